From an optimization exercise on the open Yosys and OpenROAD flow, aimed at small area and a short achievable clock period; shortcuts taken in it are not production practice.
At most, simulation tests tie the RTL to the original design; equivalence was not proved.
Runs are listed by start time; runs that overlapped did not see each other's results, and the first one shown may already differ from the original design.
Not every run is shown, and edits may drop behaviour that the tests do not exercise.
No functional check of the RTL was part of runs 2, 3, 7, 10, 18, 20, 21, 23 to 25, 28 and 29.
Power figures rest on the tool's default switching activity, not on a simulated workload.

<file path="design/flow/config.mk">
export PLATFORM = sky130hd
export DESIGN_NAME = wallace_tree_multiplier
export DESIGN_NICKNAME = wallace_tree_multiplier
export VERILOG_FILES = /design/flow/design.v
export SDC_FILE = /design/flow/constraint.sdc
export NUM_CORES = 4
export LEC_CHECK = 0
export CAP_MARGIN = 20
export CORE_MARGIN = 2
export CORE_UTILIZATION = 40
export SLEW_MARGIN = 20
</file>
<file path="design/flow/constraint.sdc">
create_clock -name core_clock -period 13.5 [get_ports {clk}]
set_input_delay 2.7000 -clock core_clock [delete_from_list [all_inputs] [get_ports {clk}]]
set_output_delay 2.7000 -clock core_clock [all_outputs]
set_load 0.01 [all_outputs]
</file>
<file path="design/flow/design.v">
module wallace_tree_multiplier (
    input  logic        clk,
    input  logic        reset,
    input  logic [31:0] multiplicand,
    input  logic [31:0] multiplier,
    output logic [63:0] product,
    output logic        overflow
);
    logic [63:0] partial_products [32];
    logic sign_a, sign_b;
    logic [31:0] abs_multiplicand, abs_multiplier;
    logic [63:0] temp_product;
    assign sign_a = multiplicand[31];
    assign sign_b = multiplier[31];
    function automatic [31:0] get_absolute(input [31:0] value);
        get_absolute = value[31] ? (~value + 1'b1) : value;
    endfunction
    always_comb begin
        abs_multiplicand = get_absolute(multiplicand);
        abs_multiplier = get_absolute(multiplier);
        for (int i = 0; i < 32; i++) begin
            partial_products[i] = abs_multiplier[i] ? (64'(abs_multiplicand) << i) : '0;
        end
    end
    always_ff @(posedge clk or posedge reset) begin
        if (reset) begin
            product <= '0;
            overflow <= 1'b0;
            temp_product <= '0;
        end else begin
            temp_product = '0;
            for (int i = 0; i < 32; i++) begin
                temp_product = temp_product + partial_products[i];
            end
            if (sign_a ^ sign_b) begin
                product <= ~temp_product + 1'b1;
            end else begin
                product <= temp_product;
            end
            overflow <= (product[63] != product[62]) && (|product[61:0]);
        end
    end
endmodule
</file>
<file path="design/flow/run.sh">
#!/bin/bash
# synth_recipe.tcl (not shown) runs the flow's synth.tcl, then flattens the netlist and writes it again
# the make line also repeats each setting of config.mk as NAME=value (left out here)
make -C /OpenROAD-flow-scripts/flow DESIGN_CONFIG=/design/flow/config.mk WORK_HOME=/design/flow/orfs CLKGATE_MAP_FILE= SYNTH_SCRIPT=/design/flow/synth_recipe.tcl finish
</file>
==> run summary, run 1 <==
Final hold violation count: 0
P&R area growth vs syn: 19.8%
Largest net degree at the start of global routing: 66
Clock root buffer: clkbuf_16
Hold Path Class: flop to flop
CTS Buffer Depth: 2
Cts hold-fix bufs: 0
DRC errors left: 0
Post-DP HPWL: 104000 um
CP Class: input port to flop
CP bufs+invs: 6
First-pass GRT wire length: 187000 um
Worst Skew: 0.00729 ns
Synthesis-stage register bit count: 65
Grt ovf: 0
Post-synth EDFFs: 0
N_diodes: 0
Post-synthesis cell area: 0.0375 mm^2
Final instance count without filler cells: 6029
Placed cells: 6005
Startpoint types: input port
# rows: 112
Chip width: 310 um
Fmax: 75.5 MHz
CTS tree: done
Routed Antenna Nets: 0
IO Port Bufs: 130
Share of post-route cells with drive strength above 1: 14.8%
1st-pass router iterations: 5
Status: no timing/DRC/antenna violations
TritonCTS Buffers: 9
Most frequent cells in the layout: fa_1 (896), inv_1 (845), nand2_1 (816), buf_4 (504), nor2_1 (328)
Setup violations, final: 0
Slew @ Worst Pin: 1.10 ns
Slowest cell on the critical path: fa_1
Netlist cell types: 84
Register area share after synthesis: 4.34%
Vias in the first global route: 33100
Number of vias after detailed routing: 31500
Starting Density: 40.3%
Crit path max-delay family: simple AND/OR/NAND/NOR gates
Die H: 310 um
Gate count of the mapped netlist: 4316
Top cell by count, worst path: fa_1
Max Fanout on Critical Path: 8
Max Slew Vio Count: 0
Die area: 0.0961 mm^2
CP Capture Type: flop
Nets: 5998
WP data arrival: 13.45 ns
GPL Wtd Cong: 0.934
Starting DRT DRC Count: 2028
Async S/R FF share, synth: 100%
I/O pins: 131
Syn_area_per_cell: 8.68 um^2
Worst-Skew Late Latency: 0.33 ns
Clk sinks: 65
Drt wl/cell: 19.7 um
Period utilisation layout: 98.1%
H-tree Lvls: 3
Initial antenna violation count: 3
Clock transition at path regs: 0.06 ns
Unrepaired setup endpoints after global routing: true
Final min period: 13.24 ns
Core Box Area: 0.0930 mm^2
Commonest register cell after synthesis: dfrtp_1
Slew headroom: 26.4%
Most common cell after layout, fill and taps aside: fa_1
CP max stage delay: 0.61 ns
Via density: 5.23
Syn. warnings: 2
Routed WL: 119000 um
Worst EP required: 13.71 ns
Max Cap Viol: 0
Syn Nets: 5544
GRT Util Overall: 25.4%
[area by class of cell]
type | count | area, um^2
flip-flops and latches | 65 | 1630
well taps | 1254 | 1570
fillers | 8974 | 48200
clock buffers | 11 | 253
inverters | 847 | 3180
repair buffers | 651 | 5360
multi-input cells | 3196 | 32800
clock inverters | 5 | 77.6
[kinds of logic after synthesis]
logic type / Yosys count / synth area share [%]
muxes: 5 / 0.134
DFF: 65 / 4.34
adders and majority gates: 1162 / 56.9
AOI/OAI and AO/OA: 398 / 7.08
xor gates and xnor gates: 188 / 4.42
and+or+nand+nor: 1443 / 16.5
buffers and inverters: 1055 / 10.6
[state kept, by name, indices dropped and copies added (netlist names)]
name and cells:
overflow 1, product 64
[cell usage after synthesis (6+ instances only)]
library cell / count / area, um^2
o31ai_1: 21 / 158
nor2_1: 334 / 1250
and2_1: 70 / 438
a31oi_1: 15 / 93.8
o211ai_1: 18 / 135
a41oi_1: 8 / 70.1
xnor2_1: 117 / 1020
o21a_1: 18 / 135
xor2_1: 70 / 613
inv_1: 846 / 3180
or4_1: 14 / 105
o2111ai_1: 6 / 52.6
a21oi_1: 99 / 495
dfrtp_1: 65 / 1630
o21ai_0: 76 / 380
nand2b_1: 7 / 43.8
or3_1: 22 / 138
fa_1: 902 / 18100
nand2_1: 831 / 3120
nor3_1: 33 / 165
and4_1: 7 / 61.3
o22ai_1: 8 / 50.1
clkbuf_1: 199 / 747
o31a_1: 7 / 61.3
o41ai_1: 8 / 70.1
nand3_1: 12 / 60.1
or2_2: 10 / 62.6
nor4_1: 26 / 163
ha_1: 260 / 3250
a21o_1: 21 / 158
nand4_1: 40 / 250
a211oi_1: 22 / 165
and3_1: 11 / 68.8
[worst min-delay path: stages, from the launching register on]
cell     delay, ns
dfrtp_1       0.37
xnor2_1       0.08
nor2_1        0.07
[final timing paths]
check | from | end | slack [ns] | cells past startpoint
max in group asynchronous | reset | product[6]$_DFF_PP0_ | 10.04 | 3
worst max register to register | product[9]$_DFF_PP0_ | overflow$_DFF_PP0_ | 11.34 | 4
worst min-delay path | product[62]$_DFF_PP0_ | overflow$_DFF_PP0_ | 0.57 | 2
worst min register to register | product[62]$_DFF_PP0_ | overflow$_DFF_PP0_ | 0.57 | 2
min in group asynchronous | reset | product[62]$_DFF_PP0_ | 2.92 | 3
worst max-delay path | multiplier[6] | product[54]$_DFF_PP0_ | 0.26 | 32
[routing by layer]
metal / share of wire, % / vias up / track usage, %
met4: 4.0 / 6 / 8.26
met3: 5.2 / 212 / 2.36
met1: 41 / 16300 / 33.9
met2: 49 / 960 / 43.7
met5: 0.029 / - / 0
li1: - / 14000 / -
[metrics by stage]
stage	util [%]	setup TNS, ns	worst slack (ns)	area (um^2)	hold slack [ns]
final	48.2	0	0.257	44900	0.573
after CTS	47.5	0	0.000283	44200	0.572
after global placement	47.1	-7.28	-0.381	43800	0.554
after floorplan	-	0	0.0385	37500	0.562
after global routing	48.2	-0.283	-0.0542	44900	0.613
after detailed placement	47.1	-9.13	-0.431	43900	0.555
[repair_timing]
item,4_1_cts,5_1_grt
pin swaps,0,42
buffers inserted,0,8
setup endpoints to repair,21,29
cloned,0,0
gates resized for setup,10,125
Power of run 1 is left out: the tool's default activity adds up to more than one toggle a clock period on the data nets, which glitch-free logic cannot reach.
--- run 2: outline of the changes from run 1 ---
design/flow/design.v: 43 -> 1635 lines; modules unchanged: 0
  wallace_tree_multiplier: edited, 43 -> 1635 lines, shown in part
==> module wallace_tree_multiplier, changes in run 2, first 38 of 1654 lines <==
@@ -7,35 +7,1627 @@
     output logic        overflow
 );
-    logic [63:0] partial_products [32];
-    logic sign_a, sign_b;
-    logic [31:0] abs_multiplicand, abs_multiplier;
-    logic [63:0] temp_product;
-    assign sign_a = multiplicand[31];
-    assign sign_b = multiplier[31];
-    function automatic [31:0] get_absolute(input [31:0] value);
-        get_absolute = value[31] ? (~value + 1'b1) : value;
-    endfunction
-    always_comb begin
-        abs_multiplicand = get_absolute(multiplicand);
-        abs_multiplier = get_absolute(multiplier);
-        for (int i = 0; i < 32; i++) begin
-            partial_products[i] = abs_multiplier[i] ? (64'(abs_multiplicand) << i) : '0;
-        end
-    end
+    logic [15:0] one, two, neg;
+    logic [33:0] ae;
+    assign ae = {multiplicand[31], multiplicand, 1'b0};
+    logic [32:0] pp0;
+    logic [32:0] pp1;
+    logic [32:0] pp2;
+    logic [32:0] pp3;
+    logic [32:0] pp4;
+    logic [32:0] pp5;
+    logic [32:0] pp6;
+    logic [32:0] pp7;
+    logic [32:0] pp8;
+    logic [32:0] pp9;
+    logic [32:0] pp10;
+    logic [32:0] pp11;
+    logic [32:0] pp12;
+    logic [32:0] pp13;
+    logic [32:0] pp14;
+    logic [32:0] pp15;
--- a/design/flow/config.mk
+++ b/design/flow/config.mk
@@ -6,4 +6,5 @@
 export NUM_CORES = 4
 export LEC_CHECK = 0
+export ABC_AREA = 1
 export CAP_MARGIN = 20
 export CORE_MARGIN = 2
==> run 2 against run 1 <==
  * Still clean
  * Setup slack better by 2.7 ns
  * Register-to-register slack worse by 0.04 ns
  * Synthesized area down 31%
  * Sequential share of layout area increased by 2.2 points
  * Wire length fell by 21%
  * Clock skew rose by 0.0020 ns
  * Flip-flop and latch count stayed put
  * Highest routed layer unchanged
==> run summary, run 2 <==
CP max stage delay: 1.05 ns (+0.44 ns)
Core Box Area: 0.0641 mm^2 (-31%)
First-pass GRT wire length: 143000 um (-24%)
Synth area leader: fa_1
Final hold violation count: 0 (unchanged)
Starting Density: 40.2% (about the same)
Syn Nets: 3780 (-32%)
Post-synthesis cell area: 0.0258 mm^2 (-31%)
Post-synth EDFFs: 0 (unchanged)
Placed cells: 3981 (-34%)
Slowest cell on the critical path: clkdlybuf4s50_1
TritonCTS Buffers: 9 (unchanged)
DRC errors left: 0 (unchanged)
Status: no timing/DRC/antenna violations
IO Port Bufs: 130 (unchanged)
Max Slew Vio Count: 0 (unchanged)
Number of setup buffers added after CTS: 0 (unchanged)
Syn. warnings: 1 (-1)
Post-cts resize count: 0 (-10)
Most frequent cells in the layout: inv_1 (616), xor2_1 (524), o22ai_1 (495), fa_1 (427), nand2_1 (307)
Via density: 5.73 (+9.5%)
P&R area growth vs syn: 9.09%
CP Launch Point: multiplier[17]
Startpoint types: input port
Routed wl met2: 41500 um (-29%)
Die H: 258 um (-17%)
Most frequent cell after synthesis: inv_1
Clock transition at path regs: 0.07 ns (about the same)
Setup TNS: 0 ns (unchanged)
Starting DRT DRC Count: 2573 (+27%)
Cts hold-fix bufs: 0 (unchanged)
Synth area leaders: fa_1 (33%), xor2_1 (18%), o22ai_1 (12%)
Grt ovf: 0 (unchanged)
Synth top area share: 33.1% (-15 points)
I/O pins: 131 (unchanged)
Clk sinks: 65 (unchanged)
Netlist cell types: 39 (-54%)
Vias in the first global route: 23200 (-30%)
Top Registers: product (64), overflow (1)
Fin Hold WS: 0.546 ns (-0.0272 ns)
Worst EP required: 13.76 ns (+0.05 ns)
Commonest register cell after synthesis: dfrtp_1
Worst-Skew Late Latency: 0.37 ns (+0.04 ns)
Max Cap Viol: 0 (unchanged)
Largest Register: product
Chip width: 258 um (-17%)
Syn_area_per_cell: 8.15 um^2 (-6.1%)
Die area: 0.0665 mm^2 (-31%)
Fill cells: 6328 (-29%)
End of the worst register-to-register path: overflow$_DFF_PP0_
Async S/R FF share, synth: 100% (unchanged)
Unrepaired setup endpoints after global routing: false
Fmax: 94.9 MHz (+26%)
Final min period: 10.54 ns (-2.70 ns)
Slew headroom: 31.5% (+5.1 points)
Slew @ Worst Pin: 1.03 ns (-0.0727 ns)
Drt wl/cell: 23.4 um (+19%)
CP Capture Type: flop
Number of vias after detailed routing: 22900 (-27%)
Max reg flops: 64 (unchanged)
Worst reg2reg path depth: 4 (unchanged)
Final instance count without filler cells: 4000 (-34%)
GPL Wtd Cong: 0.907 (-2.9%)
CTS Buffer Depth: 2 (unchanged)
WL met1: 37400 um (-24%)
Setup violations, final: 0 (unchanged)
Register-to-register setup slack: 11.30 ns (-0.04 ns)
Initial antenna violation count: 5 (+2)
Gate count of the mapped netlist: 3166 (-27%)
Register area share after synthesis: 6.30% (+2.0 points)
H-tree Lvls: 3 (unchanged)
Hold Path Class: flop to flop
Largest net degree at the start of global routing: 66 (unchanged)
Routed Antenna Nets: 0 (unchanged)
Period utilisation layout: 78.1% (-20 points)
CP Class: input port to flop
Clock root buffer: clkbuf_16
Synthesis-stage register bit count: 65 (unchanged)
Synth top cells by count: inv_1 (631), xor2_1 (524), o22ai_1 (495), fa_1 (427), nand2_1 (313)
# rows: 93 (-17%)
Worst Skew: 0.00928 ns (+0.00199 ns)
Share of post-route cells with drive strength above 1: 5.57% (-9.3 points)
Max Fanout on Critical Path: 18 (+10)
Routed WL: 93600 um (-21%)
CTS tree: done
Worst setup path end: product[57]$_DFF_PP0_
1st-pass router iterations: 6 (+1)
Met3 WL: 10400 um (+68%)
Most common cell after layout, fill and taps aside: inv_1
Top layer in use: met5
GRT Util Overall: 28.1% (+2.7 points)
WP data arrival: 10.81 ns (-2.64 ns)
Post-DP HPWL: 62400 um (-40%)
Top cell by count, worst path: fa_1
Worst r2r src: product[17]$_DFF_PP0_
Hold-critical path depth: 2 (unchanged)
Nets: 3751 (-37%)
## run 2: through the flow
| stage | cell area, um^2 | utilization, % | setup WS, ns |
|---|---|---|---|
| 2_1_floorplan | 25800 | - | 4.80 |
| 3_3_place_gp | 27800 | 43.3 | 2.79 |
| 3_5_place_dp | 27800 | 43.3 | 2.72 |
| 4_1_cts | 28100 | 43.9 | 3.12 |
| 5_1_grt | 28100 | 43.9 | 2.56 |
| 6_report | 28100 | 43.9 | 2.96 |
## run 2: worst max-delay path, delay by kind of cell
| family | cells | cell delay (ns) |
|---|---|---|
| adder cells (fa/ha/maj) | 8 | 3.73 |
| buffers and inverters | 8 | 2.36 |
| AND/OR/NAND/NOR | 9 | 1.10 |
| AO/OA/AOI/OAI | 2 | 0.67 |
| XOR/XNOR | 1 | 0.20 |
## run 2: area by class of cell
cell class	count	area, um^2	area share [%]
Antenna cell	3	7.51	0.0267
Clock buffer	11	243	0.862
Clock inverter	5	103	0.365
Inverter	647	2430	8.63
Multi-Input combinational cell	2198	20700	73.6
Sequential cell	65	1630	5.78
Tap cell	855	1070	3.80
Timing Repair Buffer	216	1950	6.92
## run 2: worst min-delay path by stage
stage	from	end	slack (ns)
CTS	product[62]$_DFF_PP0_	overflow$_DFF_PP0_	0.55
finish	product[62]$_DFF_PP0_	overflow$_DFF_PP0_	0.55
detailed placement	product[62]$_DFF_PP0_	overflow$_DFF_PP0_	0.54
global placement	product[62]$_DFF_PP0_	overflow$_DFF_PP0_	0.55
floorplan	product[62]$_DFF_PP0_	overflow$_DFF_PP0_	0.58
global route	product[62]$_DFF_PP0_	overflow$_DFF_PP0_	0.58
## run 2: cells by family (layout without fill, tap and decap cells)
| family | after synthesis | count (layout) | share of synthesized area, % |
|---|---|---|---|
| DFF | 65 | 65 | 6.30 |
| adders and majority gates | 548 | 548 | 39.0 |
| other | 0 | 3 | 0 |
| and+or+nand+nor | 507 | 507 | 8.32 |
| AOI/OAI and AO/OA | 613 | 613 | 14.7 |
| xor gates and xnor gates | 530 | 530 | 18.0 |
| buffers and inverters | 903 | 879 | 13.7 |
## run 2: routing by layer
layer	GRT usage, %	vias to the layer above
met1	37.0	11100
met2	43.8	1450
met5	0	-
li1	-	9975
met3	6.96	329
met4	12.2	2
Power of run 2 is left out for the same reason.
==> run 3: changes to the inputs <==
--- a/design/flow/config.mk
+++ b/design/flow/config.mk
@@ -6,5 +6,4 @@
 export NUM_CORES = 4
 export LEC_CHECK = 0
-export ABC_AREA = 1
 export CAP_MARGIN = 20
 export CORE_MARGIN = 2
==> run 3 against run 2 <==
  * Still clean on timing, DRC and antenna
  * Wire length rose by 52%
  * Setup slack got worse by 0.42 ns
  * Synthesized cell count up 52%
  * Critical path depth unchanged
  * Utilization is 1.8 points lower
  * Non-clock buffer count grew 32
  * Critical path type unchanged
  * Critical endpoint is now product[60]$_DFF_PP0_
==> run summary, run 3 <==
Routed Antenna Nets: 0 (unchanged)
Met3 WL: 12800 um (+23%)
Commonest register cell after synthesis: dfrtp_1
Register area share after synthesis: 4.88% (-1.4 points)
Max Slew Vio Count: 0 (unchanged)
Routed wl met2: 65100 um (+57%)
Post-DP HPWL: 103000 um (+64%)
Nets: 5070 (+35%)
Synth top area share: 25.6% (-7.5 points)
IO Port Bufs: 130 (unchanged)
Top Registers: product (64), overflow (1)
# rows: 105 (+13%)
Gate count of the mapped netlist: 4820 (+52%)
Setup violations, final: 0 (unchanged)
Clk sinks: 65 (unchanged)
CP Capture Type: flop
Unrepaired setup endpoints after global routing: false
Die H: 293 um (+13%)
Post-cts resize count: 0 (unchanged)
WL met1: 53800 um (+44%)
Syn. warnings: 1 (unchanged)
Share of post-route cells with drive strength above 1: 4.95% (-0.62 points)
Setup TNS: 0 ns (unchanged)
Slew headroom: 28.6% (-3.0 points)
Die area: 0.0857 mm^2 (+29%)
WP data arrival: 11.29 ns (+0.48 ns)
Synth top cells by count: nand2_1 (654), clkbuf_1 (517), a21oi_1 (502), inv_1 (500), fa_1 (427)
TritonCTS Buffers: 9 (unchanged)
Top cell by count, worst path: fa_1
Period utilisation layout: 81.2% (+3.1 points)
Worst EP required: 13.83 ns (+0.07 ns)
CP max stage delay: 0.79 ns (-0.26 ns)
Largest Register: product
Max Fanout on Critical Path: 31 (+13)
Reg area: 0.00163 mm^2 (unchanged)
CP Class: input port to flop
CTS tree: done
Clock root buffer: clkbuf_16
Worst-Skew Late Latency: 0.40 ns (+0.03 ns)
Via density: 6.40 (+12%)
First-pass GRT wire length: 214000 um (+50%)
1st-pass router iterations: 7 (+1)
Multi-input gate area: 0.0276 mm^2 (+33%)
Routed WL: 142000 um (+52%)
Vias in the first global route: 32600 (+41%)
P&R area growth vs syn: 3.96%
Hold Path Class: flop to flop
Fill cells: 8624 (+36%)
Top layer in use: met5
Netlist cell types: 64 (+64%)
Max Cap Viol: 0 (unchanged)
I/O pins: 131 (unchanged)
CTS Buffer Depth: 2 (unchanged)
Drt wl/cell: 25.6 um (+9.6%)
Most frequent cells in the layout: nand2_1 (653), a21oi_1 (502), inv_1 (499), fa_1 (427), o21ai_0 (379)
Slew @ Worst Pin: 1.07 ns (+0.0425 ns)
Starting DRT DRC Count: 4866 (+89%)
GRT Util Overall: 32.8% (+4.7 points)
Most frequent cell after synthesis: nand2_1
DRC errors left: 0 (unchanged)
Synth area leader: fa_1
Post-synth EDFFs: 0 (unchanged)
Fmax: 91.2 MHz (-3.8%)
Number of vias after detailed routing: 35400 (+55%)
Starting Density: 40.5% (+0.25 points)
Max reg flops: 64 (unchanged)
Worst Skew: 0.0119 ns (+0.00261 ns)
Core Box Area: 0.0824 mm^2 (+28%)
Cts hold-fix bufs: 0 (unchanged)
CP bufs+invs: 7 (-1)
Startpoint types: input port
Final min period: 10.96 ns (+0.418 ns)
Syn_area_per_cell: 6.92 um^2 (-15%)
Chip width: 293 um (+13%)
Synth area leaders: fa_1 (26%), a21oi_1 (7.5%), nand2_1 (7.4%)
Async S/R FF share, synth: 100% (unchanged)
Clock transition at path regs: 0.07 ns (about the same)
Number of setup buffers added after CTS: 0 (unchanged)
Final hold violation count: 0 (unchanged)
GPL Wtd Cong: 0.992 (+9.4%)
Status: no timing/DRC/antenna violations
Most common cell after layout, fill and taps aside: nand2_1
Crit path max-delay family: adder cells
Synthesis-stage register bit count: 65 (unchanged)
Initial antenna violation count: 2 (-3)
Syn Nets: 5434 (+44%)
Post-synthesis cell area: 0.0333 mm^2 (+29%)
Slowest cell on the critical path: nor2_1
H-tree Lvls: 3 (unchanged)
Grt ovf: 0 (unchanged)
Largest net degree at the start of global routing: 109 (+65%)
[run 3: through the flow]
stage	util, %	std cells	setup slack, ns	hold slack (ns)	cell area [um^2]
2_1_floorplan	-	4820	4.15	0.562	33300
3_3_place_gp	41.7	5514	2.26	0.683	34300
3_5_place_dp	41.7	5514	2.23	0.674	34300
4_1_cts	42.0	5530	2.61	0.692	34600
5_1_grt	42.1	5531	2.17	0.774	34700
6_report	42.1	5533	2.54	0.684	34700
[run 3: cells by family after synthesis]
logic type               count (synthesis)  share of synthesized area (%)
adder cells (fa/ha/maj)                670                           33.8
flip-flops                              65                           4.88
AND/OR/NAND/NOR                       1182                           14.7
XOR/XNOR                               104                           2.73
multiplexers                             5                          0.150
buffers and inverters                 1126                           12.7
AO/OA/AOI/OAI                         1668                           31.0
[run 3: path summary, 6_finish.rpt]
path	start	endpoint	cells past startpoint	slack (ns)
min in group asynchronous	reset	product[21]$_DFF_PP0_	3	2.94
setup reg to reg	product[35]$_DFF_PP0_	overflow$_DFF_PP0_	4	10.44
setup / recovery	multiplier[6]	product[60]$_DFF_PP0_	28	2.54
max in group asynchronous	reset	product[54]$_DFF_PP0_	3	9.86
hold / removal	product[3]$_DFF_PP0_	overflow$_DFF_PP0_	4	0.68
hold reg to reg	product[3]$_DFF_PP0_	overflow$_DFF_PP0_	4	0.68
[run 3: cell type report]
type / instances / area share (%)
inverter: 503 / 5.45
multi-input combinational: 3629 / 79.6
tap: 1070 / 3.86
clock inverter: 3 / 0.0433
timing repair buffer: 248 / 5.62
sequential: 65 / 4.69
clock buffer: 13 / 0.751
antenna: 2 / 0.0144
[run 3: per-layer routing]
| layer | global-route usage (%) | up-vias |
|---|---|---|
| met4 | 19.7 | 2 |
| li1 | - | 15700 |
| met5 | 0 | - |
| met3 | 5.05 | 412 |
| met1 | 41.6 | 17200 |
| met2 | 52.7 | 2029 |
[run 3: tightest hold or removal path: cells and delay by family (launching register included)]
family           cells  cell delay, ns
DFF                  1            0.34
and+or+nand+nor      4            0.29
Power of run 3 is left out for the same reason.
--- run 4: outline of the changes from run 3 ---
design/flow/design.v: 1635 -> 1176 lines; modules unchanged: 0
  wallace_tree_multiplier: edited, 1635 -> 1168 lines, shown in part
  mul_fa: new, 4 lines
  mul_ha: new, 4 lines
==> module wallace_tree_multiplier as of run 4, first 27 of 1168 lines <==
module wallace_tree_multiplier (
    input  logic        clk,
    input  logic        reset,
    input  logic [31:0] multiplicand,
    input  logic [31:0] multiplier,
    output logic [63:0] product,
    output logic        overflow
);
    logic [15:0] one, two, neg;
    logic [33:0] ae;
    assign ae = {multiplicand[31], multiplicand, 1'b0};
    logic [32:0] pp0;
    logic [32:0] pp1;
    logic [32:0] pp2;
    logic [32:0] pp3;
    logic [32:0] pp4;
    logic [32:0] pp5;
    logic [32:0] pp6;
    logic [32:0] pp7;
    logic [32:0] pp8;
    logic [32:0] pp9;
    logic [32:0] pp10;
    logic [32:0] pp11;
    logic [32:0] pp12;
    logic [32:0] pp13;
    logic [32:0] pp14;
    logic [32:0] pp15;
==> module mul_fa as of run 4 <==
module mul_fa (input logic a, b, c, output logic s, co);
    assign s = ~(~a ^ b ^ c);
    assign co = ~((~a & ~b) | (~a & ~c) | (~b & ~c));
endmodule
==> module mul_ha as of run 4 <==
module mul_ha (input logic a, b, output logic s, co);
    assign s = a ^ b;
    assign co = a & b;
endmodule
--- a/design/flow/config.mk
+++ b/design/flow/config.mk
@@ -6,6 +6,8 @@
 export NUM_CORES = 4
 export LEC_CHECK = 0
+export ABC_AREA = 1
 export CAP_MARGIN = 20
 export CORE_MARGIN = 2
 export CORE_UTILIZATION = 40
 export SLEW_MARGIN = 20
+export SYNTH_HIERARCHICAL = 1
==> run 4 against run 3 <==
  * Still clean on timing, DRC and antenna
  * Utilization rose by 1.6 points
  * Wire length fell by 37%
  * Largest cell class unchanged
  * Register-to-register slack improved by 0.68 ns
==> run summary, run 4 <==
Synth area leader: fa_1
Critical Path Stages: 25 (-11%)
Slowest cell on the critical path: o21ai_2
Worst Skew: 0.00970 ns (-0.00220 ns)
Fill cells: 5744 (-33%)
Starting Density: 40.4% (-0.042 points)
Syn Nets: 3356 (-38%)
Worst-Skew Late Latency: 0.38 ns (-0.02 ns)
Met3 WL: 9680 um (-24%)
Register area share after synthesis: 6.68% (+1.8 points)
Number of vias after detailed routing: 21700 (-39%)
Synthesis-stage register bit count: 65 (unchanged)
Top cell by count, worst path: fa_1
P&R area growth vs syn: 8.12%
Crit path max-delay family: adder cells
Commonest register cell after synthesis: dfrtp_1
Synth top area share: 35.1% (+9.5 points)
Largest net degree at the start of global routing: 66 (-39%)
Gate count of the mapped netlist: 2742 (-43%)
Most frequent cell after synthesis: xor2_1
Drt wl/cell: 25.5 um (-0.38%)
Initial antenna violation count: 0 (-2)
Unrepaired setup endpoints after global routing: false
Post-synthesis cell area: 0.0244 mm^2 (-27%)
WL met1: 34900 um (-35%)
Routed WL: 89100 um (-37%)
Netlist cell types: 43 (-33%)
GRT Util Overall: 28.5% (-4.3 points)
CTS Buffer Depth: 2 (unchanged)
First-pass GRT wire length: 137000 um (-36%)
Max Cap Viol: 0 (unchanged)
Core Box Area: 0.0602 mm^2 (-27%)
Largest Register: product
Async S/R FF share, synth: 100% (unchanged)
Final min period: 9.63 ns (-1.33 ns)
Synth top cells by count: xor2_1 (527), o22ai_1 (495), fa_1 (427), nand2_1 (289), inv_1 (212)
Startpoint types: input port
Hold Path Class: flop to flop
Max reg flops: 64 (unchanged)
CP Class: input port to flop
Routed Antenna Nets: 0 (unchanged)
CTS tree: done
Syn. warnings: 7 (+6)
DRC errors left: 0 (unchanged)
N_diodes: 0 (-2)
Worst reg2reg path depth: 4 (unchanged)
1st-pass router iterations: 6 (-1)
GPL Wtd Cong: 0.899 (-9.4%)
Status: no timing/DRC/antenna violations
Syn_area_per_cell: 8.89 um^2 (+28%)
Fmax: 104 MHz (+14%)
Die area: 0.0629 mm^2 (-27%)
Setup TNS: 0 ns (unchanged)
Reg area: 0.00163 mm^2 (unchanged)
H-tree Lvls: 3 (unchanged)
CP bufs+invs: 5 (-2)
Most frequent cells in the layout: xor2_1 (527), o22ai_1 (495), fa_1 (427), nand2_1 (287), inv_1 (210)
IO Port Bufs: 130 (unchanged)
Max Slew Vio Count: 0 (unchanged)
Max Fanout on Critical Path: 36 (+16%)
Worst EP required: 13.76 ns (-0.07 ns)
Vias in the first global route: 23100 (-29%)
Setup violations, final: 0 (unchanged)
TritonCTS Buffers: 9 (unchanged)
Post-synth EDFFs: 0 (unchanged)
Clk sinks: 65 (unchanged)
WP data arrival: 9.90 ns (-1.39 ns)
Chip width: 251 um (-14%)
I/O pins: 131 (unchanged)
Multi-input gate area: 0.0208 mm^2 (-25%)
Period utilisation layout: 71.4% (-9.8 points)
Clock transition at path regs: 0.06 ns (about the same)
Final hold violation count: 0 (unchanged)
Post-cts resize count: 0 (unchanged)
Hold-critical path depth: 2 (-2)
Top layer in use: met4
Starting DRT DRC Count: 2503 (-49%)
CP max stage delay: 0.61 ns (-0.18 ns)
Top Registers: product (64), overflow (1)
Slew @ Worst Pin: 1.08 ns (+0.0143 ns)
Via density: 6.22 (-2.8%)
Post-DP HPWL: 59200 um (-42%)
Number of setup buffers added after CTS: 0 (unchanged)
Routed wl met2: 40400 um (-38%)
Synth area leaders: fa_1 (35%), xor2_1 (19%), o22ai_1 (13%)
CP Capture Type: flop
# rows: 90 (-14%)
Die H: 251 um (-14%)
Cts hold-fix bufs: 0 (unchanged)
Nets: 3314 (-35%)
Clock root buffer: clkbuf_16
Most common cell after layout, fill and taps aside: xor2_1
Share of post-route cells with drive strength above 1: 6.88% (+1.9 points)
Grt ovf: 0 (unchanged)
Slew headroom: 27.2% (-1.4 points)
run 4: Yosys stat by module, one instance, submodules excluded:
module | flip-flops and latches | cells inside | area, um^2
mul_ha | 0 | 1 | 12.5
mul_fa | 0 | 1 | 20.0
wallace_tree_multiplier | 65 | 2275 | 15400
run 4: through the flow:
| stage | hold WS (ns) | setup slack [ns] | util, % | instances | area (um^2) |
|---|---|---|---|---|---|
| after global placement | 0.671 | 3.51 | 43.3 | 3471 | 26100 |
| after global routing | 0.738 | 3.59 | 43.7 | 3487 | 26300 |
| after floorplan | 0.584 | 5.23 | - | 2742 | 24400 |
| after detailed placement | 0.673 | 3.48 | 43.3 | 3471 | 26100 |
| after CTS | 0.689 | 3.88 | 43.7 | 3487 | 26300 |
| final | 0.671 | 3.87 | 43.7 | 3487 | 26300 |
run 4: area by class of cell:
cell class	instances	area share (%)
inverter	218	3.11
timing repair buffer	210	6.92
clock inverter	5	0.119
tap	782	3.71
multi-input combinational	2196	79.0
clock buffer	11	0.921
sequential	65	6.17
run 4: path summary, 6_finish.rpt:
| path | startpoint | endpoint | slack (ns) |
|---|---|---|---|
| min in group asynchronous | reset | product[34]$_DFF_PP0_ | 2.94 |
| max reg2reg | product[21]$_DFF_PP0_ | overflow$_DFF_PP0_ | 11.12 |
| max | multiplier[5] | product[33]$_DFF_PP0_ | 3.87 |
| min | product[62]$_DFF_PP0_ | overflow$_DFF_PP0_ | 0.67 |
| min reg2reg | product[62]$_DFF_PP0_ | overflow$_DFF_PP0_ | 0.67 |
| max in group asynchronous | reset | product[13]$_DFF_PP0_ | 9.93 |
run 4: metal layers:
metal  track usage [%]  up-vias
met3              7.20      278
li1                  -     9087
met1              36.9    10900
met4              13.9        0
met2              44.5     1419
met5                 0        -
run 4: kinds of logic (layout without fill, tap and decap cells):
| kind of cell | count (synthesis) | after routing | synth area share [%] |
|---|---|---|---|
| AOI/OAI and AO/OA | 615 | 615 | 15.8 |
| adders and majority gates | 548 | 548 | 41.3 |
| xor gates and xnor gates | 533 | 533 | 19.2 |
| and+or+nand+nor | 500 | 500 | 8.90 |
| buffers and inverters | 481 | 444 | 8.17 |
| DFF | 65 | 65 | 6.68 |
run 4: worst min-delay path: stages, from the launching register on:
cell and delay, ns:
dfrtp_1 0.36, xnor2_1 0.21, a21oi_1 0.06
Power of run 4 is left out for the same reason.
==> run 5: changes to the inputs <==
--- a/design/flow/config.mk
+++ b/design/flow/config.mk
@@ -10,4 +10,5 @@
 export CORE_MARGIN = 2
 export CORE_UTILIZATION = 40
+export SETUP_SLACK_MARGIN = 3
 export SLEW_MARGIN = 20
 export SYNTH_HIERARCHICAL = 1
==> run 5 against run 4 <==
  * Clock skew stayed put
  * Maximum frequency stayed put
  * Still clean on timing, DRC and antenna
  * Critical path depth stayed put
==> run summary, run 5 <==
Syn_area_per_cell: 8.89 um^2 (unchanged)
Final min period: 9.63 ns (unchanged)
Fmax: 104 MHz (unchanged)
Largest Register: product
Period utilisation layout: 71.4% (unchanged)
Largest net degree at the start of global routing: 66 (unchanged)
Max Slew Vio Count: 0 (unchanged)
N_diodes: 0 (unchanged)
Synth top area share: 35.1% (unchanged)
Worst Skew: 0.00970 ns (unchanged)
Worst EP required: 13.76 ns (about the same)
Top cell by count, worst path: fa_1
Most frequent cells in the layout: xor2_1 (527), o22ai_1 (495), fa_1 (427), nand2_1 (287), inv_1 (210)
Max Fanout on Critical Path: 36 (unchanged)
Via density: 6.22 (unchanged)
Status: no timing/DRC/antenna violations
CP max stage delay: 0.61 ns (about the same)
Slew headroom: 27.2% (unchanged)
Number of vias after detailed routing: 21700 (unchanged)
Register area share after synthesis: 6.68% (unchanged)
Post-synthesis cell area: 0.0244 mm^2 (unchanged)
Most frequent cell after synthesis: xor2_1
Slowest cell on the critical path: o21ai_2
Clock root buffer: clkbuf_16
TritonCTS Buffers: 9 (unchanged)
CP Capture Type: flop
Syn. warnings: 7 (unchanged)
GPL Wtd Cong: 0.899 (unchanged)
First-pass GRT wire length: 137000 um (unchanged)
Synth top cells by count: xor2_1 (527), o22ai_1 (495), fa_1 (427), nand2_1 (289), inv_1 (212)
DRC errors left: 0 (unchanged)
Final hold violation count: 0 (unchanged)
Die H: 251 um (unchanged)
Netlist cell types: 43 (unchanged)
IO Port Bufs: 130 (unchanged)
Final instance count without filler cells: 3487 (unchanged)
Synth area leader: fa_1
Die area: 0.0629 mm^2 (unchanged)
Vias in the first global route: 23100 (unchanged)
Worst setup path end: product[33]$_DFF_PP0_
Critical Path Stages: 25 (unchanged)
Worst-Skew Late Latency: 0.38 ns (about the same)
Fin Hold WS: 0.671 ns (unchanged)
Starting DRT DRC Count: 2503 (unchanged)
End of the worst register-to-register path: overflow$_DFF_PP0_
CP Class: input port to flop
GRT Util Overall: 28.5% (unchanged)
Placed cells: 3471 (unchanged)
CTS tree: done
I/O pins: 131 (unchanged)
Cts hold-fix bufs: 0 (unchanged)
CP bufs+invs: 5 (unchanged)
Max reg flops: 64 (unchanged)
Routed WL: 89100 um (unchanged)
Commonest register cell after synthesis: dfrtp_1
Worst reg2reg path depth: 4 (unchanged)
CP Launch Point: multiplier[5]
WP data arrival: 9.90 ns (about the same)
Gate count of the mapped netlist: 2742 (unchanged)
Setup TNS: 0 ns (unchanged)
Syn Nets: 3356 (unchanged)
Async S/R FF share, synth: 100% (unchanged)
Synth area leaders: fa_1 (35%), xor2_1 (19%), o22ai_1 (13%)
Synthesis-stage register bit count: 65 (unchanged)
CTS Buffer Depth: 2 (unchanged)
Hold-critical path depth: 2 (unchanged)
Drt wl/cell: 25.5 um (unchanged)
Register-to-register setup slack: 11.12 ns (about the same)
1st-pass router iterations: 6 (unchanged)
Clock transition at path regs: 0.06 ns (about the same)
Routed Antenna Nets: 0 (unchanged)
P&R area growth vs syn: 8.12% (unchanged)
Post-synth EDFFs: 0 (unchanged)
Post-DP HPWL: 59200 um (unchanged)
Top Registers: product (64), overflow (1)
Slew @ Worst Pin: 1.08 ns (unchanged)
Chip width: 251 um (unchanged)
Clk sinks: 65 (unchanged)
Max Cap Viol: 0 (unchanged)
Nets: 3314 (unchanged)
Share of post-route cells with drive strength above 1: 6.88% (unchanged)
Hold Path Class: flop to flop
Unrepaired setup endpoints after global routing: false
Worst r2r src: product[21]$_DFF_PP0_
Number of setup buffers added after CTS: 0 (unchanged)
Startpoint types: input port
Initial antenna violation count: 0 (unchanged)
Setup violations, final: 0 (unchanged)
Grt ovf: 0 (unchanged)
Crit path max-delay family: adder cells
# rows: 90 (unchanged)
Starting Density: 40.4% (unchanged)
Most common cell after layout, fill and taps aside: xor2_1
Post-cts resize count: 0 (unchanged)
Core Box Area: 0.0602 mm^2 (unchanged)
H-tree Lvls: 3 (unchanged)
## run 5: worst min-delay path by stage
stage                         endpoint                   from
finish              overflow$_DFF_PP0_  product[62]$_DFF_PP0_
global route        overflow$_DFF_PP0_  product[62]$_DFF_PP0_
global placement    overflow$_DFF_PP0_  product[56]$_DFF_PP0_
detailed placement  overflow$_DFF_PP0_  product[36]$_DFF_PP0_
floorplan           overflow$_DFF_PP0_  product[62]$_DFF_PP0_
CTS                 overflow$_DFF_PP0_  product[62]$_DFF_PP0_
## run 5: through the flow
step	utilization, %	setup slack, ns	area (um^2)
final	43.7	3.87	26300
after global routing	43.7	3.59	26300
after CTS	43.7	3.88	26300
after detailed placement	43.3	3.48	26100
after global placement	43.3	3.51	26100
after floorplan	-	5.23	24400
## run 5: per-layer routing
metal  GRT usage (%)  wire length [um]
met5               0                 0
met1            36.9             34900
met2            44.5             40400
met4            13.9              4060
met3            7.20              9680
## run 5: kinds of logic (layout without fill, tap and decap cells)
| kind of cell | Yosys count | count (layout) | share of synthesized area (%) |
|---|---|---|---|
| AO/OA/AOI/OAI | 615 | 615 | 15.8 |
| adder cells (fa/ha/maj) | 548 | 548 | 41.3 |
| XOR/XNOR | 533 | 533 | 19.2 |
| AND/OR/NAND/NOR | 500 | 500 | 8.90 |
| buffers and inverters | 481 | 444 | 8.17 |
| flip-flops | 65 | 65 | 6.68 |
## run 5: final cells by class
type | instances | area [um^2]
fillers | 5744 | 33900
multi-input cells | 2196 | 20800
repair buffers | 210 | 1820
flip-flops and latches | 65 | 1630
well taps | 782 | 978
inverters | 218 | 818
clock buffers | 11 | 243
clock inverters | 5 | 31.3
## run 5: worst reg2reg max path: stages (launching register included)
cell,delay (ns)
dfrtp_1,0.38
nor4_1,0.92
nand4_1,0.16
nor2_1,0.63
a21oi_1,0.14
## run 5: Yosys stat by module (local to each module, per instance)
module                   flip-flops and latches  copies in the design  cell area [um^2]  cells
wallace_tree_multiplier                      65                     1             15400   2275
mul_fa                                        0                   422              20.0      1
mul_ha                                        0                    45              12.5      1
Power of run 5 is left out for the same reason.
==> run 6: changes to the inputs <==
--- a/design/flow/config.mk
+++ b/design/flow/config.mk
@@ -10,5 +10,5 @@
 export CORE_MARGIN = 2
 export CORE_UTILIZATION = 40
-export SETUP_SLACK_MARGIN = 3
+export SETUP_SLACK_MARGIN = 5
 export SLEW_MARGIN = 20
 export SYNTH_HIERARCHICAL = 1
==> run 6 against run 5 <==
  * Synthesized area unchanged
  * Highest routed layer is now met5
  * Non-clock buffer count increased by 120
  * Cell count increased by 3.7%
  * Utilization grew 4.9 points
  * Design area increased by 11%
  * Critical path type unchanged
  * Register-to-register slack barely moved
  * Via count increased by 6.5%
  * Maximum frequency increased by 15%
  * Global-route usage up 0.65 points
==> run summary, run 6 <==
Status: no timing/DRC/antenna violations
Final min period: 8.38 ns (-1.25 ns)
Number of vias after detailed routing: 23100 (+6.5%)
GPL Wtd Cong: 0.899 (unchanged)
Hold Path Class: flop to flop
Setup TNS: 0 ns (unchanged)
CP Capture Type: flop
WP data arrival: 8.65 ns (-1.25 ns)
Max Fanout on Critical Path: 18 (-50%)
H-tree Lvls: 3 (unchanged)
Initial antenna violation count: 4 (+4)
Drt wl/cell: 27.3 um (+6.9%)
Startpoint types: input port
Clock root buffer: clkbuf_16
Routed Antenna Nets: 0 (unchanged)
Post-Synth XOR/XNOR Area: 19.2% (unchanged)
Worst-Skew Late Latency: 0.38 ns (about the same)
1st-pass router iterations: 6 (unchanged)
IO Port Bufs: 130 (unchanged)
Syn_area_per_cell: 8.89 um^2 (unchanged)
Starting DRT DRC Count: 3039 (+21%)
Final hold violation count: 0 (unchanged)
Core Box Area: 0.0602 mm^2 (unchanged)
Fill cells: 5463 (-4.9%)
Synth top area share: 35.1% (unchanged)
Worst Skew: 0.0102 ns (+0.000510 ns)
Reg area: 0.00163 mm^2 (unchanged)
Register-to-register setup slack: 11.11 ns (about the same)
Post-synthesis mux area share: 0% (unchanged)
CTS Buffer Depth: 2 (unchanged)
Starting Density: 40.4% (unchanged)
Most frequent cell after synthesis: xor2_1
Unrepaired setup endpoints after global routing: false
Chip width: 251 um (unchanged)
Slew headroom: 29.8% (+2.6 points)
CTS tree: done
Vias in the first global route: 23400 (+1.4%)
Die H: 251 um (unchanged)
Most frequent cells in the layout: xor2_1 (519), o22ai_1 (478), fa_1 (397), nand2_1 (260), inv_1 (192)
Synth top cells by count: xor2_1 (527), o22ai_1 (495), fa_1 (427), nand2_1 (289), inv_1 (212)
Post-synthesis cell area: 0.0244 mm^2 (unchanged)
Worst EP required: 13.77 ns (about the same)
Post-Synth Adder-Cell Area: 41.3% (unchanged)
Worst slack at placement: 3.48 ns (unchanged)
Via density: 6.39 (+2.7%)
Most common cell after layout, fill and taps aside: xor2_1
Async S/R FF share, synth: 100% (unchanged)
Period utilisation layout: 62.1% (-9.3 points)
Fin Hold WS: 0.663 ns (-0.00728 ns)
Syn. warnings: 7 (unchanged)
Placed inst area: 0.0261 mm^2 (unchanged)
Largest family of logic cells by synthesized area: adder cells
Post-route cell area: 0.0293 mm^2 (+11%)
I/O pins: 131 (unchanged)
P&R area growth vs syn: 20.4%
Fmax: 119 MHz (+15%)
Clk sinks: 65 (unchanged)
Die area: 0.0629 mm^2 (unchanged)
CP Class: input port to flop
Largest net degree at the start of global routing: 66 (unchanged)
Grt ovf: 0 (unchanged)
Max reg flops: 64 (unchanged)
Synthesis-stage register bit count: 65 (unchanged)
DRC errors left: 0 (unchanged)
TritonCTS Buffers: 9 (unchanged)
Setup violations, final: 0 (unchanged)
Post-DP HPWL: 59200 um (unchanged)
Register area share after synthesis: 6.68% (unchanged)
Routed WL: 98700 um (+11%)
Syn Nets: 3356 (unchanged)
Netlist cell types: 43 (unchanged)
Nets: 3441 (+3.8%)
Gate count of the mapped netlist: 2742 (unchanged)
Max Slew Vio Count: 0 (unchanged)
# rows: 90 (unchanged)
Final Worst Setup Slack: 5.12 ns (+1.25 ns)
Share of post-route cells with drive strength above 1: 16.1% (+9.2 points)
Max Cap Viol: 0 (unchanged)
Slew @ Worst Pin: 1.04 ns (-0.0389 ns)
Largest Register: product
Simple-Gate Fraction of Synth Area: 8.90% (unchanged)
First-pass GRT wire length: 140000 um (+2.0%)
Post-synthesis compound-gate area fraction: 15.8% (unchanged)
Commonest register cell after synthesis: dfrtp_1
GRT Util Overall: 29.2% (+0.65 points)
Top Registers: product (64), overflow (1)
Synth area leader: fa_1
Synth area leaders: fa_1 (35%), xor2_1 (19%), o22ai_1 (13%)
Clock transition at path regs: 0.06 ns (about the same)
Multi-input gate area: 0.0217 mm^2 (+4.1%)
Post-synth EDFFs: 0 (unchanged)
## run 6: cell counts after synthesis
No cell type changed its count.
## run 6: critical path: stages
cell and delay (ns):
buf_2 0.15, buf_12 0.24, inv_1 0.16, o21ai_4 0.31
buf_12 0.20, o22ai_1 0.09, xor2_1 0.21, fa_1 0.49
fa_1 0.52, fa_1 0.42, fa_2 0.35, fa_1 0.50
fa_1 0.44, ha_1 0.30, ha_1 0.33, inv_1 0.12
o21bai_1 0.08, nor2_1 0.10, nand2_1 0.09, a21oi_4 0.21
nand2_8 0.11, fa_1 0.39, xor2_1 0.15
## run 6: per-stage QoR
| stage | utilization, % | cells |
|---|---|---|
| finish | 48.7 | 3615 |
| detailed placement | 43.3 | 3471 |
| floorplan | - | 2742 |
| global route | 48.7 | 3615 |
| CTS | 45.2 | 3519 |
| global placement | 43.3 | 3471 |
## run 6: modules after synthesis (local to each module, per instance)
module | cell area (um^2) | times used | cells
mul_fa | 20.0 | 422 | 1
mul_ha | 12.5 | 45 | 1
wallace_tree_multiplier | 15400 | 1 | 2275
## run 6: metal layers
layer  wire [um]  vias to the layer above  global-route usage (%)
met1       36700                    11400                    37.9
met2       43100                     1872                    45.0
met5          28                        -                       0
met3       12800                      435                    7.33
li1            -                     9379                       -
met4        6020                        6                    15.0
## run 6: layout make-up
type	count	share of cell area, %
clock inverters	5	0.107
multi-input cells	2202	73.9
repair buffers	330	13.3
clock buffers	11	0.828
well taps	782	3.34
repair inverters	1	0.0256
flip-flops and latches	65	5.55
inverters	218	2.96
diodes	1	0.00853
## run 6: worst paths after layout
| path | startpoint | endpoint | cells after the start |
|---|---|---|---|
| worst max-delay path | multiplier[17] | product[33]$_DFF_PP0_ | 23 |
| worst min-delay path | product[62]$_DFF_PP0_ | overflow$_DFF_PP0_ | 2 |
| worst min register to register | product[62]$_DFF_PP0_ | overflow$_DFF_PP0_ | 2 |
| worst max register to register | product[21]$_DFF_PP0_ | overflow$_DFF_PP0_ | 4 |
| min in group asynchronous | reset | product[34]$_DFF_PP0_ | 3 |
| max in group asynchronous | reset | product[13]$_DFF_PP0_ | 3 |
## run 6: kinds of logic after synthesis
| group | Yosys count |
|---|---|
| flops | 65 |
| xor+xnor | 533 |
| fa+ha+maj | 548 |
| compound gates | 615 |
| buf+inv | 481 |
| simple gates | 500 |
## run 6: what timing repair did
item | CTS | global route
endpoints found under the setup margin | 40 | 32
gates cloned | 5 | 31
setup buffers | 27 | 64
resized for setup | 142 | 218
hold buffers | 0 | 0
pin swaps | 14 | 51
Power of run 6 is left out for the same reason.
==> run 7: changes to the inputs <==
--- a/design/flow/design.v
+++ b/design/flow/design.v
@@ -26,5 +26,5 @@
     logic [32:0] pp14;
     logic [32:0] pp15;
-    logic s1, c2, s3, c4, s5, c6, s7, c8, s9, c10, s11, c12, s13, c14, s15, c16, s17, c18, s19, c20, s21, c22, s23, c24, s25, c26, s27, c28, s29, c30, s31, c32, s33, c34, s35, c36, s37, c38, s39, c40, s41, c42, s43, c44, s45, c46, s47, c48, s49, c50, s51, c52, s53, c54, s55, c56, s57, c58, s59, c60, s61, c62, s63, c64, s65, c66, s67, c68, s69, c70, s71, c72, s73, c74, s75, c76, s77, c78, s79, c80, s81, c82, s83, c84, s85, c86, s87, c88, s89, c90, s91, c92, s93, c94, s95, c96, s97, c98, s99, c100, s101, c102, s103, c104, s105, c106, s107, c108, s109, c110, s111, c112, s113, c114, s115, c116, s117, c118, s119, c120, s121, c122, s123, c124, s125, c126, s127, c128, s129, c130, s131, c132, s133, c134, s135, c136, s137, c138, s139, c140, s141, c142, s143, c144, s145, c146, s147, c148, s149, c150, s151, c152, s153, c154, s155, c156, s157, c158, s159, c160, s161, c162, s163, c164, s165, c166, s167, c168, s169, c170, s171, c172, s173, c174, s175, c176, s177, c178, s179, c180, s181, c182, s183, c184, s185, c186, s187, c188, s189, c190, s191, c192, s193, c194, s195, c196, s197, c198, s199, c200, s201, c202, s203, c204, s205, c206, s207, c208, s209, c210, s211, c212, s213, c214, s215, c216, s217, c218, s219, c220, s221, c222, s223, c224, s225, c226, s227, c228, s229, c230, s231, c232, s233, c234, s235, c236, s237, c238, s239, c240, s241, c242, s243, c244, s245, c246, s247, c248, s249, c250, s251, c252, s253, c254, s255, c256, s257, c258, s259, c260, s261, c262, s263, c264, s265, c266, s267, c268, s269, c270, s271, c272, s273, c274, s275, c276, s277, c278, s279, c280, s281, c282, s283, c284, s285, c286, s287, c288, s289, c290, s291, c292, s293, c294, s295, c296, s297, c298, s299, c300, s301, c302, s303, c304, s305, c306, s307, c308, s309, c310, s311, c312, s313, c314, s315, c316, s317, c318, s319, c320, s321, c322, s323, c324, s325, c326, s327, c328, s329, c330, s331, c332, s333, c334, s335, c336, s337, c338, s339, c340, s341, c342, s343, c344, s345, c346, s347, c348, s349, c350, s351, c352, s353, c354, s355, c356, s357, c358, s359, c360, s361, c362, s363, c364, s365, c366, s367, c368, s369, c370, s371, c372, s373, c374, s375, c376, s377, c378, s379, c380, s381, c382, s383, c384, s385, c386, s387, c388, s389, c390, s391, c392, s393, c394, s395, c396, s397, c398, s399, c400, s401, c402, s403, c404, s405, c406, s407, c408, s409, c410, s411, c412, s413, c414, s415, c416, s417, c418, s419, c420, s421, c422, s423, c424, s425, c426, s427, c428, s429, c430, s431, c432, s433, c434, s435, c436, s437, c438, s439, c440, s441, c442, s443, c444, s445, c446, s447, c448, s449, c450, s451, c452, s453, c454, s455, c456, s457, c458, s459, c460, s461, c462, s463, c464, s465, c466, s467, c468, s469, c470, s471, c472, s473, c474, s475, c476, s477, c478, s479, c480, s481, c482, s483, c484, s485, c486, s487, c488, s489, c490, s491, c492, s493, c494, s495, c496, s497, c498, s499, c500, s501, c502, s503, c504, s505, c506, s507, c508, s509, c510, s511, c512, s513, c514, s515, c516, s517, c518, s519, c520, s521, c522, s523, c524, s525, c526, s527, c528, s529, c530, s531, c532, s533, c534, s535, c536, s537, c538, s539, c540, s541, c542, s543, c544, s545, c546, s547, c548, s549, c550, s551, c552, s553, c554, s555, c556, s557, c558, s559, c560, s561, c562, s563, c564, s565, c566, s567, c568, s569, c570, s571, c572, s573, c574, s575, c576, s577, c578, s579, c580, s581, c582, s583, c584, s585, c586, s587, c588, s589, c590, s591, c592, s593, c594, s595, c596, s597, c598, s599, c600, s601, c602, s603, c604, s605, c606, s607, c608, s609, c610, s611, c612, s613, c614, s615, c616, s617, c618, s619, c620, s621, c622, s623, c624, s625, c626, s627, c628, s629, c630, s631, c632, s633, c634, s635, c636, s637, c638, s639, c640, s641, c642, s643, c644, s645, c646, s647, c648, s649, c650, s651, c652, s653, c654, s655, c656, s657, c658, s659, c660, s661, c662, s663, c664, s665, c666, s667, c668, s669, c670, s671, c672, s673, c674, s675, c676, s677, c678, s679, c680, s681, c682, s683, c684, s685, c686, s687, c688, s689, c690, s691, c692, s693, c694, s695, c696, s697, c698, s699, c700, s701, c702, s703, c704, s705, c706, s707, c708, s709, c710, s711, c712, s713, c714, s715, c716, s717, c718, s719, c720, s721, c722, s723, c724, s725, c726, s727, c728, s729, c730, s731, c732, s733, c734, s735, c736, s737, c738, s739, c740, s741, c742, s743, c744, s745, c746, s747, c748, s749, c750, s751, c752, s753, c754, s755, c756, s757, c758, s759, c760, s761, c762, s763, c764, s765, c766, s767, c768, s769, c770, s771, c772, s773, c774, s775, c776, s777, c778, s779, c780, s781, c782, s783, c784, s785, c786, s787, c788, s789, c790, s791, c792, s793, c794, s795, c796, s797, c798, s799, c800, s801, c802, s803, c804, s805, c806, s807, c808, s809, c810, s811, c812, s813, c814, s815, c816, s817, c818, s819, c820, s821, c822, s823, c824, s825, c826, s827, c828, s829, c830, s831, c832, s833, c834, s835, c836, s837, c838, s839, c840, s841, c842, s843, c844, s845, c846, s847, c848, s849, c850, s851, c852, s853, c854, s855, c856, s857, c858, s859, c860, s861, c862, s863, c864, s865, c866, s867, c868, s869, c870, s871, c872, s873, c874, s875, c876, s877, c878, s879, c880, s881, c882, s883, c884, s885, c886, s887, c888, s889, c890, s891, c892, s893, c894, s895, c896, s897, c898, s899, c900, s901, c902, s903, c904, s905, c906, s907, c908, s909, c910, s911, c912, s913, c914, s915, c916, s917, c918, s919, c920, s921, c922, s923, c924, s925, c926, s927, c928, s929, c930, s931, c932, s933, c934, s935, c936, s937, c938, s939, c940, s941, c942, s943, c944, s945, c946, s947, c948, s949, c950, s951, c952, s953, c954, s955, c956, s957, c958, s959, c960, s961, c962, g963, p964, g965, p966, g967, p968, g969, p970, g971, p972, g973, p974, g975, p976, g977, p978, g979, p980, g981, p982, g983, p984, g985, p986, g987, p988, g989, p990, g991, p992, g993, p994, g995, p996, g997, p998, g999, p1000, g1001, p1002, g1003, p1004, g1005, p1006, g1007, p1008, g1009, p1010, g1011, p1012, g1013, p1014, g1015, p1016, g1017, p1018, g1019, p1020, g1021, p1022, g1023, p1024, g1025, p1026, g1027, p1028, g1029, p1030, g1031, p1032, g1033, p1034, g1035, p1036, g1037, p1038, g1039, p1040, g1041, p1042, g1043, p1044, g1045, p1046, g1047, p1048, g1049, p1050, g1051, p1052, g1053, p1054, g1055, p1056, g1057, p1058, g1059, p1060, g1061, p1062, g1063, p1064, g1065, p1066, g1067, p1068, g1069, p1070, g1071, p1072, g1073, p1074, g1075, p1076, g1077, p1078, g1079, p1080, g1081, p1082, g1083, p1084, G1085, P1086, G1087, P1088, G1089, P1090, G1091, P1092, G1093, P1094, G1095, P1096, G1097, P1098, G1099, P1100, G1101, P1102, G1103, P1104, G1105, P1106, G1107, P1108, G1109, P1110, G1111, P1112, G1113, P1114, G1115, P1116, G1117, P1118, G1119, P1120, G1121, P1122, G1123, P1124, G1125, P1126, G1127, P1128, G1129, P1130, G1131, P1132, G1133, P1134, G1135, P1136, G1137, P1138, G1139, P1140, G1141, P1142, G1143, P1144, G1145, P1146, G1147, P1148, G1149, P1150, G1151, P1152, G1153, P1154, G1155, P1156, G1157, P1158, G1159, P1160, G1161, P1162, G1163, P1164, G1165, P1166, G1167, P1168, G1169, P1170, G1171, P1172, G1173, P1174, G1175, P1176, G1177, P1178, G1179, P1180, G1181, P1182, G1183, P1184, G1185, P1186, G1187, P1188, G1189, P1190, G1191, P1192, G1193, P1194, G1195, P1196, G1197, P1198, G1199, P1200, G1201, P1202, G1203, P1204, G1205, P1206, G1207, P1208, G1209, P1210, G1211, P1212, G1213, P1214, G1215, P1216, G1217, P1218, G1219, P1220, G1221, P1222, G1223, P1224, G1225, P1226, G1227, P1228, G1229, P1230, G1231, P1232, G1233, P1234, G1235, P1236, G1237, P1238, G1239, P1240, G1241, P1242, G1243, P1244, G1245, P1246, G1247, P1248, G1249, P1250, G1251, P1252, G1253, P1254, G1255, P1256, G1257, P1258, G1259, P1260, G1261, P1262, G1263, P1264, G1265, P1266, G1267, P1268, G1269, P1270, G1271, P1272, G1273, P1274, G1275, P1276, G1277, P1278, G1279, P1280, G1281, P1282, G1283, P1284, G1285, P1286, G1287, P1288, G1289, P1290, G1291, P1292, G1293, P1294, G1295, P1296, G1297, P1298, G1299, P1300, G1301, P1302, G1303, P1304, G1305, P1306, G1307, P1308, G1309, P1310, G1311, P1312, G1313, P1314, G1315, P1316, G1317, P1318, G1319, P1320, G1321, P1322, G1323, P1324, G1325, P1326, G1327, P1328, G1329, P1330, G1331, P1332, G1333, P1334, G1335, P1336, G1337, P1338, G1339, P1340, G1341, P1342, G1343, P1344, G1345, P1346, G1347, P1348, G1349, P1350, G1351, P1352, G1353, P1354, G1355, P1356, G1357, P1358, G1359, P1360, G1361, P1362, G1363, P1364, G1365, P1366, G1367, P1368, G1369, P1370, G1371, P1372, G1373, P1374, G1375, P1376, G1377, P1378, G1379, P1380, G1381, P1382, G1383, P1384, G1385, P1386, G1387, P1388, G1389, P1390, G1391, P1392, G1393, P1394, G1395, P1396, G1397, P1398, G1399, P1400, G1401, P1402, G1403, P1404, G1405, P1406, G1407, P1408, G1409, P1410, G1411, P1412, G1413, P1414, G1415, P1416, G1417, P1418, G1419, P1420, G1421, P1422, G1423, P1424, G1425, P1426, G1427, P1428, G1429, P1430, G1431, P1432, G1433, P1434, G1435, P1436, G1437, P1438, G1439, P1440, G1441, P1442, G1443, P1444, G1445, P1446, G1447, P1448, G1449, P1450, G1451, P1452, G1453, P1454, G1455, P1456, G1457, P1458, G1459, P1460, G1461, P1462, G1463, P1464, G1465, P1466, G1467, P1468;
+    logic s1, c2, s3, c4, s5, c6, s7, c8, s9, c10, s11, c12, s13, c14, s15, c16, s17, c18, s19, c20, s21, c22, s23, c24, s25, c26, s27, c28, s29, c30, s31, c32, s33, c34, s35, c36, s37, c38, s39, c40, s41, c42, s43, c44, s45, c46, s47, c48, s49, c50, s51, c52, s53, c54, s55, c56, s57, c58, s59, c60, s61, c62, s63, c64, s65, c66, s67, c68, s69, c70, s71, c72, s73, c74, s75, c76, s77, c78, s79, c80, s81, c82, s83, c84, s85, c86, s87, c88, s89, c90, s91, c92, s93, c94, s95, c96, s97, c98, s99, c100, s101, c102, s103, c104, s105, c106, s107, c108, s109, c110, s111, c112, s113, c114, s115, c116, s117, c118, s119, c120, s121, c122, s123, c124, s125, c126, s127, c128, s129, c130, s131, c132, s133, c134, s135, c136, s137, c138, s139, c140, s141, c142, s143, c144, s145, c146, s147, c148, s149, c150, s151, c152, s153, c154, s155, c156, s157, c158, s159, c160, s161, c162, s163, c164, s165, c166, s167, c168, s169, c170, s171, c172, s173, c174, s175, c176, s177, c178, s179, c180, s181, c182, s183, c184, s185, c186, s187, c188, s189, c190, s191, c192, s193, c194, s195, c196, s197, c198, s199, c200, s201, c202, s203, c204, s205, c206, s207, c208, s209, c210, s211, c212, s213, c214, s215, c216, s217, c218, s219, c220, s221, c222, s223, c224, s225, c226, s227, c228, s229, c230, s231, c232, s233, c234, s235, c236, s237, c238, s239, c240, s241, c242, s243, c244, s245, c246, s247, c248, s249, c250, s251, c252, s253, c254, s255, c256, s257, c258, s259, c260, s261, c262, s263, c264, s265, c266, s267, c268, s269, c270, s271, c272, s273, c274, s275, c276, s277, c278, s279, c280, s281, c282, s283, c284, s285, c286, s287, c288, s289, c290, s291, c292, s293, c294, s295, c296, s297, c298, s299, c300, s301, c302, s303, c304, s305, c306, s307, c308, s309, c310, s311, c312, s313, c314, s315, c316, s317, c318, s319, c320, s321, c322, s323, c324, s325, c326, s327, c328, s329, c330, s331, c332, s333, c334, s335, c336, s337, c338, s339, c340, s341, c342, s343, c344, s345, c346, s347, c348, s349, c350, s351, c352, s353, c354, s355, c356, s357, c358, s359, c360, s361, c362, s363, c364, s365, c366, s367, c368, s369, c370, s371, c372, s373, c374, s375, c376, s377, c378, s379, c380, s381, c382, s383, c384, s385, c386, s387, c388, s389, c390, s391, c392, s393, c394, s395, c396, s397, c398, s399, c400, s401, c402, s403, c404, s405, c406, s407, c408, s409, c410, s411, c412, s413, c414, s415, c416, s417, c418, s419, c420, s421, c422, s423, c424, s425, c426, s427, c428, s429, c430, s431, c432, s433, c434, s435, c436, s437, c438, s439, c440, s441, c442, s443, c444, s445, c446, s447, c448, s449, c450, s451, c452, s453, c454, s455, c456, s457, c458, s459, c460, s461, c462, s463, c464, s465, c466, s467, c468, s469, c470, s471, c472, s473, c474, s475, c476, s477, c478, s479, c480, s481, c482, s483, c484, s485, c486, s487, c488, s489, c490, s491, c492, s493, c494, s495, c496, s497, c498, s499, c500, s501, c502, s503, c504, s505, c506, s507, c508, s509, c510, s511, c512, s513, c514, s515, c516, s517, c518, s519, c520, s521, c522, s523, c524, s525, c526, s527, c528, s529, c530, s531, c532, s533, c534, s535, c536, s537, c538, s539, c540, s541, c542, s543, c544, s545, c546, s547, c548, s549, c550, s551, c552, s553, c554, s555, c556, s557, c558, s559, c560, s561, c562, s563, c564, s565, c566, s567, c568, s569, c570, s571, c572, s573, c574, s575, c576, s577, c578, s579, c580, s581, c582, s583, c584, s585, c586, s587, c588, s589, c590, s591, c592, s593, c594, s595, c596, s597, c598, s599, c600, s601, c602, s603, c604, s605, c606, s607, c608, s609, c610, s611, c612, s613, c614, s615, c616, s617, c618, s619, c620, s621, c622, s623, c624, s625, c626, s627, c628, s629, c630, s631, c632, s633, c634, s635, c636, s637, c638, s639, c640, s641, c642, s643, c644, s645, c646, s647, c648, s649, c650, s651, c652, s653, c654, s655, c656, s657, c658, s659, c660, s661, c662, s663, c664, s665, c666, s667, c668, s669, c670, s671, c672, s673, c674, s675, c676, s677, c678, s679, c680, s681, c682, s683, c684, s685, c686, s687, c688, s689, c690, s691, c692, s693, c694, s695, c696, s697, c698, s699, c700, s701, c702, s703, c704, s705, c706, s707, c708, s709, c710, s711, c712, s713, c714, s715, c716, s717, c718, s719, c720, s721, c722, s723, c724, s725, c726, s727, c728, s729, c730, s731, c732, s733, c734, s735, c736, s737, c738, s739, c740, s741, c742, s743, c744, s745, c746, s747, c748, s749, c750, s751, c752, s753, c754, s755, c756, s757, c758, s759, c760, s761, c762, s763, c764, s765, c766, s767, c768, s769, c770, s771, c772, s773, c774, s775, c776, s777, c778, s779, c780, s781, c782, s783, c784, s785, c786, s787, c788, s789, c790, s791, c792, s793, c794, s795, c796, s797, c798, s799, c800, s801, c802, s803, c804, s805, c806, s807, c808, s809, c810, s811, c812, s813, c814, s815, c816, s817, c818, s819, c820, s821, c822, s823, c824, s825, c826, s827, c828, s829, c830, s831, c832, s833, c834, s835, c836, s837, c838, s839, c840, s841, c842, s843, c844, s845, c846, s847, c848, s849, c850, s851, c852, s853, c854, s855, c856, s857, c858, s859, c860, s861, c862, s863, c864, s865, c866, s867, c868, s869, c870, s871, c872, s873, c874, s875, c876, s877, c878, s879, c880, s881, c882, s883, c884, s885, c886, s887, c888, s889, c890, s891, c892, s893, c894, s895, c896, s897, c898, s899, c900, s901, c902, s903, c904, s905, c906, s907, c908, s909, c910, s911, c912, s913, c914, s915, c916, s917, c918, s919, c920, s921, c922, s923, c924, s925, c926, s927, c928, s929, c930, s931, c932, s933, c934, s935, c936, s937, c938, s939, c940, s941, c942, s943, c944, s945, c946, s947, c948, s949, c950, s951, c952, s953, c954, s955, c956, s957, c958, s959, c960, s961, c962, g963, p964, g965, p966, g967, p968, g969, p970, g971, p972, g973, p974, g975, p976, g977, p978, g979, p980, g981, p982, g983, p984, g985, p986, g987, p988, g989, p990, g991, p992, g993, p994, g995, p996, g997, p998, g999, p1000, g1001, p1002, g1003, p1004, g1005, p1006, g1007, p1008, g1009, p1010, g1011, p1012, g1013, p1014, g1015, p1016, g1017, p1018, g1019, p1020, g1021, p1022, g1023, p1024, g1025, p1026, g1027, p1028, g1029, p1030, g1031, p1032, g1033, p1034, g1035, p1036, g1037, p1038, g1039, p1040, g1041, p1042, g1043, p1044, g1045, p1046, g1047, p1048, g1049, p1050, g1051, p1052, g1053, p1054, g1055, p1056, g1057, p1058, g1059, p1060, g1061, p1062, g1063, p1064, g1065, p1066, g1067, p1068, g1069, p1070, g1071, p1072, g1073, p1074, g1075, p1076, g1077, p1078, g1079, p1080, g1081, p1082, g1083, p1084, rc1085, rc1086, rc1087, rc1088, rc1089, rc1090, rc1091, g1092, G1093, P1094, G1095, P1096, G1097, P1098, G1099, P1100, G1101, P1102, G1103, P1104, G1105, P1106, G1107, P1108, G1109, P1110, G1111, P1112, G1113, P1114, G1115, P1116, G1117, P1118, G1119, P1120, G1121, P1122, G1123, P1124, G1125, P1126, G1127, P1128, G1129, P1130, G1131, P1132, G1133, P1134, G1135, P1136, G1137, P1138, G1139, P1140, G1141, P1142, G1143, P1144, G1145, P1146, G1147, P1148, G1149, P1150, G1151, P1152, G1153, P1154, G1155, P1156, G1157, P1158, G1159, P1160, G1161, P1162, G1163, P1164, G1165, P1166, G1167, P1168, G1169, P1170, G1171, P1172, G1173, P1174, G1175, P1176, G1177, P1178, G1179, P1180, G1181, P1182, G1183, P1184, G1185, P1186, G1187, P1188, G1189, P1190, G1191, P1192, G1193, P1194, G1195, P1196, G1197, P1198, G1199, P1200, G1201, P1202, G1203, P1204, G1205, P1206, G1207, P1208, G1209, P1210, G1211, P1212, G1213, P1214, G1215, P1216, G1217, P1218, G1219, P1220, G1221, P1222, G1223, P1224, G1225, P1226, G1227, P1228, G1229, P1230, G1231, P1232, G1233, P1234, G1235, P1236, G1237, P1238, G1239, P1240, G1241, P1242, G1243, P1244, G1245, P1246, G1247, P1248, G1249, P1250, G1251, P1252, G1253, P1254, G1255, P1256, G1257, P1258, G1259, P1260, G1261, P1262, G1263, P1264, G1265, P1266, G1267, P1268, G1269, P1270, G1271, P1272, G1273, P1274, G1275, P1276, G1277, P1278, G1279, P1280, G1281, P1282, G1283, P1284, G1285, P1286, G1287, P1288, G1289, P1290, G1291, P1292, G1293, P1294, G1295, P1296, G1297, P1298, G1299, P1300, G1301, P1302, G1303, P1304, G1305, P1306, G1307, P1308, G1309, P1310, G1311, P1312, G1313, P1314, G1315, P1316, G1317, P1318, G1319, P1320, G1321, P1322, G1323, P1324, G1325, P1326, G1327, P1328, G1329, P1330, G1331, P1332, G1333, P1334, G1335, P1336, G1337, P1338, G1339, P1340, G1341, P1342, G1343, P1344, G1345, P1346, G1347, P1348, G1349, P1350, G1351, P1352, G1353, P1354, G1355, P1356, G1357, P1358, G1359, P1360, G1361, P1362, G1363, P1364, G1365, P1366, G1367, P1368, G1369, P1370, G1371, P1372, G1373, P1374, G1375, P1376, G1377, P1378, G1379, P1380, G1381, P1382, G1383, P1384, G1385, P1386, G1387, P1388, G1389, P1390, G1391, P1392, G1393, P1394, G1395, P1396, G1397, P1398, G1399, P1400, G1401, P1402, G1403, P1404;
     logic [63:0] sum;
     assign one[0] = multiplier[0] ^ 1'b0;
@@ -709,13 +709,13 @@
     assign g1083 = ~pp15[32] & c962;
     assign p1084 = ~pp15[32] ^ c962;
-    assign G1085 = 1'b0 | (pp0[1] & g963);
-    assign P1086 = pp0[1] & p964;
-    assign G1087 = g967 | (p968 & g965);
-    assign P1088 = p968 & p966;
-    assign G1089 = g971 | (p972 & g969);
-    assign P1090 = p972 & p970;
-    assign G1091 = g975 | (p976 & g973);
-    assign P1092 = p976 & p974;
-    assign G1093 = g979 | (p980 & g977);
+    assign rc1085 = 1'b0 | (pp0[1] & g963);
+    assign rc1086 = g965 | (p966 & rc1085);
+    assign rc1087 = g967 | (p968 & rc1086);
+    assign rc1088 = g969 | (p970 & rc1087);
+    assign rc1089 = g971 | (p972 & rc1088);
+    assign rc1090 = g973 | (p974 & rc1089);
+    assign rc1091 = g975 | (p976 & rc1090);
+    assign g1092 = g977 | (p978 & rc1091);
+    assign G1093 = g979 | (p980 & g1092);
     assign P1094 = p980 & p978;
     assign G1095 = g983 | (p984 & g981);
@@ -773,388 +773,324 @@
     assign G1147 = 1'b0 | (1'b1 & g1083);
     assign P1148 = 1'b1 & p1084;
-    assign G1149 = g965 | (p966 & G1085);
-    assign P1150 = p966 & P1086;
-    assign G1151 = G1087 | (P1088 & G1085);
-    assign P1152 = P1088 & P1086;
-    assign G1153 = g973 | (p974 & G1089);
-    assign P1154 = p974 & P1090;
-    assign G1155 = G1091 | (P1092 & G1089);
-    assign P1156 = P1092 & P1090;
-    assign G1157 = g981 | (p982 & G1093);
-    assign P1158 = p982 & P1094;
-    assign G1159 = G1095 | (P1096 & G1093);
-    assign P1160 = P1096 & P1094;
-    assign G1161 = g989 | (p990 & G1097);
-    assign P1162 = p990 & P1098;
-    assign G1163 = G1099 | (P1100 & G1097);
-    assign P1164 = P1100 & P1098;
-    assign G1165 = g997 | (p998 & G1101);
-    assign P1166 = p998 & P1102;
-    assign G1167 = G1103 | (P1104 & G1101);
-    assign P1168 = P1104 & P1102;
-    assign G1169 = g1005 | (p1006 & G1105);
-    assign P1170 = p1006 & P1106;
-    assign G1171 = G1107 | (P1108 & G1105);
-    assign P1172 = P1108 & P1106;
-    assign G1173 = g1013 | (p1014 & G1109);
-    assign P1174 = p1014 & P1110;
-    assign G1175 = G1111 | (P1112 & G1109);
-    assign P1176 = P1112 & P1110;
-    assign G1177 = g1021 | (p1022 & G1113);
-    assign P1178 = p1022 & P1114;
-    assign G1179 = G1115 | (P1116 & G1113);
-    assign P1180 = P1116 & P1114;
-    assign G1181 = g1029 | (p1030 & G1117);
-    assign P1182 = p1030 & P1118;
-    assign G1183 = G1119 | (P1120 & G1117);
-    assign P1184 = P1120 & P1118;
-    assign G1185 = g1037 | (p1038 & G1121);
-    assign P1186 = p1038 & P1122;
-    assign G1187 = G1123 | (P1124 & G1121);
-    assign P1188 = P1124 & P1122;
-    assign G1189 = g1045 | (p1046 & G1125);
-    assign P1190 = p1046 & P1126;
-    assign G1191 = G1127 | (P1128 & G1125);
-    assign P1192 = P1128 & P1126;
-    assign G1193 = g1053 | (p1054 & G1129);
-    assign P1194 = p1054 & P1130;
-    assign G1195 = G1131 | (P1132 & G1129);
-    assign P1196 = P1132 & P1130;
-    assign G1197 = g1061 | (p1062 & G1133);
-    assign P1198 = p1062 & P1134;
-    assign G1199 = G1135 | (P1136 & G1133);
-    assign P1200 = P1136 & P1134;
-    assign G1201 = g1069 | (p1070 & G1137);
-    assign P1202 = p1070 & P1138;
-    assign G1203 = G1139 | (P1140 & G1137);
-    assign P1204 = P1140 & P1138;
-    assign G1205 = g1077 | (p1078 & G1141);
-    assign P1206 = p1078 & P1142;
-    assign G1207 = G1143 | (P1144 & G1141);
-    assign P1208 = P1144 & P1142;
-    assign G1209 = g1083 | (p1084 & G1145);
-    assign P1210 = p1084 & P1146;
-    assign G1211 = G1147 | (P1148 & G1145);
-    assign P1212 = P1148 & P1146;
-    assign G1213 = g969 | (p970 & G1151);
-    assign P1214 = p970 & P1152;
-    assign G1215 = G1089 | (P1090 & G1151);
-    assign P1216 = P1090 & P1152;
-    assign G1217 = G1153 | (P1154 & G1151);
-    assign P1218 = P1154 & P1152;
-    assign G1219 = G1155 | (P1156 & G1151);
-    assign P1220 = P1156 & P1152;
-    assign G1221 = g985 | (p986 & G1159);
-    assign P1222 = p986 & P1160;
-    assign G1223 = G1097 | (P1098 & G1159);
-    assign P1224 = P1098 & P1160;
-    assign G1225 = G1161 | (P1162 & G1159);
-    assign P1226 = P1162 & P1160;
-    assign G1227 = G1163 | (P1164 & G1159);
-    assign P1228 = P1164 & P1160;
-    assign G1229 = g1001 | (p1002 & G1167);
-    assign P1230 = p1002 & P1168;
-    assign G1231 = G1105 | (P1106 & G1167);
-    assign P1232 = P1106 & P1168;
-    assign G1233 = G1169 | (P1170 & G1167);
-    assign P1234 = P1170 & P1168;
-    assign G1235 = G1171 | (P1172 & G1167);
-    assign P1236 = P1172 & P1168;
-    assign G1237 = g1017 | (p1018 & G1175);
-    assign P1238 = p1018 & P1176;
-    assign G1239 = G1113 | (P1114 & G1175);
-    assign P1240 = P1114 & P1176;
-    assign G1241 = G1177 | (P1178 & G1175);
-    assign P1242 = P1178 & P1176;
-    assign G1243 = G1179 | (P1180 & G1175);
-    assign P1244 = P1180 & P1176;
-    assign G1245 = g1033 | (p1034 & G1183);
-    assign P1246 = p1034 & P1184;
-    assign G1247 = G1121 | (P1122 & G1183);
-    assign P1248 = P1122 & P1184;
-    assign G1249 = G1185 | (P1186 & G1183);
-    assign P1250 = P1186 & P1184;
-    assign G1251 = G1187 | (P1188 & G1183);
-    assign P1252 = P1188 & P1184;
-    assign G1253 = g1049 | (p1050 & G1191);
-    assign P1254 = p1050 & P1192;
-    assign G1255 = G1129 | (P1130 & G1191);
-    assign P1256 = P1130 & P1192;
-    assign G1257 = G1193 | (P1194 & G1191);
-    assign P1258 = P1194 & P1192;
-    assign G1259 = G1195 | (P1196 & G1191);
-    assign P1260 = P1196 & P1192;
-    assign G1261 = g1065 | (p1066 & G1199);
-    assign P1262 = p1066 & P1200;
-    assign G1263 = G1137 | (P1138 & G1199);
-    assign P1264 = P1138 & P1200;
-    assign G1265 = G1201 | (P1202 & G1199);
-    assign P1266 = P1202 & P1200;
-    assign G1267 = G1203 | (P1204 & G1199);
-    assign P1268 = P1204 & P1200;
-    assign G1269 = g1081 | (p1082 & G1207);
-    assign P1270 = p1082 & P1208;
-    assign G1271 = G1145 | (P1146 & G1207);
-    assign P1272 = P1146 & P1208;
-    assign G1273 = G1209 | (P1210 & G1207);
-    assign P1274 = P1210 & P1208;
-    assign G1275 = G1211 | (P1212 & G1207);
-    assign P1276 = P1212 & P1208;
-    assign G1277 = g977 | (p978 & G1219);
-    assign P1278 = p978 & P1220;
-    assign G1279 = G1093 | (P1094 & G1219);
-    assign P1280 = P1094 & P1220;
-    assign G1281 = G1157 | (P1158 & G1219);
-    assign P1282 = P1158 & P1220;
-    assign G1283 = G1159 | (P1160 & G1219);
-    assign P1284 = P1160 & P1220;
-    assign G1285 = G1221 | (P1222 & G1219);
-    assign P1286 = P1222 & P1220;
-    assign G1287 = G1223 | (P1224 & G1219);
-    assign P1288 = P1224 & P1220;
-    assign G1289 = G1225 | (P1226 & G1219);
-    assign P1290 = P1226 & P1220;
-    assign G1291 = G1227 | (P1228 & G1219);
-    assign P1292 = P1228 & P1220;
-    assign G1293 = g1009 | (p1010 & G1235);
-    assign P1294 = p1010 & P1236;
-    assign G1295 = G1109 | (P1110 & G1235);
-    assign P1296 = P1110 & P1236;
-    assign G1297 = G1173 | (P1174 & G1235);
-    assign P1298 = P1174 & P1236;
-    assign G1299 = G1175 | (P1176 & G1235);
-    assign P1300 = P1176 & P1236;
-    assign G1301 = G1237 | (P1238 & G1235);
-    assign P1302 = P1238 & P1236;
-    assign G1303 = G1239 | (P1240 & G1235);
-    assign P1304 = P1240 & P1236;
-    assign G1305 = G1241 | (P1242 & G1235);
-    assign P1306 = P1242 & P1236;
-    assign G1307 = G1243 | (P1244 & G1235);
-    assign P1308 = P1244 & P1236;
-    assign G1309 = g1041 | (p1042 & G1251);
-    assign P1310 = p1042 & P1252;
-    assign G1311 = G1125 | (P1126 & G1251);
-    assign P1312 = P1126 & P1252;
-    assign G1313 = G1189 | (P1190 & G1251);
-    assign P1314 = P1190 & P1252;
-    assign G1315 = G1191 | (P1192 & G1251);
-    assign P1316 = P1192 & P1252;
-    assign G1317 = G1253 | (P1254 & G1251);
-    assign P1318 = P1254 & P1252;
-    assign G1319 = G1255 | (P1256 & G1251);
-    assign P1320 = P1256 & P1252;
-    assign G1321 = G1257 | (P1258 & G1251);
-    assign P1322 = P1258 & P1252;
-    assign G1323 = G1259 | (P1260 & G1251);
-    assign P1324 = P1260 & P1252;
-    assign G1325 = g1073 | (p1074 & G1267);
-    assign P1326 = p1074 & P1268;
-    assign G1327 = G1141 | (P1142 & G1267);
-    assign P1328 = P1142 & P1268;
-    assign G1329 = G1205 | (P1206 & G1267);
-    assign P1330 = P1206 & P1268;
-    assign G1331 = G1207 | (P1208 & G1267);
-    assign P1332 = P1208 & P1268;
-    assign G1333 = G1269 | (P1270 & G1267);
-    assign P1334 = P1270 & P1268;
-    assign G1335 = G1271 | (P1272 & G1267);
-    assign P1336 = P1272 & P1268;
-    assign G1337 = G1273 | (P1274 & G1267);
-    assign P1338 = P1274 & P1268;
-    assign G1339 = G1275 | (P1276 & G1267);
-    assign P1340 = P1276 & P1268;
-    assign G1341 = g993 | (p994 & G1291);
-    assign P1342 = p994 & P1292;
-    assign G1343 = G1101 | (P1102 & G1291);
-    assign P1344 = P1102 & P1292;
-    assign G1345 = G1165 | (P1166 & G1291);
-    assign P1346 = P1166 & P1292;
-    assign G1347 = G1167 | (P1168 & G1291);
-    assign P1348 = P1168 & P1292;
-    assign G1349 = G1229 | (P1230 & G1291);
-    assign P1350 = P1230 & P1292;
-    assign G1351 = G1231 | (P1232 & G1291);
-    assign P1352 = P1232 & P1292;
-    assign G1353 = G1233 | (P1234 & G1291);
-    assign P1354 = P1234 & P1292;
-    assign G1355 = G1235 | (P1236 & G1291);
-    assign P1356 = P1236 & P1292;
-    assign G1357 = G1293 | (P1294 & G1291);
-    assign P1358 = P1294 & P1292;
-    assign G1359 = G1295 | (P1296 & G1291);
-    assign P1360 = P1296 & P1292;
-    assign G1361 = G1297 | (P1298 & G1291);
-    assign P1362 = P1298 & P1292;
-    assign G1363 = G1299 | (P1300 & G1291);
-    assign P1364 = P1300 & P1292;
-    assign G1365 = G1301 | (P1302 & G1291);
-    assign P1366 = P1302 & P1292;
-    assign G1367 = G1303 | (P1304 & G1291);
-    assign P1368 = P1304 & P1292;
-    assign G1369 = G1305 | (P1306 & G1291);
-    assign P1370 = P1306 & P1292;
-    assign G1371 = G1307 | (P1308 & G1291);
-    assign P1372 = P1308 & P1292;
-    assign G1373 = g1057 | (p1058 & G1323);
-    assign P1374 = p1058 & P1324;
-    assign G1375 = G1133 | (P1134 & G1323);
-    assign P1376 = P1134 & P1324;
-    assign G1377 = G1197 | (P1198 & G1323);
-    assign P1378 = P1198 & P1324;
-    assign G1379 = G1199 | (P1200 & G1323);
-    assign P1380 = P1200 & P1324;
-    assign G1381 = G1261 | (P1262 & G1323);
-    assign P1382 = P1262 & P1324;
-    assign G1383 = G1263 | (P1264 & G1323);
-    assign P1384 = P1264 & P1324;
-    assign G1385 = G1265 | (P1266 & G1323);
-    assign P1386 = P1266 & P1324;
-    assign G1387 = G1267 | (P1268 & G1323);
-    assign P1388 = P1268 & P1324;
-    assign G1389 = G1325 | (P1326 & G1323);
-    assign P1390 = P1326 & P1324;
-    assign G1391 = G1327 | (P1328 & G1323);
-    assign P1392 = P1328 & P1324;
-    assign G1393 = G1329 | (P1330 & G1323);
-    assign P1394 = P1330 & P1324;
-    assign G1395 = G1331 | (P1332 & G1323);
-    assign P1396 = P1332 & P1324;
-    assign G1397 = G1333 | (P1334 & G1323);
-    assign P1398 = P1334 & P1324;
-    assign G1399 = G1335 | (P1336 & G1323);
-    assign P1400 = P1336 & P1324;
-    assign G1401 = G1337 | (P1338 & G1323);
-    assign P1402 = P1338 & P1324;
-    assign G1403 = G1339 | (P1340 & G1323);
-    assign P1404 = P1340 & P1324;
-    assign G1405 = g1025 | (p1026 & G1371);
-    assign P1406 = p1026 & P1372;
-    assign G1407 = G1117 | (P1118 & G1371);
-    assign P1408 = P1118 & P1372;
-    assign G1409 = G1181 | (P1182 & G1371);
-    assign P1410 = P1182 & P1372;
-    assign G1411 = G1183 | (P1184 & G1371);
-    assign P1412 = P1184 & P1372;
-    assign G1413 = G1245 | (P1246 & G1371);
-    assign P1414 = P1246 & P1372;
-    assign G1415 = G1247 | (P1248 & G1371);
-    assign P1416 = P1248 & P1372;
-    assign G1417 = G1249 | (P1250 & G1371);
-    assign P1418 = P1250 & P1372;
-    assign G1419 = G1251 | (P1252 & G1371);
-    assign P1420 = P1252 & P1372;
-    assign G1421 = G1309 | (P1310 & G1371);
-    assign P1422 = P1310 & P1372;
-    assign G1423 = G1311 | (P1312 & G1371);
-    assign P1424 = P1312 & P1372;
-    assign G1425 = G1313 | (P1314 & G1371);
-    assign P1426 = P1314 & P1372;
-    assign G1427 = G1315 | (P1316 & G1371);
-    assign P1428 = P1316 & P1372;
-    assign G1429 = G1317 | (P1318 & G1371);
-    assign P1430 = P1318 & P1372;
-    assign G1431 = G1319 | (P1320 & G1371);
-    assign P1432 = P1320 & P1372;
-    assign G1433 = G1321 | (P1322 & G1371);
-    assign P1434 = P1322 & P1372;
-    assign G1435 = G1323 | (P1324 & G1371);
-    assign P1436 = P1324 & P1372;
-    assign G1437 = G1373 | (P1374 & G1371);
-    assign P1438 = P1374 & P1372;
-    assign G1439 = G1375 | (P1376 & G1371);
-    assign P1440 = P1376 & P1372;
-    assign G1441 = G1377 | (P1378 & G1371);
-    assign P1442 = P1378 & P1372;
-    assign G1443 = G1379 | (P1380 & G1371);
-    assign P1444 = P1380 & P1372;
-    assign G1445 = G1381 | (P1382 & G1371);
-    assign P1446 = P1382 & P1372;
-    assign G1447 = G1383 | (P1384 & G1371);
-    assign P1448 = P1384 & P1372;
-    assign G1449 = G1385 | (P1386 & G1371);
-    assign P1450 = P1386 & P1372;
-    assign G1451 = G1387 | (P1388 & G1371);
-    assign P1452 = P1388 & P1372;
-    assign G1453 = G1389 | (P1390 & G1371);
-    assign P1454 = P1390 & P1372;
-    assign G1455 = G1391 | (P1392 & G1371);
-    assign P1456 = P1392 & P1372;
-    assign G1457 = G1393 | (P1394 & G1371);
-    assign P1458 = P1394 & P1372;
-    assign G1459 = G1395 | (P1396 & G1371);
-    assign P1460 = P1396 & P1372;
-    assign G1461 = G1397 | (P1398 & G1371);
-    assign P1462 = P1398 & P1372;
-    assign G1463 = G1399 | (P1400 & G1371);
-    assign P1464 = P1400 & P1372;
-    assign G1465 = G1401 | (P1402 & G1371);
-    assign P1466 = P1402 & P1372;
-    assign G1467 = G1403 | (P1404 & G1371);
-    assign P1468 = P1404 & P1372;
+    assign G1149 = g981 | (p982 & G1093);
+    assign P1150 = p982 & P1094;
+    assign G1151 = G1095 | (P1096 & G1093);
+    assign P1152 = P1096 & P1094;
+    assign G1153 = g989 | (p990 & G1097);
+    assign P1154 = p990 & P1098;
+    assign G1155 = G1099 | (P1100 & G1097);
+    assign P1156 = P1100 & P1098;
+    assign G1157 = g997 | (p998 & G1101);
+    assign P1158 = p998 & P1102;
+    assign G1159 = G1103 | (P1104 & G1101);
+    assign P1160 = P1104 & P1102;
+    assign G1161 = g1005 | (p1006 & G1105);
+    assign P1162 = p1006 & P1106;
+    assign G1163 = G1107 | (P1108 & G1105);
+    assign P1164 = P1108 & P1106;
+    assign G1165 = g1013 | (p1014 & G1109);
+    assign P1166 = p1014 & P1110;
+    assign G1167 = G1111 | (P1112 & G1109);
+    assign P1168 = P1112 & P1110;
+    assign G1169 = g1021 | (p1022 & G1113);
+    assign P1170 = p1022 & P1114;
+    assign G1171 = G1115 | (P1116 & G1113);
+    assign P1172 = P1116 & P1114;
+    assign G1173 = g1029 | (p1030 & G1117);
+    assign P1174 = p1030 & P1118;
+    assign G1175 = G1119 | (P1120 & G1117);
+    assign P1176 = P1120 & P1118;
+    assign G1177 = g1037 | (p1038 & G1121);
+    assign P1178 = p1038 & P1122;
+    assign G1179 = G1123 | (P1124 & G1121);
+    assign P1180 = P1124 & P1122;
+    assign G1181 = g1045 | (p1046 & G1125);
+    assign P1182 = p1046 & P1126;
+    assign G1183 = G1127 | (P1128 & G1125);
+    assign P1184 = P1128 & P1126;
+    assign G1185 = g1053 | (p1054 & G1129);
+    assign P1186 = p1054 & P1130;
+    assign G1187 = G1131 | (P1132 & G1129);
+    assign P1188 = P1132 & P1130;
+    assign G1189 = g1061 | (p1062 & G1133);
+    assign P1190 = p1062 & P1134;
+    assign G1191 = G1135 | (P1136 & G1133);
+    assign P1192 = P1136 & P1134;
+    assign G1193 = g1069 | (p1070 & G1137);
+    assign P1194 = p1070 & P1138;
+    assign G1195 = G1139 | (P1140 & G1137);
+    assign P1196 = P1140 & P1138;
+    assign G1197 = g1077 | (p1078 & G1141);
+    assign P1198 = p1078 & P1142;
+    assign G1199 = G1143 | (P1144 & G1141);
+    assign P1200 = P1144 & P1142;
+    assign G1201 = g1083 | (p1084 & G1145);
+    assign P1202 = p1084 & P1146;
+    assign G1203 = G1147 | (P1148 & G1145);
+    assign P1204 = P1148 & P1146;
+    assign G1205 = g985 | (p986 & G1151);
+    assign P1206 = p986 & P1152;
+    assign G1207 = G1097 | (P1098 & G1151);
+    assign P1208 = P1098 & P1152;
+    assign G1209 = G1153 | (P1154 & G1151);
+    assign P1210 = P1154 & P1152;
+    assign G1211 = G1155 | (P1156 & G1151);
+    assign P1212 = P1156 & P1152;
+    assign G1213 = g1001 | (p1002 & G1159);
+    assign P1214 = p1002 & P1160;
+    assign G1215 = G1105 | (P1106 & G1159);
+    assign P1216 = P1106 & P1160;
+    assign G1217 = G1161 | (P1162 & G1159);
+    assign P1218 = P1162 & P1160;
+    assign G1219 = G1163 | (P1164 & G1159);
+    assign P1220 = P1164 & P1160;
+    assign G1221 = g1017 | (p1018 & G1167);
+    assign P1222 = p1018 & P1168;
+    assign G1223 = G1113 | (P1114 & G1167);
+    assign P1224 = P1114 & P1168;
+    assign G1225 = G1169 | (P1170 & G1167);
+    assign P1226 = P1170 & P1168;
+    assign G1227 = G1171 | (P1172 & G1167);
+    assign P1228 = P1172 & P1168;
+    assign G1229 = g1033 | (p1034 & G1175);
+    assign P1230 = p1034 & P1176;
+    assign G1231 = G1121 | (P1122 & G1175);
+    assign P1232 = P1122 & P1176;
+    assign G1233 = G1177 | (P1178 & G1175);
+    assign P1234 = P1178 & P1176;
+    assign G1235 = G1179 | (P1180 & G1175);
+    assign P1236 = P1180 & P1176;
+    assign G1237 = g1049 | (p1050 & G1183);
+    assign P1238 = p1050 & P1184;
+    assign G1239 = G1129 | (P1130 & G1183);
+    assign P1240 = P1130 & P1184;
+    assign G1241 = G1185 | (P1186 & G1183);
+    assign P1242 = P1186 & P1184;
+    assign G1243 = G1187 | (P1188 & G1183);
+    assign P1244 = P1188 & P1184;
+    assign G1245 = g1065 | (p1066 & G1191);
+    assign P1246 = p1066 & P1192;
+    assign G1247 = G1137 | (P1138 & G1191);
+    assign P1248 = P1138 & P1192;
+    assign G1249 = G1193 | (P1194 & G1191);
+    assign P1250 = P1194 & P1192;
+    assign G1251 = G1195 | (P1196 & G1191);
+    assign P1252 = P1196 & P1192;
+    assign G1253 = g1081 | (p1082 & G1199);
+    assign P1254 = p1082 & P1200;
+    assign G1255 = G1145 | (P1146 & G1199);
+    assign P1256 = P1146 & P1200;
+    assign G1257 = G1201 | (P1202 & G1199);
+    assign P1258 = P1202 & P1200;
+    assign G1259 = G1203 | (P1204 & G1199);
+    assign P1260 = P1204 & P1200;
+    assign G1261 = g993 | (p994 & G1211);
+    assign P1262 = p994 & P1212;
+    assign G1263 = G1101 | (P1102 & G1211);
+    assign P1264 = P1102 & P1212;
+    assign G1265 = G1157 | (P1158 & G1211);
+    assign P1266 = P1158 & P1212;
+    assign G1267 = G1159 | (P1160 & G1211);
+    assign P1268 = P1160 & P1212;
+    assign G1269 = G1213 | (P1214 & G1211);
+    assign P1270 = P1214 & P1212;
+    assign G1271 = G1215 | (P1216 & G1211);
+    assign P1272 = P1216 & P1212;
+    assign G1273 = G1217 | (P1218 & G1211);
+    assign P1274 = P1218 & P1212;
+    assign G1275 = G1219 | (P1220 & G1211);
+    assign P1276 = P1220 & P1212;
+    assign G1277 = g1025 | (p1026 & G1227);
+    assign P1278 = p1026 & P1228;
+    assign G1279 = G1117 | (P1118 & G1227);
+    assign P1280 = P1118 & P1228;
+    assign G1281 = G1173 | (P1174 & G1227);
+    assign P1282 = P1174 & P1228;
+    assign G1283 = G1175 | (P1176 & G1227);
+    assign P1284 = P1176 & P1228;
+    assign G1285 = G1229 | (P1230 & G1227);
+    assign P1286 = P1230 & P1228;
+    assign G1287 = G1231 | (P1232 & G1227);
+    assign P1288 = P1232 & P1228;
+    assign G1289 = G1233 | (P1234 & G1227);
+    assign P1290 = P1234 & P1228;
+    assign G1291 = G1235 | (P1236 & G1227);
+    assign P1292 = P1236 & P1228;
+    assign G1293 = g1057 | (p1058 & G1243);
+    assign P1294 = p1058 & P1244;
+    assign G1295 = G1133 | (P1134 & G1243);
+    assign P1296 = P1134 & P1244;
+    assign G1297 = G1189 | (P1190 & G1243);
+    assign P1298 = P1190 & P1244;
+    assign G1299 = G1191 | (P1192 & G1243);
+    assign P1300 = P1192 & P1244;
+    assign G1301 = G1245 | (P1246 & G1243);
+    assign P1302 = P1246 & P1244;
+    assign G1303 = G1247 | (P1248 & G1243);
+    assign P1304 = P1248 & P1244;
+    assign G1305 = G1249 | (P1250 & G1243);
+    assign P1306 = P1250 & P1244;
+    assign G1307 = G1251 | (P1252 & G1243);
+    assign P1308 = P1252 & P1244;
+    assign G1309 = g1009 | (p1010 & G1275);
+    assign P1310 = p1010 & P1276;
+    assign G1311 = G1109 | (P1110 & G1275);
+    assign P1312 = P1110 & P1276;
+    assign G1313 = G1165 | (P1166 & G1275);
+    assign P1314 = P1166 & P1276;
+    assign G1315 = G1167 | (P1168 & G1275);
+    assign P1316 = P1168 & P1276;
+    assign G1317 = G1221 | (P1222 & G1275);
+    assign P1318 = P1222 & P1276;
+    assign G1319 = G1223 | (P1224 & G1275);
+    assign P1320 = P1224 & P1276;
+    assign G1321 = G1225 | (P1226 & G1275);
+    assign P1322 = P1226 & P1276;
+    assign G1323 = G1227 | (P1228 & G1275);
+    assign P1324 = P1228 & P1276;
+    assign G1325 = G1277 | (P1278 & G1275);
+    assign P1326 = P1278 & P1276;
+    assign G1327 = G1279 | (P1280 & G1275);
+    assign P1328 = P1280 & P1276;
+    assign G1329 = G1281 | (P1282 & G1275);
+    assign P1330 = P1282 & P1276;
+    assign G1331 = G1283 | (P1284 & G1275);
+    assign P1332 = P1284 & P1276;
+    assign G1333 = G1285 | (P1286 & G1275);
+    assign P1334 = P1286 & P1276;
+    assign G1335 = G1287 | (P1288 & G1275);
+    assign P1336 = P1288 & P1276;
+    assign G1337 = G1289 | (P1290 & G1275);
+    assign P1338 = P1290 & P1276;
+    assign G1339 = G1291 | (P1292 & G1275);
+    assign P1340 = P1292 & P1276;
+    assign G1341 = g1073 | (p1074 & G1307);
+    assign P1342 = p1074 & P1308;
+    assign G1343 = G1141 | (P1142 & G1307);
+    assign P1344 = P1142 & P1308;
+    assign G1345 = G1197 | (P1198 & G1307);
+    assign P1346 = P1198 & P1308;
+    assign G1347 = G1199 | (P1200 & G1307);
+    assign P1348 = P1200 & P1308;
+    assign G1349 = G1253 | (P1254 & G1307);
+    assign P1350 = P1254 & P1308;
+    assign G1351 = G1255 | (P1256 & G1307);
+    assign P1352 = P1256 & P1308;
+    assign G1353 = G1257 | (P1258 & G1307);
+    assign P1354 = P1258 & P1308;
+    assign G1355 = G1259 | (P1260 & G1307);
+    assign P1356 = P1260 & P1308;
+    assign G1357 = g1041 | (p1042 & G1339);
+    assign P1358 = p1042 & P1340;
+    assign G1359 = G1125 | (P1126 & G1339);
+    assign P1360 = P1126 & P1340;
+    assign G1361 = G1181 | (P1182 & G1339);
+    assign P1362 = P1182 & P1340;
+    assign G1363 = G1183 | (P1184 & G1339);
+    assign P1364 = P1184 & P1340;
+    assign G1365 = G1237 | (P1238 & G1339);
+    assign P1366 = P1238 & P1340;
+    assign G1367 = G1239 | (P1240 & G1339);
+    assign P1368 = P1240 & P1340;
+    assign G1369 = G1241 | (P1242 & G1339);
+    assign P1370 = P1242 & P1340;
+    assign G1371 = G1243 | (P1244 & G1339);
+    assign P1372 = P1244 & P1340;
+    assign G1373 = G1293 | (P1294 & G1339);
+    assign P1374 = P1294 & P1340;
+    assign G1375 = G1295 | (P1296 & G1339);
+    assign P1376 = P1296 & P1340;
+    assign G1377 = G1297 | (P1298 & G1339);
+    assign P1378 = P1298 & P1340;
+    assign G1379 = G1299 | (P1300 & G1339);
+    assign P1380 = P1300 & P1340;
+    assign G1381 = G1301 | (P1302 & G1339);
+    assign P1382 = P1302 & P1340;
+    assign G1383 = G1303 | (P1304 & G1339);
+    assign P1384 = P1304 & P1340;
+    assign G1385 = G1305 | (P1306 & G1339);
+    assign P1386 = P1306 & P1340;
+    assign G1387 = G1307 | (P1308 & G1339);
+    assign P1388 = P1308 & P1340;
+    assign G1389 = G1341 | (P1342 & G1339);
+    assign P1390 = P1342 & P1340;
+    assign G1391 = G1343 | (P1344 & G1339);
+    assign P1392 = P1344 & P1340;
+    assign G1393 = G1345 | (P1346 & G1339);
+    assign P1394 = P1346 & P1340;
+    assign G1395 = G1347 | (P1348 & G1339);
+    assign P1396 = P1348 & P1340;
+    assign G1397 = G1349 | (P1350 & G1339);
+    assign P1398 = P1350 & P1340;
+    assign G1399 = G1351 | (P1352 & G1339);
+    assign P1400 = P1352 & P1340;
+    assign G1401 = G1353 | (P1354 & G1339);
+    assign P1402 = P1354 & P1340;
+    assign G1403 = G1355 | (P1356 & G1339);
+    assign P1404 = P1356 & P1340;
     assign sum[0] = p964;
     assign sum[1] = pp0[1] ^ g963;
-    assign sum[2] = p966 ^ G1085;
-    assign sum[3] = p968 ^ G1149;
-    assign sum[4] = p970 ^ G1151;
-    assign sum[5] = p972 ^ G1213;
-    assign sum[6] = p974 ^ G1215;
-    assign sum[7] = p976 ^ G1217;
-    assign sum[8] = p978 ^ G1219;
-    assign sum[9] = p980 ^ G1277;
-    assign sum[10] = p982 ^ G1279;
-    assign sum[11] = p984 ^ G1281;
-    assign sum[12] = p986 ^ G1283;
-    assign sum[13] = p988 ^ G1285;
-    assign sum[14] = p990 ^ G1287;
-    assign sum[15] = p992 ^ G1289;
-    assign sum[16] = p994 ^ G1291;
-    assign sum[17] = p996 ^ G1341;
-    assign sum[18] = p998 ^ G1343;
-    assign sum[19] = p1000 ^ G1345;
-    assign sum[20] = p1002 ^ G1347;
-    assign sum[21] = p1004 ^ G1349;
-    assign sum[22] = p1006 ^ G1351;
-    assign sum[23] = p1008 ^ G1353;
-    assign sum[24] = p1010 ^ G1355;
-    assign sum[25] = p1012 ^ G1357;
-    assign sum[26] = p1014 ^ G1359;
-    assign sum[27] = p1016 ^ G1361;
-    assign sum[28] = p1018 ^ G1363;
-    assign sum[29] = p1020 ^ G1365;
-    assign sum[30] = p1022 ^ G1367;
-    assign sum[31] = p1024 ^ G1369;
-    assign sum[32] = p1026 ^ G1371;
-    assign sum[33] = p1028 ^ G1405;
-    assign sum[34] = p1030 ^ G1407;
-    assign sum[35] = p1032 ^ G1409;
-    assign sum[36] = p1034 ^ G1411;
-    assign sum[37] = p1036 ^ G1413;
-    assign sum[38] = p1038 ^ G1415;
-    assign sum[39] = p1040 ^ G1417;
-    assign sum[40] = p1042 ^ G1419;
-    assign sum[41] = p1044 ^ G1421;
-    assign sum[42] = p1046 ^ G1423;
-    assign sum[43] = p1048 ^ G1425;
-    assign sum[44] = p1050 ^ G1427;
-    assign sum[45] = p1052 ^ G1429;
-    assign sum[46] = p1054 ^ G1431;
-    assign sum[47] = p1056 ^ G1433;
-    assign sum[48] = p1058 ^ G1435;
-    assign sum[49] = p1060 ^ G1437;
-    assign sum[50] = p1062 ^ G1439;
-    assign sum[51] = p1064 ^ G1441;
-    assign sum[52] = p1066 ^ G1443;
-    assign sum[53] = p1068 ^ G1445;
-    assign sum[54] = p1070 ^ G1447;
-    assign sum[55] = p1072 ^ G1449;
-    assign sum[56] = p1074 ^ G1451;
-    assign sum[57] = p1076 ^ G1453;
-    assign sum[58] = p1078 ^ G1455;
-    assign sum[59] = p1080 ^ G1457;
-    assign sum[60] = p1082 ^ G1459;
-    assign sum[61] = s961 ^ G1461;
-    assign sum[62] = p1084 ^ G1463;
-    assign sum[63] = 1'b1 ^ G1465;
+    assign sum[2] = p966 ^ rc1085;
+    assign sum[3] = p968 ^ rc1086;
+    assign sum[4] = p970 ^ rc1087;
+    assign sum[5] = p972 ^ rc1088;
+    assign sum[6] = p974 ^ rc1089;
+    assign sum[7] = p976 ^ rc1090;
+    assign sum[8] = p978 ^ rc1091;
+    assign sum[9] = p980 ^ g1092;
+    assign sum[10] = p982 ^ G1093;
+    assign sum[11] = p984 ^ G1149;
+    assign sum[12] = p986 ^ G1151;
+    assign sum[13] = p988 ^ G1205;
+    assign sum[14] = p990 ^ G1207;
+    assign sum[15] = p992 ^ G1209;
+    assign sum[16] = p994 ^ G1211;
+    assign sum[17] = p996 ^ G1261;
+    assign sum[18] = p998 ^ G1263;
+    assign sum[19] = p1000 ^ G1265;
+    assign sum[20] = p1002 ^ G1267;
+    assign sum[21] = p1004 ^ G1269;
+    assign sum[22] = p1006 ^ G1271;
+    assign sum[23] = p1008 ^ G1273;
+    assign sum[24] = p1010 ^ G1275;
+    assign sum[25] = p1012 ^ G1309;
+    assign sum[26] = p1014 ^ G1311;
+    assign sum[27] = p1016 ^ G1313;
+    assign sum[28] = p1018 ^ G1315;
+    assign sum[29] = p1020 ^ G1317;
+    assign sum[30] = p1022 ^ G1319;
+    assign sum[31] = p1024 ^ G1321;
+    assign sum[32] = p1026 ^ G1323;
+    assign sum[33] = p1028 ^ G1325;
+    assign sum[34] = p1030 ^ G1327;
+    assign sum[35] = p1032 ^ G1329;
+    assign sum[36] = p1034 ^ G1331;
+    assign sum[37] = p1036 ^ G1333;
+    assign sum[38] = p1038 ^ G1335;
+    assign sum[39] = p1040 ^ G1337;
+    assign sum[40] = p1042 ^ G1339;
+    assign sum[41] = p1044 ^ G1357;
+    assign sum[42] = p1046 ^ G1359;
+    assign sum[43] = p1048 ^ G1361;
+    assign sum[44] = p1050 ^ G1363;
+    assign sum[45] = p1052 ^ G1365;
+    assign sum[46] = p1054 ^ G1367;
+    assign sum[47] = p1056 ^ G1369;
+    assign sum[48] = p1058 ^ G1371;
+    assign sum[49] = p1060 ^ G1373;
+    assign sum[50] = p1062 ^ G1375;
+    assign sum[51] = p1064 ^ G1377;
+    assign sum[52] = p1066 ^ G1379;
+    assign sum[53] = p1068 ^ G1381;
+    assign sum[54] = p1070 ^ G1383;
+    assign sum[55] = p1072 ^ G1385;
+    assign sum[56] = p1074 ^ G1387;
+    assign sum[57] = p1076 ^ G1389;
+    assign sum[58] = p1078 ^ G1391;
+    assign sum[59] = p1080 ^ G1393;
+    assign sum[60] = p1082 ^ G1395;
+    assign sum[61] = s961 ^ G1397;
+    assign sum[62] = p1084 ^ G1399;
+    assign sum[63] = 1'b1 ^ G1401;
     always_ff @(posedge clk or posedge reset) begin
         if (reset) begin
==> run 7 against run 6 <==
  * Critical path depth grew 3
  * Flip-flop and latch count is the same
  * Cell count shrank 3.4%
  * Critical path type unchanged
  * Critical endpoint is now product[40]$_DFF_PP0_
  * Largest cell class unchanged
==> run summary, run 7 <==
Status: no timing/DRC/antenna violations
Commonest register cell after synthesis: dfrtp_1
Number of vias after detailed routing: 22500 (-2.7%)
CP Class: input port to flop
Fin Hold WS: 0.577 ns (-0.0868 ns)
Post-route cell area: 0.0296 mm^2 (+1.1%)
Worst r2r src: product[17]$_DFF_PP0_
CP Capture Type: flop
Synth area leader: fa_1
Clk sinks: 65 (unchanged)
Hold path endpoint: overflow$_DFF_PP0_
Syn_area_per_cell: 9.07 um^2 (+2.1%)
Placed inst area: 0.0255 mm^2 (-2.2%)
Grt ovf: 0 (unchanged)
Post-synthesis cell area: 0.0237 mm^2 (-2.7%)
Vias in the first global route: 23200 (-0.77%)
Period utilisation layout: 62.4% (+0.29 points)
Gate count of the mapped netlist: 2613 (-4.7%)
Initial antenna violation count: 4 (unchanged)
IO Port Bufs: 130 (unchanged)
Worst Skew: 0.0124 ns (+0.00218 ns)
# rows: 89 (-1.1%)
Register-to-register setup slack: 11.26 ns (+0.15 ns)
I/O pins: 131 (unchanged)
Unrepaired setup endpoints after global routing: true
Routed Antenna Nets: 0 (unchanged)
Synth top cells by count: xor2_1 (527), o22ai_1 (495), fa_1 (435), nand2_1 (244), inv_1 (194)
Synthesis-stage register bit count: 65 (unchanged)
P&R area growth vs syn: 25.1%
First-pass GRT wire length: 145000 um (+3.8%)
End of the worst register-to-register path: overflow$_DFF_PP0_
GPL Wtd Cong: 0.927 (+3.2%)
Clock transition at path regs: 0.06 ns (about the same)
Largest Register: product
Final hold violation count: 0 (unchanged)
Async S/R FF share, synth: 100% (unchanged)
Post-DP HPWL: 59500 um (+0.50%)
Largest net degree at the start of global routing: 66 (unchanged)
Die H: 247 um (-1.3%)
Syn. warnings: 7 (unchanged)
1st-pass router iterations: 8 (+2)
WP data arrival: 8.70 ns (+0.05 ns)
Starting DRT DRC Count: 2908 (-4.3%)
DRC errors left: 0 (unchanged)
Drt wl/cell: 28.6 um (+4.9%)
Register area share after synthesis: 6.86% (+0.18 points)
Netlist cell types: 37 (-14%)
Most frequent cells in the layout: xor2_1 (515), o22ai_1 (464), fa_1 (351), nand2_1 (206), inv_1 (170)
CTS tree: done
Fill cells: 5354 (-2.0%)
Synth area leaders: fa_1 (37%), xor2_1 (19%), o22ai_1 (13%)
Most common cell after layout, fill and taps aside: xor2_1
Max Slew Vio Count: 0 (unchanged)
Setup TNS: 0 ns (unchanged)
Clock root buffer: clkbuf_16
Worst EP required: 13.79 ns (+0.02 ns)
Top Registers: product (64), overflow (1)
CTS Buffer Depth: 2 (unchanged)
Max Cap Viol: 0 (unchanged)
Synth top area share: 36.7% (+1.6 points)
Die area: 0.0612 mm^2 (-2.6%)
Final instance count without filler cells: 3491 (-3.4%)
Core Box Area: 0.0588 mm^2 (-2.4%)
Cts hold-fix bufs: 0 (unchanged)
Via density: 6.44 (+0.77%)
TritonCTS Buffers: 9 (unchanged)
Worst-Skew Late Latency: 0.39 ns (about the same)
Hold_sp: product[63]$_DFF_PP0_
GRT Util Overall: 32.0% (+2.9 points)
Nets: 3328 (-3.3%)
Max Fanout on Critical Path: 7 (-11)
Fmax: 119 MHz (-0.46%)
H-tree Lvls: 3 (unchanged)
Slew @ Worst Pin: 1.17 ns (+0.131 ns)
Placed cells: 3341 (-3.7%)
Most frequent cell after synthesis: xor2_1
Chip width: 247 um (-1.3%)
Setup violations, final: 0 (unchanged)
Slew headroom: 21.0% (-8.8 points)
Post-synth EDFFs: 0 (unchanged)
Starting Density: 40.3% (-0.12 points)
Share of post-route cells with drive strength above 1: 20.0% (+3.9 points)
Hold-critical path depth: 2 (unchanged)
Syn Nets: 3227 (-3.8%)
Final min period: 8.42 ns (+0.0389 ns)
Worst reg2reg path depth: 4 (unchanged)
Hold Path Class: flop to flop
Routed WL: 100000 um (+1.3%)
Startpoint types: input port
Max reg flops: 64 (unchanged)
N_diodes: 0 (-1)
run 7: what timing repair did:
action	CTS	global route
cloned	24	9
buffers inserted	72	30
pin swaps	38	79
resized for setup	281	261
endpoints found under the setup margin	45	28
run 7: layout make-up:
class	instances	area (um^2)	area share [%]
Clock buffer	12	246	0.831
Clock inverter	3	65.1	0.219
Inverter	196	782	2.64
Multi-Input combinational cell	2096	21600	72.9
Sequential cell	65	1630	5.49
Tap cell	773	967	3.26
Timing Repair Buffer	344	4320	14.6
Timing Repair inverter	2	15.0	0.0506
run 7: worst max path at each step:
stage / from / end / slack [ns]
after detailed placement: multiplier[17] / product[41]$_DFF_PP0_ / 3.24
after global routing: multiplicand[26] / product[40]$_DFF_PP0_ / 4.96
final: multiplier[17] / product[40]$_DFF_PP0_ / 5.08
after floorplan: multiplier[3] / product[41]$_DFF_PP0_ / 5.09
after global placement: multiplier[17] / product[40]$_DFF_PP0_ / 3.29
after CTS: multiplicand[21] / product[41]$_DFF_PP0_ / 5.01
run 7: stage by stage:
step	util [%]	setup slack [ns]
global route	50.4	4.96
global placement	43.4	3.29
floorplan	-	5.09
finish	50.4	5.08
CTS	47.9	5.01
detailed placement	43.4	3.24
run 7: cells by family (layout without fill, tap and decap cells):
| kind of cell | after synthesis | in the layout | share of synthesized area (%) |
|---|---|---|---|
| AOI/OAI and AO/OA | 603 | 603 | 15.6 |
| adders and majority gates | 548 | 548 | 42.7 |
| xor gates and xnor gates | 533 | 533 | 19.7 |
| buffers and inverters | 455 | 557 | 7.85 |
| and+or+nand+nor | 409 | 412 | 7.27 |
| DFF | 65 | 65 | 6.86 |
run 7: per-layer routing:
metal  vias up  part of all wire [%]  track usage, %
li1       8991                     -               -
met1     11100                    36            39.5
met2      1870                    44            48.4
met3       511                    13            10.2
met4         8                   7.0            20.4
met5         -                 0.056               0
run 7: worst max-delay path, stage by stage:
cell        delay (ns)
buf_2             0.14
buf_12            0.15
clkinvlp_4        0.14
o21ai_4           0.20
buf_12            0.16
buf_12            0.15
buf_4             0.18
o22ai_1           0.09
xor2_1            0.19
fa_1              0.43
fa_1              0.52
fa_1              0.48
fa_1              0.50
fa_2              0.61
fa_2              0.50
ha_4              0.32
nand2_2           0.10
nor2_1            0.12
nand2_1           0.06
nand2_1           0.11
a21oi_4           0.05
nand2_4           0.07
buf_12            0.14
inv_1             0.06
fa_1              0.47
inv_1             0.04
run 7: Yosys stat by module, one instance, submodules excluded:
module | cells | copies in the design | cell area, um^2 | flops+latches
mul_ha | 1 | 45 | 12.5 | 0
wallace_tree_multiplier | 2146 | 1 | 14700 | 65
mul_fa | 1 | 422 | 20.0 | 0
Power of run 7 is left out for the same reason.
==> run 8: changes to the inputs <==
==> design/flow/design.v: back to that of run 4 <==
==> design/flow/flow/run.sh (new file) <==
#!/bin/bash
# Standard ORFS layout, with plain buf_1 cells as the port buffers (buffer_ports
# otherwise picks a delay-cell buffer for every port).
set -euo pipefail
export BUFFER_PORTS_ARGS="-buffer_cell sky130_fd_sc_hd__buf_1"
bash standard.sh > standard_flow.log 2>&1
==> design/flow/standard.sh (new file) <==
#!/bin/bash
# synth_recipe.tcl (not shown) runs the flow's synth.tcl, then flattens the netlist and writes it again
# the make line also repeats each setting of config.mk as NAME=value (left out here)
make -C /OpenROAD-flow-scripts/flow DESIGN_CONFIG=/design/flow/config.mk WORK_HOME=/design/flow/orfs CLKGATE_MAP_FILE= SYNTH_SCRIPT=/design/flow/synth_recipe.tcl "${@:-finish}"
removed: design/flow/run.sh
==> run 8 against run 7 <==
  * Design area fell by 5.7%
  * Global-route usage fell by 2.4 points
  * Utilization fell by 4.0 points
  * Worst hold slack improved by 0.098 ns
  * First-iteration DRC count rose by 8.5%
  * Non-clock buffer count fell by 58
  * Still clean
  * Synthesized cell count rose by 4.9%
  * Die area rose by 2.7%
  * Clock-buffer cell count fell by 1
  * Critical path type unchanged
  * Synthesized area rose by 2.8%
  * Setup slack improved by 0.020 ns
  * Critical path depth fell by 1
==> run summary, run 8 <==
Worst Skew: 0.0116 ns (-0.000815 ns)
Die area: 0.0629 mm^2 (+2.7%)
Gate count of the mapped netlist: 2742 (+4.9%)
P&R area growth vs syn: 14.7%
GPL Wtd Cong: 0.933 (+0.65%)
Syn Nets: 3356 (+4.0%)
Max Slew Vio Count: 0 (unchanged)
Worst-Skew Late Latency: 0.39 ns (about the same)
Via density: 6.38 (-0.88%)
Grt ovf: 0 (unchanged)
Worst r2r src: product[21]$_DFF_PP0_
Worst EP required: 13.78 ns (about the same)
Cts hold-fix bufs: 0 (unchanged)
H-tree Lvls: 3 (unchanged)
Unrepaired setup endpoints after global routing: true
Initial antenna violation count: 2 (-2)
Routed Antenna Nets: 0 (unchanged)
Die H: 251 um (+1.3%)
CP max stage delay: 0.59 ns (-0.02 ns)
Netlist cell types: 43 (+16%)
Synth top area share: 35.1% (-1.6 points)
Syn. warnings: 7 (unchanged)
Top cell by count, worst path: fa_1
Max reg flops: 64 (unchanged)
Clock transition at path regs: 0.06 ns (about the same)
Startpoint types: input port
Starting DRT DRC Count: 3155 (+8.5%)
Most frequent cell after synthesis: xor2_1
Slowest cell on the critical path: fa_2
Max Fanout on Critical Path: 23 (+16)
Async S/R FF share, synth: 100% (unchanged)
Register-to-register setup slack: 11.01 ns (-0.25 ns)
Core Box Area: 0.0602 mm^2 (+2.5%)
Routed WL: 96600 um (-3.4%)
# rows: 90 (+1.1%)
Hold_sp: product[62]$_DFF_PP0_
Chip width: 251 um (+1.3%)
Hold path endpoint: overflow$_DFF_PP0_
Commonest register cell after synthesis: dfrtp_1
End of the worst register-to-register path: overflow$_DFF_PP0_
Top Registers: product (64), overflow (1)
Largest Register: product
Post-synthesis cell area: 0.0244 mm^2 (+2.8%)
Max Cap Viol: 0 (unchanged)
Synth top cells by count: xor2_1 (527), o22ai_1 (495), fa_1 (427), nand2_1 (289), inv_1 (212)
Crit path max-delay family: adder cells
WP data arrival: 8.68 ns (-0.02 ns)
Synth area leaders: fa_1 (35%), xor2_1 (19%), o22ai_1 (13%)
Slew headroom: 20.9% (-0.12 points)
Nets: 3395 (+2.0%)
GRT Util Overall: 29.6% (-2.4 points)
Starting Density: 40.4% (+0.12 points)
Number of vias after detailed routing: 22800 (+1.3%)
Post-DP HPWL: 59500 um (about the same)
Worst reg2reg path depth: 4 (unchanged)
Most frequent cells in the layout: xor2_1 (523), o22ai_1 (485), fa_1 (406), nand2_1 (275), inv_1 (197)
Slew @ Worst Pin: 1.18 ns (+0.00184 ns)
CP bufs+invs: 6 (-3)
1st-pass router iterations: 8 (unchanged)
Synthesis-stage register bit count: 65 (unchanged)
Post-synth EDFFs: 0 (unchanged)
Status: no timing/DRC/antenna violations
Vias in the first global route: 23300 (+0.30%)
Hold Path Class: flop to flop
N_diodes: 0 (unchanged)
CTS Buffer Depth: 2 (unchanged)
Drt wl/cell: 27.1 um (-5.4%)
IO Port Bufs: 130 (unchanged)
First-pass GRT wire length: 141000 um (-2.9%)
CP Capture Type: flop
Clock root buffer: clkbuf_16
CTS tree: done
Syn_area_per_cell: 8.89 um^2 (-2.1%)
Hold-critical path depth: 2 (unchanged)
Fmax: 119 MHz (+0.23%)
Largest net degree at the start of global routing: 66 (unchanged)
Setup violations, final: 0 (unchanged)
TritonCTS Buffers: 9 (unchanged)
Register area share after synthesis: 6.68% (-0.18 points)
Synth area leader: fa_1
Period utilisation layout: 62.2% (-0.14 points)
Critical Path Stages: 25 (-3.8%)
Final min period: 8.40 ns (-0.0195 ns)
Share of post-route cells with drive strength above 1: 13.3% (-6.7 points)
CP Class: input port to flop
Most common cell after layout, fill and taps aside: xor2_1
I/O pins: 131 (unchanged)
Final hold violation count: 0 (unchanged)
DRC errors left: 0 (unchanged)
Setup TNS: 0 ns (unchanged)
CP Launch Point: multiplier[3]
Clk sinks: 65 (unchanged)
run 8: cell types whose count changed in the layout (fill, tap and decap cells not counted), moves of 27 or more:
cell / previous run / this run
inv_1: 170 / 197
nand2_1: 206 / 275
buf_1: 0 / 112
fa_2: 84 / 21
fa_1: 351 / 406
clkdlybuf4s50_1: 97 / 0
run 8: cell type report:
type,count,area [um^2]
clock buffer,11,243
clock inverter,5,31.3
fill,5550,32300
inverter,218,851
multi-input combinational,2200,21500
sequential,65,1630
tap,782,978
timing repair buffer,286,2720
timing repair inverter,1,7.51
run 8: timing repair:
| action | 4_1_cts | 5_1_grt |
|---|---|---|
| pin swaps | 11 | 55 |
| resized for setup | 152 | 130 |
| buffers inserted | 16 | 37 |
| setup endpoints to repair | 41 | 34 |
| cloned | 15 | 12 |
run 8: through the flow:
stage / hold WS (ns) / area [um^2] / utilization (%) / cells / worst slack [ns]
2_1_floorplan: 0.584 / 24400 / - / 2742 / 5.23
3_3_place_gp: 0.665 / 25300 / 42.1 / 3472 / 3.78
3_5_place_dp: 0.668 / 25300 / 42.1 / 3472 / 3.71
4_1_cts: 0.681 / 26800 / 44.5 / 3519 / 5.00
5_1_grt: 0.720 / 27900 / 46.4 / 3568 / 4.95
6_report: 0.675 / 27900 / 46.4 / 3568 / 5.10
run 8: tightest hold or removal path: stages (launching register included):
cell     delay [ns]
dfrtp_1        0.37
xnor2_1        0.20
a21oi_1        0.06
run 8: cell families (layout without fill, tap and decap cells):
logic type | Yosys count | in the layout | synth area share, %
buf+inv | 481 | 521 | 8.17
flops | 65 | 65 | 6.68
compound gates | 615 | 615 | 15.8
simple gates | 500 | 504 | 8.90
xor+xnor | 533 | 533 | 19.2
fa+ha+maj | 548 | 548 | 41.3
run 8: worst max path at each step:
stage / end / slack (ns)
3_3_place_gp: product[33]$_DFF_PP0_ / 3.78
4_1_cts: product[46]$_DFF_PP0_ / 5.00
3_5_place_dp: product[33]$_DFF_PP0_ / 3.71
5_1_grt: product[45]$_DFF_PP0_ / 4.95
2_1_floorplan: product[33]$_DFF_PP0_ / 5.23
6_report: product[49]$_DFF_PP0_ / 5.10
run 8: Yosys stat by module, one instance, submodules excluded:
module / times used / flops+latches
wallace_tree_multiplier: 1 / 65
mul_ha: 45 / 0
mul_fa: 422 / 0
run 8: routing by layer:
layer	track usage (%)	part of all wire, %	vias up
met5	0	0.12	-
met4	17.0	6.5	6
met3	8.90	13	453
met2	45.3	44	1820
met1	37.2	37	11200
li1	-	-	9272
Power of run 8 is left out for the same reason.
==> run 9: changes to the inputs <==
==> design/flow/run.sh (new file) <==
#!/bin/bash
# synth_recipe.tcl (not shown) runs the flow's synth.tcl, then flattens the netlist and writes it again
# the make line also repeats each setting of config.mk as NAME=value (left out here)
make -C /OpenROAD-flow-scripts/flow DESIGN_CONFIG=/design/flow/config.mk WORK_HOME=/design/flow/orfs CLKGATE_MAP_FILE= SYNTH_SCRIPT=/design/flow/synth_recipe.tcl finish
--- a/design/flow/config.mk
+++ b/design/flow/config.mk
@@ -9,5 +9,5 @@
 export CAP_MARGIN = 20
 export CORE_MARGIN = 2
-export CORE_UTILIZATION = 40
+export CORE_UTILIZATION = 60
 export SETUP_SLACK_MARGIN = 5
 export SLEW_MARGIN = 20
removed: design/flow/flow/run.sh
removed: design/flow/standard.sh
==> run 9 against run 8 <==
  * Utilization rose by 25 points
  * Die area is 33% lower
  * Synthesized area unchanged
  * Critical path depth unchanged
  * Design area is 2.6% higher
  * Register-to-register slack better by 0.53 ns
  * First-iteration DRC count up 19%
  * Flip-flop and latch count is the same
  * Wire length barely moved
  * Synthesized cell count is the same
  * Maximum frequency is 0.35% lower
  * Critical endpoint is now product[53]$_DFF_PP0_
==> run summary, run 9 <==
Slew headroom: 33.8% (+13 points)
Post-synth EDFFs: 0 (unchanged)
Syn_area_per_cell: 8.89 um^2 (unchanged)
TritonCTS Buffers: 9 (unchanged)
Unrepaired setup endpoints after global routing: false
Max Slew Vio Count: 0 (unchanged)
Vias in the first global route: 23300 (-0.069%)
Routed Antenna Nets: 0 (unchanged)
H-tree Lvls: 3 (unchanged)
# rows: 73 (-19%)
CP max stage delay: 0.70 ns (+0.11 ns)
Gate count of the mapped netlist: 2742 (unchanged)
Worst Skew: 0.00801 ns (-0.00356 ns)
CP bufs+invs: 4 (-2)
Clk sinks: 65 (unchanged)
Syn Nets: 3356 (unchanged)
Clock transition at path regs: 0.06 ns (about the same)
Async S/R FF share, synth: 100% (unchanged)
Most frequent cells in the layout: xor2_1 (524), o22ai_1 (485), fa_1 (393), nand2_1 (262), inv_1 (200)
Slew @ Worst Pin: 0.983 ns (-0.193 ns)
Synth area leader: fa_1
Routed WL: 96600 um (about the same)
CTS Buffer Depth: 2 (unchanged)
Most common cell after layout, fill and taps aside: xor2_1
Chip width: 206 um (-18%)
GPL Wtd Cong: 0.993 (+6.4%)
Setup TNS: 0 ns (unchanged)
Largest net degree at the start of global routing: 66 (unchanged)
Max Cap Viol: 0 (unchanged)
Via density: 6.98 (+9.5%)
Most frequent cell after synthesis: xor2_1
Synth top area share: 35.1% (unchanged)
Top cell by count, worst path: fa_1
Status: no timing/DRC/antenna violations
Initial antenna violation count: 2 (unchanged)
Final min period: 8.43 ns (+0.0298 ns)
Register area share after synthesis: 6.68% (unchanged)
First-pass GRT wire length: 137000 um (-2.6%)
Fmax: 119 MHz (-0.35%)
Max Fanout on Critical Path: 32 (+39%)
GRT Util Overall: 43.6% (+14 points)
Nets: 3433 (+1.1%)
Share of post-route cells with drive strength above 1: 15.3% (+2.1 points)
I/O pins: 131 (unchanged)
Synth top cells by count: xor2_1 (527), o22ai_1 (495), fa_1 (427), nand2_1 (289), inv_1 (212)
Clock root buffer: clkbuf_16
Syn. warnings: 7 (unchanged)
Reg area: 0.00163 mm^2 (unchanged)
Period utilisation layout: 62.4% (+0.22 points)
Top Registers: product (64), overflow (1)
CP Capture Type: flop
Hold Path Class: flop to flop
Synthesis-stage register bit count: 65 (unchanged)
Worst-Skew Late Latency: 0.38 ns (about the same)
Drt wl/cell: 28.8 um (+6.5%)
Crit path max-delay family: adder cells
Multi-input gate area: 0.0216 mm^2 (+0.75%)
Starting DRT DRC Count: 3742 (+19%)
Starting Density: 61.0% (+21 points)
Final hold violation count: 0 (unchanged)
1st-pass router iterations: 13 (+5)
Fill cells: 3037 (-45%)
Post-DP HPWL: 58700 um (-1.4%)
IO Port Bufs: 130 (unchanged)
CTS tree: done
Die H: 206 um (-18%)
WP data arrival: 8.69 ns (about the same)
Worst EP required: 13.76 ns (-0.02 ns)
CP Class: input port to flop
Largest Register: product
Startpoint types: input port
P&R area growth vs syn: 17.7%
Core Box Area: 0.0399 mm^2 (-34%)
Slowest cell on the critical path: fa_2
Max reg flops: 64 (unchanged)
Register-to-register setup slack: 11.54 ns (+0.53 ns)
Number of vias after detailed routing: 23400 (+2.8%)
Synth area leaders: fa_1 (35%), xor2_1 (19%), o22ai_1 (13%)
Commonest register cell after synthesis: dfrtp_1
Die area: 0.0422 mm^2 (-33%)
DRC errors left: 0 (unchanged)
Grt ovf: 0 (unchanged)
Setup violations, final: 0 (unchanged)
Post-synthesis cell area: 0.0244 mm^2 (unchanged)
Netlist cell types: 43 (unchanged)
Cts hold-fix bufs: 0 (unchanged)
run 9: worst paths after layout:
path | cells after the start | startpoint | end
setup reg to reg | 4 | product[17]$_DFF_PP0_ | overflow$_DFF_PP0_
setup / recovery | 25 | multiplicand[14] | product[53]$_DFF_PP0_
min in group asynchronous | 3 | reset | product[58]$_DFF_PP0_
max in group asynchronous | 3 | reset | product[15]$_DFF_PP0_
hold reg to reg | 2 | product[63]$_DFF_PP0_ | overflow$_DFF_PP0_
hold / removal | 2 | product[63]$_DFF_PP0_ | overflow$_DFF_PP0_
run 9: repair_timing:
action / in CTS / in global routing
pin swaps: 19 / 44
resized for setup: 131 / 185
setup endpoints to repair: 43 / 32
buffers inserted: 38 / 56
gates cloned: 6 / 19
run 9: modules after synthesis (local to each module, per instance):
module	area (um^2)	copies in the design	flops+latches	cells
wallace_tree_multiplier	15400	1	65	2275
mul_ha	12.5	45	0	1
mul_fa	20.0	422	0	1
run 9: metrics by stage:
step	hold slack (ns)	setup slack [ns]	area, um^2	cells	utilization, %
after floorplan	0.584	5.23	24400	2742	-
after global placement	0.583	3.58	25700	3214	64.5
after detailed placement	0.580	3.51	25700	3214	64.5
after CTS	0.593	4.97	27000	3274	67.7
after global routing	0.600	4.91	28700	3350	71.8
final	0.586	5.07	28700	3350	71.8
run 9: cell type report:
cell class | count | area share (%)
flip-flops and latches | 65 | 5.67
clock buffers | 11 | 0.847
multi-input cells | 2201 | 75.5
well taps | 525 | 2.29
repair buffers | 324 | 12.6
clock inverters | 5 | 0.109
diodes | 1 | 0.00873
inverters | 218 | 2.94
run 9: worst min-delay path, cell delays in order, from the launching register on:
cell and delay [ns]:
dfrtp_1 0.35, xnor2_1 0.15, a21oi_1 0.04
run 9: per-layer routing:
layer / vias to the layer above / share of wire, % / global-route usage (%)
li1: 9347 / - / -
met1: 11200 / 37 / 58.7
met2: 2268 / 41 / 62.4
met3: 542 / 16 / 16.1
met4: 2 / 6.0 / 20.1
met5: - / 0.019 / 0.357
run 9: cells by family after synthesis:
logic type | synth area share [%]
compound gates | 15.8
flops | 6.68
buf+inv | 8.17
fa+ha+maj | 41.3
simple gates | 8.90
xor+xnor | 19.2
Power of run 9 is left out for the same reason.
==> run 10: changes to the inputs <==
--- a/design/flow/design.v
+++ b/design/flow/design.v
@@ -26,5 +26,5 @@
     logic [32:0] pp14;
     logic [32:0] pp15;
-    logic s1, c2, s3, c4, s5, c6, s7, c8, s9, c10, s11, c12, s13, c14, s15, c16, s17, c18, s19, c20, s21, c22, s23, c24, s25, c26, s27, c28, s29, c30, s31, c32, s33, c34, s35, c36, s37, c38, s39, c40, s41, c42, s43, c44, s45, c46, s47, c48, s49, c50, s51, c52, s53, c54, s55, c56, s57, c58, s59, c60, s61, c62, s63, c64, s65, c66, s67, c68, s69, c70, s71, c72, s73, c74, s75, c76, s77, c78, s79, c80, s81, c82, s83, c84, s85, c86, s87, c88, s89, c90, s91, c92, s93, c94, s95, c96, s97, c98, s99, c100, s101, c102, s103, c104, s105, c106, s107, c108, s109, c110, s111, c112, s113, c114, s115, c116, s117, c118, s119, c120, s121, c122, s123, c124, s125, c126, s127, c128, s129, c130, s131, c132, s133, c134, s135, c136, s137, c138, s139, c140, s141, c142, s143, c144, s145, c146, s147, c148, s149, c150, s151, c152, s153, c154, s155, c156, s157, c158, s159, c160, s161, c162, s163, c164, s165, c166, s167, c168, s169, c170, s171, c172, s173, c174, s175, c176, s177, c178, s179, c180, s181, c182, s183, c184, s185, c186, s187, c188, s189, c190, s191, c192, s193, c194, s195, c196, s197, c198, s199, c200, s201, c202, s203, c204, s205, c206, s207, c208, s209, c210, s211, c212, s213, c214, s215, c216, s217, c218, s219, c220, s221, c222, s223, c224, s225, c226, s227, c228, s229, c230, s231, c232, s233, c234, s235, c236, s237, c238, s239, c240, s241, c242, s243, c244, s245, c246, s247, c248, s249, c250, s251, c252, s253, c254, s255, c256, s257, c258, s259, c260, s261, c262, s263, c264, s265, c266, s267, c268, s269, c270, s271, c272, s273, c274, s275, c276, s277, c278, s279, c280, s281, c282, s283, c284, s285, c286, s287, c288, s289, c290, s291, c292, s293, c294, s295, c296, s297, c298, s299, c300, s301, c302, s303, c304, s305, c306, s307, c308, s309, c310, s311, c312, s313, c314, s315, c316, s317, c318, s319, c320, s321, c322, s323, c324, s325, c326, s327, c328, s329, c330, s331, c332, s333, c334, s335, c336, s337, c338, s339, c340, s341, c342, s343, c344, s345, c346, s347, c348, s349, c350, s351, c352, s353, c354, s355, c356, s357, c358, s359, c360, s361, c362, s363, c364, s365, c366, s367, c368, s369, c370, s371, c372, s373, c374, s375, c376, s377, c378, s379, c380, s381, c382, s383, c384, s385, c386, s387, c388, s389, c390, s391, c392, s393, c394, s395, c396, s397, c398, s399, c400, s401, c402, s403, c404, s405, c406, s407, c408, s409, c410, s411, c412, s413, c414, s415, c416, s417, c418, s419, c420, s421, c422, s423, c424, s425, c426, s427, c428, s429, c430, s431, c432, s433, c434, s435, c436, s437, c438, s439, c440, s441, c442, s443, c444, s445, c446, s447, c448, s449, c450, s451, c452, s453, c454, s455, c456, s457, c458, s459, c460, s461, c462, s463, c464, s465, c466, s467, c468, s469, c470, s471, c472, s473, c474, s475, c476, s477, c478, s479, c480, s481, c482, s483, c484, s485, c486, s487, c488, s489, c490, s491, c492, s493, c494, s495, c496, s497, c498, s499, c500, s501, c502, s503, c504, s505, c506, s507, c508, s509, c510, s511, c512, s513, c514, s515, c516, s517, c518, s519, c520, s521, c522, s523, c524, s525, c526, s527, c528, s529, c530, s531, c532, s533, c534, s535, c536, s537, c538, s539, c540, s541, c542, s543, c544, s545, c546, s547, c548, s549, c550, s551, c552, s553, c554, s555, c556, s557, c558, s559, c560, s561, c562, s563, c564, s565, c566, s567, c568, s569, c570, s571, c572, s573, c574, s575, c576, s577, c578, s579, c580, s581, c582, s583, c584, s585, c586, s587, c588, s589, c590, s591, c592, s593, c594, s595, c596, s597, c598, s599, c600, s601, c602, s603, c604, s605, c606, s607, c608, s609, c610, s611, c612, s613, c614, s615, c616, s617, c618, s619, c620, s621, c622, s623, c624, s625, c626, s627, c628, s629, c630, s631, c632, s633, c634, s635, c636, s637, c638, s639, c640, s641, c642, s643, c644, s645, c646, s647, c648, s649, c650, s651, c652, s653, c654, s655, c656, s657, c658, s659, c660, s661, c662, s663, c664, s665, c666, s667, c668, s669, c670, s671, c672, s673, c674, s675, c676, s677, c678, s679, c680, s681, c682, s683, c684, s685, c686, s687, c688, s689, c690, s691, c692, s693, c694, s695, c696, s697, c698, s699, c700, s701, c702, s703, c704, s705, c706, s707, c708, s709, c710, s711, c712, s713, c714, s715, c716, s717, c718, s719, c720, s721, c722, s723, c724, s725, c726, s727, c728, s729, c730, s731, c732, s733, c734, s735, c736, s737, c738, s739, c740, s741, c742, s743, c744, s745, c746, s747, c748, s749, c750, s751, c752, s753, c754, s755, c756, s757, c758, s759, c760, s761, c762, s763, c764, s765, c766, s767, c768, s769, c770, s771, c772, s773, c774, s775, c776, s777, c778, s779, c780, s781, c782, s783, c784, s785, c786, s787, c788, s789, c790, s791, c792, s793, c794, s795, c796, s797, c798, s799, c800, s801, c802, s803, c804, s805, c806, s807, c808, s809, c810, s811, c812, s813, c814, s815, c816, s817, c818, s819, c820, s821, c822, s823, c824, s825, c826, s827, c828, s829, c830, s831, c832, s833, c834, s835, c836, s837, c838, s839, c840, s841, c842, s843, c844, s845, c846, s847, c848, s849, c850, s851, c852, s853, c854, s855, c856, s857, c858, s859, c860, s861, c862, s863, c864, s865, c866, s867, c868, s869, c870, s871, c872, s873, c874, s875, c876, s877, c878, s879, c880, s881, c882, s883, c884, s885, c886, s887, c888, s889, c890, s891, c892, s893, c894, s895, c896, s897, c898, s899, c900, s901, c902, s903, c904, s905, c906, s907, c908, s909, c910, s911, c912, s913, c914, s915, c916, s917, c918, s919, c920, s921, c922, s923, c924, s925, c926, s927, c928, s929, c930, s931, c932, s933, c934, s935, c936, s937, c938, s939, c940, s941, c942, s943, c944, s945, c946, s947, c948, s949, c950, s951, c952, s953, c954, s955, c956, s957, c958, s959, c960, s961, c962, g963, p964, g965, p966, g967, p968, g969, p970, g971, p972, g973, p974, g975, p976, g977, p978, g979, p980, g981, p982, g983, p984, g985, p986, g987, p988, g989, p990, g991, p992, g993, p994, g995, p996, g997, p998, g999, p1000, g1001, p1002, g1003, p1004, g1005, p1006, g1007, p1008, g1009, p1010, g1011, p1012, g1013, p1014, g1015, p1016, g1017, p1018, g1019, p1020, g1021, p1022, g1023, p1024, g1025, p1026, g1027, p1028, g1029, p1030, g1031, p1032, g1033, p1034, g1035, p1036, g1037, p1038, g1039, p1040, g1041, p1042, g1043, p1044, g1045, p1046, g1047, p1048, g1049, p1050, g1051, p1052, g1053, p1054, g1055, p1056, g1057, p1058, g1059, p1060, g1061, p1062, g1063, p1064, g1065, p1066, g1067, p1068, g1069, p1070, g1071, p1072, g1073, p1074, g1075, p1076, g1077, p1078, g1079, p1080, g1081, p1082, g1083, p1084, G1085, P1086, G1087, P1088, G1089, P1090, G1091, P1092, G1093, P1094, G1095, P1096, G1097, P1098, G1099, P1100, G1101, P1102, G1103, P1104, G1105, P1106, G1107, P1108, G1109, P1110, G1111, P1112, G1113, P1114, G1115, P1116, G1117, P1118, G1119, P1120, G1121, P1122, G1123, P1124, G1125, P1126, G1127, P1128, G1129, P1130, G1131, P1132, G1133, P1134, G1135, P1136, G1137, P1138, G1139, P1140, G1141, P1142, G1143, P1144, G1145, P1146, G1147, P1148, G1149, P1150, G1151, P1152, G1153, P1154, G1155, P1156, G1157, P1158, G1159, P1160, G1161, P1162, G1163, P1164, G1165, P1166, G1167, P1168, G1169, P1170, G1171, P1172, G1173, P1174, G1175, P1176, G1177, P1178, G1179, P1180, G1181, P1182, G1183, P1184, G1185, P1186, G1187, P1188, G1189, P1190, G1191, P1192, G1193, P1194, G1195, P1196, G1197, P1198, G1199, P1200, G1201, P1202, G1203, P1204, G1205, P1206, G1207, P1208, G1209, P1210, G1211, P1212, G1213, P1214, G1215, P1216, G1217, P1218, G1219, P1220, G1221, P1222, G1223, P1224, G1225, P1226, G1227, P1228, G1229, P1230, G1231, P1232, G1233, P1234, G1235, P1236, G1237, P1238, G1239, P1240, G1241, P1242, G1243, P1244, G1245, P1246, G1247, P1248, G1249, P1250, G1251, P1252, G1253, P1254, G1255, P1256, G1257, P1258, G1259, P1260, G1261, P1262, G1263, P1264, G1265, P1266, G1267, P1268, G1269, P1270, G1271, P1272, G1273, P1274, G1275, P1276, G1277, P1278, G1279, P1280, G1281, P1282, G1283, P1284, G1285, P1286, G1287, P1288, G1289, P1290, G1291, P1292, G1293, P1294, G1295, P1296, G1297, P1298, G1299, P1300, G1301, P1302, G1303, P1304, G1305, P1306, G1307, P1308, G1309, P1310, G1311, P1312, G1313, P1314, G1315, P1316, G1317, P1318, G1319, P1320, G1321, P1322, G1323, P1324, G1325, P1326, G1327, P1328, G1329, P1330, G1331, P1332, G1333, P1334, G1335, P1336, G1337, P1338, G1339, P1340, G1341, P1342, G1343, P1344, G1345, P1346, G1347, P1348, G1349, P1350, G1351, P1352, G1353, P1354, G1355, P1356, G1357, P1358, G1359, P1360, G1361, P1362, G1363, P1364, G1365, P1366, G1367, P1368, G1369, P1370, G1371, P1372, G1373, P1374, G1375, P1376, G1377, P1378, G1379, P1380, G1381, P1382, G1383, P1384, G1385, P1386, G1387, P1388, G1389, P1390, G1391, P1392, G1393, P1394, G1395, P1396, G1397, P1398, G1399, P1400, G1401, P1402, G1403, P1404, G1405, P1406, G1407, P1408, G1409, P1410, G1411, P1412, G1413, P1414, G1415, P1416, G1417, P1418, G1419, P1420, G1421, P1422, G1423, P1424, G1425, P1426, G1427, P1428, G1429, P1430, G1431, P1432, G1433, P1434, G1435, P1436, G1437, P1438, G1439, P1440, G1441, P1442, G1443, P1444, G1445, P1446, G1447, P1448, G1449, P1450, G1451, P1452, G1453, P1454, G1455, P1456, G1457, P1458, G1459, P1460, G1461, P1462, G1463, P1464, G1465, P1466, G1467, P1468;
+    logic s1, c2, s3, c4, s5, c6, s7, c8, s9, c10, s11, c12, s13, c14, s15, c16, s17, c18, s19, c20, s21, c22, s23, c24, s25, c26, s27, c28, s29, c30, s31, c32, s33, c34, s35, c36, s37, c38, s39, c40, s41, c42, s43, c44, s45, c46, s47, c48, s49, c50, s51, c52, s53, c54, s55, c56, s57, c58, s59, c60, s61, c62, s63, c64, s65, c66, s67, c68, s69, c70, s71, c72, s73, c74, s75, c76, s77, c78, s79, c80, s81, c82, s83, c84, s85, c86, s87, c88, s89, c90, s91, c92, s93, c94, s95, c96, s97, c98, s99, c100, s101, c102, s103, c104, s105, c106, s107, c108, s109, c110, s111, c112, s113, c114, s115, c116, s117, c118, s119, c120, s121, c122, s123, c124, s125, c126, s127, c128, s129, c130, s131, c132, s133, c134, s135, c136, s137, c138, s139, c140, s141, c142, s143, c144, s145, c146, s147, c148, s149, c150, s151, c152, s153, c154, s155, c156, s157, c158, s159, c160, s161, c162, s163, c164, s165, c166, s167, c168, s169, c170, s171, c172, s173, c174, s175, c176, s177, c178, s179, c180, s181, c182, s183, c184, s185, c186, s187, c188, s189, c190, s191, c192, s193, c194, s195, c196, s197, c198, s199, c200, s201, c202, s203, c204, s205, c206, s207, c208, s209, c210, s211, c212, s213, c214, s215, c216, s217, c218, s219, c220, s221, c222, s223, c224, s225, c226, s227, c228, s229, c230, s231, c232, s233, c234, s235, c236, s237, c238, s239, c240, s241, c242, s243, c244, s245, c246, s247, c248, s249, c250, s251, c252, s253, c254, s255, c256, s257, c258, s259, c260, s261, c262, s263, c264, s265, c266, s267, c268, s269, c270, s271, c272, s273, c274, s275, c276, s277, c278, s279, c280, s281, c282, s283, c284, s285, c286, s287, c288, s289, c290, s291, c292, s293, c294, s295, c296, s297, c298, s299, c300, s301, c302, s303, c304, s305, c306, s307, c308, s309, c310, s311, c312, s313, c314, s315, c316, s317, c318, s319, c320, s321, c322, s323, c324, s325, c326, s327, c328, s329, c330, s331, c332, s333, c334, s335, c336, s337, c338, s339, c340, s341, c342, s343, c344, s345, c346, s347, c348, s349, c350, s351, c352, s353, c354, s355, c356, s357, c358, s359, c360, s361, c362, s363, c364, s365, c366, s367, c368, s369, c370, s371, c372, s373, c374, s375, c376, s377, c378, s379, c380, s381, c382, s383, c384, s385, c386, s387, c388, s389, c390, s391, c392, s393, c394, s395, c396, s397, c398, s399, c400, s401, c402, s403, c404, s405, c406, s407, c408, s409, c410, s411, c412, s413, c414, s415, c416, s417, c418, s419, c420, s421, c422, s423, c424, s425, c426, s427, c428, s429, c430, s431, c432, s433, c434, s435, c436, s437, c438, s439, c440, s441, c442, s443, c444, s445, c446, s447, c448, s449, c450, s451, c452, s453, c454, s455, c456, s457, c458, s459, c460, s461, c462, s463, c464, s465, c466, s467, c468, s469, c470, s471, c472, s473, c474, s475, c476, s477, c478, s479, c480, s481, c482, s483, c484, s485, c486, s487, c488, s489, c490, s491, c492, s493, c494, s495, c496, s497, c498, s499, c500, s501, c502, s503, c504, s505, c506, s507, c508, s509, c510, s511, c512, s513, c514, s515, c516, s517, c518, s519, c520, s521, c522, s523, c524, s525, c526, s527, c528, s529, c530, s531, c532, s533, c534, s535, c536, s537, c538, s539, c540, s541, c542, s543, c544, s545, c546, s547, c548, s549, c550, s551, c552, s553, c554, s555, c556, s557, c558, s559, c560, s561, c562, s563, c564, s565, c566, s567, c568, s569, c570, s571, c572, s573, c574, s575, c576, s577, c578, s579, c580, s581, c582, s583, c584, s585, c586, s587, c588, s589, c590, s591, c592, s593, c594, s595, c596, s597, c598, s599, c600, s601, c602, s603, c604, s605, c606, s607, c608, s609, c610, s611, c612, s613, c614, s615, c616, s617, c618, s619, c620, s621, c622, s623, c624, s625, c626, s627, c628, s629, c630, s631, c632, s633, c634, s635, c636, s637, c638, s639, c640, s641, c642, s643, c644, s645, c646, s647, c648, s649, c650, s651, c652, s653, c654, s655, c656, s657, c658, s659, c660, s661, c662, s663, c664, s665, c666, s667, c668, s669, c670, s671, c672, s673, c674, s675, c676, s677, c678, s679, c680, s681, c682, s683, c684, s685, c686, s687, c688, s689, c690, s691, c692, s693, c694, s695, c696, s697, c698, s699, c700, s701, c702, s703, c704, s705, c706, s707, c708, s709, c710, s711, c712, s713, c714, s715, c716, s717, c718, s719, c720, s721, c722, s723, c724, s725, c726, s727, c728, s729, c730, s731, c732, s733, c734, s735, c736, s737, c738, s739, c740, s741, c742, s743, c744, s745, c746, s747, c748, s749, c750, s751, c752, s753, c754, s755, c756, s757, c758, s759, c760, s761, c762, s763, c764, s765, c766, s767, c768, s769, c770, s771, c772, s773, c774, s775, c776, s777, c778, s779, c780, s781, c782, s783, c784, s785, c786, s787, c788, s789, c790, s791, c792, s793, c794, s795, c796, s797, c798, s799, c800, s801, c802, s803, c804, s805, c806, s807, c808, s809, c810, s811, c812, s813, c814, s815, c816, s817, c818, s819, c820, s821, c822, s823, c824, s825, c826, s827, c828, s829, c830, s831, c832, s833, c834, s835, c836, s837, c838, s839, c840, s841, c842, s843, c844, s845, c846, s847, c848, s849, c850, s851, c852, s853, c854, s855, c856, s857, c858, s859, c860, s861, c862, s863, c864, s865, c866, s867, c868, s869, c870, s871, c872, s873, c874, s875, c876, s877, c878, s879, c880, s881, c882, s883, c884, s885, c886, s887, c888, s889, c890, s891, c892, s893, c894, s895, c896, s897, c898, s899, c900, s901, c902, s903, c904, s905, c906, s907, c908, s909, c910, s911, c912, s913, c914, s915, c916, s917, c918, s919, c920, s921, c922, s923, c924, s925, c926, s927, c928, s929, c930, s931, c932, s933, c934, s935, c936, s937, c938, s939, c940, s941, c942, s943, c944, s945, c946, s947, c948, s949, c950, s951, c952, s953, c954, s955, c956, s957, c958, s959, c960, s961, c962, g963, p964, g965, p966, g967, p968, g969, p970, g971, p972, g973, p974, g975, p976, g977, p978, g979, p980, g981, p982, g983, p984, g985, p986, g987, p988, g989, p990, g991, p992, g993, p994, g995, p996, g997, p998, g999, p1000, g1001, p1002, g1003, p1004, g1005, p1006, g1007, p1008, g1009, p1010, g1011, p1012, g1013, p1014, g1015, p1016, g1017, p1018, g1019, p1020, g1021, p1022, g1023, p1024, g1025, p1026, g1027, p1028, g1029, p1030, g1031, p1032, g1033, p1034, g1035, p1036, g1037, p1038, g1039, p1040, g1041, p1042, g1043, p1044, g1045, p1046, g1047, p1048, g1049, p1050, g1051, p1052, g1053, p1054, g1055, p1056, g1057, p1058, g1059, p1060, g1061, p1062, g1063, p1064, g1065, p1066, g1067, p1068, g1069, p1070, g1071, p1072, g1073, p1074, g1075, p1076, g1077, p1078, g1079, p1080, g1081, p1082, g1083, p1084, G1085, P1086, G1087, P1088, G1089, P1090, G1091, P1092, G1093, P1094, G1095, P1096, G1097, P1098, G1099, P1100, G1101, P1102, G1103, P1104, G1105, P1106, G1107, P1108, G1109, P1110, G1111, P1112, G1113, P1114, G1115, P1116, G1117, P1118, G1119, P1120, G1121, P1122, G1123, P1124, G1125, P1126, G1127, P1128, G1129, P1130, G1131, P1132, G1133, P1134, G1135, P1136, G1137, P1138, G1139, P1140, G1141, P1142, G1143, P1144, G1145, P1146, G1147, P1148, G1149, P1150, G1151, P1152, G1153, P1154, G1155, P1156, G1157, P1158, G1159, P1160, G1161, P1162, G1163, P1164, G1165, P1166, G1167, P1168, G1169, P1170, G1171, P1172, G1173, P1174, G1175, P1176, G1177, P1178, G1179, P1180, G1181, P1182, G1183, P1184, G1185, P1186, G1187, P1188, G1189, P1190, G1191, P1192, G1193, P1194, G1195, P1196, G1197, P1198, G1199, P1200, G1201, P1202, G1203, P1204, G1205, P1206, G1207, P1208, G1209, P1210, G1211, P1212, G1213, P1214, G1215, P1216, G1217, P1218, G1219, P1220, G1221, P1222, G1223, P1224, G1225, P1226, G1227, P1228, G1229, P1230, G1231, P1232, G1233, P1234, G1235, P1236, G1237, P1238, G1239, P1240, G1241, P1242, G1243, P1244, G1245, P1246, G1247, P1248, G1249, P1250, G1251, P1252, G1253, P1254, G1255, P1256, G1257, P1258, G1259, P1260, G1261, P1262, G1263, P1264, G1265, P1266, G1267, P1268, G1269, P1270, G1271, P1272, G1273, P1274, G1275, P1276, G1277, P1278, G1279, P1280, G1281, P1282, G1283, P1284, G1285, P1286, G1287, P1288, G1289, P1290, G1291, P1292, G1293, P1294, G1295, P1296, G1297, P1298, G1299, P1300, G1301, P1302, G1303, P1304, G1305, P1306, G1307, P1308, G1309, P1310, G1311, P1312, G1313, P1314, G1315, P1316, G1317, P1318, G1319, P1320, G1321, P1322, G1323, P1324;
     logic [63:0] sum;
     assign one[0] = multiplier[0] ^ 1'b0;
@@ -773,388 +773,244 @@
     assign G1147 = 1'b0 | (1'b1 & g1083);
     assign P1148 = 1'b1 & p1084;
-    assign G1149 = g965 | (p966 & G1085);
-    assign P1150 = p966 & P1086;
-    assign G1151 = G1087 | (P1088 & G1085);
-    assign P1152 = P1088 & P1086;
-    assign G1153 = g973 | (p974 & G1089);
-    assign P1154 = p974 & P1090;
-    assign G1155 = G1091 | (P1092 & G1089);
-    assign P1156 = P1092 & P1090;
-    assign G1157 = g981 | (p982 & G1093);
-    assign P1158 = p982 & P1094;
-    assign G1159 = G1095 | (P1096 & G1093);
-    assign P1160 = P1096 & P1094;
-    assign G1161 = g989 | (p990 & G1097);
-    assign P1162 = p990 & P1098;
-    assign G1163 = G1099 | (P1100 & G1097);
-    assign P1164 = P1100 & P1098;
-    assign G1165 = g997 | (p998 & G1101);
-    assign P1166 = p998 & P1102;
-    assign G1167 = G1103 | (P1104 & G1101);
-    assign P1168 = P1104 & P1102;
-    assign G1169 = g1005 | (p1006 & G1105);
-    assign P1170 = p1006 & P1106;
-    assign G1171 = G1107 | (P1108 & G1105);
-    assign P1172 = P1108 & P1106;
-    assign G1173 = g1013 | (p1014 & G1109);
-    assign P1174 = p1014 & P1110;
-    assign G1175 = G1111 | (P1112 & G1109);
-    assign P1176 = P1112 & P1110;
-    assign G1177 = g1021 | (p1022 & G1113);
-    assign P1178 = p1022 & P1114;
-    assign G1179 = G1115 | (P1116 & G1113);
-    assign P1180 = P1116 & P1114;
-    assign G1181 = g1029 | (p1030 & G1117);
-    assign P1182 = p1030 & P1118;
-    assign G1183 = G1119 | (P1120 & G1117);
-    assign P1184 = P1120 & P1118;
-    assign G1185 = g1037 | (p1038 & G1121);
-    assign P1186 = p1038 & P1122;
-    assign G1187 = G1123 | (P1124 & G1121);
-    assign P1188 = P1124 & P1122;
-    assign G1189 = g1045 | (p1046 & G1125);
-    assign P1190 = p1046 & P1126;
-    assign G1191 = G1127 | (P1128 & G1125);
-    assign P1192 = P1128 & P1126;
-    assign G1193 = g1053 | (p1054 & G1129);
-    assign P1194 = p1054 & P1130;
-    assign G1195 = G1131 | (P1132 & G1129);
-    assign P1196 = P1132 & P1130;
-    assign G1197 = g1061 | (p1062 & G1133);
-    assign P1198 = p1062 & P1134;
-    assign G1199 = G1135 | (P1136 & G1133);
-    assign P1200 = P1136 & P1134;
-    assign G1201 = g1069 | (p1070 & G1137);
-    assign P1202 = p1070 & P1138;
-    assign G1203 = G1139 | (P1140 & G1137);
-    assign P1204 = P1140 & P1138;
-    assign G1205 = g1077 | (p1078 & G1141);
-    assign P1206 = p1078 & P1142;
-    assign G1207 = G1143 | (P1144 & G1141);
-    assign P1208 = P1144 & P1142;
-    assign G1209 = g1083 | (p1084 & G1145);
-    assign P1210 = p1084 & P1146;
-    assign G1211 = G1147 | (P1148 & G1145);
-    assign P1212 = P1148 & P1146;
-    assign G1213 = g969 | (p970 & G1151);
-    assign P1214 = p970 & P1152;
-    assign G1215 = G1089 | (P1090 & G1151);
-    assign P1216 = P1090 & P1152;
-    assign G1217 = G1153 | (P1154 & G1151);
-    assign P1218 = P1154 & P1152;
-    assign G1219 = G1155 | (P1156 & G1151);
-    assign P1220 = P1156 & P1152;
-    assign G1221 = g985 | (p986 & G1159);
-    assign P1222 = p986 & P1160;
-    assign G1223 = G1097 | (P1098 & G1159);
-    assign P1224 = P1098 & P1160;
-    assign G1225 = G1161 | (P1162 & G1159);
-    assign P1226 = P1162 & P1160;
-    assign G1227 = G1163 | (P1164 & G1159);
-    assign P1228 = P1164 & P1160;
-    assign G1229 = g1001 | (p1002 & G1167);
-    assign P1230 = p1002 & P1168;
-    assign G1231 = G1105 | (P1106 & G1167);
-    assign P1232 = P1106 & P1168;
-    assign G1233 = G1169 | (P1170 & G1167);
-    assign P1234 = P1170 & P1168;
-    assign G1235 = G1171 | (P1172 & G1167);
-    assign P1236 = P1172 & P1168;
-    assign G1237 = g1017 | (p1018 & G1175);
-    assign P1238 = p1018 & P1176;
-    assign G1239 = G1113 | (P1114 & G1175);
-    assign P1240 = P1114 & P1176;
-    assign G1241 = G1177 | (P1178 & G1175);
-    assign P1242 = P1178 & P1176;
-    assign G1243 = G1179 | (P1180 & G1175);
-    assign P1244 = P1180 & P1176;
-    assign G1245 = g1033 | (p1034 & G1183);
-    assign P1246 = p1034 & P1184;
-    assign G1247 = G1121 | (P1122 & G1183);
-    assign P1248 = P1122 & P1184;
-    assign G1249 = G1185 | (P1186 & G1183);
-    assign P1250 = P1186 & P1184;
-    assign G1251 = G1187 | (P1188 & G1183);
-    assign P1252 = P1188 & P1184;
-    assign G1253 = g1049 | (p1050 & G1191);
-    assign P1254 = p1050 & P1192;
-    assign G1255 = G1129 | (P1130 & G1191);
-    assign P1256 = P1130 & P1192;
-    assign G1257 = G1193 | (P1194 & G1191);
-    assign P1258 = P1194 & P1192;
-    assign G1259 = G1195 | (P1196 & G1191);
-    assign P1260 = P1196 & P1192;
-    assign G1261 = g1065 | (p1066 & G1199);
-    assign P1262 = p1066 & P1200;
-    assign G1263 = G1137 | (P1138 & G1199);
-    assign P1264 = P1138 & P1200;
-    assign G1265 = G1201 | (P1202 & G1199);
-    assign P1266 = P1202 & P1200;
-    assign G1267 = G1203 | (P1204 & G1199);
-    assign P1268 = P1204 & P1200;
-    assign G1269 = g1081 | (p1082 & G1207);
-    assign P1270 = p1082 & P1208;
-    assign G1271 = G1145 | (P1146 & G1207);
-    assign P1272 = P1146 & P1208;
-    assign G1273 = G1209 | (P1210 & G1207);
-    assign P1274 = P1210 & P1208;
-    assign G1275 = G1211 | (P1212 & G1207);
-    assign P1276 = P1212 & P1208;
-    assign G1277 = g977 | (p978 & G1219);
-    assign P1278 = p978 & P1220;
-    assign G1279 = G1093 | (P1094 & G1219);
-    assign P1280 = P1094 & P1220;
-    assign G1281 = G1157 | (P1158 & G1219);
-    assign P1282 = P1158 & P1220;
-    assign G1283 = G1159 | (P1160 & G1219);
-    assign P1284 = P1160 & P1220;
-    assign G1285 = G1221 | (P1222 & G1219);
-    assign P1286 = P1222 & P1220;
-    assign G1287 = G1223 | (P1224 & G1219);
-    assign P1288 = P1224 & P1220;
-    assign G1289 = G1225 | (P1226 & G1219);
-    assign P1290 = P1226 & P1220;
-    assign G1291 = G1227 | (P1228 & G1219);
-    assign P1292 = P1228 & P1220;
-    assign G1293 = g1009 | (p1010 & G1235);
-    assign P1294 = p1010 & P1236;
-    assign G1295 = G1109 | (P1110 & G1235);
-    assign P1296 = P1110 & P1236;
-    assign G1297 = G1173 | (P1174 & G1235);
-    assign P1298 = P1174 & P1236;
-    assign G1299 = G1175 | (P1176 & G1235);
-    assign P1300 = P1176 & P1236;
-    assign G1301 = G1237 | (P1238 & G1235);
-    assign P1302 = P1238 & P1236;
-    assign G1303 = G1239 | (P1240 & G1235);
-    assign P1304 = P1240 & P1236;
-    assign G1305 = G1241 | (P1242 & G1235);
-    assign P1306 = P1242 & P1236;
-    assign G1307 = G1243 | (P1244 & G1235);
-    assign P1308 = P1244 & P1236;
-    assign G1309 = g1041 | (p1042 & G1251);
-    assign P1310 = p1042 & P1252;
-    assign G1311 = G1125 | (P1126 & G1251);
-    assign P1312 = P1126 & P1252;
-    assign G1313 = G1189 | (P1190 & G1251);
-    assign P1314 = P1190 & P1252;
-    assign G1315 = G1191 | (P1192 & G1251);
-    assign P1316 = P1192 & P1252;
-    assign G1317 = G1253 | (P1254 & G1251);
-    assign P1318 = P1254 & P1252;
-    assign G1319 = G1255 | (P1256 & G1251);
-    assign P1320 = P1256 & P1252;
-    assign G1321 = G1257 | (P1258 & G1251);
-    assign P1322 = P1258 & P1252;
-    assign G1323 = G1259 | (P1260 & G1251);
-    assign P1324 = P1260 & P1252;
-    assign G1325 = g1073 | (p1074 & G1267);
-    assign P1326 = p1074 & P1268;
-    assign G1327 = G1141 | (P1142 & G1267);
-    assign P1328 = P1142 & P1268;
-    assign G1329 = G1205 | (P1206 & G1267);
-    assign P1330 = P1206 & P1268;
-    assign G1331 = G1207 | (P1208 & G1267);
-    assign P1332 = P1208 & P1268;
-    assign G1333 = G1269 | (P1270 & G1267);
-    assign P1334 = P1270 & P1268;
-    assign G1335 = G1271 | (P1272 & G1267);
-    assign P1336 = P1272 & P1268;
-    assign G1337 = G1273 | (P1274 & G1267);
-    assign P1338 = P1274 & P1268;
-    assign G1339 = G1275 | (P1276 & G1267);
-    assign P1340 = P1276 & P1268;
-    assign G1341 = g993 | (p994 & G1291);
-    assign P1342 = p994 & P1292;
-    assign G1343 = G1101 | (P1102 & G1291);
-    assign P1344 = P1102 & P1292;
-    assign G1345 = G1165 | (P1166 & G1291);
-    assign P1346 = P1166 & P1292;
-    assign G1347 = G1167 | (P1168 & G1291);
-    assign P1348 = P1168 & P1292;
-    assign G1349 = G1229 | (P1230 & G1291);
-    assign P1350 = P1230 & P1292;
-    assign G1351 = G1231 | (P1232 & G1291);
-    assign P1352 = P1232 & P1292;
-    assign G1353 = G1233 | (P1234 & G1291);
-    assign P1354 = P1234 & P1292;
-    assign G1355 = G1235 | (P1236 & G1291);
-    assign P1356 = P1236 & P1292;
-    assign G1357 = G1293 | (P1294 & G1291);
-    assign P1358 = P1294 & P1292;
-    assign G1359 = G1295 | (P1296 & G1291);
-    assign P1360 = P1296 & P1292;
-    assign G1361 = G1297 | (P1298 & G1291);
-    assign P1362 = P1298 & P1292;
-    assign G1363 = G1299 | (P1300 & G1291);
-    assign P1364 = P1300 & P1292;
-    assign G1365 = G1301 | (P1302 & G1291);
-    assign P1366 = P1302 & P1292;
-    assign G1367 = G1303 | (P1304 & G1291);
-    assign P1368 = P1304 & P1292;
-    assign G1369 = G1305 | (P1306 & G1291);
-    assign P1370 = P1306 & P1292;
-    assign G1371 = G1307 | (P1308 & G1291);
-    assign P1372 = P1308 & P1292;
-    assign G1373 = g1057 | (p1058 & G1323);
-    assign P1374 = p1058 & P1324;
-    assign G1375 = G1133 | (P1134 & G1323);
-    assign P1376 = P1134 & P1324;
-    assign G1377 = G1197 | (P1198 & G1323);
-    assign P1378 = P1198 & P1324;
-    assign G1379 = G1199 | (P1200 & G1323);
-    assign P1380 = P1200 & P1324;
-    assign G1381 = G1261 | (P1262 & G1323);
-    assign P1382 = P1262 & P1324;
-    assign G1383 = G1263 | (P1264 & G1323);
-    assign P1384 = P1264 & P1324;
-    assign G1385 = G1265 | (P1266 & G1323);
-    assign P1386 = P1266 & P1324;
-    assign G1387 = G1267 | (P1268 & G1323);
-    assign P1388 = P1268 & P1324;
-    assign G1389 = G1325 | (P1326 & G1323);
-    assign P1390 = P1326 & P1324;
-    assign G1391 = G1327 | (P1328 & G1323);
-    assign P1392 = P1328 & P1324;
-    assign G1393 = G1329 | (P1330 & G1323);
-    assign P1394 = P1330 & P1324;
-    assign G1395 = G1331 | (P1332 & G1323);
-    assign P1396 = P1332 & P1324;
-    assign G1397 = G1333 | (P1334 & G1323);
-    assign P1398 = P1334 & P1324;
-    assign G1399 = G1335 | (P1336 & G1323);
-    assign P1400 = P1336 & P1324;
-    assign G1401 = G1337 | (P1338 & G1323);
-    assign P1402 = P1338 & P1324;
-    assign G1403 = G1339 | (P1340 & G1323);
-    assign P1404 = P1340 & P1324;
-    assign G1405 = g1025 | (p1026 & G1371);
-    assign P1406 = p1026 & P1372;
-    assign G1407 = G1117 | (P1118 & G1371);
-    assign P1408 = P1118 & P1372;
-    assign G1409 = G1181 | (P1182 & G1371);
-    assign P1410 = P1182 & P1372;
-    assign G1411 = G1183 | (P1184 & G1371);
-    assign P1412 = P1184 & P1372;
-    assign G1413 = G1245 | (P1246 & G1371);
-    assign P1414 = P1246 & P1372;
-    assign G1415 = G1247 | (P1248 & G1371);
-    assign P1416 = P1248 & P1372;
-    assign G1417 = G1249 | (P1250 & G1371);
-    assign P1418 = P1250 & P1372;
-    assign G1419 = G1251 | (P1252 & G1371);
-    assign P1420 = P1252 & P1372;
-    assign G1421 = G1309 | (P1310 & G1371);
-    assign P1422 = P1310 & P1372;
-    assign G1423 = G1311 | (P1312 & G1371);
-    assign P1424 = P1312 & P1372;
-    assign G1425 = G1313 | (P1314 & G1371);
-    assign P1426 = P1314 & P1372;
-    assign G1427 = G1315 | (P1316 & G1371);
-    assign P1428 = P1316 & P1372;
-    assign G1429 = G1317 | (P1318 & G1371);
-    assign P1430 = P1318 & P1372;
-    assign G1431 = G1319 | (P1320 & G1371);
-    assign P1432 = P1320 & P1372;
-    assign G1433 = G1321 | (P1322 & G1371);
-    assign P1434 = P1322 & P1372;
-    assign G1435 = G1323 | (P1324 & G1371);
-    assign P1436 = P1324 & P1372;
-    assign G1437 = G1373 | (P1374 & G1371);
-    assign P1438 = P1374 & P1372;
-    assign G1439 = G1375 | (P1376 & G1371);
-    assign P1440 = P1376 & P1372;
-    assign G1441 = G1377 | (P1378 & G1371);
-    assign P1442 = P1378 & P1372;
-    assign G1443 = G1379 | (P1380 & G1371);
-    assign P1444 = P1380 & P1372;
-    assign G1445 = G1381 | (P1382 & G1371);
-    assign P1446 = P1382 & P1372;
-    assign G1447 = G1383 | (P1384 & G1371);
-    assign P1448 = P1384 & P1372;
-    assign G1449 = G1385 | (P1386 & G1371);
-    assign P1450 = P1386 & P1372;
-    assign G1451 = G1387 | (P1388 & G1371);
-    assign P1452 = P1388 & P1372;
-    assign G1453 = G1389 | (P1390 & G1371);
-    assign P1454 = P1390 & P1372;
-    assign G1455 = G1391 | (P1392 & G1371);
-    assign P1456 = P1392 & P1372;
-    assign G1457 = G1393 | (P1394 & G1371);
-    assign P1458 = P1394 & P1372;
-    assign G1459 = G1395 | (P1396 & G1371);
-    assign P1460 = P1396 & P1372;
-    assign G1461 = G1397 | (P1398 & G1371);
-    assign P1462 = P1398 & P1372;
-    assign G1463 = G1399 | (P1400 & G1371);
-    assign P1464 = P1400 & P1372;
-    assign G1465 = G1401 | (P1402 & G1371);
-    assign P1466 = P1402 & P1372;
-    assign G1467 = G1403 | (P1404 & G1371);
-    assign P1468 = P1404 & P1372;
+    assign G1149 = G1087 | (P1088 & G1085);
+    assign P1150 = P1088 & P1086;
+    assign G1151 = G1091 | (P1092 & G1089);
+    assign P1152 = P1092 & P1090;
+    assign G1153 = G1095 | (P1096 & G1093);
+    assign P1154 = P1096 & P1094;
+    assign G1155 = G1099 | (P1100 & G1097);
+    assign P1156 = P1100 & P1098;
+    assign G1157 = G1103 | (P1104 & G1101);
+    assign P1158 = P1104 & P1102;
+    assign G1159 = G1107 | (P1108 & G1105);
+    assign P1160 = P1108 & P1106;
+    assign G1161 = G1111 | (P1112 & G1109);
+    assign P1162 = P1112 & P1110;
+    assign G1163 = G1115 | (P1116 & G1113);
+    assign P1164 = P1116 & P1114;
+    assign G1165 = G1119 | (P1120 & G1117);
+    assign P1166 = P1120 & P1118;
+    assign G1167 = G1123 | (P1124 & G1121);
+    assign P1168 = P1124 & P1122;
+    assign G1169 = G1127 | (P1128 & G1125);
+    assign P1170 = P1128 & P1126;
+    assign G1171 = G1131 | (P1132 & G1129);
+    assign P1172 = P1132 & P1130;
+    assign G1173 = G1135 | (P1136 & G1133);
+    assign P1174 = P1136 & P1134;
+    assign G1175 = G1139 | (P1140 & G1137);
+    assign P1176 = P1140 & P1138;
+    assign G1177 = G1143 | (P1144 & G1141);
+    assign P1178 = P1144 & P1142;
+    assign G1179 = G1147 | (P1148 & G1145);
+    assign P1180 = P1148 & P1146;
+    assign G1181 = G1151 | (P1152 & G1149);
+    assign P1182 = P1152 & P1150;
+    assign G1183 = G1155 | (P1156 & G1153);
+    assign P1184 = P1156 & P1154;
+    assign G1185 = G1159 | (P1160 & G1157);
+    assign P1186 = P1160 & P1158;
+    assign G1187 = G1163 | (P1164 & G1161);
+    assign P1188 = P1164 & P1162;
+    assign G1189 = G1167 | (P1168 & G1165);
+    assign P1190 = P1168 & P1166;
+    assign G1191 = G1171 | (P1172 & G1169);
+    assign P1192 = P1172 & P1170;
+    assign G1193 = G1175 | (P1176 & G1173);
+    assign P1194 = P1176 & P1174;
+    assign G1195 = G1179 | (P1180 & G1177);
+    assign P1196 = P1180 & P1178;
+    assign G1197 = G1183 | (P1184 & G1181);
+    assign P1198 = P1184 & P1182;
+    assign G1199 = G1187 | (P1188 & G1185);
+    assign P1200 = P1188 & P1186;
+    assign G1201 = G1191 | (P1192 & G1189);
+    assign P1202 = P1192 & P1190;
+    assign G1203 = G1195 | (P1196 & G1193);
+    assign P1204 = P1196 & P1194;
+    assign G1205 = G1199 | (P1200 & G1197);
+    assign P1206 = P1200 & P1198;
+    assign G1207 = G1203 | (P1204 & G1201);
+    assign P1208 = P1204 & P1202;
+    assign G1209 = G1207 | (P1208 & G1205);
+    assign P1210 = P1208 & P1206;
+    assign G1211 = G1201 | (P1202 & G1205);
+    assign P1212 = P1202 & P1206;
+    assign G1213 = G1185 | (P1186 & G1197);
+    assign P1214 = P1186 & P1198;
+    assign G1215 = G1189 | (P1190 & G1205);
+    assign P1216 = P1190 & P1206;
+    assign G1217 = G1193 | (P1194 & G1211);
+    assign P1218 = P1194 & P1212;
+    assign G1219 = G1153 | (P1154 & G1181);
+    assign P1220 = P1154 & P1182;
+    assign G1221 = G1157 | (P1158 & G1197);
+    assign P1222 = P1158 & P1198;
+    assign G1223 = G1161 | (P1162 & G1213);
+    assign P1224 = P1162 & P1214;
+    assign G1225 = G1165 | (P1166 & G1205);
+    assign P1226 = P1166 & P1206;
+    assign G1227 = G1169 | (P1170 & G1215);
+    assign P1228 = P1170 & P1216;
+    assign G1229 = G1173 | (P1174 & G1211);
+    assign P1230 = P1174 & P1212;
+    assign G1231 = G1177 | (P1178 & G1217);
+    assign P1232 = P1178 & P1218;
+    assign G1233 = G1089 | (P1090 & G1149);
+    assign P1234 = P1090 & P1150;
+    assign G1235 = G1093 | (P1094 & G1181);
+    assign P1236 = P1094 & P1182;
+    assign G1237 = G1097 | (P1098 & G1219);
+    assign P1238 = P1098 & P1220;
+    assign G1239 = G1101 | (P1102 & G1197);
+    assign P1240 = P1102 & P1198;
+    assign G1241 = G1105 | (P1106 & G1221);
+    assign P1242 = P1106 & P1222;
+    assign G1243 = G1109 | (P1110 & G1213);
+    assign P1244 = P1110 & P1214;
+    assign G1245 = G1113 | (P1114 & G1223);
+    assign P1246 = P1114 & P1224;
+    assign G1247 = G1117 | (P1118 & G1205);
+    assign P1248 = P1118 & P1206;
+    assign G1249 = G1121 | (P1122 & G1225);
+    assign P1250 = P1122 & P1226;
+    assign G1251 = G1125 | (P1126 & G1215);
+    assign P1252 = P1126 & P1216;
+    assign G1253 = G1129 | (P1130 & G1227);
+    assign P1254 = P1130 & P1228;
+    assign G1255 = G1133 | (P1134 & G1211);
+    assign P1256 = P1134 & P1212;
+    assign G1257 = G1137 | (P1138 & G1229);
+    assign P1258 = P1138 & P1230;
+    assign G1259 = G1141 | (P1142 & G1217);
+    assign P1260 = P1142 & P1218;
+    assign G1261 = G1145 | (P1146 & G1231);
+    assign P1262 = P1146 & P1232;
+    assign G1263 = g965 | (p966 & G1085);
+    assign P1264 = p966 & P1086;
+    assign G1265 = g969 | (p970 & G1149);
+    assign P1266 = p970 & P1150;
+    assign G1267 = g973 | (p974 & G1233);
+    assign P1268 = p974 & P1234;
+    assign G1269 = g977 | (p978 & G1181);
+    assign P1270 = p978 & P1182;
+    assign G1271 = g981 | (p982 & G1235);
+    assign P1272 = p982 & P1236;
+    assign G1273 = g985 | (p986 & G1219);
+    assign P1274 = p986 & P1220;
+    assign G1275 = g989 | (p990 & G1237);
+    assign P1276 = p990 & P1238;
+    assign G1277 = g993 | (p994 & G1197);
+    assign P1278 = p994 & P1198;
+    assign G1279 = g997 | (p998 & G1239);
+    assign P1280 = p998 & P1240;
+    assign G1281 = g1001 | (p1002 & G1221);
+    assign P1282 = p1002 & P1222;
+    assign G1283 = g1005 | (p1006 & G1241);
+    assign P1284 = p1006 & P1242;
+    assign G1285 = g1009 | (p1010 & G1213);
+    assign P1286 = p1010 & P1214;
+    assign G1287 = g1013 | (p1014 & G1243);
+    assign P1288 = p1014 & P1244;
+    assign G1289 = g1017 | (p1018 & G1223);
+    assign P1290 = p1018 & P1224;
+    assign G1291 = g1021 | (p1022 & G1245);
+    assign P1292 = p1022 & P1246;
+    assign G1293 = g1025 | (p1026 & G1205);
+    assign P1294 = p1026 & P1206;
+    assign G1295 = g1029 | (p1030 & G1247);
+    assign P1296 = p1030 & P1248;
+    assign G1297 = g1033 | (p1034 & G1225);
+    assign P1298 = p1034 & P1226;
+    assign G1299 = g1037 | (p1038 & G1249);
+    assign P1300 = p1038 & P1250;
+    assign G1301 = g1041 | (p1042 & G1215);
+    assign P1302 = p1042 & P1216;
+    assign G1303 = g1045 | (p1046 & G1251);
+    assign P1304 = p1046 & P1252;
+    assign G1305 = g1049 | (p1050 & G1227);
+    assign P1306 = p1050 & P1228;
+    assign G1307 = g1053 | (p1054 & G1253);
+    assign P1308 = p1054 & P1254;
+    assign G1309 = g1057 | (p1058 & G1211);
+    assign P1310 = p1058 & P1212;
+    assign G1311 = g1061 | (p1062 & G1255);
+    assign P1312 = p1062 & P1256;
+    assign G1313 = g1065 | (p1066 & G1229);
+    assign P1314 = p1066 & P1230;
+    assign G1315 = g1069 | (p1070 & G1257);
+    assign P1316 = p1070 & P1258;
+    assign G1317 = g1073 | (p1074 & G1217);
+    assign P1318 = p1074 & P1218;
+    assign G1319 = g1077 | (p1078 & G1259);
+    assign P1320 = p1078 & P1260;
+    assign G1321 = g1081 | (p1082 & G1231);
+    assign P1322 = p1082 & P1232;
+    assign G1323 = g1083 | (p1084 & G1261);
+    assign P1324 = p1084 & P1262;
     assign sum[0] = p964;
     assign sum[1] = pp0[1] ^ g963;
     assign sum[2] = p966 ^ G1085;
-    assign sum[3] = p968 ^ G1149;
-    assign sum[4] = p970 ^ G1151;
-    assign sum[5] = p972 ^ G1213;
-    assign sum[6] = p974 ^ G1215;
-    assign sum[7] = p976 ^ G1217;
-    assign sum[8] = p978 ^ G1219;
-    assign sum[9] = p980 ^ G1277;
-    assign sum[10] = p982 ^ G1279;
-    assign sum[11] = p984 ^ G1281;
-    assign sum[12] = p986 ^ G1283;
-    assign sum[13] = p988 ^ G1285;
-    assign sum[14] = p990 ^ G1287;
-    assign sum[15] = p992 ^ G1289;
-    assign sum[16] = p994 ^ G1291;
-    assign sum[17] = p996 ^ G1341;
-    assign sum[18] = p998 ^ G1343;
-    assign sum[19] = p1000 ^ G1345;
-    assign sum[20] = p1002 ^ G1347;
-    assign sum[21] = p1004 ^ G1349;
-    assign sum[22] = p1006 ^ G1351;
-    assign sum[23] = p1008 ^ G1353;
-    assign sum[24] = p1010 ^ G1355;
-    assign sum[25] = p1012 ^ G1357;
-    assign sum[26] = p1014 ^ G1359;
-    assign sum[27] = p1016 ^ G1361;
-    assign sum[28] = p1018 ^ G1363;
-    assign sum[29] = p1020 ^ G1365;
-    assign sum[30] = p1022 ^ G1367;
-    assign sum[31] = p1024 ^ G1369;
-    assign sum[32] = p1026 ^ G1371;
-    assign sum[33] = p1028 ^ G1405;
-    assign sum[34] = p1030 ^ G1407;
-    assign sum[35] = p1032 ^ G1409;
-    assign sum[36] = p1034 ^ G1411;
-    assign sum[37] = p1036 ^ G1413;
-    assign sum[38] = p1038 ^ G1415;
-    assign sum[39] = p1040 ^ G1417;
-    assign sum[40] = p1042 ^ G1419;
-    assign sum[41] = p1044 ^ G1421;
-    assign sum[42] = p1046 ^ G1423;
-    assign sum[43] = p1048 ^ G1425;
-    assign sum[44] = p1050 ^ G1427;
-    assign sum[45] = p1052 ^ G1429;
-    assign sum[46] = p1054 ^ G1431;
-    assign sum[47] = p1056 ^ G1433;
-    assign sum[48] = p1058 ^ G1435;
-    assign sum[49] = p1060 ^ G1437;
-    assign sum[50] = p1062 ^ G1439;
-    assign sum[51] = p1064 ^ G1441;
-    assign sum[52] = p1066 ^ G1443;
-    assign sum[53] = p1068 ^ G1445;
-    assign sum[54] = p1070 ^ G1447;
-    assign sum[55] = p1072 ^ G1449;
-    assign sum[56] = p1074 ^ G1451;
-    assign sum[57] = p1076 ^ G1453;
-    assign sum[58] = p1078 ^ G1455;
-    assign sum[59] = p1080 ^ G1457;
-    assign sum[60] = p1082 ^ G1459;
-    assign sum[61] = s961 ^ G1461;
-    assign sum[62] = p1084 ^ G1463;
-    assign sum[63] = 1'b1 ^ G1465;
+    assign sum[3] = p968 ^ G1263;
+    assign sum[4] = p970 ^ G1149;
+    assign sum[5] = p972 ^ G1265;
+    assign sum[6] = p974 ^ G1233;
+    assign sum[7] = p976 ^ G1267;
+    assign sum[8] = p978 ^ G1181;
+    assign sum[9] = p980 ^ G1269;
+    assign sum[10] = p982 ^ G1235;
+    assign sum[11] = p984 ^ G1271;
+    assign sum[12] = p986 ^ G1219;
+    assign sum[13] = p988 ^ G1273;
+    assign sum[14] = p990 ^ G1237;
+    assign sum[15] = p992 ^ G1275;
+    assign sum[16] = p994 ^ G1197;
+    assign sum[17] = p996 ^ G1277;
+    assign sum[18] = p998 ^ G1239;
+    assign sum[19] = p1000 ^ G1279;
+    assign sum[20] = p1002 ^ G1221;
+    assign sum[21] = p1004 ^ G1281;
+    assign sum[22] = p1006 ^ G1241;
+    assign sum[23] = p1008 ^ G1283;
+    assign sum[24] = p1010 ^ G1213;
+    assign sum[25] = p1012 ^ G1285;
+    assign sum[26] = p1014 ^ G1243;
+    assign sum[27] = p1016 ^ G1287;
+    assign sum[28] = p1018 ^ G1223;
+    assign sum[29] = p1020 ^ G1289;
+    assign sum[30] = p1022 ^ G1245;
+    assign sum[31] = p1024 ^ G1291;
+    assign sum[32] = p1026 ^ G1205;
+    assign sum[33] = p1028 ^ G1293;
+    assign sum[34] = p1030 ^ G1247;
+    assign sum[35] = p1032 ^ G1295;
+    assign sum[36] = p1034 ^ G1225;
+    assign sum[37] = p1036 ^ G1297;
+    assign sum[38] = p1038 ^ G1249;
+    assign sum[39] = p1040 ^ G1299;
+    assign sum[40] = p1042 ^ G1215;
+    assign sum[41] = p1044 ^ G1301;
+    assign sum[42] = p1046 ^ G1251;
+    assign sum[43] = p1048 ^ G1303;
+    assign sum[44] = p1050 ^ G1227;
+    assign sum[45] = p1052 ^ G1305;
+    assign sum[46] = p1054 ^ G1253;
+    assign sum[47] = p1056 ^ G1307;
+    assign sum[48] = p1058 ^ G1211;
+    assign sum[49] = p1060 ^ G1309;
+    assign sum[50] = p1062 ^ G1255;
+    assign sum[51] = p1064 ^ G1311;
+    assign sum[52] = p1066 ^ G1229;
+    assign sum[53] = p1068 ^ G1313;
+    assign sum[54] = p1070 ^ G1257;
+    assign sum[55] = p1072 ^ G1315;
+    assign sum[56] = p1074 ^ G1217;
+    assign sum[57] = p1076 ^ G1317;
+    assign sum[58] = p1078 ^ G1259;
+    assign sum[59] = p1080 ^ G1319;
+    assign sum[60] = p1082 ^ G1231;
+    assign sum[61] = s961 ^ G1321;
+    assign sum[62] = p1084 ^ G1261;
+    assign sum[63] = 1'b1 ^ G1323;
     always_ff @(posedge clk or posedge reset) begin
         if (reset) begin
==> design/flow/flow/run.sh (new file) <==
#!/bin/bash
# Standard ORFS layout, with plain buf_1 cells as the port buffers (buffer_ports
# otherwise picks a delay-cell buffer for every port).
set -euo pipefail
export BUFFER_PORTS_ARGS="-buffer_cell sky130_fd_sc_hd__buf_1"
bash standard.sh > standard_flow.log 2>&1
==> design/flow/standard.sh (new file) <==
#!/bin/bash
# synth_recipe.tcl (not shown) runs the flow's synth.tcl, then flattens the netlist and writes it again
# the make line also repeats each setting of config.mk as NAME=value (left out here)
make -C /OpenROAD-flow-scripts/flow DESIGN_CONFIG=/design/flow/config.mk WORK_HOME=/design/flow/orfs CLKGATE_MAP_FILE= SYNTH_SCRIPT=/design/flow/synth_recipe.tcl "${@:-finish}"
--- a/design/flow/config.mk
+++ b/design/flow/config.mk
@@ -9,5 +9,5 @@
 export CAP_MARGIN = 20
 export CORE_MARGIN = 2
-export CORE_UTILIZATION = 60
+export CORE_UTILIZATION = 40
 export SETUP_SLACK_MARGIN = 5
 export SLEW_MARGIN = 20
removed: design/flow/run.sh
==> run 10 against run 9 <==
  * Setup slack got worse by 0.24 ns
  * Via count is 6.1% lower
  * Critical path depth decreased by 1
  * First-iteration DRC count fell by 15%
  * Non-clock buffer count increased by 38
  * Design area up 1.2%
  * Utilization down 21 points
  * Cell count down 1.8%
  * Maximum frequency fell by 2.8%
  * Worst hold slack worse by 0.025 ns
  * Synthesized cell count fell by 12%
  * Register-to-register slack lost 0.81 ns
==> run summary, run 10 <==
Status: no timing/DRC/antenna violations
Met1 usage: 38.5% (-20 points)
Commonest register cell after synthesis: dfrtp_1
1st-pass router iterations: 6 (-7)
Final min period: 8.67 ns (+0.240 ns)
End of the worst register-to-register path: overflow$_DFF_PP0_
Gate count of the mapped netlist: 2401 (-12%)
CP Launch Point: multiplier[13]
Starting DRT DRC Count: 3166 (-15%)
Slew @ Worst Pin: 1.04 ns (+0.0533 ns)
Largest Register: product
Top Registers: product (64), overflow (1)
Post-synth EDFFs: 0 (unchanged)
Most common cell after layout, fill and taps aside: xor2_1
Core Box Area: 0.0576 mm^2 (+44%)
Grt ovf: 0 (unchanged)
Worst r2r src: product[14]$_DFF_PP0_
GRT Util Overall: 33.3% (-10 points)
Max reg flops: 64 (unchanged)
Chip width: 245 um (+19%)
Final hold violation count: 0 (unchanged)
Die area: 0.0601 mm^2 (+42%)
TritonCTS Buffers: 9 (unchanged)
Routed Antenna Nets: 0 (unchanged)
Syn. warnings: 7 (unchanged)
Worst Skew: 0.0130 ns (+0.00503 ns)
Startpoint types: input port
DRC errors left: 0 (unchanged)
Worst EP required: 13.80 ns (+0.04 ns)
I/O pins: 131 (unchanged)
Hold path endpoint: overflow$_DFF_PP0_
Most frequent cells in the layout: xor2_1 (517), o22ai_1 (464), fa_1 (356), inv_1 (132), buf_4 (129)
Register-to-register setup slack: 10.73 ns (-0.81 ns)
Met2 GRT Util: 50.1% (-12 points)
Via density: 6.68 (-4.4%)
Synth top cells by count: xor2_1 (532), o22ai_1 (495), fa_1 (453), inv_1 (151), clkbuf_1 (126)
Netlist cell types: 38 (-12%)
Reg area: 0.00163 mm^2 (unchanged)
First-pass GRT wire length: 148000 um (+7.9%)
CP Capture Type: flop
Largest net degree at the start of global routing: 38 (-42%)
Fmax: 115 MHz (-2.8%)
Final instance count without filler cells: 3290 (-1.8%)
GPL Wtd Cong: 0.927 (-6.7%)
Synth area leader: fa_1
Worst-Skew Late Latency: 0.40 ns (+0.02 ns)
IO Port Bufs: 130 (unchanged)
P&R area growth vs syn: 24.6%
Drt wl/cell: 30.7 um (+6.3%)
# rows: 88 (+21%)
CTS tree: done
Routed WL: 101000 um (+4.4%)
Synth area leaders: fa_1 (39%), xor2_1 (20%), o22ai_1 (13%)
Most frequent cell after synthesis: xor2_1
Multi-input gate area: 0.0214 mm^2 (-1.1%)
Register area share after synthesis: 6.99% (+0.31 points)
Max Slew Vio Count: 0 (unchanged)
Async S/R FF share, synth: 100% (unchanged)
Period utilisation layout: 64.2% (+1.8 points)
Hold Path Class: flop to flop
WP data arrival: 8.97 ns (+0.28 ns)
GR Util met3: 13.0% (-3.1 points)
Syn_area_per_cell: 9.69 um^2 (+9.1%)
CP Class: input port to flop
CTS Buffer Depth: 2 (unchanged)
Number of vias after detailed routing: 22000 (-6.1%)
Unrepaired setup endpoints after global routing: true
Most Crowded Layer GR: met2
Placed cells: 3115 (-3.1%)
Max Fanout on Critical Path: 16 (-50%)
Hold_sp: product[62]$_DFF_PP0_
Clk sinks: 65 (unchanged)
Worst reg2reg path depth: 4 (unchanged)
Post-synthesis cell area: 0.0233 mm^2 (-4.5%)
Die H: 245 um (+19%)
Clock root buffer: clkbuf_16
Syn Nets: 3040 (-9.4%)
Starting Density: 40.4% (-21 points)
N_diodes: 0 (-1)
Setup TNS: 0 ns (unchanged)
Vias in the first global route: 23400 (+0.67%)
Nets: 3159 (-8.0%)
Synth top area share: 39.0% (+3.9 points)
Clock transition at path regs: 0.07 ns (about the same)
Max Cap Viol: 0 (unchanged)
Share of post-route cells with drive strength above 1: 22.9% (+7.6 points)
Fill cells: 5057 (+67%)
Setup violations, final: 0 (unchanged)
H-tree Lvls: 3 (unchanged)
Hold-critical path depth: 2 (unchanged)
Synthesis-stage register bit count: 65 (unchanged)
Post-DP HPWL: 57800 um (-1.4%)
Initial antenna violation count: 0 (-2)
Slew headroom: 30.3% (-3.6 points)
run 10: routing by layer:
metal | vias to the layer above | wire length, um
met5 | - | 147
met2 | 2028 | 44400
li1 | 8412 | -
met4 | 2 | 8760
met3 | 663 | 13600
met1 | 10900 | 34000
run 10: cell type report:
| class | instances | share of cell area, % |
|---|---|---|
| inverters | 155 | 2.19 |
| well taps | 765 | 3.30 |
| repair buffers | 362 | 13.8 |
| flip-flops and latches | 65 | 5.61 |
| clock buffers | 10 | 0.790 |
| repair inverters | 1 | 0.0173 |
| clock inverters | 6 | 0.397 |
| multi-input cells | 1926 | 73.9 |
run 10: worst max-delay path by stage:
stage / end / slack, ns / cells past startpoint
floorplan: product[55]$_DFF_PP0_ / 5.00 / 27
global placement: product[62]$_DFF_PP0_ / 2.96 / 28
detailed placement: product[47]$_DFF_PP0_ / 2.83 / 25
CTS: product[47]$_DFF_PP0_ / 4.89 / 32
global route: product[62]$_DFF_PP0_ / 4.67 / 25
finish: product[60]$_DFF_PP0_ / 4.83 / 24
run 10: timing repair:
item / 4_1_cts / 5_1_grt
pin swaps: 61 / 91
endpoints found under the setup margin: 48 / 38
hold buffers: 0 / 0
resized for setup: 300 / 164
setup buffers: 86 / 33
cloned: 38 / 2
run 10: through the flow:
stage | hold WS [ns] | utilization [%] | worst slack, ns | area (um^2)
finish | 0.560 | 50.4 | 4.83 | 29000
global route | 0.581 | 50.4 | 4.67 | 29000
CTS | 0.563 | 48.5 | 4.89 | 27900
detailed placement | 0.553 | 42.3 | 2.83 | 24400
global placement | 0.560 | 42.3 | 2.96 | 24400
floorplan | 0.578 | - | 5.00 | 23400
run 10: critical path, cell delays in order:
cell and delay [ns]:
buf_8 0.19, clkinvlp_4 0.19, o21ai_4 0.24, bufbuf_16 0.36, o22ai_2 0.12, xor2_2 0.21, fa_1 0.54, fa_2 0.37
fa_1 0.57, fa_1 0.48, fa_1 0.59, fa_2 0.52, ha_4 0.29, nand4_1 0.19, nor4_4 0.35, nand2_4 0.07
nand2_4 0.10, nand2_4 0.05, nand2_4 0.07, nand2_2 0.05, nand2_2 0.07, inv_1 0.06, fa_2 0.52, inv_1 0.04
run 10: cells by family after synthesis:
kind of cell	after synthesis	synth area share (%)
AOI/OAI and AO/OA	580	15.6
adders and majority gates	573	45.4
buffers and inverters	412	7.10
and+or+nand+nor	229	4.52
DFF	65	6.99
xor gates and xnor gates	542	20.4
run 10: per-module statistics from Yosys (local to each module, per instance):
| module | flops+latches | area, um^2 | times used | cells |
|---|---|---|---|---|
| mul_fa | 0 | 20.0 | 422 | 1 |
| mul_ha | 0 | 12.5 | 45 | 1 |
| wallace_tree_multiplier | 65 | 14300 | 1 | 1934 |
Power of run 10 is left out for the same reason.
## Run 11: large edit since run 10, in outline
design/flow/design.v: 1032 -> 1136 lines; modules unchanged: 2
  wallace_tree_multiplier: edited, 1024 -> 1128 lines, shown in part
==> module wallace_tree_multiplier, changes in run 11, first 3 of 1090 lines <==
@@ -26,5 +26,5 @@
     logic [32:0] pp14;
     logic [32:0] pp15;
==> run 11 against run 10 <==
  * Still clean on timing, DRC and antenna
  * Worst hold slack worse by 0.0037 ns
  * Setup slack gained 0.25 ns
  * Clock skew down 0.0050 ns
  * Critical path type unchanged
  * Critical endpoint is now product[33]$_DFF_PP0_
==> run summary, run 11 <==
Status: no timing/DRC/antenna violations
Largest net degree at the start of global routing: 66 (+74%)
Post-synthesis cell area: 0.0239 mm^2 (+2.8%)
Worst Skew: 0.00803 ns (-0.00501 ns)
Grt ovf: 0 (unchanged)
CP Class: input port to flop
CP Capture Type: flop
Clk sinks: 65 (unchanged)
Initial antenna violation count: 2 (+2)
Fmax: 119 MHz (+3.0%)
Met2 GRT Util: 45.4% (-4.7 points)
Synthesis-stage register bit count: 65 (unchanged)
Worst-Skew Late Latency: 0.38 ns (-0.02 ns)
WP data arrival: 8.68 ns (-0.29 ns)
Starting DRT DRC Count: 3032 (-4.2%)
Worst reg2reg path depth: 4 (unchanged)
CTS Buffer Depth: 2 (unchanged)
Die H: 249 um (+1.3%)
TritonCTS Buffers: 9 (unchanged)
First-pass GRT wire length: 142000 um (-4.2%)
# rows: 89 (+1.1%)
Final min period: 8.42 ns (-0.251 ns)
CP Launch Point: multiplicand[9]
P&R area growth vs syn: 15.6%
Syn Nets: 3246 (+6.8%)
Routed Antenna Nets: 0 (unchanged)
Max reg flops: 64 (unchanged)
Max Cap Viol: 0 (unchanged)
Slew headroom: 24.5% (-5.8 points)
N_diodes: 0 (unchanged)
Commonest register cell after synthesis: dfrtp_1
Setup violations, final: 0 (unchanged)
Worst EP required: 13.76 ns (-0.04 ns)
Fill cells: 5518 (+9.1%)
Core Box Area: 0.0590 mm^2 (+2.5%)
Most Crowded Layer GR: met2
Vias in the first global route: 22700 (-3.2%)
Hold Path Class: flop to flop
Syn. warnings: 7 (unchanged)
Post-synth EDFFs: 0 (unchanged)
Most common cell after layout, fill and taps aside: xor2_1
Netlist cell types: 43 (+13%)
Async S/R FF share, synth: 100% (unchanged)
Synth area leaders: fa_1 (37%), xor2_1 (19%), o22ai_1 (13%)
GRT Util Overall: 30.3% (-3.0 points)
Top Registers: product (64), overflow (1)
Final hold violation count: 0 (unchanged)
1st-pass router iterations: 9 (+3)
Clock transition at path regs: 0.06 ns (about the same)
Startpoint types: input port
GPL Wtd Cong: 0.958 (+3.3%)
CTS tree: done
End of the worst register-to-register path: overflow$_DFF_PP0_
Share of post-route cells with drive strength above 1: 14.9% (-8.1 points)
Post-DP HPWL: 60700 um (+4.9%)
Unrepaired setup endpoints after global routing: false
Starting Density: 40.5% (+0.11 points)
Final Worst Setup Slack: 5.08 ns (+0.251 ns)
GR Util met3: 8.72% (-4.2 points)
DRC errors left: 0 (unchanged)
Chip width: 249 um (+1.3%)
I/O pins: 131 (unchanged)
Max Slew Vio Count: 0 (unchanged)
Setup TNS: 0 ns (unchanged)
Worst r2r src: product[21]$_DFF_PP0_
Max Fanout on Critical Path: 32 (+16)
Routed WL: 97900 um (-2.9%)
Syn_area_per_cell: 9.02 um^2 (-7.0%)
Register area share after synthesis: 6.80% (-0.19 points)
Period utilisation layout: 62.4% (-1.9 points)
H-tree Lvls: 3 (unchanged)
Largest Register: product
Via density: 6.48 (-3.0%)
IO Port Bufs: 130 (unchanged)
Most frequent cells in the layout: xor2_1 (523), o22ai_1 (478), fa_1 (417), nand2_1 (233), inv_1 (154)
Synth top cells by count: xor2_1 (527), o22ai_1 (495), fa_1 (444), nand2_1 (248), inv_1 (186)
Register-to-register setup slack: 11.41 ns (+0.68 ns)
Slew @ Worst Pin: 1.12 ns (+0.0862 ns)
Synth area leader: fa_1
Die area: 0.0618 mm^2 (+2.7%)
Nets: 3286 (+4.0%)
Most frequent cell after synthesis: xor2_1
Worst setup path end: product[33]$_DFF_PP0_
Synth top area share: 37.2% (-1.8 points)
Gate count of the mapped netlist: 2652 (+10%)
Clock root buffer: clkbuf_16
Number of vias after detailed routing: 22500 (+2.3%)
Worst slack at placement: 3.32 ns (+0.495 ns)
Drt wl/cell: 28.2 um (-7.9%)
Met1 usage: 38.9% (+0.41 points)
-- run 11: worst min-delay path by stage --
stage | endpoint | slack (ns) | from | cells past startpoint
4_1_cts | overflow$_DFF_PP0_ | 0.57 | product[63]$_DFF_PP0_ | 2
5_1_grt | overflow$_DFF_PP0_ | 0.60 | product[62]$_DFF_PP0_ | 2
3_5_place_dp | overflow$_DFF_PP0_ | 0.55 | product[63]$_DFF_PP0_ | 2
2_1_floorplan | overflow$_DFF_PP0_ | 0.58 | product[62]$_DFF_PP0_ | 2
6_report | overflow$_DFF_PP0_ | 0.56 | product[63]$_DFF_PP0_ | 2
3_3_place_gp | overflow$_DFF_PP0_ | 0.54 | product[62]$_DFF_PP0_ | 2
-- run 11: per-module statistics from Yosys, one instance, submodules excluded --
| module | cells | times used |
|---|---|---|
| wallace_tree_multiplier | 2185 | 1 |
| mul_fa | 1 | 442 |
| mul_ha | 1 | 25 |
-- run 11: kinds of logic after synthesis --
group | count (synthesis) | synth area share (%)
buffers and inverters | 457 | 7.95
adders and majority gates | 528 | 41.6
and+or+nand+nor | 458 | 8.38
xor gates and xnor gates | 531 | 19.4
DFF | 65 | 6.80
AOI/OAI and AO/OA | 613 | 15.9
-- run 11: metrics by stage --
| step | util (%) | cells | area (um^2) | hold slack [ns] |
|---|---|---|---|---|
| 2_1_floorplan | - | 2652 | 23900 | 0.584 |
| 3_3_place_gp | 42.2 | 3373 | 24900 | 0.543 |
| 3_5_place_dp | 42.2 | 3373 | 24900 | 0.555 |
| 4_1_cts | 44.9 | 3433 | 26500 | 0.571 |
| 5_1_grt | 46.8 | 3470 | 27600 | 0.596 |
| 6_report | 46.8 | 3470 | 27600 | 0.556 |
-- run 11: timing repair --
item                                    4_1_cts  5_1_grt
buffers inserted                             31       27
pin swaps                                    12       47
gates resized for setup                     159      166
gates cloned                                 13       10
endpoints found under the setup margin       48       33
hold buffers                                  0        0
-- run 11: layout make-up --
class                      count  area [um^2]  area share, %
timing repair buffer         289         2690           9.73
sequential                    65         1630           5.89
clock inverter                 5         77.6          0.281
clock buffer                  11          253          0.914
multi-input combinational   2133        21200           76.8
tap                          773          967           3.50
timing repair inverter         1         7.51         0.0272
inverter                     193          778           2.82
-- run 11: metal layers --
metal	share of wire (%)	vias up
met4	6.9	4
met1	37	11000
met3	13	489
li1	-	8992
met5	0.023	-
met2	43	1958
-- run 11: critical path, cell delays in order --
cell	delay, ns
buf_1	0.08
inv_2	0.73
o22ai_1	0.24
xor2_1	0.26
fa_1	0.63
fa_2	0.48
fa_1	0.41
fa_1	0.56
fa_1	0.44
ha_1	0.20
ha_1	0.28
ha_1	0.37
nand2_4	0.13
nor2_4	0.04
buf_4	0.13
a21oi_4	0.18
nand3_4	0.10
buf_12	0.16
fa_1	0.37
xor2_1	0.15
Power of run 11 is left out for the same reason.
==> run 12: changes to the inputs <==
--- a/design/flow/config.mk
+++ b/design/flow/config.mk
@@ -9,5 +9,5 @@
 export CAP_MARGIN = 20
 export CORE_MARGIN = 2
-export CORE_UTILIZATION = 40
+export CORE_UTILIZATION = 50
 export SETUP_SLACK_MARGIN = 5
 export SLEW_MARGIN = 20
==> run 12 against run 11 <==
  * Critical path type unchanged
  * Critical path depth is 3 higher
  * Still clean
  * Sequential share of layout area is 0.089 points higher
  * Design area is 1.5% lower
  * Highest routed layer is now met4
  * Critical endpoint is now product[32]$_DFF_PP0_
==> run summary, run 12 <==
First-pass GRT wire length: 139000 um (-2.1%)
Most frequent cells in the layout: xor2_1 (525), o22ai_1 (486), fa_1 (412), nand2_1 (234), inv_1 (171)
Core Box Area: 0.0474 mm^2 (-20%)
Number of vias after detailed routing: 22100 (-1.8%)
Slew headroom: 14.6% (-9.8 points)
Final Worst Setup Slack: 5.11 ns (+0.0235 ns)
H-tree Lvls: 3 (unchanged)
Setup violations, final: 0 (unchanged)
Largest family of logic cells by synthesized area: adder cells
Largest Register: product
Setup TNS: 0 ns (unchanged)
Most common cell after layout, fill and taps aside: xor2_1
Max Fanout on Critical Path: 31 (-3.1%)
Synth top cells by count: xor2_1 (527), o22ai_1 (495), fa_1 (444), nand2_1 (248), inv_1 (186)
Share of post-route cells with drive strength above 1: 14.7% (-0.13 points)
Worst-Skew Late Latency: 0.38 ns (about the same)
Worst reg2reg path depth: 4 (unchanged)
Clk sinks: 65 (unchanged)
Worst EP required: 13.76 ns (about the same)
Unrepaired setup endpoints after global routing: false
CTS tree: done
Commonest register cell after synthesis: dfrtp_1
Most frequent cell after synthesis: xor2_1
End of the worst register-to-register path: overflow$_DFF_PP0_
Max reg flops: 64 (unchanged)
Die area: 0.0496 mm^2 (-20%)
Top Registers: product (64), overflow (1)
GRT Util Overall: 37.1% (+6.8 points)
Post-Synth XOR/XNOR Area: 19.4% (unchanged)
Drt wl/cell: 28.1 um (-0.53%)
Initial antenna violation count: 0 (-2)
Post-synthesis cell area: 0.0239 mm^2 (unchanged)
Async S/R FF share, synth: 100% (unchanged)
Worst r2r src: product[44]$_DFF_PP0_
Die H: 223 um (-10%)
Netlist cell types: 43 (unchanged)
Gate count of the mapped netlist: 2652 (unchanged)
Startpoint types: input port
Synth top area share: 37.2% (unchanged)
Worst Skew: 0.00727 ns (-0.000758 ns)
Largest net degree at the start of global routing: 66 (unchanged)
Post-synth EDFFs: 0 (unchanged)
CP Launch Point: multiplier[9]
Syn. warnings: 7 (unchanged)
Max Slew Vio Count: 0 (unchanged)
Worst setup path end: product[32]$_DFF_PP0_
IO Port Bufs: 130 (unchanged)
GPL Wtd Cong: 0.913 (-4.6%)
Worst slack at placement: 3.14 ns (-0.182 ns)
Cts hold-fix bufs: 0 (unchanged)
Max Cap Viol: 0 (unchanged)
I/O pins: 131 (unchanged)
Post-DP HPWL: 58500 um (-3.5%)
Synthesis-stage register bit count: 65 (unchanged)
Clock transition at path regs: 0.06 ns (about the same)
CP Class: input port to flop
Synth area leaders: fa_1 (37%), xor2_1 (19%), o22ai_1 (13%)
# rows: 80 (-10%)
Routed Antenna Nets: 0 (unchanged)
Status: no timing/DRC/antenna violations
Period utilisation layout: 62.2% (-0.17 points)
Hold Path Class: flop to flop
Register area share after synthesis: 6.80% (unchanged)
Starting DRT DRC Count: 2773 (-8.5%)
Fmax: 119 MHz (+0.28%)
Post-Synth Adder-Cell Area: 41.6% (unchanged)
Syn_area_per_cell: 9.02 um^2 (unchanged)
WP data arrival: 8.65 ns (-0.03 ns)
CP Capture Type: flop
P&R area growth vs syn: 13.9%
Final hold violation count: 0 (unchanged)
Final min period: 8.39 ns (-0.0235 ns)
Simple-Gate Fraction of Synth Area: 8.38% (unchanged)
Starting Density: 50.4% (+9.9 points)
Via density: 6.64 (+2.5%)
1st-pass router iterations: 7 (-2)
CTS Buffer Depth: 2 (unchanged)
Routed WL: 93300 um (-4.7%)
Synth area leader: fa_1
Vias in the first global route: 22200 (-2.1%)
DRC errors left: 0 (unchanged)
Register-to-register setup slack: 11.34 ns (-0.07 ns)
Syn Nets: 3246 (unchanged)
Grt ovf: 0 (unchanged)
TritonCTS Buffers: 9 (unchanged)
Nets: 3297 (+0.33%)
Post-synthesis mux area share: 0% (unchanged)
Post-synthesis compound-gate area fraction: 15.9% (unchanged)
Chip width: 223 um (-10%)
Clock root buffer: clkbuf_16
Slew @ Worst Pin: 1.27 ns (+0.146 ns)
N_diodes: 0 (unchanged)
[run 12: cell counts after synthesis]
Identical to the previous run, type by type.
[run 12: stage by stage]
| step | utilization [%] | cell area (um^2) | cells | hold WS, ns |
|---|---|---|---|---|
| floorplan | - | 23900 | 2652 | 0.584 |
| global route | 57.4 | 27200 | 3323 | 0.628 |
| global placement | 52.0 | 24700 | 3214 | 0.595 |
| finish | 57.4 | 27200 | 3323 | 0.616 |
| detailed placement | 52.0 | 24700 | 3214 | 0.584 |
| CTS | 55.2 | 26200 | 3271 | 0.601 |
[run 12: final cells by class]
cell class / instances / area, um^2
sequential: 65 / 1630
multi-input combinational: 2133 / 21200
clock inverter: 5 / 77.6
clock buffer: 11 / 253
fill: 4225 / 20200
tap: 615 / 769
inverter: 193 / 761
timing repair buffer: 300 / 2530
timing repair inverter: 1 / 7.51
[run 12: what timing repair did]
item	4_1_cts	5_1_grt
endpoints found under the hold margin	0	0
gates cloned	8	6
endpoints found under the setup margin	53	32
resized for setup	152	136
setup buffers	33	46
pin swaps	15	53
[run 12: cell families after synthesis]
| group | count (synthesis) |
|---|---|
| adders and majority gates | 528 |
| DFF | 65 |
| buffers and inverters | 457 |
| AOI/OAI and AO/OA | 613 |
| xor gates and xnor gates | 531 |
| and+or+nand+nor | 458 |
[run 12: metal layers]
layer	vias to the layer above	track usage (%)	part of all wire [%]
met5	-	0	0
met4	0	16.4	4.7
met3	307	10.1	13
met2	1704	54.9	43
met1	11000	51.2	39
li1	9021	-	-
[run 12: worst min-delay path by stage]
stage	start	to	slack [ns]	cells past startpoint
global placement	product[62]$_DFF_PP0_	overflow$_DFF_PP0_	0.59	2
finish	product[62]$_DFF_PP0_	overflow$_DFF_PP0_	0.62	2
detailed placement	product[62]$_DFF_PP0_	overflow$_DFF_PP0_	0.58	2
global route	product[62]$_DFF_PP0_	overflow$_DFF_PP0_	0.63	2
floorplan	product[62]$_DFF_PP0_	overflow$_DFF_PP0_	0.58	2
CTS	product[62]$_DFF_PP0_	overflow$_DFF_PP0_	0.60	2
[run 12: worst max-delay path, cell delays in order]
cell,delay [ns]
clkbuf_2,0.10
buf_12,0.19
clkinvlp_4,0.15
o21ai_2,0.19
buf_12,0.25
o22ai_2,0.10
xor2_1,0.28
fa_1,0.51
fa_2,0.39
fa_1,0.44
fa_1,0.39
fa_1,0.46
fa_1,0.58
ha_2,0.31
ha_4,0.29
nand2_1,0.10
nor2_4,0.13
nand2_1,0.10
nor2_2,0.14
nand2_4,0.09
nand3_4,0.09
buf_12,0.16
fa_1,0.42
[run 12: modules after synthesis (local to each module, per instance)]
module / cells inside / times used
mul_ha: 1 / 25
mul_fa: 1 / 442
wallace_tree_multiplier: 2185 / 1
Power of run 12 is left out for the same reason.
==> run 13: changes to the inputs <==
--- a/design/flow/config.mk
+++ b/design/flow/config.mk
@@ -9,6 +9,6 @@
 export CAP_MARGIN = 20
 export CORE_MARGIN = 2
-export CORE_UTILIZATION = 50
-export SETUP_SLACK_MARGIN = 5
+export CORE_UTILIZATION = 40
+export SETUP_SLACK_MARGIN = 4.5
 export SLEW_MARGIN = 20
 export SYNTH_HIERARCHICAL = 1
==> run 13 against run 12 <==
  * Clock-buffer cell count unchanged
  * Clock skew fell by 0.0010 ns
  * Critical endpoint is now product[47]$_DFF_PP0_
  * Synthesized area unchanged
==> run summary, run 13 <==
Worst Skew: 0.00625 ns (-0.00102 ns)
CP Capture Type: flop
Cts hold-fix bufs: 0 (unchanged)
Synth area leaders: fa_1 (37%), xor2_1 (19%), o22ai_1 (13%)
CP Class: input port to flop
Worst-Skew Late Latency: 0.38 ns (about the same)
IO Port Bufs: 130 (unchanged)
Synth top cells by count: xor2_1 (527), o22ai_1 (495), fa_1 (444), nand2_1 (248), inv_1 (186)
Worst reg2reg path depth: 4 (unchanged)
Setup violations, final: 0 (unchanged)
Synth area leader: fa_1
WP data arrival: 9.07 ns (+0.42 ns)
Synth top area share: 37.2% (unchanged)
Placed cells: 3373 (+4.9%)
Max Fanout on Critical Path: 36 (+16%)
CTS Buffer Depth: 2 (unchanged)
Register area share after synthesis: 6.80% (unchanged)
Share of post-route cells with drive strength above 1: 9.09% (-5.6 points)
Post-synth EDFFs: 0 (unchanged)
Fmax: 113 MHz (-4.9%)
Register-to-register setup slack: 11.57 ns (+0.23 ns)
Post-DP HPWL: 60700 um (+3.7%)
Fill cells: 5668 (+34%)
DRC errors left: 0 (unchanged)
I/O pins: 131 (unchanged)
Gate count of the mapped netlist: 2652 (unchanged)
Netlist cell types: 43 (unchanged)
Largest net degree at the start of global routing: 66 (unchanged)
Status: no timing/DRC/antenna violations
Hold_sp: product[63]$_DFF_PP0_
Initial antenna violation count: 4 (+4)
Largest Register: product
Syn. warnings: 7 (unchanged)
Period utilisation layout: 65.4% (+3.2 points)
Drt wl/cell: 27.0 um (-3.9%)
Clk sinks: 65 (unchanged)
Post-synthesis cell area: 0.0239 mm^2 (unchanged)
H-tree Lvls: 3 (unchanged)
P&R area growth vs syn: 8.55%
End of the worst register-to-register path: overflow$_DFF_PP0_
Setup TNS: 0 ns (unchanged)
Most common cell after layout, fill and taps aside: xor2_1
Unrepaired setup endpoints after global routing: true
GRT Util Overall: 29.2% (-7.9 points)
Chip width: 249 um (+12%)
Worst EP required: 13.75 ns (about the same)
Max Slew Vio Count: 0 (unchanged)
Via density: 6.30 (-5.1%)
Clock transition at path regs: 0.06 ns (about the same)
Clock root buffer: clkbuf_16
Die area: 0.0618 mm^2 (+25%)
# rows: 89 (+11%)
Routed Antenna Nets: 0 (unchanged)
First-pass GRT wire length: 137000 um (-1.0%)
CTS tree: done
Synthesis-stage register bit count: 65 (unchanged)
Slew headroom: 23.0% (+8.4 points)
GPL Wtd Cong: 0.958 (+4.9%)
Async S/R FF share, synth: 100% (unchanged)
Most frequent cell after synthesis: xor2_1
Top Registers: product (64), overflow (1)
Final hold violation count: 0 (unchanged)
Reg area: 0.00163 mm^2 (unchanged)
Most frequent cells in the layout: xor2_1 (526), o22ai_1 (494), fa_1 (443), nand2_1 (241), inv_1 (167)
1st-pass router iterations: 7 (unchanged)
Vias in the first global route: 22200 (+0.12%)
Hold Path Class: flop to flop
TritonCTS Buffers: 9 (unchanged)
Startpoint types: input port
Core Box Area: 0.0590 mm^2 (+24%)
Die H: 249 um (+12%)
Final instance count without filler cells: 3413 (+2.7%)
Commonest register cell after synthesis: dfrtp_1
Syn Nets: 3246 (unchanged)
Grt ovf: 0 (unchanged)
Worst r2r src: product[21]$_DFF_PP0_
Nets: 3228 (-2.1%)
Slew @ Worst Pin: 1.14 ns (-0.125 ns)
Starting Density: 40.5% (-9.9 points)
Final min period: 8.82 ns (+0.429 ns)
Multi-input gate area: 0.0206 mm^2 (-2.8%)
Number of vias after detailed routing: 21500 (-2.6%)
Routed WL: 92100 um (-1.3%)
Max reg flops: 64 (unchanged)
Max Cap Viol: 0 (unchanged)
Hold-critical path depth: 2 (unchanged)
Hold path endpoint: overflow$_DFF_PP0_
Syn_area_per_cell: 9.02 um^2 (unchanged)
Starting DRT DRC Count: 2966 (+7.0%)
run 13: area by class of cell:
class | instances | share of cell area, %
clock inverters | 5 | 0.299
flip-flops and latches | 65 | 6.27
diodes | 1 | 0.00964
repair buffers | 234 | 6.48
clock buffers | 11 | 0.974
well taps | 773 | 3.73
inverters | 193 | 2.86
multi-input cells | 2131 | 79.4
run 13: what timing repair did:
| item | 4_1_cts | 5_1_grt |
|---|---|---|
| cloned | 2 | 3 |
| gates resized for setup | 71 | 45 |
| buffers inserted | 9 | 9 |
| pin swaps | 6 | 2 |
| endpoints found under the setup margin | 32 | 32 |
run 13: worst max-delay path, cell delays in order:
cell	delay, ns
clkbuf_2	0.10
buf_12	0.28
inv_1	0.20
o21ai_2	0.19
buf_4	0.32
o22ai_1	0.13
xor2_1	0.24
fa_1	0.50
fa_1	0.45
fa_1	0.46
fa_1	0.43
fa_1	0.53
fa_1	0.43
ha_1	0.28
ha_1	0.33
nand2_1	0.15
nor2_4	0.18
nand2_1	0.08
nor2_1	0.15
nand2_2	0.10
nand3_4	0.12
buf_12	0.15
buf_4	0.23
nand2_1	0.09
nand3_1	0.08
nand2_1	0.10
run 13: cells by family (layout without fill, tap and decap cells):
kind of cell,Yosys count,after routing,synth area share [%]
adders and majority gates,528,528,41.6
DFF,65,65,6.80
xor gates and xnor gates,531,531,19.4
buffers and inverters,457,443,7.95
other,0,1,0
AOI/OAI and AO/OA,613,613,15.9
and+or+nand+nor,458,459,8.38
run 13: worst max path at each step:
stage / startpoint / to / slack, ns / depth (start not counted)
floorplan: multiplier[3] / product[33]$_DFF_PP0_ / 5.28 / 23
global placement: multiplier[11] / product[33]$_DFF_PP0_ / 3.36 / 21
detailed placement: multiplier[9] / product[33]$_DFF_PP0_ / 3.32 / 21
CTS: multiplier[7] / product[48]$_DFF_PP0_ / 4.50 / 24
global route: multiplier[19] / product[49]$_DFF_PP0_ / 4.47 / 27
finish: multiplier[21] / product[47]$_DFF_PP0_ / 4.68 / 26
run 13: per-module statistics from Yosys, one instance, submodules excluded:
| module | flip-flops and latches | area [um^2] | copies in the design |
|---|---|---|---|
| mul_fa | 0 | 20.0 | 442 |
| mul_ha | 0 | 12.5 | 25 |
| wallace_tree_multiplier | 65 | 14800 | 1 |
run 13: metal layers:
metal  vias up  GRT usage (%)  wire, um
met5         -              0        43
met4         6           14.9      4910
met3       351           8.31     11100
met2      1611           44.8     40800
met1     10700           37.6     35200
li1       8860              -         -
run 13: metrics by stage:
stage | utilization [%] | hold WS, ns | worst slack (ns) | instance area [um^2]
floorplan | - | 0.584 | 5.28 | 23900
global placement | 42.2 | 0.543 | 3.36 | 24900
detailed placement | 42.2 | 0.555 | 3.32 | 24900
CTS | 43.5 | 0.571 | 4.50 | 25600
global route | 44.0 | 0.597 | 4.47 | 26000
finish | 44.0 | 0.557 | 4.68 | 26000
Power of run 13 is left out for the same reason.
==> run 14: changes to the inputs <==
--- a/design/flow/config.mk
+++ b/design/flow/config.mk
@@ -9,6 +9,6 @@
 export CAP_MARGIN = 20
 export CORE_MARGIN = 2
-export CORE_UTILIZATION = 40
-export SETUP_SLACK_MARGIN = 4.5
+export CORE_UTILIZATION = 60
+export SETUP_SLACK_MARGIN = 5
 export SLEW_MARGIN = 20
 export SYNTH_HIERARCHICAL = 1
==> run 14 against run 13 <==
  * Register-to-register slack got worse by 0.07 ns
  * Setup slack gained 0.47 ns
  * Critical endpoint is now product[33]$_DFF_PP0_
  * Synthesized cell count stayed put
==> run summary, run 14 <==
Setup violations, final: 0 (unchanged)
Most frequent cell after synthesis: xor2_1
# rows: 73 (-18%)
Hold_sp: product[62]$_DFF_PP0_
Clock root buffer: clkbuf_16
Clock transition at path regs: 0.06 ns (about the same)
Core Box Area: 0.0395 mm^2 (-33%)
Worst EP required: 13.75 ns (about the same)
Starting Density: 60.5% (+20 points)
Startpoint types: input port
Hold path endpoint: overflow$_DFF_PP0_
Synth area leaders: fa_1 (37%), xor2_1 (19%), o22ai_1 (13%)
Die H: 204 um (-18%)
Routed WL: 94000 um (+2.1%)
Slew headroom: 39.4% (+16 points)
TritonCTS Buffers: 9 (unchanged)
N_diodes: 0 (-1)
Post-DP HPWL: 58200 um (-4.0%)
Register-to-register setup slack: 11.50 ns (-0.07 ns)
Max Fanout on Critical Path: 31 (-14%)
Fmax: 120 MHz (+5.7%)
Max Slew Vio Count: 0 (unchanged)
Synth top area share: 37.2% (unchanged)
1st-pass router iterations: 9 (+2)
CP Launch Point: multiplier[5]
Multi-input gate area: 0.0212 mm^2 (+2.8%)
WP data arrival: 8.60 ns (-0.47 ns)
Number of vias after detailed routing: 22400 (+4.1%)
Max Cap Viol: 0 (unchanged)
First-pass GRT wire length: 137000 um (-0.55%)
Die area: 0.0415 mm^2 (-33%)
Setup TNS: 0 ns (unchanged)
Top Registers: product (64), overflow (1)
Netlist cell types: 43 (unchanged)
Final hold violation count: 0 (unchanged)
Most common cell after layout, fill and taps aside: xor2_1
IO Port Bufs: 130 (unchanged)
Async S/R FF share, synth: 100% (unchanged)
GPL Wtd Cong: 0.948 (-1.0%)
Drt wl/cell: 29.2 um (+8.3%)
CP Class: input port to flop
Max reg flops: 64 (unchanged)
Largest net degree at the start of global routing: 66 (unchanged)
Initial antenna violation count: 0 (-4)
Most frequent cells in the layout: xor2_1 (520), o22ai_1 (486), fa_1 (416), nand2_1 (232), inv_1 (166)
Worst r2r src: product[21]$_DFF_PP0_
I/O pins: 131 (unchanged)
Register area share after synthesis: 6.80% (unchanged)
Period utilisation layout: 61.9% (-3.5 points)
Worst reg2reg path depth: 4 (unchanged)
Worst Skew: 0.00718 ns (+0.000926 ns)
Synth top cells by count: xor2_1 (527), o22ai_1 (495), fa_1 (444), nand2_1 (248), inv_1 (186)
Final min period: 8.35 ns (-0.473 ns)
End of the worst register-to-register path: overflow$_DFF_PP0_
Hold Path Class: flop to flop
GRT Util Overall: 44.4% (+15 points)
Share of post-route cells with drive strength above 1: 14.1% (+5.0 points)
CP Capture Type: flop
Cts hold-fix bufs: 0 (unchanged)
Syn_area_per_cell: 9.02 um^2 (unchanged)
Commonest register cell after synthesis: dfrtp_1
Synth area leader: fa_1
Routed Antenna Nets: 0 (unchanged)
Worst-Skew Late Latency: 0.37 ns (about the same)
Clk sinks: 65 (unchanged)
Syn Nets: 3246 (unchanged)
CTS tree: done
Unrepaired setup endpoints after global routing: false
H-tree Lvls: 3 (unchanged)
Gate count of the mapped netlist: 2652 (unchanged)
Starting DRT DRC Count: 3292 (+11%)
P&R area growth vs syn: 13.0%
Synthesis-stage register bit count: 65 (unchanged)
Status: no timing/DRC/antenna violations
Vias in the first global route: 22300 (+0.19%)
Syn. warnings: 7 (unchanged)
Chip width: 204 um (-18%)
Hold-critical path depth: 2 (unchanged)
Post-synth EDFFs: 0 (unchanged)
Largest Register: product
Grt ovf: 0 (unchanged)
Slew @ Worst Pin: 0.906 ns (-0.238 ns)
Fill cells: 3252 (-43%)
DRC errors left: 0 (unchanged)
CTS Buffer Depth: 2 (unchanged)
Nets: 3282 (+1.7%)
Via density: 6.96 (+10%)
Post-synthesis cell area: 0.0239 mm^2 (unchanged)
Reg area: 0.00163 mm^2 (unchanged)
-- run 14: cell counts after synthesis --
No cell type changed its count.
-- run 14: routing by layer --
metal	up-vias	wire length (um)	track usage (%)	part of all wire [%]
met3	420	14000	14.9	15
li1	8979	-	-	-
met4	0	5030	20.5	5.3
met2	2086	39500	63.4	42
met1	10900	35400	61.1	38
met5	-	0	0	0
-- run 14: critical path, cell delays in order --
cell      delay [ns]
clkbuf_2        0.15
buf_12          0.16
nand2_2         0.08
inv_1           0.06
nor2_2          0.11
clkinv_1        0.11
buf_8           0.20
o22ai_1         0.27
xor2_2          0.33
fa_1            0.50
fa_1            0.43
fa_1            0.46
fa_1            0.56
fa_1            0.46
ha_1            0.30
ha_1            0.33
nand2_1         0.12
nor2_1          0.07
nor2_2          0.16
nand2_4         0.14
nand2_4         0.16
nand3_4         0.14
fa_1            0.40
xor2_1          0.15
-- run 14: final cells by class --
cell class,count,area share [%]
clock inverter,6,0.333
sequential,65,6.02
tap,525,2.43
multi-input combinational,2134,78.4
clock buffer,10,0.884
inverter,193,2.79
timing repair buffer,285,9.15
-- run 14: timing repair --
| action | CTS | global route |
|---|---|---|
| resized for setup | 127 | 160 |
| buffers inserted | 14 | 44 |
| setup endpoints to repair | 47 | 35 |
| pin swaps | 7 | 39 |
| gates cloned | 10 | 7 |
-- run 14: kinds of logic after synthesis --
| family | after synthesis | share of synthesized area, % |
|---|---|---|
| AOI/OAI and AO/OA | 613 | 15.9 |
| xor gates and xnor gates | 531 | 19.4 |
| adders and majority gates | 528 | 41.6 |
| and+or+nand+nor | 458 | 8.38 |
| buffers and inverters | 457 | 7.95 |
| DFF | 65 | 6.80 |
-- run 14: worst max-delay path by stage --
stage | endpoint | slack, ns | cells past startpoint
after floorplan | product[33]$_DFF_PP0_ | 5.28 | 23
after global placement | product[33]$_DFF_PP0_ | 3.51 | 21
after detailed placement | product[33]$_DFF_PP0_ | 3.52 | 21
after CTS | product[33]$_DFF_PP0_ | 5.00 | 24
after global routing | product[52]$_DFF_PP0_ | 4.94 | 27
final | product[33]$_DFF_PP0_ | 5.15 | 24
-- run 14: per-stage QoR --
stage,instance area [um^2],util [%],instances,setup slack (ns),hold slack [ns]
after floorplan,23900,-,2652,5.28,0.584
after global placement,24600,62.2,3127,3.51,0.533
after detailed placement,24600,62.2,3127,3.52,0.553
after CTS,25800,65.4,3167,5.00,0.550
after global routing,27000,68.3,3218,4.94,0.596
final,27000,68.3,3218,5.15,0.549
-- run 14: modules after synthesis (local to each module, per instance) --
module                   flops+latches  copies in the design  area (um^2)
wallace_tree_multiplier             65                     1        14800
mul_ha                               0                    25         12.5
mul_fa                               0                   442         20.0
Power of run 14 is left out for the same reason.
==> run 15: changes to the inputs <==
--- a/design/flow/config.mk
+++ b/design/flow/config.mk
@@ -9,6 +9,6 @@
 export CAP_MARGIN = 20
 export CORE_MARGIN = 2
-export CORE_UTILIZATION = 60
-export SETUP_SLACK_MARGIN = 5
+export CORE_UTILIZATION = 50
+export SETUP_SLACK_MARGIN = 4.5
 export SLEW_MARGIN = 20
 export SYNTH_HIERARCHICAL = 1
==> run 15 against run 14 <==
  * Synthesized cell count unchanged
  * Utilization decreased by 14 points
  * Largest cell class unchanged
  * Synthesized area unchanged
  * Critical endpoint is now product[53]$_DFF_PP0_
  * Critical path type unchanged
  * Design area decreased by 4.5%
  * Still clean on timing, DRC and antenna
==> run summary, run 15 <==
I/O pins: 131 (unchanged)
Vias in the first global route: 21900 (-1.7%)
Netlist cell types: 43 (unchanged)
Post-synth EDFFs: 0 (unchanged)
Crit path cell chain: buf_4 > inv_1 > o21ai_4 > buf_4 > o22ai_1 > xor2_1 > fa_1 > fa_1 > fa_1 > fa_1 > fa_1 > fa_1 > ha_1 > nand2_2 > inv_2 > nand2_2 > nor2_2 > nand2_2 > nor3_1 > nand2_1 > nand3_1 > nand2_1
Status: no timing/DRC/antenna violations
Slew headroom: 16.6% (-23 points)
Setup TNS: 0 ns (unchanged)
N_diodes: 0 (unchanged)
Commonest register cell after synthesis: dfrtp_1
Post-DP HPWL: 58500 um (+0.52%)
Most frequent cells in the layout: xor2_1 (527), o22ai_1 (495), fa_1 (444), nand2_1 (241), inv_1 (180)
Async S/R FF share, synth: 100% (unchanged)
Register area share after synthesis: 6.80% (unchanged)
Most frequent cell after synthesis: xor2_1
CP max stage delay: 0.59 ns (+0.03 ns)
Starting Density: 50.4% (-10 points)
CTS Buffer Depth: 2 (unchanged)
Fin Hold WS: 0.604 ns (+0.0551 ns)
Startpoint types: input port
Clock root buffer: clkbuf_16
Share of post-route cells with drive strength above 1: 9.34% (-4.7 points)
WP data arrival: 9.08 ns (+0.48 ns)
Unrepaired setup endpoints after global routing: false
Final hold violation count: 0 (unchanged)
P&R area growth vs syn: 7.96%
Syn Nets: 3246 (unchanged)
Worst EP required: 13.77 ns (+0.02 ns)
Initial antenna violation count: 0 (unchanged)
Routed Antenna Nets: 0 (unchanged)
Slowest cell on the critical path: fa_1
Hold Path Class: flop to flop
Max Cap Viol: 0 (unchanged)
Syn. warnings: 7 (unchanged)
Largest Register: product
1st-pass router iterations: 6 (-3)
GRT Util Overall: 36.2% (-8.2 points)
Period utilisation layout: 65.3% (+3.4 points)
Clock transition at path regs: 0.06 ns (about the same)
H-tree Lvls: 3 (unchanged)
Max Fanout on Critical Path: 23 (-26%)
DRC errors left: 0 (unchanged)
Slew @ Worst Pin: 1.24 ns (+0.334 ns)
Final min period: 8.81 ns (+0.458 ns)
Routed WL: 90000 um (-4.3%)
Synth top cells by count: xor2_1 (527), o22ai_1 (495), fa_1 (444), nand2_1 (248), inv_1 (186)
Clk sinks: 65 (unchanged)
Nets: 3244 (-1.2%)
Starting DRT DRC Count: 2727 (-17%)
Post-synthesis cell area: 0.0239 mm^2 (unchanged)
Top Registers: product (64), overflow (1)
CTS tree: done
Die area: 0.0496 mm^2 (+20%)
Multi-input gate area: 0.0206 mm^2 (-2.7%)
Fill cells: 4396 (+35%)
Number of vias after detailed routing: 21500 (-4.0%)
Via density: 6.57 (-5.5%)
CP Class: input port to flop
Worst Skew: 0.00836 ns (+0.00118 ns)
GPL Wtd Cong: 0.913 (-3.7%)
Core Box Area: 0.0474 mm^2 (+20%)
Max reg flops: 64 (unchanged)
Synth top area share: 37.2% (unchanged)
Chip width: 223 um (+9.4%)
Synth area leaders: fa_1 (37%), xor2_1 (19%), o22ai_1 (13%)
Setup violations, final: 0 (unchanged)
CP Capture Type: flop
Most common cell after layout, fill and taps aside: xor2_1
# rows: 80 (+9.6%)
TritonCTS Buffers: 9 (unchanged)
Top cell by count, worst path: fa_1
Gate count of the mapped netlist: 2652 (unchanged)
Die H: 223 um (+9.4%)
Reg area: 0.00163 mm^2 (unchanged)
Max Slew Vio Count: 0 (unchanged)
Synthesis-stage register bit count: 65 (unchanged)
Largest net degree at the start of global routing: 66 (unchanged)
Synth area leader: fa_1
Worst-Skew Late Latency: 0.38 ns (about the same)
Drt wl/cell: 27.5 um (-5.8%)
Syn_area_per_cell: 9.02 um^2 (unchanged)
Fmax: 114 MHz (-5.2%)
IO Port Bufs: 130 (unchanged)
Grt ovf: 0 (unchanged)
First-pass GRT wire length: 136000 um (-0.74%)
==> run 15: cell counts after synthesis <==
No cell type changed its count.
==> run 15: kinds of logic (layout without fill, tap and decap cells) <==
logic type      after synthesis  after routing  synth area share (%)
buf+inv                     457            459                  7.95
flops                        65             65                  6.80
fa+ha+maj                   528            528                  41.6
compound gates              613            613                  15.9
simple gates                458            459                  8.38
xor+xnor                    531            531                  19.4
==> run 15: worst paths after layout <==
check	start	end	slack, ns	cells after the start
min reg2reg	product[62]$_DFF_PP0_	overflow$_DFF_PP0_	0.60	2
min in group asynchronous	reset	product[0]$_DFF_PP0_	2.57	3
max in group asynchronous	reset	product[40]$_DFF_PP0_	10.31	3
max reg2reg	product[44]$_DFF_PP0_	overflow$_DFF_PP0_	11.38	4
max	multiplier[27]	product[53]$_DFF_PP0_	4.69	22
min	product[62]$_DFF_PP0_	overflow$_DFF_PP0_	0.60	2
==> run 15: through the flow <==
step / utilization (%) / setup slack [ns] / cell area, um^2 / cells
3_5_place_dp: 52.0 / 3.14 / 24700 / 3214
6_report: 54.4 / 4.69 / 25800 / 3270
2_1_floorplan: - / 5.28 / 23900 / 2652
4_1_cts: 53.4 / 4.49 / 25400 / 3250
5_1_grt: 54.4 / 4.49 / 25800 / 3270
3_3_place_gp: 52.0 / 3.33 / 24700 / 3214
==> run 15: final cells by class <==
| type | instances | area share (%) |
|---|---|---|
| Clock buffer | 11 | 0.979 |
| Clock inverter | 5 | 0.300 |
| Inverter | 193 | 2.87 |
| Multi-Input combinational cell | 2131 | 79.8 |
| Sequential cell | 65 | 6.30 |
| Tap cell | 615 | 2.98 |
| Timing Repair Buffer | 249 | 6.70 |
| Timing Repair inverter | 1 | 0.0194 |
==> run 15: Yosys stat by module, one instance, submodules excluded <==
module / copies in the design / cells / flip-flops and latches / cell area (um^2)
wallace_tree_multiplier: 1 / 2185 / 65 / 14800
mul_fa: 442 / 1 / 0 / 20.0
mul_ha: 25 / 1 / 0 / 12.5
==> run 15: critical path, delay by kind of cell <==
family                   cells  cell delay, ns
adder cells (fa/ha/maj)      7            3.21
buffers and inverters        4            1.18
XOR/XNOR                     1            0.19
AND/OR/NAND/NOR              8            1.17
AO/OA/AOI/OAI                2            0.58
==> run 15: timing repair <==
action	in CTS	in global routing
cloned	2	3
resized for setup	39	65
endpoints found under the setup margin	46	32
pin swaps	3	2
buffers inserted	18	17
hold buffers	0	0
==> run 15: routing by layer <==
layer / vias to the layer above / wire length (um) / global-route usage, % / part of all wire [%]
li1: 8895 / - / - / -
met1: 10800 / 35700 / 49.8 / 40
met2: 1544 / 39400 / 54.1 / 44
met3: 264 / 11000 / 9.64 / 12
met4: 0 / 3900 / 14.8 / 4.3
met5: - / 0 / 0 / 0
Power of run 15 is left out for the same reason.
==> run 16: changes to the inputs <==
--- a/design/flow/config.mk
+++ b/design/flow/config.mk
@@ -10,5 +10,5 @@
 export CORE_MARGIN = 2
 export CORE_UTILIZATION = 50
-export SETUP_SLACK_MARGIN = 4.5
+export SETUP_SLACK_MARGIN = 4
 export SLEW_MARGIN = 20
 export SYNTH_HIERARCHICAL = 1
==> run 16 against run 15 <==
  * Wire length down 1.6%
  * First-iteration DRC count is 6.0% lower
  * Die area is the same
  * Setup slack got worse by 0.42 ns
==> run summary, run 16 <==
Status: no timing/DRC/antenna violations
CP Class: input port to flop
WP data arrival: 9.50 ns (+0.42 ns)
GRT Util Overall: 36.0% (-0.17 points)
Unrepaired setup endpoints after global routing: false
Fin Hold WS: 0.601 ns (-0.00321 ns)
Clock root buffer: clkbuf_16
WL met1: 35700 um (about the same)
Clk sinks: 65 (unchanged)
Synth area leader: fa_1
Nets: 3219 (-0.77%)
Via density: 6.60 (+0.42%)
Initial antenna violation count: 0 (unchanged)
Syn. warnings: 7 (unchanged)
Post-synth EDFFs: 0 (unchanged)
IO Port Bufs: 130 (unchanged)
CTS Buffer Depth: 2 (unchanged)
Register area share after synthesis: 6.80% (unchanged)
Setup violations, final: 0 (unchanged)
Share of post-route cells with drive strength above 1: 7.87% (-1.5 points)
Netlist cell types: 43 (unchanged)
Most common cell after layout, fill and taps aside: xor2_1
Chip width: 223 um (unchanged)
CP max stage delay: 0.47 ns (-0.12 ns)
Drt wl/cell: 27.3 um (-0.83%)
I/O pins: 131 (unchanged)
Max reg flops: 64 (unchanged)
TritonCTS Buffers: 9 (unchanged)
Fmax: 108 MHz (-4.5%)
H-tree Lvls: 3 (unchanged)
Slew @ Worst Pin: 1.13 ns (-0.108 ns)
Max Cap Viol: 0 (unchanged)
Synthesis-stage register bit count: 65 (unchanged)
Vias in the first global route: 21900 (+0.14%)
N_diodes: 0 (unchanged)
Met3 WL: 10400 um (-4.8%)
Cts hold-fix bufs: 0 (unchanged)
CP bufs+invs: 4 (unchanged)
Synth area leaders: fa_1 (37%), xor2_1 (19%), o22ai_1 (13%)
Top Registers: product (64), overflow (1)
Slowest cell on the critical path: fa_1
Final core occ: 53.3% (-1.1 points)
Max Fanout on Critical Path: 36 (+57%)
Largest Register: product
Top cell by count, worst path: fa_1
CP Capture Type: flop
Hold Path Class: flop to flop
Grt ovf: 0 (unchanged)
Post-synthesis cell area: 0.0239 mm^2 (unchanged)
DRC errors left: 0 (unchanged)
Commonest register cell after synthesis: dfrtp_1
Crit path cell chain: clkbuf_2 > buf_8 > nor2_1 > nor2_1 > clkinvlp_4 > buf_4 > o22ai_1 > xor2_1 > fa_1 > fa_1 > fa_1 > fa_1 > fa_1 > fa_1 > fa_1 > ha_1 > nand2_1 > nor2_2 > nand3_1 > nor4_1 > nand2_1 > nand3_1 > nand2_1
Routed Antenna Nets: 0 (unchanged)
Period utilisation layout: 68.3% (+3.1 points)
Max Slew Vio Count: 0 (unchanged)
Crit path max-delay family: adder cells
Die area: 0.0496 mm^2 (unchanged)
Final hold violation count: 0 (unchanged)
Routed wl met2: 38700 um (-2.0%)
1st-pass router iterations: 6 (unchanged)
Largest net degree at the start of global routing: 66 (unchanged)
Synth top area share: 37.2% (unchanged)
Gate count of the mapped netlist: 2652 (unchanged)
Core Box Area: 0.0474 mm^2 (unchanged)
Syn Nets: 3246 (unchanged)
Most frequent cells in the layout: xor2_1 (527), o22ai_1 (495), fa_1 (444), nand2_1 (243), inv_1 (180)
Syn_area_per_cell: 9.02 um^2 (unchanged)
Worst Skew: 0.00638 ns (-0.00199 ns)
Worst EP required: 13.77 ns (about the same)
# rows: 80 (unchanged)
Final min period: 9.23 ns (+0.416 ns)
P&R area growth vs syn: 5.69%
Startpoint types: input port
Clock transition at path regs: 0.06 ns (about the same)
Worst-Skew Late Latency: 0.38 ns (about the same)
Top layer in use: met4
Most frequent cell after synthesis: xor2_1
Post-DP HPWL: 58500 um (unchanged)
Die H: 223 um (unchanged)
Number of vias after detailed routing: 21400 (-0.35%)
First-pass GRT wire length: 135000 um (-0.40%)
CTS tree: done
GPL Wtd Cong: 0.913 (unchanged)
Routed WL: 88600 um (-1.6%)
Slew headroom: 23.8% (+7.3 points)
Fill cells: 4435 (+0.89%)
Synth top cells by count: xor2_1 (527), o22ai_1 (495), fa_1 (444), nand2_1 (248), inv_1 (186)
Setup TNS: 0 ns (unchanged)
Starting DRT DRC Count: 2563 (-6.0%)
Async S/R FF share, synth: 100% (unchanged)
Starting Density: 50.4% (unchanged)
[run 16: path summary, 6_finish.rpt]
kind	start	endpoint	slack, ns	depth (start not counted)
max	multiplier[21]	product[47]$_DFF_PP0_	4.27	23
max reg2reg	product[21]$_DFF_PP0_	overflow$_DFF_PP0_	11.39	4
min reg2reg	product[62]$_DFF_PP0_	overflow$_DFF_PP0_	0.60	2
min	product[62]$_DFF_PP0_	overflow$_DFF_PP0_	0.60	2
min in group asynchronous	reset	product[0]$_DFF_PP0_	2.57	3
max in group asynchronous	reset	product[41]$_DFF_PP0_	10.30	3
[run 16: per-layer routing]
layer	vias to the layer above	GRT usage (%)
li1	8851	-
met1	10800	49.6
met2	1533	53.9
met3	265	9.39
met4	0	14.9
met5	-	0
[run 16: cells by family after synthesis]
kind of cell | synth area share, %
adders and majority gates | 41.6
AOI/OAI and AO/OA | 15.9
buffers and inverters | 7.95
and+or+nand+nor | 8.38
DFF | 6.80
xor gates and xnor gates | 19.4
[run 16: metrics by stage]
step / setup slack (ns) / cells / instance area, um^2
floorplan: 5.28 / 2652 / 23900
global placement: 3.33 / 3214 / 24700
detailed placement: 3.14 / 3214 / 24700
CTS: 4.02 / 3239 / 25100
global route: 4.02 / 3245 / 25300
finish: 4.27 / 3245 / 25300
[run 16: cell type report]
type	count	area [um^2]	area share (%)
clock buffers	11	253	1.00
clock inverters	5	77.6	0.307
inverters	193	738	2.92
multi-input cells	2131	20500	81.2
flip-flops and latches	65	1630	6.44
well taps	615	769	3.04
repair buffers	225	1300	5.13
[run 16: worst min-delay path: cells and delay by family (launching register included)]
kind	cells	cell delay (ns)
AO/OA/AOI/OAI	1	0.04
XOR/XNOR	1	0.14
flip-flops	1	0.38
[run 16: per-module statistics from Yosys (local to each module, per instance)]
module	copies in the design	cell area, um^2	flip-flops and latches	cells inside
mul_fa	442	20.0	0	1
mul_ha	25	12.5	0	1
wallace_tree_multiplier	1	14800	65	2185
[run 16: what timing repair did]
| action | CTS | global route |
|---|---|---|
| buffers inserted | 8 | 6 |
| setup endpoints to repair | 32 | 32 |
| endpoints found under the hold margin | 0 | 0 |
| pin swaps | 1 | 2 |
| gates resized for setup | 10 | 24 |
| gates cloned | 1 | 0 |
Power of run 16 is left out for the same reason.
==> run 17: changes to the inputs <==
--- a/design/flow/config.mk
+++ b/design/flow/config.mk
@@ -9,6 +9,6 @@
 export CAP_MARGIN = 20
 export CORE_MARGIN = 2
-export CORE_UTILIZATION = 50
-export SETUP_SLACK_MARGIN = 4
+export CORE_UTILIZATION = 60
+export SETUP_SLACK_MARGIN = 4.5
 export SLEW_MARGIN = 20
 export SYNTH_HIERARCHICAL = 1
==> run 17 against run 16 <==
  * Critical path depth up 3
  * Die area fell by 16%
  * Non-clock buffer count is 2 higher
  * Via count grew 1.4%
  * Setup slack better by 0.42 ns
  * Largest cell class unchanged
  * Still clean on timing, DRC and antenna
  * Sequential share of layout area about the same
==> run summary, run 17 <==
Slew @ Worst Pin: 0.891 ns (-0.242 ns)
Gate count of the mapped netlist: 2652 (unchanged)
Routed Antenna Nets: 0 (unchanged)
Worst EP required: 13.74 ns (-0.03 ns)
Core Box Area: 0.0395 mm^2 (-17%)
Unrepaired setup endpoints after global routing: true
CTS Buffer Depth: 2 (unchanged)
Post-DP HPWL: 58200 um (-0.51%)
Commonest register cell after synthesis: dfrtp_1
Routed WL: 89300 um (+0.80%)
IO Port Bufs: 130 (unchanged)
Placed inst area: 0.0246 mm^2 (-0.25%)
Netlist cell types: 43 (unchanged)
Grt ovf: 0 (unchanged)
Status: no timing/DRC/antenna violations
Max Slew Vio Count: 0 (unchanged)
First-pass GRT wire length: 133000 um (-1.7%)
Vias in the first global route: 22000 (+0.27%)
Largest net degree at the start of global routing: 66 (unchanged)
Top cell by count, worst path: fa_1
Post-synth EDFFs: 0 (unchanged)
Clk sinks: 65 (unchanged)
Clock root buffer: clkbuf_16
CP max stage delay: 0.54 ns (+0.07 ns)
Slowest cell on the critical path: fa_1
Syn. warnings: 7 (unchanged)
Final Worst Setup Slack: 4.69 ns (+0.416 ns)
Largest Register: product
Setup violations, final: 0 (unchanged)
Fill cells: 3385 (-24%)
Most common cell after layout, fill and taps aside: xor2_1
CP Class: input port to flop
Clock transition at path regs: 0.06 ns (about the same)
Startpoint types: input port
Max reg flops: 64 (unchanged)
Starting DRT DRC Count: 3157 (+23%)
Post-route cell area: 0.0254 mm^2 (+0.65%)
Async S/R FF share, synth: 100% (unchanged)
I/O pins: 131 (unchanged)
Nets: 3221 (+0.062%)
Worst-Skew Late Latency: 0.36 ns (-0.02 ns)
Final core occ: 64.3% (+11 points)
Most frequent cells in the layout: xor2_1 (527), o22ai_1 (495), fa_1 (444), nand2_1 (241), inv_1 (175)
Number of vias after detailed routing: 21700 (+1.4%)
Synthesis-stage register bit count: 65 (unchanged)
Via density: 6.88 (+4.2%)
Slew headroom: 40.6% (+17 points)
TritonCTS Buffers: 9 (unchanged)
DRC errors left: 0 (unchanged)
H-tree Lvls: 3 (unchanged)
Crit path max-delay family: adder cells
Chip width: 204 um (-8.6%)
Final hold violation count: 0 (unchanged)
Post-synthesis cell area: 0.0239 mm^2 (unchanged)
CP Capture Type: flop
Synth area leader: fa_1
Max Fanout on Critical Path: 21 (-42%)
Setup TNS: 0 ns (unchanged)
Drt wl/cell: 28.3 um (+3.6%)
CP bufs+invs: 6 (+2)
Final min period: 8.81 ns (-0.416 ns)
1st-pass router iterations: 8 (+2)
Initial antenna violation count: 1 (+1)
Die area: 0.0415 mm^2 (-16%)
Worst Skew: 0.00684 ns (+0.000464 ns)
Syn Nets: 3246 (unchanged)
GRT Util Overall: 42.9% (+6.9 points)
Worst slack at placement: 3.52 ns (+0.385 ns)
Die H: 204 um (-8.6%)
GPL Wtd Cong: 0.948 (+3.8%)
Share of post-route cells with drive strength above 1: 8.21% (+0.34 points)
Starting Density: 60.5% (+10 points)
Most frequent cell after synthesis: xor2_1
Synth area leaders: fa_1 (37%), xor2_1 (19%), o22ai_1 (13%)
CTS tree: done
P&R area growth vs syn: 6.38%
Register area share after synthesis: 6.80% (unchanged)
# rows: 73 (-8.8%)
WP data arrival: 9.04 ns (-0.46 ns)
Period utilisation layout: 65.3% (-3.1 points)
Max Cap Viol: 0 (unchanged)
Synth top cells by count: xor2_1 (527), o22ai_1 (495), fa_1 (444), nand2_1 (248), inv_1 (186)
Fmax: 114 MHz (+4.7%)
Top Registers: product (64), overflow (1)
Syn_area_per_cell: 9.02 um^2 (unchanged)
Hold Path Class: flop to flop
Synth top area share: 37.2% (unchanged)
==> run 17: worst paths after layout <==
kind,start,to,slack [ns],cells past startpoint
worst max-delay path,multiplier[21],product[52]$_DFF_PP0_,4.69,26
worst min-delay path,product[62]$_DFF_PP0_,overflow$_DFF_PP0_,0.55,2
worst max register to register,product[21]$_DFF_PP0_,overflow$_DFF_PP0_,11.55,4
worst min register to register,product[62]$_DFF_PP0_,overflow$_DFF_PP0_,0.55,2
max in group asynchronous,reset,product[49]$_DFF_PP0_,10.33,3
min in group asynchronous,reset,product[9]$_DFF_PP0_,2.58,3
==> run 17: logic make-up (layout without fill, tap and decap cells) <==
| kind of cell | Yosys count | count (layout) | synth area share [%] |
|---|---|---|---|
| xor+xnor | 531 | 531 | 19.4 |
| compound gates | 613 | 613 | 15.9 |
| simple gates | 458 | 459 | 8.38 |
| flops | 65 | 65 | 6.80 |
| other cells | 0 | 1 | 0 |
| buf+inv | 457 | 436 | 7.95 |
| fa+ha+maj | 528 | 528 | 41.6 |
==> run 17: worst min-delay path, cell delays in order (launching register included) <==
cell	delay [ns]
dfrtp_1	0.36
xnor2_1	0.12
a21oi_1	0.04
==> run 17: per-stage QoR <==
stage          hold slack (ns)  std cells
6_report                 0.549       3158
4_1_cts                  0.550       3148
5_1_grt                  0.597       3157
3_3_place_gp             0.533       3127
2_1_floorplan            0.584       2652
3_5_place_dp             0.553       3127
==> run 17: cell type report <==
cell class | count | area, um^2 | share of cell area (%)
Timing Repair Buffer | 227 | 1540 | 6.05
Tap cell | 525 | 657 | 2.58
Multi-Input combinational cell | 2131 | 20500 | 80.8
Clock buffer | 10 | 239 | 0.939
Clock inverter | 6 | 90.1 | 0.354
Sequential cell | 65 | 1630 | 6.39
Inverter | 193 | 736 | 2.89
Antenna cell | 1 | 2.50 | 0.00984
==> run 17: modules after synthesis (local to each module, per instance) <==
module / flops+latches / times used
mul_ha: 0 / 25
mul_fa: 0 / 442
wallace_tree_multiplier: 65 / 1
==> run 17: what timing repair did <==
item                                    in CTS  in global routing
endpoints found under the setup margin      32                 32
pin swaps                                    2                  2
hold buffers                                 0                  0
gates resized for setup                     23                 79
setup buffers                                4                  6
cloned                                       1                  3
==> run 17: metal layers <==
layer | wire length, um | vias to the layer above | track usage (%)
met5 | 0 | - | 0
li1 | - | 8853 | -
met4 | 4140 | 0 | 17.9
met2 | 37800 | 1868 | 62.5
met1 | 34400 | 10600 | 59.1
met3 | 13000 | 370 | 13.9
Power of run 17 is left out for the same reason.
--- run 18: outline of the changes from run 17 ---
design/flow/design.v: 1136 -> 1072 lines; modules unchanged: 2
  wallace_tree_multiplier: edited, 1128 -> 1064 lines, shown in part
==> module wallace_tree_multiplier, changes in run 18, first 3 of 942 lines <==
@@ -26,5 +26,5 @@
     logic [32:0] pp14;
     logic [32:0] pp15;
==> run 18 against run 17 <==
  * Still clean on timing, DRC and antenna
  * Global-route usage is 0.16 points lower
  * Clock-buffer cell count stayed put
  * Register-to-register slack worse by 0.31 ns
  * Maximum frequency is 0.69% lower
  * Synthesized cell count is 0.75% lower
  * Utilization is 0.88 points higher
  * Critical path depth is 2 higher
  * Setup slack worse by 0.061 ns
  * Wire length is 2.3% lower
  * Clock skew is 0.00055 ns higher
  * Flip-flop and latch count stayed put
==> run summary, run 18 <==
Status: no timing/DRC/antenna violations
Vias in the first global route: 22100 (+0.56%)
Drt wl/cell: 27.7 um (-1.9%)
Max Slew Vio Count: 0 (unchanged)
Largest net degree at the start of global routing: 64 (-3.0%)
Number of vias after detailed routing: 21500 (-1.0%)
Routed Antenna Nets: 0 (unchanged)
Worst EP required: 13.78 ns (+0.04 ns)
CTS tree: done
Register area share after synthesis: 6.88% (+0.080 points)
Slew headroom: 33.1% (-7.6 points)
Final Worst Setup Slack: 4.63 ns (-0.0610 ns)
Nets: 3221 (unchanged)
Starting DRT DRC Count: 2720 (-14%)
H-tree Lvls: 3 (unchanged)
1st-pass router iterations: 9 (+1)
Post-DP HPWL: 59600 um (+2.4%)
Period utilisation layout: 65.7% (+0.45 points)
GPL Wtd Cong: 0.962 (+1.5%)
Placed cells: 3101 (-0.83%)
Starting Density: 61.0% (+0.55 points)
Async S/R FF share, synth: 100% (unchanged)
Synthesis-stage register bit count: 65 (unchanged)
Final core occ: 65.2% (+0.88 points)
Most frequent cell after synthesis: xor2_1
Die area: 0.0410 mm^2 (-1.1%)
Final instance count without filler cells: 3144 (-0.44%)
Largest Register: product
Worst slack at placement: 3.39 ns (-0.135 ns)
Syn Nets: 3233 (-0.40%)
I/O pins: 131 (unchanged)
Top Registers: product (64), overflow (1)
Top layer in use: met5
Setup TNS: 0 ns (unchanged)
Grt ovf: 0 (unchanged)
Post-synth EDFFs: 0 (unchanged)
# rows: 72 (-1.4%)
Clock transition at path regs: 0.06 ns (about the same)
Setup violations, final: 0 (unchanged)
Syn. warnings: 7 (unchanged)
Most frequent cells in the layout: xor2_1 (491), o22ai_1 (467), fa_1 (446), nand2_1 (242), inv_1 (173)
Routed WL: 87200 um (-2.3%)
Unrepaired setup endpoints after global routing: true
Final min period: 8.87 ns (+0.0610 ns)
Gate count of the mapped netlist: 2632 (-0.75%)
WL met1: 32400 um (-5.7%)
Clk sinks: 65 (unchanged)
Routed wl met2: 38000 um (+0.58%)
Post-synthesis cell area: 0.0236 mm^2 (-1.2%)
P&R area growth vs syn: 6.86%
Max Fanout on Critical Path: 18 (-14%)
Via density: 6.84 (-0.59%)
WP data arrival: 9.15 ns (+0.11 ns)
Worst-Skew Late Latency: 0.38 ns (+0.02 ns)
Commonest register cell after synthesis: dfrtp_1
Met3 WL: 11000 um (-16%)
Synth top cells by count: xor2_1 (493), o22ai_1 (467), fa_1 (446), nand2_1 (248), inv_1 (179)
Share of post-route cells with drive strength above 1: 8.27% (+0.060 points)
Synth top area share: 37.8% (+0.61 points)
Core Box Area: 0.0387 mm^2 (-2.1%)
Syn_area_per_cell: 8.98 um^2 (-0.42%)
Synth area leader: fa_1
IO Port Bufs: 130 (unchanged)
DRC errors left: 0 (unchanged)
Die H: 202 um (-0.57%)
Max reg flops: 64 (unchanged)
Most common cell after layout, fill and taps aside: xor2_1
CTS Buffer Depth: 2 (unchanged)
Multi-input gate area: 0.0204 mm^2 (-0.71%)
Max Cap Viol: 0 (unchanged)
Fill cells: 3335 (-1.5%)
Worst Skew: 0.00739 ns (+0.000549 ns)
CP Class: input port to flop
GRT Util Overall: 42.8% (-0.16 points)
Clock root buffer: clkbuf_16
Hold Path Class: flop to flop
TritonCTS Buffers: 9 (unchanged)
First-pass GRT wire length: 131000 um (-1.1%)
Netlist cell types: 39 (-9.3%)
Synth area leaders: fa_1 (38%), xor2_1 (18%), o22ai_1 (12%)
Initial antenna violation count: 1 (unchanged)
Fmax: 113 MHz (-0.69%)
Slew @ Worst Pin: 1.00 ns (+0.113 ns)
Startpoint types: input port
CP Capture Type: flop
Chip width: 202 um (-0.57%)
Final hold violation count: 0 (unchanged)
Reg area: 0.00163 mm^2 (unchanged)
run 18: area by class of cell:
type	instances	area share (%)
clock buffers	10	0.946
clock inverters	6	0.168
diodes	1	0.00991
multi-input cells	2121	80.8
repair inverters	1	0.0297
well taps	518	2.57
repair buffers	238	6.29
flip-flops and latches	65	6.44
inverters	184	2.76
run 18: critical path, cell delays in order:
cell and delay (ns):
clkbuf_2 0.16, buf_12 0.21, nand2_1 0.11, inv_1 0.08, nor2_4 0.16, clkinvlp_4 0.10, buf_4 0.19, o22ai_1 0.28
xor2_1 0.36, fa_1 0.51, fa_1 0.41, fa_1 0.44, fa_1 0.39, fa_1 0.51, fa_1 0.41, ha_1 0.28
ha_1 0.34, nand2_1 0.12, inv_1 0.05, a21oi_2 0.14, nand2_2 0.18, a21oi_4 0.27, buf_4 0.24, nand2_4 0.18
nand2_2 0.11, nand2_1 0.06, nand2_1 0.06, nand2_1 0.05
run 18: metrics by stage:
step	hold WS, ns	area [um^2]
final	0.563	25300
after global routing	0.584	25300
after CTS	0.566	24800
after detailed placement	0.550	24400
after global placement	0.534	24400
after floorplan	0.584	23600
run 18: cell families (layout without fill, tap and decap cells):
kind of cell | after synthesis | after routing | synth area share (%)
AND/OR/NAND/NOR | 450 | 451 | 8.07
flip-flops | 65 | 65 | 6.88
other | 0 | 1 | 0
AO/OA/AOI/OAI | 634 | 634 | 16.2
buffers and inverters | 447 | 439 | 7.75
XOR/XNOR | 501 | 501 | 18.6
adder cells (fa/ha/maj) | 535 | 535 | 42.5
run 18: path summary, 6_finish.rpt:
| path | endpoint | cells past startpoint | slack (ns) | from |
|---|---|---|---|---|
| min in group asynchronous | product[61]$_DFF_PP0_ | 2 | 2.39 | reset |
| worst min register to register | overflow$_DFF_PP0_ | 2 | 0.56 | product[62]$_DFF_PP0_ |
| max in group asynchronous | product[37]$_DFF_PP0_ | 3 | 10.13 | reset |
| worst max-delay path | product[58]$_DFF_PP0_ | 28 | 4.63 | multiplier[9] |
| worst max register to register | overflow$_DFF_PP0_ | 4 | 11.24 | product[33]$_DFF_PP0_ |
| worst min-delay path | overflow$_DFF_PP0_ | 2 | 0.56 | product[62]$_DFF_PP0_ |
run 18: timing repair:
item,CTS,global route
gates cloned,1,3
pin swaps,1,8
buffers inserted,5,17
setup endpoints to repair,31,24
hold buffers,0,0
resized for setup,39,62
run 18: Yosys stat by module (local to each module, per instance):
| module | times used | area (um^2) |
|---|---|---|
| mul_ha | 25 | 12.5 |
| wallace_tree_multiplier | 1 | 14500 |
| mul_fa | 442 | 20.0 |
run 18: per-layer routing:
layer	track usage (%)	vias up
li1	-	8796
met1	55.2	10600
met2	63.3	1717
met3	13.2	383
met4	25.4	4
met5	2.62	-
Power of run 18 is left out for the same reason.
==> run 19: changes to the inputs <==
==> design/flow/design.v: back to that of run 11 <==
--- a/design/flow/config.mk
+++ b/design/flow/config.mk
@@ -9,5 +9,5 @@
 export CAP_MARGIN = 20
 export CORE_MARGIN = 2
-export CORE_UTILIZATION = 60
+export CORE_UTILIZATION = 70
 export SETUP_SLACK_MARGIN = 4.5
 export SLEW_MARGIN = 20
==> run 19 against run 18 <==
  * Worst hold slack worse by 0.0025 ns
  * Critical path depth decreased by 8
  * Still clean on timing, DRC and antenna
  * Non-clock buffer count is 5 lower
  * Largest cell class unchanged
  * Wire length down 0.84%
  * Clock-buffer cell count unchanged
  * Flip-flop and latch count did not move
  * Maximum frequency up 0.58%
==> run summary, run 19 <==
Vias in the first global route: 22300 (+0.99%)
Setup TNS: 0 ns (unchanged)
Worst r2r src: product[21]$_DFF_PP0_
Post-DP HPWL: 56500 um (-5.1%)
GPL Wtd Cong: 0.981 (+1.9%)
Max Slew Vio Count: 0 (unchanged)
Worst setup path end: product[33]$_DFF_PP0_
Synth top cells by count: xor2_1 (527), o22ai_1 (495), fa_1 (444), nand2_1 (248), inv_1 (186)
Worst reg2reg path depth: 4 (unchanged)
Placed inst area: 0.0245 mm^2 (+0.57%)
Synth top area share: 37.2% (-0.61 points)
Starting DRT DRC Count: 3347 (+23%)
First-pass GRT wire length: 130000 um (-0.79%)
Startpoint types: input port
Fmax: 113 MHz (+0.58%)
Netlist cell types: 43 (+10%)
Post-synthesis cell area: 0.0239 mm^2 (+1.2%)
Synthesis-stage register bit count: 65 (unchanged)
Syn Nets: 3246 (+0.40%)
Via density: 7.21 (+5.5%)
Nets: 3227 (+0.19%)
Share of post-route cells with drive strength above 1: 8.76% (+0.49 points)
1st-pass router iterations: 8 (-1)
Drt wl/cell: 28.0 um (+1.0%)
Gate count of the mapped netlist: 2652 (+0.76%)
Final core occ: 75.5% (+10 points)
Slew @ Worst Pin: 0.854 ns (-0.150 ns)
Worst EP required: 13.74 ns (-0.04 ns)
CTS Buffer Depth: 2 (unchanged)
Clock transition at path regs: 0.06 ns (about the same)
CTS tree: done
Fill cells: 2520 (-24%)
Period utilisation layout: 65.3% (-0.38 points)
# rows: 67 (-6.9%)
Syn_area_per_cell: 9.02 um^2 (+0.42%)
Chip width: 189 um (-6.7%)
Met1 usage: 64.8% (+9.6 points)
TritonCTS Buffers: 9 (unchanged)
Core Box Area: 0.0336 mm^2 (-13%)
Grt ovf: 0 (unchanged)
Synth area leaders: fa_1 (37%), xor2_1 (19%), o22ai_1 (13%)
Max Fanout on Critical Path: 21 (+3)
Fin Hold WS: 0.561 ns (-0.00247 ns)
Final hold violation count: 0 (unchanged)
Largest net degree at the start of global routing: 66 (+3.1%)
Post-route cell area: 0.0254 mm^2 (+0.44%)
Die H: 189 um (-6.7%)
GRT Util Overall: 48.5% (+5.7 points)
Max Cap Viol: 0 (unchanged)
Worst Skew: 0.00617 ns (-0.00122 ns)
Setup violations, final: 0 (unchanged)
DRC errors left: 0 (unchanged)
Cts hold-fix bufs: 0 (unchanged)
Status: no timing/DRC/antenna violations
Most common cell after layout, fill and taps aside: xor2_1
P&R area growth vs syn: 6.08%
Clock root buffer: clkbuf_16
Max reg flops: 64 (unchanged)
CP Class: input port to flop
Hold Path Class: flop to flop
Post-synth EDFFs: 0 (unchanged)
Most frequent cell after synthesis: xor2_1
IO Port Bufs: 130 (unchanged)
Most frequent cells in the layout: xor2_1 (527), o22ai_1 (494), fa_1 (443), nand2_1 (243), inv_1 (179)
GR Util met3: 19.9% (+6.7 points)
Async S/R FF share, synth: 100% (unchanged)
CP Capture Type: flop
Number of vias after detailed routing: 22300 (+3.5%)
Die area: 0.0357 mm^2 (-13%)
CP Launch Point: multiplier[21]
End of the worst register-to-register path: overflow$_DFF_PP0_
Initial antenna violation count: 0 (-1)
Unrepaired setup endpoints after global routing: false
Met2 GRT Util: 69.4% (+6.0 points)
Register-to-register setup slack: 11.65 ns (+0.41 ns)
Clk sinks: 65 (unchanged)
Routed Antenna Nets: 0 (unchanged)
Starting Density: 71.1% (+10 points)
WP data arrival: 9.06 ns (-0.09 ns)
Final min period: 8.82 ns (-0.0511 ns)
Largest Register: product
Commonest register cell after synthesis: dfrtp_1
N_diodes: 0 (-1)
Worst-Skew Late Latency: 0.36 ns (-0.02 ns)
I/O pins: 131 (unchanged)
Synth area leader: fa_1
Register area share after synthesis: 6.80% (-0.080 points)
Most Crowded Layer GR: met2
Syn. warnings: 7 (unchanged)
Slew headroom: 43.1% (+10 points)
Top Registers: product (64), overflow (1)
H-tree Lvls: 3 (unchanged)
Routed WL: 86500 um (-0.84%)
run 19: changes by cell type after synthesis, sizes merged, moves of 10 or more:
cell    before  now
a21oi       90   67
buf        129  153
clkbuf     134  111
inv        183  193
nand3       39   51
nor2       114   97
o21ai       50   24
o22ai      467  495
xor2       493  527
run 19: per-layer routing:
layer | vias up | wire length [um]
li1 | 8859 | -
met1 | 10600 | 30300
met2 | 2246 | 35700
met3 | 513 | 15500
met4 | 0 | 5080
met5 | - | 0
run 19: repair_timing:
item	CTS	global route
pin swaps	3	5
cloned	1	1
resized for setup	30	79
setup buffers	5	13
endpoints found under the setup margin	33	32
run 19: final cells by class:
cell class                 count  area, um^2  area share [%]
clock buffer                  10         239           0.942
multi-input combinational   2131       20600            81.1
sequential                    65        1630            6.41
inverter                     193         732            2.89
clock inverter                 6        90.1           0.355
tap                          448         561            2.21
timing repair buffer         233        1540            6.07
run 19: worst max-delay path, stage by stage:
cell,delay (ns)
buf_4,0.33
inv_1,0.24
o21ai_4,0.31
buf_6,0.32
o22ai_1,0.12
xor2_1,0.19
fa_1,0.50
fa_1,0.48
fa_1,0.45
fa_1,0.41
fa_1,0.53
fa_1,0.42
ha_1,0.29
ha_1,0.32
a21oi_1,0.18
o21ai_0,0.12
a21oi_2,0.37
nand3_4,0.18
fa_1,0.42
xor2_1,0.15
run 19: how the worst min path moves through the flow:
stage	from	endpoint	slack, ns	cells past startpoint
finish	product[62]$_DFF_PP0_	overflow$_DFF_PP0_	0.56	2
global route	product[62]$_DFF_PP0_	overflow$_DFF_PP0_	0.58	2
CTS	product[62]$_DFF_PP0_	overflow$_DFF_PP0_	0.56	2
detailed placement	product[62]$_DFF_PP0_	overflow$_DFF_PP0_	0.55	2
global placement	product[62]$_DFF_PP0_	overflow$_DFF_PP0_	0.54	2
floorplan	product[62]$_DFF_PP0_	overflow$_DFF_PP0_	0.58	2
run 19: through the flow:
step | std cells | worst slack (ns)
after global routing | 3086 | 4.46
final | 3086 | 4.68
after floorplan | 2652 | 5.28
after detailed placement | 3050 | 3.49
after global placement | 3050 | 3.62
after CTS | 3072 | 4.50
run 19: cell families (layout without fill, tap and decap cells):
family / count (synthesis) / count (layout) / share of synthesized area (%)
and+or+nand+nor: 458 / 459 / 8.38
DFF: 65 / 65 / 6.80
buffers and inverters: 457 / 442 / 7.95
AOI/OAI and AO/OA: 613 / 613 / 15.9
xor gates and xnor gates: 531 / 531 / 19.4
adders and majority gates: 528 / 528 / 41.6
run 19: modules after synthesis, one instance, submodules excluded:
module	copies in the design	cells inside	area (um^2)	flip-flops and latches
mul_fa	442	1	20.0	0
wallace_tree_multiplier	1	2185	14800	65
mul_ha	25	1	12.5	0
Power of run 19 is left out for the same reason.
==> run 20: changes to the inputs <==
--- a/design/flow/design.v
+++ b/design/flow/design.v
@@ -28,4 +28,5 @@
     logic s1, c2, s3, c4, s5, c6, s7, c8, s9, c10, s11, c12, s13, c14, s15, c16, s17, c18, s19, c20, s21, c22, s23, c24, s25, c26, s27, c28, s29, c30, s31, c32, s33, c34, s35, c36, s37, c38, s39, c40, s41, c42, s43, c44, s45, c46, s47, c48, s49, c50, s51, c52, s53, c54, s55, c56, s57, c58, s59, c60, s61, c62, s63, c64, s65, c66, s67, c68, s69, c70, s71, c72, s73, c74, s75, c76, s77, c78, s79, c80, s81, c82, s83, c84, s85, c86, s87, c88, s89, c90, s91, c92, s93, c94, s95, c96, s97, c98, s99, c100, s101, c102, s103, c104, s105, c106, s107, c108, s109, c110, s111, c112, s113, c114, s115, c116, s117, c118, s119, c120, s121, c122, s123, c124, s125, c126, s127, c128, s129, c130, s131, c132, s133, c134, s135, c136, s137, c138, s139, c140, s141, c142, s143, c144, s145, c146, s147, c148, s149, c150, s151, c152, s153, c154, s155, c156, s157, c158, s159, c160, s161, c162, s163, c164, s165, c166, s167, c168, s169, c170, s171, c172, s173, c174, s175, c176, s177, c178, s179, c180, s181, c182, s183, c184, s185, c186, s187, c188, s189, c190, s191, c192, s193, c194, s195, c196, s197, c198, s199, c200, s201, c202, s203, c204, s205, c206, s207, c208, s209, c210, s211, c212, s213, c214, s215, c216, s217, c218, s219, c220, s221, c222, s223, c224, s225, c226, s227, c228, s229, c230, s231, c232, s233, c234, s235, c236, s237, c238, s239, c240, s241, c242, s243, c244, s245, c246, s247, c248, s249, c250, s251, c252, s253, c254, s255, c256, s257, c258, s259, c260, s261, c262, s263, c264, s265, c266, s267, c268, s269, c270, s271, c272, s273, c274, s275, c276, s277, c278, s279, c280, s281, c282, s283, c284, s285, c286, s287, c288, s289, c290, s291, c292, s293, c294, s295, c296, s297, c298, s299, c300, s301, c302, s303, c304, s305, c306, s307, c308, s309, c310, s311, c312, s313, c314, s315, c316, s317, c318, s319, c320, s321, c322, s323, c324, s325, c326, s327, c328, s329, c330, s331, c332, s333, c334, s335, c336, s337, c338, s339, c340, s341, c342, s343, c344, s345, c346, s347, c348, s349, c350, s351, c352, s353, c354, s355, c356, s357, c358, s359, c360, s361, c362, s363, c364, s365, c366, s367, c368, s369, c370, s371, c372, s373, c374, s375, c376, s377, c378, s379, c380, s381, c382, s383, c384, s385, c386, s387, c388, s389, c390, s391, c392, s393, c394, s395, c396, s397, c398, s399, c400, s401, c402, s403, c404, s405, c406, s407, c408, s409, c410, s411, c412, s413, c414, s415, c416, s417, c418, s419, c420, s421, c422, s423, c424, s425, c426, s427, c428, s429, c430, s431, c432, s433, c434, s435, c436, s437, c438, s439, c440, s441, c442, s443, c444, s445, c446, s447, c448, s449, c450, s451, c452, s453, c454, s455, c456, s457, c458, s459, c460, s461, c462, s463, c464, s465, c466, s467, c468, s469, c470, s471, c472, s473, c474, s475, c476, s477, c478, s479, c480, s481, c482, s483, c484, s485, c486, s487, c488, s489, c490, s491, c492, s493, c494, s495, c496, s497, c498, s499, c500, s501, c502, s503, c504, s505, c506, s507, c508, s509, c510, s511, c512, s513, c514, s515, c516, s517, c518, s519, c520, s521, c522, s523, c524, s525, c526, s527, c528, s529, c530, s531, c532, s533, c534, s535, c536, s537, c538, s539, c540, s541, c542, s543, c544, s545, c546, s547, c548, s549, c550, s551, c552, s553, c554, s555, c556, s557, c558, s559, c560, s561, c562, s563, c564, s565, c566, s567, c568, s569, c570, s571, c572, s573, c574, s575, c576, s577, c578, s579, c580, s581, c582, s583, c584, s585, c586, s587, c588, s589, c590, s591, c592, s593, c594, s595, c596, s597, c598, s599, c600, s601, c602, s603, c604, s605, c606, s607, c608, s609, c610, s611, c612, s613, c614, s615, c616, s617, c618, s619, c620, s621, c622, s623, c624, s625, c626, s627, c628, s629, c630, s631, c632, s633, c634, s635, c636, s637, c638, s639, c640, s641, c642, s643, c644, s645, c646, s647, c648, s649, c650, s651, c652, s653, c654, s655, c656, s657, c658, s659, c660, s661, c662, s663, c664, s665, c666, s667, c668, s669, c670, s671, c672, s673, c674, s675, c676, s677, c678, s679, c680, s681, c682, s683, c684, s685, c686, s687, c688, s689, c690, s691, c692, s693, c694, s695, c696, s697, c698, s699, c700, s701, c702, s703, c704, s705, c706, s707, c708, s709, c710, s711, c712, s713, c714, s715, c716, s717, c718, s719, c720, s721, c722, s723, c724, s725, c726, s727, c728, s729, c730, s731, c732, s733, c734, s735, c736, s737, c738, s739, c740, s741, c742, s743, c744, s745, c746, s747, c748, s749, c750, s751, c752, s753, c754, s755, c756, s757, c758, s759, c760, s761, c762, s763, c764, s765, c766, s767, c768, s769, c770, s771, c772, s773, c774, s775, c776, s777, c778, s779, c780, s781, c782, s783, c784, s785, c786, s787, c788, s789, c790, s791, c792, s793, c794, s795, c796, s797, c798, s799, c800, s801, c802, s803, c804, s805, c806, s807, c808, s809, c810, s811, c812, s813, c814, s815, c816, s817, c818, s819, c820, s821, c822, s823, c824, s825, c826, s827, c828, s829, c830, s831, c832, s833, c834, s835, c836, s837, c838, s839, c840, s841, c842, s843, c844, s845, c846, s847, c848, s849, c850, s851, c852, s853, c854, s855, c856, s857, c858, s859, c860, s861, c862, s863, c864, s865, c866, s867, c868, s869, c870, s871, c872, s873, c874, s875, c876, s877, c878, s879, c880, s881, c882, s883, c884, s885, c886, s887, c888, s889, c890, s891, c892, s893, c894, s895, c896, s897, c898, s899, c900, s901, c902, s903, c904, s905, c906, s907, c908, s909, c910, s911, c912, s913, c914, s915, c916, s917, c918, s919, c920, s921, c922, s923, c924, s925, c926, s927, c928, s929, c930, s931, c932, s933, c934, s935, c936, s937, c938, s939, c940, s941, c942, s943, c944, s945, c946, s947, c948, s949, c950, s951, c952, s953, c954, s955, c956, s957, c958, s959, c960, s961, c962, g963, p964, g965, p966, g967, p968, g969, p970, g971, p972, g973, p974, g975, p976, g977, p978, g979, p980, g981, p982, g983, p984, g985, p986, g987, p988, g989, p990, g991, p992, g993, p994, g995, p996, g997, p998, g999, p1000, g1001, p1002, g1003, p1004, g1005, p1006, g1007, p1008, g1009, p1010, g1011, p1012, g1013, p1014, g1015, p1016, g1017, p1018, g1019, p1020, g1021, p1022, g1023, p1024, g1025, p1026, g1027, p1028, g1029, p1030, g1031, p1032, g1033, p1034, g1035, p1036, g1037, p1038, g1039, p1040, g1041, p1042, g1043, p1044, G1045, P1046, G1047, P1048, G1049, P1050, G1051, P1052, G1053, P1054, G1055, P1056, G1057, P1058, G1059, P1060, G1061, P1062, G1063, P1064, G1065, P1066, G1067, P1068, G1069, P1070, G1071, P1072, G1073, P1074, G1075, P1076, G1077, P1078, G1079, P1080, G1081, P1082, G1083, P1084, G1085, P1086, G1087, P1088, G1089, P1090, G1091, P1092, G1093, P1094, G1095, P1096, G1097, P1098, G1099, P1100, G1101, P1102, G1103, P1104, G1105, P1106, G1107, P1108, G1109, P1110, G1111, P1112, G1113, P1114, G1115, P1116, G1117, P1118, G1119, P1120, G1121, P1122, G1123, P1124, G1125, P1126, G1127, P1128, G1129, P1130, G1131, P1132, G1133, P1134, G1135, P1136, G1137, P1138, G1139, P1140, G1141, P1142, G1143, P1144, G1145, P1146, G1147, P1148, G1149, P1150, G1151, P1152, G1153, P1154, G1155, P1156, G1157, P1158, G1159, P1160, G1161, P1162, G1163, P1164, G1165, P1166, G1167, P1168, G1169, P1170, G1171, P1172, G1173, P1174, G1175, P1176, G1177, P1178, G1179, P1180, G1181, P1182, G1183, P1184, G1185, P1186, G1187, P1188, G1189, P1190, G1191, P1192, G1193, P1194, G1195, P1196, G1197, P1198, G1199, P1200, G1201, P1202, G1203, P1204, G1205, P1206, G1207, P1208, G1209, P1210, G1211, P1212, G1213, P1214, G1215, P1216, G1217, P1218, G1219, P1220, G1221, P1222, G1223, P1224, G1225, P1226, G1227, P1228, G1229, P1230, G1231, P1232, G1233, P1234, G1235, P1236, G1237, P1238, G1239, P1240, G1241, P1242, G1243, P1244, G1245, P1246, G1247, P1248, G1249, P1250, G1251, P1252, G1253, P1254, G1255, P1256, G1257, P1258, G1259, P1260, G1261, P1262, G1263, P1264, G1265, P1266, G1267, P1268, G1269, P1270, G1271, P1272, G1273, P1274, G1275, P1276, G1277, P1278, G1279, P1280, G1281, P1282, G1283, P1284, G1285, P1286, G1287, P1288, G1289, P1290, G1291, P1292, G1293, P1294, G1295, P1296, G1297, P1298, G1299, P1300, G1301, P1302, G1303, P1304, G1305, P1306, G1307, P1308, G1309, P1310, G1311, P1312, G1313, P1314, G1315, P1316, G1317, P1318, G1319, P1320, G1321, P1322, G1323, P1324, G1325, P1326, G1327, P1328, G1329, P1330, G1331, P1332, G1333, P1334, G1335, P1336, G1337, P1338, G1339, P1340, G1341, P1342, G1343, P1344, G1345, P1346, G1347, P1348, G1349, P1350, G1351, P1352, G1353, P1354, G1355, P1356, G1357, P1358, G1359, P1360, G1361, P1362, G1363, P1364, G1365, P1366, G1367, P1368, G1369, P1370, G1371, P1372, G1373, P1374, G1375, P1376, G1377, P1378, G1379, P1380, G1381, P1382, G1383, P1384, G1385, P1386, G1387, P1388, G1389, P1390, G1391, P1392, G1393, P1394, G1395, P1396, G1397, P1398, G1399, P1400, G1401, P1402, G1403, P1404, G1405, P1406, G1407, P1408, G1409, P1410, G1411, P1412, G1413, P1414, G1415, P1416, G1417, P1418, G1419, P1420, G1421, P1422, G1423, P1424, G1425, P1426, G1427, P1428;
     logic [63:0] sum;
+    logic [63:0] da, db, qa, qb;
     assign one[0] = multiplier[0] ^ 1'b0;
     assign two[0] = (multiplier[1] & ~multiplier[0] & ~1'b0) | (~multiplier[1] & multiplier[0] & 1'b0);
@@ -383,6 +384,6 @@
     mul_fa us577 (.a(pp10[15]), .b(pp11[13]), .c(pp12[11]), .s(s577), .co(c578));
     mul_fa us579 (.a(pp13[9]), .b(pp14[7]), .c(pp15[5]), .s(s579), .co(c580));
-    mul_fa us581 (.a(c542), .b(c544), .c(c546), .s(s581), .co(c582));
-    mul_fa us583 (.a(c548), .b(c550), .c(s571), .s(s583), .co(c584));
+    mul_fa us581 (.a(s571), .b(c542), .c(c544), .s(s581), .co(c582));
+    mul_fa us583 (.a(c546), .b(c548), .c(c550), .s(s583), .co(c584));
     mul_fa us585 (.a(s573), .b(s575), .c(s577), .s(s585), .co(c586));
     mul_fa us587 (.a(s579), .b(c552), .c(c554), .s(s587), .co(c588));
@@ -399,9 +400,9 @@
     mul_fa us609 (.a(c574), .b(c576), .c(c578), .s(s609), .co(c610));
     mul_fa us611 (.a(c580), .b(s599), .c(s601), .s(s611), .co(c612));
-    mul_fa us613 (.a(s603), .b(s605), .c(c582), .s(s613), .co(c614));
-    mul_fa us615 (.a(c584), .b(c586), .c(s607), .s(s615), .co(c616));
-    mul_fa us617 (.a(s609), .b(s611), .c(c588), .s(s617), .co(c618));
-    mul_fa us619 (.a(s613), .b(c590), .c(s615), .s(s619), .co(c620));
-    mul_fa us621 (.a(c592), .b(s617), .c(s619), .s(s621), .co(c622));
+    mul_fa us613 (.a(s603), .b(s605), .c(s607), .s(s613), .co(c614));
+    mul_fa us615 (.a(c582), .b(c584), .c(c586), .s(s615), .co(c616));
+    mul_fa us617 (.a(s609), .b(s611), .c(s613), .s(s617), .co(c618));
+    mul_fa us619 (.a(c588), .b(c590), .c(s615), .s(s619), .co(c620));
+    mul_fa us621 (.a(s617), .b(c592), .c(s619), .s(s621), .co(c622));
     mul_fa us623 (.a(c594), .b(s621), .c(c596), .s(s623), .co(c624));
     assign s625 = ~(pp3[31] ^ pp4[29]);
@@ -410,12 +411,12 @@
     mul_fa us629 (.a(pp8[21]), .b(pp9[19]), .c(pp10[17]), .s(s629), .co(c630));
     mul_fa us631 (.a(pp11[15]), .b(pp12[13]), .c(pp13[11]), .s(s631), .co(c632));
-    mul_fa us633 (.a(pp14[9]), .b(pp15[7]), .c(c600), .s(s633), .co(c634));
-    mul_fa us635 (.a(c602), .b(c604), .c(c606), .s(s635), .co(c636));
-    mul_fa us637 (.a(s625), .b(s627), .c(s629), .s(s637), .co(c638));
-    mul_fa us639 (.a(s631), .b(c608), .c(c610), .s(s639), .co(c640));
-    mul_fa us641 (.a(c612), .b(s633), .c(s635), .s(s641), .co(c642));
-    mul_fa us643 (.a(s637), .b(c614), .c(c616), .s(s643), .co(c644));
-    mul_fa us645 (.a(s639), .b(s641), .c(c618), .s(s645), .co(c646));
-    mul_fa us647 (.a(c620), .b(s643), .c(s645), .s(s647), .co(c648));
+    mul_fa us633 (.a(pp14[9]), .b(pp15[7]), .c(s625), .s(s633), .co(c634));
+    mul_fa us635 (.a(c600), .b(c602), .c(c604), .s(s635), .co(c636));
+    mul_fa us637 (.a(c606), .b(s627), .c(s629), .s(s637), .co(c638));
+    mul_fa us639 (.a(s631), .b(c608), .c(s633), .s(s639), .co(c640));
+    mul_fa us641 (.a(c610), .b(c612), .c(s635), .s(s641), .co(c642));
+    mul_fa us643 (.a(s637), .b(c614), .c(s639), .s(s643), .co(c644));
+    mul_fa us645 (.a(c616), .b(s641), .c(c618), .s(s645), .co(c646));
+    mul_fa us647 (.a(s643), .b(c620), .c(s645), .s(s647), .co(c648));
     mul_ha us649 (.a(c622), .b(s647), .s(s649), .co(c650));
     mul_fa us651 (.a(pp4[30]), .b(pp5[28]), .c(pp6[26]), .s(s651), .co(c652));
@@ -436,6 +437,6 @@
     mul_fa us679 (.a(pp9[21]), .b(pp10[19]), .c(pp11[17]), .s(s679), .co(c680));
     mul_fa us681 (.a(pp12[15]), .b(pp13[13]), .c(pp14[11]), .s(s681), .co(c682));
-    mul_fa us683 (.a(pp15[9]), .b(c652), .c(c654), .s(s683), .co(c684));
-    mul_fa us685 (.a(c656), .b(c658), .c(s675), .s(s685), .co(c686));
+    mul_fa us683 (.a(pp15[9]), .b(s675), .c(c652), .s(s683), .co(c684));
+    mul_fa us685 (.a(c654), .b(c656), .c(c658), .s(s685), .co(c686));
     mul_fa us687 (.a(s677), .b(s679), .c(s681), .s(s687), .co(c688));
     mul_fa us689 (.a(c660), .b(c662), .c(c664), .s(s689), .co(c690));
@@ -460,6 +461,6 @@
     mul_fa us725 (.a(pp10[21]), .b(pp11[19]), .c(pp12[17]), .s(s725), .co(c726));
     mul_fa us727 (.a(pp13[15]), .b(pp14[13]), .c(pp15[11]), .s(s727), .co(c728));
-    mul_fa us729 (.a(c700), .b(c702), .c(c704), .s(s729), .co(c730));
-    mul_fa us731 (.a(c706), .b(s721), .c(s723), .s(s731), .co(c732));
+    mul_fa us729 (.a(s721), .b(c700), .c(c702), .s(s729), .co(c730));
+    mul_fa us731 (.a(c704), .b(c706), .c(s723), .s(s731), .co(c732));
     mul_fa us733 (.a(s725), .b(s727), .c(c708), .s(s733), .co(c734));
     mul_fa us735 (.a(c710), .b(s729), .c(s731), .s(s735), .co(c736));
@@ -473,5 +474,5 @@
     mul_fa us751 (.a(c724), .b(c726), .c(c728), .s(s751), .co(c752));
     mul_fa us753 (.a(s743), .b(s745), .c(s747), .s(s753), .co(c754));
-    mul_fa us755 (.a(c730), .b(c732), .c(s749), .s(s755), .co(c756));
+    mul_fa us755 (.a(s749), .b(c730), .c(c732), .s(s755), .co(c756));
     mul_fa us757 (.a(s751), .b(s753), .c(c734), .s(s757), .co(c758));
     mul_fa us759 (.a(c736), .b(s755), .c(c738), .s(s759), .co(c760));
@@ -481,9 +482,9 @@
     mul_fa us765 (.a(pp8[27]), .b(pp9[25]), .c(pp10[23]), .s(s765), .co(c766));
     mul_fa us767 (.a(pp11[21]), .b(pp12[19]), .c(pp13[17]), .s(s767), .co(c768));
-    mul_fa us769 (.a(pp14[15]), .b(pp15[13]), .c(c744), .s(s769), .co(c770));
-    mul_fa us771 (.a(c746), .b(c748), .c(s763), .s(s771), .co(c772));
+    mul_fa us769 (.a(pp14[15]), .b(pp15[13]), .c(s763), .s(s769), .co(c770));
+    mul_fa us771 (.a(c744), .b(c746), .c(c748), .s(s771), .co(c772));
     mul_fa us773 (.a(s765), .b(s767), .c(c750), .s(s773), .co(c774));
-    mul_fa us775 (.a(c752), .b(c754), .c(s769), .s(s775), .co(c776));
-    mul_fa us777 (.a(s771), .b(c756), .c(s773), .s(s777), .co(c778));
+    mul_fa us775 (.a(s769), .b(c752), .c(c754), .s(s775), .co(c776));
+    mul_fa us777 (.a(s771), .b(s773), .c(c756), .s(s777), .co(c778));
     mul_fa us779 (.a(s775), .b(c758), .c(s777), .s(s779), .co(c780));
     mul_ha us781 (.a(c760), .b(s779), .s(s781), .co(c782));
@@ -494,16 +495,16 @@
     mul_fa us791 (.a(c768), .b(s783), .c(s785), .s(s791), .co(c792));
     mul_fa us793 (.a(s787), .b(c770), .c(c772), .s(s793), .co(c794));
-    mul_fa us795 (.a(s789), .b(s791), .c(c774), .s(s795), .co(c796));
-    mul_fa us797 (.a(c776), .b(s793), .c(c778), .s(s797), .co(c798));
-    mul_fa us799 (.a(s795), .b(c780), .c(s797), .s(s799), .co(c800));
+    mul_fa us795 (.a(s789), .b(c774), .c(s791), .s(s795), .co(c796));
+    mul_fa us797 (.a(c776), .b(s793), .c(s795), .s(s797), .co(c798));
+    mul_fa us799 (.a(c778), .b(s797), .c(c780), .s(s799), .co(c800));
     assign s801 = ~(pp7[31] ^ pp8[29]);
     assign c802 = pp7[31] | pp8[29];
     mul_fa us803 (.a(pp9[27]), .b(pp10[25]), .c(pp11[23]), .s(s803), .co(c804));
     mul_fa us805 (.a(pp12[21]), .b(pp13[19]), .c(pp14[17]), .s(s805), .co(c806));
-    mul_fa us807 (.a(pp15[15]), .b(c784), .c(c786), .s(s807), .co(c808));
-    mul_fa us809 (.a(c788), .b(s801), .c(s803), .s(s809), .co(c810));
+    mul_fa us807 (.a(pp15[15]), .b(s801), .c(c784), .s(s807), .co(c808));
+    mul_fa us809 (.a(c786), .b(c788), .c(s803), .s(s809), .co(c810));
     mul_fa us811 (.a(s805), .b(c790), .c(c792), .s(s811), .co(c812));
     mul_fa us813 (.a(s807), .b(s809), .c(c794), .s(s813), .co(c814));
-    mul_fa us815 (.a(s811), .b(c796), .c(s813), .s(s815), .co(c816));
+    mul_fa us815 (.a(c796), .b(s811), .c(s813), .s(s815), .co(c816));
     mul_ha us817 (.a(c798), .b(s815), .s(s817), .co(c818));
     mul_fa us819 (.a(pp8[30]), .b(pp9[28]), .c(pp10[26]), .s(s819), .co(c820));
@@ -519,6 +520,6 @@
     mul_fa us837 (.a(pp10[27]), .b(pp11[25]), .c(pp12[23]), .s(s837), .co(c838));
     mul_fa us839 (.a(pp13[21]), .b(pp14[19]), .c(pp15[17]), .s(s839), .co(c840));
-    mul_fa us841 (.a(c820), .b(c822), .c(c824), .s(s841), .co(c842));
-    mul_fa us843 (.a(s835), .b(s837), .c(s839), .s(s843), .co(c844));
+    mul_fa us841 (.a(s835), .b(c820), .c(c822), .s(s841), .co(c842));
+    mul_fa us843 (.a(c824), .b(s837), .c(s839), .s(s843), .co(c844));
     mul_fa us845 (.a(c826), .b(s841), .c(c828), .s(s845), .co(c846));
     mul_fa us847 (.a(s843), .b(c830), .c(s845), .s(s847), .co(c848));
@@ -528,13 +529,13 @@
     mul_fa us855 (.a(pp15[18]), .b(~pp8[32]), .c(c836), .s(s855), .co(c856));
     mul_fa us857 (.a(c838), .b(c840), .c(s851), .s(s857), .co(c858));
-    mul_fa us859 (.a(s853), .b(c842), .c(c844), .s(s859), .co(c860));
-    mul_fa us861 (.a(s855), .b(s857), .c(c846), .s(s861), .co(c862));
-    mul_fa us863 (.a(s859), .b(c848), .c(s861), .s(s863), .co(c864));
+    mul_fa us859 (.a(s853), .b(s855), .c(c842), .s(s859), .co(c860));
+    mul_fa us861 (.a(c844), .b(s857), .c(s859), .s(s861), .co(c862));
+    mul_fa us863 (.a(c846), .b(s861), .c(c848), .s(s863), .co(c864));
     assign s865 = ~(pp9[31] ^ pp10[29]);
     assign c866 = pp9[31] | pp10[29];
     mul_fa us867 (.a(pp11[27]), .b(pp12[25]), .c(pp13[23]), .s(s867), .co(c868));
-    mul_fa us869 (.a(pp14[21]), .b(pp15[19]), .c(c852), .s(s869), .co(c870));
-    mul_fa us871 (.a(c854), .b(s865), .c(s867), .s(s871), .co(c872));
-    mul_fa us873 (.a(c856), .b(c858), .c(s869), .s(s873), .co(c874));
+    mul_fa us869 (.a(pp14[21]), .b(pp15[19]), .c(s865), .s(s869), .co(c870));
+    mul_fa us871 (.a(c852), .b(c854), .c(s867), .s(s871), .co(c872));
+    mul_fa us873 (.a(c856), .b(s869), .c(c858), .s(s873), .co(c874));
     mul_fa us875 (.a(s871), .b(c860), .c(s873), .s(s875), .co(c876));
     mul_fa us877 (.a(c862), .b(s875), .c(c864), .s(s877), .co(c878));
@@ -543,11 +544,11 @@
     mul_fa us883 (.a(~pp9[32]), .b(c866), .c(c868), .s(s883), .co(c884));
     mul_fa us885 (.a(s879), .b(s881), .c(c870), .s(s885), .co(c886));
-    mul_fa us887 (.a(c872), .b(s883), .c(c874), .s(s887), .co(c888));
-    mul_fa us889 (.a(s885), .b(c876), .c(s887), .s(s889), .co(c890));
+    mul_fa us887 (.a(c872), .b(s883), .c(s885), .s(s887), .co(c888));
+    mul_fa us889 (.a(c874), .b(s887), .c(c876), .s(s889), .co(c890));
     assign s891 = ~(pp10[31] ^ pp11[29]);
     assign c892 = pp10[31] | pp11[29];
     mul_fa us893 (.a(pp12[27]), .b(pp13[25]), .c(pp14[23]), .s(s893), .co(c894));
-    mul_fa us895 (.a(pp15[21]), .b(c880), .c(c882), .s(s895), .co(c896));
-    mul_fa us897 (.a(s891), .b(s893), .c(c884), .s(s897), .co(c898));
+    mul_fa us895 (.a(pp15[21]), .b(s891), .c(c880), .s(s895), .co(c896));
+    mul_fa us897 (.a(c882), .b(s893), .c(c884), .s(s897), .co(c898));
     mul_fa us899 (.a(s895), .b(c886), .c(s897), .s(s899), .co(c900));
     mul_fa us901 (.a(c888), .b(s899), .c(c890), .s(s901), .co(c902));
@@ -560,15 +561,15 @@
     assign c914 = pp11[31] | pp12[29];
     mul_fa us915 (.a(pp13[27]), .b(pp14[25]), .c(pp15[23]), .s(s915), .co(c916));
-    mul_fa us917 (.a(c904), .b(c906), .c(s913), .s(s917), .co(c918));
+    mul_fa us917 (.a(s913), .b(c904), .c(c906), .s(s917), .co(c918));
     mul_fa us919 (.a(s915), .b(c908), .c(s917), .s(s919), .co(c920));
     mul_fa us921 (.a(c910), .b(s919), .c(c912), .s(s921), .co(c922));
     mul_fa us923 (.a(pp12[30]), .b(pp13[28]), .c(pp14[26]), .s(s923), .co(c924));
     mul_fa us925 (.a(pp15[24]), .b(~pp11[32]), .c(c914), .s(s925), .co(c926));
-    mul_fa us927 (.a(c916), .b(s923), .c(c918), .s(s927), .co(c928));
-    mul_fa us929 (.a(s925), .b(c920), .c(s927), .s(s929), .co(c930));
+    mul_fa us927 (.a(c916), .b(s923), .c(s925), .s(s927), .co(c928));
+    mul_fa us929 (.a(c918), .b(s927), .c(c920), .s(s929), .co(c930));
     assign s931 = ~(pp12[31] ^ pp13[29]);
     assign c932 = pp12[31] | pp13[29];
-    mul_fa us933 (.a(pp14[27]), .b(pp15[25]), .c(c924), .s(s933), .co(c934));
-    mul_fa us935 (.a(s931), .b(c926), .c(s933), .s(s935), .co(c936));
+    mul_fa us933 (.a(pp14[27]), .b(pp15[25]), .c(s931), .s(s933), .co(c934));
+    mul_fa us935 (.a(c924), .b(c926), .c(s933), .s(s935), .co(c936));
     mul_fa us937 (.a(c928), .b(s935), .c(c930), .s(s937), .co(c938));
     mul_fa us939 (.a(pp13[30]), .b(pp14[28]), .c(pp15[26]), .s(s939), .co(c940));
@@ -577,5 +578,5 @@
     assign s945 = ~(pp13[31] ^ pp14[29]);
     assign c946 = pp13[31] | pp14[29];
-    mul_fa us947 (.a(pp15[27]), .b(c940), .c(s945), .s(s947), .co(c948));
+    mul_fa us947 (.a(pp15[27]), .b(s945), .c(c940), .s(s947), .co(c948));
     mul_fa us949 (.a(c942), .b(s947), .c(c944), .s(s949), .co(c950));
     mul_fa us951 (.a(pp14[30]), .b(pp15[28]), .c(~pp13[32]), .s(s951), .co(c952));
@@ -583,110 +584,238 @@
     assign s955 = ~(pp14[31] ^ pp15[29]);
     assign c956 = pp14[31] | pp15[29];
-    mul_fa us957 (.a(c952), .b(s955), .c(c954), .s(s957), .co(c958));
+    mul_fa us957 (.a(s955), .b(c952), .c(c954), .s(s957), .co(c958));
     mul_fa us959 (.a(pp15[30]), .b(~pp14[32]), .c(c956), .s(s959), .co(c960));
     assign s961 = ~(pp15[31] ^ c960);
     assign c962 = pp15[31] | c960;
-    assign g963 = neg[0] & pp0[0];
-    assign p964 = neg[0] ^ pp0[0];
-    assign g965 = s39 & c32;
-    assign p966 = s39 ^ c32;
-    assign g967 = s83 & c72;
-    assign p968 = s83 ^ c72;
-    assign g969 = s127 & c112;
-    assign p970 = s127 ^ c112;
-    assign g971 = s161 & c144;
-    assign p972 = s161 ^ c144;
-    assign g973 = s199 & c180;
-    assign p974 = s199 ^ c180;
-    assign g975 = c200 & s219;
-    assign p976 = c200 ^ s219;
-    assign g977 = c220 & s241;
-    assign p978 = c220 ^ s241;
-    assign g979 = c242 & s263;
-    assign p980 = c242 ^ s263;
-    assign g981 = c264 & s287;
-    assign p982 = c264 ^ s287;
-    assign g983 = c288 & s311;
-    assign p984 = c288 ^ s311;
-    assign g985 = c312 & s337;
-    assign p986 = c312 ^ s337;
-    assign g987 = c338 & s363;
-    assign p988 = c338 ^ s363;
-    assign g989 = s389 & s391;
-    assign p990 = s389 ^ s391;
-    assign g991 = c392 & s419;
-    assign p992 = c392 ^ s419;
-    assign g993 = c420 & s449;
-    assign p994 = c420 ^ s449;
-    assign g995 = c450 & s479;
-    assign p996 = c450 ^ s479;
-    assign g997 = c480 & s509;
-    assign p998 = c480 ^ s509;
-    assign g999 = c510 & s539;
-    assign p1000 = c510 ^ s539;
-    assign g1001 = c540 & s569;
-    assign p1002 = c540 ^ s569;
-    assign g1003 = c570 & s597;
-    assign p1004 = c570 ^ s597;
-    assign g1005 = s623 & c598;
-    assign p1006 = s623 ^ c598;
-    assign g1007 = c624 & s649;
-    assign p1008 = c624 ^ s649;
-    assign g1009 = c650 & s673;
-    assign p1010 = c650 ^ s673;
-    assign g1011 = s697 & c674;
-    assign p1012 = s697 ^ c674;
-    assign g1013 = c698 & s719;
-    assign p1014 = c698 ^ s719;
-    assign g1015 = s741 & c720;
-    assign p1016 = s741 ^ c720;
-    assign g1017 = c742 & s761;
-    assign p1018 = c742 ^ s761;
-    assign g1019 = c762 & s781;
-    assign p1020 = c762 ^ s781;
-    assign g1021 = c782 & s799;
-    assign p1022 = c782 ^ s799;
-    assign g1023 = c800 & s817;
-    assign p1024 = c800 ^ s817;
-    assign g1025 = c818 & s833;
-    assign p1026 = c818 ^ s833;
-    assign g1027 = s849 & c834;
-    assign p1028 = s849 ^ c834;
-    assign g1029 = c850 & s863;
-    assign p1030 = c850 ^ s863;
-    assign g1031 = s889 & c878;
-    assign p1032 = s889 ^ c878;
-    assign g1033 = s911 & c902;
-    assign p1034 = s911 ^ c902;
-    assign g1035 = s929 & c922;
-    assign p1036 = s929 ^ c922;
-    assign g1037 = s943 & c938;
-    assign p1038 = s943 ^ c938;
-    assign g1039 = s953 & c950;
-    assign p1040 = s953 ^ c950;
-    assign g1041 = s959 & c958;
-    assign p1042 = s959 ^ c958;
-    assign g1043 = ~pp15[32] & c962;
-    assign p1044 = ~pp15[32] ^ c962;
-    assign G1045 = 1'b0 | (pp0[1] & g963);
-    assign P1046 = pp0[1] & p964;
-    assign G1047 = 1'b0 | (s3 & 1'b0);
-    assign P1048 = s3 & s1;
-    assign G1049 = 1'b0 | (s11 & 1'b0);
-    assign P1050 = s11 & s7;
-    assign G1051 = 1'b0 | (s23 & 1'b0);
-    assign P1052 = s23 & s17;
+    assign da[0] = neg[0];
+    assign db[0] = pp0[0];
+    assign da[1] = pp0[1];
+    assign db[1] = 1'b0;
+    assign da[2] = s1;
+    assign db[2] = 1'b0;
+    assign da[3] = s3;
+    assign db[3] = 1'b0;
+    assign da[4] = s7;
+    assign db[4] = 1'b0;
+    assign da[5] = s11;
+    assign db[5] = 1'b0;
+    assign da[6] = s17;
+    assign db[6] = 1'b0;
+    assign da[7] = s23;
+    assign db[7] = 1'b0;
+    assign da[8] = s31;
+    assign db[8] = 1'b0;
+    assign da[9] = s39;
+    assign db[9] = c32;
+    assign da[10] = s49;
+    assign db[10] = 1'b0;
+    assign da[11] = s59;
+    assign db[11] = 1'b0;
+    assign da[12] = s71;
+    assign db[12] = 1'b0;
+    assign da[13] = s83;
+    assign db[13] = c72;
+    assign da[14] = s97;
+    assign db[14] = 1'b0;
+    assign da[15] = s111;
+    assign db[15] = 1'b0;
+    assign da[16] = s127;
+    assign db[16] = c112;
+    assign da[17] = s143;
+    assign db[17] = 1'b0;
+    assign da[18] = s161;
+    assign db[18] = c144;
+    assign da[19] = s179;
+    assign db[19] = 1'b0;
+    assign da[20] = s199;
+    assign db[20] = c180;
+    assign da[21] = c200;
+    assign db[21] = s219;
+    assign da[22] = c220;
+    assign db[22] = s241;
+    assign da[23] = c242;
+    assign db[23] = s263;
+    assign da[24] = c264;
+    assign db[24] = s287;
+    assign da[25] = c288;
+    assign db[25] = s311;
+    assign da[26] = c312;
+    assign db[26] = s337;
+    assign da[27] = c338;
+    assign db[27] = s363;
+    assign da[28] = s389;
+    assign db[28] = s391;
+    assign da[29] = c392;
+    assign db[29] = s419;
+    assign da[30] = c420;
+    assign db[30] = s449;
+    assign da[31] = c450;
+    assign db[31] = s479;
+    assign da[32] = c480;
+    assign db[32] = s509;
+    assign da[33] = c510;
+    assign db[33] = s539;
+    assign da[34] = c540;
+    assign db[34] = s569;
+    assign da[35] = c570;
+    assign db[35] = s597;
+    assign da[36] = s623;
+    assign db[36] = c598;
+    assign da[37] = s649;
+    assign db[37] = c624;
+    assign da[38] = c650;
+    assign db[38] = s673;
+    assign da[39] = s697;
+    assign db[39] = c674;
+    assign da[40] = c698;
+    assign db[40] = s719;
+    assign da[41] = s741;
+    assign db[41] = c720;
+    assign da[42] = c742;
+    assign db[42] = s761;
+    assign da[43] = c762;
+    assign db[43] = s781;
+    assign da[44] = c782;
+    assign db[44] = s799;
+    assign da[45] = s817;
+    assign db[45] = c800;
+    assign da[46] = c818;
+    assign db[46] = s833;
+    assign da[47] = s849;
+    assign db[47] = c834;
+    assign da[48] = c850;
+    assign db[48] = s863;
+    assign da[49] = s877;
+    assign db[49] = 1'b0;
+    assign da[50] = s889;
+    assign db[50] = c878;
+    assign da[51] = s901;
+    assign db[51] = 1'b0;
+    assign da[52] = s911;
+    assign db[52] = c902;
+    assign da[53] = s921;
+    assign db[53] = 1'b0;
+    assign da[54] = s929;
+    assign db[54] = c922;
+    assign da[55] = s937;
+    assign db[55] = 1'b0;
+    assign da[56] = s943;
+    assign db[56] = c938;
+    assign da[57] = s949;
+    assign db[57] = 1'b0;
+    assign da[58] = s953;
+    assign db[58] = c950;
+    assign da[59] = s957;
+    assign db[59] = 1'b0;
+    assign da[60] = s959;
+    assign db[60] = c958;
+    assign da[61] = s961;
+    assign db[61] = 1'b0;
+    assign da[62] = ~pp15[32];
+    assign db[62] = c962;
+    assign da[63] = 1'b1;
+    assign db[63] = 1'b0;
+    assign g963 = qa[0] & qb[0];
+    assign p964 = qa[0] ^ qb[0];
+    assign g965 = qa[9] & qb[9];
+    assign p966 = qa[9] ^ qb[9];
+    assign g967 = qa[13] & qb[13];
+    assign p968 = qa[13] ^ qb[13];
+    assign g969 = qa[16] & qb[16];
+    assign p970 = qa[16] ^ qb[16];
+    assign g971 = qa[18] & qb[18];
+    assign p972 = qa[18] ^ qb[18];
+    assign g973 = qa[20] & qb[20];
+    assign p974 = qa[20] ^ qb[20];
+    assign g975 = qa[21] & qb[21];
+    assign p976 = qa[21] ^ qb[21];
+    assign g977 = qa[22] & qb[22];
+    assign p978 = qa[22] ^ qb[22];
+    assign g979 = qa[23] & qb[23];
+    assign p980 = qa[23] ^ qb[23];
+    assign g981 = qa[24] & qb[24];
+    assign p982 = qa[24] ^ qb[24];
+    assign g983 = qa[25] & qb[25];
+    assign p984 = qa[25] ^ qb[25];
+    assign g985 = qa[26] & qb[26];
+    assign p986 = qa[26] ^ qb[26];
+    assign g987 = qa[27] & qb[27];
+    assign p988 = qa[27] ^ qb[27];
+    assign g989 = qa[28] & qb[28];
+    assign p990 = qa[28] ^ qb[28];
+    assign g991 = qa[29] & qb[29];
+    assign p992 = qa[29] ^ qb[29];
+    assign g993 = qa[30] & qb[30];
+    assign p994 = qa[30] ^ qb[30];
+    assign g995 = qa[31] & qb[31];
+    assign p996 = qa[31] ^ qb[31];
+    assign g997 = qa[32] & qb[32];
+    assign p998 = qa[32] ^ qb[32];
+    assign g999 = qa[33] & qb[33];
+    assign p1000 = qa[33] ^ qb[33];
+    assign g1001 = qa[34] & qb[34];
+    assign p1002 = qa[34] ^ qb[34];
+    assign g1003 = qa[35] & qb[35];
+    assign p1004 = qa[35] ^ qb[35];
+    assign g1005 = qa[36] & qb[36];
+    assign p1006 = qa[36] ^ qb[36];
+    assign g1007 = qa[37] & qb[37];
+    assign p1008 = qa[37] ^ qb[37];
+    assign g1009 = qa[38] & qb[38];
+    assign p1010 = qa[38] ^ qb[38];
+    assign g1011 = qa[39] & qb[39];
+    assign p1012 = qa[39] ^ qb[39];
+    assign g1013 = qa[40] & qb[40];
+    assign p1014 = qa[40] ^ qb[40];
+    assign g1015 = qa[41] & qb[41];
+    assign p1016 = qa[41] ^ qb[41];
+    assign g1017 = qa[42] & qb[42];
+    assign p1018 = qa[42] ^ qb[42];
+    assign g1019 = qa[43] & qb[43];
+    assign p1020 = qa[43] ^ qb[43];
+    assign g1021 = qa[44] & qb[44];
+    assign p1022 = qa[44] ^ qb[44];
+    assign g1023 = qa[45] & qb[45];
+    assign p1024 = qa[45] ^ qb[45];
+    assign g1025 = qa[46] & qb[46];
+    assign p1026 = qa[46] ^ qb[46];
+    assign g1027 = qa[47] & qb[47];
+    assign p1028 = qa[47] ^ qb[47];
+    assign g1029 = qa[48] & qb[48];
+    assign p1030 = qa[48] ^ qb[48];
+    assign g1031 = qa[50] & qb[50];
+    assign p1032 = qa[50] ^ qb[50];
+    assign g1033 = qa[52] & qb[52];
+    assign p1034 = qa[52] ^ qb[52];
+    assign g1035 = qa[54] & qb[54];
+    assign p1036 = qa[54] ^ qb[54];
+    assign g1037 = qa[56] & qb[56];
+    assign p1038 = qa[56] ^ qb[56];
+    assign g1039 = qa[58] & qb[58];
+    assign p1040 = qa[58] ^ qb[58];
+    assign g1041 = qa[60] & qb[60];
+    assign p1042 = qa[60] ^ qb[60];
+    assign g1043 = qa[62] & qb[62];
+    assign p1044 = qa[62] ^ qb[62];
+    assign G1045 = 1'b0 | (qa[1] & g963);
+    assign P1046 = qa[1] & p964;
+    assign G1047 = 1'b0 | (qa[3] & 1'b0);
+    assign P1048 = qa[3] & qa[2];
+    assign G1049 = 1'b0 | (qa[5] & 1'b0);
+    assign P1050 = qa[5] & qa[4];
+    assign G1051 = 1'b0 | (qa[7] & 1'b0);
+    assign P1052 = qa[7] & qa[6];
     assign G1053 = g965 | (p966 & 1'b0);
-    assign P1054 = p966 & s31;
-    assign G1055 = 1'b0 | (s59 & 1'b0);
-    assign P1056 = s59 & s49;
+    assign P1054 = p966 & qa[8];
+    assign G1055 = 1'b0 | (qa[11] & 1'b0);
+    assign P1056 = qa[11] & qa[10];
     assign G1057 = g967 | (p968 & 1'b0);
-    assign P1058 = p968 & s71;
-    assign G1059 = 1'b0 | (s111 & 1'b0);
-    assign P1060 = s111 & s97;
-    assign G1061 = 1'b0 | (s143 & g969);
-    assign P1062 = s143 & p970;
-    assign G1063 = 1'b0 | (s179 & g971);
-    assign P1064 = s179 & p972;
+    assign P1058 = p968 & qa[12];
+    assign G1059 = 1'b0 | (qa[15] & 1'b0);
+    assign P1060 = qa[15] & qa[14];
+    assign G1061 = 1'b0 | (qa[17] & g969);
+    assign P1062 = qa[17] & p970;
+    assign G1063 = 1'b0 | (qa[19] & g971);
+    assign P1064 = qa[19] & p972;
     assign G1065 = g975 | (p976 & g973);
     assign P1066 = p976 & p974;
@@ -717,34 +846,34 @@
     assign G1091 = g1027 | (p1028 & g1025);
     assign P1092 = p1028 & p1026;
-    assign G1093 = 1'b0 | (s877 & g1029);
-    assign P1094 = s877 & p1030;
-    assign G1095 = 1'b0 | (s901 & g1031);
-    assign P1096 = s901 & p1032;
-    assign G1097 = 1'b0 | (s921 & g1033);
-    assign P1098 = s921 & p1034;
-    assign G1099 = 1'b0 | (s937 & g1035);
-    assign P1100 = s937 & p1036;
-    assign G1101 = 1'b0 | (s949 & g1037);
-    assign P1102 = s949 & p1038;
-    assign G1103 = 1'b0 | (s957 & g1039);
-    assign P1104 = s957 & p1040;
-    assign G1105 = 1'b0 | (s961 & g1041);
-    assign P1106 = s961 & p1042;
-    assign G1107 = 1'b0 | (1'b1 & g1043);
-    assign P1108 = 1'b1 & p1044;
-    assign G1109 = 1'b0 | (s1 & G1045);
-    assign P1110 = s1 & P1046;
+    assign G1093 = 1'b0 | (qa[49] & g1029);
+    assign P1094 = qa[49] & p1030;
+    assign G1095 = 1'b0 | (qa[51] & g1031);
+    assign P1096 = qa[51] & p1032;
+    assign G1097 = 1'b0 | (qa[53] & g1033);
+    assign P1098 = qa[53] & p1034;
+    assign G1099 = 1'b0 | (qa[55] & g1035);
+    assign P1100 = qa[55] & p1036;
+    assign G1101 = 1'b0 | (qa[57] & g1037);
+    assign P1102 = qa[57] & p1038;
+    assign G1103 = 1'b0 | (qa[59] & g1039);
+    assign P1104 = qa[59] & p1040;
+    assign G1105 = 1'b0 | (qa[61] & g1041);
+    assign P1106 = qa[61] & p1042;
+    assign G1107 = 1'b0 | (qa[63] & g1043);
+    assign P1108 = qa[63] & p1044;
+    assign G1109 = 1'b0 | (qa[2] & G1045);
+    assign P1110 = qa[2] & P1046;
     assign G1111 = G1047 | (P1048 & G1045);
     assign P1112 = P1048 & P1046;
-    assign G1113 = 1'b0 | (s17 & G1049);
-    assign P1114 = s17 & P1050;
+    assign G1113 = 1'b0 | (qa[6] & G1049);
+    assign P1114 = qa[6] & P1050;
     assign G1115 = G1051 | (P1052 & G1049);
     assign P1116 = P1052 & P1050;
-    assign G1117 = 1'b0 | (s49 & G1053);
-    assign P1118 = s49 & P1054;
+    assign G1117 = 1'b0 | (qa[10] & G1053);
+    assign P1118 = qa[10] & P1054;
     assign G1119 = G1055 | (P1056 & G1053);
     assign P1120 = P1056 & P1054;
-    assign G1121 = 1'b0 | (s97 & G1057);
-    assign P1122 = s97 & P1058;
+    assign G1121 = 1'b0 | (qa[14] & G1057);
+    assign P1122 = qa[14] & P1058;
     assign G1123 = G1059 | (P1060 & G1057);
     assign P1124 = P1060 & P1058;
@@ -797,6 +926,6 @@
     assign G1171 = G1107 | (P1108 & G1105);
     assign P1172 = P1108 & P1106;
-    assign G1173 = 1'b0 | (s7 & G1111);
-    assign P1174 = s7 & P1112;
+    assign G1173 = 1'b0 | (qa[4] & G1111);
+    assign P1174 = qa[4] & P1112;
     assign G1175 = G1049 | (P1050 & G1111);
     assign P1176 = P1050 & P1112;
@@ -805,6 +934,6 @@
     assign G1179 = G1115 | (P1116 & G1111);
     assign P1180 = P1116 & P1112;
-    assign G1181 = 1'b0 | (s71 & G1119);
-    assign P1182 = s71 & P1120;
+    assign G1181 = 1'b0 | (qa[12] & G1119);
+    assign P1182 = qa[12] & P1120;
     assign G1183 = G1057 | (P1058 & G1119);
     assign P1184 = P1058 & P1120;
@@ -861,6 +990,6 @@
     assign G1235 = G1171 | (P1172 & G1167);
     assign P1236 = P1172 & P1168;
-    assign G1237 = 1'b0 | (s31 & G1179);
-    assign P1238 = s31 & P1180;
+    assign G1237 = 1'b0 | (qa[8] & G1179);
+    assign P1238 = qa[8] & P1180;
     assign G1239 = G1053 | (P1054 & G1179);
     assign P1240 = P1054 & P1180;
@@ -1054,23 +1183,23 @@
     assign P1428 = P1364 & P1332;
     assign sum[0] = p964;
-    assign sum[1] = pp0[1] ^ g963;
-    assign sum[2] = s1 ^ G1045;
-    assign sum[3] = s3 ^ G1109;
-    assign sum[4] = s7 ^ G1111;
-    assign sum[5] = s11 ^ G1173;
-    assign sum[6] = s17 ^ G1175;
-    assign sum[7] = s23 ^ G1177;
-    assign sum[8] = s31 ^ G1179;
+    assign sum[1] = qa[1] ^ g963;
+    assign sum[2] = qa[2] ^ G1045;
+    assign sum[3] = qa[3] ^ G1109;
+    assign sum[4] = qa[4] ^ G1111;
+    assign sum[5] = qa[5] ^ G1173;
+    assign sum[6] = qa[6] ^ G1175;
+    assign sum[7] = qa[7] ^ G1177;
+    assign sum[8] = qa[8] ^ G1179;
     assign sum[9] = p966 ^ G1237;
-    assign sum[10] = s49 ^ G1239;
-    assign sum[11] = s59 ^ G1241;
-    assign sum[12] = s71 ^ G1243;
+    assign sum[10] = qa[10] ^ G1239;
+    assign sum[11] = qa[11] ^ G1241;
+    assign sum[12] = qa[12] ^ G1243;
     assign sum[13] = p968 ^ G1245;
-    assign sum[14] = s97 ^ G1247;
-    assign sum[15] = s111 ^ G1249;
+    assign sum[14] = qa[14] ^ G1247;
+    assign sum[15] = qa[15] ^ G1249;
     assign sum[16] = p970 ^ G1251;
-    assign sum[17] = s143 ^ G1301;
+    assign sum[17] = qa[17] ^ G1301;
     assign sum[18] = p972 ^ G1303;
-    assign sum[19] = s179 ^ G1305;
+    assign sum[19] = qa[19] ^ G1305;
     assign sum[20] = p974 ^ G1307;
     assign sum[21] = p976 ^ G1309;
@@ -1102,25 +1231,28 @@
     assign sum[47] = p1028 ^ G1393;
     assign sum[48] = p1030 ^ G1395;
-    assign sum[49] = s877 ^ G1397;
+    assign sum[49] = qa[49] ^ G1397;
     assign sum[50] = p1032 ^ G1399;
-    assign sum[51] = s901 ^ G1401;
+    assign sum[51] = qa[51] ^ G1401;
     assign sum[52] = p1034 ^ G1403;
-    assign sum[53] = s921 ^ G1405;
+    assign sum[53] = qa[53] ^ G1405;
     assign sum[54] = p1036 ^ G1407;
-    assign sum[55] = s937 ^ G1409;
+    assign sum[55] = qa[55] ^ G1409;
     assign sum[56] = p1038 ^ G1411;
-    assign sum[57] = s949 ^ G1413;
+    assign sum[57] = qa[57] ^ G1413;
     assign sum[58] = p1040 ^ G1415;
-    assign sum[59] = s957 ^ G1417;
+    assign sum[59] = qa[59] ^ G1417;
     assign sum[60] = p1042 ^ G1419;
-    assign sum[61] = s961 ^ G1421;
+    assign sum[61] = qa[61] ^ G1421;
     assign sum[62] = p1044 ^ G1423;
-    assign sum[63] = 1'b1 ^ G1425;
+    assign sum[63] = qa[63] ^ G1425;
+    assign product = sum;
     always_ff @(posedge clk or posedge reset) begin
         if (reset) begin
-            product <= '0;
+            qa <= '0;
+            qb <= '0;
             overflow <= 1'b0;
         end else begin
-            product <= sum;
+            qa <= da;
+            qb <= db;
             overflow <= (product[63] != product[62]) && (|product[61:0]);
         end
==> design/flow/flow/run.sh (replaced) <==
#!/bin/bash
# Standard ORFS layout, with plain buf_1 cells as the port buffers (buffer_ports
# otherwise picks a delay-cell buffer for every port), and timing repair aimed
# at a 5.9 ns setup margin.
set -euo pipefail
export BUFFER_PORTS_ARGS="-buffer_cell sky130_fd_sc_hd__buf_1"
bash standard.sh SETUP_SLACK_MARGIN=5.9 finish > standard_flow.log 2>&1
--- a/design/flow/config.mk
+++ b/design/flow/config.mk
@@ -10,5 +10,4 @@
 export CORE_MARGIN = 2
 export CORE_UTILIZATION = 70
-export SETUP_SLACK_MARGIN = 4.5
 export SLEW_MARGIN = 20
 export SYNTH_HIERARCHICAL = 1
==> run 20 against run 19 <==
  * Clock-buffer cell count stayed put
  * Via count is 0.84% higher
  * Wire length is 2.9% lower
  * Cell count is 5.5% higher
  * Critical path depth is 7 lower
  * Flip-flop and latch count is 41 higher
==> run summary, run 20 <==
Fmax: 133 MHz (+17%)
Hold Path Class: flop to flop
CP Launch Point: multiplier[3]
Routed Antenna Nets: 0 (unchanged)
Post-synthesis cell area: 0.0251 mm^2 (+5.0%)
Worst Skew: 0.0144 ns (+0.00819 ns)
Gate count of the mapped netlist: 2824 (+6.5%)
End of the worst register-to-register path: overflow$_DFF_PP0_
Via density: 6.89 (-4.4%)
Max reg flops: 64 (unchanged)
Commonest register cell after synthesis: dfrtp_1
Netlist cell types: 45 (+4.7%)
Status: no timing/DRC/antenna violations
GPL Wtd Cong: 0.973 (-0.76%)
Starting DRT DRC Count: 3124 (-6.7%)
Setup violations, final: 0 (unchanged)
Worst EP required: 13.78 ns (+0.04 ns)
Die area: 0.0374 mm^2 (+4.9%)
Post-synth EDFFs: 0 (unchanged)
Chip width: 193 um (+2.4%)
Largest Register: qa
Hold_sp: qa[63]$_DFF_PP0_
Startpoint types: input port
Syn Nets: 3418 (+5.3%)
Clock root buffer: clkbuf_16
Number of vias after detailed routing: 22400 (+0.84%)
Drt wl/cell: 25.8 um (-8.0%)
Async S/R FF share, synth: 100% (unchanged)
Initial antenna violation count: 2 (+2)
I/O pins: 131 (unchanged)
Synth area leaders: fa_1 (35%), xor2_1 (17%), o22ai_1 (12%)
CP Capture Type: flop
Starting Density: 70.7% (-0.40 points)
Largest net degree at the start of global routing: 70 (+6.1%)
Final hold violation count: 0 (unchanged)
Top Registers: qa (64), qb (41), overflow (1)
Setup TNS: 0 ns (unchanged)
Synthesis-stage register bit count: 106 (+63%)
Share of post-route cells with drive strength above 1: 6.62% (-2.1 points)
Core Box Area: 0.0355 mm^2 (+5.6%)
Clk sinks: 106 (+63%)
CTS Buffer Depth: 2 (unchanged)
Syn_area_per_cell: 8.89 um^2 (-1.4%)
Crit path cell chain: clkbuf_2 > buf_4 > nor2_2 > o21ai_4 > o22ai_1 > xor2_1 > fa_1 > fa_1 > fa_1 > fa_1 > fa_1 > fa_1 > ha_1
Period utilisation layout: 55.7% (-9.6 points)
Max Slew Vio Count: 0 (unchanged)
Max Cap Viol: 0 (unchanged)
Syn. warnings: 7 (unchanged)
Final min period: 7.52 ns (-1.30 ns)
Fill cells: 2698 (+7.1%)
Synth area leader: fa_1
H-tree Lvls: 3 (unchanged)
Hold path endpoint: overflow$_DFF_PP0_
Routed WL: 84000 um (-2.9%)
CP Class: input port to flop
Register area share after synthesis: 10.6% (+3.8 points)
Slew headroom: 36.2% (-6.8 points)
CTS tree: done
GRT Util Overall: 45.4% (-3.2 points)
P&R area growth vs syn: 4.84%
Worst-Skew Late Latency: 0.40 ns (+0.04 ns)
TritonCTS Buffers: 9 (unchanged)
Synth top area share: 35.4% (-1.8 points)
Die H: 193 um (+2.4%)
Unrepaired setup endpoints after global routing: true
WP data arrival: 7.80 ns (-1.26 ns)
Most frequent cell after synthesis: xor2_1
First-pass GRT wire length: 130000 um (-0.22%)
Worst reg2reg path depth: 26 (+22)
DRC errors left: 0 (unchanged)
Clock transition at path regs: 0.08 ns (+0.02 ns)
Nets: 3383 (+4.8%)
Synth top cells by count: xor2_1 (490), o22ai_1 (465), fa_1 (444), nand2_1 (313), clkbuf_1 (237)
Vias in the first global route: 23200 (+3.8%)
Register-to-register setup slack: 8.22 ns (-3.43 ns)
1st-pass router iterations: 9 (+1)
Worst r2r src: qa[0]$_DFF_PP0_
Hold-critical path depth: 5 (+3)
Slew @ Worst Pin: 0.956 ns (+0.102 ns)
Top cell by count, worst path: fa_1
Slowest cell on the critical path: o21ai_4
IO Port Bufs: 130 (unchanged)
CP max stage delay: 0.68 ns (+0.15 ns)
Cts hold-fix bufs: 0 (unchanged)
# rows: 69 (+3.0%)
Grt ovf: 0 (unchanged)
Most frequent cells in the layout: xor2_1 (490), o22ai_1 (465), fa_1 (444), nand2_1 (311), inv_1 (224)
Most common cell after layout, fill and taps aside: xor2_1
Max Fanout on Critical Path: 39 (+86%)
Post-DP HPWL: 57500 um (+1.7%)
## run 20: changes by cell type after synthesis, sizes merged, moves of 27 or more
cell	change
buf	-124
clkbuf	+126
dfrtp	+41
inv	+41
nand2	+57
nor2	+46
o21ai	+27
o22ai	-30
xor2	-35
## run 20: critical path, delay by kind of cell
family          cells  cell delay [ns]
simple gates        1             0.25
xor+xnor            1             0.22
compound gates      2             0.88
fa+ha+maj           7             3.09
buf+inv             2             0.63
## run 20: layer usage
layer / GRT usage [%] / up-vias / part of all wire [%]
met2: 67.0 / 1895 / 43
met1: 59.6 / 10900 / 36
met3: 13.9 / 416 / 14
met4: 26.4 / 2 / 6.6
met5: 0 / - / 0.015
li1: - / 9270 / -
## run 20: final cells by class
cell class                 count  area [um^2]  area share (%)
multi-input combinational   2219        20700            78.6
sequential                   106         2650            10.1
timing repair buffer         217         1180            4.48
inverter                     235          892            3.39
tap                          461          577            2.19
clock buffer                  10          239           0.908
clock inverter                 6         72.6           0.276
timing repair inverter         1         7.51          0.0285
antenna                        1         2.50         0.00951
## run 20: stage by stage
stage | cell area (um^2) | utilization (%) | hold WS, ns | instances | setup WS (ns)
after floorplan | 25100 | - | 0.715 | 2824 | 6.40
after global placement | 25800 | 72.8 | 0.757 | 3227 | 5.43
after detailed placement | 25800 | 72.8 | 0.772 | 3227 | 5.32
after CTS | 26200 | 73.9 | 0.788 | 3248 | 5.95
after global routing | 26300 | 74.2 | 0.840 | 3255 | 5.85
final | 26300 | 74.2 | 0.776 | 3256 | 5.98
## run 20: cell families (layout without fill, tap and decap cells)
logic type	Yosys count	after routing	synth area share, %
DFF	106	106	10.6
buffers and inverters	501	469	7.60
AOI/OAI and AO/OA	641	643	15.5
other	1	2	0.0149
and+or+nand+nor	545	545	9.14
xor gates and xnor gates	502	502	17.6
adders and majority gates	528	528	39.6
## run 20: repair_timing
action,4_1_cts,5_1_grt
buffers inserted,3,6
setup endpoints to repair,8,20
resized for setup,4,13
gates cloned,2,1
pin swaps,1,2
## run 20: worst max path at each step
stage | endpoint | slack (ns) | depth (start not counted)
floorplan | qb[35]$_DFF_PP0_ | 6.40 | 13
global placement | qb[29]$_DFF_PP0_ | 5.43 | 14
detailed placement | qb[29]$_DFF_PP0_ | 5.32 | 14
CTS | qb[35]$_DFF_PP0_ | 5.95 | 13
global route | qb[35]$_DFF_PP0_ | 5.85 | 14
finish | qb[32]$_DFF_PP0_ | 5.98 | 13
## run 20: per-module statistics from Yosys (local to each module, per instance)
| module | cells inside | flops+latches |
|---|---|---|
| mul_ha | 1 | 0 |
| mul_fa | 1 | 0 |
| wallace_tree_multiplier | 2357 | 106 |
Power of run 20 is not shown: the default activity estimate is doubtful for this run.
==> run 21: changes to the inputs <==
==> design/flow/flow/run.sh (replaced) <==
#!/bin/bash
# Standard ORFS layout, with plain buf_1 cells as the port buffers (buffer_ports
# otherwise picks a delay-cell buffer for every port), and timing repair aimed
# at a 6.3 ns setup margin.
set -euo pipefail
export BUFFER_PORTS_ARGS="-buffer_cell sky130_fd_sc_hd__buf_1"
bash standard.sh SETUP_SLACK_MARGIN=6.3 finish > standard_flow.log 2>&1
==> run 21 against run 20 <==
  * Worst hold slack improved by 0.00052 ns
  * Utilization grew 0.93 points
  * Register-to-register slack about the same
  * Wire length up 0.61%
  * Sequential share of layout area is 0.12 points lower
  * Cell count grew 0.34%
  * Flip-flop and latch count unchanged
  * First-iteration DRC count rose by 1.3%
  * Synthesized cell count is the same
  * Via count grew 0.28%
  * Critical path depth stayed put
  * Maximum frequency up 5.0%
  * Largest cell class unchanged
  * Highest routed layer unchanged
==> run summary, run 21 <==
Status: no timing/DRC/antenna violations
Max Fanout on Critical Path: 35 (-10%)
GPL Wtd Cong: 0.973 (unchanged)
Register area share after synthesis: 10.6% (unchanged)
Period utilisation layout: 53.1% (-2.7 points)
Grt ovf: 0 (unchanged)
Synthesis-stage register bit count: 106 (unchanged)
Synth top cells by count: xor2_1 (490), o22ai_1 (465), fa_1 (444), nand2_1 (313), clkbuf_1 (237)
Gate count of the mapped netlist: 2824 (unchanged)
Startpoint types: input port
Hold-critical path depth: 5 (unchanged)
Vias in the first global route: 23300 (+0.78%)
Chip width: 193 um (unchanged)
First-pass GRT wire length: 131000 um (+0.59%)
Final instance count without filler cells: 3267 (+0.34%)
Largest net degree at the start of global routing: 70 (unchanged)
Netlist cell types: 45 (unchanged)
WP data arrival: 7.45 ns (-0.35 ns)
# rows: 69 (unchanged)
Via density: 6.89 (about the same)
Fill cells: 2640 (-2.1%)
End of the worst register-to-register path: overflow$_DFF_PP0_
Number of vias after detailed routing: 22500 (+0.28%)
Max Cap Viol: 0 (unchanged)
Setup violations, final: 0 (unchanged)
Starting Density: 70.7% (unchanged)
TritonCTS Buffers: 9 (unchanged)
Clock Power Share: 4.0%
Final min period: 7.16 ns (-0.359 ns)
Placed cells: 3227 (unchanged)
Worst r2r src: qa[0]$_DFF_PP0_
Most common cell after layout, fill and taps aside: xor2_1
Max Slew Vio Count: 0 (unchanged)
Pleak: 11.6 nW
Slew headroom: 37.0% (+0.72 points)
Logic pwr share: 86.0%
Fmax: 140 MHz (+5.0%)
IO Port Bufs: 130 (unchanged)
DRC errors left: 0 (unchanged)
Share of post-route cells with drive strength above 1: 7.45% (+0.83 points)
Syn_area_per_cell: 8.89 um^2 (unchanged)
1st-pass router iterations: 8 (-1)
Starting DRT DRC Count: 3164 (+1.3%)
Syn. warnings: 7 (unchanged)
Setup TNS: 0 ns (unchanged)
Hold Path Class: flop to flop
Post-DP HPWL: 57500 um (unchanged)
Routed Antenna Nets: 0 (unchanged)
Synth top area share: 35.4% (unchanged)
VDD IR max: 0.332 mV
Worst-Skew Late Latency: 0.40 ns (about the same)
Synth area leaders: fa_1 (35%), xor2_1 (17%), o22ai_1 (12%)
Clock root buffer: clkbuf_16
CP Launch Point: multiplier[29]
Drt wl/cell: 25.9 um (+0.27%)
Worst Skew: 0.0125 ns (-0.00183 ns)
Max reg flops: 64 (unchanged)
Worst reg2reg path depth: 26 (unchanged)
CTS Buffer Depth: 2 (unchanged)
Final hold violation count: 0 (unchanged)
Top Registers: qa (64), qb (41), overflow (1)
GRT Util Overall: 45.7% (+0.32 points)
Routed WL: 84500 um (+0.61%)
Async S/R FF share, synth: 100% (unchanged)
Unrepaired setup endpoints after global routing: true
Clk sinks: 106 (unchanged)
PD cells: 276 mW/mm^2
P&R area growth vs syn: 6.15%
Register-to-register setup slack: 8.22 ns (about the same)
Internal: 0.00348 W
Post-synth EDFFs: 0 (unchanged)
Hold_sp: qa[63]$_DFF_PP0_
I/O pins: 131 (unchanged)
Worst setup path end: qb[35]$_DFF_PP0_
Slew @ Worst Pin: 0.946 ns (-0.0108 ns)
Sw power: 0.00387 W
Clock transition at path regs: 0.09 ns (about the same)
CP Capture Type: flop
CP Class: input port to flop
Register share of total power: 9.9%
Nets: 3395 (+0.35%)
Syn Nets: 3418 (unchanged)
Most frequent cell after synthesis: xor2_1
CTS tree: done
Largest Register: qa
Worst EP required: 13.78 ns (about the same)
Sw frac: 52.7%
Post-synthesis cell area: 0.0251 mm^2 (unchanged)
Commonest register cell after synthesis: dfrtp_1
Core Box Area: 0.0355 mm^2 (unchanged)
H-tree Lvls: 3 (unchanged)
Die H: 193 um (unchanged)
Initial antenna violation count: 2 (unchanged)
N_diodes: 0 (-1)
Most frequent cells in the layout: xor2_1 (490), o22ai_1 (465), fa_1 (444), nand2_1 (308), inv_1 (221)
Die area: 0.0374 mm^2 (unchanged)
Power consumption: 0.00734 W
Synth area leader: fa_1
## run 21: cell types whose count changed in the layout (fill, tap and decap cells not counted), moves of 2 or more
| cell | delta |
|---|---|
| buf_6 | +11 |
| clkinvlp_4 | +2 |
| nor2_2 | +3 |
| nand2_4 | +3 |
| inv_1 | -3 |
| buf_4 | -14 |
| buf_8 | +3 |
| nor2_4 | +3 |
| clkbuf_8 | +4 |
| nor2_1 | -6 |
| nand2_1 | -3 |
| buf_12 | +7 |
## run 21: cell families (layout without fill, tap and decap cells)
family	after synthesis	after routing	synth area share (%)
adders and majority gates	528	528	39.6
xor gates and xnor gates	502	502	17.6
buffers and inverters	501	481	7.60
DFF	106	106	10.6
and+or+nand+nor	545	545	9.14
other	1	1	0.0149
AOI/OAI and AO/OA	641	643	15.5
## run 21: critical path: stages
cell and delay, ns:
clkbuf_2 0.09, buf_6 0.42, inv_1 0.27, o21ai_4 0.52, o22ai_1 0.18, xor2_1 0.20, fa_1 0.43, fa_1 0.43
fa_1 0.50, fa_1 0.40, fa_1 0.46, fa_1 0.40, fa_1 0.43
## run 21: timing repair
action / 4_1_cts / 5_1_grt
setup buffers: 10 / 10
hold buffers: 0 / 0
gates resized for setup: 30 / 48
endpoints found under the hold margin: 0 / 0
gates cloned: 3 / 1
pin swaps: 4 / 4
endpoints found under the setup margin: 58 / 31
## run 21: power groups by stage
stage | logic, W | registers, W | clock network [W]
after CTS | 0.00629 | 0.000728 | 0.000301
after detailed placement | 0.00623 | 0.000733 | 0
final | 0.00632 | 0.000730 | 0.000297
after floorplan | 0.00440 | 0.000709 | 0
after global placement | 0.00596 | 0.000730 | 0
after global routing | 0.00720 | 0.000742 | 0.000311
## run 21: layer usage
layer  track usage, %  up-vias  share of wire (%)
met5                0        -              0.015
met4             27.1        2                6.8
met3             14.4      432                 14
met2             67.4     1929                 43
met1             59.5    10900                 36
li1                 -     9278                  -
## run 21: cell type report
class                           count  area, um^2  share of cell area, %
Clock buffer                       10         239                  0.897
Clock inverter                      6        72.6                  0.272
Multi-Input combinational cell   2219       20800                   77.9
Timing Repair inverter              2        12.5                 0.0470
Tap cell                          461         577                   2.16
Timing Repair Buffer              228        1440                   5.40
Sequential cell                   106        2650                   9.95
Inverter                          235         900                   3.38
## run 21: metrics by stage
stage | util (%) | hold WS [ns] | worst slack, ns | cell area [um^2]
global route | 75.1 | 0.840 | 6.23 | 26600
floorplan | - | 0.715 | 6.40 | 25100
CTS | 74.3 | 0.788 | 6.30 | 26400
detailed placement | 72.8 | 0.772 | 5.32 | 25800
global placement | 72.8 | 0.757 | 5.43 | 25800
finish | 75.1 | 0.777 | 6.34 | 26600
## run 21: how the worst min path moves through the flow
stage | end | slack (ns)
finish | overflow$_DFF_PP0_ | 0.78
global route | overflow$_DFF_PP0_ | 0.84
CTS | overflow$_DFF_PP0_ | 0.79
detailed placement | overflow$_DFF_PP0_ | 0.77
global placement | overflow$_DFF_PP0_ | 0.76
floorplan | overflow$_DFF_PP0_ | 0.71
## run 21: modules after synthesis (local to each module, per instance)
module | copies in the design | cells | area [um^2] | flip-flops and latches
mul_ha | 25 | 1 | 12.5 | 0
wallace_tree_multiplier | 1 | 2357 | 15900 | 106
mul_fa | 442 | 1 | 20.0 | 0
==> run 22: changes to the inputs <==
--- a/design/flow/design.v
+++ b/design/flow/design.v
@@ -28,5 +28,5 @@
     logic s1, c2, s3, c4, s5, c6, s7, c8, s9, c10, s11, c12, s13, c14, s15, c16, s17, c18, s19, c20, s21, c22, s23, c24, s25, c26, s27, c28, s29, c30, s31, c32, s33, c34, s35, c36, s37, c38, s39, c40, s41, c42, s43, c44, s45, c46, s47, c48, s49, c50, s51, c52, s53, c54, s55, c56, s57, c58, s59, c60, s61, c62, s63, c64, s65, c66, s67, c68, s69, c70, s71, c72, s73, c74, s75, c76, s77, c78, s79, c80, s81, c82, s83, c84, s85, c86, s87, c88, s89, c90, s91, c92, s93, c94, s95, c96, s97, c98, s99, c100, s101, c102, s103, c104, s105, c106, s107, c108, s109, c110, s111, c112, s113, c114, s115, c116, s117, c118, s119, c120, s121, c122, s123, c124, s125, c126, s127, c128, s129, c130, s131, c132, s133, c134, s135, c136, s137, c138, s139, c140, s141, c142, s143, c144, s145, c146, s147, c148, s149, c150, s151, c152, s153, c154, s155, c156, s157, c158, s159, c160, s161, c162, s163, c164, s165, c166, s167, c168, s169, c170, s171, c172, s173, c174, s175, c176, s177, c178, s179, c180, s181, c182, s183, c184, s185, c186, s187, c188, s189, c190, s191, c192, s193, c194, s195, c196, s197, c198, s199, c200, s201, c202, s203, c204, s205, c206, s207, c208, s209, c210, s211, c212, s213, c214, s215, c216, s217, c218, s219, c220, s221, c222, s223, c224, s225, c226, s227, c228, s229, c230, s231, c232, s233, c234, s235, c236, s237, c238, s239, c240, s241, c242, s243, c244, s245, c246, s247, c248, s249, c250, s251, c252, s253, c254, s255, c256, s257, c258, s259, c260, s261, c262, s263, c264, s265, c266, s267, c268, s269, c270, s271, c272, s273, c274, s275, c276, s277, c278, s279, c280, s281, c282, s283, c284, s285, c286, s287, c288, s289, c290, s291, c292, s293, c294, s295, c296, s297, c298, s299, c300, s301, c302, s303, c304, s305, c306, s307, c308, s309, c310, s311, c312, s313, c314, s315, c316, s317, c318, s319, c320, s321, c322, s323, c324, s325, c326, s327, c328, s329, c330, s331, c332, s333, c334, s335, c336, s337, c338, s339, c340, s341, c342, s343, c344, s345, c346, s347, c348, s349, c350, s351, c352, s353, c354, s355, c356, s357, c358, s359, c360, s361, c362, s363, c364, s365, c366, s367, c368, s369, c370, s371, c372, s373, c374, s375, c376, s377, c378, s379, c380, s381, c382, s383, c384, s385, c386, s387, c388, s389, c390, s391, c392, s393, c394, s395, c396, s397, c398, s399, c400, s401, c402, s403, c404, s405, c406, s407, c408, s409, c410, s411, c412, s413, c414, s415, c416, s417, c418, s419, c420, s421, c422, s423, c424, s425, c426, s427, c428, s429, c430, s431, c432, s433, c434, s435, c436, s437, c438, s439, c440, s441, c442, s443, c444, s445, c446, s447, c448, s449, c450, s451, c452, s453, c454, s455, c456, s457, c458, s459, c460, s461, c462, s463, c464, s465, c466, s467, c468, s469, c470, s471, c472, s473, c474, s475, c476, s477, c478, s479, c480, s481, c482, s483, c484, s485, c486, s487, c488, s489, c490, s491, c492, s493, c494, s495, c496, s497, c498, s499, c500, s501, c502, s503, c504, s505, c506, s507, c508, s509, c510, s511, c512, s513, c514, s515, c516, s517, c518, s519, c520, s521, c522, s523, c524, s525, c526, s527, c528, s529, c530, s531, c532, s533, c534, s535, c536, s537, c538, s539, c540, s541, c542, s543, c544, s545, c546, s547, c548, s549, c550, s551, c552, s553, c554, s555, c556, s557, c558, s559, c560, s561, c562, s563, c564, s565, c566, s567, c568, s569, c570, s571, c572, s573, c574, s575, c576, s577, c578, s579, c580, s581, c582, s583, c584, s585, c586, s587, c588, s589, c590, s591, c592, s593, c594, s595, c596, s597, c598, s599, c600, s601, c602, s603, c604, s605, c606, s607, c608, s609, c610, s611, c612, s613, c614, s615, c616, s617, c618, s619, c620, s621, c622, s623, c624, s625, c626, s627, c628, s629, c630, s631, c632, s633, c634, s635, c636, s637, c638, s639, c640, s641, c642, s643, c644, s645, c646, s647, c648, s649, c650, s651, c652, s653, c654, s655, c656, s657, c658, s659, c660, s661, c662, s663, c664, s665, c666, s667, c668, s669, c670, s671, c672, s673, c674, s675, c676, s677, c678, s679, c680, s681, c682, s683, c684, s685, c686, s687, c688, s689, c690, s691, c692, s693, c694, s695, c696, s697, c698, s699, c700, s701, c702, s703, c704, s705, c706, s707, c708, s709, c710, s711, c712, s713, c714, s715, c716, s717, c718, s719, c720, s721, c722, s723, c724, s725, c726, s727, c728, s729, c730, s731, c732, s733, c734, s735, c736, s737, c738, s739, c740, s741, c742, s743, c744, s745, c746, s747, c748, s749, c750, s751, c752, s753, c754, s755, c756, s757, c758, s759, c760, s761, c762, s763, c764, s765, c766, s767, c768, s769, c770, s771, c772, s773, c774, s775, c776, s777, c778, s779, c780, s781, c782, s783, c784, s785, c786, s787, c788, s789, c790, s791, c792, s793, c794, s795, c796, s797, c798, s799, c800, s801, c802, s803, c804, s805, c806, s807, c808, s809, c810, s811, c812, s813, c814, s815, c816, s817, c818, s819, c820, s821, c822, s823, c824, s825, c826, s827, c828, s829, c830, s831, c832, s833, c834, s835, c836, s837, c838, s839, c840, s841, c842, s843, c844, s845, c846, s847, c848, s849, c850, s851, c852, s853, c854, s855, c856, s857, c858, s859, c860, s861, c862, s863, c864, s865, c866, s867, c868, s869, c870, s871, c872, s873, c874, s875, c876, s877, c878, s879, c880, s881, c882, s883, c884, s885, c886, s887, c888, s889, c890, s891, c892, s893, c894, s895, c896, s897, c898, s899, c900, s901, c902, s903, c904, s905, c906, s907, c908, s909, c910, s911, c912, s913, c914, s915, c916, s917, c918, s919, c920, s921, c922, s923, c924, s925, c926, s927, c928, s929, c930, s931, c932, s933, c934, s935, c936, s937, c938, s939, c940, s941, c942, s943, c944, s945, c946, s947, c948, s949, c950, s951, c952, s953, c954, s955, c956, s957, c958, s959, c960, s961, c962, g963, p964, g965, p966, g967, p968, g969, p970, g971, p972, g973, p974, g975, p976, g977, p978, g979, p980, g981, p982, g983, p984, g985, p986, g987, p988, g989, p990, g991, p992, g993, p994, g995, p996, g997, p998, g999, p1000, g1001, p1002, g1003, p1004, g1005, p1006, g1007, p1008, g1009, p1010, g1011, p1012, g1013, p1014, g1015, p1016, g1017, p1018, g1019, p1020, g1021, p1022, g1023, p1024, g1025, p1026, g1027, p1028, g1029, p1030, g1031, p1032, g1033, p1034, g1035, p1036, g1037, p1038, g1039, p1040, g1041, p1042, g1043, p1044, G1045, P1046, G1047, P1048, G1049, P1050, G1051, P1052, G1053, P1054, G1055, P1056, G1057, P1058, G1059, P1060, G1061, P1062, G1063, P1064, G1065, P1066, G1067, P1068, G1069, P1070, G1071, P1072, G1073, P1074, G1075, P1076, G1077, P1078, G1079, P1080, G1081, P1082, G1083, P1084, G1085, P1086, G1087, P1088, G1089, P1090, G1091, P1092, G1093, P1094, G1095, P1096, G1097, P1098, G1099, P1100, G1101, P1102, G1103, P1104, G1105, P1106, G1107, P1108, G1109, P1110, G1111, P1112, G1113, P1114, G1115, P1116, G1117, P1118, G1119, P1120, G1121, P1122, G1123, P1124, G1125, P1126, G1127, P1128, G1129, P1130, G1131, P1132, G1133, P1134, G1135, P1136, G1137, P1138, G1139, P1140, G1141, P1142, G1143, P1144, G1145, P1146, G1147, P1148, G1149, P1150, G1151, P1152, G1153, P1154, G1155, P1156, G1157, P1158, G1159, P1160, G1161, P1162, G1163, P1164, G1165, P1166, G1167, P1168, G1169, P1170, G1171, P1172, G1173, P1174, G1175, P1176, G1177, P1178, G1179, P1180, G1181, P1182, G1183, P1184, G1185, P1186, G1187, P1188, G1189, P1190, G1191, P1192, G1193, P1194, G1195, P1196, G1197, P1198, G1199, P1200, G1201, P1202, G1203, P1204, G1205, P1206, G1207, P1208, G1209, P1210, G1211, P1212, G1213, P1214, G1215, P1216, G1217, P1218, G1219, P1220, G1221, P1222, G1223, P1224, G1225, P1226, G1227, P1228, G1229, P1230, G1231, P1232, G1233, P1234, G1235, P1236, G1237, P1238, G1239, P1240, G1241, P1242, G1243, P1244, G1245, P1246, G1247, P1248, G1249, P1250, G1251, P1252, G1253, P1254, G1255, P1256, G1257, P1258, G1259, P1260, G1261, P1262, G1263, P1264, G1265, P1266, G1267, P1268, G1269, P1270, G1271, P1272, G1273, P1274, G1275, P1276, G1277, P1278, G1279, P1280, G1281, P1282, G1283, P1284, G1285, P1286, G1287, P1288, G1289, P1290, G1291, P1292, G1293, P1294, G1295, P1296, G1297, P1298, G1299, P1300, G1301, P1302, G1303, P1304, G1305, P1306, G1307, P1308, G1309, P1310, G1311, P1312, G1313, P1314, G1315, P1316, G1317, P1318, G1319, P1320, G1321, P1322, G1323, P1324, G1325, P1326, G1327, P1328, G1329, P1330, G1331, P1332, G1333, P1334, G1335, P1336, G1337, P1338, G1339, P1340, G1341, P1342, G1343, P1344, G1345, P1346, G1347, P1348, G1349, P1350, G1351, P1352, G1353, P1354, G1355, P1356, G1357, P1358, G1359, P1360, G1361, P1362, G1363, P1364, G1365, P1366, G1367, P1368, G1369, P1370, G1371, P1372, G1373, P1374, G1375, P1376, G1377, P1378, G1379, P1380, G1381, P1382, G1383, P1384, G1385, P1386, G1387, P1388, G1389, P1390, G1391, P1392, G1393, P1394, G1395, P1396, G1397, P1398, G1399, P1400, G1401, P1402, G1403, P1404, G1405, P1406, G1407, P1408, G1409, P1410, G1411, P1412, G1413, P1414, G1415, P1416, G1417, P1418, G1419, P1420, G1421, P1422, G1423, P1424, G1425, P1426, G1427, P1428;
     logic [63:0] sum;
-    logic [63:0] da, db, qa, qb;
+    logic [63:0] da, qa, db, qb;
     assign one[0] = multiplier[0] ^ 1'b0;
     assign two[0] = (multiplier[1] & ~multiplier[0] & ~1'b0) | (~multiplier[1] & multiplier[0] & 1'b0);
==> run 22 against run 21 <==
  * Critical path type unchanged
  * Worst hold slack is the same
  * First-iteration DRC count is the same
  * Via count is the same
  * Combinational power is essentially flat
  * Largest power group unchanged
  * Utilization is the same
  * Clock skew is the same
  * Design area is the same
  * Highest routed layer unchanged
  * Register-to-register slack is essentially flat
  * Global-route usage is the same
  * Flip-flop and latch count is the same
  * Still clean on timing, DRC and antenna
  * Synthesized cell count is the same
==> run summary, run 22 <==
Most common cell after layout, fill and taps aside: xor2_1
I/O pins: 131 (unchanged)
Routed WL: 84500 um (unchanged)
Worst r2r src: qa[0]$_DFF_PP0_
Pleak: 11.6 nW (unchanged)
PD cells: 276 mW/mm^2 (unchanged)
Max Slew Vio Count: 0 (unchanged)
Nets: 3395 (unchanged)
GPL Wtd Cong: 0.973 (unchanged)
Starting DRT DRC Count: 3164 (unchanged)
Simple-Gate Fraction of Synth Area: 9.14% (unchanged)
Synth area leaders: fa_1 (35%), xor2_1 (17%), o22ai_1 (12%)
Sw frac: 52.7% (unchanged)
Period utilisation layout: 53.1% (unchanged)
Internal: 0.00348 W (unchanged)
Top Registers: qa (64), qb (41), overflow (1)
Via density: 6.89 (unchanged)
Largest Register: qa
WP data arrival: 7.45 ns (about the same)
Async S/R FF share, synth: 100% (unchanged)
Worst-Skew Late Latency: 0.40 ns (about the same)
Fmax: 140 MHz (unchanged)
TritonCTS Buffers: 9 (unchanged)
Die area: 0.0374 mm^2 (unchanged)
Max Fanout on Critical Path: 35 (unchanged)
Synthesis-stage register bit count: 106 (unchanged)
Commonest register cell after synthesis: dfrtp_1
Core Box Area: 0.0355 mm^2 (unchanged)
Final min period: 7.16 ns (unchanged)
Register area share after synthesis: 10.6% (unchanged)
Synth top area share: 35.4% (unchanged)
Syn Nets: 3418 (unchanged)
Slew @ Worst Pin: 0.946 ns (unchanged)
Final Worst Setup Slack: 6.34 ns (unchanged)
P&R area growth vs syn: 6.15% (unchanged)
CP Launch Point: multiplier[29]
H-tree Lvls: 3 (unchanged)
Number of vias after detailed routing: 22500 (unchanged)
Synth area leader: fa_1
Max Cap Viol: 0 (unchanged)
Gate count of the mapped netlist: 2824 (unchanged)
Grt ovf: 0 (unchanged)
Worst Skew: 0.0125 ns (unchanged)
Fill cells: 2640 (unchanged)
Post-DP HPWL: 57500 um (unchanged)
Hold Path Class: flop to flop
Syn. warnings: 7 (unchanged)
Die H: 193 um (unchanged)
Chip width: 193 um (unchanged)
Hold_sp: qa[63]$_DFF_PP0_
Worst EP required: 13.78 ns (about the same)
# rows: 69 (unchanged)
Clock Power Share: 4.0% (about the same)
VDD IR max: 0.332 mV (unchanged)
GRT Util Overall: 45.7% (unchanged)
Syn_area_per_cell: 8.89 um^2 (unchanged)
Largest net degree at the start of global routing: 70 (unchanged)
Placed inst area: 0.0258 mm^2 (unchanged)
Post-synthesis mux area share: 0% (unchanged)
Post-Synth XOR/XNOR Area: 17.6% (unchanged)
Post-Synth Adder-Cell Area: 39.6% (unchanged)
Vias in the first global route: 23300 (unchanged)
1st-pass router iterations: 8 (unchanged)
Post-synthesis cell area: 0.0251 mm^2 (unchanged)
Setup violations, final: 0 (unchanged)
Register share of total power: 9.9% (about the same)
Cts hold-fix bufs: 0 (unchanged)
Slew headroom: 37.0% (unchanged)
Routed Antenna Nets: 0 (unchanged)
Unrepaired setup endpoints after global routing: true
Power consumption: 0.00734 W (unchanged)
Clk sinks: 106 (unchanged)
Netlist cell types: 45 (unchanged)
Post-synth EDFFs: 0 (unchanged)
Startpoint types: input port
Sw power: 0.00387 W (unchanged)
Max reg flops: 64 (unchanged)
Placed cells: 3227 (unchanged)
Most frequent cells in the layout: xor2_1 (490), o22ai_1 (465), fa_1 (444), nand2_1 (308), inv_1 (221)
Register-to-register setup slack: 8.22 ns (about the same)
DRC errors left: 0 (unchanged)
Post-route cell area: 0.0266 mm^2 (unchanged)
Initial antenna violation count: 2 (unchanged)
IO Port Bufs: 130 (unchanged)
Post-synthesis compound-gate area fraction: 15.5% (unchanged)
N_diodes: 0 (unchanged)
Logic pwr share: 86.0% (about the same)
First-pass GRT wire length: 131000 um (unchanged)
Clock root buffer: clkbuf_16
Worst slack at placement: 5.32 ns (unchanged)
Most frequent cell after synthesis: xor2_1
Final instance count without filler cells: 3267 (unchanged)
Drt wl/cell: 25.9 um (unchanged)
Clock transition at path regs: 0.09 ns (about the same)
Largest family of logic cells by synthesized area: adder cells
CTS Buffer Depth: 2 (unchanged)
Share of post-route cells with drive strength above 1: 7.45% (unchanged)
Synth top cells by count: xor2_1 (490), o22ai_1 (465), fa_1 (444), nand2_1 (313), clkbuf_1 (237)
CP Capture Type: flop
Starting Density: 70.7% (unchanged)
Final hold violation count: 0 (unchanged)
Setup TNS: 0 ns (unchanged)
Status: no timing/DRC/antenna violations
CP Class: input port to flop
CTS tree: done
-- run 22: cell counts after synthesis --
Identical to the previous run, type by type.
-- run 22: power by group through the flow --
stage / registers [W] / clock network, W / logic, W
after floorplan: 0.000709 / 0 / 0.00440
final: 0.000730 / 0.000297 / 0.00632
after detailed placement: 0.000733 / 0 / 0.00623
after CTS: 0.000728 / 0.000301 / 0.00629
after global placement: 0.000730 / 0 / 0.00596
after global routing: 0.000742 / 0.000311 / 0.00720
-- run 22: cell type report --
type                       count  area [um^2]  area share (%)
clock buffer                  10          239           0.897
clock inverter                 6         72.6           0.272
inverter                     235          900            3.38
multi-input combinational   2219        20800            77.9
sequential                   106         2650            9.95
tap                          461          577            2.16
timing repair buffer         228         1440            5.40
timing repair inverter         2         12.5          0.0470
-- run 22: per-layer routing --
metal | part of all wire (%) | vias up | global-route usage (%)
li1 | - | 9278 | -
met1 | 36 | 10900 | 59.5
met2 | 43 | 1929 | 67.4
met3 | 14 | 432 | 14.4
met4 | 6.8 | 2 | 27.1
met5 | 0.015 | - | 0
-- run 22: worst paths after layout --
path                                            to  depth (start not counted)
worst max-delay path              qb[35]$_DFF_PP0_                         13
worst min-delay path            overflow$_DFF_PP0_                          5
worst max register to register  overflow$_DFF_PP0_                         26
worst min register to register  overflow$_DFF_PP0_                          5
max in group asynchronous         qa[40]$_DFF_PP0_                          3
min in group asynchronous         qa[19]$_DFF_PP0_                          2
-- run 22: per-module statistics from Yosys (local to each module, per instance) --
module                   area [um^2]  cells  copies in the design  flops+latches
wallace_tree_multiplier        15900   2357                     1            106
mul_fa                          20.0      1                   442              0
mul_ha                          12.5      1                    25              0
-- run 22: worst max-delay path: stages --
cell,delay [ns]
clkbuf_2,0.09
buf_6,0.42
inv_1,0.27
o21ai_4,0.52
o22ai_1,0.18
xor2_1,0.20
fa_1,0.43
fa_1,0.43
fa_1,0.50
fa_1,0.40
fa_1,0.46
fa_1,0.40
fa_1,0.43
-- run 22: logic make-up after synthesis --
logic type | after synthesis
other cells | 1
xor+xnor | 502
compound gates | 641
buf+inv | 501
flops | 106
simple gates | 545
fa+ha+maj | 528
-- run 22: stage by stage --
stage | util, % | hold WS (ns)
floorplan | - | 0.715
global placement | 72.8 | 0.757
detailed placement | 72.8 | 0.772
CTS | 74.3 | 0.788
global route | 75.1 | 0.840
finish | 75.1 | 0.777
-- run 22: what timing repair did --
action                                  4_1_cts  5_1_grt
gates resized for setup                      30       48
endpoints found under the setup margin       58       31
buffers inserted                             10       10
gates cloned                                  3        1
pin swaps                                     4        4
## Run 23: large edit since run 22, in outline
design/flow/design.v: 1268 -> 1374 lines; modules unchanged: 2
  wallace_tree_multiplier: edited, 1260 -> 1366 lines, shown in part
==> module wallace_tree_multiplier as of run 23, first 27 of 1366 lines <==
module wallace_tree_multiplier (
    input  logic        clk,
    input  logic        reset,
    input  logic [31:0] multiplicand,
    input  logic [31:0] multiplier,
    output logic [63:0] product,
    output logic        overflow
);
    logic [15:0] one, two, neg;
    logic [33:0] ae;
    assign ae = {multiplicand[31], multiplicand, 1'b0};
    logic [32:0] pp0;
    logic [32:0] pp1;
    logic [32:0] pp2;
    logic [32:0] pp3;
    logic [32:0] pp4;
    logic [32:0] pp5;
    logic [32:0] pp6;
    logic [32:0] pp7;
    logic [32:0] pp8;
    logic [32:0] pp9;
    logic [32:0] pp10;
    logic [32:0] pp11;
    logic [32:0] pp12;
    logic [32:0] pp13;
    logic [32:0] pp14;
    logic [32:0] pp15;
==> design/flow/flow/run.sh (replaced) <==
#!/bin/bash
# Standard ORFS layout, with plain buf_1 cells as the port buffers (buffer_ports
# otherwise picks a delay-cell buffer for every port), and timing repair aimed
# at a 6.7 ns setup margin.
set -euo pipefail
export BUFFER_PORTS_ARGS="-buffer_cell sky130_fd_sc_hd__buf_1"
bash standard.sh SETUP_SLACK_MARGIN=6.7 finish > standard_flow.log 2>&1
==> run 23 against run 22 <==
  * Via count up 2.8%
  * Synthesized area up 4.4%
  * Worst hold slack got worse by 0.014 ns
  * Maximum frequency is 6.9% higher
  * Synthesized cell count grew 2.3%
  * Die area up 4.3%
  * Flip-flop and latch count grew 38
  * Register-to-register slack better by 0.43 ns
  * Critical endpoint is now qb[32]$_DFF_PP0_
  * Still clean on timing, DRC and antenna
  * Wire length fell by 1.1%
==> run summary, run 23 <==
Status: no timing/DRC/antenna violations
Final instance count without filler cells: 3371 (+3.2%)
H-tree Lvls: 4 (+1)
Share of post-route cells with drive strength above 1: 7.31% (-0.14 points)
Setup violations, final: 0 (unchanged)
Post-synthesis cell area: 0.0262 mm^2 (+4.4%)
CTS tree: done
Placed inst area: 0.0270 mm^2 (+4.3%)
Final min period: 6.70 ns (-0.460 ns)
Syn_area_per_cell: 9.07 um^2 (+2.1%)
Die H: 198 um (+2.2%)
P&R area growth vs syn: 7.29%
Max reg flops: 64 (unchanged)
Max Slew Vio Count: 0 (unchanged)
Hold Path Class: flop to flop
# rows: 70 (+1.4%)
Synthesis-stage register bit count: 144 (+36%)
DRC errors left: 0 (unchanged)
Final hold violation count: 0 (unchanged)
First-pass GRT wire length: 131000 um (about the same)
Slowest cell on the critical path: fa_1
Unrepaired setup endpoints after global routing: false
Netlist cell types: 36 (-20%)
Slew headroom: 38.1% (+1.1 points)
Worst EP required: 13.83 ns (+0.05 ns)
GRT Util Overall: 44.4% (-1.3 points)
Fin Hold WS: 0.763 ns (-0.0140 ns)
Most frequent cell after synthesis: xor2_1
Top layer in use: met4
Nets: 3502 (+3.2%)
Top cell by count, worst path: fa_1
TritonCTS Buffers: 17 (+8)
Cts hold-fix bufs: 0 (unchanged)
CTS Buffer Depth: 2 (unchanged)
Gate count of the mapped netlist: 2890 (+2.3%)
Initial antenna violation count: 1 (-1)
I/O pins: 131 (unchanged)
Routed wl met2: 38100 um (+5.1%)
Startpoint types: input port
Max Fanout on Critical Path: 35 (unchanged)
Synth top cells by count: xor2_1 (518), o22ai_1 (495), fa_1 (427), nand2_1 (350), inv_1 (248)
WL met1: 29100 um (-4.2%)
GPL Wtd Cong: 0.940 (-3.5%)
Routed WL: 83600 um (-1.1%)
Max Cap Viol: 0 (unchanged)
Clock transition at path regs: 0.06 ns (-0.03 ns)
Core Box Area: 0.0368 mm^2 (+3.7%)
Drt wl/cell: 24.8 um (-4.2%)
Period utilisation layout: 49.7% (-3.4 points)
Top Registers: qa (64), qb (61), qc (18)
Slew @ Worst Pin: 0.926 ns (-0.0201 ns)
Clk sinks: 144 (+36%)
Chip width: 198 um (+2.2%)
Largest Register: qa
Worst-Skew Late Latency: 0.46 ns (+0.06 ns)
Hold_sp: qa[63]$_DFF_PP0_
Most common cell after layout, fill and taps aside: xor2_1
Crit path cell chain: clkbuf_2 > buf_8 > inv_1 > o21ai_2 > buf_6 > o22ai_1 > xor2_1 > fa_1 > fa_1 > fa_1 > fa_1 > fa_1 > fa_1
Number of vias after detailed routing: 23100 (+2.8%)
Via density: 6.87 (-0.32%)
Starting Density: 71.3% (+0.53 points)
Synth top area share: 32.6% (-2.8 points)
Placed cells: 3304 (+2.4%)
Fmax: 149 MHz (+6.9%)
CP max stage delay: 0.53 ns (about the same)
CP Launch Point: multiplier[29]
Worst r2r src: qa[2]$_DFF_PP0_
Most frequent cells in the layout: xor2_1 (518), o22ai_1 (495), fa_1 (427), nand2_1 (345), inv_1 (241)
WP data arrival: 7.03 ns (-0.42 ns)
Largest net degree at the start of global routing: 80 (+14%)
Async S/R FF share, synth: 100% (unchanged)
Fill cells: 2583 (-2.2%)
Clock root buffer: clkbuf_16
Synth area leaders: fa_1 (33%), xor2_1 (17%), dfrtp_1 (14%)
Commonest register cell after synthesis: dfrtp_1
Routed Antenna Nets: 0 (unchanged)
Vias in the first global route: 23900 (+2.3%)
IO Port Bufs: 130 (unchanged)
Post-synth EDFFs: 0 (unchanged)
Synth area leader: fa_1
Post-DP HPWL: 57300 um (-0.36%)
Syn Nets: 3503 (+2.5%)
Setup TNS: 0 ns (unchanged)
Met3 WL: 9850 um (-19%)
Register area share after synthesis: 13.7% (+3.2 points)
Syn. warnings: 7 (unchanged)
Starting DRT DRC Count: 3081 (-2.6%)
Die area: 0.0390 mm^2 (+4.3%)
1st-pass router iterations: 9 (+1)
CP Capture Type: flop
Worst Skew: 0.0105 ns (-0.00203 ns)
Grt ovf: 0 (unchanged)
Post-route cell area: 0.0281 mm^2 (+5.6%)
CP Class: input port to flop
[run 23: changes by cell type in the layout (fill, tap and decap cells not counted), moves of 13 or more]
cell / before / now
xor2_1: 490 / 518
nand2_1: 308 / 345
nand3_1: 42 / 55
fa_1: 444 / 427
inv_1: 221 / 241
o22ai_1: 465 / 495
a21oi_1: 83 / 67
o21ai_0: 37 / 4
nor2_1: 131 / 95
dfrtp_1: 106 / 144
buf_4: 68 / 85
ha_1: 84 / 120
[run 23: stage by stage]
stage / util (%) / setup WS, ns
floorplan: - / 6.75
global placement: 73.3 / 5.77
detailed placement: 73.3 / 5.67
CTS: 75.7 / 6.69
global route: 76.5 / 6.71
finish: 76.5 / 6.80
[run 23: final timing paths]
path	endpoint	slack (ns)	depth (start not counted)
max	qb[32]$_DFF_PP0_	6.80	13
min reg2reg	overflow$_DFF_PP0_	0.76	5
max in group asynchronous	qb[35]$_DFF_PP0_	9.75	3
min	overflow$_DFF_PP0_	0.76	5
max reg2reg	overflow$_DFF_PP0_	8.65	22
min in group asynchronous	qb[29]$_DFF_PP0_	2.40	2
[run 23: cell families (layout without fill, tap and decap cells)]
family / Yosys count / count (layout) / share of synthesized area (%)
xor gates and xnor gates: 526 / 526 / 17.6
and+or+nand+nor: 544 / 544 / 8.44
buffers and inverters: 513 / 525 / 7.47
DFF: 144 / 144 / 13.7
AOI/OAI and AO/OA: 615 / 615 / 14.4
other: 1 / 2 / 0.0143
adders and majority gates: 547 / 547 / 38.3
[run 23: per-layer routing]
layer  GRT usage (%)  up-vias
met5               0        -
met4            29.2        0
met3            12.7      499
met2            69.3     1859
met1            54.2    11200
li1                -     9578
[run 23: area by class of cell]
| type | count | area, um^2 | share of cell area (%) |
|---|---|---|---|
| Timing Repair inverter | 2 | 15.0 | 0.0534 |
| Antenna cell | 1 | 2.50 | 0.00890 |
| Inverter | 249 | 950 | 3.38 |
| Timing Repair Buffer | 242 | 1540 | 5.46 |
| Tap cell | 468 | 586 | 2.08 |
| Sequential cell | 144 | 3600 | 12.8 |
| Clock inverter | 11 | 164 | 0.583 |
| Clock buffer | 21 | 440 | 1.57 |
| Multi-Input combinational cell | 2233 | 20800 | 74.1 |
[run 23: worst max-delay path: cells and delay by family]
family	cells	cell delay [ns]
AOI/OAI and AO/OA	2	0.32
xor gates and xnor gates	1	0.17
adders and majority gates	6	2.78
buffers and inverters	4	1.04
[run 23: what timing repair did]
item,in CTS,in global routing
setup buffers,20,12
cloned,2,0
gates resized for setup,35,55
pin swaps,6,3
setup endpoints to repair,47,42
[run 23: per-module statistics from Yosys (local to each module, per instance)]
module                   flops+latches  cells inside  times used  cell area [um^2]
mul_fa                               0             1         423              20.0
mul_ha                               0             1          46              12.5
wallace_tree_multiplier            144          2421           1             17200
Power of run 23 is not shown: the default activity estimate is doubtful for this run.
==> run 24: changes to the inputs <==
==> design/flow/flow/run.sh (replaced) <==
#!/bin/bash
# Standard ORFS layout, with plain buf_1 cells as the port buffers (buffer_ports
# otherwise picks a delay-cell buffer for every port), and timing repair aimed
# at a 7.1 ns setup margin.
set -euo pipefail
export BUFFER_PORTS_ARGS="-buffer_cell sky130_fd_sc_hd__buf_1"
bash standard.sh SETUP_SLACK_MARGIN=7.1 finish > standard_flow.log 2>&1
==> run 24 against run 23 <==
  * Worst hold slack gained 0.017 ns
  * Sequential share of layout area shrank 0.67 points
  * Utilization is 4.2 points higher
  * Critical endpoint is now qb[34]$_DFF_PP0_
  * Clock skew decreased by 0.0038 ns
  * Highest routed layer is now met5
  * Die area is the same
  * Largest cell class unchanged
  * Register-to-register slack gained 0.45 ns
  * Synthesized cell count is the same
==> run summary, run 24 <==
WL met1: 31900 um (+9.6%)
H-tree Lvls: 4 (unchanged)
Final hold violation count: 0 (unchanged)
Drt wl/cell: 26.4 um (+6.6%)
Cts hold-fix bufs: 0 (unchanged)
Slew headroom: 38.5% (+0.40 points)
Largest Register: qa
Synth area leader: fa_1
Max reg flops: 64 (unchanged)
Largest net degree at the start of global routing: 63 (-21%)
Fmax: 155 MHz (+4.1%)
Routed wl met2: 39100 um (+2.6%)
Netlist cell types: 36 (unchanged)
Most common cell after layout, fill and taps aside: xor2_1
Synth area leaders: fa_1 (33%), xor2_1 (17%), dfrtp_1 (14%)
Top layer in use: met5
Slew @ Worst Pin: 0.923 ns (-0.00261 ns)
Syn. warnings: 7 (unchanged)
Die area: 0.0390 mm^2 (unchanged)
Grt ovf: 0 (unchanged)
Starting Density: 71.3% (unchanged)
Clock root buffer: clkbuf_16
Gate count of the mapped netlist: 2890 (unchanged)
Synth top cells by count: xor2_1 (518), o22ai_1 (495), fa_1 (427), nand2_1 (350), inv_1 (248)
Setup violations, final: 0 (unchanged)
Unrepaired setup endpoints after global routing: true
Most frequent cells in the layout: xor2_1 (516), o22ai_1 (478), fa_1 (413), nand2_1 (334), inv_1 (235)
Commonest register cell after synthesis: dfrtp_1
Synth top area share: 32.6% (unchanged)
Core Box Area: 0.0368 mm^2 (unchanged)
Post-DP HPWL: 57700 um (+0.67%)
Synthesis-stage register bit count: 144 (unchanged)
Final min period: 6.44 ns (-0.264 ns)
N_diodes: 0 (-1)
Routed WL: 90800 um (+8.7%)
TritonCTS Buffers: 17 (unchanged)
# rows: 70 (unchanged)
Starting DRT DRC Count: 3555 (+15%)
GPL Wtd Cong: 1.00 (+6.6%)
Routed Antenna Nets: 0 (unchanged)
Max Cap Viol: 0 (unchanged)
I/O pins: 131 (unchanged)
Number of vias after detailed routing: 24000 (+3.5%)
Syn_area_per_cell: 9.07 um^2 (unchanged)
Vias in the first global route: 24100 (+0.84%)
Max Slew Vio Count: 0 (unchanged)
DRC errors left: 0 (unchanged)
Worst EP required: 13.84 ns (about the same)
Hold-critical path depth: 5 (unchanged)
IO Port Bufs: 130 (unchanged)
Via density: 6.97 (+1.5%)
CTS Buffer Depth: 2 (unchanged)
Nets: 3570 (+1.9%)
Register area share after synthesis: 13.7% (unchanged)
Max Fanout on Critical Path: 18 (-49%)
CTS tree: done
Clk sinks: 144 (unchanged)
CP Class: input port to flop
Share of post-route cells with drive strength above 1: 11.8% (+4.5 points)
Met3 WL: 13500 um (+38%)
Status: no timing/DRC/antenna violations
Post-synth EDFFs: 0 (unchanged)
Setup TNS: 0 ns (unchanged)
WP data arrival: 6.78 ns (-0.25 ns)
Initial antenna violation count: 0 (-1)
Clock transition at path regs: 0.07 ns (about the same)
Top Registers: qa (64), qb (61), qc (18)
Post-synthesis cell area: 0.0262 mm^2 (unchanged)
Worst Skew: 0.00674 ns (-0.00376 ns)
Fill cells: 2326 (-9.9%)
Async S/R FF share, synth: 100% (unchanged)
GRT Util Overall: 45.8% (+1.4 points)
Hold Path Class: flop to flop
Worst reg2reg path depth: 19 (-14%)
Syn Nets: 3503 (unchanged)
Period utilisation layout: 47.7% (-2.0 points)
1st-pass router iterations: 9 (unchanged)
Worst-Skew Late Latency: 0.47 ns (about the same)
Most frequent cell after synthesis: xor2_1
CP Capture Type: flop
First-pass GRT wire length: 134000 um (+2.5%)
Startpoint types: input port
Chip width: 198 um (unchanged)
P&R area growth vs syn: 13.2%
Die H: 198 um (unchanged)
[run 24: cell counts after synthesis]
No cell type changed its count.
[run 24: layout make-up]
class                      instances  area [um^2]  share of cell area (%)
multi-input combinational       2234        21200                    71.4
timing repair inverter             1         7.51                  0.0253
clock buffer                      19          443                    1.49
sequential                       144         3600                    12.1
clock inverter                    12          159                   0.536
timing repair buffer             310         2710                    9.12
tap                              468          586                    1.97
inverter                         249          975                    3.28
[run 24: worst paths after layout]
check,start,end,slack (ns)
setup / recovery,multiplier[15],qb[34]$_DFF_PP0_,7.06
min in group asynchronous,reset,qb[22]$_DFF_PP0_,2.32
hold / removal,qa[63]$_DFF_PP0_,overflow$_DFF_PP0_,0.78
hold reg to reg,qa[63]$_DFF_PP0_,overflow$_DFF_PP0_,0.78
setup reg to reg,qa[2]$_DFF_PP0_,overflow$_DFF_PP0_,9.10
max in group asynchronous,reset,qb[38]$_DFF_PP0_,9.92
[run 24: worst max-delay path, stage by stage]
cell	delay (ns)
clkbuf_2	0.15
buf_12	0.21
clkinvlp_4	0.16
o21ai_4	0.16
buf_4	0.29
o22ai_1	0.14
xor2_1	0.20
fa_1	0.46
fa_1	0.49
fa_1	0.51
fa_1	0.39
fa_1	0.51
fa_1	0.42
[run 24: per-stage QoR]
| stage | setup slack [ns] | hold slack [ns] | area (um^2) | utilization (%) | cells |
|---|---|---|---|---|---|
| final | 7.06 | 0.780 | 29700 | 80.7 | 3437 |
| after global routing | 6.99 | 0.849 | 29700 | 80.7 | 3437 |
| after CTS | 7.05 | 0.777 | 28500 | 77.4 | 3372 |
| after detailed placement | 5.83 | 0.760 | 27000 | 73.4 | 3305 |
| after global placement | 5.86 | 0.733 | 27000 | 73.4 | 3305 |
| after floorplan | 7.04 | 0.687 | 26400 | - | 2890 |
[run 24: logic make-up after synthesis]
group | share of synthesized area, %
compound gates | 14.4
fa+ha+maj | 38.3
simple gates | 8.44
xor+xnor | 17.6
buf+inv | 7.47
flops | 13.7
other cells | 0.0143
[run 24: per-module statistics from Yosys, one instance, submodules excluded]
module | flops+latches | area (um^2) | cells
mul_fa | 0 | 20.0 | 1
mul_ha | 0 | 12.5 | 1
wallace_tree_multiplier | 144 | 17200 | 2421
[run 24: timing repair]
item	in CTS	in global routing
gates cloned	8	13
buffers inserted	28	52
setup endpoints to repair	76	40
pin swaps	12	47
gates resized for setup	99	117
[run 24: layer usage]
metal	up-vias	track usage, %
met4	2	25.5
met1	11500	58.8
met5	-	0
met3	536	16.4
met2	2184	67.7
li1	9717	-
Power of run 24 is not shown: the default activity estimate is doubtful for this run.
==> run 25: too many edits to list; what changed since run 24 <==
design/flow/design.v: 1374 -> 1308 lines; modules unchanged: 2
  wallace_tree_multiplier: edited, 1366 -> 1300 lines, shown in part
==> module wallace_tree_multiplier as of run 25, first 27 of 1300 lines <==
module wallace_tree_multiplier (
    input  logic        clk,
    input  logic        reset,
    input  logic [31:0] multiplicand,
    input  logic [31:0] multiplier,
    output logic [63:0] product,
    output logic        overflow
);
    logic [15:0] one, two, neg;
    logic [33:0] ae;
    assign ae = {multiplicand[31], multiplicand, 1'b0};
    logic [32:0] pp0;
    logic [32:0] pp1;
    logic [32:0] pp2;
    logic [32:0] pp3;
    logic [32:0] pp4;
    logic [32:0] pp5;
    logic [32:0] pp6;
    logic [32:0] pp7;
    logic [32:0] pp8;
    logic [32:0] pp9;
    logic [32:0] pp10;
    logic [32:0] pp11;
    logic [32:0] pp12;
    logic [32:0] pp13;
    logic [32:0] pp14;
    logic [32:0] pp15;
==> design/flow/flow/run.sh (replaced) <==
#!/bin/bash
# Standard ORFS layout, with plain buf_1 cells as the port buffers (buffer_ports
# otherwise picks a delay-cell buffer for every port), and timing repair aimed
# at a 6.7 ns setup margin.
set -euo pipefail
export BUFFER_PORTS_ARGS="-buffer_cell sky130_fd_sc_hd__buf_1"
bash standard.sh SETUP_SLACK_MARGIN=6.7 finish > standard_flow.log 2>&1
==> run 25 against run 24 <==
  * Register-to-register slack worse by 0.54 ns
  * Largest cell class unchanged
  * Clock-buffer cell count shrank 2
  * First-iteration DRC count fell by 12%
  * Setup slack worse by 0.33 ns
  * Worst hold slack got worse by 0.063 ns
  * Via count shrank 5.7%
==> run summary, run 25 <==
Register-to-register setup slack: 8.56 ns (-0.54 ns)
Netlist cell types: 39 (+8.3%)
IO Port Bufs: 130 (unchanged)
Fin Hold WS: 0.717 ns (-0.0627 ns)
Largest Register: qa
Register area share after synthesis: 13.5% (-0.28 points)
Worst EP required: 13.83 ns (about the same)
Slew headroom: 38.0% (-0.48 points)
Max Fanout on Critical Path: 36 (+18)
Synth area leaders: fa_1 (34%), xor2_1 (18%), dfrtp_1 (13%)
Core Box Area: 0.0363 mm^2 (-1.2%)
Routed WL: 87100 um (-4.1%)
N_diodes: 0 (unchanged)
GRT Util Overall: 47.0% (+1.3 points)
Nets: 3323 (-6.9%)
Grt ovf: 0 (unchanged)
Hold Path Class: flop to flop
I/O pins: 131 (unchanged)
Slew @ Worst Pin: 0.924 ns (+0.000502 ns)
Drt wl/cell: 27.3 um (+3.4%)
Unrepaired setup endpoints after global routing: true
Top Registers: qa (64), qb (54), qc (18)
H-tree Lvls: 4 (unchanged)
Post-synth EDFFs: 0 (unchanged)
Most frequent cell after synthesis: xor2_1
CTS tree: done
Commonest register cell after synthesis: dfrtp_1
Clock root buffer: clkbuf_16
Max Cap Viol: 0 (unchanged)
First-pass GRT wire length: 134000 um (+0.25%)
Synth area leader: fa_1
Period utilisation layout: 50.1% (+2.4 points)
Setup TNS: 0 ns (unchanged)
Die H: 195 um (-1.1%)
Largest net degree at the start of global routing: 82 (+30%)
Starting Density: 70.5% (-0.74 points)
Fmax: 148 MHz (-4.8%)
Post-DP HPWL: 56200 um (-2.5%)
Post-synthesis cell area: 0.0256 mm^2 (-2.2%)
TritonCTS Buffers: 17 (unchanged)
GPL Wtd Cong: 0.936 (-6.5%)
Synth top cells by count: xor2_1 (520), o22ai_1 (495), fa_1 (435), nand2_1 (271), clkbuf_1 (220)
Clock transition at path regs: 0.06 ns (about the same)
Via density: 7.09 (+1.7%)
Synthesis-stage register bit count: 138 (-4.2%)
CP Capture Type: flop
CTS Buffer Depth: 2 (unchanged)
Worst-Skew Late Latency: 0.46 ns (about the same)
Syn_area_per_cell: 9.36 um^2 (+3.2%)
Max Slew Vio Count: 0 (unchanged)
Chip width: 195 um (-1.1%)
Most frequent cells in the layout: xor2_1 (518), o22ai_1 (495), fa_1 (434), nand2_1 (267), inv_1 (206)
P&R area growth vs syn: 6.74%
Final core occ: 75.3% (-5.4 points)
Synth top area share: 34.0% (+1.4 points)
Final hold violation count: 0 (unchanged)
Max reg flops: 64 (unchanged)
CP Class: input port to flop
Syn Nets: 3353 (-4.3%)
Syn. warnings: 7 (unchanged)
1st-pass router iterations: 8 (-1)
Async S/R FF share, synth: 100% (unchanged)
Final min period: 6.77 ns (+0.327 ns)
WP data arrival: 7.10 ns (+0.32 ns)
Fill cells: 2675 (+15%)
Multi-input gate area: 0.0205 mm^2 (-3.3%)
Share of post-route cells with drive strength above 1: 7.39% (-4.4 points)
Status: no timing/DRC/antenna violations
Worst Skew: 0.00694 ns (+0.000203 ns)
Reg area: 0.00345 mm^2 (-4.2%)
Starting DRT DRC Count: 3119 (-12%)
DRC errors left: 0 (unchanged)
Setup violations, final: 0 (unchanged)
Routed Antenna Nets: 0 (unchanged)
Startpoint types: input port
Number of vias after detailed routing: 22600 (-5.7%)
Clk sinks: 138 (-4.2%)
# rows: 70 (unchanged)
Gate count of the mapped netlist: 2739 (-5.2%)
Vias in the first global route: 23800 (-1.3%)
Initial antenna violation count: 1 (+1)
Most common cell after layout, fill and taps aside: xor2_1
Die area: 0.0382 mm^2 (-2.2%)
-- run 25: layout make-up --
cell class	count	share of cell area, %
multi-input cells	2119	74.9
flip-flops and latches	138	12.6
repair buffers	216	5.10
inverters	215	3.01
well taps	468	2.14
clock buffers	17	1.55
clock inverters	14	0.626
repair inverters	2	0.0549
-- run 25: worst max-delay path: stages --
cell and delay (ns):
clkbuf_2 0.09, buf_8 0.34, inv_1 0.23, o21ai_4 0.23
buf_6 0.33, o22ai_1 0.13, xor2_1 0.26, fa_1 0.50
fa_1 0.45, fa_1 0.48, fa_1 0.43, fa_1 0.42
fa_1 0.48
-- run 25: stage by stage --
stage	setup slack [ns]	area [um^2]	instances
floorplan	6.73	25600	2739
finish	6.73	27400	3189
global route	6.69	27400	3189
global placement	5.88	26400	3149
detailed placement	5.80	26400	3149
CTS	6.70	27100	3187
-- run 25: per-layer routing --
metal | vias up | wire (um) | global-route usage [%] | part of all wire [%]
met5 | - | 13 | 1.02 | 0.015
met4 | 2 | 5630 | 26.4 | 6.5
met3 | 506 | 13100 | 17.0 | 15
met2 | 2040 | 37100 | 69.0 | 43
met1 | 11000 | 31300 | 60.9 | 36
li1 | 9045 | - | - | -
-- run 25: worst paths after layout --
| check | startpoint | to | cells past startpoint |
|---|---|---|---|
| max reg2reg | qa[8]$_DFF_PP0_ | overflow$_DFF_PP0_ | 24 |
| max | multiplier[15] | qb[32]$_DFF_PP0_ | 13 |
| min reg2reg | qa[63]$_DFF_PP0_ | overflow$_DFF_PP0_ | 3 |
| max in group asynchronous | reset | qb[18]$_DFF_PP0_ | 3 |
| min | qa[63]$_DFF_PP0_ | overflow$_DFF_PP0_ | 3 |
| min in group asynchronous | reset | overflow$_DFF_PP0_ | 2 |
-- run 25: cell families after synthesis --
family | count (synthesis) | share of synthesized area (%)
AOI/OAI and AO/OA | 594 | 14.4
adders and majority gates | 548 | 39.5
xor gates and xnor gates | 527 | 18.0
buffers and inverters | 482 | 7.30
and+or+nand+nor | 449 | 7.35
DFF | 138 | 13.5
other | 1 | 0.0146
-- run 25: modules after synthesis (local to each module, per instance) --
| module | flops+latches | area (um^2) |
|---|---|---|
| wallace_tree_multiplier | 138 | 16600 |
| mul_fa | 0 | 20.0 |
| mul_ha | 0 | 12.5 |
-- run 25: timing repair --
item | 4_1_cts | 5_1_grt
hold buffers | 0 | 0
endpoints found under the setup margin | 41 | 26
gates cloned | 2 | 0
pin swaps | 0 | 0
buffers inserted | 5 | 2
gates resized for setup | 32 | 61
Power of run 25 is not shown: the default activity estimate is doubtful for this run.
==> run 26: changes to the inputs <==
--- a/design/flow/design.v
+++ b/design/flow/design.v
@@ -26,5 +26,5 @@
     logic [32:0] pp14;
     logic [32:0] pp15;
-    logic s1, c2, s3, c4, s5, c6, s7, c8, s9, c10, s11, c12, s13, c14, s15, c16, s17, c18, s19, c20, s21, c22, s23, c24, s25, c26, s27, c28, s29, c30, s31, c32, s33, c34, s35, c36, s37, c38, s39, c40, s41, c42, s43, c44, s45, c46, s47, c48, s49, c50, s51, c52, s53, c54, s55, c56, s57, c58, s59, c60, s61, c62, s63, c64, s65, c66, s67, c68, s69, c70, s71, c72, s73, c74, s75, c76, s77, c78, s79, c80, s81, c82, s83, c84, s85, c86, s87, c88, s89, c90, s91, c92, s93, c94, s95, c96, s97, c98, s99, c100, s101, c102, s103, c104, s105, c106, s107, c108, s109, c110, s111, c112, s113, c114, s115, c116, s117, c118, s119, c120, s121, c122, s123, c124, s125, c126, s127, c128, s129, c130, s131, c132, s133, c134, s135, c136, s137, c138, s139, c140, s141, c142, s143, c144, s145, c146, s147, c148, s149, c150, s151, c152, s153, c154, s155, c156, s157, c158, s159, c160, s161, c162, s163, c164, s165, c166, s167, c168, s169, c170, s171, c172, s173, c174, s175, c176, s177, c178, s179, c180, s181, c182, s183, c184, s185, c186, s187, c188, s189, c190, s191, c192, s193, c194, s195, c196, s197, c198, s199, c200, s201, c202, s203, c204, s205, c206, s207, c208, s209, c210, s211, c212, s213, c214, s215, c216, s217, c218, s219, c220, s221, c222, s223, c224, s225, c226, s227, c228, s229, c230, s231, c232, s233, c234, s235, c236, s237, c238, s239, c240, s241, c242, s243, c244, s245, c246, s247, c248, s249, c250, s251, c252, s253, c254, s255, c256, s257, c258, s259, c260, s261, c262, s263, c264, s265, c266, s267, c268, s269, c270, s271, c272, s273, c274, s275, c276, s277, c278, s279, c280, s281, c282, s283, c284, s285, c286, s287, c288, s289, c290, s291, c292, s293, c294, s295, c296, s297, c298, s299, c300, s301, c302, s303, c304, s305, c306, s307, c308, s309, c310, s311, c312, s313, c314, s315, c316, s317, c318, s319, c320, s321, c322, s323, c324, s325, c326, s327, c328, s329, c330, s331, c332, s333, c334, s335, c336, s337, c338, s339, c340, s341, c342, s343, c344, s345, c346, s347, c348, s349, c350, s351, c352, s353, c354, s355, c356, s357, c358, s359, c360, s361, c362, s363, c364, s365, c366, s367, c368, s369, c370, s371, c372, s373, c374, s375, c376, s377, c378, s379, c380, s381, c382, s383, c384, s385, c386, s387, c388, s389, c390, s391, c392, s393, c394, s395, c396, s397, c398, s399, c400, s401, c402, s403, c404, s405, c406, s407, c408, s409, c410, s411, c412, s413, c414, s415, c416, s417, c418, s419, c420, s421, c422, s423, c424, s425, c426, s427, c428, s429, c430, s431, c432, s433, c434, s435, c436, s437, c438, s439, c440, s441, c442, s443, c444, s445, c446, s447, c448, s449, c450, s451, c452, s453, c454, s455, c456, s457, c458, s459, c460, s461, c462, s463, c464, s465, c466, s467, c468, s469, c470, s471, c472, s473, c474, s475, c476, s477, c478, s479, c480, s481, c482, s483, c484, s485, c486, s487, c488, s489, c490, s491, c492, s493, c494, s495, c496, s497, c498, s499, c500, s501, c502, s503, c504, s505, c506, s507, c508, s509, c510, s511, c512, s513, c514, s515, c516, s517, c518, s519, c520, s521, c522, s523, c524, s525, c526, s527, c528, s529, c530, s531, c532, s533, c534, s535, c536, s537, c538, s539, c540, s541, c542, s543, c544, s545, c546, s547, c548, s549, c550, s551, c552, s553, c554, s555, c556, s557, c558, s559, c560, s561, c562, s563, c564, s565, c566, s567, c568, s569, c570, s571, c572, s573, c574, s575, c576, s577, c578, s579, c580, s581, c582, s583, c584, s585, c586, s587, c588, s589, c590, s591, c592, s593, c594, s595, c596, s597, c598, s599, c600, s601, c602, s603, c604, s605, c606, s607, c608, s609, c610, s611, c612, s613, c614, s615, c616, s617, c618, s619, c620, s621, c622, s623, c624, s625, c626, s627, c628, s629, c630, s631, c632, s633, c634, s635, c636, s637, c638, s639, c640, s641, c642, s643, c644, s645, c646, s647, c648, s649, c650, s651, c652, s653, c654, s655, c656, s657, c658, s659, c660, s661, c662, s663, c664, s665, c666, s667, c668, s669, c670, s671, c672, s673, c674, s675, c676, s677, c678, s679, c680, s681, c682, s683, c684, s685, c686, s687, c688, s689, c690, s691, c692, s693, c694, s695, c696, s697, c698, s699, c700, s701, c702, s703, c704, s705, c706, s707, c708, s709, c710, s711, c712, s713, c714, s715, c716, s717, c718, s719, c720, s721, c722, s723, c724, s725, c726, s727, c728, s729, c730, s731, c732, s733, c734, s735, c736, s737, c738, s739, c740, s741, c742, s743, c744, s745, c746, s747, c748, s749, c750, s751, c752, s753, c754, s755, c756, s757, c758, s759, c760, s761, c762, s763, c764, s765, c766, s767, c768, s769, c770, s771, c772, s773, c774, s775, c776, s777, c778, s779, c780, s781, c782, s783, c784, s785, c786, s787, c788, s789, c790, s791, c792, s793, c794, s795, c796, s797, c798, s799, c800, s801, c802, s803, c804, s805, c806, s807, c808, s809, c810, s811, c812, s813, c814, s815, c816, s817, c818, s819, c820, s821, c822, s823, c824, s825, c826, s827, c828, s829, c830, s831, c832, s833, c834, s835, c836, s837, c838, s839, c840, s841, c842, s843, c844, s845, c846, s847, c848, s849, c850, s851, c852, s853, c854, ls855, lc856, ls857, lc858, ls859, lc860, ls861, lc862, ls863, lc864, ls865, lc866, ls867, lc868, ls869, lc870, s871, c872, s873, c874, s875, c876, s877, c878, s879, c880, s881, c882, s883, c884, s885, c886, s887, c888, s889, c890, s891, c892, s893, c894, s895, c896, s897, c898, s899, c900, s901, c902, s903, c904, s905, c906, s907, c908, s909, c910, s911, c912, s913, c914, s915, c916, s917, c918, s919, c920, s921, c922, s923, c924, s925, c926, s927, c928, s929, c930, s931, c932, s933, c934, s935, c936, s937, c938, s939, c940, s941, c942, s943, c944, s945, c946, s947, c948, s949, c950, s951, c952, s953, c954, s955, c956, s957, c958, s959, c960, s961, c962, s963, c964, s965, c966, s967, c968, s969, c970, s971, c972, s973, c974, s975, c976, s977, c978, g979, p980, g981, p982, g983, p984, g985, p986, g987, p988, g989, p990, g991, p992, g993, p994, g995, p996, g997, p998, g999, p1000, g1001, p1002, g1003, p1004, g1005, p1006, g1007, p1008, g1009, p1010, g1011, p1012, g1013, p1014, g1015, p1016, g1017, p1018, g1019, p1020, g1021, p1022, g1023, p1024, g1025, p1026, g1027, p1028, g1029, p1030, g1031, p1032, g1033, p1034, g1035, p1036, g1037, p1038, g1039, p1040, g1041, p1042, g1043, p1044, g1045, p1046, g1047, p1048, g1049, p1050, g1051, p1052, g1053, p1054, g1055, p1056, g1057, p1058, g1059, p1060, g1061, p1062, g1063, p1064, g1065, p1066, g1067, p1068, g1069, p1070, g1071, p1072, g1073, p1074, g1075, p1076, g1077, p1078, g1079, p1080, g1081, p1082, g1083, p1084, g1085, p1086, g1087, G1088, P1089, G1090, P1091, G1092, P1093, G1094, P1095, G1096, P1097, G1098, P1099, G1100, P1101, G1102, P1103, G1104, P1105, G1106, P1107, G1108, P1109, G1110, P1111, G1112, P1113, G1114, P1115, G1116, P1117, G1118, P1119, G1120, P1121, G1122, P1123, G1124, P1125, G1126, P1127, G1128, P1129, G1130, P1131, G1132, P1133, G1134, P1135, G1136, P1137, G1138, P1139, G1140, P1141, G1142, P1143, G1144, P1145, G1146, P1147, G1148, P1149, G1150, P1151, G1152, P1153, G1154, P1155, G1156, P1157, G1158, P1159, G1160, P1161, G1162, P1163, G1164, P1165, G1166, P1167, G1168, P1169, G1170, P1171, G1172, P1173, G1174, P1175, G1176, P1177, G1178, P1179, G1180, P1181, G1182, P1183, G1184, P1185, G1186, P1187, G1188, P1189, G1190, P1191, G1192, P1193, G1194, P1195, G1196, P1197, G1198, P1199, G1200, P1201, G1202, P1203, G1204, P1205, G1206, P1207, G1208, P1209, G1210, P1211, G1212, P1213, G1214, P1215, G1216, P1217, G1218, P1219, G1220, P1221, G1222, P1223, G1224, P1225, G1226, P1227, G1228, P1229, G1230, P1231, G1232, P1233, G1234, P1235, G1236, P1237, G1238, P1239, G1240, P1241, G1242, P1243, G1244, P1245, G1246, P1247, G1248, P1249, G1250, P1251, G1252, P1253, G1254, P1255, G1256, P1257, G1258, P1259, G1260, P1261, G1262, P1263, G1264, P1265, G1266, P1267, G1268, P1269, G1270, P1271, G1272, P1273, G1274, P1275, G1276, P1277, G1278, P1279, G1280, P1281, G1282, P1283, G1284, P1285, G1286, P1287, G1288, P1289, G1290, P1291, G1292, P1293, G1294, P1295, G1296, P1297, G1298, P1299, G1300, P1301, G1302, P1303, G1304, P1305, G1306, P1307, G1308, P1309, G1310, P1311, G1312, P1313, G1314, P1315, G1316, P1317, G1318, P1319, G1320, P1321, G1322, P1323, G1324, P1325, G1326, P1327, G1328, P1329, G1330, P1331, G1332, P1333, G1334, P1335, G1336, P1337, G1338, P1339, G1340, P1341, G1342, P1343, G1344, P1345, G1346, P1347, G1348, P1349, G1350, P1351, G1352, P1353, G1354, P1355, G1356, P1357, G1358, P1359, G1360, P1361, G1362, P1363, G1364, P1365, G1366, P1367, G1368, P1369, G1370, P1371, G1372, P1373, G1374, P1375, G1376, P1377, G1378, P1379, G1380, P1381, G1382, P1383, G1384, P1385, G1386, P1387, G1388, P1389, G1390, P1391, G1392, P1393, G1394, P1395, G1396, P1397, G1398, P1399;
+    logic s1, c2, s3, c4, s5, c6, s7, c8, s9, c10, s11, c12, s13, c14, s15, c16, s17, c18, s19, c20, s21, c22, s23, c24, s25, c26, s27, c28, s29, c30, s31, c32, s33, c34, s35, c36, s37, c38, s39, c40, s41, c42, s43, c44, s45, c46, s47, c48, s49, c50, s51, c52, s53, c54, s55, c56, s57, c58, s59, c60, s61, c62, s63, c64, s65, c66, s67, c68, s69, c70, s71, c72, s73, c74, s75, c76, s77, c78, s79, c80, s81, c82, s83, c84, s85, c86, s87, c88, s89, c90, s91, c92, s93, c94, s95, c96, s97, c98, s99, c100, s101, c102, s103, c104, s105, c106, s107, c108, s109, c110, s111, c112, s113, c114, s115, c116, s117, c118, s119, c120, s121, c122, s123, c124, s125, c126, s127, c128, s129, c130, s131, c132, s133, c134, s135, c136, s137, c138, s139, c140, s141, c142, s143, c144, s145, c146, s147, c148, s149, c150, s151, c152, s153, c154, s155, c156, s157, c158, s159, c160, s161, c162, s163, c164, s165, c166, s167, c168, s169, c170, s171, c172, s173, c174, s175, c176, s177, c178, s179, c180, s181, c182, s183, c184, s185, c186, s187, c188, s189, c190, s191, c192, s193, c194, s195, c196, s197, c198, s199, c200, s201, c202, s203, c204, s205, c206, s207, c208, s209, c210, s211, c212, s213, c214, s215, c216, s217, c218, s219, c220, s221, c222, s223, c224, s225, c226, s227, c228, s229, c230, s231, c232, s233, c234, s235, c236, s237, c238, s239, c240, s241, c242, s243, c244, s245, c246, s247, c248, s249, c250, s251, c252, s253, c254, s255, c256, s257, c258, s259, c260, s261, c262, s263, c264, s265, c266, s267, c268, s269, c270, s271, c272, s273, c274, s275, c276, s277, c278, s279, c280, s281, c282, s283, c284, s285, c286, s287, c288, s289, c290, s291, c292, s293, c294, s295, c296, s297, c298, s299, c300, s301, c302, s303, c304, s305, c306, s307, c308, s309, c310, s311, c312, s313, c314, s315, c316, s317, c318, s319, c320, s321, c322, s323, c324, s325, c326, s327, c328, s329, c330, s331, c332, s333, c334, s335, c336, s337, c338, s339, c340, s341, c342, s343, c344, s345, c346, s347, c348, s349, c350, s351, c352, s353, c354, s355, c356, s357, c358, s359, c360, s361, c362, s363, c364, s365, c366, s367, c368, s369, c370, s371, c372, s373, c374, s375, c376, s377, c378, s379, c380, s381, c382, s383, c384, s385, c386, s387, c388, s389, c390, s391, c392, s393, c394, s395, c396, s397, c398, s399, c400, s401, c402, s403, c404, s405, c406, s407, c408, s409, c410, s411, c412, s413, c414, s415, c416, s417, c418, s419, c420, s421, c422, s423, c424, s425, c426, s427, c428, s429, c430, s431, c432, s433, c434, s435, c436, s437, c438, s439, c440, s441, c442, s443, c444, s445, c446, s447, c448, s449, c450, s451, c452, s453, c454, s455, c456, s457, c458, s459, c460, s461, c462, s463, c464, s465, c466, s467, c468, s469, c470, s471, c472, s473, c474, s475, c476, s477, c478, s479, c480, s481, c482, s483, c484, s485, c486, s487, c488, s489, c490, s491, c492, s493, c494, s495, c496, s497, c498, s499, c500, s501, c502, s503, c504, s505, c506, s507, c508, s509, c510, s511, c512, s513, c514, s515, c516, s517, c518, s519, c520, s521, c522, s523, c524, s525, c526, s527, c528, s529, c530, s531, c532, s533, c534, s535, c536, s537, c538, s539, c540, s541, c542, s543, c544, s545, c546, s547, c548, s549, c550, s551, c552, s553, c554, s555, c556, s557, c558, s559, c560, s561, c562, s563, c564, s565, c566, s567, c568, s569, c570, s571, c572, s573, c574, s575, c576, s577, c578, s579, c580, s581, c582, s583, c584, s585, c586, s587, c588, s589, c590, s591, c592, s593, c594, s595, c596, s597, c598, s599, c600, s601, c602, s603, c604, s605, c606, s607, c608, s609, c610, s611, c612, s613, c614, s615, c616, s617, c618, s619, c620, s621, c622, s623, c624, s625, c626, s627, c628, s629, c630, s631, c632, s633, c634, s635, c636, s637, c638, s639, c640, s641, c642, s643, c644, s645, c646, s647, c648, s649, c650, s651, c652, s653, c654, s655, c656, s657, c658, s659, c660, s661, c662, s663, c664, s665, c666, s667, c668, s669, c670, s671, c672, s673, c674, s675, c676, s677, c678, s679, c680, s681, c682, s683, c684, s685, c686, s687, c688, s689, c690, s691, c692, s693, c694, s695, c696, s697, c698, s699, c700, s701, c702, s703, c704, s705, c706, s707, c708, s709, c710, s711, c712, s713, c714, s715, c716, s717, c718, s719, c720, s721, c722, s723, c724, s725, c726, s727, c728, s729, c730, s731, c732, s733, c734, s735, c736, s737, c738, s739, c740, s741, c742, s743, c744, s745, c746, s747, c748, s749, c750, s751, c752, s753, c754, s755, c756, s757, c758, s759, c760, s761, c762, s763, c764, s765, c766, s767, c768, s769, c770, s771, c772, s773, c774, s775, c776, s777, c778, s779, c780, s781, c782, s783, c784, s785, c786, s787, c788, s789, c790, s791, c792, s793, c794, s795, c796, s797, c798, s799, c800, s801, c802, s803, c804, s805, c806, s807, c808, s809, c810, s811, c812, s813, c814, s815, c816, s817, c818, s819, c820, s821, c822, s823, c824, s825, c826, s827, c828, s829, c830, s831, c832, s833, c834, s835, c836, s837, c838, s839, c840, s841, c842, s843, c844, s845, c846, s847, c848, s849, c850, s851, c852, s853, c854, ls855, lc856, ls857, lc858, ls859, lc860, ls861, lc862, ls863, lc864, ls865, lc866, ls867, lc868, ls869, lc870, s871, c872, s873, c874, s875, c876, s877, c878, s879, c880, s881, c882, s883, c884, s885, c886, s887, c888, s889, c890, s891, c892, s893, c894, s895, c896, s897, c898, s899, c900, s901, c902, s903, c904, s905, c906, s907, c908, s909, c910, s911, c912, s913, c914, s915, c916, s917, c918, s919, c920, s921, c922, s923, c924, s925, c926, s927, c928, s929, c930, s931, c932, s933, c934, s935, c936, s937, c938, s939, c940, s941, c942, s943, c944, s945, c946, s947, c948, s949, c950, s951, c952, s953, c954, s955, c956, s957, c958, s959, c960, s961, c962, s963, c964, s965, c966, s967, c968, s969, c970, s971, c972, s973, c974, s975, c976, g977, p978, g979, p980, g981, p982, g983, p984, g985, p986, g987, p988, g989, p990, g991, p992, g993, p994, g995, p996, g997, p998, g999, p1000, g1001, p1002, g1003, p1004, g1005, p1006, g1007, p1008, g1009, p1010, g1011, p1012, g1013, p1014, g1015, p1016, g1017, p1018, g1019, p1020, g1021, p1022, g1023, p1024, g1025, p1026, g1027, p1028, g1029, p1030, g1031, p1032, g1033, p1034, g1035, p1036, g1037, p1038, g1039, p1040, g1041, p1042, g1043, p1044, g1045, p1046, g1047, p1048, g1049, p1050, g1051, p1052, g1053, p1054, g1055, p1056, g1057, p1058, g1059, p1060, g1061, p1062, g1063, p1064, g1065, p1066, g1067, p1068, g1069, p1070, g1071, p1072, g1073, p1074, g1075, p1076, g1077, p1078, g1079, p1080, g1081, p1082, g1083, p1084, g1085, p1086, g1087, G1088, P1089, G1090, P1091, G1092, P1093, G1094, P1095, G1096, P1097, G1098, P1099, G1100, P1101, G1102, P1103, G1104, P1105, G1106, P1107, G1108, P1109, G1110, P1111, G1112, P1113, G1114, P1115, G1116, P1117, G1118, P1119, G1120, P1121, G1122, P1123, G1124, P1125, G1126, P1127, G1128, P1129, G1130, P1131, G1132, P1133, G1134, P1135, G1136, P1137, G1138, P1139, G1140, P1141, G1142, P1143, G1144, P1145, G1146, P1147, G1148, P1149, G1150, P1151, G1152, P1153, G1154, P1155, G1156, P1157, G1158, P1159, G1160, P1161, G1162, P1163, G1164, P1165, G1166, P1167, G1168, P1169, G1170, P1171, G1172, P1173, G1174, P1175, G1176, P1177, G1178, P1179, G1180, P1181, G1182, P1183, G1184, P1185, G1186, P1187, G1188, P1189, G1190, P1191, G1192, P1193, G1194, P1195, G1196, P1197, G1198, P1199, G1200, P1201, G1202, P1203, G1204, P1205, G1206, P1207, G1208, P1209, G1210, P1211, G1212, P1213, G1214, P1215, G1216, P1217, G1218, P1219, G1220, P1221, G1222, P1223, G1224, P1225, G1226, P1227, G1228, P1229, G1230, P1231, G1232, P1233, G1234, P1235, G1236, P1237, G1238, P1239, G1240, P1241, G1242, P1243, G1244, P1245, G1246, P1247, G1248, P1249, G1250, P1251, G1252, P1253, G1254, P1255, G1256, P1257, G1258, P1259, G1260, P1261, G1262, P1263, G1264, P1265, G1266, P1267, G1268, P1269, G1270, P1271, G1272, P1273, G1274, P1275, G1276, P1277, G1278, P1279, G1280, P1281, G1282, P1283, G1284, P1285, G1286, P1287, G1288, P1289, G1290, P1291, G1292, P1293, G1294, P1295, G1296, P1297, G1298, P1299, G1300, P1301, G1302, P1303, G1304, P1305, G1306, P1307, G1308, P1309, G1310, P1311, G1312, P1313, G1314, P1315, G1316, P1317, G1318, P1319, G1320, P1321, G1322, P1323, G1324, P1325, G1326, P1327, G1328, P1329, G1330, P1331, G1332, P1333, G1334, P1335, G1336, P1337, G1338, P1339, G1340, P1341, G1342, P1343, G1344, P1345, G1346, P1347, G1348, P1349, G1350, P1351, G1352, P1353, G1354, P1355, G1356, P1357, G1358, P1359, G1360, P1361, G1362, P1363, G1364, P1365, G1366, P1367, G1368, P1369, G1370, P1371, G1372, P1373, G1374, P1375, G1376, P1377, G1378, P1379, G1380, P1381, G1382, P1383, G1384, P1385, G1386, P1387, G1388, P1389, G1390, P1391, G1392, P1393, G1394, P1395, G1396, P1397, G1398, P1399;
     logic [63:0] sum;
     logic [63:0] da, qa, db, qb, dc, qc;
@@ -743,5 +743,5 @@
     assign db[63] = 1'b0;
     assign dc[63] = 1'b0;
-    mul_fa us871 (.a(qa[8]), .b(qb[8]), .c(qc[8]), .s(s871), .co(c872));
+    mul_ha us871 (.a(qa[8]), .b(qb[8]), .s(s871), .co(c872));
     mul_ha us873 (.a(qa[9]), .b(qb[9]), .s(s873), .co(c874));
     mul_ha us875 (.a(qa[10]), .b(qb[10]), .s(s875), .co(c876));
@@ -796,116 +796,117 @@
     mul_ha us973 (.a(qa[59]), .b(qb[59]), .s(s973), .co(c974));
     mul_fa us975 (.a(qa[60]), .b(qb[60]), .c(qc[60]), .s(s975), .co(c976));
-    mul_ha us977 (.a(qa[62]), .b(qb[62]), .s(s977), .co(c978));
-    assign g979 = s873 & c872;
-    assign p980 = s873 ^ c872;
-    assign g981 = s875 & c874;
-    assign p982 = s875 ^ c874;
-    assign g983 = s877 & c876;
-    assign p984 = s877 ^ c876;
-    assign g985 = s879 & c878;
-    assign p986 = s879 ^ c878;
-    assign g987 = s881 & c880;
-    assign p988 = s881 ^ c880;
-    assign g989 = s883 & c882;
-    assign p990 = s883 ^ c882;
-    assign g991 = s885 & c884;
-    assign p992 = s885 ^ c884;
-    assign g993 = s887 & c886;
-    assign p994 = s887 ^ c886;
-    assign g995 = s889 & c888;
-    assign p996 = s889 ^ c888;
-    assign g997 = s891 & c890;
-    assign p998 = s891 ^ c890;
-    assign g999 = s893 & c892;
-    assign p1000 = s893 ^ c892;
-    assign g1001 = s895 & c894;
-    assign p1002 = s895 ^ c894;
-    assign g1003 = s897 & c896;
-    assign p1004 = s897 ^ c896;
-    assign g1005 = s899 & c898;
-    assign p1006 = s899 ^ c898;
-    assign g1007 = s901 & c900;
-    assign p1008 = s901 ^ c900;
-    assign g1009 = s903 & c902;
-    assign p1010 = s903 ^ c902;
-    assign g1011 = s905 & c904;
-    assign p1012 = s905 ^ c904;
-    assign g1013 = s907 & c906;
-    assign p1014 = s907 ^ c906;
-    assign g1015 = s909 & c908;
-    assign p1016 = s909 ^ c908;
-    assign g1017 = s911 & c910;
-    assign p1018 = s911 ^ c910;
-    assign g1019 = s913 & c912;
-    assign p1020 = s913 ^ c912;
-    assign g1021 = s915 & c914;
-    assign p1022 = s915 ^ c914;
-    assign g1023 = s917 & c916;
-    assign p1024 = s917 ^ c916;
-    assign g1025 = s919 & c918;
-    assign p1026 = s919 ^ c918;
-    assign g1027 = s921 & c920;
-    assign p1028 = s921 ^ c920;
-    assign g1029 = s923 & c922;
-    assign p1030 = s923 ^ c922;
-    assign g1031 = s925 & c924;
-    assign p1032 = s925 ^ c924;
-    assign g1033 = s927 & c926;
-    assign p1034 = s927 ^ c926;
-    assign g1035 = s929 & c928;
-    assign p1036 = s929 ^ c928;
-    assign g1037 = s931 & c930;
-    assign p1038 = s931 ^ c930;
-    assign g1039 = s933 & c932;
-    assign p1040 = s933 ^ c932;
-    assign g1041 = s935 & c934;
-    assign p1042 = s935 ^ c934;
-    assign g1043 = s937 & c936;
-    assign p1044 = s937 ^ c936;
-    assign g1045 = s939 & c938;
-    assign p1046 = s939 ^ c938;
-    assign g1047 = s941 & c940;
-    assign p1048 = s941 ^ c940;
-    assign g1049 = s943 & c942;
-    assign p1050 = s943 ^ c942;
-    assign g1051 = s945 & c944;
-    assign p1052 = s945 ^ c944;
-    assign g1053 = s947 & c946;
-    assign p1054 = s947 ^ c946;
-    assign g1055 = s949 & c948;
-    assign p1056 = s949 ^ c948;
-    assign g1057 = s951 & c950;
-    assign p1058 = s951 ^ c950;
-    assign g1059 = s953 & c952;
-    assign p1060 = s953 ^ c952;
-    assign g1061 = s955 & c954;
-    assign p1062 = s955 ^ c954;
-    assign g1063 = s957 & c956;
-    assign p1064 = s957 ^ c956;
-    assign g1065 = s959 & c958;
-    assign p1066 = s959 ^ c958;
-    assign g1067 = s961 & c960;
-    assign p1068 = s961 ^ c960;
-    assign g1069 = s963 & c962;
-    assign p1070 = s963 ^ c962;
-    assign g1071 = s965 & c964;
-    assign p1072 = s965 ^ c964;
-    assign g1073 = s967 & c966;
-    assign p1074 = s967 ^ c966;
-    assign g1075 = s969 & c968;
-    assign p1076 = s969 ^ c968;
-    assign g1077 = s971 & c970;
-    assign p1078 = s971 ^ c970;
-    assign g1079 = s973 & c972;
-    assign p1080 = s973 ^ c972;
-    assign g1081 = s975 & c974;
-    assign p1082 = s975 ^ c974;
-    assign g1083 = qa[61] & c976;
-    assign p1084 = qa[61] ^ c976;
-    assign g1085 = qa[63] & c978;
-    assign p1086 = qa[63] ^ c978;
-    assign g1087 = 1'b0 | (s871 & qy);
+    assign g977 = s871 & qc[8];
+    assign p978 = s871 ^ qc[8];
+    assign g979 = c872 & s873;
+    assign p980 = c872 ^ s873;
+    assign g981 = c874 & s875;
+    assign p982 = c874 ^ s875;
+    assign g983 = c876 & s877;
+    assign p984 = c876 ^ s877;
+    assign g985 = c878 & s879;
+    assign p986 = c878 ^ s879;
+    assign g987 = c880 & s881;
+    assign p988 = c880 ^ s881;
+    assign g989 = c882 & s883;
+    assign p990 = c882 ^ s883;
+    assign g991 = c884 & s885;
+    assign p992 = c884 ^ s885;
+    assign g993 = c886 & s887;
+    assign p994 = c886 ^ s887;
+    assign g995 = c888 & s889;
+    assign p996 = c888 ^ s889;
+    assign g997 = c890 & s891;
+    assign p998 = c890 ^ s891;
+    assign g999 = c892 & s893;
+    assign p1000 = c892 ^ s893;
+    assign g1001 = c894 & s895;
+    assign p1002 = c894 ^ s895;
+    assign g1003 = c896 & s897;
+    assign p1004 = c896 ^ s897;
+    assign g1005 = c898 & s899;
+    assign p1006 = c898 ^ s899;
+    assign g1007 = c900 & s901;
+    assign p1008 = c900 ^ s901;
+    assign g1009 = c902 & s903;
+    assign p1010 = c902 ^ s903;
+    assign g1011 = c904 & s905;
+    assign p1012 = c904 ^ s905;
+    assign g1013 = c906 & s907;
+    assign p1014 = c906 ^ s907;
+    assign g1015 = c908 & s909;
+    assign p1016 = c908 ^ s909;
+    assign g1017 = c910 & s911;
+    assign p1018 = c910 ^ s911;
+    assign g1019 = c912 & s913;
+    assign p1020 = c912 ^ s913;
+    assign g1021 = c914 & s915;
+    assign p1022 = c914 ^ s915;
+    assign g1023 = c916 & s917;
+    assign p1024 = c916 ^ s917;
+    assign g1025 = c918 & s919;
+    assign p1026 = c918 ^ s919;
+    assign g1027 = c920 & s921;
+    assign p1028 = c920 ^ s921;
+    assign g1029 = c922 & s923;
+    assign p1030 = c922 ^ s923;
+    assign g1031 = c924 & s925;
+    assign p1032 = c924 ^ s925;
+    assign g1033 = c926 & s927;
+    assign p1034 = c926 ^ s927;
+    assign g1035 = c928 & s929;
+    assign p1036 = c928 ^ s929;
+    assign g1037 = c930 & s931;
+    assign p1038 = c930 ^ s931;
+    assign g1039 = c932 & s933;
+    assign p1040 = c932 ^ s933;
+    assign g1041 = c934 & s935;
+    assign p1042 = c934 ^ s935;
+    assign g1043 = c936 & s937;
+    assign p1044 = c936 ^ s937;
+    assign g1045 = c938 & s939;
+    assign p1046 = c938 ^ s939;
+    assign g1047 = c940 & s941;
+    assign p1048 = c940 ^ s941;
+    assign g1049 = c942 & s943;
+    assign p1050 = c942 ^ s943;
+    assign g1051 = c944 & s945;
+    assign p1052 = c944 ^ s945;
+    assign g1053 = c946 & s947;
+    assign p1054 = c946 ^ s947;
+    assign g1055 = c948 & s949;
+    assign p1056 = c948 ^ s949;
+    assign g1057 = c950 & s951;
+    assign p1058 = c950 ^ s951;
+    assign g1059 = c952 & s953;
+    assign p1060 = c952 ^ s953;
+    assign g1061 = c954 & s955;
+    assign p1062 = c954 ^ s955;
+    assign g1063 = c956 & s957;
+    assign p1064 = c956 ^ s957;
+    assign g1065 = c958 & s959;
+    assign p1066 = c958 ^ s959;
+    assign g1067 = c960 & s961;
+    assign p1068 = c960 ^ s961;
+    assign g1069 = c962 & s963;
+    assign p1070 = c962 ^ s963;
+    assign g1071 = c964 & s965;
+    assign p1072 = c964 ^ s965;
+    assign g1073 = c966 & s967;
+    assign p1074 = c966 ^ s967;
+    assign g1075 = c968 & s969;
+    assign p1076 = c968 ^ s969;
+    assign g1077 = c970 & s971;
+    assign p1078 = c970 ^ s971;
+    assign g1079 = c972 & s973;
+    assign p1080 = c972 ^ s973;
+    assign g1081 = c974 & s975;
+    assign p1082 = c974 ^ s975;
+    assign g1083 = c976 & qa[61];
+    assign p1084 = c976 ^ qa[61];
+    assign g1085 = qa[62] & qb[62];
+    assign p1086 = qa[62] ^ qb[62];
+    assign g1087 = g977 | (p978 & qy);
     assign G1088 = g979 | (p980 & g1087);
-    assign P1089 = p980 & s871;
+    assign P1089 = p980 & p978;
     assign G1090 = g983 | (p984 & g981);
     assign P1091 = p984 & p982;
@@ -960,6 +961,6 @@
     assign G1140 = g1083 | (p1084 & g1081);
     assign P1141 = p1084 & p1082;
-    assign G1142 = g1085 | (p1086 & 1'b0);
-    assign P1143 = p1086 & s977;
+    assign G1142 = 1'b0 | (qa[63] & g1085);
+    assign P1143 = qa[63] & p1086;
     assign G1144 = g981 | (p982 & G1088);
     assign P1145 = p982 & P1089;
@@ -1014,6 +1015,6 @@
     assign G1194 = G1138 | (P1139 & G1136);
     assign P1195 = P1139 & P1137;
-    assign G1196 = 1'b0 | (s977 & G1140);
-    assign P1197 = s977 & P1141;
+    assign G1196 = g1085 | (p1086 & G1140);
+    assign P1197 = p1086 & P1141;
     assign G1198 = G1142 | (P1143 & G1140);
     assign P1199 = P1143 & P1141;
@@ -1226,5 +1227,5 @@
     assign sum[6] = qa[6];
     assign sum[7] = qa[7];
-    assign sum[8] = s871 ^ qy;
+    assign sum[8] = p978 ^ qy;
     assign sum[9] = p980 ^ g1087;
     assign sum[10] = p982 ^ G1088;
@@ -1280,6 +1281,6 @@
     assign sum[60] = p1082 ^ G1390;
     assign sum[61] = p1084 ^ G1392;
-    assign sum[62] = s977 ^ G1394;
-    assign sum[63] = p1086 ^ G1396;
+    assign sum[62] = p1086 ^ G1394;
+    assign sum[63] = qa[63] ^ G1396;
     assign product = sum;
     always_ff @(posedge clk or posedge reset) begin
==> run 26 against run 25 <==
  * Synthesized cell count rose by 0.29%
  * Design area grew 0.35%
  * Critical path depth up 1
  * Cell count up 0.34%
  * Clock-buffer cell count rose by 6
  * Maximum frequency grew 0.34%
  * Critical path type unchanged
  * Largest cell class unchanged
==> run summary, run 26 <==
Status: no timing/DRC/antenna violations
CTS Buffer Depth: 2 (unchanged)
Most common cell after layout, fill and taps aside: xor2_1
Starting Density: 70.7% (+0.17 points)
Slew headroom: 33.3% (-4.7 points)
CP Class: input port to flop
Startpoint types: input port
Clock root buffer: clkbuf_16
Synth area leader: fa_1
Multi-input gate area: 0.0206 mm^2 (+0.74%)
CTS tree: done
Final instance count without filler cells: 3200 (+0.34%)
Post-DP HPWL: 57200 um (+1.8%)
Post-Synth Adder-Cell Area: 39.4% (-0.096 points)
I/O pins: 131 (unchanged)
Register area share after synthesis: 13.4% (-0.033 points)
Number of vias after detailed routing: 22500 (-0.23%)
N_diodes: 0 (unchanged)
Post-Synth XOR/XNOR Area: 17.9% (-0.11 points)
Final min period: 6.74 ns (-0.0231 ns)
Synth top area share: 33.9% (-0.083 points)
Commonest register cell after synthesis: dfrtp_1
Core Box Area: 0.0363 mm^2 (unchanged)
Reg area: 0.00345 mm^2 (unchanged)
Worst r2r src: qa[8]$_DFF_PP0_
Routed Antenna Nets: 0 (unchanged)
Hold Path Class: flop to flop
Post-synthesis cell area: 0.0257 mm^2 (+0.24%)
Unrepaired setup endpoints after global routing: true
Worst EP required: 13.84 ns (about the same)
Hold-critical path depth: 5 (+2)
Async S/R FF share, synth: 100% (unchanged)
Share of post-route cells with drive strength above 1: 8.05% (+0.67 points)
IO Port Bufs: 130 (unchanged)
Max Fanout on Critical Path: 35 (-2.8%)
Fin Hold WS: 0.656 ns (-0.0610 ns)
Drt wl/cell: 26.9 um (-1.4%)
DRC errors left: 0 (unchanged)
Grt ovf: 0 (unchanged)
Post-synthesis mux area share: 0% (unchanged)
Slew @ Worst Pin: 0.993 ns (+0.0693 ns)
Max Slew Vio Count: 0 (unchanged)
P&R area growth vs syn: 6.85%
Max reg flops: 64 (unchanged)
Largest net degree at the start of global routing: 73 (-11%)
Fill cells: 2615 (-2.2%)
Hold path endpoint: overflow$_DFF_PP0_
TritonCTS Buffers: 17 (unchanged)
Worst-Skew Late Latency: 0.46 ns (about the same)
Clk sinks: 138 (unchanged)
Setup TNS: 0 ns (unchanged)
Worst slack at placement: 5.88 ns (+0.0770 ns)
Netlist cell types: 41 (+5.1%)
Die H: 196 um (+0.12%)
H-tree Lvls: 4 (unchanged)
Clock transition at path regs: 0.06 ns (about the same)
GPL Wtd Cong: 0.961 (+2.6%)
Largest family of logic cells by synthesized area: adder cells
Post-synth EDFFs: 0 (unchanged)
Cts hold-fix bufs: 0 (unchanged)
Syn Nets: 3361 (+0.24%)
GRT Util Overall: 46.1% (-0.89 points)
Vias in the first global route: 23600 (-0.90%)
Syn. warnings: 7 (unchanged)
Hold_sp: qa[63]$_DFF_PP0_
Routed WL: 86200 um (-1.1%)
Simple-Gate Fraction of Synth Area: 7.69% (+0.35 points)
Setup violations, final: 0 (unchanged)
Most frequent cells in the layout: xor2_1 (516), o22ai_1 (492), fa_1 (433), nand2_1 (264), inv_1 (196)
Synthesis-stage register bit count: 138 (unchanged)
Worst Skew: 0.00851 ns (+0.00157 ns)
Initial antenna violation count: 1 (unchanged)
End of the worst register-to-register path: overflow$_DFF_PP0_
Post-synthesis compound-gate area fraction: 14.4% (+0.019 points)
Chip width: 196 um (+0.12%)
Most frequent cell after synthesis: xor2_1
Nets: 3334 (+0.33%)
1st-pass router iterations: 7 (-1)
Max Cap Viol: 0 (unchanged)
Gate count of the mapped netlist: 2747 (+0.29%)
CP Capture Type: flop
Fmax: 148 MHz (+0.34%)
Syn_area_per_cell: 9.36 um^2 (about the same)
Register-to-register setup slack: 8.33 ns (-0.23 ns)
Top Registers: qa (64), qb (54), qc (18)
Via density: 7.05 (-0.58%)
Final Worst Setup Slack: 6.76 ns (+0.0231 ns)
Starting DRT DRC Count: 3195 (+2.4%)
Worst reg2reg path depth: 26 (+8.3%)
# rows: 70 (unchanged)
Placed cells: 3159 (+0.32%)
Period utilisation layout: 50.0% (-0.17 points)
First-pass GRT wire length: 132000 um (-1.5%)
Die area: 0.0383 mm^2 (+0.24%)
Final hold violation count: 0 (unchanged)
Largest Register: qa
WP data arrival: 7.08 ns (-0.02 ns)
Synth area leaders: fa_1 (34%), xor2_1 (18%), dfrtp_1 (13%)
Synth top cells by count: xor2_1 (518), o22ai_1 (495), fa_1 (435), nand2_1 (268), clkbuf_1 (220)
[run 26: cell types whose count changed after synthesis, moves of 3 or more]
cell,change
inv_1,-10
inv_2,+5
nand3_1,+5
a21oi_1,+3
nand2_1,-3
nor2_2,+3
nor4_1,+3
[run 26: through the flow]
step / util, % / area [um^2]
floorplan: - / 25700
global route: 75.6 / 27500
global placement: 72.7 / 26400
finish: 75.6 / 27500
CTS: 74.7 / 27100
detailed placement: 72.7 / 26400
[run 26: worst max path at each step]
stage | startpoint | end | depth (start not counted)
finish | multiplier[9] | qb[34]$_DFF_PP0_ | 14
detailed placement | multiplier[17] | qb[34]$_DFF_PP0_ | 13
global placement | multiplier[15] | qb[34]$_DFF_PP0_ | 13
floorplan | multiplier[11] | qb[34]$_DFF_PP0_ | 12
global route | multiplier[11] | qb[34]$_DFF_PP0_ | 13
CTS | multiplier[3] | qb[34]$_DFF_PP0_ | 14
[run 26: cell type report]
cell class              count  share of cell area [%]
clock buffers              23                    1.70
clock inverters             8                   0.173
inverters                 211                    2.92
multi-input cells        2131                    75.2
flip-flops and latches    138                    12.6
well taps                 468                    2.13
repair buffers            221                    5.32
[run 26: worst max-delay path, stage by stage]
cell and delay, ns:
clkbuf_2 0.11, buf_12 0.18, nor2_2 0.30, inv_1 0.07, nand2_1 0.07, buf_4 0.41
o22ai_1 0.15, xor2_1 0.20, fa_1 0.50, fa_1 0.46, fa_1 0.47, fa_1 0.46
fa_1 0.51, fa_1 0.41
[run 26: Yosys stat by module (local to each module, per instance)]
module	cells inside	cell area, um^2	copies in the design
wallace_tree_multiplier	2280	16600	1
mul_fa	1	20.0	428
mul_ha	1	12.5	39
[run 26: logic make-up after synthesis]
group	count (synthesis)
compound gates	598
fa+ha+maj	548
xor+xnor	525
buf+inv	478
simple gates	459
flops	138
other cells	1
[run 26: timing repair]
item | 4_1_cts | 5_1_grt
pin swaps | 2 | 5
endpoints found under the setup margin | 38 | 19
gates cloned | 0 | 1
buffers inserted | 1 | 8
resized for setup | 41 | 55
[run 26: per-layer routing]
metal / part of all wire (%) / track usage, % / up-vias
li1: - / - / 9087
met1: 36 / 60.9 / 10900
met2: 43 / 67.1 / 2078
met3: 15 / 16.0 / 512
met4: 6.1 / 25.2 / 4
met5: 0.051 / 0.766 / -
Power of run 26 is not shown: the default activity estimate is doubtful for this run.
==> run 27: changes to the inputs <==
==> design/flow/flow/run.sh (replaced) <==
#!/bin/bash
# Standard ORFS layout, with plain buf_1 cells as the port buffers (buffer_ports
# otherwise picks a delay-cell buffer for every port), and timing repair aimed
# at a 6.5 ns setup margin.
set -euo pipefail
export BUFFER_PORTS_ARGS="-buffer_cell sky130_fd_sc_hd__buf_1"
bash standard.sh SETUP_SLACK_MARGIN=6.5 finish > standard_flow.log 2>&1
==> run 27 against run 26 <==
  * Clock-buffer cell count unchanged
  * Critical endpoint unchanged
  * Clock skew hardly changed
  * Critical path depth is 1 lower
  * Die area did not move
  * First-iteration DRC count up 4.0%
  * Utilization shrank 0.78 points
  * Global-route usage shrank 0.099 points
  * Still clean on timing, DRC and antenna
  * Non-clock buffer count down 8
  * Setup slack got worse by 0.16 ns
==> run summary, run 27 <==
Async S/R FF share, synth: 100% (unchanged)
Most frequent cells in the layout: xor2_1 (517), o22ai_1 (494), fa_1 (434), nand2_1 (264), inv_1 (198)
Most common cell after layout, fill and taps aside: xor2_1
Syn. warnings: 7 (unchanged)
GPL Wtd Cong: 0.961 (unchanged)
Worst r2r src: qa[8]$_DFF_PP0_
Fill cells: 2658 (+1.6%)
Commonest register cell after synthesis: dfrtp_1
1st-pass router iterations: 6 (-1)
Core Box Area: 0.0363 mm^2 (unchanged)
P&R area growth vs syn: 5.75%
CP Capture Type: flop
Setup TNS: 0 ns (unchanged)
Netlist cell types: 41 (unchanged)
Slowest cell on the critical path: fa_1
Final hold violation count: 0 (unchanged)
CP max stage delay: 0.51 ns (about the same)
CP Class: input port to flop
Drt wl/cell: 26.7 um (-0.76%)
Share of post-route cells with drive strength above 1: 7.34% (-0.71 points)
CTS Buffer Depth: 2 (unchanged)
I/O pins: 131 (unchanged)
Hold_sp: qa[63]$_DFF_PP0_
N_diodes: 0 (unchanged)
Worst EP required: 13.83 ns (about the same)
Crit path cell chain: clkbuf_2 > buf_8 > inv_1 > o21ai_4 > buf_4 > o22ai_1 > xor2_1 > fa_1 > fa_1 > fa_1 > fa_1 > fa_1 > fa_1
Met2 GRT Util: 66.9% (-0.19 points)
Post-synthesis cell area: 0.0257 mm^2 (unchanged)
Routed Antenna Nets: 0 (unchanged)
Max reg flops: 64 (unchanged)
Unrepaired setup endpoints after global routing: true
Gate count of the mapped netlist: 2747 (unchanged)
Startpoint types: input port
Starting DRT DRC Count: 3323 (+4.0%)
Clock root buffer: clkbuf_16
Largest Register: qa
Fmax: 145 MHz (-2.4%)
# rows: 70 (unchanged)
Slew headroom: 38.5% (+5.2 points)
Die area: 0.0383 mm^2 (unchanged)
IO Port Bufs: 130 (unchanged)
Worst slack at placement: 5.88 ns (unchanged)
Worst-Skew Late Latency: 0.46 ns (about the same)
Max Cap Viol: 0 (unchanged)
Crit path max-delay family: adder cells
Period utilisation layout: 51.2% (+1.2 points)
Initial antenna violation count: 1 (unchanged)
Final min period: 6.91 ns (+0.163 ns)
Grt ovf: 0 (unchanged)
Reg area: 0.00345 mm^2 (unchanged)
Final core occ: 74.8% (-0.78 points)
Post-DP HPWL: 57200 um (unchanged)
Clk sinks: 138 (unchanged)
Clock transition at path regs: 0.06 ns (about the same)
Synthesis-stage register bit count: 138 (unchanged)
Post-synth EDFFs: 0 (unchanged)
Most frequent cell after synthesis: xor2_1
Vias in the first global route: 23500 (-0.28%)
Starting Density: 70.7% (unchanged)
Nets: 3326 (-0.24%)
Top Registers: qa (64), qb (54), qc (18)
GR Util met3: 16.1% (+0.069 points)
Largest net degree at the start of global routing: 73 (unchanged)
Slew @ Worst Pin: 0.922 ns (-0.0706 ns)
First-pass GRT wire length: 132000 um (-0.13%)
Synth area leader: fa_1
TritonCTS Buffers: 17 (unchanged)
GRT Util Overall: 46.0% (-0.099 points)
Chip width: 196 um (unchanged)
Synth top area share: 33.9% (unchanged)
Max Fanout on Critical Path: 35 (unchanged)
Hold Path Class: flop to flop
Via density: 7.04 (-0.10%)
Synth area leaders: fa_1 (34%), xor2_1 (18%), dfrtp_1 (13%)
Fin Hold WS: 0.656 ns (-0.0000820 ns)
Top cell by count, worst path: fa_1
DRC errors left: 0 (unchanged)
Routed WL: 85300 um (-1.0%)
Final Worst Setup Slack: 6.59 ns (-0.163 ns)
Syn_area_per_cell: 9.36 um^2 (unchanged)
Met1 usage: 60.7% (-0.21 points)
Most Crowded Layer GR: met2
Multi-input gate area: 0.0206 mm^2 (-0.35%)
Synth top cells by count: xor2_1 (518), o22ai_1 (495), fa_1 (435), nand2_1 (268), clkbuf_1 (220)
Worst Skew: 0.00834 ns (-0.000175 ns)
Max Slew Vio Count: 0 (unchanged)
H-tree Lvls: 4 (unchanged)
CTS tree: done
Die H: 196 um (unchanged)
Setup violations, final: 0 (unchanged)
CP Launch Point: multiplier[9]
Register area share after synthesis: 13.4% (unchanged)
WP data arrival: 7.24 ns (+0.16 ns)
Status: no timing/DRC/antenna violations
Syn Nets: 3361 (unchanged)
CP bufs+invs: 4 (unchanged)
Number of vias after detailed routing: 22500 (-0.35%)
-- run 27: cells by family after synthesis --
logic type	Yosys count	share of synthesized area, %
buffers and inverters	478	7.17
xor gates and xnor gates	525	17.9
other	1	0.0146
AOI/OAI and AO/OA	598	14.4
and+or+nand+nor	459	7.69
DFF	138	13.4
adders and majority gates	548	39.4
-- run 27: tightest hold or removal path, delay by kind of cell, from the launching register on --
family / cells / cell delay [ns]
flip-flops: 1 / 0.33
AND/OR/NAND/NOR: 5 / 0.30
-- run 27: worst paths after layout --
kind	endpoint	slack, ns	depth (start not counted)
worst min-delay path	overflow$_DFF_PP0_	0.66	5
worst max-delay path	qb[34]$_DFF_PP0_	6.59	13
min in group asynchronous	qa[63]$_DFF_PP0_	2.34	2
worst max register to register	overflow$_DFF_PP0_	8.33	25
max in group asynchronous	qb[23]$_DFF_PP0_	9.74	3
worst min register to register	overflow$_DFF_PP0_	0.66	5
-- run 27: per-layer routing --
| layer | share of wire [%] | vias to the layer above |
|---|---|---|
| met5 | 0.013 | - |
| met4 | 5.8 | 2 |
| met3 | 15 | 465 |
| met2 | 43 | 2039 |
| met1 | 37 | 10900 |
| li1 | - | 9060 |
-- run 27: final cells by class --
class                      count  share of cell area [%]
timing repair buffer         213                    4.61
clock buffer                  23                    1.72
tap                          468                    2.15
sequential                   138                    12.7
clock inverter                 8                   0.175
inverter                     211                    2.93
multi-input combinational   2131                    75.7
-- run 27: modules after synthesis, one instance, submodules excluded --
module / copies in the design / area [um^2]
mul_fa: 428 / 20.0
mul_ha: 39 / 12.5
wallace_tree_multiplier: 1 / 16600
-- run 27: per-stage QoR --
| step | instance area [um^2] | cells |
|---|---|---|
| after floorplan | 25700 | 2747 |
| final | 27200 | 3192 |
| after global placement | 26400 | 3159 |
| after global routing | 27200 | 3192 |
| after CTS | 27000 | 3190 |
| after detailed placement | 26400 | 3159 |
-- run 27: timing repair --
| item | 4_1_cts | 5_1_grt |
|---|---|---|
| buffers inserted | 0 | 1 |
| hold buffers | 0 | 0 |
| hold endpoints to repair | 0 | 0 |
| gates cloned | 0 | 1 |
| resized for setup | 14 | 36 |
| pin swaps | 0 | 1 |
| endpoints found under the setup margin | 9 | 21 |
Power of run 27 is not shown: the default activity estimate is doubtful for this run.
==> run 28: changes to the inputs <==
--- a/design/flow/design.v
+++ b/design/flow/design.v
@@ -180,5 +180,5 @@
     mul_fa us169 (.a(s163), .b(c148), .c(c150), .s(s169), .co(c170));
     mul_fa us171 (.a(s165), .b(s167), .c(c152), .s(s171), .co(c172));
-    mul_fa us173 (.a(s169), .b(c154), .c(s171), .s(s173), .co(c174));
+    mul_ha us173 (.a(s169), .b(c154), .s(s173), .co(c174));
     mul_fa us175 (.a(pp0[21]), .b(pp1[19]), .c(pp2[17]), .s(s175), .co(c176));
     mul_fa us177 (.a(pp3[15]), .b(pp4[13]), .c(pp5[11]), .s(s177), .co(c178));
@@ -199,5 +199,5 @@
     mul_fa us207 (.a(c184), .b(c186), .c(s201), .s(s207), .co(c208));
     mul_fa us209 (.a(s203), .b(c188), .c(s205), .s(s209), .co(c210));
-    mul_fa us211 (.a(s207), .b(c190), .c(s209), .s(s211), .co(c212));
+    mul_ha us211 (.a(s207), .b(c190), .s(s211), .co(c212));
     mul_fa us213 (.a(pp0[23]), .b(pp1[21]), .c(pp2[19]), .s(s213), .co(c214));
     mul_fa us215 (.a(pp3[17]), .b(pp4[15]), .c(pp5[13]), .s(s215), .co(c216));
@@ -220,5 +220,5 @@
     mul_fa us249 (.a(s241), .b(s243), .c(s245), .s(s249), .co(c250));
     mul_fa us251 (.a(c226), .b(c228), .c(s247), .s(s251), .co(c252));
-    mul_fa us253 (.a(s249), .b(c230), .c(s251), .s(s253), .co(c254));
+    mul_ha us253 (.a(s249), .b(c230), .s(s253), .co(c254));
     mul_fa us255 (.a(pp0[25]), .b(pp1[23]), .c(pp2[21]), .s(s255), .co(c256));
     mul_fa us257 (.a(pp3[19]), .b(pp4[17]), .c(pp5[15]), .s(s257), .co(c258));
@@ -243,5 +243,5 @@
     mul_fa us295 (.a(s287), .b(s289), .c(s291), .s(s295), .co(c296));
     mul_fa us297 (.a(c270), .b(c272), .c(s293), .s(s297), .co(c298));
-    mul_fa us299 (.a(s295), .b(c274), .c(s297), .s(s299), .co(c300));
+    mul_ha us299 (.a(s295), .b(c274), .s(s299), .co(c300));
     mul_fa us301 (.a(pp0[27]), .b(pp1[25]), .c(pp2[23]), .s(s301), .co(c302));
     mul_fa us303 (.a(pp3[21]), .b(pp4[19]), .c(pp5[17]), .s(s303), .co(c304));
@@ -268,5 +268,5 @@
     mul_fa us345 (.a(s339), .b(c316), .c(c318), .s(s345), .co(c346));
     mul_fa us347 (.a(s341), .b(s343), .c(c320), .s(s347), .co(c348));
-    mul_fa us349 (.a(c322), .b(s345), .c(s347), .s(s349), .co(c350));
+    mul_ha us349 (.a(c322), .b(s345), .s(s349), .co(c350));
     mul_fa us351 (.a(pp0[29]), .b(pp1[27]), .c(pp2[25]), .s(s351), .co(c352));
     mul_fa us353 (.a(pp3[23]), .b(pp4[21]), .c(pp5[19]), .s(s353), .co(c354));
@@ -281,5 +281,5 @@
     mul_fa us371 (.a(s365), .b(c342), .c(c344), .s(s371), .co(c372));
     mul_fa us373 (.a(s367), .b(s369), .c(c346), .s(s373), .co(c374));
-    mul_ha us375 (.a(s371), .b(c348), .s(s375), .co(c376));
+    mul_ha us375 (.a(s371), .b(c350), .s(s375), .co(c376));
     mul_fa us377 (.a(neg[15]), .b(pp0[30]), .c(pp1[28]), .s(s377), .co(c378));
     mul_fa us379 (.a(pp2[26]), .b(pp3[24]), .c(pp4[22]), .s(s379), .co(c380));
@@ -295,5 +295,5 @@
     mul_fa us399 (.a(s393), .b(c368), .c(c370), .s(s399), .co(c400));
     mul_fa us401 (.a(s395), .b(s397), .c(c372), .s(s401), .co(c402));
-    mul_fa us403 (.a(s399), .b(c374), .c(s401), .s(s403), .co(c404));
+    mul_ha us403 (.a(s399), .b(c374), .s(s403), .co(c404));
     mul_fa us405 (.a(pp0[31]), .b(pp1[29]), .c(pp2[27]), .s(s405), .co(c406));
     mul_fa us407 (.a(pp3[25]), .b(pp4[23]), .c(pp5[21]), .s(s407), .co(c408));
@@ -323,5 +323,5 @@
     mul_fa us455 (.a(c424), .b(s449), .c(c426), .s(s455), .co(c456));
     mul_fa us457 (.a(s451), .b(s453), .c(c428), .s(s457), .co(c458));
-    mul_fa us459 (.a(s455), .b(c430), .c(s457), .s(s459), .co(c460));
+    mul_ha us459 (.a(s455), .b(c430), .s(s459), .co(c460));
     mul_fa us461 (.a(pp0[32]), .b(pp1[31]), .c(pp2[29]), .s(s461), .co(c462));
     mul_fa us463 (.a(pp3[27]), .b(pp4[25]), .c(pp5[23]), .s(s463), .co(c464));
@@ -351,5 +351,5 @@
     mul_fa us511 (.a(c480), .b(s505), .c(s507), .s(s511), .co(c512));
     mul_fa us513 (.a(c482), .b(s509), .c(c484), .s(s513), .co(c514));
-    mul_fa us515 (.a(s511), .b(c486), .c(s513), .s(s515), .co(c516));
+    mul_ha us515 (.a(s511), .b(c486), .s(s515), .co(c516));
     assign s517 = ~(pp2[31] ^ pp3[29]);
     assign c518 = pp2[31] | pp3[29];
@@ -390,5 +390,5 @@
     mul_fa us585 (.a(s579), .b(c558), .c(s581), .s(s585), .co(c586));
     mul_fa us587 (.a(c560), .b(s583), .c(c562), .s(s587), .co(c588));
-    mul_fa us589 (.a(s585), .b(c564), .c(s587), .s(s589), .co(c590));
+    mul_ha us589 (.a(s585), .b(c564), .s(s589), .co(c590));
     mul_fa us591 (.a(pp4[30]), .b(pp5[28]), .c(pp6[26]), .s(s591), .co(c592));
     mul_fa us593 (.a(pp7[24]), .b(pp8[22]), .c(pp9[20]), .s(s593), .co(c594));
@@ -413,5 +413,5 @@
     mul_fa us629 (.a(s621), .b(s623), .c(s625), .s(s629), .co(c630));
     mul_fa us631 (.a(c606), .b(c608), .c(s627), .s(s631), .co(c632));
-    mul_fa us633 (.a(s629), .b(c610), .c(s631), .s(s633), .co(c634));
+    mul_ha us633 (.a(s629), .b(c610), .s(s633), .co(c634));
     mul_fa us635 (.a(pp5[30]), .b(pp6[28]), .c(pp7[26]), .s(s635), .co(c636));
     mul_fa us637 (.a(pp8[24]), .b(pp9[22]), .c(pp10[20]), .s(s637), .co(c638));
@@ -434,5 +434,5 @@
     mul_fa us669 (.a(c646), .b(s663), .c(s665), .s(s669), .co(c670));
     mul_fa us671 (.a(c648), .b(c650), .c(s667), .s(s671), .co(c672));
-    mul_fa us673 (.a(s669), .b(c652), .c(s671), .s(s673), .co(c674));
+    mul_ha us673 (.a(s669), .b(c652), .s(s673), .co(c674));
     mul_fa us675 (.a(pp6[30]), .b(pp7[28]), .c(pp8[26]), .s(s675), .co(c676));
     mul_fa us677 (.a(pp9[24]), .b(pp10[22]), .c(pp11[20]), .s(s677), .co(c678));
@@ -453,5 +453,5 @@
     mul_fa us705 (.a(s699), .b(c684), .c(c686), .s(s705), .co(c706));
     mul_fa us707 (.a(s701), .b(s703), .c(c688), .s(s707), .co(c708));
-    mul_fa us709 (.a(s705), .b(c690), .c(s707), .s(s709), .co(c710));
+    mul_ha us709 (.a(s705), .b(c690), .s(s709), .co(c710));
     mul_fa us711 (.a(pp7[30]), .b(pp8[28]), .c(pp9[26]), .s(s711), .co(c712));
     mul_fa us713 (.a(pp10[24]), .b(pp11[22]), .c(pp12[20]), .s(s713), .co(c714));
@@ -611,79 +611,79 @@
     assign db[19] = s155;
     assign dc[19] = 1'b0;
-    assign da[20] = c156;
+    assign da[20] = s171;
     assign db[20] = s173;
-    assign dc[20] = 1'b0;
+    assign dc[20] = c156;
     assign da[21] = c174;
     assign db[21] = s191;
     assign dc[21] = 1'b0;
-    assign da[22] = c192;
+    assign da[22] = s209;
     assign db[22] = s211;
-    assign dc[22] = 1'b0;
+    assign dc[22] = c192;
     assign da[23] = c212;
     assign db[23] = s231;
     assign dc[23] = 1'b0;
-    assign da[24] = c232;
+    assign da[24] = s251;
     assign db[24] = s253;
-    assign dc[24] = 1'b0;
+    assign dc[24] = c232;
     assign da[25] = c254;
     assign db[25] = s275;
     assign dc[25] = 1'b0;
-    assign da[26] = c276;
+    assign da[26] = s297;
     assign db[26] = s299;
-    assign dc[26] = 1'b0;
+    assign dc[26] = c276;
     assign da[27] = c300;
     assign db[27] = s323;
     assign dc[27] = 1'b0;
-    assign da[28] = c324;
-    assign db[28] = s349;
-    assign dc[28] = 1'b0;
-    assign da[29] = s373;
-    assign db[29] = s375;
-    assign dc[29] = c350;
+    assign da[28] = s349;
+    assign db[28] = s347;
+    assign dc[28] = c324;
+    assign da[29] = c348;
+    assign db[29] = s373;
+    assign dc[29] = s375;
     assign da[30] = c376;
-    assign db[30] = s403;
-    assign dc[30] = 1'b0;
+    assign db[30] = s401;
+    assign dc[30] = s403;
     assign da[31] = s429;
-    assign db[31] = s431;
-    assign dc[31] = c404;
-    assign da[32] = c432;
-    assign db[32] = s459;
-    assign dc[32] = 1'b0;
+    assign db[31] = c404;
+    assign dc[31] = s431;
+    assign da[32] = s457;
+    assign db[32] = c432;
+    assign dc[32] = s459;
     assign da[33] = s485;
-    assign db[33] = s487;
-    assign dc[33] = c460;
-    assign da[34] = c488;
-    assign db[34] = s515;
-    assign dc[34] = 1'b0;
+    assign db[33] = c460;
+    assign dc[33] = s487;
+    assign da[34] = s513;
+    assign db[34] = c488;
+    assign dc[34] = s515;
     assign da[35] = c514;
-    assign db[35] = s541;
-    assign dc[35] = c516;
+    assign db[35] = c516;
+    assign dc[35] = s541;
     assign da[36] = c540;
     assign db[36] = s565;
     assign dc[36] = c542;
-    assign da[37] = c566;
+    assign da[37] = s587;
     assign db[37] = s589;
-    assign dc[37] = 1'b0;
+    assign dc[37] = c566;
     assign da[38] = c588;
-    assign db[38] = s611;
-    assign dc[38] = c590;
-    assign da[39] = c612;
+    assign db[38] = c590;
+    assign dc[38] = s611;
+    assign da[39] = s631;
     assign db[39] = s633;
-    assign dc[39] = 1'b0;
+    assign dc[39] = c612;
     assign da[40] = s651;
     assign db[40] = c634;
     assign dc[40] = s653;
-    assign da[41] = c654;
+    assign da[41] = s671;
     assign db[41] = s673;
-    assign dc[41] = 1'b0;
+    assign dc[41] = c654;
     assign da[42] = s689;
     assign db[42] = c674;
     assign dc[42] = s691;
-    assign da[43] = c692;
+    assign da[43] = s707;
     assign db[43] = s709;
-    assign dc[43] = 1'b0;
+    assign dc[43] = c692;
     assign da[44] = c708;
-    assign db[44] = s725;
-    assign dc[44] = c710;
+    assign db[44] = c710;
+    assign dc[44] = s725;
     assign da[45] = c726;
     assign db[45] = s741;
@@ -755,28 +755,28 @@
     mul_ha us891 (.a(qa[18]), .b(qb[18]), .s(s891), .co(c892));
     mul_ha us893 (.a(qa[19]), .b(qb[19]), .s(s893), .co(c894));
-    mul_ha us895 (.a(qa[20]), .b(qb[20]), .s(s895), .co(c896));
+    mul_fa us895 (.a(qa[20]), .b(qb[20]), .c(qc[20]), .s(s895), .co(c896));
     mul_ha us897 (.a(qa[21]), .b(qb[21]), .s(s897), .co(c898));
-    mul_ha us899 (.a(qa[22]), .b(qb[22]), .s(s899), .co(c900));
+    mul_fa us899 (.a(qa[22]), .b(qb[22]), .c(qc[22]), .s(s899), .co(c900));
     mul_ha us901 (.a(qa[23]), .b(qb[23]), .s(s901), .co(c902));
-    mul_ha us903 (.a(qa[24]), .b(qb[24]), .s(s903), .co(c904));
+    mul_fa us903 (.a(qa[24]), .b(qb[24]), .c(qc[24]), .s(s903), .co(c904));
     mul_ha us905 (.a(qa[25]), .b(qb[25]), .s(s905), .co(c906));
-    mul_ha us907 (.a(qa[26]), .b(qb[26]), .s(s907), .co(c908));
+    mul_fa us907 (.a(qa[26]), .b(qb[26]), .c(qc[26]), .s(s907), .co(c908));
     mul_ha us909 (.a(qa[27]), .b(qb[27]), .s(s909), .co(c910));
-    mul_ha us911 (.a(qa[28]), .b(qb[28]), .s(s911), .co(c912));
+    mul_fa us911 (.a(qa[28]), .b(qb[28]), .c(qc[28]), .s(s911), .co(c912));
     mul_fa us913 (.a(qa[29]), .b(qb[29]), .c(qc[29]), .s(s913), .co(c914));
-    mul_ha us915 (.a(qa[30]), .b(qb[30]), .s(s915), .co(c916));
+    mul_fa us915 (.a(qa[30]), .b(qb[30]), .c(qc[30]), .s(s915), .co(c916));
     mul_fa us917 (.a(qa[31]), .b(qb[31]), .c(qc[31]), .s(s917), .co(c918));
-    mul_ha us919 (.a(qa[32]), .b(qb[32]), .s(s919), .co(c920));
+    mul_fa us919 (.a(qa[32]), .b(qb[32]), .c(qc[32]), .s(s919), .co(c920));
     mul_fa us921 (.a(qa[33]), .b(qb[33]), .c(qc[33]), .s(s921), .co(c922));
-    mul_ha us923 (.a(qa[34]), .b(qb[34]), .s(s923), .co(c924));
+    mul_fa us923 (.a(qa[34]), .b(qb[34]), .c(qc[34]), .s(s923), .co(c924));
     mul_fa us925 (.a(qa[35]), .b(qb[35]), .c(qc[35]), .s(s925), .co(c926));
     mul_fa us927 (.a(qa[36]), .b(qb[36]), .c(qc[36]), .s(s927), .co(c928));
-    mul_ha us929 (.a(qa[37]), .b(qb[37]), .s(s929), .co(c930));
+    mul_fa us929 (.a(qa[37]), .b(qb[37]), .c(qc[37]), .s(s929), .co(c930));
     mul_fa us931 (.a(qa[38]), .b(qb[38]), .c(qc[38]), .s(s931), .co(c932));
-    mul_ha us933 (.a(qa[39]), .b(qb[39]), .s(s933), .co(c934));
+    mul_fa us933 (.a(qa[39]), .b(qb[39]), .c(qc[39]), .s(s933), .co(c934));
     mul_fa us935 (.a(qa[40]), .b(qb[40]), .c(qc[40]), .s(s935), .co(c936));
-    mul_ha us937 (.a(qa[41]), .b(qb[41]), .s(s937), .co(c938));
+    mul_fa us937 (.a(qa[41]), .b(qb[41]), .c(qc[41]), .s(s937), .co(c938));
     mul_fa us939 (.a(qa[42]), .b(qb[42]), .c(qc[42]), .s(s939), .co(c940));
-    mul_ha us941 (.a(qa[43]), .b(qb[43]), .s(s941), .co(c942));
+    mul_fa us941 (.a(qa[43]), .b(qb[43]), .c(qc[43]), .s(s941), .co(c942));
     mul_fa us943 (.a(qa[44]), .b(qb[44]), .c(qc[44]), .s(s943), .co(c944));
     mul_ha us945 (.a(qa[45]), .b(qb[45]), .s(s945), .co(c946));
==> design/flow/flow/run.sh (replaced) <==
#!/bin/bash
# Standard ORFS layout, with plain buf_1 cells as the port buffers (buffer_ports
# otherwise picks a delay-cell buffer for every port), and timing repair aimed
# at a 6.9 ns setup margin.
set -euo pipefail
export BUFFER_PORTS_ARGS="-buffer_cell sky130_fd_sc_hd__buf_1"
bash standard.sh SETUP_SLACK_MARGIN=6.9 finish > standard_flow.log 2>&1
==> run 28 against run 27 <==
  * Still clean
  * Via count increased by 3.8%
  * Maximum frequency rose by 5.1%
  * Die area grew 1.1%
  * Design area increased by 3.8%
  * Non-clock buffer count increased by 34
  * Utilization grew 2.3 points
  * Clock-buffer cell count increased by 2
  * Clock skew up 0.00074 ns
  * Flip-flop and latch count increased by 12
  * Synthesized area rose by 1.2%
  * Highest routed layer unchanged
==> run summary, run 28 <==
Status: no timing/DRC/antenna violations
Final hold violation count: 0 (unchanged)
Final min period: 6.57 ns (-0.335 ns)
WP data arrival: 6.91 ns (-0.33 ns)
Largest family of logic cells by synthesized area: adder cells
Fmax: 152 MHz (+5.1%)
Startpoint types: input port
Initial antenna violation count: 1 (unchanged)
Unrepaired setup endpoints after global routing: true
CTS tree: done
Hold Path Class: flop to flop
Simple-Gate Fraction of Synth Area: 7.60% (-0.089 points)
Post-route cell area: 0.0282 mm^2 (+3.8%)
CP Class: input port to flop
Commonest register cell after synthesis: dfrtp_1
Async S/R FF share, synth: 100% (unchanged)
Top Registers: qa (64), qb (54), qc (30)
Slew @ Worst Pin: 0.945 ns (+0.0226 ns)
Worst EP required: 13.84 ns (about the same)
Drt wl/cell: 27.8 um (+4.1%)
CTS Buffer Depth: 2 (unchanged)
DRC errors left: 0 (unchanged)
Number of vias after detailed routing: 23300 (+3.8%)
Die H: 197 um (+0.57%)
N_diodes: 0 (unchanged)
Max Slew Vio Count: 0 (unchanged)
Synth top cells by count: xor2_1 (518), o22ai_1 (495), fa_1 (435), nand2_1 (268), clkbuf_1 (220)
Clock transition at path regs: 0.06 ns (about the same)
Max Fanout on Critical Path: 39 (+11%)
Syn. warnings: 7 (unchanged)
Post-synthesis cell area: 0.0260 mm^2 (+1.2%)
Starting Density: 71.0% (+0.31 points)
Worst Skew: 0.00908 ns (+0.000743 ns)
Routed WL: 90200 um (+5.8%)
Period utilisation layout: 48.7% (-2.5 points)
Hold_sp: qa[63]$_DFF_PP0_
Starting DRT DRC Count: 3459 (+4.1%)
Post-Synth XOR/XNOR Area: 17.7% (-0.21 points)
Setup violations, final: 0 (unchanged)
Synth area leader: fa_1
IO Port Bufs: 130 (unchanged)
Most frequent cells in the layout: xor2_1 (518), o22ai_1 (495), fa_1 (433), nand2_1 (263), inv_1 (197)
Chip width: 197 um (+0.57%)
Grt ovf: 0 (unchanged)
Fill cells: 2567 (-3.4%)
Post-synthesis mux area share: 0% (unchanged)
Vias in the first global route: 24700 (+5.3%)
Setup TNS: 0 ns (unchanged)
Gate count of the mapped netlist: 2759 (+0.44%)
# rows: 70 (unchanged)
P&R area growth vs syn: 8.52%
Largest net degree at the start of global routing: 151 (+110%)
Share of post-route cells with drive strength above 1: 8.90% (+1.6 points)
TritonCTS Buffers: 17 (unchanged)
GPL Wtd Cong: 0.952 (-0.95%)
Worst r2r src: qa[8]$_DFF_PP0_
Clk sinks: 150 (+8.7%)
Core Box Area: 0.0366 mm^2 (+0.72%)
H-tree Lvls: 4 (unchanged)
Synthesis-stage register bit count: 150 (+8.7%)
CP Launch Point: multiplier[3]
Register area share after synthesis: 14.4% (+1.0 points)
First-pass GRT wire length: 140000 um (+5.6%)
Via density: 7.20 (+2.2%)
Synth top area share: 33.5% (-0.39 points)
Syn_area_per_cell: 9.42 um^2 (+0.73%)
Syn Nets: 3373 (+0.36%)
Post-DP HPWL: 56900 um (-0.55%)
Cts hold-fix bufs: 0 (unchanged)
Die area: 0.0387 mm^2 (+1.1%)
Post-Synth Adder-Cell Area: 38.9% (-0.45 points)
Slew headroom: 36.6% (-2.0 points)
Most common cell after layout, fill and taps aside: xor2_1
Largest Register: qa
Netlist cell types: 41 (unchanged)
Synth area leaders: fa_1 (33%), xor2_1 (17%), dfrtp_1 (14%)
GRT Util Overall: 48.3% (+2.2 points)
Post-synthesis compound-gate area fraction: 14.2% (-0.17 points)
Max reg flops: 64 (unchanged)
Max Cap Viol: 0 (unchanged)
Post-synth EDFFs: 0 (unchanged)
1st-pass router iterations: 9 (+3)
Most frequent cell after synthesis: xor2_1
Clock root buffer: clkbuf_16
CP Capture Type: flop
Nets: 3376 (+1.5%)
Worst-Skew Late Latency: 0.47 ns (about the same)
I/O pins: 131 (unchanged)
Placed inst area: 0.0267 mm^2 (+1.2%)
Routed Antenna Nets: 0 (unchanged)
-- run 28: kinds of logic after synthesis --
kind of cell    Yosys count
buf+inv                 478
flops                   150
compound gates          598
simple gates            459
other cells               1
fa+ha+maj               548
xor+xnor                525
-- run 28: modules after synthesis, one instance, submodules excluded --
module	flops+latches	copies in the design	area [um^2]
mul_ha	0	39	12.5
mul_fa	0	428	20.0
wallace_tree_multiplier	150	1	16900
-- run 28: metrics by stage --
| step | hold WS (ns) | util, % | std cells | worst slack, ns |
|---|---|---|---|---|
| 5_1_grt | 0.779 | 77.1 | 3242 | 6.86 |
| 4_1_cts | 0.681 | 76.1 | 3225 | 6.88 |
| 2_1_floorplan | 0.619 | - | 2759 | 6.97 |
| 3_5_place_dp | 0.673 | 73.1 | 3167 | 5.89 |
| 6_report | 0.676 | 77.1 | 3242 | 6.93 |
| 3_3_place_gp | 0.649 | 73.1 | 3167 | 5.94 |
-- run 28: area by class of cell --
class                           instances  area (um^2)  area share [%]
Clock buffer                           25          515            1.83
Clock inverter                          6          114           0.404
Inverter                              211          800            2.83
Multi-Input combinational cell       2134        20700            73.4
Sequential cell                       150         3750            13.3
Tap cell                              468          586            2.08
Timing Repair Buffer                  247         1720            6.10
Timing Repair inverter                  1         7.51          0.0266
-- run 28: timing repair --
action	CTS	global route
gates resized for setup	48	48
endpoints found under the setup margin	64	35
setup buffers	23	17
pin swaps	12	7
cloned	4	0
-- run 28: path summary, 6_finish.rpt --
path	endpoint	slack (ns)	depth (start not counted)
max	qc[35]$_DFF_PP0_	6.93	13
min	overflow$_DFF_PP0_	0.68	5
min reg2reg	overflow$_DFF_PP0_	0.68	5
max reg2reg	overflow$_DFF_PP0_	8.67	26
min in group asynchronous	overflow$_DFF_PP0_	2.43	3
max in group asynchronous	qa[23]$_DFF_PP0_	10.35	3
-- run 28: worst max-delay path: stages --
cell and delay, ns:
clkbuf_2 0.10, buf_12 0.19, nor2_1 0.31, nor2_1 0.13, inv_2 0.22, buf_4 0.38, o22ai_1 0.14, xor2_1 0.20
fa_1 0.56, fa_1 0.47, fa_1 0.52, fa_1 0.54, fa_1 0.41
-- run 28: per-layer routing --
layer | wire [um] | track usage, %
met1 | 31500 | 61.4
met2 | 38700 | 70.8
met3 | 14200 | 19.7
met4 | 5730 | 26.3
met5 | 13 | 0
Power of run 28 is not shown: the default activity estimate is doubtful for this run.
==> run 29: changes to the inputs <==
==> design/flow/flow/run.sh (replaced) <==
#!/bin/bash
# Standard ORFS layout, with plain buf_1 cells as the port buffers (buffer_ports
# otherwise picks a delay-cell buffer for every port), and timing repair aimed
# at a 6.7 ns setup margin.
set -euo pipefail
export BUFFER_PORTS_ARGS="-buffer_cell sky130_fd_sc_hd__buf_1"
bash standard.sh SETUP_SLACK_MARGIN=6.7 finish > standard_flow.log 2>&1
==> run 29 against run 28 <==
  * Global-route usage fell by 0.69 points
  * Die area unchanged
  * Clock skew rose by 0.0042 ns
  * Register-to-register slack worse by 0.15 ns
  * Sequential share of layout area grew 0.22 points
  * First-iteration DRC count increased by 1.9%
  * Non-clock buffer count down 17
  * Synthesized area unchanged
  * Utilization fell by 1.2 points
  * Flip-flop and latch count unchanged
  * Wire length is 1.5% lower
  * Critical path type unchanged
==> run summary, run 29 <==
Status: no timing/DRC/antenna violations
Reg area: 0.00375 mm^2 (unchanged)
Synth top area share: 33.5% (unchanged)
CP max stage delay: 0.56 ns (about the same)
GRT Util Overall: 47.6% (-0.69 points)
CP Class: input port to flop
Chip width: 197 um (unchanged)
Setup violations, final: 0 (unchanged)
DRC errors left: 0 (unchanged)
Hold Path Class: flop to flop
Multi-input gate area: 0.0206 mm^2 (-0.45%)
Post-synthesis cell area: 0.0260 mm^2 (unchanged)
Most frequent cell after synthesis: xor2_1
Syn_area_per_cell: 9.42 um^2 (unchanged)
Drt wl/cell: 27.5 um (-1.0%)
Commonest register cell after synthesis: dfrtp_1
WP data arrival: 7.13 ns (+0.22 ns)
Die area: 0.0387 mm^2 (unchanged)
# rows: 70 (unchanged)
TritonCTS Buffers: 17 (unchanged)
Core Box Area: 0.0366 mm^2 (unchanged)
Post-synth EDFFs: 0 (unchanged)
Slew @ Worst Pin: 0.939 ns (-0.00567 ns)
Starting DRT DRC Count: 3525 (+1.9%)
GPL Wtd Cong: 0.965 (+1.4%)
N_diodes: 0 (unchanged)
Top cell by count, worst path: fa_1
Syn Nets: 3373 (unchanged)
Routed WL: 88800 um (-1.5%)
Synth area leaders: fa_1 (33%), xor2_1 (17%), dfrtp_1 (14%)
Synth area leader: fa_1
IO Port Bufs: 130 (unchanged)
Worst EP required: 13.85 ns (about the same)
Final hold violation count: 0 (unchanged)
CP Capture Type: flop
Unrepaired setup endpoints after global routing: true
Register area share after synthesis: 14.4% (unchanged)
Period utilisation layout: 50.3% (+1.6 points)
Setup TNS: 0 ns (unchanged)
1st-pass router iterations: 9 (unchanged)
Share of post-route cells with drive strength above 1: 8.20% (-0.71 points)
Nets: 3358 (-0.53%)
Via density: 7.13 (-0.93%)
Post-DP HPWL: 56800 um (-0.15%)
P&R area growth vs syn: 6.79%
Worst Skew: 0.0132 ns (+0.00415 ns)
Number of vias after detailed routing: 23000 (-1.5%)
Syn. warnings: 7 (unchanged)
Fmax: 147 MHz (-3.1%)
Most frequent cells in the layout: xor2_1 (518), o22ai_1 (495), fa_1 (434), nand2_1 (263), inv_1 (197)
Netlist cell types: 41 (unchanged)
Gate count of the mapped netlist: 2759 (unchanged)
Async S/R FF share, synth: 100% (unchanged)
H-tree Lvls: 4 (unchanged)
Final min period: 6.79 ns (+0.213 ns)
Most common cell after layout, fill and taps aside: xor2_1
Final instance count without filler cells: 3225 (-0.52%)
Max reg flops: 64 (unchanged)
Clk sinks: 150 (unchanged)
Startpoint types: input port
Starting Density: 71.0% (unchanged)
Crit path cell chain: clkbuf_2 > buf_4 > inv_1 > nand2_1 > o21ai_4 > buf_4 > o22ai_1 > xor2_1 > fa_1 > fa_1 > fa_1 > fa_1 > fa_1 > ha_1
Clock transition at path regs: 0.07 ns (about the same)
Cts hold-fix bufs: 0 (unchanged)
Max Fanout on Critical Path: 36 (-7.7%)
Slew headroom: 36.7% (+0.17 points)
Fill cells: 2592 (+0.97%)
Top Registers: qa (64), qb (54), qc (30)
Clock root buffer: clkbuf_16
Largest Register: qa
CTS tree: done
First-pass GRT wire length: 137000 um (-1.6%)
Initial antenna violation count: 1 (unchanged)
Grt ovf: 0 (unchanged)
Synthesis-stage register bit count: 150 (unchanged)
Max Cap Viol: 0 (unchanged)
Largest net degree at the start of global routing: 88 (-42%)
Slowest cell on the critical path: buf_4
Placed cells: 3166 (-0.032%)
I/O pins: 131 (unchanged)
Die H: 197 um (unchanged)
Worst-Skew Late Latency: 0.46 ns (about the same)
Synth top cells by count: xor2_1 (518), o22ai_1 (495), fa_1 (435), nand2_1 (268), clkbuf_1 (220)
Vias in the first global route: 24300 (-1.9%)
Routed Antenna Nets: 0 (unchanged)
CTS Buffer Depth: 2 (unchanged)
Max Slew Vio Count: 0 (unchanged)
run 29: Yosys stat by module, one instance, submodules excluded:
module	times used	cell area [um^2]
wallace_tree_multiplier	1	16900
mul_ha	39	12.5
mul_fa	428	20.0
run 29: cell families after synthesis:
kind of cell | count (synthesis) | share of synthesized area (%)
buffers and inverters | 478 | 7.09
other | 1 | 0.0144
adder cells (fa/ha/maj) | 548 | 38.9
flip-flops | 150 | 14.4
XOR/XNOR | 525 | 17.7
AND/OR/NAND/NOR | 459 | 7.60
AO/OA/AOI/OAI | 598 | 14.2
run 29: critical path, delay by kind of cell:
kind            cells  cell delay [ns]
fa+ha+maj           6             2.41
buf+inv             4             1.13
compound gates      2             0.39
xor+xnor            1             0.24
simple gates        1             0.20
run 29: path summary, 6_finish.rpt:
kind / startpoint / end / slack, ns / cells after the start
max: multiplier[17] / qc[34]$_DFF_PP0_ / 6.71 / 14
min reg2reg: qa[63]$_DFF_PP0_ / overflow$_DFF_PP0_ / 0.69 / 5
min: qa[63]$_DFF_PP0_ / overflow$_DFF_PP0_ / 0.69 / 5
max reg2reg: qa[8]$_DFF_PP0_ / overflow$_DFF_PP0_ / 8.52 / 24
min in group asynchronous: reset / overflow$_DFF_PP0_ / 2.38 / 2
max in group asynchronous: reset / qa[15]$_DFF_PP0_ / 9.75 / 3
run 29: timing repair:
item	CTS	global route
setup endpoints to repair	41	43
resized for setup	17	21
pin swaps	3	6
setup buffers	9	15
cloned	3	0
run 29: final cells by class:
cell class                      instances  share of cell area, %
Multi-Input combinational cell       2133                   74.3
Clock buffer                           21                   1.66
Tap cell                              468                   2.11
Timing Repair inverter                  1                 0.0270
Inverter                              211                   2.88
Clock inverter                         11                  0.451
Timing Repair Buffer                  230                   5.07
Sequential cell                       150                   13.5
run 29: through the flow:
| step | hold slack, ns | util [%] | instance area, um^2 | worst slack [ns] |
|---|---|---|---|---|
| 3_5_place_dp | 0.681 | 73.0 | 26700 | 5.92 |
| 6_report | 0.686 | 75.8 | 27800 | 6.71 |
| 2_1_floorplan | 0.619 | - | 26000 | 6.76 |
| 5_1_grt | 0.769 | 75.8 | 27800 | 6.65 |
| 3_3_place_gp | 0.639 | 73.0 | 26700 | 5.96 |
| 4_1_cts | 0.690 | 75.1 | 27500 | 6.62 |
run 29: layer usage:
metal  track usage, %  vias up  part of all wire (%)
met5                0        -                     0
met4             27.2        0                   6.2
met3             18.4      523                    16
met2             69.6     2206                    43
met1             60.9    11100                    35
li1                 -     9164                     -
Power of run 29 is not shown: the default activity estimate is doubtful for this run.
==> run 30: changes to the inputs <==
==> design/flow/design.v: back to that of run 26 <==
--- a/design/flow/config.mk
+++ b/design/flow/config.mk
@@ -9,5 +9,5 @@
 export CAP_MARGIN = 20
 export CORE_MARGIN = 2
-export CORE_UTILIZATION = 70
+export CORE_UTILIZATION = 80
 export SLEW_MARGIN = 20
 export SYNTH_HIERARCHICAL = 1
==> run 30 against run 29 <==
  * Still clean on timing, DRC and antenna
  * Cell count down 2.7%
  * Clock skew down 0.0025 ns
  * Sequential share of layout area down 0.92 points
  * First-iteration DRC count up 33%
  * Global-route usage up 8.5 points
  * Clock-buffer cell count down 3
  * Register-to-register slack worse by 0.08 ns
  * Maximum frequency down 1.0%
  * Synthesized area down 1.2%
  * Flip-flop and latch count down 12
  * Non-clock buffer count down 10
  * Critical path type unchanged
  * Highest routed layer unchanged
==> run summary, run 30 <==
Share of post-route cells with drive strength above 1: 7.90% (-0.30 points)
Cts hold-fix bufs: 0 (unchanged)
Vias in the first global route: 25100 (+3.5%)
Max Cap Viol: 0 (unchanged)
# rows: 65 (-7.1%)
Synthesis-stage register bit count: 138 (-8.0%)
Async S/R FF share, synth: 100% (unchanged)
Commonest register cell after synthesis: dfrtp_1
Max Slew Vio Count: 0 (unchanged)
Post-synth EDFFs: 0 (unchanged)
Core Box Area: 0.0316 mm^2 (-14%)
Setup TNS: 0 ns (unchanged)
Number of vias after detailed routing: 24200 (+5.4%)
Clk sinks: 138 (-8.0%)
H-tree Lvls: 4 (unchanged)
Largest Register: qa
Syn Nets: 3361 (-0.36%)
First-pass GRT wire length: 139000 um (+1.4%)
Die H: 183 um (-6.9%)
Fill cells: 1617 (-38%)
Largest net degree at the start of global routing: 78 (-11%)
CP Class: input port to flop
Nets: 3335 (-0.68%)
1st-pass router iterations: 15 (+6)
Synth top area share: 33.9% (+0.39 points)
Worst reg2reg path depth: 25 (+4.2%)
GPL Wtd Cong: 0.973 (+0.86%)
Most frequent cell after synthesis: xor2_1
Syn_area_per_cell: 9.36 um^2 (-0.72%)
Die area: 0.0336 mm^2 (-13%)
Synth area leaders: fa_1 (34%), xor2_1 (18%), dfrtp_1 (13%)
Initial antenna violation count: 0 (-1)
Gate count of the mapped netlist: 2747 (-0.43%)
Slew headroom: 33.7% (-3.1 points)
WP data arrival: 7.19 ns (+0.06 ns)
Slew @ Worst Pin: 0.988 ns (+0.0489 ns)
Clock root buffer: clkbuf_16
Clock transition at path regs: 0.06 ns (about the same)
Via density: 7.72 (+8.3%)
Synth top cells by count: xor2_1 (518), o22ai_1 (495), fa_1 (435), nand2_1 (268), clkbuf_1 (220)
Period utilisation layout: 50.8% (+0.51 points)
Netlist cell types: 41 (unchanged)
Syn. warnings: 7 (unchanged)
Max Fanout on Critical Path: 39 (+8.3%)
Post-synthesis cell area: 0.0257 mm^2 (-1.2%)
I/O pins: 131 (unchanged)
Fmax: 146 MHz (-1.0%)
Worst EP required: 13.83 ns (-0.02 ns)
Grt ovf: 0 (unchanged)
Max reg flops: 64 (unchanged)
Routed Antenna Nets: 0 (unchanged)
Drt wl/cell: 29.5 um (+7.0%)
CTS tree: done
Most frequent cells in the layout: xor2_1 (518), o22ai_1 (495), fa_1 (434), nand2_1 (264), inv_1 (198)
Synth area leader: fa_1
Top Registers: qa (64), qb (54), qc (18)
Worst-Skew Late Latency: 0.47 ns (about the same)
Register area share after synthesis: 13.4% (-1.0 points)
Startpoint types: input port
GRT Util Overall: 56.1% (+8.5 points)
Most common cell after layout, fill and taps aside: xor2_1
Setup violations, final: 0 (unchanged)
Starting Density: 81.4% (+10 points)
Final hold violation count: 0 (unchanged)
Starting DRT DRC Count: 4674 (+33%)
IO Port Bufs: 130 (unchanged)
CP Capture Type: flop
DRC errors left: 0 (unchanged)
Routed WL: 92500 um (+4.1%)
Worst Skew: 0.0107 ns (-0.00253 ns)
P&R area growth vs syn: 6.62%
Hold Path Class: flop to flop
Hold-critical path depth: 5 (unchanged)
TritonCTS Buffers: 17 (unchanged)
Status: no timing/DRC/antenna violations
CTS Buffer Depth: 2 (unchanged)
Chip width: 183 um (-6.9%)
Post-DP HPWL: 57100 um (+0.39%)
Unrepaired setup endpoints after global routing: true
Final min period: 6.85 ns (+0.0685 ns)
run 30: worst paths after layout:
path / start / to / slack [ns]
hold reg to reg: qa[63]$_DFF_PP0_ / overflow$_DFF_PP0_ / 0.66
setup / recovery: multiplier[3] / qb[34]$_DFF_PP0_ / 6.65
setup reg to reg: qa[8]$_DFF_PP0_ / overflow$_DFF_PP0_ / 8.44
min in group asynchronous: reset / qa[63]$_DFF_PP0_ / 2.39
hold / removal: qa[63]$_DFF_PP0_ / overflow$_DFF_PP0_ / 0.66
max in group asynchronous: reset / qb[18]$_DFF_PP0_ / 9.75
run 30: logic make-up after synthesis:
logic type / Yosys count / synth area share [%]
adders and majority gates: 548 / 39.4
and+or+nand+nor: 459 / 7.69
DFF: 138 / 13.4
AOI/OAI and AO/OA: 598 / 14.4
xor gates and xnor gates: 525 / 17.9
other: 1 / 0.0146
buffers and inverters: 478 / 7.17
run 30: metal layers:
layer / GRT usage [%] / vias to the layer above / wire [um]
met3: 31.2 / 1013 / 17100
met5: 1.33 / - / 0
met1: 65.9 / 11300 / 28600
met4: 35.9 / 0 / 8780
li1: - / 9108 / -
met2: 79.7 / 2778 / 38000
run 30: layout make-up:
| class | count | area, um^2 | area share, % |
|---|---|---|---|
| tap | 402 | 503 | 1.84 |
| antenna | 2 | 5.00 | 0.0183 |
| timing repair inverter | 1 | 7.51 | 0.0274 |
| multi-input combinational | 2132 | 20600 | 75.2 |
| inverter | 211 | 805 | 2.94 |
| sequential | 138 | 3450 | 12.6 |
| timing repair buffer | 220 | 1430 | 5.20 |
| clock inverter | 14 | 146 | 0.534 |
| clock buffer | 18 | 439 | 1.60 |
run 30: through the flow:
| stage | hold slack, ns | worst slack, ns | area [um^2] | utilization, % | std cells |
|---|---|---|---|---|---|
| 6_report | 0.656 | 6.65 | 27400 | 86.8 | 3138 |
| 5_1_grt | 0.694 | 6.59 | 27400 | 86.8 | 3136 |
| 4_1_cts | 0.661 | 6.71 | 27100 | 85.9 | 3128 |
| 3_5_place_dp | 0.653 | 5.69 | 26300 | 83.5 | 3091 |
| 3_3_place_gp | 0.634 | 5.80 | 26300 | 83.5 | 3091 |
| 2_1_floorplan | 0.619 | 6.72 | 25700 | - | 2747 |
run 30: worst max-delay path: stages:
cell and delay [ns]:
clkbuf_2 0.11, buf_12 0.28, nor2_1 0.17, nor2_1 0.28, clkinvlp_4 0.18, buf_12 0.18, o22ai_1 0.19, xor2_1 0.24
fa_1 0.51, fa_1 0.48, fa_1 0.48, fa_1 0.40, fa_1 0.52, fa_1 0.41
run 30: modules after synthesis (local to each module, per instance):
module	times used	area, um^2	flops+latches
mul_fa	428	20.0	0
mul_ha	39	12.5	0
wallace_tree_multiplier	1	16600	138
run 30: timing repair:
item,CTS,global route
pin swaps,2,6
setup buffers,3,7
resized for setup,33,51
gates cloned,2,1
endpoints found under the setup margin,47,29
Power of run 30 is not shown: the default activity estimate is doubtful for this run.

-- what the ideal ports hide --
How much do the figures lean on ideal ports? The routed layouts below were timed once more, with nothing changed but the port constraints.
Step 1 sets driving cells, clkbuf_16 on the clock port and buf_2 on the other inputs (assumed; they add their load-dependent delay and slew).
Step 2 moves the port delays by t, midway between the first and last clock arrival at a register: inputs arrive t later, outputs are due t later. That takes back most of the time a late clock gives input paths.
a / b / c = no drivers / after step 1 / after step 2; a / b = the first two.
run | t, ns | setup slack, ns | latest minus earliest clock arrival (ns)
run 1 | 0.360 | 0.257 / 0.268 / -0.092 | 0.009 / 0.009
run 2 | 0.420 | 2.957 / 2.981 / 2.561 | 0.011 / 0.011
run 3 | 0.459 | 2.539 / 2.577 / 2.118 | 0.013 / 0.014
run 4 | 0.440 | 3.867 / 3.897 / 3.457 | 0.016 / 0.016
run 5 | 0.440 | 3.867 / 3.897 / 3.457 | 0.016 / 0.016
run 6 | 0.444 | 5.120 / 5.142 / 4.698 | 0.016 / 0.016
run 7 | 0.446 | 5.081 / 5.086 / 4.641 | 0.014 / 0.015
run 8 | 0.442 | 5.101 / 5.115 / 4.673 | 0.011 / 0.012
run 9 | 0.431 | 5.071 / 5.102 / 4.671 | 0.009 / 0.008
run 10 | 0.453 | 4.831 / 4.834 / 4.381 | 0.016 / 0.017
run 11 | 0.442 | 5.082 / 5.119 / 4.678 | 0.012 / 0.011
run 12 | 0.435 | 5.105 / 5.128 / 4.693 | 0.009 / 0.009
run 13 | 0.441 | 4.676 / 4.711 / 4.270 | 0.010 / 0.010
run 14 | 0.415 | 5.149 / 5.152 / 4.737 | 0.012 / 0.012
run 15 | 0.443 | 4.691 / 4.711 / 4.269 | 0.009 / 0.009
run 16 | 0.447 | 4.275 / 4.314 / 3.868 | 0.009 / 0.009
run 17 | 0.410 | 4.691 / 4.712 / 4.302 | 0.012 / 0.012
run 18 | 0.442 | 4.630 / 4.660 / 4.218 | 0.012 / 0.012
run 19 | 0.404 | 4.681 / 4.700 / 4.296 | 0.008 / 0.007
run 20 | 0.448 | 5.977 / 6.010 / 5.562 | 0.020 / 0.020
run 21 | 0.450 | 6.336 / 6.360 / 5.910 | 0.019 / 0.019
run 22 | 0.450 | 6.336 / 6.360 / 5.910 | 0.019 / 0.019
run 23 | 0.509 | 6.796 / 6.830 / 6.321 | 0.013 / 0.012
run 24 | 0.521 | 7.060 / 7.083 / 6.562 | 0.011 / 0.012
run 25 | 0.514 | 6.733 / 6.765 / 6.253 | 0.013 / 0.013
run 26 | 0.522 | 6.756 / 6.778 / 6.256 | 0.011 / 0.012
run 27 | 0.518 | 6.593 / 6.606 / 6.089 | 0.011 / 0.011
run 28 | 0.523 | 6.927 / 6.933 / 6.438 | 0.010 / 0.010
run 29 | 0.514 | 6.715 / 6.747 / 6.234 | 0.015 / 0.015
run 30 | 0.519 | 6.646 / 6.668 / 6.149 | 0.011 / 0.012
With both steps, setup timing fails in run 1, where it was met with ideal ports. For run 27, which loses most, drivers alone change the setup slack by +0.013 ns; drivers and shift together by -0.504 ns.
